Background: an optimization exercise with open tools, aiming at small area, a short achievable clock period and few clock cycles. Do not read the settings as production practice. At most, simulation tests tie the RTL to the original design; equivalence was not proved. Order is by start time. A run may have started before the one above it ended, and the first run may already hold edits. Some runs may be left out. An edit can pass the tests and still lose a function that they never use. No functional check of the RTL was part of runs 3 to 10, 15, 21, 25 to 27 and 34.

--- design/flow/design.v ---
module alu
  #(parameter WIDTH = 8)
   (
    input [WIDTH-1:0]  data_1,
    input [WIDTH-1:0]  data_2,
    input              subtract,
    output [WIDTH-1:0] data_out,
    output             carry,
    output             zero             
    );                              
   assign {carry, data_out} = subtract ? data_1 - data_2 : data_1 + data_2;
   assign zero = (data_out == 0);
endmodule
module bus_multiplexer (input [7:0] a_data,
                        input        a_data_en,
                        input [7:0]  pc_data,
                        input        pc_data_en,
                        input [7:0]  ram_data,
                        input        ram_data_en,
                        input [7:0]  ireg_data,
                        input        ireg_data_en,
                        input [7:0]  alu_data,
                        input        alu_data_en,
                        output [7:0] bus
                        );
   assign bus = a_data_en ? a_data :
                pc_data_en ? pc_data :
                ram_data_en ? ram_data :
                ireg_data_en ? ireg_data :
                alu_data_en ? alu_data :
                8'b0;
endmodule
module counter 
  #(parameter WIDTH = 4)
   (
    input              clock,
    input              reset,
    input              clear,
    input              set,
    input              incr_en,
    input [WIDTH-1:0]  data_in,
    output [WIDTH-1:0] data_out
    );
   reg [WIDTH-1:0]     cntr;
   localparam [WIDTH-1:0] ONE = { {WIDTH-1 {1'b0}},  1'b1 };
   always @(posedge clock)
     begin
        if (reset || clear)
          cntr <= 0;
        else if (incr_en)
          cntr <= cntr + ONE;
        else if (set) 
          cntr <= data_in;
     end
   assign data_out = cntr;
endmodule
module cpu_register
  #(parameter WIDTH = 8)
   (
    input              clock,
    input              reset,
    input [WIDTH-1:0]  data_in,
    input              data_in_en,
    output [WIDTH-1:0] data_out
    );
   reg [WIDTH-1:0]     register;
   always @(posedge clock)
     begin
        if (reset)
          register <= 0;
        else if (data_in_en) 
          register <= data_in;         
     end
   assign data_out = register;
endmodule
module ram 
  #(parameter DATA_WIDTH = 8,
    parameter ADDR_WIDTH = 4)
   (
    input                   clock,
    input [DATA_WIDTH-1:0]  data_in,
    input [ADDR_WIDTH-1:0]  addr,
    input                   data_in_en,
    input                   prog_en,
    input [ADDR_WIDTH-1:0]  prog_addr,
    input [DATA_WIDTH-1:0]  prog_data,
    output [DATA_WIDTH-1:0] data_out
    );
   localparam DEPTH = 1 << ADDR_WIDTH;
   reg [DATA_WIDTH-1:0]    mem [0:DEPTH-1];
   always @(posedge clock)
     begin
        if (prog_en)
          mem[prog_addr] <= prog_data;
        else if (data_in_en) 
          mem[addr] <= data_in;
     end
   assign data_out = mem[addr];
endmodule
module ucode(
             input [8:0]   address,
             output reg [15:0] data
             );
   localparam HLT = 16'b1000_0000_0000_0000;   
   localparam MI  = 16'b0100_0000_0000_0000;   
   localparam RI  = 16'b0010_0000_0000_0000;   
   localparam RO  = 16'b0001_0000_0000_0000;   
   localparam IO  = 16'b0000_1000_0000_0000;   
   localparam II  = 16'b0000_0100_0000_0000;   
   localparam AI  = 16'b0000_0010_0000_0000;   
   localparam AO  = 16'b0000_0001_0000_0000;   
   localparam EO  = 16'b0000_0000_1000_0000;   
   localparam SU  = 16'b0000_0000_0100_0000;   
   localparam BI  = 16'b0000_0000_0010_0000;   
   localparam OI  = 16'b0000_0000_0001_0000;   
   localparam CE  = 16'b0000_0000_0000_1000;   
   localparam CO  = 16'b0000_0000_0000_0100;   
   localparam J   = 16'b0000_0000_0000_0010;   
   localparam FI  = 16'b0000_0000_0000_0001;   
   always @ (address) 
     begin 
        casez (address)
          9'b??_0000_000:       data = MI | CO;
          9'b??_0000_001:       data = RO | II | CE;
          9'b??_0000_010:       data = 16'b0;
          9'b??_0000_011:       data = 16'b0;
          9'b??_0000_100:       data = 16'b0;
          9'b??_0000_101:       data = 16'b0;
          9'b??_0000_110:       data = 16'b0;
          9'b??_0000_111:       data = 16'b0;
          9'b??_0001_000:       data = MI | CO;
          9'b??_0001_001:       data = RO | II | CE;
          9'b??_0001_010:       data = MI | IO;
          9'b??_0001_011:       data = RO | AI;
          9'b??_0001_100:       data = 16'b0;
          9'b??_0001_101:       data = 16'b0;
          9'b??_0001_110:       data = 16'b0;
          9'b??_0001_111:       data = 16'b0;
          9'b??_0010_000:       data = MI | CO;
          9'b??_0010_001:       data = RO | II | CE;
          9'b??_0010_010:       data = MI | IO;
          9'b??_0010_011:       data = RO | BI;
          9'b??_0010_100:       data = AI | EO | FI;
          9'b??_0010_101:       data = 16'b0;
          9'b??_0010_110:       data = 16'b0;
          9'b??_0010_111:       data = 16'b0;
          9'b??_0011_000:       data = MI | CO;
          9'b??_0011_001:       data = RO | II | CE;
          9'b??_0011_010:       data = MI | IO;
          9'b??_0011_011:       data = RO | BI;
          9'b??_0011_100:       data = AI | EO | SU | FI;
          9'b??_0011_101:       data = 16'b0;
          9'b??_0011_110:       data = 16'b0;
          9'b??_0011_111:       data = 16'b0;
          9'b??_0100_000:       data = MI | CO;
          9'b??_0100_001:       data = RO | II | CE;
          9'b??_0100_010:       data = MI | IO;
          9'b??_0100_011:       data = AO | RI;
          9'b??_0100_100:       data = 16'b0;
          9'b??_0100_101:       data = 16'b0;
          9'b??_0100_110:       data = 16'b0;
          9'b??_0100_111:       data = 16'b0;
          9'b??_0101_000:       data = MI | CO;
          9'b??_0101_001:       data = RO | II | CE;
          9'b??_0101_010:       data = AI | IO;
          9'b??_0101_011:       data = 16'b0;
          9'b??_0101_100:       data = 16'b0;
          9'b??_0101_101:       data = 16'b0;
          9'b??_0101_110:       data = 16'b0;
          9'b??_0101_111:       data = 16'b0;
          9'b??_0110_000:       data = MI | CO;
          9'b??_0110_001:       data = RO | II | CE;
          9'b??_0110_010:       data = J  | IO;
          9'b??_0110_011:       data = 16'b0;
          9'b??_0110_100:       data = 16'b0;
          9'b??_0110_101:       data = 16'b0;
          9'b??_0110_110:       data = 16'b0;
          9'b??_0110_111:       data = 16'b0;
          9'b?0_0111_000:       data = MI | CO;
          9'b?0_0111_001:       data = RO | II | CE;
          9'b?0_0111_010:       data = 16'b0;
          9'b?0_0111_011:       data = 16'b0;
          9'b?0_0111_100:       data = 16'b0;
          9'b?0_0111_101:       data = 16'b0;
          9'b?0_0111_110:       data = 16'b0;
          9'b?0_0111_111:       data = 16'b0;
          9'b?1_0111_000:       data = MI | CO;
          9'b?1_0111_001:       data = RO | II | CE;
          9'b?1_0111_010:       data = J  | IO;
          9'b?1_0111_011:       data = 16'b0;
          9'b?1_0111_100:       data = 16'b0;
          9'b?1_0111_101:       data = 16'b0;
          9'b?1_0111_110:       data = 16'b0;
          9'b?1_0111_111:       data = 16'b0;
          9'b0?_1000_000:       data = MI | CO;
          9'b0?_1000_001:       data = RO | II | CE;
          9'b0?_1000_010:       data = 16'b0;
          9'b0?_1000_011:       data = 16'b0;
          9'b0?_1000_100:       data = 16'b0;
          9'b0?_1000_101:       data = 16'b0;
          9'b0?_1000_110:       data = 16'b0;
          9'b0?_1000_111:       data = 16'b0;
          9'b1?_1000_000:       data = MI | CO;
          9'b1?_1000_001:       data = RO | II | CE;
          9'b1?_1000_010:       data = J  | IO;
          9'b1?_1000_011:       data = 16'b0;
          9'b1?_1000_100:       data = 16'b0;
          9'b1?_1000_101:       data = 16'b0;
          9'b1?_1000_110:       data = 16'b0;
          9'b1?_1000_111:       data = 16'b0;
          9'b??_1110_000:       data = MI | CO;
          9'b??_1110_001:       data = RO | II | CE;
          9'b??_1110_010:       data = OI | AO;
          9'b??_1110_011:       data = 16'b0;
          9'b??_1110_100:       data = 16'b0;
          9'b??_1110_101:       data = 16'b0;
          9'b??_1110_110:       data = 16'b0;
          9'b??_1110_111:       data = 16'b0;
          9'b??_1111_000:       data = MI | CO;
          9'b??_1111_001:       data = RO | II | CE;
          9'b??_1111_010:       data = HLT;
          9'b??_1111_011:       data = 16'b0;
          9'b??_1111_100:       data = 16'b0;
          9'b??_1111_101:       data = 16'b0;
          9'b??_1111_110:       data = 16'b0;
          9'b??_1111_111:       data = 16'b0;
          default:              data = 16'b0;
        endcase 
     end 
endmodule
module cpu(
           input        clk,
           input        reset,
           input        prog_we,     
           input  [3:0] prog_addr,   
           input  [7:0] prog_data,   
           output [7:0] out,
           output       out_valid,   
           output       halt_o);     
   wire hlt;   
   wire mi;    
   wire ri;    
   wire ro;    
   wire io;    
   wire ii;    
   wire ai;    
   wire ao;    
   wire eo;    
   wire su;    
   wire bi;    
   wire oi;    
   wire ce;    
   wire co;    
   wire j;     
   wire fi;    
   wire [7:0] bus;
   wire [3:0] pc_data;
   wire [7:0] rega_data;
   wire [7:0] regb_data;   
   wire [7:0] ireg_data;
   wire [7:0] oreg_data;
   wire [3:0] mar_data;
   wire [7:0] ram_data;
   wire [7:0] alu_data;
   wire [7:0] flags_data;
   wire       carry_ind;
   wire       zero_ind;
   reg        halted;
   always @(posedge clk)
     begin
        if (reset)
          halted <= 1'b0;
        else if (hlt)
          halted <= 1'b1;
     end
   wire [3:0] opcode;
   assign opcode = ireg_data[7:4];
   ram #(.DATA_WIDTH(8), .ADDR_WIDTH(4)) ram
     (
      .clock(clk),
      .data_in(bus),
      .addr(mar_data),
      .data_in_en(ri),
      .prog_en(reset && prog_we),
      .prog_addr(prog_addr),
      .prog_data(prog_data),
      .data_out(ram_data)
      );
   alu alu1
     (
      .data_1(rega_data),
      .data_2(regb_data),
      .subtract(su),
      .data_out(alu_data),
      .carry(carry_ind),
      .zero(zero_ind)
      );
   cpu_register flags
     (
      .clock(clk),
      .reset(reset),
      .data_in({6'b0, zero_ind, carry_ind}),
      .data_in_en(fi),
      .data_out(flags_data)
     );   
   counter #(.WIDTH(4)) pc
     (.clock(clk),
      .reset(reset),
      .clear(1'b0),
      .set(j),
      .incr_en(ce),
      .data_in(bus[3:0]),
      .data_out(pc_data)
      );
   cpu_register regA
     (
      .clock(clk),
      .reset(reset),
      .data_in(bus),
      .data_in_en(ai),
      .data_out(rega_data)
     );
   cpu_register regB
     (
      .clock(clk),
      .reset(reset),
      .data_in(bus),
      .data_in_en(bi),
      .data_out(regb_data)
     );
   cpu_register ireg
     (
      .clock(clk),
      .reset(reset),
      .data_in(bus),
      .data_in_en(ii),
      .data_out(ireg_data)
     );
   cpu_register oreg
     (
      .clock(clk),
      .reset(reset),
      .data_in(bus),
      .data_in_en(oi),
      .data_out(oreg_data)
      );
   cpu_register #(.WIDTH(4)) mar
     (
      .clock(clk),
      .reset(reset),
      .data_in(bus[3:0]),
      .data_in_en(mi),
      .data_out(mar_data)
      );
   bus_multiplexer busmux
     (
      .a_data(rega_data),
      .a_data_en(ao),
      .pc_data({4'b0000, pc_data}),
      .pc_data_en(co),
      .ram_data(ram_data),
      .ram_data_en(ro),
      .ireg_data({4'b0000, ireg_data[3:0]}),
      .ireg_data_en(io),
      .alu_data(alu_data),
      .alu_data_en(eo),
      .bus(bus)
     );
   wire [2:0]  step_data;
   counter #(.WIDTH(3)) ustepper
     (.clock(clk),
      .reset(reset),
      .clear(1'b0),
      .set(1'b0),
      .incr_en(!halted),
      .data_in(3'b0),
      .data_out(step_data)
     );
   reg [7:0]   t_state;
   always @(step_data)
     begin
        case (step_data)
          3'b000: t_state = 1'b1 << 0;
          3'b001: t_state = 1'b1 << 1;
          3'b010: t_state = 1'b1 << 2;
          3'b011: t_state = 1'b1 << 3;
          3'b100: t_state = 1'b1 << 4;
          3'b101: t_state = 1'b1 << 5;
          3'b110: t_state = 1'b1 << 6;
          3'b111: t_state = 1'b1 << 7;
        endcase  
     end
   wire [8:0] ucaddr;
   assign ucaddr = {flags_data[1:0], ireg_data[7:4], step_data};
   wire [15:0] ucdat;
   ucode ucode(.address(ucaddr), 
               .data(ucdat));
   assign {hlt, mi, ri, ro, io, ii, ai, ao, eo, su, bi, oi, ce, co, j, fi} =
          reset ? 16'd0 : ucdat[15:0];
   reg        oreg_loaded;
   always @(posedge clk)
     begin
        if (reset)
          oreg_loaded <= 1'b0;
        else
          oreg_loaded <= oi;
     end
   assign out = oreg_data;
   assign out_valid = oreg_loaded;
   assign halt_o = halted;
endmodule
--- design/flow/run.sh ---
#!/bin/bash
# synth_recipe.tcl (not shown) runs the flow's synth.tcl, then flattens the netlist and writes it again
# the make line also repeats each setting of config.mk as NAME=value (left out here)
make -C /OpenROAD-flow-scripts/flow DESIGN_CONFIG=/design/flow/config.mk WORK_HOME=/design/flow/orfs CLKGATE_MAP_FILE= SYNTH_SCRIPT=/design/flow/synth_recipe.tcl finish
--- design/flow/config.mk ---
export PLATFORM = sky130hd
export DESIGN_NAME = cpu
export DESIGN_NICKNAME = cpu
export VERILOG_FILES = /design/flow/design.v
export SDC_FILE = /design/flow/constraint.sdc
export NUM_CORES = 4
export LEC_CHECK = 0
export CAP_MARGIN = 20
export CORE_MARGIN = 2
export CORE_UTILIZATION = 40
export SLEW_MARGIN = 20
--- design/flow/constraint.sdc ---
create_clock -name core_clock -period 4.5 [get_ports {clk}]
set_input_delay 0.9000 -clock core_clock [delete_from_list [all_inputs] [get_ports {clk}]]
set_output_delay 0.9000 -clock core_clock [all_outputs]
set_load 0.01 [all_outputs]
==> results.txt, run 1 <==
- The number of rows created at floorplan is 52.
- The DRC violations left is 0.
- The buffers plus inverters on the worst setup path is 1.
- The clock reaches the later pin of the worst-skew pair after roughly 0.44 ns.
- Setup repair after global routing left no endpoint under its margin.
- Grouping stages by cell kind, the critical path spends the most delay in simple AND/OR/NAND/NOR gates.
- The total count of hold-check failures in the final report came to 0.
- The synthesized net count is around 650.
- The complex-gate fraction of the synthesized area came to 0.0999.
- Measured along the x axis, the die boundary spans ~150 um.
- The fraction of final layout cells with drive strength greater than 1 is 0.160.
- Across the run, the number of max-cap violations was 0.
- Counting every sink on the clock net gives about 180.
- The layout overhead on the synthesized area is 14.7%.
- The post-synth design cell area is 8140 um^2.
- At the pin with the least slew margin, the transition time is 0.925 ns.
- The first global-routing pass estimated roughly 31000 um of wire.
- The most used flip-flop cell after synthesis is edfxtp_1.
- The cell sitting at the root of the clock tree is a clkbuf_16.
- The final layout net count is 676.
- Dividing the detail-routed wire length by the instance count gives 21.4 um.
- Leaving out fill and tap cells, the most frequent cell in the layout is edfxtp_1.
- The number of nets with antenna violations after detailed routing is 0.
- The post-synthesis sequential area ratio is 0.597.
- STA puts the critical path data arrival time at 4.09 ns.
- Yosys printed 7 warnings.
- The flow ran to the end and the layout has no timing, DRC or antenna violations.
- The clock tree from TritonCTS is yes.
- The data required time of the worst path is approximately 4.9 ns.
- The path class of the tightest hold or removal check is reg2reg.
- The number of primary I/O pins is 25.
- The post-synthesis mux area share is 0.119.
- The total routing resource utilization after global routing is 0.191.
- The first-iteration detailed-routing DRC count is 501.
- Setup violations remaining at the end of the flow were counted as 0.
- After clock tree synthesis, the flow added hold-fix buffers numbering 0.
- The normalized max-slew margin is 0.381.
- The average footprint of a synthesized cell is 13.3 um^2.
- The clock slew seen by the registers of the worst setup and hold paths is approximately 0.07 ns.
- The diode insertion count for antenna repair is 0.
- The floorplan step defined a die boundary enclosing 21500 um^2.
- The type of the setup path with the least slack is in2reg.
- The number of setup buffers added after CTS is 0.
- The worst setup path is launched from a primary input.
- For this configuration, the core starts out at a cell density of 0.405.
- By area, the combinational part of the netlist is dominated by simple AND/OR/NAND/NOR gates.
- The sum of routed wire length over all layers is roughly 20000 um.
- Of the total synthesized cell area, the portion taken by XOR and XNOR cells is 0.0140.
- The simple-gate portion of the synthesized area is 0.120.
- The number of register bits inferred by synthesis is 179.
- Across all hold checks on the routed design, the worst slack comes to around 0.46 ns.
- The number of instances in the synthesized netlist is 614.
- Setup total negative slack on the finished layout was measured at 0 ns.
- The post-synthesis async set-or-reset flop share is 0.
- From bottom edge to top edge, the die measures 147 um.
- Counting flops with a built-in enable in the synthesized netlist gives 128.
- The floorplan step defined a core boundary enclosing a little over 20000 um^2.
- The count of buffers inserted at the top-level ports is 24.
- The via count of the first global-routing pass came to 5366.
- The share of synthesized cell area in full adder, half adder and majority cells is 0.0255.
- After global routing the overflow that remains totals 0.
- The signal on the critical path passes through clkdlybuf4s50_1 -> nor3_1 -> nand2_1 -> nand2_1 -> o21ai_0 -> fa_1 -> nor2b_1 -> o31ai_1 -> a21oi_1 -> a21oi_1 -> or4b_1 -> o31ai_2.
- The wire-length estimate of the detail-placed layout is around 14000 um.
- The element type at the critical path end is a flop.
- The final number of max-transition violations is 0.
- The timing-limited maximum frequency is 268 MHz.
- The number of buffers on the longest clock path is 2.
- The minimum clock period is 3.74 ns.
- After detailed routing, the number of vias per cell comes to slightly below 6.
- Dividing the final minimum period by the clock period gives 0.830.
- The initial antenna violation count is 0.
- The global placer's final weighted congestion is approximately 0.89.
- The number of different library cells used by synthesis comes to 67.
- Before antenna repair, the detailed router went through 5 iterations.
- Of all nets on the critical path, the largest fanout is 8.
- The largest single stage delay on the critical path is 0.55 ns.
- Clock tree synthesis inserted a total of 17 buffers.
- The clock tree synthesis step divided the H-tree into 4 levels.
- Post-CTS repair changed the size of 0 cells.
- In the layout the commonest cells are 128 x edfxtp_1, 61 x nor2_1, 52 x nand2_1.
- The worst clock skew on the final layout is 0.00726 ns.
- The cell with the biggest individual delay on the critical path is or4b_1.
- Detailed routing inserted a total of roughly 5400 vias.
- Entering global routing, the biggest net connects 40 pins.
## worst reg2reg max path, cell delays in order (launching register included)
cell and delay [ns]:
dfxtp_1 0.34, inv_1 0.11, ha_1 0.25, nand4b_4 0.13
nor3_1 0.26, nand2_1 0.24, nand2_1 0.13, o21ai_0 0.16
fa_1 0.50, nor2b_1 0.22, o31ai_1 0.14, a21oi_1 0.22
a21oi_1 0.10, or4b_1 0.55, o31ai_2 0.21
## sequential cells by signal, summed over array words and instances (netlist names), named ones only
signal and count:
ireg.register 8, flags.register 2, halted 1, ustepper.cntr 3, ram.mem 128, mar.register 4, regB.register 8, regA.register 8
pc.cntr 4, oreg.register 8, oreg_loaded 1
## cell families (layout without fill, tap and decap cells)
logic type	count (synthesis)	count (layout)
AOI/OAI and AO/OA	119	119
xor gates and xnor gates	13	13
adders and majority gates	16	16
buffers and inverters	44	88
DFF	179	179
muxes	49	49
and+or+nand+nor	194	194
## metal layers
metal  up-vias  wire [um]  GRT usage
met5         -          0          0
met4         0        330     0.0558
met3        27       1020     0.0434
met2       197       9850      0.314
met1      2718       8640      0.255
li1       2448          -          -
## cell usage after synthesis, drive strengths merged, types with 2 or more instances
library cell | n | area, um^2
o31a | 2 | 17.5
o22a | 2 | 17.5
nand3b | 3 | 22.5
o32ai | 2 | 25.0
ha | 15 | 188
nor3b | 3 | 22.5
nor2b | 4 | 25.0
o311ai | 2 | 17.5
or2 | 4 | 25.0
mux2i | 8 | 80.1
o22ai | 7 | 43.8
nand2 | 53 | 201
xor2 | 6 | 52.6
a31oi | 11 | 68.8
nor3 | 12 | 60.1
a311oi | 4 | 47.6
or3 | 8 | 50.1
and3b | 3 | 26.3
a21oi | 19 | 103
xnor2 | 7 | 61.3
nand2b | 2 | 20.0
buf | 19 | 103
edfxtp | 128 | 3840
nand4b | 3 | 41.3
o21a | 7 | 52.6
clkbuf | 9 | 33.8
mux2 | 3 | 33.8
nor2 | 61 | 229
and3 | 5 | 31.3
o21ai | 29 | 145
mux4 | 38 | 856
a32oi | 4 | 35.0
nor4 | 2 | 12.5
or4b | 2 | 20.0
inv | 16 | 60.1
o211ai | 3 | 22.5
or3b | 3 | 26.3
a211oi | 10 | 75.1
nand4 | 7 | 43.8
o41ai | 2 | 17.5
nand3 | 15 | 75.1
o31ai | 9 | 72.6
dfxtp | 51 | 1020
## path summary, 6_finish.rpt
kind	start	end	slack (ns)	cells after the start
hold / removal	oreg.register[0]	oreg.register[0]	0.46	2
hold reg to reg	oreg.register[0]	oreg.register[0]	0.46	2
setup / recovery	reset	flags.register[1]	0.76	12
setup reg to reg	ustepper.cntr[1]	flags.register[1]	0.86	14
## stage by stage
| stage | setup slack, ns | instance area (um^2) | util | std cells |
|---|---|---|---|---|
| floorplan | 0.831 | 8140 | - | 614 |
| global placement | 0.493 | 8710 | 0.433 | 896 |
| detailed placement | 0.377 | 8710 | 0.433 | 896 |
| CTS | 0.837 | 9330 | 0.464 | 928 |
| global route | 0.573 | 9340 | 0.464 | 928 |
| finish | 0.764 | 9340 | 0.464 | 928 |
## final cells by class
type	instances	area, um^2
clock buffer	17	425
clock inverter	15	200
fill	1765	10800
inverter	16	60.1
multi-input combinational	391	3090
sequential	179	4870
tap	270	338
timing repair buffer	40	360
Testbench counts, summed over its fixed seeds: cycles 263,072.
Power of run 1 is not shown: the default activity estimate is doubtful for this run.
==> run 2: changes to the inputs <==
==> design/flow/design.v (replaced) <==
module cpu(
           input        clk,
           input        reset,
           input        prog_we,     
           input  [3:0] prog_addr,   
           input  [7:0] prog_data,   
           output [7:0] out,
           output       out_valid,   
           output       halt_o);     
   reg [7:0]  mem [0:15];
   reg [7:0]  ir;       
   reg [3:0]  pc;       
   reg [7:0]  opr;      
   reg        e_ld;     
   reg        e_ar;     
   reg        e_sub;
   reg        e_sta;    
   reg        e_out;
   reg        e_hlt;
   reg [7:0]  a;
   reg        c, z;
   reg [7:0]  oreg;
   reg        ovalid;
   reg        halted;
   wire [8:0] sum = {1'b0, a} + {1'b0, opr} + {8'b0, e_sub};
   wire       c_new = sum[8] ^ e_sub;
   wire [7:0] kin = {a[6:0] | opr[6:0], e_sub};
   wire       z_new = &(~(a ^ opr ^ kin));
   wire       c_f = e_ar ? c_new : c;
   wire       z_f = e_ar ? z_new : z;
   wire [3:0] op = ir[7:4];
   wire [3:0] n  = ir[3:0];
   wire d_lda = (op == 4'h1);
   wire d_add = (op == 4'h2);
   wire d_sub = (op == 4'h3);
   wire d_sta = (op == 4'h4);
   wire d_ldi = (op == 4'h5);
   wire d_jmp = (op == 4'h6);
   wire d_jc  = (op == 4'h7);
   wire d_jz  = (op == 4'h8);
   wire d_out = (op == 4'he);
   wire d_hlt = (op == 4'hf);
   wire hold  = d_hlt | (op >= 4'h9 && op <= 4'hd);
   wire [7:0] rd_n = (e_sta && opr[3:0] == n) ? a : mem[n];
   wire [7:0] rd_p = (e_sta && opr[3:0] == pc) ? a : mem[pc];
   wire taken = d_jmp | (d_jc & c_f) | (d_jz & z_f);
   wire stall = d_sta && (n == pc);
   always @(posedge clk) begin
      if (reset) begin
         ir <= 8'h00;
         pc <= 4'd0;
      end else if (!hold) begin
         if (stall) begin
            ir <= 8'h00;
         end else if (taken) begin
            ir <= rd_n;
            pc <= n + 4'd1;
         end else begin
            ir <= rd_p;
            pc <= pc + 4'd1;
         end
      end
   end
   always @(posedge clk) begin
      if (reset) begin
         e_ld  <= 1'b0;
         e_ar  <= 1'b0;
         e_sub <= 1'b0;
         e_sta <= 1'b0;
         e_out <= 1'b0;
         e_hlt <= 1'b0;
      end else begin
         e_ld  <= d_lda | d_ldi;
         e_ar  <= d_add | d_sub;
         e_sub <= d_sub;
         e_sta <= d_sta;
         e_out <= d_out;
         e_hlt <= d_hlt;
      end
      opr <= (d_ldi | d_sta) ? {4'b0, n} : (d_sub ? ~rd_n : rd_n);
   end
   always @(posedge clk) begin
      if (reset) begin
         a <= 8'd0;
         c <= 1'b0;
         z <= 1'b0;
         oreg <= 8'd0;
         ovalid <= 1'b0;
         halted <= 1'b0;
      end else begin
         if (e_ld)
           a <= opr;
         else if (e_ar)
           a <= sum[7:0];
         if (e_ar) begin
            c <= c_new;
            z <= z_new;
         end
         if (e_out)
           oreg <= a;
         ovalid <= e_out;
         if (e_hlt)
           halted <= 1'b1;
      end
   end
   wire       we    = reset ? prog_we : e_sta;
   wire [3:0] waddr = reset ? prog_addr : opr[3:0];
   wire [7:0] wdata = reset ? prog_data : a;
   always @(posedge clk)
     if (we)
       mem[waddr] <= wdata;
   assign out = oreg;
   assign out_valid = ovalid;
   assign halt_o = halted;
endmodule
==> run 2 against run 1 <==
Core utilization increased by 0.10 points; sequential share of layout area decreased by 3.9 points; non-clock buffer count increased by 14; final cell count is 1.8% higher; still clean; die area increased by 10%; maximum frequency is 0.88% lower; area after synthesis grew 11%; via count rose by 3.8%; final area grew 9.5%; setup slack got worse by 0.033 ns.
==> results.txt, run 2 <==
- The flow ran to the end and the layout has no timing, DRC or antenna violations.
- The die extent in y is 154 um.
- The die is 154 um wide.
- In this run, post-CTS repair resized a total of 0 instances.
- The total non-filler cell area in the finished layout is between 10000 and 15000 um^2.
- Yosys mapped a number of flops with a built-in enable equal to 128.
- For this block, the via count after detailed routing is between 5000 and 6000.
- The total count of hold-check failures in the final report is 0.
- The number of inserted filler cells in the final layout is between 1500 and 2000.
- The largest area contributor in the netlist is edfxtp_1.
- The first global-routing pass estimated between 30000 and 40000 um of wire.
- The DRC violations left is 0.
- Summed over all nets, wire length on met3 after detailed routing comes to 1140 um.
- The TritonCTS sink count is 182.
- In the layout the commonest cells are 128 x edfxtp_1, 80 x mux4_2, 53 x nor2_1.
- The global placer's final weighted congestion is between 0.8 and 0.9.
- The area share of the largest cell type after synthesis is 0.426.
- The highest layer touched by signal routing is met4.
- In this run the tightest slew margin relative to its limit is 0.361.
- The final number of max-transition violations is 0.
- Across all register-to-register paths, the minimum setup slack is around 0.73 ns.
- Counting I/O delays and the setup requirement, the final critical path takes 3.77 ns.
- The net count of the finished layout is 684.
- The cell with the biggest individual delay on the critical path is dfxtp_1.
- The number of register bits inferred by synthesis is 182.
- In this run the count of I/O pins placed on the die edge is 25.
- In the final layout, the multi-input gates occupy 3810 um^2.
- After synthesis, the most frequently instantiated cells are 128 x edfxtp_1, 80 x mux4_2, 54 x dfxtp_1, 53 x nor2_1, 38 x nand2_1.
- The worst-margin pin slew is between 0.9 and 1 ns.
- The number of nets handed over by synthesis was 653.
- The final layout contains routed wiring with a total length of roughly 23000 um.
- The number of cells on the worst reg-to-reg path is 12.
- The remaining global-route overflow is 0.
- The register cell area after layout is 4930 um^2.
- The clock slew seen by the registers of the worst setup and hold paths is ~0.070 ns.
- The final core area utilization is 0.465.
- The number of setup buffers added after CTS is 0.
- In the final routed layout, each cell accounts on average for approximately 24 um.
- The HPWL reported at the end of detailed placement is between 15000 and 20000 um.
- The average footprint of a synthesized cell is 14.5 um^2.
- Traced cell by cell, the critical path runs through inv_1 -> fa_1 -> inv_1 -> fa_1 -> a211oi_1 -> o32ai_1 -> a311oi_1 -> o21bai_1 -> mux2_2 -> ha_1 -> or3b_1 -> a31oi_1.
- 0 antenna diodes ended up in the layout.
- The first routing iteration left about 460 violations.
- After routing, the total negative slack on setup checks comes to 0 ns.
- In this run the worst path has a maximum fanout of 5.
- The worst clock skew on the final layout is 0.0173 ns.
- The final worst-path cycle share is 0.837.
- The number of hold buffers added after CTS is 0.
- The register with the most flip-flops in the layout has 128 of them.
- The startpoint of the worst-slack reg-to-reg timing path is a[0].
- The timing-limited maximum frequency is 265 MHz.
- For this run, the number of Yosys warnings is 1.
- The number of violations of the max-capacitance limit is 0.
- The nature of the critical path startpoint is a flop.
- Of the synthesized area, sequential elements account for 0.546.
- The most used flip-flop cell after synthesis is edfxtp_1.
- The number of distinct library cell variants in the gate-level netlist after synthesis is 52.
- The via count of the first global-routing pass is 5781.
- Synthesis produced a netlist whose cell count is 621.
- Among all cell types in the netlist, the one instantiated most often is edfxtp_1.
- At the worst endpoint, the arrival time is between 4 and 5 ns.
- In the synthesized netlist the async set-or-reset flop fraction comes to 0.
- In this run, CTS created clock tree buffers numbering 17.
- The initial antenna violation count is 0.
- The area of the die is roughly 24000 um^2.
- For this configuration, the core starts out at a cell density of 0.410.
- The class of the worst hold path is reg2reg.
- The layout overhead on the synthesized area is 13.4%.
- For the worst setup path, the data required time is ~4.9 ns.
- The cell area that synthesis handed to floorplanning was between 9000 and 10000 um^2.
- Summing all placed instances gives a cell area of 9640 um^2.
- The number of buffers on the longest clock path is 2.
- The most frequent standard cell in the layout excluding fill and tap cells is edfxtp_1.
- The final cell count without fillers is 945.
- The number of nets with antenna violations after detailed routing is 0.
- The first TritonRoute pass finished after 5 iterations.
- The clock tree from TritonCTS is yes.
- In this run the standard cell core region covers between 20000 and 25000 um^2.
- The via density per instance is 5.92.
- Setup repair after global routing left no endpoint under its margin.
- By area the synthesized netlist is led by edfxtp_1 43%, mux4_2 20%, dfxtp_1 12%, mux2i_1 2.8%, nor2_1 2.2%.
- The number of levels in the clock H-tree is 4.
- The worst setup path is captured at a flop.
- The count of buffers added on input and output ports is 24.
- Of the cells placed in the final design, the portion with a size suffix greater than 1 is 0.238.
- The largest single stage delay on the critical path is 0.46 ns.
- The routed length on met2 is 11800 um.
- The detailed router put a total of 9250 um of wire on met1.
- The most flop-heavy register is mem.
- Setup violations remaining at the end of the flow were counted as 0.
- The type of the setup path with the least slack is reg2reg.
- The number of placed instances with taps included is 913.
- The number of rows created at floorplan is 54.
- The critical path launch point is a[0].
- Clock tree synthesis selected as its root buffer the cell clkbuf_16.
- The total routing resource utilization after global routing is 0.196.
- The clock reaches the later pin of the worst-skew pair after 0.44 ns.
- Entering global routing, the biggest net connects 45 pins.
run 2: changes by cell type after synthesis, sizes merged, moves of 6 or more:
cell | before | now
nand2 | 53 | 38
nor2 | 61 | 53
o31ai | 9 | 1
mux4 | 38 | 80
o21a | 7 | 1
a21oi | 19 | 9
xnor2 | 7 | 16
a31oi | 11 | 5
inv | 16 | 23
o22ai | 7 | 0
clkbuf | 9 | 24
mux2i | 8 | 28
run 2: metrics by stage:
step,setup slack (ns),hold WS [ns]
global placement,0.949,0.432
global route,0.600,0.497
CTS,0.788,0.452
detailed placement,0.836,0.434
floorplan,0.874,0.411
finish,0.731,0.446
run 2: final cells by class:
| class | instances | area share |
|---|---|---|
| clock buffers | 17 | 0.0416 |
| clock inverters | 15 | 0.0152 |
| inverters | 23 | 0.00845 |
| multi-input cells | 374 | 0.373 |
| flip-flops and latches | 182 | 0.482 |
| well taps | 280 | 0.0343 |
| repair buffers | 54 | 0.0451 |
run 2: worst max-delay path: cells and delay by family (launching register included):
family,cells,cell delay (ns)
AOI/OAI and AO/OA,5,1.28
adders and majority gates,3,0.92
buffers and inverters,2,0.24
DFF,1,0.46
muxes,1,0.39
and+or+nand+nor,1,0.38
run 2: kinds of logic (layout without fill, tap and decap cells):
kind of cell               count (synthesis)  in the layout  share of synthesized area
AOI/OAI and AO/OA                         81             81                     0.0601
xor gates and xnor gates                  24             24                     0.0233
adders and majority gates                 17             17                     0.0253
buffers and inverters                     65            109                     0.0305
DFF                                      182            182                      0.546
muxes                                    115            115                      0.244
and+or+nand+nor                          137            137                     0.0705
run 2: routing by layer:
metal	up-vias	GRT usage
met4	0	0.0699
met1	2882	0.241
met3	34	0.0400
met5	-	0
li1	2497	-
met2	183	0.345
run 2: worst min path at each step:
| stage | from | to | slack (ns) | cells past startpoint |
|---|---|---|---|---|
| global placement | e_hlt | halted | 0.43 | 2 |
| finish | e_hlt | halted | 0.45 | 2 |
| floorplan | e_hlt | halted | 0.41 | 2 |
| CTS | e_hlt | halted | 0.45 | 2 |
| detailed placement | e_hlt | halted | 0.43 | 2 |
| global route | e_hlt | halted | 0.50 | 2 |
Testbench counts for the RTL of run 2, summed over its fixed seeds: cycles 34,497.
Power of run 2 is not shown: the default activity estimate is doubtful for this run.
==> run 3: changes to the inputs <==
--- a/design/flow/design.v
+++ b/design/flow/design.v
@@ -45,4 +45,6 @@
    wire [7:0] rd_p = (e_sta && opr[3:0] == pc) ? a : mem[pc];
    wire taken = d_jmp | (d_jc & c_f) | (d_jz & z_f);
+   wire [3:0] n_inc  = n + 4'd1;
+   wire [3:0] pc_inc = pc + 4'd1;
    wire stall = d_sta && (n == pc);
    always @(posedge clk) begin
@@ -55,8 +57,8 @@
          end else if (taken) begin
             ir <= rd_n;
-            pc <= n + 4'd1;
+            pc <= n_inc;
          end else begin
             ir <= rd_p;
-            pc <= pc + 4'd1;
+            pc <= pc_inc;
          end
       end
==> run 3 against run 2 <==
Count of clock-buffer cells in the layout unchanged; critical path depth unchanged; sequential share of layout area unchanged; synthesized cell count unchanged; clock skew down 0.0038 ns; flip-flop and latch count unchanged; largest cell class unchanged; global-route usage up 0.73 points; final area unchanged; hold slack worse by 0.0039 ns; final cell count unchanged; first-iteration DRC count up 21%.
==> results.txt, run 3 <==
- The flow ran to the end and the layout has no timing, DRC or antenna violations.
- The data required time of the worst path is 4.85 ns.
- The number of register bits inferred by synthesis is 182.
- Clock-pin slew was measured on the worst setup and hold paths at about 0.080 ns.
- For this run, the number of Yosys warnings is 1.
- After technology mapping, the gate count stands at 621.
- For the finished layout, the period the worst path requires is 3.72 ns.
- The worst register-to-register path has a depth of 12.
- The most frequent standard cell in the layout excluding fill and tap cells is edfxtp_1.
- The top cell types in the final layout, fill and taps aside, are 128 x edfxtp_1, 80 x mux4_2, 53 x nor2_1.
- By instance count, the leading cell after synthesis is edfxtp_1.
- The first TritonRoute pass finished after 8 iterations.
- The final worst-path cycle share is 0.827.
- At the pin with the least slew margin, the transition time is 0.999 ns.
- The post-placement cell area is between 9000 and 10000 um^2.
- The first global-routing pass estimated 35500 um of wire.
- The HPWL reported at the end of detailed placement is around 16000 um.
- The via count of the first global-routing pass was just under 6000.
- In this run the cell area of the synthesized design comes to 9010 um^2.
- Gates resized during post-CTS repair numbered 0.
- The sum of routed wire length over all layers is 23000 um.
- The standard cell core area is 22000 um^2.
- The clock passes through at most 2 buffers.
- The first-iteration detailed-routing DRC count is between 500 and 600.
- The register with the most flip-flops in the layout has approximately 130 of them.
- The clock drives ~180 sinks.
- The worst endpoint data arrival time is 4.07 ns.
- The die covers about 24000 um^2.
- Counting every net in the synthesized netlist gives 653.
- The DRC violations left is 0.
- The total non-filler cell area in the finished layout is 10200 um^2.
- At the end of routability-driven placement, the weighted congestion stood at 0.835.
- After global routing the overflow that remains totals 0.
- The horizontal die dimension is 154 um.
- The final layout net count is 684.
- The worst hold margin is 0.442 ns.
- Summed over all failing endpoints, the final setup total negative slack is 0 ns.
- Of all cell types, the one taking the most synthesized area is edfxtp_1.
- The tightest min-delay check is of the reg2reg type.
- The worst pin sits at a relative slew slack of 0.333.
- The nature of the critical path startpoint is a flop.
- The number of nets with antenna violations after detailed routing is 0.
- The count of buffers inserted at the top-level ports is 24.
- Counting instances in the post-synthesis netlist gives the leading cell types as 128 x edfxtp_1, 80 x mux4_2, 54 x dfxtp_1, 53 x nor2_1, 38 x nand2_1.
- The initial antenna violation count is 0.
- The clock tree root buffer cell is clkbuf_16.
- Setup repair after global routing left no endpoint under its margin.
- The type of the setup path with the least slack is reg2reg.
- Across every metal layer, demand over resource in global routing totals 0.204.
- The final cell count without fillers is 945.
- The area share of the largest cell type after synthesis is 0.426.
- The worst-path maximum fanout is 5.
- The overall via count from detail_route is 5651.
- Dividing the detail-routed wire length by the instance count gives 24.4 um.
- The worst register-to-register path has a setup slack of 0.78 ns.
- The average footprint of a synthesized cell is about 15 um^2.
- The number of rows created at floorplan is 54.
- The total count of hold-check failures in the final report is 0.
- Entering global routing, the biggest net connects 46 pins.
- Synthesis instantiated between 50 and 60 different standard cells from the library.
- STA classifies the critical path endpoint as a flop.
- The tool flagged a number of max-cap violations equal to 0.
- Setup violations remaining at the end of the flow were counted as 0.
- For this configuration, the core starts out at a cell density of 0.410.
- Buffers inserted during clock tree synthesis total 17.
- The number of hold buffers added after CTS is 0.
- The most flop-heavy register is mem.
- The die extent in y is 154 um.
- The startpoint identified for the worst register-to-register timing path is a[0].
- The final number of max-transition violations was 0.
- The critical path launch point is a[0].
- The post-synthesis async set-or-reset flop share is 0.
- The count of flip-flops with a built-in enable after synthesis is 128.
- The clock tree from TritonCTS is yes.
- Using the TritonRoute via totals, the vias-per-cell ratio works out to 5.98.
- Sorting the synthesized cells by area gives the leading types as edfxtp_1 43%, mux4_2 20%, dfxtp_1 12%, mux2i_1 2.8%, nor2_1 2.2%.
- The clock insertion delay at the later pin of the skew report is 0.44 ns.
- Once placement completed, the tool counted placed cells totaling a little over 900.
- For this run, the top clock speed supported by timing is 269 MHz.
- Buffers added to address setup during post-CTS repair amount to 0.
- Among all flip-flop cells after synthesis, the most frequent one is edfxtp_1.
- From synthesis to final layout, the design area changed by 13.4%.
- Of the synthesized area, sequential elements account for 0.546.
- 0 antenna diodes ended up in the layout.
- For the final database, setup skew stands at ~0.014 ns.
- The number of levels in the clock H-tree is 4.
- 25 I/O pins were placed.
- The fraction of final layout cells with drive strength greater than 1 is 0.238.
## run 3: cells by family after synthesis
| logic type | count (synthesis) | share of synthesized area |
|---|---|---|
| AOI/OAI and AO/OA | 81 | 0.0601 |
| xor gates and xnor gates | 24 | 0.0233 |
| adders and majority gates | 17 | 0.0253 |
| buffers and inverters | 65 | 0.0305 |
| DFF | 182 | 0.546 |
| muxes | 115 | 0.244 |
| and+or+nand+nor | 137 | 0.0705 |
## run 3: how the worst min path moves through the flow
stage          slack (ns)  cells after the start   from     end
2_1_floorplan        0.41                      2  e_hlt  halted
5_1_grt              0.50                      2  e_hlt  halted
3_5_place_dp         0.43                      2  e_hlt  halted
4_1_cts              0.45                      2  e_hlt  halted
6_report             0.44                      2  e_hlt  halted
3_3_place_gp         0.43                      2  e_hlt  halted
## run 3: final cells by class
| cell class | count | area (um^2) |
|---|---|---|
| fillers | 1881 | 11700 |
| multi-input cells | 374 | 3810 |
| clock inverters | 15 | 155 |
| inverters | 23 | 86.3 |
| repair buffers | 54 | 460 |
| well taps | 280 | 350 |
| flip-flops and latches | 182 | 4930 |
| clock buffers | 17 | 425 |
## run 3: metrics by stage
step,util,setup slack (ns)
after floorplan,-,0.874
after global placement,0.439,0.948
after detailed placement,0.439,0.829
after CTS,0.465,0.793
after global routing,0.465,0.538
final,0.465,0.780
## run 3: critical path, cell delays in order (launching register included)
cell and delay (ns):
dfxtp_1 0.45, inv_1 0.13, fa_1 0.46, inv_1 0.08, fa_1 0.24, a211oi_1 0.12
o32ai_1 0.36, a311oi_1 0.17, o21bai_1 0.41, mux2_2 0.39, ha_1 0.23, or3b_1 0.38
a31oi_1 0.20
## run 3: layer usage
layer	up-vias	GRT usage	part of all wire
met5	-	0	0
met4	0	0.0685	0.021
met3	35	0.0403	0.060
met2	213	0.352	0.53
met1	2908	0.257	0.39
li1	2495	-	-
Power of run 3 is not shown: the default activity estimate is doubtful for this run.
==> run 4: changes to the inputs <==
--- a/design/flow/config.mk
+++ b/design/flow/config.mk
@@ -9,3 +9,4 @@
 export CORE_MARGIN = 2
 export CORE_UTILIZATION = 40
+export SETUP_SLACK_MARGIN = 2.5
 export SLEW_MARGIN = 20
==> run 4 against run 3 <==
Critical path depth up 3; final area increased by 11%; wire length rose by 7.8%; final cell count up 3.9%; area after synthesis stayed put; first-iteration DRC count is 2.9% lower; sequential share of layout area shrank 4.6 points; hold slack worse by 0.00060 ns; critical path type unchanged; highest routed layer unchanged.
==> results.txt, run 4 <==
- The run finished with no timing, DRC or antenna violations.
- In this run, placement finished with an instance count of 890.
- The average footprint of a synthesized cell is 14.5 um^2.
- Entering global routing, the biggest net connects 33 pins.
- In the synthesized netlist the dominant register cell turns out to be edfxtp_1.
- The number of nets with antenna violations after detailed routing is 0.
- The number of antenna diodes in the final layout is 0.
- After detailed routing, the total wire length is 24800 um.
- The worst register-to-register path begins at opr[0].
- The cell with the most instances after synthesis is edfxtp_1.
- The register with the most flip-flops in the final layout is mem.
- The startpoint of the lowest-slack hold path is e_hlt.
- The library cells used most frequently in the layout, excluding fill and tap cells, are 128 x edfxtp_1, 80 x mux4_2, 39 x dfxtp_1.
- Input and output buffers added on the ports amount to 24.
- For this block, the via count after detailed routing is a little under 6000.
- The signal on the critical path passes through inv_4 -> fa_2 -> inv_2 -> fa_2 -> a211oi_4 -> o32ai_2 -> buf_4 -> a311oi_4 -> o21bai_4 -> buf_4 -> buf_6 -> buf_6 -> buf_12 -> or3_4 -> a31oi_4.
- From synthesis to final layout, the design area changed by 26.2%.
- The post-synthesis sequential area ratio is 0.546.
- The number of violations of the max-capacitance limit is 0.
- The number of search-and-repair iterations in the first detailed-routing pass is 5.
- The library cell used most frequently in the layout, excluding fill and tap cells, is edfxtp_1.
- Setup violations remaining at the end of the flow were counted as 0.
- The wire-length estimate of the detail-placed layout is between 15000 and 20000 um.
- In this run, distinct cell masters in the synthesized netlist total 52.
- The tree built by TritonCTS fans out to ~180 sinks.
- The post-synthesis async set-or-reset flop share is 0.
- The share of synthesized area in the top cell type comes to 0.426.
- Global routing finished with a remaining overflow of 0.
- Measured along the x axis, the die boundary spans 154 um.
- In the routed layout, each cell is associated on average with a via count of between 6 and 7.
- The register with the most flip-flops in the layout has 128 of them.
- TritonCTS built the clock tree.
- In this run the core area contains 54 standard-cell rows.
- The congestion estimate from routability-driven global placement came to 0.884.
- The buffers plus inverters on the worst setup path is 7.
- The fraction of final layout cells with drive strength greater than 1 is 0.410.
- The die extent in y is 154 um.
- The total count of hold-check failures in the final report is 0.
- The via count of the first global-routing pass is 6055.
- Setup repair after global routing could not meet its margin everywhere.
- The critical path runs through a total of 15 cells.
- The setup total negative slack is 0 ns.
- The number of register bits inferred by synthesis is 182.
- For this block, the initial DRC count from the detailed router was ~550.
- The initial antenna violation count was 0.
- Synthesis handed over a netlist of 621 instances.
- STA classifies the critical path endpoint as a flop.
- The worst clock skew on the final layout is 0.0108 ns.
- After clock tree synthesis, the clock-pin slew on the worst setup and hold paths is 0.07 ns.
- The total routing resource utilization after global routing is 0.213.
- Along the worst path, the maximum fanout reaches 6.
- The die covers 23800 um^2.
- The synthesized net count is 653.
- In the routed design, unresolved DRC markers number 0.
- The number of levels in the clock H-tree is 4.
- The count of warnings emitted by yosys is 1.
- The number of primary I/O pins is 25.
- The smallest setup slack after layout is about 1.4 ns.
- Sorting the synthesized cells by area gives the leading types as edfxtp_1 43%, mux4_2 20%, dfxtp_1 12%, mux2i_1 2.8%, nor2_1 2.2%.
- The number of buffers on the longest clock path is 2.
- The largest single stage delay on the critical path is 0.41 ns.
- The commonest cells after synthesis are 128 x edfxtp_1, 80 x mux4_2, 54 x dfxtp_1, 53 x nor2_1, 38 x nand2_1.
- For the worst setup path, the data required time is roughly 4.9 ns.
- The worst setup path is of the reg2reg kind.
- The minimum clock period is 3.12 ns.
- The count of flip-flops with a built-in enable after synthesis is 128.
- The biggest area contributor in the post-synthesis netlist is edfxtp_1.
- The worst-margin pin slew is 0.894 ns.
- The post-synth design cell area is 9010 um^2.
- Across all register-to-register paths, the minimum setup slack is between 1 and 1.5 ns.
- The wire length of the first global-routing pass is 36900 um.
- In the final routed layout, each cell accounts on average for 25.3 um.
- The final core area utilization is 0.518.
- Data arrives at the worst endpoint at between 3 and 4 ns.
- After the last flow step, the layout net total stands at just over 700.
- Clock tree synthesis selected as its root buffer the cell clkbuf_16.
- STA classifies the critical path startpoint as a flop.
- The final worst-path cycle share is 0.693.
- For this configuration, the core starts out at a cell density of 0.410.
- The clock insertion delay at the later pin of the skew report is 0.44 ns.
- The final number of max-transition violations is 0.
- The kind of cell with the highest combined delay on the critical path is compound AO/OA/AOI/OAI gates.
- The worst hold path belongs to the class reg2reg.
- The number of cells on the worst reg-to-reg path is 15.
- The cell with the biggest individual delay on the critical path is fa_2.
- The normalized max-slew margin is 0.404.
- The final cell count without fillers is 982.
- Derived from the worst setup path, the maximum achievable clock frequency is 321 MHz.
- Prior to clock tree synthesis, the placed netlist has a worst setup slack of roughly 1.1 ns.
- The critical path starts at opr[0].
- In this run, CTS created clock tree buffers numbering 17.
- The core region is 22000 um^2.
## run 4: area by class of cell
type	count	area, um^2
clock inverters	15	133
multi-input cells	374	4370
well taps	280	350
repair buffers	91	1050
inverters	23	91.3
clock buffers	17	425
flip-flops and latches	182	4960
fillers	1743	10600
## run 4: worst register-to-register path, cell delays in order (launching register included)
cell and delay (ns):
dfxtp_4 0.35, inv_4 0.06, fa_2 0.22, inv_2 0.05, fa_2 0.41, a211oi_4 0.24, o32ai_2 0.14, buf_4 0.16
a311oi_4 0.27, o21bai_4 0.12, buf_4 0.15, buf_6 0.10, buf_6 0.11, buf_12 0.12, or3_4 0.39, a31oi_4 0.14
## run 4: repair_timing
item | 4_1_cts | 5_1_grt
hold buffers | 0 | 0
gates resized for setup | 60 | 66
setup endpoints to repair | 250 | 181
pin swaps | 33 | 25
gates cloned | 0 | 1
setup buffers | 39 | 20
## run 4: through the flow
| step | hold WS, ns | instance area (um^2) |
|---|---|---|
| 2_1_floorplan | 0.411 | 9350 |
| 3_3_place_gp | 0.429 | 9700 |
| 3_5_place_dp | 0.430 | 9700 |
| 4_1_cts | 0.447 | 10900 |
| 5_1_grt | 0.482 | 11400 |
| 6_report | 0.441 | 11400 |
## run 4: worst min path at each step
| stage | cells after the start | end | slack [ns] |
|---|---|---|---|
| 3_3_place_gp | 2 | halted | 0.43 |
| 3_5_place_dp | 2 | halted | 0.43 |
| 2_1_floorplan | 2 | halted | 0.41 |
| 5_1_grt | 2 | halted | 0.48 |
| 6_report | 2 | halted | 0.44 |
| 4_1_cts | 2 | halted | 0.45 |
## run 4: per-layer routing
| metal | routed length, um | vias to the layer above | track usage |
|---|---|---|---|
| met5 | 0 | - | 0 |
| li1 | - | 2572 | - |
| met2 | 12400 | 230 | 0.349 |
| met4 | 800 | 0 | 0.0903 |
| met1 | 10100 | 3061 | 0.280 |
| met3 | 1520 | 47 | 0.0420 |
## run 4: kinds of logic after synthesis
logic type / Yosys count / share of synthesized area
flip-flops: 182 / 0.546
XOR/XNOR: 24 / 0.0233
AO/OA/AOI/OAI: 81 / 0.0601
AND/OR/NAND/NOR: 137 / 0.0705
adder cells (fa/ha/maj): 17 / 0.0253
multiplexers: 115 / 0.244
buffers and inverters: 65 / 0.0305
Power of run 4 is not shown: the default activity estimate is doubtful for this run.
==> run 5: changes to the inputs <==
--- a/design/flow/design.v
+++ b/design/flow/design.v
@@ -23,5 +23,28 @@
    reg        ovalid;
    reg        halted;
-   wire [8:0] sum = {1'b0, a} + {1'b0, opr} + {8'b0, e_sub};
+   wire [7:0] ag = a & opr;
+   wire [7:0] ap = a ^ opr;
+   wire [8:0] cy;                     
+   assign cy[0] = e_sub;
+   wire g0  = ag[0] | (ap[0] & e_sub);             
+   wire g10 = ag[1] | (ap[1] & g0);                
+   wire g32 = ag[3] | (ap[3] & ag[2]);
+   wire p32 = ap[3] & ap[2];
+   wire g54 = ag[5] | (ap[5] & ag[4]);
+   wire p54 = ap[5] & ap[4];
+   wire g76 = ag[7] | (ap[7] & ag[6]);
+   wire p76 = ap[7] & ap[6];
+   wire g30 = g32 | (p32 & g10);                    
+   wire g74 = g76 | (p76 & g54);
+   wire p74 = p76 & p54;
+   assign cy[1] = g0;
+   assign cy[2] = g10;
+   assign cy[3] = ag[2] | (ap[2] & g10);
+   assign cy[4] = g30;
+   assign cy[5] = ag[4] | (ap[4] & g30);
+   assign cy[6] = g54 | (p54 & g30);
+   assign cy[7] = ag[6] | (ap[6] & cy[6]);
+   assign cy[8] = g74 | (p74 & g30);
+   wire [8:0] sum = {cy[8], ap ^ cy[7:0]};
    wire       c_new = sum[8] ^ e_sub;
    wire [7:0] kin = {a[6:0] | opr[6:0], e_sub};
@@ -45,6 +68,6 @@
    wire [7:0] rd_p = (e_sta && opr[3:0] == pc) ? a : mem[pc];
    wire taken = d_jmp | (d_jc & c_f) | (d_jz & z_f);
-   wire [3:0] n_inc  = n + 4'd1;
-   wire [3:0] pc_inc = pc + 4'd1;
+   wire [3:0] n_inc  = {n[3] ^ (&n[2:0]), n[2] ^ (&n[1:0]), n[1] ^ n[0], ~n[0]};
+   wire [3:0] pc_inc = {pc[3] ^ (&pc[2:0]), pc[2] ^ (&pc[1:0]), pc[1] ^ pc[0], ~pc[0]};
    wire stall = d_sta && (n == pc);
    always @(posedge clk) begin
==> run 5 against run 4 <==
Flip-flop and latch count did not move; core utilization about the same; via count is 3.5% lower; wire length shrank 3.1%; hold slack better by 0.013 ns; sequential share of layout area is 0.14 points higher; final cell count decreased by 1.2%; global-route usage decreased by 0.52 points; critical path depth grew 1; critical path type unchanged.
==> results.txt, run 5 <==
- The clock tree from TritonCTS is yes.
- The wire length of the first global-routing pass is between 30000 and 40000 um.
- The area share of the largest cell type after synthesis is 0.433.
- Measured along the x axis, the die boundary spans 153 um.
- Clock-pin slew was measured on the worst setup and hold paths at 0.07 ns.
- Entering global routing, the biggest net connects between 40 and 50 pins.
- Clock skew on the completed layout was measured at 0.0115 ns.
- The area of the die is ~23000 um^2.
- Counting flops with an async set or reset pin after synthesis yields a share of 0.
- The sum of routed wire length over all layers is 24000 um.
- Relative to the synthesized area, the layout overhead comes to 27.4%.
- The remaining global-route overflow is 0.
- Setup repair after global routing could not meet its margin everywhere.
- After detailed routing, the average wire length per cell comes to 24.8 um.
- In the final layout, the share of cells above drive strength 1 is 0.422.
- The initial antenna violation count is 0.
- For the worst setup path, the data arrival time is 3.09 ns.
- The final layout net count is 714.
- The number of nets with antenna violations after detailed routing is 0.
- STA puts the critical path data required time at 4.88 ns.
- Once placement completed, the tool counted placed cells totaling 876.
- The number of violations of the max-capacitance limit is 0.
- The number of distinct library cell variants in the gate-level netlist after synthesis is 57.
- The post-synthesis sequential area ratio is 0.554.
- The diode insertion count for antenna repair is 0.
- In this run the count of I/O pins placed on the die edge is 25.
- By area the synthesized netlist is led by edfxtp_1 43%, mux4_2 19%, dfxtp_1 12%, mux2i_1 2.7%, nor2_1 2.6%.
- The library cell used most frequently in the layout, excluding fill and tap cells, is edfxtp_1.
- The number of inserted filler cells in the final layout is 1754.
- In this run the worst path has a maximum fanout of 2.
- The count of flip-flops with a built-in enable after synthesis is 128.
- The via count of the first global-routing pass is 5910.
- Counting cells, the worst reg-to-reg path comes to 16.
- The normalized max-slew margin is 0.389.
- The number of cells traversed by the worst hold path is 2.
- The number of hold buffers added after CTS is 0.
- In this run, CTS created clock tree buffers numbering 17.
- For the pin with the worst max-slew slack, the measured transition is slightly above 0.9 ns.
- The region available for standard cell placement spans 21800 um^2.
- The number of nets in the synthesized netlist is 639.
- Clock latency on the worst-skew pair, taken at its later pin, is between 0.4 and 0.5 ns.
- The number of register bits inferred by synthesis is 182.
- For this block, the via count after detailed routing is 5702.
- The final number of max-transition violations is 0.
- For this run, the total global-route usage over all layers was measured as 0.208.
- The nature of the critical path startpoint is a flop.
- For this configuration, the core starts out at a cell density of 0.407.
- More flip-flops sit in one register than any other, and that register is mem.
- The most used flip-flop cell after synthesis is edfxtp_1.
- Leaving out fill and tap cells, the most frequent cells in the layout are 128 x edfxtp_1, 76 x mux4_2, 44 x nor2_1.
- STA classifies the critical path endpoint as a flop.
- The final worst-path cycle share is 0.603.
- The total count of hold-check failures in the final report is 0.
- The first-iteration detailed-routing DRC count is between 400 and 500.
- The register cell area after layout is around 5000 um^2.
- The number of search-and-repair iterations in the first detailed-routing pass is 7.
- The global placer's final weighted congestion is 0.807.
- The class of the worst hold path is reg2reg.
- Counting every instance in the synthesized netlist gives between 600 and 700.
- The minimum setup slack among reg-to-reg paths is approximately 1.8 ns.
- The count of warnings emitted by yosys is 1.
- Summing all multi-input logic gate instances after layout gives 4180 um^2.
- Yosys instantiated no cell more often than edfxtp_1.
- The type of the setup path with the least slack is reg2reg.
- Summing every instance area after synthesis gives approximately 8900 um^2.
- The die is 153 um tall.
- The count of buffers inserted at the top-level ports is 24.
- For this run, the top clock speed supported by timing is 369 MHz.
- The number of flip-flops in the largest register is 128.
- The longest clock path from root to sink contains 2 buffers.
- The run finished with no timing, DRC or antenna violations.
- The setup-violating endpoint count in the final report is 0.
- CTS saw 182 sinks.
- The setup total negative slack is 0 ns.
- Detailed placement ended at an HPWL of approximately 15000 um.
- The average footprint of a synthesized cell is 14.8 um^2.
- For this run, the number of standard cells in the final layout without fillers is 970.
- The via density per instance is between 5 and 6.
- The minimum clock period is 2.71 ns.
- By count the netlist is led by 128 x edfxtp_1, 76 x mux4_2, 61 x nor2_1, 54 x dfxtp_1.
- The clock tree root buffer cell is clkbuf_16.
- edfxtp_1 takes more of the synthesized area than any other cell.
- For this run, design rule violations remaining after detail routing come to 0.
- The floorplan has 54 rows.
- The number of levels in the clock H-tree is 4.
run 5: cell types whose count changed after synthesis, sizes merged, moves of 6 or more:
cell	delta
o211ai	-6
nand3	-10
a22oi	+7
a21oi	+7
nor2	+8
xor2	+6
a211oi	+6
nand2	-13
xnor2	-6
run 5: stage by stage:
stage / utilization / area [um^2] / worst slack, ns / hold WS [ns]
finish: 0.518 / 11300 / 1.79 / 0.454
global route: 0.518 / 11300 / 1.70 / 0.470
CTS: 0.501 / 10900 / 1.77 / 0.460
detailed placement: 0.439 / 9580 / 1.52 / 0.441
global placement: 0.439 / 9580 / 1.58 / 0.428
floorplan: - / 9160 / 1.85 / 0.411
run 5: layout make-up:
cell class,count,share of cell area
inverters,25,0.00874
multi-input cells,356,0.369
clock inverters,15,0.0180
well taps,280,0.0310
clock buffers,17,0.0376
repair buffers,95,0.0978
flip-flops and latches,182,0.437
run 5: kinds of logic after synthesis:
group                    after synthesis  share of synthesized area
AND/OR/NAND/NOR                      119                     0.0610
adder cells (fa/ha/maj)               22                     0.0352
AO/OA/AOI/OAI                         86                     0.0678
flip-flops                           182                      0.554
buffers and inverters                 64                     0.0318
multiplexers                         105                      0.226
XOR/XNOR                              24                     0.0237
run 5: what timing repair did:
action                                  in CTS  in global routing
gates resized for setup                     60                 49
pin swaps                                   42                 25
setup buffers                               48                 13
endpoints found under the setup margin     216                200
endpoints found under the hold margin        0                  0
cloned                                       0                  1
run 5: worst max-delay path, cell delays in order, from the launching register on:
cell and delay (ns):
dfxtp_4 0.35, inv_4 0.06, fa_2 0.20, inv_2 0.04, fa_2 0.33, a21o_1 0.22
o21ai_2 0.15, buf_4 0.13, buf_4 0.09, buf_4 0.09, buf_4 0.09, nand2_1 0.06
fa_2 0.37, xnor2_2 0.15, a211oi_2 0.18, a21oi_1 0.06, nor2_1 0.10
run 5: per-layer routing:
metal	GRT usage	up-vias	wire length (um)
li1	-	2495	-
met1	0.273	2950	9800
met2	0.351	209	12200
met3	0.0335	48	1250
met4	0.0811	0	808
met5	0	-	0
run 5: final timing paths:
path	start	to
hold reg to reg	e_hlt	halted
setup / recovery	a[0]	a[7]
setup reg to reg	a[0]	a[7]
hold / removal	e_hlt	halted
Power of run 5 is not shown: the default activity estimate is doubtful for this run.
==> run 6: changes to the inputs <==
--- a/design/flow/config.mk
+++ b/design/flow/config.mk
@@ -9,4 +9,4 @@
 export CORE_MARGIN = 2
 export CORE_UTILIZATION = 40
-export SETUP_SLACK_MARGIN = 2.5
+export SETUP_SLACK_MARGIN = 3.0
 export SLEW_MARGIN = 20
==> run 6 against run 5 <==
Synthesized cell count stayed put; clock skew about the same; register-to-register slack got worse by 0.05 ns; highest routed layer unchanged; final area grew 3.0%; first-iteration DRC count is 32% higher; global-route usage grew 1.3 points; count of clock-buffer cells in the layout grew 1; area after synthesis did not move.
==> results.txt, run 6 <==
- The worst endpoint data arrival time is 3.12 ns.
- The number of search-and-repair iterations in the first detailed-routing pass is 4.
- The area share of the largest cell type after synthesis is 0.433.
- The layout overhead on the synthesized area is 31.2%.
- The die covers 23400 um^2.
- Synthesis produced a netlist with a net count of 639.
- The worst-path maximum fanout is 8.
- The number of inserted filler cells in the final layout is 1695.
- Yosys mapped the design onto between 50 and 60 distinct sky130hd cell types.
- For this design, the CTS-stage hold fixing added 0 buffers.
- The count of warnings emitted by yosys is 1.
- The nature of the critical path startpoint is a flop.
- For this block, the routed nets add up to 26200 um of wire.
- The wire length of the first global-routing pass is about 38000 um.
- The clock tree root buffer cell is clkbuf_16.
- The diode insertion count for antenna repair is 0.
- The pre-CTS setup slack is roughly 1.4 ns.
- Once detail routing completed, the nets flagged for antenna violations numbered 0.
- Leaving out fill and tap cells, the most frequent cell in the layout is edfxtp_1.
- Following the worst setup path forward leads to its endpoint at ir[2].
- The finished cells cover 11600 um^2.
- The die is around 150 um wide.
- The tool flagged a number of max-cap violations equal to 0.
- Timing would allow up to 362 MHz.
- Buffers placed on the I/O ports in this run total 24.
- The area of the multi-input gates is 4420 um^2.
- The number of primary I/O pins is 25.
- Dividing the detail-routed wire length by the instance count gives 26.8 um.
- Of the available clock period, the critical path in the final layout requires 0.614.
- Counting flops with an async set or reset pin after synthesis yields a share of 0.
- For this run, the post-layout net count is 724.
- Each instance of the synthesized netlist takes up on average 14.8 um^2.
- Clock-pin slew was measured on the worst setup and hold paths at 0.07 ns.
- The register with the most flip-flops in the layout has about 130 of them.
- The worst-margin pin slew is 0.898 ns.
- The clock insertion delay at the later pin of the skew report is 0.44 ns.
- The congestion estimate from routability-driven global placement came to 0.883.
- STA puts the critical path data required time at 4.86 ns.
- After floorplanning, the core was divided into 54 placement rows.
- The TritonCTS sink count is 182.
- For this configuration, the core starts out at a cell density of 0.407.
- In the final layout, the share of cells above drive strength 1 is 0.496.
- The setup total negative slack is 0 ns.
- The run finished with no timing, DRC or antenna violations.
- The die extent in y is roughly 150 um.
- The element type at the critical path end is a flop.
- For this block, the via count after detailed routing is 5879.
- The smallest setup slack after layout is 1.74 ns.
- The final number of max-transition violations was 0.
- The total routing resource utilization after global routing is 0.221.
- Synthesis produced 602 cells.
- The number of register bits inferred by synthesis is 182.
- Summed over all instances, the cell type with the most area after synthesis is edfxtp_1.
- mem holds more flip-flops than any other register.
- The critical path launch point is opr[0].
- In the layout the commonest cells are 128 x edfxtp_1, 76 x mux4_2, 43 x nor2_1.
- The HPWL reported at the end of detailed placement is 16900 um.
- Once placement finished, the instance area stood at between 9000 and 10000 um^2.
- The type of the setup path with the least slack is reg2reg.
- The class of the worst hold path is reg2reg.
- The clock passes through at most 2 buffers.
- The logic depth of the worst register-to-register path is 11.
- In this run the most critical hold path is launched from e_hlt.
- The startpoint of the worst-slack reg-to-reg timing path is opr[0].
- The initial antenna violation count was 0.
- In the post-synthesis netlist, the cell with the most instances is edfxtp_1.
- Among all flip-flop cells after synthesis, the most frequent one is edfxtp_1.
- Counting flops with a built-in enable in the synthesized netlist gives 128.
- The endpoint of the lowest-slack register-to-register path is ir[2].
- The clock tree from TritonCTS is yes.
- After detailed routing, the number of vias per cell comes to 6.00.
- Setup repair after global routing could not meet its margin everywhere.
- The number of levels in the clock H-tree is 4.
- The normalized max-slew margin is 0.401.
- In this run, CTS created clock tree buffers numbering 17.
- The DRC violations left is 0.
- The minimum setup slack among reg-to-reg paths is 1.74 ns.
- Sorting the synthesized cells by area gives the leading types as edfxtp_1 43%, mux4_2 19%, dfxtp_1 12%, mux2i_1 2.7%, nor2_1 2.6%.
- The post-synthesis sequential area ratio is 0.554.
- In this run the cell area of the synthesized design comes to between 8000 and 9000 um^2.
- On the final layout, the worst clock skew is 0.0118 ns.
- The largest net degree at the start of global routing is 33.
- Registers take 4990 um^2.
- After the first detailed-routing iteration, the DRC count stood at 601.
- The via count of the first global-routing pass is roughly 6000.
- On the final layout, the worst hold slack is 0.449 ns.
- The total count of hold-check failures in the final report was 0.
- The remaining global-route overflow is 0.
- By count the netlist is led by 128 x edfxtp_1, 76 x mux4_2, 61 x nor2_1, 54 x dfxtp_1.
- The standard cell core area is 21800 um^2.
- The minimum clock period is between 2 and 3 ns.
- Setup violations remaining at the end of the flow were counted as 0.
-- run 6: cell counts after synthesis --
Identical to the previous run, type by type.
-- run 6: worst min path at each step --
| stage | end | slack (ns) | cells past startpoint |
|---|---|---|---|
| finish | halted | 0.45 | 2 |
| global route | halted | 0.47 | 2 |
| CTS | halted | 0.45 | 2 |
| detailed placement | halted | 0.44 | 2 |
| global placement | halted | 0.42 | 2 |
| floorplan | halted | 0.41 | 2 |
-- run 6: layer usage --
metal / global-route usage / routed length (um) / up-vias
met3: 0.0414 / 1860 / 45
met4: 0.0798 / 813 / 0
met2: 0.373 / 13300 / 268
met1: 0.287 / 10300 / 3036
met5: 0 / 0 / -
li1: - / - / 2530
-- run 6: worst max-delay path, cell delays in order (launching register included) --
cell,delay (ns)
dfxtp_4,0.35
inv_4,0.07
fa_1,0.16
inv_1,0.05
fa_2,0.34
a21o_1,0.22
o21ai_2,0.19
a32oi_2,0.15
xnor2_2,0.17
a221o_2,0.44
or2_4,0.36
o221ai_4,0.18
-- run 6: what timing repair did --
item	in CTS	in global routing
pin swaps	56	36
resized for setup	170	48
cloned	4	2
hold endpoints to repair	0	0
endpoints found under the setup margin	310	224
setup buffers	48	18
-- run 6: area by class of cell --
class	instances	area share
tap	280	0.0301
timing repair buffer	102	0.105
sequential	182	0.428
multi-input combinational	359	0.380
inverter	25	0.00891
clock buffer	18	0.0368
clock inverter	14	0.0115
-- run 6: stage by stage --
stage | std cells | util
3_3_place_gp | 876 | 0.445
2_1_floorplan | 602 | -
5_1_grt | 980 | 0.534
4_1_cts | 960 | 0.516
6_report | 980 | 0.534
3_5_place_dp | 876 | 0.445
-- run 6: kinds of logic after synthesis --
family | after synthesis | synth area share
adders and majority gates | 22 | 0.0352
buffers and inverters | 64 | 0.0318
DFF | 182 | 0.554
muxes | 105 | 0.226
and+or+nand+nor | 119 | 0.0610
AOI/OAI and AO/OA | 86 | 0.0678
xor gates and xnor gates | 24 | 0.0237
Power of run 6 is not shown: the default activity estimate is doubtful for this run.
==> run 7: changes to the inputs <==
--- a/design/flow/design.v
+++ b/design/flow/design.v
@@ -8,5 +8,5 @@
            output       out_valid,   
            output       halt_o);     
-   reg [7:0]  mem [0:15];
+   reg [127:0] mem;
    reg [7:0]  ir;       
    reg [3:0]  pc;       
@@ -52,4 +52,12 @@
    wire       c_f = e_ar ? c_new : c;
    wire       z_f = e_ar ? z_new : z;
+   function [7:0] ram_rd(input [127:0] m, input [3:0] ad);
+      integer k;
+      begin
+         ram_rd = 8'd0;
+         for (k = 0; k < 16; k = k + 1)
+           ram_rd = ram_rd | (m[k*8 +: 8] & {8{ad == k}});
+      end
+   endfunction
    wire [3:0] op = ir[7:4];
    wire [3:0] n  = ir[3:0];
@@ -65,6 +73,6 @@
    wire d_hlt = (op == 4'hf);
    wire hold  = d_hlt | (op >= 4'h9 && op <= 4'hd);
-   wire [7:0] rd_n = (e_sta && opr[3:0] == n) ? a : mem[n];
-   wire [7:0] rd_p = (e_sta && opr[3:0] == pc) ? a : mem[pc];
+   wire [7:0] rd_n = (e_sta && opr[3:0] == n) ? a : ram_rd(mem, n);
+   wire [7:0] rd_p = (e_sta && opr[3:0] == pc) ? a : ram_rd(mem, pc);
    wire taken = d_jmp | (d_jc & c_f) | (d_jz & z_f);
    wire [3:0] n_inc  = {n[3] ^ (&n[2:0]), n[2] ^ (&n[1:0]), n[1] ^ n[0], ~n[0]};
@@ -132,7 +140,12 @@
    wire [3:0] waddr = reset ? prog_addr : opr[3:0];
    wire [7:0] wdata = reset ? prog_data : a;
-   always @(posedge clk)
-     if (we)
-       mem[waddr] <= wdata;
+   genvar i;
+   generate
+      for (i = 0; i < 16; i = i + 1) begin : ram
+         always @(posedge clk)
+           if (we && waddr == i)
+             mem[i*8 +: 8] <= wdata;
+      end
+   endgenerate
    assign out = oreg;
    assign out_valid = ovalid;
--- a/design/flow/config.mk
+++ b/design/flow/config.mk
@@ -9,4 +9,5 @@
 export CORE_MARGIN = 2
 export CORE_UTILIZATION = 40
-export SETUP_SLACK_MARGIN = 3.0
+export CTS_BUF_LIST = sky130_fd_sc_hd__clkbuf_4 sky130_fd_sc_hd__clkbuf_8
+export SETUP_SLACK_MARGIN = 2.5
 export SLEW_MARGIN = 20
==> run 7 against run 6 <==
Hold slack better by 0.036 ns; first-iteration DRC count increased by 62%; wire length rose by 16%; still clean; die area grew 0.48%; final cell count is 18% higher; register-to-register slack gained 0.24 ns; area after synthesis up 0.49%.
==> results.txt, run 7 <==
- The flow ran to the end and the layout has no timing, DRC or antenna violations.
- The final worst-path cycle share is 0.562.
- The TritonCTS sink count is roughly 170.
- Summing all multi-input logic gate instances after layout gives 4500 um^2.
- The number of distinct library cell variants in the gate-level netlist after synthesis is 68.
- The library cell used most frequently in the layout, excluding fill and tap cells, is edfxtp_1.
- The worst register-to-register path begins at e_sub.
- Using the TritonRoute via totals, the vias-per-cell ratio works out to 6.45.
- After detailed routing, the total wire length is 30600 um.
- The minimum clock period is roughly 2.5 ns.
- Of the cells placed in the final design, the portion with a size suffix greater than 1 is 0.342.
- The post-synth design cell area is roughly 8900 um^2.
- The tool flagged a number of max-cap violations equal to 0.
- The HPWL reported at the end of detailed placement is 17700 um.
- Yosys attributes the largest share of cell area to edfxtp_1 43%, dfxtp_1 10%, ha_1 3.2%, a22oi_1 2.9%, a21oi_1 2.8%.
- The die covers 23500 um^2.
- STA classifies the critical path startpoint as a flop.
- The endpoint of the lowest-slack register-to-register path is a[7].
- For the final routed database, the setup TNS stands at 0 ns.
- The first-iteration detailed-routing DRC count is 971.
- The number of inserted filler cells in the final layout is around 1900.
- The synthesized net count is roughly 830.
- The die extent in y is 153 um.
- In the final layout, flip-flops and latches occupy 4810 um^2.
- The count of nets left with antenna violations once routing finished came out at 0.
- The first detailed-routing pass ran for 7 iterations.
- From left edge to right edge, the die measures 153 um.
- The layout overhead on the synthesized area is 29.0%.
- The total count of hold-check failures in the final report is 0.
- The clock insertion delay at the later pin of the skew report is 0.48 ns.
- For this run, the register share of the synthesized area comes to 0.534.
- The worst endpoint data arrival time is 2.93 ns.
- edfxtp_1 takes more of the synthesized area than any other cell.
- The global placer's final weighted congestion is 0.919.
- The initial antenna violation count is 0.
- The final number of max-transition violations is 0.
- The repair_antennas step left the layout with diodes totalling 0.
- For the worst setup path, the data required time is 4.90 ns.
- Once layout is complete, the utilization of the core stands at 0.526.
- The cell with the most instances after synthesis is edfxtp_1.
- The normalized max-slew margin is 0.378.
- Leaving out fill and tap cells, the most frequent cells in the layout are 128 x edfxtp_1, 54 x buf_4, 47 x nand2_1.
- The remaining global-route overflow is 0.
- The area share of the largest cell type after synthesis is 0.431.
- The worst-path maximum fanout is 2.
- The setup path with the least slack is of type reg2reg.
- Among all flip-flop cells after synthesis, the most frequent one is edfxtp_1.
- The cell sitting at the root of the clock tree is a clkbuf_8.
- The H-tree generated during clock tree synthesis spans 4 levels.
- The class of the worst hold path is reg2reg.
- Clock tree synthesis inserted a total of 17 buffers.
- STA classifies the critical path endpoint as a flop.
- The number of rows created at floorplan is 54.
- The register with the most flip-flops in the layout has 128 of them.
- Setup repair after global routing could not meet its margin everywhere.
- For this run, design rule violations remaining after detail routing come to 0.
- Synthesis produced about 800 cells.
- The detail-routed net length per standard cell is about 26 um.
- The first global-routing pass estimated around 46000 um of wire.
- The worst-margin pin slew is between 0.9 and 1 ns.
- Summing over every cut layer, the via total after detailed routing is 7479.
- The startpoint identified for the worst hold timing path is e_hlt.
- The number of buffers on the longest clock path is 2.
- The logic depth of the worst register-to-register path is 12.
- In this run, synthesis produced a sequential element count of between 150 and 200.
- The count of flip-flops with a built-in enable after synthesis is around 130.
- Each instance of the synthesized netlist takes up on average around 11 um^2.
- The count of buffers added on input and output ports is 24.
- The worst hold path was traced through 2 stages.
- In the global route stage, overall resource usage came out at 0.257.
- The minimum setup slack among reg-to-reg paths is 1.97 ns.
- The terminating pin of the worst hold path is halted.
- The standard cell core area is 21900 um^2.
- For this configuration, the core starts out at a cell density of 0.408.
- The clock slew seen by the registers of the worst setup and hold paths is 0.10 ns.
- The most flop-heavy register is mem.
- The number of primary I/O pins is 25.
- The number of hold buffers added after CTS is 0.
- The via count of the first global-routing pass is between 7000 and 8000.
- Clock skew on the completed layout was measured at 0.0241 ns.
- Entering global routing, the biggest net connects 42 pins.
- After synthesis, the most frequently instantiated cells are 128 x edfxtp_1, 53 x nand2_1, 50 x a21oi_1, 50 x nor2_1, 46 x dfxtp_1.
- TritonCTS built the clock tree.
- Setup violations remaining at the end of the flow were counted as 0.
- The final layout net count is 909.
- For this run, the number of Yosys warnings is 1.
- After synthesis, the share of flip-flops with an asynchronous set or reset is 0.
- The timing-limited maximum frequency is 396 MHz.
[run 7: cell count changes after synthesis, moves of 12 or more]
cell | before | now
a21oi_1 | 16 | 50
a221oi_1 | 0 | 19
a222oi_1 | 0 | 21
a22o_1 | 0 | 18
a22oi_1 | 8 | 34
buf_2 | 6 | 24
mux4_2 | 76 | 1
nand2_1 | 25 | 53
nand3_1 | 4 | 18
nor3_1 | 2 | 14
[run 7: how the worst max path moves through the flow]
stage	cells past startpoint	slack, ns	from	end
after detailed placement	4	1.64	prog_addr[3]	mem[23]
after floorplan	12	2.05	opr[0]	ir[6]
after CTS	12	1.98	e_sub	a[7]
after global placement	4	1.70	prog_addr[2]	mem[23]
final	12	1.97	e_sub	a[7]
after global routing	12	1.82	e_sub	a[7]
[run 7: what timing repair did]
item | in CTS | in global routing
pin swaps | 54 | 36
gates cloned | 2 | 0
gates resized for setup | 102 | 62
endpoints found under the setup margin | 221 | 197
setup buffers | 66 | 14
[run 7: logic make-up after synthesis]
group / synth area share
buffers and inverters: 0.0437
AOI/OAI and AO/OA: 0.206
muxes: 0.0548
xor gates and xnor gates: 0.0236
DFF: 0.534
and+or+nand+nor: 0.0943
adders and majority gates: 0.0435
[run 7: layout make-up]
class / instances / area share
Clock inverter: 13 / 0.0133
Multi-Input combinational cell: 525 / 0.391
Inverter: 30 / 0.0109
Sequential cell: 174 / 0.418
Tap cell: 280 / 0.0304
Clock buffer: 19 / 0.0216
Timing Repair Buffer: 118 / 0.115
[run 7: metrics by stage]
stage | setup WS (ns) | std cells | cell area [um^2] | hold WS, ns
6_report | 1.97 | 1159 | 11500 | 0.485
3_3_place_gp | 1.70 | 1045 | 9650 | 0.422
3_5_place_dp | 1.64 | 1045 | 9650 | 0.459
5_1_grt | 1.82 | 1159 | 11500 | 0.510
4_1_cts | 1.98 | 1145 | 11200 | 0.484
2_1_floorplan | 2.05 | 791 | 9340 | 0.411
[run 7: critical path: stages (launching register included)]
cell and delay [ns]:
dfxtp_2 0.35, inv_4 0.07, fa_2 0.20, inv_2 0.04, fa_2 0.36, a211oi_4 0.25, o21bai_1 0.11, a21o_1 0.22
fa_2 0.37, xnor2_2 0.14, a211oi_2 0.17, a21oi_1 0.06, nor2_1 0.11
[run 7: metal layers]
metal	part of all wire	GRT usage	vias up
met4	0.029	0.0865	0
met1	0.41	0.362	3687
met5	0	0	-
li1	-	-	3225
met2	0.46	0.401	486
met3	0.10	0.0476	81
Power of run 7 is not shown: the default activity estimate is doubtful for this run.
==> run 8: changes to the inputs <==
--- a/design/flow/design.v
+++ b/design/flow/design.v
@@ -23,31 +23,10 @@
    reg        ovalid;
    reg        halted;
-   wire [7:0] ag = a & opr;
-   wire [7:0] ap = a ^ opr;
-   wire [8:0] cy;                     
-   assign cy[0] = e_sub;
-   wire g0  = ag[0] | (ap[0] & e_sub);             
-   wire g10 = ag[1] | (ap[1] & g0);                
-   wire g32 = ag[3] | (ap[3] & ag[2]);
-   wire p32 = ap[3] & ap[2];
-   wire g54 = ag[5] | (ap[5] & ag[4]);
-   wire p54 = ap[5] & ap[4];
-   wire g76 = ag[7] | (ap[7] & ag[6]);
-   wire p76 = ap[7] & ap[6];
-   wire g30 = g32 | (p32 & g10);                    
-   wire g74 = g76 | (p76 & g54);
-   wire p74 = p76 & p54;
-   assign cy[1] = g0;
-   assign cy[2] = g10;
-   assign cy[3] = ag[2] | (ap[2] & g10);
-   assign cy[4] = g30;
-   assign cy[5] = ag[4] | (ap[4] & g30);
-   assign cy[6] = g54 | (p54 & g30);
-   assign cy[7] = ag[6] | (ap[6] & cy[6]);
-   assign cy[8] = g74 | (p74 & g30);
-   wire [8:0] sum = {cy[8], ap ^ cy[7:0]};
-   wire       c_new = sum[8] ^ e_sub;
-   wire [7:0] kin = {a[6:0] | opr[6:0], e_sub};
-   wire       z_new = &(~(a ^ opr ^ kin));
+   wire [7:0] ax = a ^ {8{e_sub}};
+   wire [8:0] sx = {1'b0, ax} + {1'b0, opr};
+   wire [7:0] res = sx[7:0] ^ {8{e_sub}};
+   wire       c_new = sx[8];
+   wire [7:0] kin = {a[6:0] | opr[6:0], 1'b0};
+   wire       z_new = e_sub ? (a == opr) : &(~(a ^ opr ^ kin));
    wire       c_f = e_ar ? c_new : c;
    wire       z_f = e_ar ? z_new : z;
@@ -111,5 +90,5 @@
          e_hlt <= d_hlt;
       end
-      opr <= (d_ldi | d_sta) ? {4'b0, n} : (d_sub ? ~rd_n : rd_n);
+      opr <= (d_ldi | d_sta) ? {4'b0, n} : rd_n;
    end
    always @(posedge clk) begin
@@ -125,5 +104,5 @@
            a <= opr;
          else if (e_ar)
-           a <= sum[7:0];
+           a <= res;
          if (e_ar) begin
             c <= c_new;
==> run 8 against run 7 <==
Critical path type unchanged; hold slack lost 0.042 ns; sequential share of layout area shrank 2.0 points; wire length grew 4.7%; highest routed layer unchanged; via count grew 5.2%; core utilization shrank 0.31 points; maximum frequency grew 5.6%; critical path depth shrank 4; still clean on timing, DRC and antenna.
==> results.txt, run 8 <==
- The run finished with no timing, DRC or antenna violations.
- The setup total negative slack is 0 ns.
- Clock latency on the worst-skew pair, taken at its later pin, is 0.47 ns.
- The normalized max-slew margin is 0.408.
- After detailed routing, the number of remaining DRC violations is 0.
- The post-synthesis sequential area ratio is 0.506.
- The floorplan step defined a core boundary enclosing approximately 23000 um^2.
- The initial antenna violation count came to 0.
- After synthesis the cells add up to 9410 um^2.
- For the worst setup path, the data required time is 4.86 ns.
- The post-synthesis async set-or-reset flop share is 0.
- The die is 157 um tall.
- For the pin with the worst max-slew slack, the measured transition is a little under 0.9 ns.
- Between clock sinks in the finished design, the worst skew comes to 0.0138 ns.
- The register with the most flip-flops in the layout has 128 of them.
- The number of buffers and inverters on the critical path is 2.
- The area of the die is 24800 um^2.
- The clock tree synthesis step divided the H-tree into 4 levels.
- The layout overhead on the synthesized area is 29.3%.
- Summed over all layers, the routed wires come to about 32000 um.
- In this run the core area contains 56 standard-cell rows.
- The routed design could run at a clock period as short as 2.40 ns.
- Summing over every cut layer, the via total after detailed routing is between 7000 and 8000.
- In this run, post-CTS hold repair placed 0 buffers.
- The detail-routed net length per standard cell is 25.1 um.
- The number of nets with antenna violations after detailed routing is 0.
- In the post-synthesis netlist, the biggest area contributors are edfxtp_1 41%, dfxtp_1 9.8%, ha_1 3.2%, a22oi_1 2.9%, nand2_1 2.8%.
- Pin placement for this block handled 25 I/O pins.
- The average footprint of a synthesized cell is about 11 um^2.
- The most flop-heavy register is mem.
- The via count of the first global-routing pass is roughly 7500.
- The timing-limited maximum frequency is 418 MHz.
- Entering global routing, the biggest net connects 41 pins.
- The horizontal die dimension is about 160 um.
- The fraction of final layout cells with drive strength greater than 1 is 0.324.
- For this run, the leading register cell type out of synthesis is edfxtp_1.
- In the global route stage, overall resource usage came out at 0.257.
- For this run the aggregate overflow at the end of global routing stands at 0.
- Setup violations remaining at the end of the flow were counted as 0.
- The cell count after synthesis came out at 851.
- By count the netlist is led by 128 x edfxtp_1, 70 x nand2_1, 52 x nor2_1, 46 x dfxtp_1, 36 x a22oi_1.
- The diode insertion count for antenna repair is 0.
- Of the post-synthesis cell area, the dominant cell type holds 0.409.
- The highest metal layer used by the detailed router is met4.
- For this run, the slowest stage of the critical path takes 0.64 ns.
- The library cell used most frequently in the layout, excluding fill and tap cells, is edfxtp_1.
- For this design, the slowest cell found on the critical path is a222oi_1.
- The total count of hold-check failures in the final report is 0.
- By instance count, the leading cell after synthesis is edfxtp_1.
- The signal on the critical path passes through inv_2 -> ha_4 -> buf_12 -> a221o_1 -> a222oi_1 -> and2_1 -> o41ai_4 -> a31o_1.
- The count of flip-flops with a built-in enable after synthesis is ~130.
- The detailed router put a total of 12800 um of wire on met1.
- STA puts the critical path data arrival time at 2.75 ns.
- After clock tree synthesis, the clock-pin slew on the worst setup and hold paths is 0.09 ns.
- After the first detailed-routing iteration, the DRC count stood at 1091.
- The initial core utilization is 0.404.
- The TritonCTS sink count is 174.
- The count of buffers inserted at the top-level ports is 24.
- Along the worst path, the maximum fanout reaches 14.
- For this run, the number of Yosys warnings is 1.
- The clock tree root buffer cell is clkbuf_8.
- The final number of max-transition violations is 0.
- The HPWL reported at the end of detailed placement is 18800 um.
- Detailed routing placed a total of roughly 3200 um of wire on met3.
- The routed length on met2 is 14700 um.
- The type of the setup path with the least slack is reg2reg.
- The number of buffers on the longest clock path is 2.
- The final worst-path cycle share is 0.532.
- TritonCTS built the clock tree.
- The largest area contributor in the netlist is edfxtp_1.
- The global placer's final weighted congestion is 0.878.
- The number of violations of the max-capacitance limit is 0.
- The worst setup path is captured at a flop.
- The number of buffers created by CTS is 17.
- The wire length of the first global-routing pass is roughly 47000 um.
- The via density per instance is 6.17.
- Counting every net in the synthesized netlist gives 891.
- The final layout contains 983 nets.
- STA classifies the critical path startpoint as a flop.
- The class of the worst hold path is reg2reg.
- The first detailed-routing pass took 6 iterations.
- In the layout the commonest cells are 128 x edfxtp_1, 68 x buf_4, 65 x nand2_1.
- The number of different library cells used by synthesis comes to 83.
- Counting flops and latches in the post-synthesis netlist gives 174.
- The kind of cell with the highest combined delay on the critical path is compound AO/OA/AOI/OAI gates.
- Setup repair after global routing could not meet its margin everywhere.
==> run 8: changes by cell type after synthesis, moves of 7 or more <==
cell / previous run / this run
xor2_1: 3 / 24
a21oi_1: 50 / 31
nand2_1: 53 / 70
clkbuf_1: 30 / 16
a222oi_1: 21 / 10
nand3_1: 18 / 28
o211ai_1: 1 / 10
o22ai_1: 2 / 11
a211oi_1: 21 / 13
a22o_1: 18 / 10
nor2b_1: 9 / 17
buf_2: 24 / 31
==> run 8: area by class of cell <==
cell class | count | area, um^2
Fill cell | 2016 | 11100
Inverter | 31 | 134
Clock inverter | 15 | 126
Clock buffer | 17 | 234
Timing Repair Buffer | 138 | 1510
Tap cell | 319 | 399
Multi-Input combinational cell | 581 | 4920
Sequential cell | 174 | 4840
==> run 8: routing by layer <==
metal,track usage,vias to the layer above
met3,0.0647,79
met4,0.101,0
met2,0.395,476
met1,0.348,3856
li1,-,3457
met5,0,-
==> run 8: kinds of logic after synthesis <==
logic type / count (synthesis) / synth area share
buf+inv: 97 / 0.0540
compound gates: 250 / 0.203
simple gates: 225 / 0.116
flops: 174 / 0.506
fa+ha+maj: 25 / 0.0340
xor+xnor: 41 / 0.0382
mux: 39 / 0.0487
==> run 8: final timing paths <==
path	cells after the start	startpoint	endpoint	slack (ns)
min reg2reg	2	e_hlt	halted	0.44
min	2	e_hlt	halted	0.44
max	8	pc[1]	ir[0]	2.10
max reg2reg	8	pc[1]	ir[0]	2.10
==> run 8: worst reg2reg max path: stages (launching register included) <==
cell and delay, ns:
dfxtp_4 0.39, inv_2 0.07, ha_4 0.18, buf_12 0.15, a221o_1 0.34, a222oi_1 0.64
and2_1 0.27, o41ai_4 0.07, a31o_1 0.18
==> run 8: stage by stage <==
step           hold slack (ns)  setup WS [ns]  cells  instance area, um^2   util
2_1_floorplan            0.411           2.13    851                 9710      -
3_3_place_gp             0.420           1.31   1143                10000  0.430
3_5_place_dp             0.427           1.23   1143                10000  0.430
4_1_cts                  0.448           2.20   1248                11600  0.499
5_1_grt                  0.484           2.04   1275                12200  0.523
6_report                 0.443           2.10   1275                12200  0.523
==> run 8: timing repair <==
action	CTS	global route
endpoints found under the setup margin	231	154
pin swaps	52	40
gates resized for setup	127	74
buffers inserted	70	25
cloned	3	2
hold endpoints to repair	0	0
Power of run 8 is not shown: the default activity estimate is doubtful for this run.
==> run 9: changes to the inputs <==
--- a/design/flow/design.v
+++ b/design/flow/design.v
@@ -24,5 +24,26 @@
    reg        halted;
    wire [7:0] ax = a ^ {8{e_sub}};
-   wire [8:0] sx = {1'b0, ax} + {1'b0, opr};
+   wire [7:0] g = ax & opr;
+   wire [7:0] p = ax | opr;
+   wire [8:0] cy;
+   genvar ci, cj;
+   generate
+      for (ci = 0; ci <= 8; ci = ci + 1) begin : cla
+         if (ci == 0) begin : c0
+            assign cy[0] = 1'b0;
+         end else begin : cn
+            wire [ci-1:0] t;
+            for (cj = 0; cj < ci; cj = cj + 1) begin : term
+               if (cj == ci - 1) begin : last
+                  assign t[cj] = g[cj];
+               end else begin : mid
+                  assign t[cj] = g[cj] & (&p[ci-1:cj+1]);
+               end
+            end
+            assign cy[ci] = |t;
+         end
+      end
+   endgenerate
+   wire [8:0] sx = {cy[8], ax ^ opr ^ cy[7:0]};
    wire [7:0] res = sx[7:0] ^ {8{e_sub}};
    wire       c_new = sx[8];
==> run 9 against run 8 <==
Still clean on timing, DRC and antenna; core utilization rose by 1.4 points; area after synthesis fell by 2.1%; via count rose by 2.0%; die area fell by 2.0%.
==> results.txt, run 9 <==
- The flow ran to the end and the layout has no timing, DRC or antenna violations.
- Once detailed placement completed, the half-perimeter wirelength came to 18600 um.
- For this run, the number of Yosys warnings is 1.
- Across all setup checks in the final design, the least slack found is 2.05 ns.
- With fillers left out, the area of the finished cells amounts to 12200 um^2.
- The number of flip-flops in the largest register is 128.
- The number of buffers created by CTS is 17.
- Clock skew on the completed layout was measured at 0.0170 ns.
- Sorting the synthesized cells by area gives the leading types as edfxtp_1 42%, dfxtp_1 10%, ha_1 4.2%, a22oi_1 3.8%, nand2_1 2.7%.
- Setup repair after global routing could not meet its margin everywhere.
- The fraction of final layout cells with drive strength greater than 1 is 0.337.
- From synthesis to final layout, the design area changed by 32.0%.
- After floorplanning, the core was sized to cover 22600 um^2.
- The number of search-and-repair iterations in the first detailed-routing pass is 6.
- For this run, asynchronously set or reset flops after synthesis account for 0.
- The worst-path maximum fanout is 7.
- The number of register bits inferred by synthesis is 174.
- mem holds more flip-flops than any other register.
- The sum of routed wire length over all layers is 33000 um.
- Leaving out fill and tap cells, the most frequent cell in the layout is edfxtp_1.
- The count of buffers inserted at the top-level ports is 24.
- The element type at the critical path end is a flop.
- The floorplan has 55 rows.
- The timing-limited maximum frequency is slightly above 400 MHz.
- After layout, the minimum clock period comes to roughly 2.4 ns.
- The TritonCTS sink count is 174.
- The number of violations of the max-capacitance limit is 0.
- Before CTS, the worst setup slack after placement is approximately 1.5 ns.
- The mapped netlist covers 9210 um^2.
- The total count of hold-check failures in the final report was 0.
- Measured against its own limit, the worst slew margin works out to 0.418.
- The largest area contributor in the netlist is edfxtp_1.
- After detailed placement, the total cell area comes to just under 10000 um^2.
- The number of buffers on the longest clock path is 2.
- The H-tree was split into 4 levels.
- The die is 156 um tall.
- Dividing the detail-routed wire length by the instance count gives 26.1 um.
- The total overflow left after global routing is 0.
- The final layout net count is about 1000.
- The final core area utilization is 0.537.
- The die covers 24300 um^2.
- The final number of max-transition violations was 0.
- Dividing the final minimum period by the clock period gives 0.543.
- The number of inserted filler cells in the final layout is around 1900.
- The clock tree root buffer cell is clkbuf_8.
- Synthesis produced 867 cells.
- The critical path is of the reg2reg type.
- The largest net degree at the start of global routing is 39.
- Once detail routing completed, the nets flagged for antenna violations numbered 0.
- The via count of the first global-routing pass was 7508.
- The global placer's final weighted congestion is 0.847.
- Clock latency on the worst-skew pair, taken at its later pin, is 0.48 ns.
- The setup-violating endpoint count in the final report is 0.
- The most used flip-flop cell after synthesis is edfxtp_1.
- The complex-gate fraction of the synthesized area is 0.200.
- The library cells used most frequently in the layout, excluding fill and tap cells, are 128 x edfxtp_1, 78 x buf_4, 63 x nand2_1.
- The share of synthesized area in the top cell type comes to 0.417.
- The number of distinct library cell variants in the gate-level netlist after synthesis is 68.
- The worst setup path is launched from a flop.
- The share of synthesized cell area in full adder, half adder and majority cells is 0.0443.
- The number of antenna diodes in the final layout is 0.
- The initial core utilization is 0.407.
- The synthesized design contains 128 enable-type register cells.
- The initial antenna violation count is 2.
- The average footprint of a synthesized cell is 10.6 um^2.
- Yosys instantiated no cell more often than edfxtp_1.
- Of the post-synthesis cell area, the part taken by muxes is 0.0310.
- In this run, the number of DRC markers left after iteration 0 of detailed routing was 1016.
- The die is approximately 160 um wide.
- The largest family of logic cells by synthesized area is compound AO/OA/AOI/OAI gates.
- The clock slew seen by the registers of the worst setup and hold paths is approximately 0.10 ns.
- The worst endpoint data arrival time is 2.80 ns.
- The via density per instance is 6.34.
- The setup total negative slack is 0 ns.
- After detailed routing, the number of remaining DRC violations is 0.
- For this design the top-level I/O count stands at 25.
- The first global-routing pass estimated around 47000 um of wire.
- The clock tree from TritonCTS is yes.
- The post-synthesis xor/xnor area fraction is 0.0417.
- The synthesized net count is 914.
- The worst hold path belongs to the class reg2reg.
- By count the netlist is led by 128 x edfxtp_1, 66 x nand2_1, 62 x nor2_1, 48 x a21oi_1, 47 x a22oi_1.
- The worst-margin pin slew is 0.870 ns.
- The total routing resource utilization after global routing is 0.267.
- The post-synthesis sequential area ratio is 0.517.
- Of the total synthesized cell area, the portion taken by AND, OR, NAND and NOR gates is 0.120.
- The detailed router placed 8027 vias in this run.
- STA puts the critical path data required time at 4.86 ns.
==> run 9: changes by cell type after synthesis, sizes merged, moves of 6 or more <==
cell,before,now
ha,24,31
mux2i,21,15
nand3,28,40
a22oi,36,47
a211oi,14,23
nor2,52,62
nor3,17,7
o22ai,11,5
buf,50,44
o21ai,35,46
a222oi,10,16
a21oi,32,48
==> run 9: cells by family (layout without fill, tap and decap cells) <==
group	Yosys count	after routing
AOI/OAI and AO/OA	259	259
and+or+nand+nor	232	232
DFF	174	174
buffers and inverters	101	216
xor gates and xnor gates	43	43
adders and majority gates	32	32
muxes	26	26
==> run 9: worst paths after layout <==
check / cells past startpoint / start / slack, ns / end
worst min register to register: 2 / e_hlt / 0.45 / halted
worst max register to register: 12 / e_sub / 2.05 / pc[2]
worst min-delay path: 2 / e_hlt / 0.45 / halted
worst max-delay path: 12 / e_sub / 2.05 / pc[2]
==> run 9: cell type report <==
class	count	area, um^2	area share
clock buffers	17	234	0.0192
clock inverters	15	171	0.0141
inverters	36	153	0.0126
multi-input cells	592	4830	0.397
flip-flops and latches	174	4840	0.398
well taps	285	357	0.0293
repair buffers	148	1580	0.130
==> run 9: per-layer routing <==
metal  track usage  vias to the layer above  routed length (um)
li1              -                     3502                   -
met2         0.411                      479               15100
met4         0.108                        0                1220
met3        0.0492                       90                3290
met1         0.373                     3956               13400
met5             0                        -                   0
==> run 9: through the flow <==
step / instances / hold slack [ns]
after global routing: 1267 / 0.511
after floorplan: 867 / 0.411
after global placement: 1127 / 0.422
final: 1267 / 0.449
after detailed placement: 1127 / 0.429
after CTS: 1230 / 0.452
==> run 9: repair_timing <==
| item | CTS | global route |
|---|---|---|
| buffers inserted | 70 | 35 |
| endpoints found under the setup margin | 295 | 134 |
| pin swaps | 32 | 47 |
| gates cloned | 1 | 2 |
| hold buffers | 0 | 0 |
| gates resized for setup | 116 | 112 |
| endpoints found under the hold margin | 0 | 0 |
==> run 9: worst max-delay path, stage by stage, from the launching register on <==
cell and delay [ns]:
dfxtp_4 0.40, buf_4 0.16, xor2_2 0.18, inv_2 0.09, ha_4 0.16, nor2b_1 0.06, nor3b_2 0.25, a31oi_4 0.13
a221oi_2 0.30, buf_6 0.18, buf_4 0.12, mux2i_1 0.22, a211oi_2 0.09
Power of run 9 is not shown: the default activity estimate is doubtful for this run.
==> run 10: changes to the inputs <==
--- a/design/flow/config.mk
+++ b/design/flow/config.mk
@@ -6,4 +6,5 @@
 export NUM_CORES = 4
 export LEC_CHECK = 0
+export ABC_AREA = 1
 export CAP_MARGIN = 20
 export CORE_MARGIN = 2
==> run 10 against run 9 <==
Still clean; die area is 5.7% higher; wire length is 16% higher; non-clock buffer count is 48 lower; critical path type unchanged; critical endpoint is now ir[7]; largest cell class is now multi-input combinational cells; highest routed layer unchanged.
==> results.txt, run 10 <==
- The flow ran to the end and the layout has no timing, DRC or antenna violations.
- Of all flip-flops after synthesis, the portion carrying an async set or reset was 0.
- The most used flip-flop cell after synthesis is edfxtp_1.
- The worst clock skew on the final layout is roughly 0.018 ns.
- The die extent in y is 160 um.
- Setup repair after global routing could not meet its margin everywhere.
- The number of primary I/O pins is 25.
- The overall via count from detail_route is 9315.
- The data required time of the worst path is 4.88 ns.
- The synthesized netlist occupies a cell area of 9750 um^2.
- The worst-path maximum fanout is 24.
- The initial antenna violation count came to 0.
- The standard cell core area is roughly 24000 um^2.
- The element type at the critical path end is a flop.
- The startpoint of the worst-slack reg-to-reg timing path is pc[0].
- Derived from the worst setup path, the maximum achievable clock frequency is 447 MHz.
- The final number of max-transition violations came to 0.
- The number of levels in the clock H-tree is 4.
- Once placement finished, the instance area stood at 10700 um^2.
- The clock reaches the later pin of the worst-skew pair after ~0.49 ns.
- The largest area contributor in the netlist is edfxtp_1.
- Of the cells placed in the final design, the portion with a size suffix greater than 1 is 0.255.
- The via count of the first global-routing pass was 8842.
- The die covers 25600 um^2.
- The setup total negative slack is 0 ns.
- The layout has between 2000 and 2500 filler cells.
- The synthesized net count is between 1000 and 1500.
- The largest net degree at the start of global routing is 41.
- The first-iteration detailed-routing DRC count is 1185.
- The remaining global-route overflow is 0.
- The diode insertion count for antenna repair is 0.
- Summing all flip-flop and latch instances after layout gives 4820 um^2.
- The global placer's final weighted congestion is between 0.9 and 1.
- The post-synthesis sequential area ratio is 0.489.
- Measured in cells, the most critical reg-to-reg path has a length of 11.
- The detail-routed net length per standard cell is 23.6 um.
- After detailed routing, the total wire length is 38500 um.
- For this configuration, the core starts out at a cell density of 0.404.
- The horizontal die dimension is between 150 and 200 um.
- For this run, the total global-route usage over all layers was measured as 0.298.
- The normalized max-slew margin is 0.397.
- The number of flip-flops in the largest register is 128.
- The final worst-path cycle share is 0.497.
- The clock tree from TritonCTS is yes.
- The count of flip-flops with a built-in enable after synthesis is 128.
- The via density per instance is between 5 and 6.
- The number of nets with antenna violations after detailed routing is 0.
- The most flop-heavy register is mem.
- After synthesis, the most frequently instantiated cells are 327 x nand2_1, 154 x nor2_1, 137 x inv_1, 128 x edfxtp_1, 93 x nand3_1.
- The share of synthesized area in the top cell type comes to 0.394.
- The number of search-and-repair iterations in the first detailed-routing pass is 7.
- The worst hold path belongs to the class reg2reg.
- The clock passes through at most 2 buffers.
- For the pin with the worst max-slew slack, the measured transition is 0.905 ns.
- The clock tree root buffer cell is clkbuf_8.
- The final layout contains 1340 nets.
- The endpoint of the lowest-slack register-to-register path is ir[7].
- Across the run, the number of max-cap violations was 0.
- For this run, the number of Yosys warnings is 1.
- The count of buffers inserted at the top-level ports is 24.
- The most frequent standard cell in the layout excluding fill and tap cells is nand2_1.
- The number of register bits inferred by synthesis is 174.
- The number of instances in the synthesized netlist is 1212.
- The total count of hold-check failures in the final report came to 0.
- In this run, CTS created clock tree buffers numbering 17.
- The top cell types in the final layout, fill and taps aside, are 306 x nand2_1, 128 x edfxtp_1, 122 x nor2_1.
- After synthesis, the mean cell area works out to about 8.0 um^2.
- The wire length of the first global-routing pass is 55900 um.
- The number of rows created at floorplan is 57.
- Ranked by total cell area, the synthesized netlist is headed by edfxtp_1 39%, nand2_1 13%, dfxtp_1 9.4%, nor2_1 5.9%, inv_1 5.3%.
- The total non-filler cell area in the finished layout is 12600 um^2.
- The minimum setup slack among reg-to-reg paths is ~2.3 ns.
- The TritonCTS sink count is between 150 and 200.
- The area of the multi-input gates is 5330 um^2.
- The worst setup path is launched from a flop.
- The number of distinct library cell variants in the gate-level netlist after synthesis is 38.
- The critical path ends at ir[7].
- Detailed placement finished with a half-perimeter wire length of 27500 um.
- The type of the setup path with the least slack is reg2reg.
- Subtracting the final worst setup slack from the clock period gives around 2.2 ns.
- Compared with the post-synthesis result, the final layout area differs by 28.9%.
- The setup-violating endpoint count in the final report is 0.
- For the worst setup path, the data arrival time is around 2.6 ns.
- The clock slew seen by the registers of the worst setup and hold paths is 0.11 ns.
- The critical path launch point is pc[0].
- The DRC violations left is 0.
- The cell with the most instances after synthesis is nand2_1.
run 10: cell types whose count changed after synthesis, sizes merged, moves of 17 or more:
cell    previous run  this run
nand3             40        97
buf               44        27
a22oi             47         5
nor2              62       164
inv               34       142
nand2             66       327
a221oi            21         1
a211oi            23         2
nand4              7        66
run 10: timing repair:
item                       in CTS  in global routing
setup endpoints to repair     277                174
hold buffers                    0                  0
pin swaps                      36                 52
gates resized for setup       166                 90
gates cloned                    5                  0
buffers inserted               36                 27
run 10: metal layers:
layer	track usage	part of all wire	routed length, um	up-vias
met5	0	0	0	-
met4	0.184	0.069	2640	0
met3	0.0535	0.082	3150	155
met2	0.480	0.46	17700	562
met1	0.373	0.39	15000	4390
li1	-	-	-	4208
run 10: through the flow:
stage	hold WS, ns	setup slack, ns	util	std cells
6_report	0.438	2.26	0.521	1629
5_1_grt	0.470	2.15	0.521	1629
2_1_floorplan	0.411	2.37	-	1212
4_1_cts	0.453	2.28	0.502	1602
3_5_place_dp	0.431	1.61	0.443	1530
3_3_place_gp	0.419	1.60	0.442	1529
run 10: worst min path at each step:
stage	to	start	depth (start not counted)
6_report	halted	e_hlt	2
5_1_grt	halted	e_hlt	2
4_1_cts	halted	e_hlt	2
3_5_place_dp	halted	e_hlt	2
3_3_place_gp	halted	e_hlt	2
2_1_floorplan	halted	e_hlt	2
run 10: area by class of cell:
| cell class | instances | area share |
|---|---|---|
| tap | 324 | 0.0323 |
| timing repair buffer | 100 | 0.0823 |
| clock inverter | 14 | 0.0110 |
| inverter | 142 | 0.0474 |
| clock buffer | 17 | 0.0186 |
| multi-input combinational | 857 | 0.424 |
| sequential | 174 | 0.384 |
| timing repair inverter | 1 | 0.000597 |
run 10: cells by family after synthesis:
logic type / Yosys count / share of synthesized area
xor gates and xnor gates: 22 / 0.0198
buffers and inverters: 184 / 0.0784
DFF: 174 / 0.489
adders and majority gates: 32 / 0.0419
and+or+nand+nor: 686 / 0.306
AOI/OAI and AO/OA: 114 / 0.0647
run 10: worst max-delay path: stages, from the launching register on:
cell and delay, ns:
dfxtp_4 0.40, inv_1 0.13, ha_1 0.27, buf_6 0.20, nand4_1 0.12, nand2_1 0.07
nor2_1 0.23, nand3_1 0.20, o21ai_2 0.21, nand4_1 0.11, nand3_1 0.11, a21oi_2 0.06
Power of run 10 is not shown: the default activity estimate is doubtful for this run.
==> run 11: changes to the inputs <==
--- a/design/flow/design.v
+++ b/design/flow/design.v
@@ -17,5 +17,4 @@
    reg        e_sta;    
    reg        e_out;
-   reg        e_hlt;
    reg [7:0]  a;
    reg        c, z;
@@ -102,5 +101,4 @@
          e_sta <= 1'b0;
          e_out <= 1'b0;
-         e_hlt <= 1'b0;
       end else begin
          e_ld  <= d_lda | d_ldi;
@@ -109,5 +107,4 @@
          e_sta <= d_sta;
          e_out <= d_out;
-         e_hlt <= d_hlt;
       end
       opr <= (d_ldi | d_sta) ? {4'b0, n} : rd_n;
@@ -133,5 +130,5 @@
            oreg <= a;
          ovalid <= e_out;
-         if (e_hlt)
+         if (d_hlt)
            halted <= 1'b1;
       end
--- a/design/flow/config.mk
+++ b/design/flow/config.mk
@@ -6,9 +6,9 @@
 export NUM_CORES = 4
 export LEC_CHECK = 0
-export ABC_AREA = 1
 export CAP_MARGIN = 20
 export CORE_MARGIN = 2
 export CORE_UTILIZATION = 40
 export CTS_BUF_LIST = sky130_fd_sc_hd__clkbuf_4 sky130_fd_sc_hd__clkbuf_8
-export SETUP_SLACK_MARGIN = 2.5
+export SETUP_SLACK_MARGIN = 3.0
 export SLEW_MARGIN = 20
+export TNS_END_PERCENT = 5
==> run 11 against run 10 <==
Core utilization shrank 4.8 points; synthesized cell count is 29% lower; flip-flop and latch count is 1 lower; setup slack worse by 0.31 ns; maximum frequency fell by 12%; critical endpoint unchanged; register-to-register slack got worse by 0.31 ns.
==> results.txt, run 11 <==
- The diode insertion count for antenna repair is 0.
- From left edge to right edge, the die measures 156 um.
- The worst clock skew on the final layout is 0.0153 ns.
- Wires add up to between 20000 and 30000 um.
- The final worst-path cycle share is 0.567.
- At the worst endpoint, the required time is 4.85 ns.
- In this run, synthesis produced a sequential element count of 173.
- STA classifies the critical path startpoint as a flop.
- At the end of the flow the core is filled with cells to 0.474.
- Of the cells placed in the final design, the portion with a size suffix greater than 1 is 0.188.
- The post-synthesis async set-or-reset flop share is 0.
- The H-tree generated during clock tree synthesis spans 4 levels.
- The area of the die is 24400 um^2.
- The number of instances in the synthesized netlist is 861.
- Routability-driven placement finished with a final weighted congestion of 0.904.
- For the pin with the worst max-slew slack, the measured transition is 0.977 ns.
- The final layout net count is 934.
- The most frequent standard cell in the layout excluding fill and tap cells is edfxtp_1.
- TritonCTS built the clock tree.
- Ranked by total cell area, the synthesized netlist is headed by edfxtp_1 42%, dfxtp_1 9.7%, ha_1 4.2%, a22oi_1 3.7%, nand2_1 2.7%.
- The class of the worst hold path is reg2reg.
- After filler insertion, the fill cell instance count of the layout stands at approximately 2000.
- Counting instances in the post-synthesis netlist gives the leading cell types as 128 x edfxtp_1, 67 x nand2_1, 53 x nor2_1, 45 x a22oi_1, 45 x dfxtp_1.
- The initial antenna violation count is 0.
- The critical path launch point is ir[1].
- The wire length of the first global-routing pass is between 40000 and 50000 um.
- The mapped netlist covers 9250 um^2.
- Entering global routing, the biggest net connects 49 pins.
- The initial core utilization is 0.407.
- The count of buffers inserted at the top-level ports is 24.
- The clock tree root buffer cell is clkbuf_8.
- For this design, the slowest cell found on the critical path is dfxtp_2.
- The number of nets with antenna violations after detailed routing is 0.
- Of all nets on the critical path, the largest fanout is 31.
- The via density per instance is between 6 and 7.
- The startpoint of the worst-slack reg-to-reg timing path is ir[1].
- The type of the setup path with the least slack is reg2reg.
- The timing-limited maximum frequency is 392 MHz.
- The initialized floorplan defines 55 standard-cell rows.
- For this run, the slowest stage of the critical path takes 0.45 ns.
- The count of flip-flops with a built-in enable after synthesis is 128.
- The number of primary I/O pins is 25.
- The clock slew seen by the registers of the worst setup and hold paths is 0.10 ns.
- The routed layout has 7545 vias.
- The total count of hold-check failures in the final report was 0.
- The startpoint of the lowest-slack hold path is z.
- The routed design could run at a clock period as short as 2.55 ns.
- The share of synthesized area in the top cell type comes to 0.415.
- In this run the mean area of a mapped cell was ~11 um^2.
- In the final routed layout, each cell accounts on average for 24.3 um.
- The die extent in y is 156 um.
- For this run, the leading register cell type out of synthesis is edfxtp_1.
- The final number of max-transition violations is 0.
- The number of buffers on the longest clock path is 2.
- Setup repair after global routing could not meet its margin everywhere.
- Adding up every negative setup slack in the final design gives 0 ns.
- Before antenna repair, the detailed router went through 7 iterations.
- The synthesized design spends more area on one cell type than any other, namely edfxtp_1.
- The run finished with no timing, DRC or antenna violations.
- The clock drives about 170 sinks.
- Clock latency on the worst-skew pair, taken at its later pin, is 0.47 ns.
- Across the run, the number of max-cap violations was 0.
- The via count of the first global-routing pass is slightly above 7000.
- Measured against its own limit, the worst slew margin works out to 0.346.
- STA classifies the critical path endpoint as a flop.
- The netlist uses 75 different library cells.
- The register with the most flip-flops in the layout has about 130 of them.
- The number of buffers created by CTS is 17.
- The post-synthesis sequential area ratio is 0.513.
- The number of hold buffers added after CTS was 0.
- The top cell types in the final layout, fill and taps aside, are 128 x edfxtp_1, 66 x nand2_1, 48 x nor2_1.
- For this run, the number of Yosys warnings is 1.
- The setup-violating endpoint count in the final report is 0.
- After floorplanning, the core was sized to cover 22700 um^2.
- The synthesized net count is 908.
- The first-iteration detailed-routing DRC count is approximately 1200.
- The cell with the most instances after synthesis is edfxtp_1.
- The total routing resource utilization after global routing is 0.238.
- Traced cell by cell, the critical path runs through inv_1 -> ha_1 -> buf_4 -> a222oi_1 -> a221oi_1 -> a21oi_1 -> and3_1 -> a2111oi_2 -> a311o_2.
- The layout overhead on the synthesized area is 16.2%.
- The kind of cell with the highest combined delay on the critical path is compound AO/OA/AOI/OAI gates.
- For the worst setup path, the data arrival time is 2.90 ns.
- After detailed routing, the number of remaining DRC violations is 0.
- The remaining global-route overflow is 0.
- Counting both buffers and inverters, the worst setup path holds a total of 2.
- The most flop-heavy register is mem.
- Once detailed placement completed, the half-perimeter wirelength came to 19200 um.
run 11: logic make-up (layout without fill, tap and decap cells):
family                   after synthesis  in the layout  share of synthesized area
flip-flops                           173            173                      0.513
buffers and inverters                105            143                     0.0471
AO/OA/AOI/OAI                        256            256                      0.207
adder cells (fa/ha/maj)               32             32                     0.0441
AND/OR/NAND/NOR                      230            230                      0.120
multiplexers                          26             26                     0.0320
XOR/XNOR                              39             39                     0.0377
run 11: worst register-to-register path, cell delays in order, from the launching register on:
cell	delay, ns
dfxtp_2	0.45
inv_1	0.12
ha_1	0.19
buf_4	0.27
a222oi_1	0.43
a221oi_1	0.13
a21oi_1	0.13
and3_1	0.28
a2111oi_2	0.07
a311o_2	0.36
run 11: final cells by class:
| cell class | count | area (um^2) | share of cell area |
|---|---|---|---|
| Multi-Input combinational cell | 583 | 4340 | 0.403 |
| Clock inverter | 14 | 180 | 0.0167 |
| Timing Repair Buffer | 75 | 726 | 0.0675 |
| Tap cell | 285 | 357 | 0.0332 |
| Sequential cell | 173 | 4770 | 0.444 |
| Inverter | 37 | 148 | 0.0137 |
| Clock buffer | 17 | 234 | 0.0218 |
run 11: repair_timing:
| item | CTS | global route |
|---|---|---|
| setup buffers | 12 | 17 |
| endpoints found under the setup margin | 297 | 300 |
| gates resized for setup | 45 | 41 |
| pin swaps | 11 | 13 |
| gates cloned | 0 | 1 |
run 11: through the flow:
stage / area [um^2] / worst slack, ns / std cells / hold slack [ns]
after floorplan: 9330 / 2.01 / 861 / 0.449
after global placement: 9770 / 1.44 / 1123 / 0.471
after detailed placement: 9770 / 1.41 / 1123 / 0.471
after CTS: 10400 / 2.01 / 1166 / 0.494
after global routing: 10800 / 1.87 / 1184 / 0.522
final: 10800 / 1.95 / 1184 / 0.491
run 11: path summary, 6_finish.rpt:
path              slack [ns]    end  cells after the start
setup / recovery        1.95  ir[7]                      9
hold / removal          0.49      z                      2
setup reg to reg        1.95  ir[7]                      9
hold reg to reg         0.49      z                      2
run 11: routing by layer:
layer,global-route usage,wire (um),vias up
met5,0,0,-
met4,0.0738,815,0
met3,0.0519,2750,54
met2,0.362,12800,473
met1,0.339,12400,3674
li1,-,-,3344
Testbench counts for the RTL of run 11, summed over its fixed seeds: cycles 34,401.
Power of run 11 is not shown: the default activity estimate is doubtful for this run.
==> run 12: changes to the inputs <==
--- a/design/flow/config.mk
+++ b/design/flow/config.mk
@@ -8,7 +8,7 @@
 export CAP_MARGIN = 20
 export CORE_MARGIN = 2
-export CORE_UTILIZATION = 40
+export CORE_UTILIZATION = 55
 export CTS_BUF_LIST = sky130_fd_sc_hd__clkbuf_4 sky130_fd_sc_hd__clkbuf_8
-export SETUP_SLACK_MARGIN = 3.0
+export SETUP_SLACK_MARGIN = 2.5
 export SLEW_MARGIN = 20
-export TNS_END_PERCENT = 5
+export TNS_END_PERCENT = 1
==> run 12 against run 11 <==
Highest routed layer unchanged; non-clock buffer count is 15 lower; count of clock-buffer cells in the layout up 1; maximum frequency fell by 1.3%; flip-flop and latch count unchanged; wire length rose by 10%; setup slack got worse by 0.033 ns; register-to-register slack worse by 0.03 ns; critical endpoint is now ir[5]; final area decreased by 2.6%; die area fell by 27%; core utilization increased by 16 points.
==> results.txt, run 12 <==
- The run finished with no timing, DRC or antenna violations.
- Of the cells placed in the final design, the portion with a size suffix greater than 1 is 0.183.
- The number of primary I/O pins is 25.
- For hold timing, the worst endpoint is a[6].
- The number of inserted filler cells in the final layout is 1302.
- The critical path is of the reg2reg type.
- The initial antenna violation count came to 0.
- The worst setup path is launched from a flop.
- The standard cell core area is 16500 um^2.
- The number of buffers created by CTS is 17.
- The wire-length estimate of the detail-placed layout is between 20000 and 25000 um.
- In the post-synthesis netlist, the biggest area contributors are edfxtp_1 42%, dfxtp_1 9.7%, ha_1 4.2%, a22oi_1 3.7%, nand2_1 2.7%.
- The average footprint of a synthesized cell is 10.7 um^2.
- mem holds more flip-flops than any other register.
- Yosys instantiated no cell more often than edfxtp_1.
- After clock tree synthesis, the clock-pin slew on the worst setup and hold paths is 0.10 ns.
- The final number of max-transition violations is 0.
- The via count of the first global-routing pass is 7543.
- The area share of the largest cell type after synthesis is 0.415.
- In the finished design, the share of the clock period the worst path needs comes to 0.574.
- The layout overhead on the synthesized area is 13.3%.
- The first-iteration detailed-routing DRC count is between 1000 and 1500.
- For this run, the top clock speed supported by timing is ~390 MHz.
- The clock tree root buffer cell is clkbuf_8.
- The clock insertion delay at the later pin of the skew report is 0.48 ns.
- The first global-routing pass estimated 47500 um of wire.
- The number of violations of the max-capacitance limit is 0.
- Port buffering added 24 buffers.
- The element type at the critical path end is a flop.
- At the pin with the least slew margin, the transition time is approximately 1.1 ns.
- The diode insertion count for antenna repair is 0.
- The count of warnings emitted by yosys is 1.
- Data arrives at the worst endpoint at between 2 and 3 ns.
- Of the synthesized area, sequential elements account for 0.513.
- CTS built an H-tree with a depth of 4.
- The worst register-to-register path ends at ir[5].
- Dividing the detail-routed via count by the number of cells gives 7.09.
- Along the worst hold path, the cell count comes to 2.
- The number of buffers on the longest clock path is 2.
- The overall via count from detail_route is just under 8000.
- Row generation in the floorplan step produced 47 rows.
- In the final routed layout, each cell accounts on average for 28.8 um.
- The class of the worst hold path is reg2reg.
- The worst clock skew on the final layout is 0.0195 ns.
- In the global route stage, met1 resource usage came out at 0.458.
- The data required time of the worst path is a little under 5 ns.
- The TritonCTS sink count is about 170.
- The synthesized netlist occupies a cell area of roughly 9300 um^2.
- The largest area contributor in the netlist is edfxtp_1.
- For this design, the CTS-stage hold fixing added 0 buffers.
- The routed design could run at a clock period as short as 2.58 ns.
- The worst pin sits at a relative slew slack of 0.266.
- For this configuration, the core starts out at a cell density of 0.560.
- Of all flip-flops after synthesis, the portion carrying an async set or reset was 0.
- Setup repair after global routing could not meet its margin everywhere.
- The number of search-and-repair iterations in the first detailed-routing pass is 8.
- Synthesis produced a netlist whose cell count is 861.
- The minimum setup slack among reg-to-reg paths is between 1.5 and 2 ns.
- For this run, the post-layout net count is 919.
- The number of cells on the worst reg-to-reg path is 9.
- The number of flip-flops in the largest register is 128.
- The synthesized net count is slightly above 900.
- The number of nets with antenna violations after detailed routing is 0.
- The startpoint identified for the worst hold timing path is opr[6].
- Entering global routing, the biggest net connects 45 pins.
- The final core area utilization is 0.634.
- Synthesis inferred 173 register bits.
- The startpoint of the worst-slack reg-to-reg timing path is ir[1].
- In the routed design, unresolved DRC markers number 0.
- The routing usage on met2 is 0.589.
- Sorting the synthesized cells by how often they occur yields 128 x edfxtp_1, 67 x nand2_1, 53 x nor2_1, 45 x a22oi_1, 45 x dfxtp_1.
- The remaining global-route overflow is 0.
- The clock tree from TritonCTS is yes.
- Among all flip-flop cells after synthesis, the most frequent one is edfxtp_1.
- The floorplan step set the die width to 134 um.
- The area of the die is 17900 um^2.
- For met3 alone, demand over resource in global routing was 0.0620.
- Adding up every negative setup slack in the final design gives 0 ns.
- The worst-path maximum fanout is 18.
- The global routing stage identified its most utilized layer as met2.
- Counting distinct cell types in the post-synthesis netlist gives 75.
- In the layout the commonest cells are 128 x edfxtp_1, 67 x nand2_1, 49 x nor2_1.
- At the end of routability-driven placement, the weighted congestion stood at about 1.1.
- The total routing resource utilization after global routing is 0.363.
- The sum of routed wire length over all layers is 31800 um.
- The total count of hold-check failures in the final report was 0.
- The die extent in y is 134 um.
- The setup-violating endpoint count in the final report is 0.
- The count of flip-flops with a built-in enable after synthesis is between 100 and 150.
- The most frequent standard cell in the layout excluding fill and tap cells is edfxtp_1.
==> run 12: cell counts after synthesis <==
Identical to the previous run, type by type.
==> run 12: timing repair <==
item,in CTS,in global routing
setup buffers,13,6
endpoints found under the setup margin,247,263
gates resized for setup,51,32
pin swaps,10,21
==> run 12: layer usage <==
metal  share of wire  wire (um)
met4           0.077       2440
met1            0.37      11700
met2            0.46      14500
met5               0          0
met3           0.099       3140
==> run 12: stage by stage <==
stage,std cells,worst slack (ns),instance area [um^2],hold WS [ns]
2_1_floorplan,861,2.01,9300,0.449
3_3_place_gp,1054,1.53,9650,0.460
3_5_place_dp,1054,1.47,9650,0.476
4_1_cts,1098,2.01,10300,0.481
5_1_grt,1104,1.88,10500,0.511
6_report,1104,1.92,10500,0.488
==> run 12: cells by family after synthesis <==
family	synth area share
mux	0.0320
xor+xnor	0.0377
simple gates	0.120
flops	0.513
buf+inv	0.0471
fa+ha+maj	0.0441
compound gates	0.207
==> run 12: critical path, stage by stage (launching register included) <==
cell	delay [ns]
dfxtp_4	0.40
inv_1	0.15
ha_4	0.29
buf_4	0.30
a22oi_1	0.16
a211oi_1	0.54
a31oi_1	0.08
nand3_1	0.15
o21ai_0	0.17
o31ai_1	0.25
==> run 12: worst max-delay path by stage <==
stage | slack, ns | end | from
after floorplan | 2.01 | mem[32] | reset
after global routing | 1.88 | ir[5] | ir[1]
after CTS | 2.01 | ir[1] | e_sub
final | 1.92 | ir[5] | ir[1]
after global placement | 1.53 | ir[7] | e_sub
after detailed placement | 1.47 | ir[7] | e_sub
==> run 12: layout make-up <==
type | instances | area [um^2] | area share
repair buffers | 60 | 528 | 0.0504
inverters | 37 | 143 | 0.0136
flip-flops and latches | 173 | 4790 | 0.457
clock inverters | 13 | 155 | 0.0148
well taps | 220 | 275 | 0.0263
multi-input cells | 583 | 4350 | 0.415
clock buffers | 18 | 241 | 0.0230
Power of run 12 is not shown: the default activity estimate is doubtful for this run.
==> run 13: changes to the inputs <==
--- a/design/flow/design.v
+++ b/design/flow/design.v
@@ -72,28 +72,22 @@
    wire d_hlt = (op == 4'hf);
    wire hold  = d_hlt | (op >= 4'h9 && op <= 4'hd);
-   wire [7:0] rd_n = (e_sta && opr[3:0] == n) ? a : ram_rd(mem, n);
-   wire [7:0] rd_p = (e_sta && opr[3:0] == pc) ? a : ram_rd(mem, pc);
+   wire uses_n = d_lda | d_add | d_sub | d_jmp | d_jc | d_jz;
+   wire hz_n   = e_sta & (opr[3:0] == n) & uses_n;
+   wire hz_p   = e_sta & (opr[3:0] == pc);
+   wire st_p   = d_sta & (n == pc);
+   wire [7:0] rd_n = ram_rd(mem, n);
+   wire [7:0] rd_p = ram_rd(mem, pc);
    wire taken = d_jmp | (d_jc & c_f) | (d_jz & z_f);
    wire [3:0] n_inc  = {n[3] ^ (&n[2:0]), n[2] ^ (&n[1:0]), n[1] ^ n[0], ~n[0]};
    wire [3:0] pc_inc = {pc[3] ^ (&pc[2:0]), pc[2] ^ (&pc[1:0]), pc[1] ^ pc[0], ~pc[0]};
-   wire stall = d_sta && (n == pc);
+   wire       jump   = taken & ~reset & ~hz_n;
+   wire [7:0] ir_seq = reset ? 8'h00 : (hold | hz_n) ? ir : (st_p | hz_p) ? 8'h00 : rd_p;
+   wire [3:0] pc_seq = reset ? 4'd0 : (hold | hz_n | st_p | hz_p) ? pc : pc_inc;
    always @(posedge clk) begin
-      if (reset) begin
-         ir <= 8'h00;
-         pc <= 4'd0;
-      end else if (!hold) begin
-         if (stall) begin
-            ir <= 8'h00;
-         end else if (taken) begin
-            ir <= rd_n;
-            pc <= n_inc;
-         end else begin
-            ir <= rd_p;
-            pc <= pc_inc;
-         end
-      end
+      ir <= jump ? rd_n : ir_seq;
+      pc <= jump ? n_inc : pc_seq;
    end
    always @(posedge clk) begin
-      if (reset) begin
+      if (reset || hz_n) begin
          e_ld  <= 1'b0;
          e_ar  <= 1'b0;
--- a/design/flow/config.mk
+++ b/design/flow/config.mk
@@ -8,7 +8,7 @@
 export CAP_MARGIN = 20
 export CORE_MARGIN = 2
-export CORE_UTILIZATION = 55
+export CORE_UTILIZATION = 40
 export CTS_BUF_LIST = sky130_fd_sc_hd__clkbuf_4 sky130_fd_sc_hd__clkbuf_8
 export SETUP_SLACK_MARGIN = 2.5
 export SLEW_MARGIN = 20
-export TNS_END_PERCENT = 1
+export TNS_END_PERCENT = 5
==> run 13 against run 12 <==
Setup slack better by 0.12 ns; area after synthesis is 1.3% lower; maximum frequency is 5.0% higher; die area is 35% higher; sequential share of layout area is 5.1 points lower; core utilization is 9.7 points lower; final area is 15% higher; via count is 2.2% lower; critical endpoint is now ir[0]; largest cell class unchanged; highest routed layer unchanged.
==> results.txt, run 13 <==
- The flow ran to the end and the layout has no timing, DRC or antenna violations.
- The synthesized design spends more area on one cell type than any other, namely edfxtp_1.
- The initial antenna violation count is 0.
- The number of violations of the max-capacitance limit is 0.
- Ranked by flip-flop count, first place goes to mem.
- In the synthesized netlist the dominant register cell turns out to be edfxtp_1.
- Setup repair after global routing could not meet its margin everywhere.
- The TritonCTS sink count is 173.
- The type of the setup path with the least slack is reg2reg.
- The library cell used most frequently in the layout, excluding fill and tap cells, is edfxtp_1.
- The endpoint of the lowest-slack register-to-register path is ir[0].
- The number of instances in the synthesized netlist is between 800 and 900.
- Measured against its own limit, the worst slew margin works out to 0.341.
- The number of distinct library cell variants in the gate-level netlist after synthesis is 67.
- In the layout the commonest cells are 140 x edfxtp_1, 94 x buf_4, 69 x nand2_1.
- For this run, the slowest stage of the critical path takes 0.64 ns.
- The wire length of the first global-routing pass is 45200 um.
- The simple-gate portion of the synthesized area is 0.110.
- The pre-antenna-repair detailed-routing pass consisted of 6 iterations.
- The minimum clock period is around 2.5 ns.
- Yosys mapped a number of flops with a built-in enable equal to 140.
- The worst endpoint data arrival time is 2.68 ns.
- The setup-violating endpoint count in the final report is 0.
- The number of buffers on the longest clock path is 2.
- In this run, synthesis produced a sequential element count of approximately 170.
- Counting cells, the worst reg-to-reg path comes to 7.
- The remaining global-route overflow is 0.
- The via count of the first global-routing pass is 7003.
- The startpoint of the lowest-slack hold path is oreg[7].
- Traced cell by cell, the critical path runs through inv_2 -> ha_4 -> buf_6 -> a222oi_1 -> mux4_2 -> and3_4 -> o2bb2ai_2.
- The number of nets in the synthesized netlist is 859.
- The standard cell core area is between 20000 and 25000 um^2.
- The worst clock skew on the final layout is between 0.02 and 0.025 ns.
- The fraction of final layout cells with drive strength greater than 1 is 0.376.
- The area share of the largest cell type after synthesis is 0.460.
- The final number of max-transition violations is 0.
- The clock tree from TritonCTS is yes.
- The floorplan step set the die width to approximately 160 um.
- The floorplan step defined a die boundary enclosing 24100 um^2.
- The number of buffers created by CTS is 17.
- The startpoint identified for the worst register-to-register timing path is pc[0].
- The share of the Yosys chip area taken by registers is 0.532.
- The share of synthesized cell area in full adder, half adder and majority cells is 0.0446.
- At the pin with the least slew margin, the transition time is 0.988 ns.
- The average footprint of a synthesized cell is between 10 and 15 um^2.
- The largest family of logic cells by synthesized area is compound AO/OA/AOI/OAI gates.
- For this run, design rule violations remaining after detail routing come to 0.
- The clock slew seen by the registers of the worst setup and hold paths is about 0.1 ns.
- The worst-path maximum fanout is 8.
- The number of levels in the clock H-tree is 4.
- The data required time of the worst path is 4.72 ns.
- The layout overhead on the synthesized area is 32.4%.
- The global placer's final weighted congestion is just over 1.
- The clock reaches the later pin of the worst-skew pair after between 0.4 and 0.5 ns.
- The number of hold buffers added after CTS was 0.
- The number of primary I/O pins is 25.
- For this run, the top clock speed supported by timing is 406 MHz.
- 0 antenna diodes ended up in the layout.
- The post-synthesis mux area share is 0.0446.
- For this run, the post-layout net count is 969.
- The sum of routed wire length over all layers is between 30000 and 40000 um.
- The HPWL reported at the end of detailed placement is 20300 um.
- After synthesis, the cell types taking the most area are edfxtp_1 46%, dfxtp_1 7.2%, ha_1 4.2%, nand2_1 3.1%, a22oi_1 3.0%.
- The path with the worst hold slack has its endpoint at oreg[7].
- The setup total negative slack is 0 ns.
- The initial utilization of the core area, before any placement, comes to 0.406.
- The register with the most flip-flops in the layout has 128 of them.
- Across all layers, the routed design uses 7651 vias.
- The die extent in y is 155 um.
- The floorplan has 55 rows.
- The number of cells traversed by the worst hold path is 2.
- The count of buffers inserted at the top-level ports is 24.
- The via density per instance is about 6.3.
- The cell with the biggest individual delay on the critical path is a222oi_1.
- The detail-routed net length per standard cell is between 20 and 30 um.
- STA classifies the critical path startpoint as a flop.
- By instance count, the leading cell after synthesis is edfxtp_1.
- For this run, the number of Yosys warnings is 1.
- The complex-gate fraction of the synthesized area is 0.187.
- Of the available clock period, the critical path in the final layout requires 0.547.
- The post-synth design cell area is 9140 um^2.
- In this run the remaining antenna-violating nets after routing total 0.
- After synthesis, the most frequently instantiated cells are 140 x edfxtp_1, 75 x nand2_1, 55 x nor2_1, 41 x a21oi_1, 37 x a22oi_1.
- In the global route stage, overall resource usage came out at 0.254.
- The total count of hold-check failures in the final report is 0.
- The minimum setup slack among reg-to-reg paths is between 2 and 2.5 ns.
- The first routing iteration left 1383 violations.
- The post-synthesis xor/xnor area fraction is 0.0403.
- The worst setup path is captured at a flop.
- The post-synthesis async set-or-reset flop share is 0.
- The clock tree root buffer cell is clkbuf_8.
- Entering global routing, the biggest net connects 51 pins.
- The class of the worst hold path is reg2reg.
[run 13: changes by cell type after synthesis, sizes merged, moves of 8 or more]
| cell | previous run | this run |
|---|---|---|
| a22oi | 45 | 37 |
| dfxtp | 45 | 33 |
| o21ai | 41 | 31 |
| nand2 | 67 | 77 |
| o211ai | 11 | 3 |
| edfxtp | 128 | 140 |
| a221oi | 7 | 18 |
| nand4 | 15 | 4 |
| nand3 | 35 | 26 |
[run 13: per-layer routing]
| layer | global-route usage | part of all wire |
|---|---|---|
| met1 | 0.346 | 0.40 |
| met2 | 0.392 | 0.46 |
| met3 | 0.0532 | 0.090 |
| met4 | 0.112 | 0.047 |
| met5 | 0 | 0 |
[run 13: worst max path at each step]
stage | cells past startpoint | from | endpoint
after floorplan | 11 | e_sub | pc[0]
after global placement | 5 | prog_addr[0] | mem[103]
after detailed placement | 5 | prog_addr[0] | mem[103]
after CTS | 7 | pc[1] | ir[0]
after global routing | 8 | pc[0] | ir[5]
final | 7 | pc[0] | ir[0]
[run 13: worst max-delay path, delay by kind of cell (launching register included)]
kind            cells  cell delay [ns]
mux                 1             0.36
buf+inv             2             0.25
compound gates      2             0.69
simple gates        1             0.20
fa+ha+maj           1             0.24
flops               1             0.47
[run 13: area by class of cell]
| cell class | instances | area, um^2 |
|---|---|---|
| multi-input combinational | 544 | 4900 |
| clock buffer | 17 | 234 |
| tap | 285 | 357 |
| timing repair buffer | 151 | 1390 |
| sequential | 173 | 4910 |
| clock inverter | 15 | 168 |
| inverter | 35 | 139 |
| fill | 1847 | 10400 |
[run 13: kinds of logic (layout without fill, tap and decap cells)]
group | Yosys count | count (layout)
AO/OA/AOI/OAI | 225 | 225
adder cells (fa/ha/maj) | 32 | 32
flip-flops | 173 | 173
AND/OR/NAND/NOR | 210 | 210
multiplexers | 35 | 35
buffers and inverters | 95 | 218
XOR/XNOR | 42 | 42
[run 13: per-stage QoR]
| stage | utilization | setup slack (ns) | hold WS [ns] | cell area (um^2) | cells |
|---|---|---|---|---|---|
| 6_report | 0.538 | 2.04 | 0.508 | 12100 | 1220 |
| 5_1_grt | 0.538 | 1.98 | 0.525 | 12100 | 1220 |
| 3_3_place_gp | 0.436 | 1.47 | 0.470 | 9820 | 1080 |
| 4_1_cts | 0.490 | 2.21 | 0.506 | 11000 | 1170 |
| 2_1_floorplan | - | 2.27 | 0.469 | 9360 | 812 |
| 3_5_place_dp | 0.436 | 1.50 | 0.481 | 9820 | 1080 |
[run 13: what timing repair did]
item | in CTS | in global routing
buffers inserted | 57 | 49
setup endpoints to repair | 224 | 306
resized for setup | 94 | 133
cloned | 1 | 1
pin swaps | 22 | 63
Testbench counts for the RTL of run 13, summed over its fixed seeds: cycles 34,429.
Power of run 13 is not shown: the default activity estimate is doubtful for this run.
==> run 14: changes to the inputs <==
--- a/design/flow/config.mk
+++ b/design/flow/config.mk
@@ -10,5 +10,5 @@
 export CORE_UTILIZATION = 40
 export CTS_BUF_LIST = sky130_fd_sc_hd__clkbuf_4 sky130_fd_sc_hd__clkbuf_8
-export SETUP_SLACK_MARGIN = 2.5
+export SETUP_SLACK_MARGIN = 2.0
 export SLEW_MARGIN = 20
 export TNS_END_PERCENT = 5
==> run 14 against run 13 <==
Clock skew increased by 0.00057 ns; sequential share of layout area is 6.2 points higher; register-to-register slack lost 0.12 ns; via count is 4.9% lower; non-clock buffer count decreased by 76; die area unchanged; wire length shrank 4.7%; first-iteration DRC count fell by 3.3%; critical path depth is 1 lower; flip-flop and latch count unchanged; core utilization fell by 7.5 points; maximum frequency fell by 5.5%; critical path type is now in2reg; critical endpoint is now mem[48]; highest routed layer unchanged.
==> results.txt, run 14 <==
- Buffers placed on the I/O ports in this run total 24.
- The average footprint of a synthesized cell is 11.3 um^2.
- The cell with the biggest individual delay on the critical path is nor2_1.
- The total routing resource utilization after global routing is 0.251.
- Clock tree synthesis found a total of 173 sinks.
- edfxtp_1 takes more of the synthesized area than any other cell.
- Including well taps, the total number of placed cells is 1086.
- The minimum clock period is 2.61 ns.
- The post-synthesis sequential area ratio is 0.532.
- The fraction of final layout cells with drive strength greater than 1 is 0.178.
- The number of antenna diodes in the final layout is 0.
- The detail route stage leaves a number of antenna-violating nets equal to 0.
- The worst setup path is launched from a primary input.
- The horizontal die dimension is 155 um.
- For this run, the number of Yosys warnings is 1.
- For the final routed database, the setup TNS stands at 0 ns.
- The die extent in y is 155 um.
- The HPWL after detailed placement is 20600 um.
- The global placer's final weighted congestion is 0.993.
- The number of search-and-repair iterations in the first detailed-routing pass is 11.
- In this run the worst path has a maximum fanout of 48.
- The count of flip-flops with a built-in enable after synthesis is 140.
- After clock tree synthesis, the clock-pin slew on the worst setup and hold paths is 0.10 ns.
- The worst setup path is captured at a flop.
- The area share of the largest cell type after synthesis is 0.460.
- Setup repair after global routing could not meet its margin everywhere.
- The number of buffers created by CTS is 17.
- The top cell types in the final layout, fill and taps aside, are 140 x edfxtp_1, 75 x nand2_1, 49 x nor2_1.
- The class of the worst hold path is reg2reg.
- Sorting the synthesized cells by area gives the leading types as edfxtp_1 46%, dfxtp_1 7.2%, ha_1 4.2%, nand2_1 3.1%, a22oi_1 3.0%.
- The synthesized net count is 859.
- The final cell count without fillers is about 1100.
- Buffers inserted to repair hold after CTS numbered 0.
- The smallest setup slack after layout is 1.89 ns.
- Dividing the detail-routed via count by the number of cells gives approximately 6.4.
- Of the available clock period, the critical path in the final layout requires 0.579.
- The minimum setup slack among reg-to-reg paths is 1.92 ns.
- The layout overhead on the synthesized area is 14.0%.
- The number of flip-flops in the largest register is 128.
- On the worst path, the slowest cell contributes a delay of 0.68 ns.
- The data required time of the worst path is 4.62 ns.
- The wire length of the first global-routing pass is 44400 um.
- Walking the worst path, the cells encountered are buf_2 -> buf_4 -> nand2b_1 -> o32ai_1 -> nand2_1 -> nor2_1.
- For the worst setup path, the data arrival time is ~2.7 ns.
- Entering global routing, the biggest net connects 49 pins.
- The tool flagged a number of max-cap violations equal to 0.
- The setup-violating endpoint count in the final report is 0.
- The via count of the first global-routing pass is just under 7000.
- The final layout net count is about 890.
- Measured against its own limit, the worst slew margin works out to 0.271.
- The DRC violations left is 0.
- The initial core utilization is 0.406.
- The total count of hold-check failures in the final report is 0.
- The sum of routed wire length over all layers is 30100 um.
- The most frequent standard cell in the layout excluding fill and tap cells is edfxtp_1.
- At the placement stage, the worst setup path has a slack of 1.40 ns.
- The layout has 2041 filler cells.
- The run finished with no timing, DRC or antenna violations.
- The clock tree root buffer cell is clkbuf_8.
- The area of the multi-input gates is 4040 um^2.
- The worst-margin pin slew is 1.09 ns.
- The clock tree from TritonCTS is yes.
- The number of rows created at floorplan is 55.
- The clock arrives with between 0.02 and 0.03 ns of skew.
- The timing-limited maximum frequency is 384 MHz.
- The final number of max-transition violations came to 0.
- The commonest cells after synthesis are 140 x edfxtp_1, 75 x nand2_1, 55 x nor2_1, 41 x a21oi_1, 37 x a22oi_1.
- The register cell area after layout is between 4000 and 5000 um^2.
- The remaining global-route overflow is 0.
- The post-synth design cell area is 9140 um^2.
- The number of register bits inferred by synthesis is roughly 170.
- The worst hold margin is 0.489 ns.
- 25 I/O pins were placed.
- At the later pin of the worst-skew pair, clock insertion delay measures ~0.5 ns.
- The H-tree generated during clock tree synthesis spans 4 levels.
- Dividing the detail-routed wire length by the instance count gives between 20 and 30 um.
- The initial antenna violation count came to 0.
- Across all layers, the routed design uses ~7300 vias.
- The standard cell core area is 22500 um^2.
- In the synthesized netlist the async set-or-reset flop fraction comes to 0.
- The type of the setup path with the least slack is in2reg.
- After the first detailed-routing iteration, the DRC count stood at 1338.
- The die covers approximately 24000 um^2.
- Ranked by flip-flop count, first place goes to mem.
- The number of instances in the synthesized netlist is 812.
- In the synthesized netlist the dominant register cell turns out to be edfxtp_1.
- The most common cell in the synthesized netlist is edfxtp_1.
- Counting along the longest clock path gives a buffer depth of 2.
- The number of distinct library cell variants in the gate-level netlist after synthesis is 67.
run 14: cell counts after synthesis:
No cell type changed its count.
run 14: worst paths after layout:
path / endpoint / cells after the start / from
setup / recovery: mem[48] / 6 / reset
hold / removal: halted / 2 / halted
setup reg to reg: ir[3] / 8 / opr[2]
hold reg to reg: halted / 2 / halted
run 14: metal layers:
| metal | global-route usage | share of wire |
|---|---|---|
| met5 | 0 | 0 |
| met4 | 0.0935 | 0.040 |
| met2 | 0.383 | 0.44 |
| met3 | 0.0635 | 0.11 |
| met1 | 0.348 | 0.41 |
run 14: kinds of logic (layout without fill, tap and decap cells):
family,Yosys count,in the layout,share of synthesized area
AOI/OAI and AO/OA,225,225,0.187
and+or+nand+nor,210,210,0.110
DFF,173,173,0.532
buffers and inverters,95,142,0.0409
xor gates and xnor gates,42,42,0.0403
muxes,35,35,0.0446
adders and majority gates,32,32,0.0446
run 14: stage by stage:
step                area [um^2]  utilization
floorplan                  9140            -
detailed placement         9690        0.431
CTS                       10100        0.451
global route              10400        0.463
global placement           9690        0.431
finish                    10400        0.463
run 14: what timing repair did:
action / 4_1_cts / 5_1_grt
endpoints found under the setup margin: 78 / 162
hold endpoints to repair: 0 / 0
gates resized for setup: 15 / 26
setup buffers: 5 / 21
pin swaps: 3 / 5
run 14: worst max-delay path, delay by kind of cell:
kind,cells,cell delay [ns]
and+or+nand+nor,3,1.09
buffers and inverters,2,0.53
AOI/OAI and AO/OA,1,0.18
run 14: final cells by class:
class                   instances  share of cell area
flip-flops and latches        173               0.468
clock buffers                  17              0.0225
repair buffers                 75              0.0604
well taps                     285              0.0342
clock inverters                15              0.0143
inverters                      35              0.0126
multi-input cells             544               0.388
Power of run 14 is not shown: the default activity estimate is doubtful for this run.
==> run 15: changes to the inputs <==
--- a/design/flow/design.v
+++ b/design/flow/design.v
@@ -15,6 +15,8 @@
    reg        e_ar;     
    reg        e_sub;
-   reg        e_sta;    
    reg        e_out;
+   reg        wq_en;
+   reg [3:0]  wq_addr;
+   reg [7:0]  wq_data;
    reg [7:0]  a;
    reg        c, z;
@@ -73,6 +75,6 @@
    wire hold  = d_hlt | (op >= 4'h9 && op <= 4'hd);
    wire uses_n = d_lda | d_add | d_sub | d_jmp | d_jc | d_jz;
-   wire hz_n   = e_sta & (opr[3:0] == n) & uses_n;
-   wire hz_p   = e_sta & (opr[3:0] == pc);
+   wire hz_n   = wq_en & (wq_addr == n) & uses_n;
+   wire hz_p   = wq_en & (wq_addr == pc);
    wire st_p   = d_sta & (n == pc);
    wire [7:0] rd_n = ram_rd(mem, n);
@@ -93,5 +95,4 @@
          e_ar  <= 1'b0;
          e_sub <= 1'b0;
-         e_sta <= 1'b0;
          e_out <= 1'b0;
       end else begin
@@ -99,9 +100,9 @@
          e_ar  <= d_add | d_sub;
          e_sub <= d_sub;
-         e_sta <= d_sta;
          e_out <= d_out;
       end
-      opr <= (d_ldi | d_sta) ? {4'b0, n} : rd_n;
+      opr <= d_ldi ? {4'b0, n} : rd_n;
    end
+   wire [7:0] a_next = e_ld ? opr : e_ar ? res : a;
    always @(posedge clk) begin
       if (reset) begin
@@ -113,8 +114,5 @@
          halted <= 1'b0;
       end else begin
-         if (e_ld)
-           a <= opr;
-         else if (e_ar)
-           a <= res;
+         a <= a_next;
          if (e_ar) begin
             c <= c_new;
@@ -128,13 +126,15 @@
       end
    end
-   wire       we    = reset ? prog_we : e_sta;
-   wire [3:0] waddr = reset ? prog_addr : opr[3:0];
-   wire [7:0] wdata = reset ? prog_data : a;
+   always @(posedge clk) begin
+      wq_en   <= reset ? prog_we   : d_sta;
+      wq_addr <= reset ? prog_addr : n;
+      wq_data <= reset ? prog_data : a_next;
+   end
    genvar i;
    generate
       for (i = 0; i < 16; i = i + 1) begin : ram
          always @(posedge clk)
-           if (we && waddr == i)
-             mem[i*8 +: 8] <= wdata;
+           if (wq_en && wq_addr == i)
+             mem[i*8 +: 8] <= wq_data;
       end
    endgenerate
==> run 15 against run 14 <==
Clock skew down 0.0012 ns; wire length down 7.3%; critical path depth up 3; area after synthesis up 2.9%; via count down 1.6%; core utilization up 0.38 points.
==> results.txt, run 15 <==
- The flow ran to the end and the layout has no timing, DRC or antenna violations.
- The minimum setup slack among reg-to-reg paths is around 1.8 ns.
- The horizontal die dimension is 157 um.
- At the pin with the least slew margin, the transition time is 1.13 ns.
- The finished layout holds 1182 standard cells, fillers aside.
- After technology mapping, the gate count stands at 818.
- The worst hold path belongs to the class reg2reg.
- The number of primary I/O pins is 25.
- 0 antenna diodes ended up in the layout.
- The DRC violations left is 0.
- In this run, synthesis inferred 140 flip-flops with an integrated enable.
- Entering global routing, the biggest net connects between 50 and 60 pins.
- The initial antenna violation count is 0.
- For this run, the top clock speed supported by timing is 367 MHz.
- Along the worst hold path, the cell count comes to 2.
- The number of levels in the clock H-tree is 4.
- Yosys instantiated no cell more often than edfxtp_1.
- Of the cells placed in the final design, the portion with a size suffix greater than 1 is 0.203.
- Setup violations remaining at the end of the flow were counted as 0.
- The top cell types in the final layout, fill and taps aside, are 140 x edfxtp_1, 54 x nor2_1, 49 x buf_4.
- The worst hold margin is 0.495 ns.
- The signal on the critical path passes through inv_2 -> ha_4 -> or4b_4 -> o31ai_4 -> a21oi_4 -> a2111oi_4 -> a31oi_4 -> buf_6 -> mux2_4.
- The root buffer cell chosen for the clock tree is clkbuf_8.
- The average footprint of a synthesized cell is 11.5 um^2.
- The register with the most flip-flops in the layout has 128 of them.
- The worst clock skew on the final layout is 0.0239 ns.
- The via count of the first global-routing pass is 6721.
- The final core area utilization is 0.467.
- The post-synthesis sequential area ratio is 0.543.
- In this run the tightest slew margin relative to its limit is 0.241.
- The post-synth design cell area is 9400 um^2.
- The data required time of the worst path is 4.74 ns.
- The startpoint of the lowest-slack hold path is halted.
- The buffers plus inverters on the worst setup path is 2.
- The initial core utilization is 0.404.
- The first TritonRoute pass finished after 8 iterations.
- The total area inside the core boundary comes to 23300 um^2.
- The worst path in the final design needs a cycle of 2.73 ns, including I/O delays and setup.
- In this run, post-CTS hold repair placed 0 buffers.
- The kind of cell with the highest combined delay on the critical path is compound AO/OA/AOI/OAI gates.
- The area share of the largest cell type after synthesis is 0.447.
- After detailed routing, the average wire length per cell comes to 23.6 um.
- The sum of routed wire length over all layers is between 20000 and 30000 um.
- Ranked by flip-flop count, first place goes to mem.
- The synthesized design contains about 190 register bits.
- The die extent in y is between 150 and 200 um.
- Data arrives at the worst endpoint at 2.97 ns.
- After the first detailed-routing iteration, the DRC count stood at between 900 and 1000.
- The layout overhead on the synthesized area is 15.5%.
- The clock insertion delay at the later pin of the skew report is 0.50 ns.
- In the finished design, the share of the clock period the worst path needs comes to 0.606.
- Across every metal layer, demand over resource in global routing totals 0.225.
- The cell with the biggest individual delay on the critical path is or4b_4.
- The element type at the critical path end is a flop.
- The clock slew seen by the registers of the worst setup and hold paths is 0.12 ns.
- Global routing finished with a remaining overflow of 0.
- The count of buffers inserted at the top-level ports is 24.
- After legalization and detailed placement, the total HPWL measured approximately 18000 um.
- Across the run, the number of max-cap violations was 0.
- The endpoint of the lowest-slack register-to-register path is ir[6].
- The number of inserted filler cells in the final layout is 2133.
- The terminating pin of the worst hold path is halted.
- In the synthesized netlist the dominant register cell turns out to be edfxtp_1.
- Setup repair after global routing could not meet its margin everywhere.
- The library cell used most frequently in the layout, excluding fill and tap cells, is edfxtp_1.
- In this run the critical register-to-register path is launched from a[4].
- The biggest area contributor in the post-synthesis netlist is edfxtp_1.
- The critical path is of the reg2reg type.
- Ranked by instance count, the synthesized netlist is headed by 140 x edfxtp_1, 58 x nor2_1, 50 x clkbuf_1, 45 x dfxtp_1, 43 x a21oi_1.
- The final number of max-transition violations came to 0.
- The delay of the slowest critical-path stage is 0.54 ns.
- The nature of the critical path startpoint is a flop.
- The logic depth of the worst register-to-register path is 9.
- Counting along the longest clock path gives a buffer depth of 2.
- In the final design database the tool counted approximately 900 nets.
- The post-synthesis async set-or-reset flop share is 0.
- Using the TritonRoute via totals, the vias-per-cell ratio works out to 6.05.
- The worst-path maximum fanout is 7.
- The clock tree from TritonCTS is yes.
- The area of the die is 24800 um^2.
- The detail route stage leaves a number of antenna-violating nets equal to 0.
- The wire length of the first global-routing pass is 40800 um.
- The global placer's final weighted congestion is 0.876.
- The critical path starts at a[4].
- The number of buffers created by CTS is 17.
- For this block, the via count after detailed routing is 7155.
- In this run, distinct cell masters in the synthesized netlist total 69.
- The clock drives between 150 and 200 sinks.
- After detailed placement, the design holds a cell count of 1127.
- In the post-synthesis netlist, the biggest area contributors are edfxtp_1 45%, dfxtp_1 9.6%, ha_1 4.1%, a22oi_1 3.4%, mux2_2 2.8%.
- The total count of hold-check failures in the final report is 0.
- The setup total negative slack is 0 ns.
- Counting every net in the synthesized netlist gives 865.
- The number of rows created at floorplan is 56.
- The count of warnings emitted by yosys is 1.
run 15: cell count changes after synthesis, sizes merged, moves of 6 or more:
cell / before / now
nand2: 77 / 39
clkbuf: 35 / 50
dfxtp: 33 / 45
mux2: 16 / 28
buf: 25 / 14
o2bb2ai: 7 / 0
a211oi: 14 / 8
nand2b: 2 / 8
xor2: 21 / 15
run 15: routing by layer:
metal	track usage	wire length [um]	up-vias
li1	-	-	3187
met1	0.317	12000	3540
met2	0.352	12700	374
met3	0.0446	2480	54
met4	0.0697	657	0
met5	0	0	-
run 15: worst max path at each step:
stage / to / slack (ns) / depth (start not counted)
floorplan: ir[3] / 1.93 / 9
CTS: ir[6] / 1.74 / 9
detailed placement: ir[5] / 1.13 / 8
global placement: ir[5] / 1.15 / 8
global route: pc[0] / 1.73 / 9
finish: ir[6] / 1.77 / 9
run 15: worst min-delay path, cell delays in order (launching register included):
cell and delay (ns):
dfxtp_1 0.34, a41oi_1 0.05, nor2_1 0.07
run 15: layout make-up:
class | instances | area [um^2] | area share
well taps | 319 | 399 | 0.0368
flip-flops and latches | 185 | 5130 | 0.473
multi-input cells | 536 | 4150 | 0.382
inverters | 33 | 126 | 0.0116
clock buffers | 17 | 234 | 0.0215
clock inverters | 15 | 155 | 0.0143
repair buffers | 77 | 656 | 0.0604
run 15: kinds of logic (layout without fill, tap and decap cells):
family,after synthesis,after routing,synth area share
AOI/OAI and AO/OA,221,221,0.173
xor gates and xnor gates,40,40,0.0387
adders and majority gates,32,32,0.0434
buffers and inverters,97,142,0.0399
DFF,185,185,0.543
muxes,48,48,0.0595
and+or+nand+nor,195,195,0.103
run 15: per-stage QoR:
stage / worst slack, ns / instance area (um^2)
global route: 1.73 / 10900
global placement: 1.15 / 10100
CTS: 1.74 / 10700
detailed placement: 1.13 / 10100
finish: 1.77 / 10900
floorplan: 1.93 / 9510
run 15: timing repair:
item	in CTS	in global routing
setup buffers	16	7
pin swaps	5	2
hold endpoints to repair	0	0
setup endpoints to repair	27	31
gates resized for setup	30	8
Power of run 15 is not shown: the default activity estimate is doubtful for this run.
==> run 16: changes to the inputs <==
==> design/flow/design.v: back to that of run 11 <==
--- a/design/flow/config.mk
+++ b/design/flow/config.mk
@@ -10,5 +10,5 @@
 export CORE_UTILIZATION = 40
 export CTS_BUF_LIST = sky130_fd_sc_hd__clkbuf_4 sky130_fd_sc_hd__clkbuf_8
-export SETUP_SLACK_MARGIN = 2.0
+export SETUP_SLACK_MARGIN = 2.5
 export SLEW_MARGIN = 20
 export TNS_END_PERCENT = 5
==> run 16 against run 15 <==
Area after synthesis shrank 1.6%; synthesized cell count up 5.3%; wire length is 3.3% higher; final area shrank 1.4%.
==> results.txt, run 16 <==
- The run finished with no timing, DRC or antenna violations.
- The die covers between 20000 and 25000 um^2.
- edfxtp_1 is the most common cell in the netlist.
- Entering global routing, the biggest net connects 45 pins.
- Along the worst path, the maximum fanout reaches 8.
- Summed over all nets, the half-perimeter wirelength after detailed placement is approximately 19000 um.
- The number of instances in the synthesized netlist is 861.
- The most used flip-flop cell after synthesis is edfxtp_1.
- The critical path goes through clkdlybuf4s50_1 -> inv_1 -> nor2_1 -> o21ai_0 -> nor2_1.
- The cell that appears most often on the critical path is nor2_1.
- After detailed routing, the number of remaining DRC violations is 0.
- The fraction of final layout cells with drive strength greater than 1 is 0.186.
- The normalized max-slew margin is 0.388.
- The largest area contributor in the netlist is edfxtp_1.
- In this run the deepest clock path goes through 2 buffers.
- The number of placed instances with taps included is 1124.
- The worst setup path is launched from a primary input.
- The buffers plus inverters on the worst setup path is 2.
- Before antenna repair, the detailed router went through 6 iterations.
- The count of cells in the finished layout, fillers not included, comes to 1184.
- Clock tree synthesis inserted a total of 17 buffers.
- In this run the number of cells on the critical path is 5.
- Counting the fill cells in the layout gives 2086.
- The H-tree was split into 4 levels.
- TritonCTS built the clock tree.
- The synthesized net count is 908.
- After synthesis the netlist holds a flip-flop and latch count of approximately 170.
- The horizontal die dimension is 156 um.
- For the pin with the worst max-slew slack, the measured transition is 0.918 ns.
- The smallest setup slack after layout is between 1.5 and 2 ns.
- By startpoint and endpoint, the worst setup path is classified as in2reg.
- The library cells used most frequently in the layout, excluding fill and tap cells, are 128 x edfxtp_1, 66 x nand2_1, 48 x nor2_1.
- Derived from the worst setup path, the maximum achievable clock frequency is 397 MHz.
- STA puts the critical path data required time at 4.60 ns.
- Clock tree synthesis selected as its root buffer the cell clkbuf_8.
- Data on the critical path arrives at its endpoint at 2.62 ns.
- The cell with the biggest individual delay on the critical path is nor2_1.
- At the end of the flow, the number of nets in the layout was 934.
- The die extent in y is 156 um.
- The standard cell core area is 22700 um^2.
- The final number of max-transition violations is 0.
- Counting flops with a built-in enable in the synthesized netlist gives between 100 and 150.
- The worst setup path is captured at a flop.
- In this run the worst hold path is classified as reg2reg.
- The congestion estimate from routability-driven global placement came to 0.956.
- On the final layout, the worst clock skew is 0.0155 ns.
- For this block, the initial DRC count from the detailed router was between 1000 and 1500.
- The setup total negative slack is 0 ns.
- More flip-flops sit in one register than any other, and that register is mem.
- In the final routed layout, each cell accounts on average for 24.3 um.
- The final worst-path cycle share is 0.559.
- The pre-CTS setup slack is between 1 and 1.5 ns.
- The number of hold buffers added after CTS is 0.
- The initial antenna violation count is 0.
- The via count of the first global-routing pass was 7072.
- The number of flip-flops in the largest register is between 100 and 150.
- Setup repair after global routing could not meet its margin everywhere.
- The via density per instance is ~6.3.
- The number of nets with antenna violations after detailed routing is 0.
- The count of warnings emitted by yosys is 1.
- The largest single stage delay on the critical path is 0.73 ns.
- The TritonCTS sink count is 173.
- The worst path in the final design needs a cycle of 2.52 ns, including I/O delays and setup.
- The number of cells traversed by the worst hold path is 2.
- The layout overhead on the synthesized area is 15.6%.
- Of the post-synthesis cell area, the dominant cell type holds 0.415.
- Clock-pin slew was measured on the worst setup and hold paths at 0.10 ns.
- The total count of hold-check failures in the final report was 0.
- The sum of routed wire length over all layers is 28800 um.
- The count of buffers inserted at the top-level ports is 24.
- The final core area utilization is 0.471.
- In the synthesized netlist the async set-or-reset flop fraction comes to 0.
- The diode insertion count for antenna repair is 0.
- The clock insertion delay at the later pin of the skew report is 0.48 ns.
- Across the run, the number of max-cap violations was 0.
- The number of primary I/O pins is 25.
- The total routing resource utilization after global routing is 0.238.
- Each instance of the synthesized netlist takes up on average between 10 and 15 um^2.
- The share of the Yosys chip area taken by registers is 0.513.
- The remaining global-route overflow is 0.
- The number of rows created at floorplan is 55.
- The post-synth design cell area is ~9300 um^2.
- The library cell used most frequently in the layout, excluding fill and tap cells, is edfxtp_1.
- Yosys attributes the largest share of cell area to edfxtp_1 42%, dfxtp_1 9.7%, ha_1 4.2%, a22oi_1 3.7%, nand2_1 2.7%.
- For this block, the via count after detailed routing is 7464.
- After synthesis, the most frequently instantiated cells are 128 x edfxtp_1, 67 x nand2_1, 53 x nor2_1, 45 x a22oi_1, 45 x dfxtp_1.
- The wire length of the first global-routing pass is 43300 um.
- For this configuration, the core starts out at a cell density of 0.407.
- The number of distinct library cell variants in the gate-level netlist after synthesis is 75.
- The worst register-to-register path has a depth of 11.
- Setup violations remaining at the end of the flow were counted as 0.
- The kind of cell with the highest combined delay on the critical path is simple AND/OR/NAND/NOR gates.
[run 16: cell count changes after synthesis, moves of 8 or more]
cell      previous run  this run
clkbuf_1            50        40
o21ai_0             26        40
nand4_1              2        15
nand3_1             27        35
edfxtp_1           140       128
a221oi_1            17         6
nand2_1             39        67
mux2_2              23         9
[run 16: per-stage QoR]
stage,hold WS (ns),cell area (um^2)
6_report,0.494,10700
5_1_grt,0.526,10700
4_1_cts,0.495,10500
3_5_place_dp,0.473,9780
3_3_place_gp,0.474,9780
2_1_floorplan,0.449,9330
[run 16: final timing paths]
kind,from,to,slack (ns)
hold / removal,opr[6],a[6],0.49
setup / recovery,prog_addr[1],mem[94],1.98
setup reg to reg,e_sub,ir[2],1.98
hold reg to reg,opr[6],a[6],0.49
[run 16: cells by family (layout without fill, tap and decap cells)]
group                      Yosys count  count (layout)  share of synthesized area
AOI/OAI and AO/OA                  256             256                      0.207
and+or+nand+nor                    230             230                      0.120
DFF                                173             173                      0.513
buffers and inverters              105             143                     0.0471
xor gates and xnor gates            39              39                     0.0377
adders and majority gates           32              32                     0.0441
muxes                               26              26                     0.0320
[run 16: layer usage]
metal / part of all wire / GRT usage
met4: 0.022 / 0.0738
met5: 0 / 0
met3: 0.097 / 0.0639
met2: 0.46 / 0.379
met1: 0.42 / 0.319
[run 16: what timing repair did]
item,in CTS,in global routing
pin swaps,18,7
setup buffers,18,11
gates resized for setup,66,13
setup endpoints to repair,174,229
[run 16: area by class of cell]
cell class                      count  area (um^2)  share of cell area
Clock buffer                       17          234              0.0219
Clock inverter                     14          148              0.0138
Inverter                           37          139              0.0130
Multi-Input combinational cell    583         4390               0.410
Sequential cell                   173         4780               0.447
Tap cell                          285          357              0.0333
Timing Repair Buffer               75          653              0.0610
[run 16: tightest hold or removal path: cells and delay by family, from the launching register on]
kind / cells / cell delay, ns
flops: 1 / 0.35
compound gates: 1 / 0.06
simple gates: 1 / 0.06
Testbench counts for the RTL of run 16, summed over its fixed seeds: cycles 34,401.
Power of run 16 is not shown: the default activity estimate is doubtful for this run.
==> run 17: changes to the inputs <==
==> design/flow/flow/run.sh (new file) <==
#!/bin/bash
# Standard layout (standard synthesis unchanged), with two ORFS settings changed:
# - port buffers are sky130_fd_sc_hd__buf_2 instead of the default choice
#   (a slow delay cell), every port still gets its buffer;
# - the resizer may change a gate's size to one with another footprint.
set -euo pipefail
bash standard.sh MATCH_CELL_FOOTPRINT=0 "BUFFER_PORTS_ARGS=-buffer_cell sky130_fd_sc_hd__buf_2" finish > make_finish.log 2>&1
==> design/flow/standard.sh (new file) <==
#!/bin/bash
# synth_recipe.tcl (not shown) runs the flow's synth.tcl, then flattens the netlist and writes it again
# the make line also repeats each setting of config.mk as NAME=value (left out here)
make -C /OpenROAD-flow-scripts/flow DESIGN_CONFIG=/design/flow/config.mk WORK_HOME=/design/flow/orfs CLKGATE_MAP_FILE= SYNTH_SCRIPT=/design/flow/synth_recipe.tcl "${@:-finish}"
removed: design/flow/run.sh
==> run 17 against run 16 <==
Final area down 0.88%; still clean; highest routed layer unchanged; critical path depth rose by 1; sequential share of layout area increased by 0.54 points; register-to-register slack barely moved.
==> results.txt, run 17 <==
- CTS saw 173 sinks.
- Clock skew on the completed layout was measured at 0.0167 ns.
- The floorplan step defined a die boundary enclosing 24400 um^2.
- STA classifies the critical path endpoint as a flop.
- The flow ran to the end and the layout has no timing, DRC or antenna violations.
- The final layout contains between 900 and 1000 nets.
- The post-synthesis async set-or-reset flop share is 0.
- Data arrives at the worst endpoint at 2.95 ns.
- The via density per instance is 6.45.
- The finished cells cover 10600 um^2.
- Dividing the detail-routed wire length by the instance count gives 25.2 um.
- The initial antenna violation count is 0.
- The register with the most flip-flops in the layout has approximately 130 of them.
- In this run, CTS created clock tree buffers numbering 17.
- The detail route stage leaves a number of antenna-violating nets equal to 0.
- The number of distinct library cell variants in the gate-level netlist after synthesis is 75.
- The clock insertion delay at the later pin of the skew report is ~0.5 ns.
- The largest area contributor in the netlist is edfxtp_1.
- The sum of routed wire length over all layers is between 20000 and 30000 um.
- The number of violations of the max-capacitance limit is 0.
- The die extent in y is 156 um.
- CTS placed an instance of clkbuf_8 at the clock tree root.
- The buffers plus inverters on the worst setup path is 0.
- Synthesis produced 861 cells.
- Ranked by total cell area, the synthesized netlist is headed by edfxtp_1 42%, dfxtp_1 9.7%, ha_1 4.2%, a22oi_1 3.7%, nand2_1 2.7%.
- The via count of the first global-routing pass is 7187.
- The global placer's final weighted congestion is 0.947.
- The count of buffers inserted at the top-level ports is 24.
- On the critical path the largest part of the delay comes from simple AND/OR/NAND/NOR gates.
- For this run, the number of Yosys warnings is 1.
- The H-tree generated during clock tree synthesis spans 4 levels.
- Summing over every cut layer, the via total after detailed routing is 7644.
- The setup-violating endpoint count in the final report is 0.
- For the pin with the worst max-slew slack, the measured transition is between 0.9 and 1 ns.
- Final hold analysis gives a worst-case slack of just under 0.5 ns.
- The clock tree from TritonCTS is yes.
- The final number of max-transition violations was 0.
- On the worst path, the slowest cell contributes a delay of 0.73 ns.
- The most flop-heavy register is mem.
- The number of primary I/O pins is 25.
- The most critical setup path has its startpoint at pc[3].
- The standard cell core area is 22700 um^2.
- The area of the multi-input gates is 4350 um^2.
- The commonest cells after synthesis are 128 x edfxtp_1, 67 x nand2_1, 53 x nor2_1, 45 x a22oi_1, 45 x dfxtp_1.
- Walking the worst path, the cells encountered are nor2b_1 -> a22o_1 -> a21oi_1 -> and3_1 -> o41a_1 -> o31ai_1.
- The worst hold path begins at halted.
- The horizontal die dimension is 156 um.
- The share of the Yosys chip area taken by registers is 0.513.
- The cell with the most instances after synthesis is edfxtp_1.
- The largest individual stage delay along the critical path comes from the cell nor2b_1.
- The final worst-path cycle share is 0.561.
- The most frequent standard cell in the layout excluding fill and tap cells is edfxtp_1.
- The placed instances occupy a cell area of 9660 um^2.
- The type of the setup path with the least slack is reg2reg.
- The worst-path maximum fanout is 8.
- The filler cells instantiated in the layout total roughly 2100.
- The count of flip-flops with a built-in enable after synthesis is 128.
- The synthesized netlist occupies a cell area of 9250 um^2.
- The most used flip-flop cell after synthesis is edfxtp_1.
- The startpoint identified for the worst register-to-register timing path is pc[3].
- The first global-routing pass estimated ~45000 um of wire.
- Counting along the longest clock path gives a buffer depth of 2.
- The total routing resource utilization after global routing is 0.249.
- The data required time of the worst path is around 4.9 ns.
- Across the whole layout, storage elements account for about 4800 um^2.
- Measured against its own limit, the worst slew margin works out to 0.385.
- Setup repair after global routing could not meet its margin everywhere.
- STA classifies the critical path startpoint as a flop.
- The number of rows created at floorplan is between 50 and 60.
- The class of the worst hold path is reg2reg.
- The clock slew seen by the registers of the worst setup and hold paths is 0.10 ns.
- The total overflow left after global routing is 0.
- The share of synthesized area in the top cell type comes to 0.415.
- The setup total negative slack is 0 ns.
- A synthesized cell averages ~11 um^2.
- The total count of hold-check failures in the final report is 0.
- In the layout the commonest cells are 128 x edfxtp_1, 67 x nand2_1, 50 x nor2_1.
- After detailed routing, the number of remaining DRC violations is 0.
- After layout, the minimum clock period comes to about 2.5 ns.
- The initial core utilization is 0.407.
- Derived from the worst setup path, the maximum achievable clock frequency is 396 MHz.
- The layout overhead on the synthesized area is 14.6%.
- Entering global routing, the biggest net connects 40 pins.
- The number of search-and-repair iterations in the first detailed-routing pass is 9.
- The first-iteration detailed-routing DRC count is 1178.
- In the final layout, the share of cells above drive strength 1 is 0.217.
- The diode insertion count for antenna repair is 0.
- The synthesized net count is roughly 900.
- The HPWL reported at the end of detailed placement is 20400 um.
- In this run, synthesis produced a sequential element count of 173.
==> run 17: cell counts after synthesis <==
No cell type changed its count.
==> run 17: cell families after synthesis <==
| kind of cell | count (synthesis) | synth area share |
|---|---|---|
| AOI/OAI and AO/OA | 256 | 0.207 |
| and+or+nand+nor | 230 | 0.120 |
| xor gates and xnor gates | 39 | 0.0377 |
| adders and majority gates | 32 | 0.0441 |
| buffers and inverters | 105 | 0.0471 |
| DFF | 173 | 0.513 |
| muxes | 26 | 0.0320 |
==> run 17: cell type report <==
cell class | count | area share
timing repair buffer | 75 | 0.0505
clock buffer | 17 | 0.0221
inverter | 37 | 0.0138
tap | 285 | 0.0336
sequential | 173 | 0.452
clock inverter | 15 | 0.0183
multi-input combinational | 583 | 0.410
==> run 17: path summary, 6_finish.rpt <==
path         endpoint  slack (ns)  depth (start not counted)
max             ir[5]        1.97                          6
max reg2reg     ir[5]        1.97                          6
min reg2reg    halted        0.49                          2
min            halted        0.49                          2
==> run 17: metal layers <==
layer  global-route usage  part of all wire
met2                0.395              0.46
met4               0.0808             0.032
met1                0.329              0.40
met3               0.0703              0.11
met5                    0                 0
==> run 17: timing repair <==
action,CTS,global route
gates resized for setup,51,34
pin swaps,14,14
hold buffers,0,0
hold endpoints to repair,0,0
buffers inserted,16,11
endpoints found under the setup margin,180,189
==> run 17: tightest hold or removal path: cells and delay by family, from the launching register on <==
family	cells	cell delay [ns]
AO/OA/AOI/OAI	1	0.04
AND/OR/NAND/NOR	1	0.08
flip-flops	1	0.34
==> run 17: through the flow <==
step | utilization | worst slack (ns) | std cells
2_1_floorplan | - | 1.99 | 861
3_3_place_gp | 0.425 | 1.48 | 1126
3_5_place_dp | 0.425 | 1.46 | 1126
4_1_cts | 0.458 | 2.08 | 1174
5_1_grt | 0.467 | 1.97 | 1185
6_report | 0.467 | 1.97 | 1185
Power of run 17 is not shown: the default activity estimate is doubtful for this run.
==> run 18: changes to the inputs <==
--- a/design/flow/config.mk
+++ b/design/flow/config.mk
@@ -10,5 +10,5 @@
 export CORE_UTILIZATION = 40
 export CTS_BUF_LIST = sky130_fd_sc_hd__clkbuf_4 sky130_fd_sc_hd__clkbuf_8
-export SETUP_SLACK_MARGIN = 2.5
+export SETUP_SLACK_MARGIN = 2.2
 export SLEW_MARGIN = 20
 export TNS_END_PERCENT = 5
==> run 18 against run 17 <==
Critical endpoint is now pc[3]; sequential share of layout area shrank 0.23 points; area after synthesis did not move; still clean; global-route usage down 0.29 points; flip-flop and latch count stayed put; clock skew up 0.0044 ns.
==> results.txt, run 18 <==
- The run finished with no timing, DRC or antenna violations.
- The final number of max-transition violations was 0.
- The worst-path maximum fanout is 8.
- In the final layout, flip-flops and latches occupy 4790 um^2.
- The total non-filler cell area in the finished layout is 10700 um^2.
- The worst setup path is captured at a flop.
- The number of register bits inferred by synthesis is 173.
- The setup-violating endpoint count in the final report is 0.
- The share of synthesized area in the top cell type comes to 0.415.
- The most frequent standard cell in the layout excluding fill and tap cells is edfxtp_1.
- The number of flip-flops in the largest register is ~130.
- The signal on the critical path passes through buf_8 -> xor2_2 -> inv_1 -> ha_2 -> or2_4 -> a2111oi_4 -> buf_4 -> o31ai_4 -> buf_6 -> a32oi_2 -> o311ai_2.
- After detailed routing, the total wire length is approximately 30000 um.
- The cell with the most instances after synthesis is edfxtp_1.
- Across all layers, the routed design uses 7603 vias.
- The worst clock skew on the final layout is 0.0211 ns.
- At the end of the flow, the number of nets in the layout was 938.
- The count of flip-flops with a built-in enable after synthesis is 128.
- The delay of the slowest critical-path stage is 0.45 ns.
- The critical path is of the reg2reg type.
- The layout overhead on the synthesized area is 15.2%.
- The number of rows created at floorplan is 55.
- The area of the die is between 20000 and 25000 um^2.
- The DRC violations left is 0.
- The number of placed instances with taps included is 1123.
- Final hold analysis gives a worst-case slack of 0.484 ns.
- The min-delay analysis places its worst path in the category reg2reg.
- The number of search-and-repair iterations in the first detailed-routing pass is 6.
- The average footprint of a synthesized cell is 10.7 um^2.
- The first global-routing pass estimated 44600 um of wire.
- After detailed routing, the number of vias per cell comes to 6.39.
- The post-placement cell area is 9650 um^2.
- The number of buffers on the longest clock path is 2.
- The setup total negative slack is 0 ns.
- The number of hold buffers added after CTS is 0.
- In this run the tightest slew margin relative to its limit is 0.320.
- In the global route stage, overall resource usage came out at 0.246.
- 25 I/O pins were placed.
- The TritonCTS sink count is 173.
- Setup repair after global routing could not meet its margin everywhere.
- The via count of the first global-routing pass was 7159.
- The number of buffers created by CTS is 17.
- The remaining global-route overflow is 0.
- Once detail routing completed, the nets flagged for antenna violations numbered 0.
- The initial core utilization is 0.407.
- mem holds more flip-flops than any other register.
- The post-synthesis sequential area ratio is 0.513.
- Entering global routing, the biggest net connects between 40 and 50 pins.
- The HPWL reported at the end of detailed placement is 19800 um.
- The number of inserted filler cells in the final layout is 2087.
- Yosys attributes the largest share of cell area to edfxtp_1 42%, dfxtp_1 9.7%, ha_1 4.2%, a22oi_1 3.7%, nand2_1 2.7%.
- The cell area that synthesis handed to floorplanning was around 9000 um^2.
- The count of buffers inserted at the top-level ports is 24.
- The nature of the critical path startpoint is a flop.
- The buffers plus inverters on the worst setup path is 4.
- The area of the multi-input gates is 4410 um^2.
- The later pin in the worst-skew pair is clocked with a latency of 0.50 ns.
- The top cell types in the final layout, fill and taps aside, are 128 x edfxtp_1, 67 x nand2_1, 50 x nor2_1.
- The fraction of final layout cells with drive strength greater than 1 is 0.225.
- The number of violations of the max-capacitance limit is 0.
- The standard cell core area is 22700 um^2.
- The finished layout holds about 1200 standard cells, fillers aside.
- 0 antenna diodes ended up in the layout.
- The post-synthesis async set-or-reset flop share is 0.
- In this run the clock root is driven by a clkbuf_8.
- The global placer's final weighted congestion is 0.922.
- The minimum clock period is 2.47 ns.
- After detailed routing, the average wire length per cell comes to 25.1 um.
- In this run the vertical extent of the chip is 156 um.
- The worst endpoint data arrival time is roughly 2.8 ns.
- The first-iteration detailed-routing DRC count is between 1000 and 1500.
- Among all flip-flop cells after synthesis, the most frequent one is edfxtp_1.
- On the critical path the largest part of the delay comes from compound AO/OA/AOI/OAI gates.
- The clock tree from TritonCTS is yes.
- The total count of hold-check failures in the final report is 0.
- The commonest cells after synthesis are 128 x edfxtp_1, 67 x nand2_1, 53 x nor2_1, 45 x a22oi_1, 45 x dfxtp_1.
- The die is 156 um wide.
- The final worst-path cycle share is 0.549.
- For the pin with the worst max-slew slack, the measured transition is 1.02 ns.
- The number of instances in the synthesized netlist is 861.
- The count of warnings emitted by yosys is 1.
- Clock-pin slew was measured on the worst setup and hold paths at 0.12 ns.
- The data required time of the worst path is just under 5 ns.
- The number of nets handed over by synthesis was around 910.
- After synthesis, the netlist uses 75 different library cells.
- The number of levels in the clock H-tree is 4.
- The timing-limited maximum frequency is 405 MHz.
- The cell with the biggest individual delay on the critical path is dfxtp_4.
- The largest area contributor in the netlist is edfxtp_1.
- The initial antenna violation count is 1.
-- run 18: cell counts after synthesis --
Identical to the previous run, type by type.
-- run 18: worst reg2reg max path: stages (launching register included) --
cell and delay [ns]:
dfxtp_4 0.45, buf_8 0.16, xor2_2 0.17, inv_1 0.06, ha_2 0.17, or2_4 0.24
a2111oi_4 0.26, buf_4 0.20, o31ai_4 0.08, buf_6 0.19, a32oi_2 0.23, o311ai_2 0.12
-- run 18: metrics by stage --
stage,util,setup WS [ns]
4_1_cts,0.459,2.08
3_3_place_gp,0.425,1.49
2_1_floorplan,-,1.99
3_5_place_dp,0.425,1.44
5_1_grt,0.469,1.94
6_report,0.469,2.03
-- run 18: final cells by class --
cell class                      count  share of cell area
Sequential cell                   173               0.450
Clock buffer                       18              0.0227
Timing Repair Buffer               79              0.0532
Inverter                           37              0.0134
Clock inverter                     14              0.0136
Tap cell                          285              0.0335
Multi-Input combinational cell    583               0.414
-- run 18: what timing repair did --
| action | CTS | global route |
|---|---|---|
| setup endpoints to repair | 81 | 113 |
| gates resized for setup | 59 | 32 |
| buffers inserted | 20 | 14 |
| pin swaps | 15 | 19 |
-- run 18: cell families after synthesis --
family / share of synthesized area
AOI/OAI and AO/OA: 0.207
and+or+nand+nor: 0.120
DFF: 0.513
buffers and inverters: 0.0471
xor gates and xnor gates: 0.0377
adders and majority gates: 0.0441
muxes: 0.0320
-- run 18: final timing paths --
kind              depth (start not counted)  slack (ns)  startpoint     to
setup / recovery                         11        2.03       e_sub  pc[3]
setup reg to reg                         11        2.03       e_sub  pc[3]
hold reg to reg                           2        0.48      opr[6]   a[6]
hold / removal                            2        0.48      opr[6]   a[6]
-- run 18: routing by layer --
| layer | track usage | vias to the layer above | wire, um |
|---|---|---|---|
| li1 | - | 3345 | - |
| met1 | 0.337 | 3626 | 12200 |
| met2 | 0.385 | 551 | 13500 |
| met3 | 0.0625 | 81 | 3280 |
| met4 | 0.0743 | 0 | 895 |
| met5 | 0 | - | 0 |
Power of run 18 is not shown: the default activity estimate is doubtful for this run.
==> run 19: changes to the inputs <==
--- a/design/flow/design.v
+++ b/design/flow/design.v
@@ -72,28 +72,22 @@
    wire d_hlt = (op == 4'hf);
    wire hold  = d_hlt | (op >= 4'h9 && op <= 4'hd);
-   wire [7:0] rd_n = (e_sta && opr[3:0] == n) ? a : ram_rd(mem, n);
-   wire [7:0] rd_p = (e_sta && opr[3:0] == pc) ? a : ram_rd(mem, pc);
+   wire uses_n = d_lda | d_add | d_sub | d_jmp | d_jc | d_jz;
+   wire hz_n   = e_sta & (opr[3:0] == n) & uses_n;
+   wire hz_p   = e_sta & (opr[3:0] == pc);
+   wire st_p   = d_sta & (n == pc);
+   wire [7:0] rd_n = ram_rd(mem, n);
+   wire [7:0] rd_p = ram_rd(mem, pc);
    wire taken = d_jmp | (d_jc & c_f) | (d_jz & z_f);
    wire [3:0] n_inc  = {n[3] ^ (&n[2:0]), n[2] ^ (&n[1:0]), n[1] ^ n[0], ~n[0]};
    wire [3:0] pc_inc = {pc[3] ^ (&pc[2:0]), pc[2] ^ (&pc[1:0]), pc[1] ^ pc[0], ~pc[0]};
-   wire stall = d_sta && (n == pc);
+   wire       jump   = taken & ~reset & ~hz_n;
+   wire [7:0] ir_seq = reset ? 8'h00 : (hold | hz_n) ? ir : (st_p | hz_p) ? 8'h00 : rd_p;
+   wire [3:0] pc_seq = reset ? 4'd0 : (hold | hz_n | st_p | hz_p) ? pc : pc_inc;
    always @(posedge clk) begin
-      if (reset) begin
-         ir <= 8'h00;
-         pc <= 4'd0;
-      end else if (!hold) begin
-         if (stall) begin
-            ir <= 8'h00;
-         end else if (taken) begin
-            ir <= rd_n;
-            pc <= n_inc;
-         end else begin
-            ir <= rd_p;
-            pc <= pc_inc;
-         end
-      end
+      ir <= jump ? rd_n : ir_seq;
+      pc <= jump ? n_inc : pc_seq;
    end
    always @(posedge clk) begin
-      if (reset) begin
+      if (reset || hz_n) begin
          e_ld  <= 1'b0;
          e_ar  <= 1'b0;
--- a/design/flow/config.mk
+++ b/design/flow/config.mk
@@ -10,4 +10,6 @@
 export CORE_UTILIZATION = 40
 export CTS_BUF_LIST = sky130_fd_sc_hd__clkbuf_4 sky130_fd_sc_hd__clkbuf_8
+export CTS_CLUSTER_DIAMETER = 60
+export CTS_CLUSTER_SIZE = 30
 export SETUP_SLACK_MARGIN = 2.2
 export SLEW_MARGIN = 20
==> run 19 against run 18 <==
Maximum frequency increased by 3.3%; flip-flop and latch count stayed put; clock skew down 0.0019 ns; die area down 1.2%; count of clock-buffer cells in the layout unchanged; non-clock buffer count is 32 higher; final area grew 2.1%; synthesized cell count down 5.7%; first-iteration DRC count fell by 28%; critical path depth is 3 lower; hold slack about the same.
==> results.txt, run 19 <==
- The final number of max-transition violations is 0.
- Averaged over all synthesized cells, the footprint is 11.3 um^2.
- 0 antenna diodes ended up in the layout.
- mem holds more flip-flops than any other register.
- The post-placement cell area is 9640 um^2.
- The top cell types in the final layout, fill and taps aside, are 140 x edfxtp_1, 79 x buf_4, 74 x nand2_1.
- The initialized floorplan defines 55 standard-cell rows.
- Setup repair after global routing could not meet its margin everywhere.
- Traced cell by cell, the critical path runs through buf_4 -> ha_4 -> buf_4 -> a22o_1 -> a211oi_1 -> a211oi_1 -> nor3_1 -> o2bb2ai_1.
- The total count of hold-check failures in the final report was 0.
- The clock tree root buffer cell is clkbuf_8.
- The worst setup path is of the reg2reg kind.
- Yosys attributes the largest share of cell area to edfxtp_1 46%, dfxtp_1 7.2%, ha_1 4.2%, nand2_1 3.1%, a22oi_1 3.0%.
- The via density per instance is 6.21.
- The post-synthesis sequential area ratio is 0.532.
- The synthesized net count is 859.
- The HPWL reported at the end of detailed placement is 17900 um.
- The post-synth design cell area is 9140 um^2.
- The number of instances in the synthesized netlist is about 800.
- The worst setup path is captured at a flop.
- At the end of routability-driven placement, the weighted congestion stood at 0.866.
- The setup-violating endpoint count in the final report is 0.
- The most common cell in the synthesized netlist is edfxtp_1.
- The setup total negative slack is 0 ns.
- In the routed design, unresolved DRC markers number 0.
- The worst endpoint data arrival time is 2.60 ns.
- At the end of the flow, the number of nets in the layout was 929.
- The register with the most flip-flops in the layout has between 100 and 150 of them.
- The normalized max-slew margin is 0.238.
- The TritonCTS sink count is approximately 170.
- The number of distinct library cell variants in the gate-level netlist after synthesis is 67.
- The largest total area in the synthesized netlist belongs to edfxtp_1.
- After routing the design area is 10900 um^2.
- For this run, the leading register cell type out of synthesis is edfxtp_1.
- The die covers 24100 um^2.
- Of the post-synthesis cell area, the dominant cell type holds 0.460.
- For the worst setup path, the data required time is between 4 and 5 ns.
- From left edge to right edge, the die measures roughly 160 um.
- After clock tree synthesis, the flow added hold-fix buffers numbering 0.
- Across all layers, the routed design uses 7328 vias.
- Yosys mapped a number of flops with a built-in enable equal to between 100 and 150.
- Clock-pin slew was measured on the worst setup and hold paths at approximately 0.11 ns.
- The library cell used most frequently in the layout, excluding fill and tap cells, is edfxtp_1.
- The class of the worst hold path is reg2reg.
- The standard cell core area is 22500 um^2.
- The clock tree from TritonCTS is yes.
- The number of violations of the max-capacitance limit is 0.
- The die extent in y is 155 um.
- The setup check on the worst reg-to-reg path leaves a slack of roughly 2.1 ns.
- The number of register bits inferred by synthesis is 173.
- The detail-routed net length per standard cell is 23.9 um.
- The initial core utilization is 0.406.
- The flow ran to the end and the layout has no timing, DRC or antenna violations.
- Entering global routing, the biggest net connects 52 pins.
- Dividing the final minimum period by the clock period gives 0.532.
- The worst path in the final design needs a cycle of around 2.4 ns, including I/O delays and setup.
- Across the routed clock network, the largest skew measured is between 0.015 and 0.02 ns.
- The first global-routing pass estimated 41700 um of wire.
- From synthesis to final layout, the design area changed by 19.1%.
- Along the worst path, the maximum fanout reaches 15.
- The remaining global-route overflow is 0.
- The number of primary I/O pins is 25.
- The number of buffers created by CTS is 17.
- The worst hold margin is about 0.48 ns.
- At the pin with the least slew margin, the transition time is around 1.1 ns.
- In this run the remaining antenna-violating nets after routing total 0.
- The via count of the first global-routing pass is about 7000.
- During placement, the flow inserted port buffers numbering 24.
- The H-tree generated during clock tree synthesis spans 4 levels.
- The cell with the biggest individual delay on the critical path is edfxtp_1.
- After the first detailed-routing iteration, the DRC count stood at 885.
- The post-synthesis async set-or-reset flop share is 0.
- Static timing analysis puts the maximum clock frequency at 418 MHz.
- STA classifies the critical path startpoint as a flop.
- Across every metal layer, demand over resource in global routing totals 0.232.
- The filler cells instantiated in the layout total 1990.
- By count the netlist is led by 140 x edfxtp_1, 75 x nand2_1, 55 x nor2_1, 41 x a21oi_1, 37 x a22oi_1.
- The initial antenna violation count came to 0.
- Summed over all layers, the routed wires come to 28200 um.
- Of the cells placed in the final design, the portion with a size suffix greater than 1 is 0.278.
- The first TritonRoute pass finished after 9 iterations.
- The number of buffers on the longest clock path is 2.
- The delay of the slowest critical-path stage is 0.49 ns.
- For the worst-skew pair, the clock arrives at the later sink with an insertion delay of 0.48 ns.
- For this run, the number of Yosys warnings is 1.
## run 19: area by class of cell
class	count	area, um^2	share of cell area
clock buffers	18	241	0.0222
clock inverters	14	183	0.0168
inverters	35	139	0.0128
multi-input cells	544	4240	0.390
flip-flops and latches	173	4900	0.450
well taps	285	357	0.0328
repair buffers	111	821	0.0754
## run 19: worst paths after layout
kind / start / depth (start not counted) / end
worst min register to register: halted / 2 / halted
worst max register to register: pc[0] / 8 / ir[7]
worst min-delay path: halted / 2 / halted
worst max-delay path: pc[0] / 8 / ir[7]
## run 19: layer usage
layer	share of wire	vias to the layer above	GRT usage
met2	0.47	387	0.371
met4	0.024	0	0.0789
met3	0.082	61	0.0393
met1	0.42	3632	0.321
li1	-	3248	-
met5	0	-	0
## run 19: repair_timing
action,4_1_cts,5_1_grt
hold endpoints to repair,0,0
setup buffers,28,29
pin swaps,5,24
gates resized for setup,40,49
endpoints found under the setup margin,96,140
## run 19: cells by family (layout without fill, tap and decap cells)
logic type,count (synthesis),count (layout),share of synthesized area
DFF,173,173,0.532
AOI/OAI and AO/OA,225,225,0.187
and+or+nand+nor,210,210,0.110
muxes,35,35,0.0446
buffers and inverters,95,178,0.0409
xor gates and xnor gates,42,42,0.0403
adders and majority gates,32,32,0.0446
## run 19: metrics by stage
stage	std cells	utilization	setup WS, ns
global placement	1091	0.428	1.43
finish	1180	0.483	2.11
global route	1180	0.483	2.05
floorplan	812	-	2.07
detailed placement	1091	0.428	1.50
CTS	1151	0.463	2.01
## run 19: worst max-delay path, delay by kind of cell (launching register included)
kind                     cells  cell delay (ns)
AND/OR/NAND/NOR              1             0.32
AO/OA/AOI/OAI                4             0.64
buffers and inverters        2             0.41
flip-flops                   1             0.49
adder cells (fa/ha/maj)      1             0.24
Testbench counts for the RTL of run 19, summed over its fixed seeds: cycles 34,429.
Power of run 19 is not shown: the default activity estimate is doubtful for this run.
==> run 20: changes to the inputs <==
--- a/design/flow/config.mk
+++ b/design/flow/config.mk
@@ -6,10 +6,9 @@
 export NUM_CORES = 4
 export LEC_CHECK = 0
+export ABC_AREA = 1
 export CAP_MARGIN = 20
 export CORE_MARGIN = 2
 export CORE_UTILIZATION = 40
 export CTS_BUF_LIST = sky130_fd_sc_hd__clkbuf_4 sky130_fd_sc_hd__clkbuf_8
-export CTS_CLUSTER_DIAMETER = 60
-export CTS_CLUSTER_SIZE = 30
 export SETUP_SLACK_MARGIN = 2.2
 export SLEW_MARGIN = 20
==> run 20 against run 19 <==
Still clean on timing, DRC and antenna; critical path type unchanged; critical path depth rose by 1; core utilization fell by 0.31 points; area after synthesis rose by 1.6%; critical endpoint is now ir[4]; global-route usage rose by 4.3 points; highest routed layer unchanged; count of clock-buffer cells in the layout fell by 1; non-clock buffer count fell by 43; clock skew rose by 0.0054 ns; setup slack got worse by 0.24 ns; flip-flop and latch count did not move; final area rose by 0.28%; synthesized cell count rose by 33%; via count rose by 11%.
==> results.txt, run 20 <==
- The run finished with no timing, DRC or antenna violations.
- The largest net degree at the start of global routing is 48.
- The via count of the first global-routing pass was 7615.
- The endpoint of the lowest-slack register-to-register path is ir[4].
- Across all setup checks in the final design, the least slack found is 1.87 ns.
- The register with the most flip-flops in the layout has between 100 and 150 of them.
- The register cell area after layout is 4880 um^2.
- Of the post-synthesis cell area, the dominant cell type holds 0.453.
- The terminating pin of the worst hold path is halted.
- In this run the number of H-tree levels came out at 4.
- No sink is reached through more buffers than the 2 on the longest clock path.
- The timing-limited maximum frequency is 380 MHz.
- After synthesis, the share of flip-flops with an asynchronous set or reset is 0.
- For this run the aggregate overflow at the end of global routing stands at 0.
- The multi-input combinational cells in the finished layout cover a total of 4200 um^2.
- The tree is rooted in a clkbuf_8.
- The first global-routing pass estimated 47900 um of wire.
- The pre-antenna-repair detailed-routing pass consisted of 6 iterations.
- The global placer's final weighted congestion is 1.09.
- The worst hold margin is 0.474 ns.
- The standard cell core area is 22700 um^2.
- The clock reaches the later pin of the worst-skew pair after 0.49 ns.
- The horizontal die dimension is 156 um.
- Once layout is done, the placed cells without fillers occupy approximately 11000 um^2.
- The total count of hold-check failures in the final report was 0.
- From bottom edge to top edge, the die measures about 160 um.
- Sorting the synthesized cells by area gives the leading types as edfxtp_1 45%, nand2_1 13%, dfxtp_1 7.1%, inv_1 5.9%, nor2_1 4.6%.
- The via density per instance is around 5.6.
- The final number of max-transition violations is 0.
- The final worst-path cycle share is 0.585.
- Setup violations remaining at the end of the flow were counted as 0.
- Of all nets on the critical path, the largest fanout is 7.
- At the worst endpoint, the required time is 4.74 ns.
- The element type at the critical path end is a flop.
- Synthesis produced a netlist whose cell count is 1081.
- The count of buffers inserted at the top-level ports is 24.
- After synthesis the netlist holds a flip-flop and latch count of about 170.
- The library cell used most frequently in the layout, excluding fill and tap cells, is nand2_1.
- The cell with the most instances after synthesis is nand2_1.
- For this run, the number of Yosys warnings is 1.
- The normalized max-slew margin is 0.305.
- The initial utilization of the core area, before any placement, comes to 0.409.
- The sum of routed wire length over all layers is 33200 um.
- In this run the remaining antenna-violating nets after routing total 0.
- For the pin with the worst max-slew slack, the measured transition is around 1.0 ns.
- The class of the worst hold path is reg2reg.
- The most used flip-flop cell after synthesis is edfxtp_1.
- Counting flops per register, the top entry is mem.
- The final route contains 8119 vias.
- Sorting the synthesized cells by how often they occur yields 312 x nand2_1, 145 x inv_1, 140 x edfxtp_1, 113 x nor2_1, 51 x nand3_1.
- For this block, the initial DRC count from the detailed router was 1130.
- The number of hold buffers added after CTS is 0.
- The clock slew seen by the registers of the worst setup and hold paths is 0.10 ns.
- Dividing the detail-routed wire length by the instance count gives 22.9 um.
- Of the cells placed in the final design, the portion with a size suffix greater than 1 is 0.188.
- The final layout net count is 1200.
- The placed instances occupy a cell area of 9790 um^2.
- The area of the die is 24400 um^2.
- The synthesized design spends more area on one cell type than any other, namely edfxtp_1.
- The startpoint of the worst-slack reg-to-reg timing path is ir[0].
- Adding up every negative setup slack in the final design gives 0 ns.
- TritonCTS built the clock tree.
- In this run, synthesis inferred 140 flip-flops with an integrated enable.
- Between clock sinks in the finished design, the worst skew comes to 0.0246 ns.
- The number of distinct library cell variants in the gate-level netlist after synthesis is 44.
- The pre-CTS setup slack is 1.41 ns.
- Setup repair after global routing could not meet its margin everywhere.
- The minimum clock period is 2.63 ns.
- The diode insertion count for antenna repair is 0.
- The number of primary I/O pins is 25.
- The type of the setup path with the least slack is reg2reg.
- The TritonCTS sink count is between 150 and 200.
- The HPWL reported at the end of detailed placement is ~25000 um.
- The startpoint identified for the worst hold timing path is halted.
- The initial antenna violation count was 0.
- The number of buffers created by CTS is 17.
- The number of cells on the worst reg-to-reg path is 9.
- The post-synthesis sequential area ratio is 0.524.
- After detailed routing, the number of remaining DRC violations is 0.
- The total routing resource utilization after global routing is 0.275.
- The worst endpoint data arrival time is 2.87 ns.
- The nature of the critical path startpoint is a flop.
- The number of rows created at floorplan is 55.
- Counting instances, the worst hold path has a depth of 2.
- The number of nets handed over by synthesis was 1128.
- The number of inserted filler cells in the final layout is 2202.
- The top cell types in the final layout, fill and taps aside, are 308 x nand2_1, 140 x inv_1, 140 x edfxtp_1.
- The minimum setup slack among reg-to-reg paths is approximately 1.9 ns.
- Max-cap violations in this run came to 0.
- Summing every instance area after synthesis gives 9280 um^2.
- After synthesis, the mean cell area works out to about 8.6 um^2.
- From synthesis to final layout, the design area changed by 17.5%.
==> run 20: cell count changes after synthesis, sizes merged, moves of 16 or more <==
cell	before	now
a222oi	18	0
a221oi	18	1
mux2	16	0
clkbuf	35	7
o21ai	31	48
mux2i	16	0
nor2	55	126
nand4	4	35
nand3	26	54
inv	35	150
nand2	77	317
a22oi	37	6
==> run 20: metrics by stage <==
stage          utilization  instances
6_report             0.480       1451
5_1_grt              0.480       1451
4_1_cts              0.463       1427
3_5_place_dp         0.431       1374
3_3_place_gp         0.431       1374
2_1_floorplan            -       1081
==> run 20: logic make-up after synthesis <==
group                    count (synthesis)  share of synthesized area
AO/OA/AOI/OAI                          121                     0.0762
buffers and inverters                  167                     0.0724
XOR/XNOR                                21                     0.0198
flip-flops                             173                      0.524
AND/OR/NAND/NOR                        567                      0.264
adder cells (fa/ha/maj)                 32                     0.0439
==> run 20: cell type report <==
cell class / count / area share
clock buffer: 17 / 0.0214
clock inverter: 15 / 0.0130
inverter: 150 / 0.0520
multi-input combinational: 743 / 0.385
sequential: 173 / 0.447
tap: 285 / 0.0327
timing repair buffer: 68 / 0.0489
==> run 20: what timing repair did <==
action                     in CTS  in global routing
gates resized for setup        35                 51
setup buffers                  21                 22
pin swaps                       6                 17
cloned                          0                  2
setup endpoints to repair     166                136
==> run 20: worst max path at each step <==
stage | startpoint | slack [ns] | cells after the start | to
after floorplan | e_sub | 2.16 | 17 | pc[0]
after global placement | reset | 1.45 | 6 | mem[52]
after detailed placement | reset | 1.41 | 6 | mem[48]
after CTS | ir[0] | 2.05 | 10 | ir[1]
after global routing | e_sub | 1.96 | 15 | ir[0]
final | ir[0] | 1.87 | 9 | ir[4]
==> run 20: per-layer routing <==
metal	up-vias	wire (um)	track usage
li1	3741	-	-
met1	3842	13800	0.383
met2	461	14900	0.420
met3	75	3150	0.0493
met4	0	1400	0.119
met5	-	0	0
==> run 20: worst max-delay path, cell delays in order, from the launching register on <==
cell,delay [ns]
edfxtp_1,0.48
ha_1,0.35
nand3_1,0.18
inv_1,0.17
nand2_1,0.18
o21ai_0,0.18
a211oi_1,0.36
nand4_1,0.27
nand3_1,0.17
nand2_1,0.07
Power of run 20 is not shown: the default activity estimate is doubtful for this run.
==> run 21: changes to the inputs <==
--- a/design/flow/design.v
+++ b/design/flow/design.v
@@ -51,12 +51,4 @@
    wire       c_f = e_ar ? c_new : c;
    wire       z_f = e_ar ? z_new : z;
-   function [7:0] ram_rd(input [127:0] m, input [3:0] ad);
-      integer k;
-      begin
-         ram_rd = 8'd0;
-         for (k = 0; k < 16; k = k + 1)
-           ram_rd = ram_rd | (m[k*8 +: 8] & {8{ad == k}});
-      end
-   endfunction
    wire [3:0] op = ir[7:4];
    wire [3:0] n  = ir[3:0];
@@ -76,6 +68,6 @@
    wire hz_p   = e_sta & (opr[3:0] == pc);
    wire st_p   = d_sta & (n == pc);
-   wire [7:0] rd_n = ram_rd(mem, n);
-   wire [7:0] rd_p = ram_rd(mem, pc);
+   wire [7:0] rd_n = mem[n*8 +: 8];
+   wire [7:0] rd_p = mem[pc*8 +: 8];
    wire taken = d_jmp | (d_jc & c_f) | (d_jz & z_f);
    wire [3:0] n_inc  = {n[3] ^ (&n[2:0]), n[2] ^ (&n[1:0]), n[1] ^ n[0], ~n[0]};
--- a/design/flow/config.mk
+++ b/design/flow/config.mk
@@ -6,5 +6,4 @@
 export NUM_CORES = 4
 export LEC_CHECK = 0
-export ABC_AREA = 1
 export CAP_MARGIN = 20
 export CORE_MARGIN = 2
==> run 21 against run 20 <==
Flip-flop and latch count stayed put; still clean on timing, DRC and antenna; critical path depth unchanged; sequential share of layout area rose by 2.1 points; maximum frequency rose by 3.9%; critical endpoint is now a[6]; final cell count shrank 34%; die area decreased by 3.3%; hold slack better by 0.029 ns; first-iteration DRC count decreased by 58%; wire length down 33%; register-to-register slack improved by 0.10 ns; clock skew shrank 0.0096 ns.
==> results.txt, run 21 <==
- The diode insertion count for antenna repair is 0.
- Averaged over all synthesized cells, the footprint is between 10 and 15 um^2.
- The complex-gate fraction of the synthesized area came to 0.0525.
- In the routed design, unresolved DRC markers number 0.
- Of all flip-flops after synthesis, the portion carrying an async set or reset was 0.
- The count of buffers inserted at the top-level ports is 24.
- The netlist uses 54 different library cells.
- mem holds more flip-flops than any other register.
- The die extent in y is 154 um.
- The setup total negative slack is 0 ns.
- The synthesized net count is 649.
- The TritonCTS sink count is 173.
- The data required time of the worst path is 4.88 ns.
- The type of the setup path with the least slack is reg2reg.
- The remaining global-route overflow is 0.
- For the worst-skew pair, the clock arrives at the later sink with an insertion delay of 0.47 ns.
- The clock passes through at most 2 buffers.
- The post-synthesis mux area share is 0.227.
- The via count of the first global-routing pass is 5735.
- The largest total area in the synthesized netlist belongs to edfxtp_1.
- The first global-routing pass estimated between 30000 and 40000 um of wire.
- In this run the count of I/O pins placed on the die edge is 25.
- The area share of the largest cell type after synthesis is 0.469.
- The total count of hold-check failures in the final report is 0.
- In this run the horizontal extent of the chip is about 150 um.
- For the pin with the worst max-slew slack, the measured transition is 0.898 ns.
- Counting instances in the post-synthesis netlist gives the leading cell types as 140 x edfxtp_1, 72 x mux4_2, 43 x nor2_1, 33 x dfxtp_1, 30 x inv_1.
- In the post-synthesis netlist, the biggest area contributors are edfxtp_1 47%, mux4_2 18%, dfxtp_1 7.4%, ha_1 3.5%, xnor2_1 2.5%.
- For the final database, setup skew stands at 0.0150 ns.
- The total routing resource utilization after global routing is 0.194.
- The run finished with no timing, DRC or antenna violations.
- Setup repair after global routing could not meet its margin everywhere.
- The first-iteration detailed-routing DRC count is approximately 470.
- The timing-limited maximum frequency is 395 MHz.
- The clock tree from TritonCTS is yes.
- The detailed router placed between 5000 and 6000 vias in this run.
- After synthesis, the largest family of logic cells by area is multiplexers.
- The most used flip-flop cell after synthesis is edfxtp_1.
- The floorplan step defined a core boundary enclosing around 22000 um^2.
- The final worst-path cycle share is 0.563.
- The number of hold buffers added after CTS is 0.
- In the final layout, the share of cells above drive strength 1 is 0.390.
- The worst setup path is captured at a flop.
- The initial antenna violation count is 0.
- STA classifies the critical path startpoint as a flop.
- The normalized max-slew margin is 0.399.
- Of the synthesized area, sequential elements account for 0.543.
- Detailed placement ended at an HPWL of 14700 um.
- The smallest clock period supported by the final layout is computed as 2.53 ns.
- In this run the worst path has a maximum fanout of 7.
- Summed over all layers, the routed wires come to 22400 um.
- The global placer's final weighted congestion is approximately 0.8.
- The class of the worst hold path is reg2reg.
- The number of register bits inferred by synthesis is 173.
- Data on the critical path arrives at its endpoint at slightly below 3 ns.
- The first detailed-routing pass took 5 iterations.
- The register with the most flip-flops in the layout has approximately 130 of them.
- The via density per instance is between 5 and 6.
- The count of warnings emitted by yosys is 1.
- Clock-pin slew was measured on the worst setup and hold paths at 0.09 ns.
- In the final routed layout, each cell accounts on average for 23.4 um.
- Of the total synthesized cell area, the portion taken by full adders, half adders and majority gates is 0.0371.
- The area of the die is 23600 um^2.
- The initial core utilization is 0.410.
- In this run, synthesis inferred 140 flip-flops with an integrated enable.
- The final number of max-transition violations was 0.
- The post-synth design cell area is 8970 um^2.
- Setup violations remaining at the end of the flow were counted as 0.
- Relative to the synthesized area, the layout overhead comes to 16.7%.
- Clock tree synthesis selected as its root buffer the cell clkbuf_8.
- The number of instances in the synthesized netlist is 608.
- The number of nets with antenna violations after detailed routing is 0.
- Among all cell types in the netlist, the one instantiated most often is edfxtp_1.
- The post-synthesis xor/xnor area fraction is 0.0389.
- In this run the number of H-tree levels came out at 4.
- Entering global routing, the biggest net connects 37 pins.
- Of the total synthesized cell area, the portion taken by AND, OR, NAND and NOR gates is 0.0666.
- The number of rows created at floorplan is 54.
- The number of inserted filler cells in the final layout is about 1900.
- The final layout net count is ~700.
- The number of buffers created by CTS is 17.
- In the layout the commonest cells are 140 x edfxtp_1, 72 x mux4_2, 46 x buf_4.
- The most frequent standard cell in the layout excluding fill and tap cells is edfxtp_1.
- The number of violations of the max-capacitance limit is 0.
[run 21: cell count changes after synthesis, sizes merged, moves of 21 or more]
cell   change
nor2      -83
nand4     -32
o21ai     -32
nand2    -293
inv      -120
mux4      +72
mux2i     +21
nand3     -49
[run 21: final timing paths]
kind | start | endpoint | slack [ns] | cells past startpoint
hold reg to reg | opr[5] | a[5] | 0.50 | 2
hold / removal | opr[5] | a[5] | 0.50 | 2
setup / recovery | e_sub | a[6] | 1.97 | 9
setup reg to reg | e_sub | a[6] | 1.97 | 9
[run 21: metal layers]
layer / global-route usage / vias to the layer above / wire (um)
li1: - / 2464 / -
met2: 0.318 / 167 / 11100
met4: 0.0660 / 0 / 437
met1: 0.254 / 2827 / 9370
met3: 0.0476 / 29 / 1470
met5: 0 / - / 0
[run 21: repair_timing]
| item | 4_1_cts | 5_1_grt |
|---|---|---|
| resized for setup | 62 | 25 |
| pin swaps | 11 | 5 |
| buffers inserted | 30 | 9 |
| endpoints found under the setup margin | 161 | 139 |
[run 21: layout make-up]
| cell class | count | area (um^2) | share of cell area |
|---|---|---|---|
| clock buffers | 17 | 234 | 0.0224 |
| clock inverters | 15 | 179 | 0.0171 |
| inverters | 30 | 116 | 0.0111 |
| multi-input cells | 364 | 4090 | 0.391 |
| flip-flops and latches | 173 | 4900 | 0.469 |
| well taps | 280 | 350 | 0.0335 |
| repair buffers | 78 | 592 | 0.0566 |
[run 21: per-stage QoR]
stage          setup slack, ns  hold slack, ns  area, um^2  instances   util
2_1_floorplan             1.97           0.449        9050        608      -
6_report                  1.97           0.503       10500        957  0.478
4_1_cts                   1.93           0.479       10300        948  0.469
3_3_place_gp              1.24           0.468        9420        886  0.430
3_5_place_dp              1.15           0.472        9420        886  0.430
5_1_grt                   1.87           0.524       10500        957  0.478
[run 21: logic make-up (layout without fill, tap and decap cells)]
| kind of cell | after synthesis | count (layout) |
|---|---|---|
| AOI/OAI and AO/OA | 67 | 67 |
| xor gates and xnor gates | 39 | 39 |
| adders and majority gates | 26 | 26 |
| buffers and inverters | 71 | 140 |
| DFF | 173 | 173 |
| muxes | 109 | 109 |
| and+or+nand+nor | 123 | 123 |
[run 21: critical path: stages, from the launching register on]
cell      delay, ns
dfxtp_4        0.42
xnor2_2        0.23
ha_4           0.19
inv_2          0.04
a221oi_4       0.31
a21oi_4        0.10
buf_4          0.17
or4b_2         0.61
a41o_1         0.22
a21oi_1        0.16
Power of run 21 is not shown: the default activity estimate is doubtful for this run.
==> run 22: changes to the inputs <==
--- a/design/flow/design.v
+++ b/design/flow/design.v
@@ -51,4 +51,12 @@
    wire       c_f = e_ar ? c_new : c;
    wire       z_f = e_ar ? z_new : z;
+   function [7:0] ram_rd(input [127:0] m, input [3:0] ad);
+      integer k;
+      begin
+         ram_rd = 8'd0;
+         for (k = 0; k < 16; k = k + 1)
+           ram_rd = ram_rd | (m[k*8 +: 8] & {8{ad == k}});
+      end
+   endfunction
    wire [3:0] op = ir[7:4];
    wire [3:0] n  = ir[3:0];
@@ -68,6 +76,6 @@
    wire hz_p   = e_sta & (opr[3:0] == pc);
    wire st_p   = d_sta & (n == pc);
-   wire [7:0] rd_n = mem[n*8 +: 8];
-   wire [7:0] rd_p = mem[pc*8 +: 8];
+   wire [7:0] rd_n = ram_rd(mem, n);
+   wire [7:0] rd_p = ram_rd(mem, pc);
    wire taken = d_jmp | (d_jc & c_f) | (d_jz & z_f);
    wire [3:0] n_inc  = {n[3] ^ (&n[2:0]), n[2] ^ (&n[1:0]), n[1] ^ n[0], ~n[0]};
--- a/design/flow/config.mk
+++ b/design/flow/config.mk
@@ -10,5 +10,5 @@
 export CORE_UTILIZATION = 40
 export CTS_BUF_LIST = sky130_fd_sc_hd__clkbuf_4 sky130_fd_sc_hd__clkbuf_8
-export SETUP_SLACK_MARGIN = 2.2
+export SETUP_SLACK_MARGIN = 2.0
 export SLEW_MARGIN = 20
 export TNS_END_PERCENT = 5
==> run 22 against run 21 <==
Critical path type is now in2reg; critical path depth is 4 lower; synthesized cell count is 34% higher; final cell count is 21% higher; non-clock buffer count is 16 higher; core utilization is 1.5 points lower; first-iteration DRC count grew to 2.5 times the previous value; hold slack worse by 0.012 ns; die area is 1.8% higher; maximum frequency is 1.9% lower; via count is 32% higher.
==> results.txt, run 22 <==
- The floorplan step set the die height to about 160 um.
- Sorting the synthesized cells by how often they occur yields 140 x edfxtp_1, 75 x nand2_1, 55 x nor2_1, 41 x a21oi_1, 37 x a22oi_1.
- Setup repair after global routing could not meet its margin everywhere.
- The kind of cell with the highest combined delay on the critical path is simple AND/OR/NAND/NOR gates.
- Setup violations remaining at the end of the flow were counted as 0.
- The final worst-path cycle share is 0.574.
- The number of primary I/O pins is 25.
- Across every metal layer, demand over resource in global routing totals 0.229.
- Yosys mapped a number of flops with a built-in enable equal to 140.
- The initial antenna violation count is 0.
- The placed instances occupy a cell area of 9660 um^2.
- The timing-limited maximum frequency is around 390 MHz.
- The number of buffers created by CTS is 17.
- The setup path with the least slack is of type in2reg.
- The synthesized net count is 859.
- The element type at the critical path end is a flop.
- The HPWL reported at the end of detailed placement is around 18000 um.
- The total non-filler cell area in the finished layout is between 10000 and 15000 um^2.
- The initial core utilization is 0.406.
- Of the synthesized area, sequential elements account for 0.532.
- The clock tree from TritonCTS is yes.
- Summed over all layers, the global routing overflow is 0.
- The normalized max-slew margin is 0.296.
- The minimum clock period is 2.58 ns.
- The via count of the first global-routing pass was 6577.
- The layout overhead on the synthesized area is 14.0%.
- Data on the critical path arrives at its endpoint at 2.77 ns.
- The number of register bits inferred by synthesis is 173.
- The buffers plus inverters on the worst setup path is 2.
- Measured on the finished design, the core utilization comes to 0.463.
- The number of levels in the clock H-tree is 4.
- The clock slew seen by the registers of the worst setup and hold paths is roughly 0.090 ns.
- For this run, design rule violations remaining after detail routing come to 0.
- The delay of the slowest critical-path stage is 0.66 ns.
- The count of nets left with antenna violations once routing finished came out at 0.
- The detail-routed net length per standard cell is 24.0 um.
- The largest individual stage delay along the critical path comes from the cell nor2_1.
- After synthesis, the cell types taking the most area are edfxtp_1 46%, dfxtp_1 7.2%, ha_1 4.2%, nand2_1 3.1%, a22oi_1 3.0%.
- The count of warnings emitted by yosys is 1.
- Of all cell types, the one taking the most synthesized area is edfxtp_1.
- After clock tree synthesis, the flow added hold-fix buffers numbering 0.
- The flow ran to the end and the layout has no timing, DRC or antenna violations.
- The largest net degree at the start of global routing is 32.
- The clock insertion delay at the later pin of the skew report is 0.48 ns.
- In this run, the number of DRC markers left after iteration 0 of detailed routing was between 1000 and 1500.
- The most used flip-flop cell after synthesis is edfxtp_1.
- Yosys instantiated no cell more often than edfxtp_1.
- The diode insertion count for antenna repair is 0.
- Yosys mapped the design onto 67 distinct sky130hd cell types.
- The share of synthesized area in the top cell type comes to 0.460.
- The area of the die is 24100 um^2.
- The overall via count from detail_route is between 7000 and 8000.
- The clock tree root buffer cell is clkbuf_8.
- The standard cell core area is 22500 um^2.
- Leaving out fill and tap cells, the most frequent cell in the layout is edfxtp_1.
- After synthesis the cells add up to 9140 um^2.
- Of all nets on the critical path, the largest fanout is 25.
- The post-synthesis async set-or-reset flop share is 0.
- The horizontal die dimension is between 150 and 200 um.
- The final number of max-transition violations is 0.
- The class of the worst hold path is reg2reg.
- At the end of the flow, the number of nets in the layout was 912.
- The first detailed-routing pass ran for 6 iterations.
- The total count of hold-check failures in the final report came to 0.
- The number of violations of the max-capacitance limit is 0.
- The count of buffers inserted at the top-level ports is 24.
- The filler cells instantiated in the layout total about 2000.
- The number of rows created at floorplan is 55.
- Averaged over all synthesized cells, the footprint is 11.3 um^2.
- The number of buffers on the longest clock path is 2.
- The TritonCTS sink count is 173.
- In the synthesized netlist, the number of instances is around 810.
- The register with the most flip-flops in the layout has about 130 of them.
- On the final layout, the worst clock skew is 0.0237 ns.
- The first global-routing pass estimated a little over 40000 um of wire.
- The sum of routed wire length over all layers is about 28000 um.
- The worst-margin pin slew is 1.05 ns.
- Setup slack on the worst reg-to-reg path comes out at 1.93 ns.
- Data on the critical path is required at its endpoint by 4.69 ns.
- Of the cells placed in the final design, the portion with a size suffix greater than 1 is 0.218.
- The worst setup path is launched from a primary input.
- Traced cell by cell, the critical path runs through clkbuf_4 -> o32ai_1 -> nand2_1 -> nor2_1 -> buf_4.
- The via density per instance is between 6 and 7.
- The congestion estimate from routability-driven global placement came to 0.880.
- After routing, the total negative slack on setup checks comes to 0 ns.
- The most flop-heavy register is mem.
- In the layout the commonest cells are 140 x edfxtp_1, 75 x nand2_1, 66 x buf_4.
==> run 22: cell count changes in the layout (fill, tap and decap cells not counted), sizes merged, moves of 8 or more <==
cell,before,now
a222oi,0,18
nand2,24,77
a22oi,0,37
buf,78,93
a21oi,8,41
nor2,43,55
nand3,5,26
xor2,13,21
o21ai,16,31
a221oi,2,18
mux4,72,3
a22o,0,9
==> run 22: timing repair <==
| action | in CTS | in global routing |
|---|---|---|
| pin swaps | 2 | 2 |
| resized for setup | 13 | 31 |
| setup buffers | 12 | 20 |
| cloned | 0 | 0 |
| setup endpoints to repair | 130 | 130 |
==> run 22: worst min-delay path, cell delays in order, from the launching register on <==
cell and delay (ns):
dfxtp_1 0.35, a41oi_1 0.05, nor2_1 0.07
==> run 22: stage by stage <==
step | setup slack, ns | hold slack, ns | std cells
after global placement | 1.28 | 0.463 | 1099
after floorplan | 1.93 | 0.469 | 812
final | 1.92 | 0.491 | 1162
after global routing | 1.79 | 0.521 | 1162
after detailed placement | 1.24 | 0.470 | 1099
after CTS | 1.73 | 0.496 | 1142
==> run 22: final timing paths <==
path / to / from / cells after the start
worst max register to register: pc[2] / e_ar / 5
worst min register to register: halted / halted / 2
worst max-delay path: mem[50] / reset / 5
worst min-delay path: halted / halted / 2
==> run 22: logic make-up (layout without fill, tap and decap cells) <==
logic type / after synthesis / after routing / share of synthesized area
xor gates and xnor gates: 42 / 42 / 0.0403
DFF: 173 / 173 / 0.532
buffers and inverters: 95 / 160 / 0.0409
and+or+nand+nor: 210 / 210 / 0.110
muxes: 35 / 35 / 0.0446
adders and majority gates: 32 / 32 / 0.0446
AOI/OAI and AO/OA: 225 / 225 / 0.187
==> run 22: final cells by class <==
type,count,area [um^2],share of cell area
sequential,173,4880,0.468
multi-input combinational,544,4030,0.387
timing repair buffer,94,676,0.0649
tap,285,357,0.0342
clock buffer,17,234,0.0225
inverter,35,135,0.0130
clock inverter,14,111,0.0107
==> run 22: layer usage <==
| layer | GRT usage | part of all wire | wire (um) | up-vias |
|---|---|---|---|---|
| met2 | 0.351 | 0.45 | 12700 | 474 |
| met5 | 0.0207 | 0.0024 | 67 | - |
| met1 | 0.328 | 0.42 | 11800 | 3502 |
| li1 | - | - | - | 3208 |
| met4 | 0.0670 | 0.020 | 566 | 2 |
| met3 | 0.0479 | 0.10 | 2780 | 51 |
Testbench counts for the RTL of run 22, summed over its fixed seeds: cycles 34,429.
Power of run 22 is not shown: the default activity estimate is doubtful for this run.
==> run 23: changes to the inputs <==
--- a/design/flow/config.mk
+++ b/design/flow/config.mk
@@ -10,5 +10,5 @@
 export CORE_UTILIZATION = 40
 export CTS_BUF_LIST = sky130_fd_sc_hd__clkbuf_4 sky130_fd_sc_hd__clkbuf_8
-export SETUP_SLACK_MARGIN = 2.0
+export SETUP_SLACK_MARGIN = 2.2
 export SLEW_MARGIN = 20
 export TNS_END_PERCENT = 5
==> run 23 against run 22 <==
Still clean on timing, DRC and antenna; largest cell class unchanged; wire length is 0.99% higher; area after synthesis stayed put; critical path depth is 3 higher; highest routed layer is now met4; non-clock buffer count is 17 higher; setup slack better by 0.19 ns; die area stayed put; clock skew is 0.0045 ns lower; register-to-register slack better by 0.18 ns.
==> results.txt, run 23 <==
- The flow ran to the end and the layout has no timing, DRC or antenna violations.
- The number of register bits inferred by synthesis is roughly 170.
- Yosys mapped a number of flops with a built-in enable equal to 140.
- The element type at the critical path end is a flop.
- The die extent in y is 155 um.
- The count of warnings emitted by yosys is 1.
- The final layout net count is 929.
- In this run, the number of DRC markers left after iteration 0 of detailed routing was 885.
- The overall via count from detail_route is 7328.
- The average footprint of a synthesized cell is 11.3 um^2.
- The worst endpoint data arrival time is 2.60 ns.
- The H-tree generated during clock tree synthesis spans 4 levels.
- The data required time of the worst path is 4.71 ns.
- After clock tree synthesis, the flow added hold-fix buffers numbering 0.
- The post-synth design cell area is 9140 um^2.
- By area the synthesized netlist is led by edfxtp_1 46%, dfxtp_1 7.2%, ha_1 4.2%, nand2_1 3.1%, a22oi_1 3.0%.
- The first global-routing pass estimated 41700 um of wire.
- Entering global routing, the biggest net connects 52 pins.
- The total count of hold-check failures in the final report is 0.
- Of all cell types, the one taking the most synthesized area is edfxtp_1.
- The most frequent standard cell in the layout excluding fill and tap cells is edfxtp_1.
- The register with the most flip-flops in the layout has 128 of them.
- The TritonCTS sink count is between 150 and 200.
- The setup-violating endpoint count in the final report is 0.
- The setup path with the least slack is of type reg2reg.
- The number of violations of the max-capacitance limit is 0.
- The die covers 24100 um^2.
- After detailed routing, the number of remaining DRC violations is 0.
- TritonCTS created 17 clock buffers.
- The worst path in the final design needs a cycle of 2.39 ns, including I/O delays and setup.
- The final layout contains routed wiring with a total length of ~28000 um.
- The area growth from synthesis to layout is 19.1%.
- The via count of the first global-routing pass is just under 7000.
- Along the worst path, the maximum fanout reaches 15.
- The post-synthesis async set-or-reset flop share is 0.
- By count the netlist is led by 140 x edfxtp_1, 75 x nand2_1, 55 x nor2_1, 41 x a21oi_1, 37 x a22oi_1.
- The synthesized net count is 859.
- The initial antenna violation count is 0.
- The worst-margin pin slew is between 1 and 1.5 ns.
- The clock tree from TritonCTS is yes.
- The final worst-path cycle share is 0.532.
- Derived from the worst setup path, the maximum achievable clock frequency is roughly 420 MHz.
- Signal routing reaches up to met4.
- The number of buffers on the longest clock path is 2.
- Summed over all failing endpoints, the final setup total negative slack is 0 ns.
- The top cell types in the final layout, fill and taps aside, are 140 x edfxtp_1, 79 x buf_4, 74 x nand2_1.
- The most used flip-flop cell after synthesis is edfxtp_1.
- The number of instances in the synthesized netlist is 812.
- The number of search-and-repair iterations in the first detailed-routing pass is 9.
- The remaining global-route overflow is 0.
- The class of the worst hold path is reg2reg.
- 25 I/O pins were placed.
- Once detail routing completed, the nets flagged for antenna violations numbered 0.
- The most flop-heavy register is mem.
- The share of synthesized area in the top cell type comes to 0.460.
- The met1 wire length is 11900 um.
- The post-synthesis sequential area ratio is 0.532.
- In the final layout, the share of cells above drive strength 1 is 0.278.
- The standard cell core area is 22500 um^2.
- Between clock sinks in the finished design, the worst skew comes to 0.0192 ns.
- In the detailed route, the total length drawn on met2 is 13300 um.
- The met3 wire length is 2320 um.
- The normalized max-slew margin is 0.238.
- The clock tree root buffer cell is clkbuf_8.
- The cell with the most instances after synthesis is edfxtp_1.
- For this run, the total global-route usage over all layers was measured as 0.232.
- At the later pin of the worst-skew pair, clock insertion delay measures 0.48 ns.
- The via density per instance is 6.21.
- The count of buffers inserted at the top-level ports is 24.
- The congestion estimate from routability-driven global placement came to around 0.87.
- The horizontal die dimension is 155 um.
- After legalization and detailed placement, the total HPWL measured 17900 um.
- The clock slew seen by the registers of the worst setup and hold paths is 0.11 ns.
- The detail-routed net length per standard cell is 23.9 um.
- The final number of max-transition violations is 0.
- Setup repair after global routing could not meet its margin everywhere.
- The number of antenna diodes in the final layout is 0.
- The number of rows created at floorplan is 55.
- The nature of the critical path startpoint is a flop.
- The number of different library cells used by synthesis comes to 67.
- The initial utilization of the core area, before any placement, comes to 0.406.
==> run 23: cell counts after synthesis <==
No cell type changed its count.
==> run 23: area by class of cell <==
class / count / area [um^2]
clock buffer: 18 / 241
clock inverter: 14 / 183
fill: 1990 / 11600
inverter: 35 / 139
multi-input combinational: 544 / 4240
sequential: 173 / 4900
tap: 285 / 357
timing repair buffer: 111 / 821
==> run 23: cell families after synthesis <==
| logic type | count (synthesis) | share of synthesized area |
|---|---|---|
| AOI/OAI and AO/OA | 225 | 0.187 |
| xor gates and xnor gates | 42 | 0.0403 |
| buffers and inverters | 95 | 0.0409 |
| muxes | 35 | 0.0446 |
| DFF | 173 | 0.532 |
| and+or+nand+nor | 210 | 0.110 |
| adders and majority gates | 32 | 0.0446 |
==> run 23: worst max-delay path, stage by stage, from the launching register on <==
cell	delay (ns)
edfxtp_1	0.49
buf_4	0.19
ha_4	0.24
buf_4	0.22
a22o_1	0.20
a211oi_1	0.22
a211oi_1	0.08
nor3_1	0.32
o2bb2ai_1	0.14
==> run 23: routing by layer <==
metal	vias up	GRT usage
met2	387	0.371
met3	61	0.0393
li1	3248	-
met5	-	0
met4	0	0.0789
met1	3632	0.321
==> run 23: final timing paths <==
kind                from  slack [ns]     end  cells after the start
setup / recovery   pc[0]        2.11   ir[7]                      8
hold reg to reg   halted        0.48  halted                      2
setup reg to reg   pc[0]        2.11   ir[7]                      8
hold / removal    halted        0.48  halted                      2
==> run 23: what timing repair did <==
action	4_1_cts	5_1_grt
pin swaps	5	24
setup endpoints to repair	96	140
gates resized for setup	40	49
setup buffers	28	29
==> run 23: per-stage QoR <==
stage | instance area [um^2] | utilization | worst slack, ns | hold WS (ns) | instances
detailed placement | 9640 | 0.428 | 1.50 | 0.464 | 1091
global route | 10900 | 0.483 | 2.05 | 0.519 | 1180
CTS | 10400 | 0.463 | 2.01 | 0.491 | 1151
floorplan | 9180 | - | 2.07 | 0.469 | 812
global placement | 9630 | 0.428 | 1.43 | 0.462 | 1091
finish | 10900 | 0.483 | 2.11 | 0.484 | 1180
Power of run 23 is not shown: the default activity estimate is doubtful for this run.
==> run 24: changes to the inputs <==
==> design/flow/flow/run.sh (replaced) <==
#!/bin/bash
# Standard layout (standard synthesis unchanged), with two ORFS settings changed:
# - port buffers are sky130_fd_sc_hd__buf_1 instead of the default choice
#   (a slow delay cell), every port still gets its buffer;
# - the resizer may change a gate's size to one with another footprint.
set -euo pipefail
bash standard.sh MATCH_CELL_FOOTPRINT=0 "BUFFER_PORTS_ARGS=-buffer_cell sky130_fd_sc_hd__buf_1" finish > make_finish.log 2>&1
--- a/design/flow/config.mk
+++ b/design/flow/config.mk
@@ -6,9 +6,9 @@
 export NUM_CORES = 4
 export LEC_CHECK = 0
-export CAP_MARGIN = 20
+export CAP_MARGIN = 5
 export CORE_MARGIN = 2
 export CORE_UTILIZATION = 40
 export CTS_BUF_LIST = sky130_fd_sc_hd__clkbuf_4 sky130_fd_sc_hd__clkbuf_8
 export SETUP_SLACK_MARGIN = 2.2
-export SLEW_MARGIN = 20
+export SLEW_MARGIN = 5
 export TNS_END_PERCENT = 5
==> run 24 against run 23 <==
Core utilization grew 0.61 points; die area is the same; final cell count grew 0.85%; flip-flop and latch count is the same; first-iteration DRC count grew 4.0%; area after synthesis is the same; via count grew 0.11%; maximum frequency shrank 0.38%; final area grew 1.3%; still clean on timing, DRC and antenna; highest routed layer unchanged; clock skew shrank 0.0032 ns; sequential share of layout area shrank 0.55 points.
==> results.txt, run 24 <==
- The run finished with no timing, DRC or antenna violations.
- The largest net degree at the start of global routing is 55.
- The startpoint identified for the worst hold timing path is halted.
- The most common cell type on the critical path is buf_4.
- The final layout net count is 939.
- Counting I/O delays and the setup requirement, the final critical path takes 2.40 ns.
- Counting instances in the post-synthesis netlist gives the leading cell types as 140 x edfxtp_1, 75 x nand2_1, 55 x nor2_1, 41 x a21oi_1, 37 x a22oi_1.
- In this design, the stage delay of the slowest critical-path cell is 0.49 ns.
- The worst clock skew on the final layout is 0.0160 ns.
- The number of nets in the synthesized netlist is 859.
- The number of rows created at floorplan is 55.
- The post-synth design cell area is 9140 um^2.
- The most used flip-flop cell after synthesis is edfxtp_1.
- Leaving out fill and tap cells, the most frequent cells in the layout are 140 x edfxtp_1, 87 x buf_4, 72 x nand2_1.
- The core region is 22500 um^2.
- By area the synthesized netlist is led by edfxtp_1 46%, dfxtp_1 7.2%, ha_1 4.2%, nand2_1 3.1%, a22oi_1 3.0%.
- Of the available clock period, the critical path in the final layout requires 0.534.
- The startpoint of the worst-slack reg-to-reg timing path is pc[0].
- The clock tree from TritonCTS is yes.
- mem holds more flip-flops than any other register.
- For the pin with the worst max-slew slack, the measured transition is about 1.3 ns.
- The critical path starts at pc[0].
- Leaving out fill and tap cells, the most frequent cell in the layout is edfxtp_1.
- The cell count along the critical path is 8.
- The number of flip-flops in the largest register is 128.
- For this run, asynchronously set or reset flops after synthesis account for 0.
- The normalized max-slew margin is 0.128.
- The data required time of the worst path is 4.72 ns.
- The initial antenna violation count came to 0.
- The number of buffers created by CTS is 17.
- The area of the multi-input gates is 4380 um^2.
- The clock slew seen by the registers of the worst setup and hold paths is roughly 0.10 ns.
- The fraction of final layout cells with drive strength greater than 1 is 0.277.
- Yosys instantiated no cell more often than edfxtp_1.
- The total routing resource utilization after global routing is 0.239.
- At the end of routability-driven placement, the weighted congestion stood at 0.846.
- The register cell area after layout is ~5000 um^2.
- After detailed routing, the total wire length is 29300 um.
- Setup repair after global routing could not meet its margin everywhere.
- The die extent in y is 155 um.
- Of all nets on the critical path, the largest fanout is 15.
- The total count of hold-check failures in the final report is 0.
- The number of register bits inferred by synthesis is 173.
- The worst setup path is captured at a flop.
- Traced cell by cell, the critical path runs through buf_4 -> ha_4 -> buf_4 -> and3_2 -> a32oi_1 -> nand2_1 -> a2111oi_4 -> o2bb2ai_1.
- The TritonCTS sink count is 173.
- For the worst flop-to-flop path, the logic depth is 8.
- The longest clock path from root to sink contains 2 buffers.
- The routed layout has about 7300 vias.
- For this run, the number of Yosys warnings is 1.
- The via density per instance is just over 6.
- In the final routed layout, each cell accounts on average for 24.6 um.
- The setup-violating endpoint count in the final report is 0.
- The area share of the largest cell type after synthesis is 0.460.
- STA puts the critical path data arrival time at between 2 and 3 ns.
- 0 antenna diodes ended up in the layout.
- The netlist uses 67 different library cells.
- In this run, placement finished with an instance count of ~1100.
- The die covers between 20000 and 25000 um^2.
- The final number of max-transition violations was 0.
- The nature of the critical path startpoint is a flop.
- The number of primary I/O pins is 25.
- For this run, the number of standard cells in the final layout without fillers is 1190.
- The post-synthesis sequential area ratio is 0.532.
- The kind of cell with the highest combined delay on the critical path is compound AO/OA/AOI/OAI gates.
- Across the run, the number of max-cap violations was 0.
- The worst hold path belongs to the class reg2reg.
- The cell with the biggest individual delay on the critical path is edfxtp_1.
- The first global-routing pass estimated 42700 um of wire.
- The worst hold path passes through 2 cells.
- The clock insertion delay at the later pin of the skew report is roughly 0.48 ns.
- The via count of the first global-routing pass came to about 7000.
- Counting the fill cells in the layout gives 1990.
- The number of search-and-repair iterations in the first detailed-routing pass is 7.
- The remaining global-route overflow is 0.
- The horizontal die dimension is 155 um.
- The setup total negative slack is 0 ns.
- The number of instances in the synthesized netlist is 812.
- The largest area contributor in the netlist is edfxtp_1.
- The timing-limited maximum frequency is 416 MHz.
- The initial core utilization is 0.406.
- The DRC violations left is 0.
- Compared with the post-synthesis result, the final layout area differs by 20.6%.
- Detailed placement ended at an HPWL of 18500 um.
- The tree is rooted in a clkbuf_8.
- The first-iteration detailed-routing DRC count is 920.
- The H-tree was split into 4 levels.
- A synthesized cell averages 11.3 um^2.
- The count of buffers inserted at the top-level ports is 24.
- The synthesized design contains 140 enable-type register cells.
- The number of nets with antenna violations after detailed routing is 0.
- The critical path is of the reg2reg type.
- The buffers plus inverters on the worst setup path is 2.
==> run 24: cell counts after synthesis <==
Identical to the previous run, type by type.
==> run 24: final cells by class <==
type,instances,share of cell area
multi-input combinational,544,0.397
sequential,173,0.445
inverter,35,0.0129
clock buffer,17,0.0212
clock inverter,15,0.0117
timing repair buffer,121,0.0798
tap,285,0.0324
==> run 24: routing by layer <==
metal | vias up | wire (um) | global-route usage
met4 | 0 | 918 | 0.0908
li1 | 3263 | - | -
met2 | 412 | 13800 | 0.382
met3 | 68 | 2710 | 0.0465
met5 | - | 0 | 0
met1 | 3593 | 11900 | 0.324
==> run 24: logic make-up (layout without fill, tap and decap cells) <==
group / after synthesis / in the layout / synth area share
fa+ha+maj: 32 / 32 / 0.0446
xor+xnor: 42 / 42 / 0.0403
simple gates: 210 / 210 / 0.110
flops: 173 / 173 / 0.532
buf+inv: 95 / 188 / 0.0409
mux: 35 / 35 / 0.0446
compound gates: 225 / 225 / 0.187
==> run 24: through the flow <==
step                setup slack, ns  cell area (um^2)  hold WS (ns)   util
finish                         2.10             11000         0.499  0.490
global route                   2.05             11000         0.528  0.490
CTS                            1.97             10400         0.503  0.463
detailed placement             1.36              9640         0.476  0.428
global placement               1.42              9640         0.468  0.428
floorplan                      2.07              9180         0.469      -
==> run 24: worst paths after layout <==
path / end / slack (ns)
setup / recovery: ir[4] / 2.10
hold / removal: halted / 0.50
hold reg to reg: halted / 0.50
setup reg to reg: ir[4] / 2.10
==> run 24: repair_timing <==
action | 4_1_cts | 5_1_grt
hold buffers | 0 | 0
gates resized for setup | 45 | 69
buffers inserted | 29 | 32
endpoints found under the setup margin | 128 | 179
pin swaps | 11 | 20
==> run 24: tightest hold or removal path, delay by kind of cell (launching register included) <==
kind | cells | cell delay [ns]
flip-flops | 1 | 0.35
AND/OR/NAND/NOR | 1 | 0.07
AO/OA/AOI/OAI | 1 | 0.05
Power of run 24 is not shown: the default activity estimate is doubtful for this run.
==> run 25: changes to the inputs <==
--- a/design/flow/design.v
+++ b/design/flow/design.v
@@ -22,7 +22,6 @@
    reg        ovalid;
    reg        halted;
-   wire [7:0] ax = a ^ {8{e_sub}};
-   wire [7:0] g = ax & opr;
-   wire [7:0] p = ax | opr;
+   wire [7:0] g = a & opr;
+   wire [7:0] p = a | opr;
    wire [8:0] cy;
    genvar ci, cj;
@@ -30,7 +29,7 @@
       for (ci = 0; ci <= 8; ci = ci + 1) begin : cla
          if (ci == 0) begin : c0
-            assign cy[0] = 1'b0;
+            assign cy[0] = e_sub;
          end else begin : cn
-            wire [ci-1:0] t;
+            wire [ci:0] t;
             for (cj = 0; cj < ci; cj = cj + 1) begin : term
                if (cj == ci - 1) begin : last
@@ -40,23 +39,15 @@
                end
             end
+            assign t[ci] = e_sub & (&p[ci-1:0]);
             assign cy[ci] = |t;
          end
       end
    endgenerate
-   wire [8:0] sx = {cy[8], ax ^ opr ^ cy[7:0]};
-   wire [7:0] res = sx[7:0] ^ {8{e_sub}};
-   wire       c_new = sx[8];
-   wire [7:0] kin = {a[6:0] | opr[6:0], 1'b0};
-   wire       z_new = e_sub ? (a == opr) : &(~(a ^ opr ^ kin));
+   wire [7:0] res = a ^ opr ^ cy[7:0];
+   wire       c_new = cy[8] ^ e_sub;
+   wire [7:0] kin = {a[6:0] | opr[6:0], e_sub};
+   wire       z_new = &(~(a ^ opr ^ kin));
    wire       c_f = e_ar ? c_new : c;
    wire       z_f = e_ar ? z_new : z;
-   function [7:0] ram_rd(input [127:0] m, input [3:0] ad);
-      integer k;
-      begin
-         ram_rd = 8'd0;
-         for (k = 0; k < 16; k = k + 1)
-           ram_rd = ram_rd | (m[k*8 +: 8] & {8{ad == k}});
-      end
-   endfunction
    wire [3:0] op = ir[7:4];
    wire [3:0] n  = ir[3:0];
@@ -76,6 +67,6 @@
    wire hz_p   = e_sta & (opr[3:0] == pc);
    wire st_p   = d_sta & (n == pc);
-   wire [7:0] rd_n = ram_rd(mem, n);
-   wire [7:0] rd_p = ram_rd(mem, pc);
+   wire [7:0] rd_n = mem[n*8 +: 8];
+   wire [7:0] rd_p = mem[pc*8 +: 8];
    wire taken = d_jmp | (d_jc & c_f) | (d_jz & z_f);
    wire [3:0] n_inc  = {n[3] ^ (&n[2:0]), n[2] ^ (&n[1:0]), n[1] ^ n[0], ~n[0]};
@@ -102,5 +93,5 @@
          e_out <= d_out;
       end
-      opr <= (d_ldi | d_sta) ? {4'b0, n} : rd_n;
+      opr <= (d_ldi | d_sta) ? {4'b0, n} : (d_sub ? ~rd_n : rd_n);
    end
    always @(posedge clk) begin
==> design/flow/flow/run.sh (replaced) <==
#!/bin/bash
# Standard layout (standard synthesis unchanged), with two ORFS settings changed:
# - port buffers are sky130_fd_sc_hd__buf_2 instead of the default choice
#   (a slow delay cell), every port still gets its buffer;
# - the resizer may change a gate's size to one with another footprint.
set -euo pipefail
bash standard.sh MATCH_CELL_FOOTPRINT=0 "BUFFER_PORTS_ARGS=-buffer_cell sky130_fd_sc_hd__buf_2" finish > make_finish.log 2>&1
--- a/design/flow/config.mk
+++ b/design/flow/config.mk
@@ -6,9 +6,9 @@
 export NUM_CORES = 4
 export LEC_CHECK = 0
-export CAP_MARGIN = 5
+export CAP_MARGIN = 20
 export CORE_MARGIN = 2
 export CORE_UTILIZATION = 40
 export CTS_BUF_LIST = sky130_fd_sc_hd__clkbuf_4 sky130_fd_sc_hd__clkbuf_8
 export SETUP_SLACK_MARGIN = 2.2
-export SLEW_MARGIN = 5
+export SLEW_MARGIN = 20
 export TNS_END_PERCENT = 5
==> run 25 against run 24 <==
Count of clock-buffer cells in the layout unchanged; synthesized cell count decreased by 26%; global-route usage decreased by 4.0 points; highest routed layer unchanged; wire length decreased by 23%.
==> results.txt, run 25 <==
- Setup repair after global routing could not meet its margin everywhere.
- The number of rows created at floorplan is 54.
- Sorting the synthesized cells by area gives the leading types as edfxtp_1 47%, mux4_2 18%, dfxtp_1 7.4%, mux4_1 2.9%, ha_1 2.8%.
- The logic depth of the worst register-to-register path is 8.
- The largest net degree at the start of global routing is 36.
- 0 antenna diodes ended up in the layout.
- The clock tree from TritonCTS is yes.
- The total routing resource utilization after global routing is 0.199.
- The final number of max-transition violations came to 0.
- The via count of the first global-routing pass is ~5700.
- The via density per instance is 5.89.
- The HPWL reported at the end of detailed placement is 15200 um.
- Wires add up to 22700 um.
- The post-synthesis sequential area ratio is 0.545.
- The flow ran to the end and the layout has no timing, DRC or antenna violations.
- The minimum clock period is 2.53 ns.
- The register with the most flip-flops in the layout has about 130 of them.
- The final layout contains 700 nets.
- The nature of the critical path startpoint is a flop.
- The total count of hold-check failures in the final report came to 0.
- The overall via count from detail_route is 5634.
- Buffers placed on the I/O ports in this run total 24.
- Data arrives at the worst endpoint at ~2.8 ns.
- The number of inserted filler cells in the final layout is between 1500 and 2000.
- The library cells used most frequently in the layout, excluding fill and tap cells, are 140 x edfxtp_1, 70 x mux4_2, 51 x buf_4.
- The count of flip-flops with a built-in enable after synthesis is 140.
- For this block, the initial DRC count from the detailed router was about 440.
- The number of violations of the max-capacitance limit is 0.
- The worst-margin pin slew is 0.885 ns.
- The number of instances in the synthesized netlist is 600.
- The number of register bits inferred by synthesis is 173.
- The number of search-and-repair iterations in the first detailed-routing pass is 5.
- The initial antenna violation count is 0.
- The critical path is of the reg2reg type.
- The pre-CTS setup slack is 1.39 ns.
- Measured along the y axis, the die boundary spans 153 um.
- The worst clock skew on the final layout is 0.0185 ns.
- For this design the top-level I/O count stands at 25.
- No sink is reached through more buffers than the 2 on the longest clock path.
- The path class of the tightest hold or removal check is reg2reg.
- For the worst setup path, the data required time is 4.73 ns.
- The area of the multi-input gates is 4070 um^2.
- The clock tree root buffer cell is clkbuf_8.
- The normalized max-slew margin is 0.410.
- The number of levels in the clock H-tree is 4.
- The number of distinct library cell variants in the gate-level netlist after synthesis is 58.
- The fraction of final layout cells with drive strength greater than 1 is 0.386.
- The detail route stage leaves a number of antenna-violating nets equal to 0.
- The worst-path maximum fanout is 5.
- The synthesized net count is 636.
- Summing all flip-flop and latch instances after layout gives about 5000 um^2.
- Setup violations remaining at the end of the flow were counted as 0.
- The most flop-heavy register is mem.
- The clock slew seen by the registers of the worst setup and hold paths is ~0.11 ns.
- For this run, the number of Yosys warnings is 1.
- The DRC violations left is 0.
- The area of the die is 23500 um^2.
- The wire length of the first global-routing pass is about 35000 um.
- The setup total negative slack is 0 ns.
- The cell with the most instances after synthesis is edfxtp_1.
- Along the worst hold path, the cell count comes to 2.
- The largest area contributor in the netlist is edfxtp_1.
- Setup slack closes at roughly 2 ns.
- The total overflow left after global routing is 0.
- The global placer's final weighted congestion is 0.841.
- Counting instances in the post-synthesis netlist gives the leading cell types as 140 x edfxtp_1, 70 x mux4_2, 44 x nor2_1, 33 x dfxtp_1, 31 x nand2_1.
- A synthesized cell averages around 15 um^2.
- Dividing the detail-routed wire length by the instance count gives 23.7 um.
- The most used flip-flop cell after synthesis is edfxtp_1.
- The number of buffers created by CTS is 17.
- The area share of the largest cell type after synthesis is 0.471.
- The TritonCTS sink count is 173.
- The most frequent standard cell in the layout excluding fill and tap cells is edfxtp_1.
- Buffers inserted to repair hold after CTS numbered 0.
- Based on the critical path, the design can be clocked at up to 395 MHz.
- The initial core utilization is 0.408.
- From synthesis to final layout, the design area changed by 17.8%.
- The die is 153 um wide.
- Of the available clock period, the critical path in the final layout requires 0.562.
- The total area inside the core boundary comes to 21900 um^2.
- The clock insertion delay at the later pin of the skew report is 0.49 ns.
- The post-synth design cell area is between 8000 and 9000 um^2.
- The post-synthesis async set-or-reset flop share is 0.
- The element type at the critical path end is a flop.
-- run 25: changes by cell type after synthesis, moves of 18 or more --
cell      delta
nand2_1     -44
mux4_2      +67
a21oi_1     -20
a22oi_1     -36
a222oi_1    -18
nand3_1     -21
-- run 25: metrics by stage --
stage | util | hold WS (ns) | instance area, um^2 | cells
after floorplan | - | 0.462 | 9040 | 600
final | 0.480 | 0.481 | 10500 | 957
after global routing | 0.480 | 0.518 | 10500 | 957
after detailed placement | 0.430 | 0.463 | 9410 | 879
after CTS | 0.477 | 0.490 | 10500 | 957
after global placement | 0.430 | 0.458 | 9410 | 879
-- run 25: worst max-delay path: stages, from the launching register on --
cell and delay (ns):
dfxtp_4 0.38, buf_4 0.14, ha_4 0.16, o41ai_4 0.50, mux2i_4 0.34, a21oi_4 0.12, a21oi_4 0.18, buf_6 0.15
mux2_4 0.30
-- run 25: cell type report --
class	instances	share of cell area
Multi-Input combinational cell	358	0.387
Inverter	30	0.0121
Timing Repair Buffer	84	0.0626
Sequential cell	173	0.466
Tap cell	280	0.0333
Clock inverter	15	0.0164
Clock buffer	17	0.0223
-- run 25: cell families after synthesis --
| group | Yosys count | share of synthesized area |
|---|---|---|
| AOI/OAI and AO/OA | 81 | 0.0612 |
| xor gates and xnor gates | 27 | 0.0265 |
| adders and majority gates | 21 | 0.0303 |
| buffers and inverters | 69 | 0.0345 |
| DFF | 173 | 0.545 |
| muxes | 105 | 0.236 |
| and+or+nand+nor | 124 | 0.0663 |
-- run 25: layer usage --
metal  routed length, um  global-route usage  share of wire  up-vias
met5                   0                   0              0        -
met1                9420               0.268           0.42     2894
met3                1360              0.0369          0.060       37
met2               11400               0.328           0.50      211
met4                 517              0.0647          0.023        0
li1                    -                   -              -     2492
-- run 25: timing repair --
action / 4_1_cts / 5_1_grt
resized for setup: 66 / 11
pin swaps: 12 / 5
buffers inserted: 44 / 0
cloned: 2 / 0
setup endpoints to repair: 158 / 162
-- run 25: path summary, 6_finish.rpt --
| kind | slack [ns] | start | endpoint |
|---|---|---|---|
| worst max-delay path | 1.97 | opr[2] | ir[5] |
| worst max register to register | 1.97 | opr[2] | ir[5] |
| worst min register to register | 0.48 | halted | halted |
| worst min-delay path | 0.48 | halted | halted |
Power of run 25 is not shown: the default activity estimate is doubtful for this run.
==> run 26: changes to the inputs <==
==> design/flow/flow/run.sh (replaced) <==
#!/bin/bash
# Standard layout (standard synthesis unchanged), with two ORFS settings changed:
# - port buffers are sky130_fd_sc_hd__buf_1 instead of the default choice
#   (a slow delay cell), every port still gets its buffer;
# - the resizer may change a gate's size to one with another footprint.
set -euo pipefail
bash standard.sh MATCH_CELL_FOOTPRINT=0 "BUFFER_PORTS_ARGS=-buffer_cell sky130_fd_sc_hd__buf_1" finish > make_finish.log 2>&1
==> run 26 against run 25 <==
Synthesized cell count did not move; wire length grew 10%; flip-flop and latch count unchanged; core utilization rose by 0.19 points; first-iteration DRC count up 20%; die area is the same; setup slack worse by 0.0072 ns; critical path depth down 2; non-clock buffer count shrank 12; register-to-register slack barely moved; final cell count is 1.3% lower; via count up 2.3%; highest routed layer unchanged.
==> results.txt, run 26 <==
- The run finished with no timing, DRC or antenna violations.
- The timing-limited maximum frequency is 394 MHz.
- STA classifies the critical path endpoint as a flop.
- The layout overhead on the synthesized area is 18.3%.
- The final layout net count is between 600 and 700.
- The most used flip-flop cell after synthesis is edfxtp_1.
- The number of register bits inferred by synthesis is about 170.
- The number of violations of the max-capacitance limit is 0.
- The via count of the first global-routing pass came to roughly 6000.
- The clock slew seen by the registers of the worst setup and hold paths is 0.10 ns.
- The clock tree root buffer cell is clkbuf_8.
- The largest area contributor in the netlist is edfxtp_1.
- Entering global routing, the biggest net connects 36 pins.
- The TritonCTS sink count is between 150 and 200.
- In the routed design, unresolved DRC markers number 0.
- The total routing resource utilization after global routing is 0.216.
- The standard cell core area is roughly 22000 um^2.
- The critical path is of the reg2reg type.
- Dividing the detail-routed via count by the number of cells gives 6.10.
- The endpoint of the worst setup timing path is ir[3].
- Clock tree synthesis inserted a total of 17 buffers.
- The initial core utilization is 0.408.
- The worst-margin pin slew is 1.05 ns.
- The sum of routed wire length over all layers is 24900 um.
- Ranked by total cell area, the synthesized netlist is headed by edfxtp_1 47%, mux4_2 18%, dfxtp_1 7.4%, mux4_1 2.9%, ha_1 2.8%.
- The count of warnings emitted by yosys is 1.
- The most critical setup path has its startpoint at pc[0].
- The clock insertion delay at the later pin of the skew report is roughly 0.5 ns.
- For the finished layout, the period the worst path requires is 2.54 ns.
- Before antenna repair, the detailed router went through 5 iterations.
- The final number of max-transition violations came to 0.
- The final worst-path cycle share is 0.564.
- The number of rows created at floorplan is 54.
- In this run the worst hold path is classified as reg2reg.
- The number of hold buffers added after CTS was 0.
- The logic depth of the worst register-to-register path is 6.
- The register with the most flip-flops in the layout has 128 of them.
- The setup-violating endpoint count in the final report is 0.
- The most frequent standard cell in the layout excluding fill and tap cells is edfxtp_1.
- Measured along the x axis, the die boundary spans 153 um.
- In the final layout, the share of cells above drive strength 1 is 0.371.
- The number of instances in the synthesized netlist is 600.
- The post-synthesis async set-or-reset flop share is 0.
- The average footprint of a synthesized cell is roughly 15 um^2.
- The count of nets left with antenna violations once routing finished came out at 0.
- The nature of the critical path startpoint is a flop.
- Counting flops per register, the top entry is mem.
- Buffers placed on the I/O ports in this run total 24.
- The post-synth design cell area is 8920 um^2.
- During I/O placement, the number of pins put on the boundary was 25.
- The number of buffers on the longest clock path is 2.
- The initial antenna violation count is 0.
- The total count of hold-check failures in the final report is 0.
- The worst hold path begins at halted.
- The diode insertion count for antenna repair is 0.
- The HPWL reported at the end of detailed placement is 16100 um.
- In the layout the commonest cells are 140 x edfxtp_1, 73 x mux4_2, 35 x buf_4.
- The die covers approximately 24000 um^2.
- Counting every net in the synthesized netlist gives 636.
- The first-iteration detailed-routing DRC count is 529.
- The number of distinct library cell variants in the gate-level netlist after synthesis is 58.
- Setup repair after global routing could not meet its margin everywhere.
- The cell with the most instances after synthesis is edfxtp_1.
- For the worst setup path, the data arrival time is 2.78 ns.
- In this run the number of H-tree levels came out at 4.
- Across the routed clock network, the largest skew measured is 0.0196 ns.
- The wire length of the first global-routing pass is 37100 um.
- The data required time of the worst path is 4.74 ns.
- After detailed routing, the average wire length per cell comes to 26.4 um.
- For the final routed database, the setup TNS stands at 0 ns.
- Across all layers, the routed design uses 5763 vias.
- The worst register-to-register path begins at pc[0].
- The clock tree from TritonCTS is yes.
- Headroom to the max-slew limit came out at 0.300.
- The global placer's final weighted congestion is 0.851.
- Counting instances in the post-synthesis netlist gives the leading cell types as 140 x edfxtp_1, 70 x mux4_2, 44 x nor2_1, 33 x dfxtp_1, 31 x nand2_1.
- The remaining global-route overflow is 0.
- The endpoint of the lowest-slack register-to-register path is ir[3].
- The post-synthesis sequential area ratio is 0.545.
- The minimum setup slack among reg-to-reg paths is 1.96 ns.
- The count of flip-flops with a built-in enable after synthesis is 140.
- The worst-path maximum fanout is 7.
- The area share of the largest cell type after synthesis is 0.471.
- The die extent in y is 153 um.
## run 26: stage by stage
stage | utilization | cell area [um^2] | instances | hold WS [ns] | setup slack, ns
3_5_place_dp | 0.429 | 9390 | 876 | 0.468 | 1.31
5_1_grt | 0.482 | 10600 | 945 | 0.541 | 1.93
6_report | 0.482 | 10600 | 945 | 0.484 | 1.96
4_1_cts | 0.475 | 10400 | 942 | 0.492 | 2.01
3_3_place_gp | 0.429 | 9390 | 876 | 0.456 | 1.37
2_1_floorplan | - | 9040 | 600 | 0.462 | 2.04
## run 26: worst min-delay path by stage
stage | end | slack, ns | cells after the start
2_1_floorplan | a[5] | 0.46 | 2
3_3_place_gp | halted | 0.46 | 2
3_5_place_dp | halted | 0.47 | 2
4_1_cts | halted | 0.49 | 2
5_1_grt | oreg[5] | 0.54 | 2
6_report | halted | 0.48 | 2
## run 26: worst max-delay path, stage by stage, from the launching register on
cell and delay, ns:
edfxtp_1 0.44, buf_6 0.18, buf_12 0.15, mux4_2 0.58
mux4_2 0.50, and3_4 0.19, mux2_4 0.25
## run 26: timing repair
action                                  in CTS  in global routing
buffers inserted                            31                  2
pin swaps                                   15                  4
cloned                                       3                  1
resized for setup                           71                 27
endpoints found under the setup margin     161                161
## run 26: logic make-up (layout without fill, tap and decap cells)
| logic type | after synthesis | in the layout | share of synthesized area |
|---|---|---|---|
| compound gates | 81 | 81 | 0.0612 |
| xor+xnor | 27 | 27 | 0.0265 |
| fa+ha+maj | 21 | 21 | 0.0303 |
| buf+inv | 69 | 134 | 0.0345 |
| flops | 173 | 173 | 0.545 |
| mux | 105 | 105 | 0.236 |
| simple gates | 124 | 124 | 0.0663 |
## run 26: cell type report
cell class / instances / area (um^2)
Tap cell: 280 / 350
Sequential cell: 173 / 4900
Inverter: 30 / 128
Multi-Input combinational cell: 358 / 4170
Clock buffer: 17 / 234
Clock inverter: 15 / 193
Timing Repair Buffer: 72 / 572
Fill cell: 1845 / 11300
## run 26: routing by layer
metal | share of wire | up-vias | track usage
li1 | - | 2465 | -
met1 | 0.39 | 2954 | 0.285
met2 | 0.48 | 300 | 0.340
met3 | 0.093 | 44 | 0.0615
met4 | 0.034 | 0 | 0.0874
met5 | 0 | - | 0
Power of run 26 is not shown: the default activity estimate is doubtful for this run.
==> run 27: changes to the inputs <==
==> design/flow/flow/run.sh (replaced) <==
#!/bin/bash
# Standard layout (standard synthesis unchanged), with these ORFS settings changed:
# - port buffers are sky130_fd_sc_hd__buf_2 instead of the default choice
#   (a slow delay cell), every port still gets its buffer;
# - the resizer may change a gate's size to one with another footprint;
# - clock tree synthesis adds no dummy loads.
set -euo pipefail
bash standard.sh MATCH_CELL_FOOTPRINT=0 "BUFFER_PORTS_ARGS=-buffer_cell sky130_fd_sc_hd__buf_2" \
  "CTS_ARGS=-sink_clustering_enable -repair_clock_nets -buf_list {sky130_fd_sc_hd__clkbuf_4 sky130_fd_sc_hd__clkbuf_8} -dont_use_dummy_load" \
  finish > make_finish.log 2>&1
==> run 27 against run 26 <==
Final area is 1.4% lower; area after synthesis is the same; wire length fell by 8.6%; non-clock buffer count rose by 13; core utilization shrank 0.67 points; global-route usage decreased by 1.8 points; sequential share of layout area is 0.63 points higher; setup slack improved by 0.0051 ns; maximum frequency increased by 0.20%; critical path type unchanged.
==> results.txt, run 27 <==
- The number of flip-flops in the largest register is ~130.
- The number of primary I/O pins is 25.
- The synthesized netlist occupies a cell area of ~9000 um^2.
- The worst-margin pin slew is ~0.99 ns.
- The type of the setup path with the least slack is reg2reg.
- The worst register-to-register path has a setup slack of 1.97 ns.
- The post-synthesis async set-or-reset flop share is 0.
- Ranked by instance count, the synthesized netlist is headed by 140 x edfxtp_1, 70 x mux4_2, 44 x nor2_1, 33 x dfxtp_1, 31 x nand2_1.
- The clock insertion delay at the later pin of the skew report is 0.47 ns.
- The via count of the first global-routing pass was 5634.
- The via density per instance is 5.90.
- The delay of the slowest critical-path stage is slightly above 0.5 ns.
- The initial antenna violation count is 0.
- Broken down by cell family, the worst path's largest delay share belongs to compound AO/OA/AOI/OAI gates.
- The final layout net count is 701.
- The overall via count from detail_route is about 5600.
- TritonCTS created 17 clock buffers.
- The startpoint of the worst-slack reg-to-reg timing path is opr[2].
- Dividing the detail-routed wire length by the instance count gives 24.1 um.
- From left edge to right edge, the die measures 153 um.
- The number of levels in the clock H-tree is 4.
- The clock tree root buffer cell is clkbuf_8.
- Row generation in the floorplan step produced 54 rows.
- Measured against its own limit, the worst slew margin works out to 0.339.
- The standard cell core area is 21900 um^2.
- Of the available clock period, the critical path in the final layout requires 0.563.
- Counting stages on the worst path, the most repeated cell is a21oi_4.
- Measured along the y axis, the die boundary spans 153 um.
- The initial core utilization is 0.408.
- The number of antenna diodes in the final layout is 0.
- The wire length of the first global-routing pass is around 34000 um.
- The cell with the biggest individual delay on the critical path is o41ai_4.
- TritonCTS built the clock tree.
- After global routing the overflow that remains totals 0.
- Setup repair after global routing could not meet its margin everywhere.
- For this run, the register share of the synthesized area comes to 0.545.
- The number of search-and-repair iterations in the first detailed-routing pass is 5.
- Input and output buffers added on the ports amount to 24.
- The top cell types in the final layout, fill and taps aside, are 140 x edfxtp_1, 70 x mux4_2, 50 x buf_4.
- The element type at the critical path end is a flop.
- The min-delay analysis places its worst path in the category reg2reg.
- The startpoint of the lowest-slack hold path is halted.
- The area share of the largest cell type after synthesis is 0.471.
- The floorplan step defined a die boundary enclosing 23500 um^2.
- The longest clock path from root to sink contains 2 buffers.
- Dividing the synthesized area by the synthesized cell count gives 14.9 um^2.
- Setup violations remaining at the end of the flow were counted as 0.
- The worst-path maximum fanout is 5.
- Max-cap violations in this run came to 0.
- The TritonCTS sink count is ~170.
- The number of hold buffers added after CTS is 0.
- Entering global routing, the biggest net connects 36 pins.
- In the synthesized netlist the dominant register cell turns out to be edfxtp_1.
- Clock-pin slew was measured on the worst setup and hold paths at 0.07 ns.
- edfxtp_1 is the most common cell in the netlist.
- In the global route stage, overall resource usage came out at 0.199.
- The worst clock skew on the final layout is ~0.043 ns.
- The biggest area contributor in the post-synthesis netlist is edfxtp_1.
- When the netlist entered floorplanning its net count stood at 636.
- The critical path launch point is opr[2].
- In the routed design, unresolved DRC markers number 0.
- By area the synthesized netlist is led by edfxtp_1 47%, mux4_2 18%, dfxtp_1 7.4%, mux4_1 2.9%, ha_1 2.8%.
- The count of flip-flops with a built-in enable after synthesis is 140.
- The flow ran to the end and the layout has no timing, DRC or antenna violations.
- The number of register bits inferred by synthesis is around 170.
- Yosys mapped the design onto just under 60 distinct sky130hd cell types.
- In the final layout, the share of cells above drive strength 1 is 0.386.
- The timing-limited maximum frequency is 395 MHz.
- STA classifies the critical path startpoint as a flop.
- The setup total negative slack is 0 ns.
- The area growth from synthesis to layout is 16.6%.
- The wire-length estimate of the detail-placed layout is 15200 um.
- The most flop-heavy register is mem.
- The congestion estimate from routability-driven global placement came to 0.841.
- The smallest clock period supported by the final layout is computed as 2.53 ns.
- The total count of hold-check failures in the final report came to 0.
- The detail route stage leaves a number of antenna-violating nets equal to 0.
- For this run, the number of Yosys warnings is 1.
- At the worst endpoint, the arrival time is 2.72 ns.
- The final number of max-transition violations is 0.
- Walking the worst path, the cells encountered are buf_4 -> ha_4 -> o41ai_4 -> mux2i_4 -> a21oi_4 -> a21oi_4 -> buf_6 -> mux2_4.
- The data required time of the worst path is 4.69 ns.
- The first-iteration detailed-routing DRC count is 482.
- The number of instances in the synthesized netlist is 600.
- The final layout contains routed wiring with a total length of 22800 um.
- The critical path contains buffers and inverters numbering 2 combined.
- The library cell used most frequently in the layout, excluding fill and tap cells, is edfxtp_1.
==> run 27: cell counts after synthesis <==
No cell type changed its count.
==> run 27: repair_timing <==
action                                 CTS  global route
setup endpoints to repair              161           161
gates cloned                             3             0
setup buffers                           37             7
pin swaps                               14            10
endpoints found under the hold margin    0             0
gates resized for setup                 65            26
==> run 27: worst paths after layout <==
path                 end  cells after the start
setup / recovery   ir[5]                      8
hold / removal    halted                      2
setup reg to reg   ir[5]                      8
hold reg to reg   halted                      2
==> run 27: kinds of logic after synthesis <==
family | synth area share
buffers and inverters | 0.0345
multiplexers | 0.236
adder cells (fa/ha/maj) | 0.0303
AND/OR/NAND/NOR | 0.0663
AO/OA/AOI/OAI | 0.0612
XOR/XNOR | 0.0265
flip-flops | 0.545
==> run 27: area by class of cell <==
type	instances	area, um^2
Timing Repair Buffer	85	689
Multi-Input combinational cell	358	4110
Sequential cell	173	4900
Clock buffer	17	234
Inverter	30	125
Tap cell	280	350
Fill cell	1904	11500
==> run 27: worst register-to-register path, stage by stage (launching register included) <==
cell	delay, ns
dfxtp_4	0.37
buf_4	0.15
ha_4	0.16
o41ai_4	0.51
mux2i_4	0.34
a21oi_4	0.12
a21oi_4	0.18
buf_6	0.15
mux2_4	0.30
==> run 27: stage by stage <==
step	hold slack (ns)	util	instance area, um^2	std cells	worst slack [ns]
CTS	0.484	0.468	10200	936	2.00
global placement	0.458	0.430	9410	879	1.45
floorplan	0.462	-	9040	600	2.04
global route	0.511	0.475	10400	943	1.91
detailed placement	0.463	0.430	9410	879	1.39
finish	0.473	0.475	10400	943	1.97
==> run 27: per-layer routing <==
metal,GRT usage,part of all wire
met4,0.0612,0.018
met5,0,0
met3,0.0408,0.068
met1,0.265,0.41
met2,0.330,0.50
Power of run 27 is not shown: the default activity estimate is doubtful for this run.
==> run 28: changes to the inputs <==
--- a/design/flow/design.v
+++ b/design/flow/design.v
@@ -24,4 +24,5 @@
    wire [7:0] g = a & opr;
    wire [7:0] p = a | opr;
+   wire       c1 = e_sub ? (a[0] | ~opr[0]) : (a[0] & opr[0]);
    wire [8:0] cy;
    genvar ci, cj;
@@ -29,8 +30,10 @@
       for (ci = 0; ci <= 8; ci = ci + 1) begin : cla
          if (ci == 0) begin : c0
-            assign cy[0] = e_sub;
+            assign cy[0] = 1'b0;
+         end else if (ci == 1) begin : c1b
+            assign cy[1] = c1;
          end else begin : cn
-            wire [ci:0] t;
-            for (cj = 0; cj < ci; cj = cj + 1) begin : term
+            wire [ci-1:1] t;
+            for (cj = 1; cj < ci; cj = cj + 1) begin : term
                if (cj == ci - 1) begin : last
                   assign t[cj] = g[cj];
@@ -39,6 +42,5 @@
                end
             end
-            assign t[ci] = e_sub & (&p[ci-1:0]);
-            assign cy[ci] = |t;
+            assign cy[ci] = (|t) | (c1 & (&p[ci-1:1]));
          end
       end
@@ -46,7 +48,6 @@
    wire [7:0] res = a ^ opr ^ cy[7:0];
    wire       c_new = cy[8] ^ e_sub;
-   wire [7:0] kin = {a[6:0] | opr[6:0], e_sub};
+   wire [7:0] kin = {a[6:1] | opr[6:1], e_sub | a[0], 1'b0};
    wire       z_new = &(~(a ^ opr ^ kin));
-   wire       c_f = e_ar ? c_new : c;
    wire       z_f = e_ar ? z_new : z;
    wire [3:0] op = ir[7:4];
@@ -69,13 +70,20 @@
    wire [7:0] rd_n = mem[n*8 +: 8];
    wire [7:0] rd_p = mem[pc*8 +: 8];
-   wire taken = d_jmp | (d_jc & c_f) | (d_jz & z_f);
    wire [3:0] n_inc  = {n[3] ^ (&n[2:0]), n[2] ^ (&n[1:0]), n[1] ^ n[0], ~n[0]};
    wire [3:0] pc_inc = {pc[3] ^ (&pc[2:0]), pc[2] ^ (&pc[1:0]), pc[1] ^ pc[0], ~pc[0]};
-   wire       jump   = taken & ~reset & ~hz_n;
+   wire       c_if1 = e_ar ? ~e_sub : c;
+   wire       c_if0 = e_ar ?  e_sub : c;
+   wire       jgo   = ~reset & ~hz_n;
+   wire       jump1 = jgo & (d_jmp | (d_jc & c_if1) | (d_jz & z_f));
+   wire       jump0 = jgo & (d_jmp | (d_jc & c_if0) | (d_jz & z_f));
    wire [7:0] ir_seq = reset ? 8'h00 : (hold | hz_n) ? ir : (st_p | hz_p) ? 8'h00 : rd_p;
    wire [3:0] pc_seq = reset ? 4'd0 : (hold | hz_n | st_p | hz_p) ? pc : pc_inc;
+   wire [7:0] ir_1 = jump1 ? rd_n : ir_seq;
+   wire [7:0] ir_0 = jump0 ? rd_n : ir_seq;
+   wire [3:0] pc_1 = jump1 ? n_inc : pc_seq;
+   wire [3:0] pc_0 = jump0 ? n_inc : pc_seq;
    always @(posedge clk) begin
-      ir <= jump ? rd_n : ir_seq;
-      pc <= jump ? n_inc : pc_seq;
+      ir <= cy[8] ? ir_1 : ir_0;
+      pc <= cy[8] ? pc_1 : pc_0;
    end
    always @(posedge clk) begin
@@ -93,23 +101,17 @@
          e_out <= d_out;
       end
-      opr <= (d_ldi | d_sta) ? {4'b0, n} : (d_sub ? ~rd_n : rd_n);
+      opr <= (d_ldi | d_sta) ? {4'b0, n} : (d_sub ? {~rd_n[7:1], rd_n[0]} : rd_n);
    end
+   wire       ar     = e_ar & ~reset;
+   wire [7:0] a_oth  = reset ? 8'd0 : e_ld ? opr : a;
    always @(posedge clk) begin
+      a <= ar ? res : a_oth;
+      c <= ar ? c_new : (~reset & c);
+      z <= ar ? z_new : (~reset & z);
       if (reset) begin
-         a <= 8'd0;
-         c <= 1'b0;
-         z <= 1'b0;
          oreg <= 8'd0;
          ovalid <= 1'b0;
          halted <= 1'b0;
       end else begin
-         if (e_ld)
-           a <= opr;
-         else if (e_ar)
-           a <= res;
-         if (e_ar) begin
-            c <= c_new;
-            z <= z_new;
-         end
          if (e_out)
            oreg <= a;
==> design/flow/flow/run.sh (replaced) <==
#!/bin/bash
# Standard layout (standard synthesis unchanged), with two ORFS settings changed:
# - port buffers are sky130_fd_sc_hd__buf_2 instead of the default choice
#   (a slow delay cell), every port still gets its buffer;
# - the resizer may change a gate's size to one with another footprint.
set -euo pipefail
bash standard.sh MATCH_CELL_FOOTPRINT=0 "BUFFER_PORTS_ARGS=-buffer_cell sky130_fd_sc_hd__buf_2" finish > make_finish.log 2>&1
==> run 28 against run 27 <==
Register-to-register slack better by 0.11 ns; wire length decreased by 1.5%; final cell count increased by 3.4%; global-route usage is 0.66 points lower; setup slack better by 0.11 ns; core utilization fell by 0.22 points; non-clock buffer count fell by 16; synthesized cell count rose by 6.2%; hold slack improved by 0.013 ns; die area rose by 0.45%; via count grew 1.9%; critical endpoint is now opr[5]; highest routed layer unchanged.
==> results.txt, run 28 <==
- The flow ran to the end and the layout has no timing, DRC or antenna violations.
- TritonCTS built the clock tree.
- The standard cell core area is roughly 22000 um^2.
- The worst-margin pin slew is 0.696 ns.
- The diode insertion count for antenna repair is 0.
- CTS built an H-tree with a depth of 4.
- The count of flip-flops with a built-in enable after synthesis is 136.
- The cell with the most instances after synthesis is edfxtp_1.
- The smallest setup slack after layout is about 2.1 ns.
- The via count of the first global-routing pass is 5732.
- In this run the worst path has a maximum fanout of 30.
- In the layout the commonest cells are 136 x edfxtp_1, 72 x mux4_2, 39 x mux2i_1.
- The library cell used most frequently in the layout, excluding fill and tap cells, is edfxtp_1.
- By count the netlist is led by 136 x edfxtp_1, 72 x mux4_2, 52 x nor2_1, 39 x mux2i_1, 37 x dfxtp_1.
- The largest area contributor in the netlist is edfxtp_1.
- Setup repair after global routing could not meet its margin everywhere.
- In the final layout, the share of cells above drive strength 1 is 0.350.
- The average footprint of a synthesized cell is between 10 and 15 um^2.
- The share of synthesized area in the top cell type comes to 0.456.
- In this run, CTS created clock tree buffers numbering 17.
- The timing-limited maximum frequency is 412 MHz.
- The worst clock skew on the final layout is 0.0138 ns.
- The die extent in y is 154 um.
- The later pin in the worst-skew pair is clocked with a latency of 0.48 ns.
- The count of buffers added on input and output ports is 24.
- After synthesis the cells add up to 8960 um^2.
- The number of instances in the synthesized netlist is around 640.
- The most common cell type on the critical path is mux4_2.
- Entering global routing, the biggest net connects 39 pins.
- Ranked by total cell area, the synthesized netlist is headed by edfxtp_1 46%, mux4_2 18%, dfxtp_1 8.3%, mux2i_1 4.4%, ha_1 2.5%.
- In this run the count of I/O pins placed on the die edge is 25.
- Summing all multi-input logic gate instances after layout gives about 4100 um^2.
- After detailed routing, the total wire length is 22400 um.
- The TritonCTS sink count is 173.
- The die covers ~24000 um^2.
- For this run, asynchronously set or reset flops after synthesis account for 0.
- The count of warnings emitted by yosys is 1.
- The cell with the biggest individual delay on the critical path is mux4_2.
- The signal on the critical path passes through buf_6 -> mux4_2 -> mux4_2 -> nor2_1 -> a21oi_1 -> o21ai_0.
- The post-synthesis sequential area ratio is 0.538.
- The overall via count from detail_route is 5665.
- Timing analysis after detailed placement gives a worst setup slack of roughly 1.5 ns.
- The floorplan has 54 rows.
- The synthesized net count is between 600 and 700.
- In the final design database the tool counted 716 nets.
- The initial antenna violation count is 0.
- The number of inserted filler cells in the final layout is 1906.
- The total routing resource utilization after global routing is 0.192.
- The class of the worst hold path is reg2reg.
- The tool flagged a number of max-cap violations equal to 0.
- STA classifies the critical path endpoint as a flop.
- The setup-violating endpoint count in the final report is 0.
- In this run the tightest slew margin relative to its limit is 0.536.
- The total overflow left after global routing is 0.
- The DRC violations left is 0.
- The wire length of the first global-routing pass is approximately 34000 um.
- The detail route stage leaves a number of antenna-violating nets equal to 0.
- The clock passes through at most 2 buffers.
- Counting distinct cell types in the post-synthesis netlist gives 60.
- The delay of the slowest critical-path stage is just under 0.6 ns.
- The data required time of the worst path is 4.87 ns.
- The final core area utilization is 0.473.
- The clock slew seen by the registers of the worst setup and hold paths is 0.11 ns.
- For the final routed database, the setup TNS stands at 0 ns.
- The total count of hold-check failures in the final report is 0.
- The layout overhead on the synthesized area is 15.6%.
- The first-iteration detailed-routing DRC count is 375.
- The first detailed-routing pass ran for 5 iterations.
- STA classifies the critical path startpoint as a flop.
- For the worst setup path, the data arrival time is 2.80 ns.
- The initial core utilization is 0.409.
- The number of flip-flops in the largest register is 128.
- Counting flops and latches in the post-synthesis netlist gives 173.
- In the routed layout, each cell is associated on average with a via count of approximately 5.8.
- On the final layout, the worst hold slack is 0.486 ns.
- The tree is rooted in a clkbuf_8.
- The minimum clock period is 2.42 ns.
- In the final routed layout, each cell accounts on average for between 20 and 25 um.
- The number of hold buffers added after CTS is 0.
- The most flop-heavy register is mem.
- The worst setup path is of the reg2reg kind.
- The HPWL reported at the end of detailed placement is around 15000 um.
- The final number of max-transition violations is 0.
- The horizontal die dimension is between 150 and 200 um.
- Of the available clock period, the critical path in the final layout requires 0.539.
- The global placer's final weighted congestion is roughly 0.84.
- The most used flip-flop cell after synthesis is edfxtp_1.
- The sequential cells in the finished layout cover a total of 4850 um^2.
-- run 28: cell type report --
cell class | instances | share of cell area
Tap cell | 280 | 0.0338
Timing Repair Buffer | 69 | 0.0528
Clock inverter | 15 | 0.0193
Multi-Input combinational cell | 390 | 0.391
Clock buffer | 17 | 0.0226
Sequential cell | 173 | 0.469
Inverter | 31 | 0.0116
-- run 28: worst paths after layout --
kind / start / to / slack (ns) / cells after the start
min: halted / halted / 0.49 / 2
min reg2reg: halted / halted / 0.49 / 2
max: ir[1] / opr[5] / 2.08 / 6
max reg2reg: ir[1] / opr[5] / 2.08 / 6
-- run 28: logic make-up after synthesis --
kind of cell    Yosys count  synth area share
compound gates           90            0.0641
xor+xnor                 27            0.0264
fa+ha+maj                19            0.0274
buf+inv                  74            0.0366
flops                   173             0.538
mux                     117             0.232
simple gates            137            0.0748
-- run 28: critical path: cells and delay by family (launching register included) --
kind / cells / cell delay [ns]
DFF: 1 / 0.49
muxes: 2 / 0.97
AOI/OAI and AO/OA: 2 / 0.34
and+or+nand+nor: 1 / 0.13
buffers and inverters: 1 / 0.36
-- run 28: per-layer routing --
metal  share of wire  up-vias  track usage
met3           0.052       30       0.0428
met5               0        -            0
met1            0.43     2930        0.259
met2            0.50      162        0.318
met4           0.017        0       0.0485
li1                -     2543            -
-- run 28: through the flow --
stage / instance area, um^2 / cells
after floorplan: 9070 / 637
after global placement: 9440 / 913
after detailed placement: 9450 / 914
after CTS: 10200 / 965
after global routing: 10400 / 975
final: 10400 / 975
-- run 28: what timing repair did --
action                                  in CTS  in global routing
pin swaps                                   10                  7
cloned                                       0                  1
setup buffers                               19                  9
endpoints found under the setup margin      20                156
resized for setup                           41                 15
hold endpoints to repair                     0                  0
Testbench counts for the RTL of run 28, summed over its fixed seeds: cycles 34,429.
Power of run 28 is not shown: the default activity estimate is doubtful for this run.
==> run 29: changes to the inputs <==
==> design/flow/flow/run.sh (replaced) <==
#!/bin/bash
# Standard layout (standard synthesis unchanged), with these ORFS settings changed:
# - port buffers are sky130_fd_sc_hd__buf_2 instead of the default choice
#   (a slow delay cell), every port still gets its buffer;
# - the resizer may change a gate's size to one with another footprint;
# - clock tree synthesis adds no dummy loads.
set -euo pipefail
bash standard.sh MATCH_CELL_FOOTPRINT=0 "BUFFER_PORTS_ARGS=-buffer_cell sky130_fd_sc_hd__buf_2" \
  "CTS_ARGS=-sink_clustering_enable -repair_clock_nets -buf_list {sky130_fd_sc_hd__clkbuf_4 sky130_fd_sc_hd__clkbuf_8} -dont_use_dummy_load" \
  finish > make_finish.log 2>&1
--- a/design/flow/config.mk
+++ b/design/flow/config.mk
@@ -10,5 +10,5 @@
 export CORE_UTILIZATION = 40
 export CTS_BUF_LIST = sky130_fd_sc_hd__clkbuf_4 sky130_fd_sc_hd__clkbuf_8
-export SETUP_SLACK_MARGIN = 2.2
+export SETUP_SLACK_MARGIN = 2.4
 export SLEW_MARGIN = 20
 export TNS_END_PERCENT = 5
==> run 29 against run 28 <==
Sequential share of layout area is 0.93 points higher; maximum frequency shrank 1.8%; setup slack got worse by 0.046 ns; critical path depth increased by 4; via count is 2.0% lower; clock skew is 0.028 ns higher; register-to-register slack got worse by 0.05 ns; critical endpoint is now pc[1].
==> results.txt, run 29 <==
- For this run, the number of Yosys warnings is 1.
- The initial core utilization is 0.409.
- The final worst-path cycle share is 0.549.
- The via count of the first global-routing pass came to roughly 5700.
- The worst clock skew on the final layout is 0.0418 ns.
- The complex-gate fraction of the synthesized area came to 0.0641.
- Counting I/O delays and the setup requirement, the final critical path takes about 2.5 ns.
- mem holds more flip-flops than any other register.
- In this run the clock root is driven by a clkbuf_8.
- The area share of the largest cell type after synthesis is 0.456.
- Data arrives at the worst endpoint at 2.77 ns.
- The DRC violations left is 0.
- Synthesis produced a netlist whose cell count is roughly 640.
- The first-iteration detailed-routing DRC count is 510.
- The cell with the most instances after synthesis is edfxtp_1.
- After detailed routing, the average wire length per cell comes to 23.2 um.
- In this run, post-CTS hold repair placed 0 buffers.
- The most frequent standard cell in the layout excluding fill and tap cells is edfxtp_1.
- The number of rows created at floorplan is 54.
- Setup repair after global routing could not meet its margin everywhere.
- The worst-margin pin slew is 0.862 ns.
- The portion of synthesized area spent on multiplexers is 0.232.
- After detailed routing, the total wire length is 22100 um.
- Of the total synthesized cell area, the portion taken by AND, OR, NAND and NOR gates is 0.0748.
- The total count of hold-check failures in the final report is 0.
- The layout overhead on the synthesized area is 13.4%.
- The final number of max-transition violations is 0.
- After detailed routing, the number of vias per cell comes to 5.83.
- The class of the worst hold path is reg2reg.
- Counting flops with a built-in enable in the synthesized netlist gives around 140.
- Summed over all failing endpoints, the final setup total negative slack is 0 ns.
- The most used flip-flop cell after synthesis is edfxtp_1.
- The mapped netlist covers 8960 um^2.
- The initial antenna violation count is 0.
- STA classifies the critical path endpoint as a flop.
- The die is about 150 um wide.
- The congestion estimate from routability-driven global placement came to 0.839.
- Counting flops with an async set or reset pin after synthesis yields a share of 0.
- Max-cap violations in this run came to 0.
- The number of flip-flops in the largest register is about 130.
- In this run, CTS created clock tree buffers numbering 17.
- Clock-pin slew was measured on the worst setup and hold paths at approximately 0.060 ns.
- The number of search-and-repair iterations in the first detailed-routing pass is 5.
- The H-tree was split into 4 levels.
- The floorplan step defined a die boundary enclosing 23600 um^2.
- The largest net degree at the start of global routing is 56.
- Once detail routing completed, the nets flagged for antenna violations numbered 0.
- Of the cells placed in the final design, the portion with a size suffix greater than 1 is 0.349.
- The top cell types in the final layout, fill and taps aside, are 136 x edfxtp_1, 72 x mux4_2, 39 x mux2i_1.
- The worst setup path is of the reg2reg kind.
- The normalized max-slew margin is 0.425.
- The clock tree from TritonCTS is yes.
- The synthesized net count is between 600 and 700.
- The die extent in y is 154 um.
- The number of cells traversed by the worst hold path is 2.
- Along the worst path, the maximum fanout reaches 7.
- After synthesis, the cell types taking the most area are edfxtp_1 46%, mux4_2 18%, dfxtp_1 8.3%, mux2i_1 4.4%, ha_1 2.5%.
- For this run, the total global-route usage over all layers was measured as 0.193.
- The run finished with no timing, DRC or antenna violations.
- At the end of the flow, the number of nets in the layout was 709.
- The commonest cells after synthesis are 136 x edfxtp_1, 72 x mux4_2, 52 x nor2_1, 39 x mux2i_1, 37 x dfxtp_1.
- The largest family of logic cells by synthesized area is multiplexers.
- The number of register bits inferred by synthesis is approximately 170.
- The setup-violating endpoint count in the final report is 0.
- The number of distinct library cell variants in the gate-level netlist after synthesis is 60.
- Once detailed placement completed, the half-perimeter wirelength came to 15200 um.
- The number of primary I/O pins is 25.
- The diode insertion count for antenna repair is 0.
- The post-synthesis sequential area ratio is 0.538.
- The detailed router placed 5554 vias in this run.
- After global routing the overflow that remains totals 0.
- Timing analysis after detailed placement gives a worst setup slack of roughly 1.6 ns.
- The number of buffers on the longest clock path is 2.
- Of the total synthesized cell area, the portion taken by full adders, half adders and majority gates is 0.0274.
- After layout, the worst setup slack is between 2 and 2.5 ns.
- The logic depth of the worst register-to-register path is 10.
- The TritonCTS sink count is approximately 170.
- The clock insertion delay at the later pin of the skew report is 0.46 ns.
- The standard cell core area is 21900 um^2.
- The first global-routing pass estimated between 30000 and 40000 um of wire.
- The nature of the critical path startpoint is a flop.
- The largest area contributor in the netlist is edfxtp_1.
- Of the total synthesized cell area, the portion taken by XOR and XNOR cells is 0.0264.
- Data on the critical path is required at its endpoint by around 4.8 ns.
- Timing would allow up to about 400 MHz.
- Fill cells in the final layout number 1914.
- The average footprint of a synthesized cell is 14.1 um^2.
- Input and output buffers added on the ports amount to 24.
==> run 29: cell counts after synthesis <==
Identical to the previous run, type by type.
==> run 29: per-stage QoR <==
stage / util / hold slack (ns) / std cells / area [um^2]
2_1_floorplan: - / 0.471 / 637 / 9220
3_3_place_gp: 0.436 / 0.466 / 907 / 9530
3_5_place_dp: 0.436 / 0.467 / 907 / 9540
4_1_cts: 0.459 / 0.486 / 946 / 10000
5_1_grt: 0.464 / 0.535 / 953 / 10200
6_report: 0.464 / 0.490 / 953 / 10200
==> run 29: worst max-delay path: stages, from the launching register on <==
cell	delay [ns]
dfxtp_2	0.48
inv_4	0.08
ha_4	0.19
buf_4	0.13
xor2_1	0.15
nand2_1	0.11
nor4_4	0.36
a21oi_2	0.10
nor3b_2	0.21
a31o_4	0.21
mux2_4	0.32
==> run 29: layout make-up <==
cell class	count	area (um^2)	area share
clock buffer	17	234	0.0230
timing repair buffer	62	464	0.0457
tap	280	350	0.0345
inverter	31	123	0.0121
sequential	173	4860	0.478
multi-input combinational	390	4140	0.407
==> run 29: worst paths after layout <==
check	from	slack [ns]	endpoint
worst min register to register	halted	0.49	halted
worst max register to register	opr[3]	2.03	pc[1]
worst max-delay path	opr[3]	2.03	pc[1]
worst min-delay path	halted	0.49	halted
==> run 29: routing by layer <==
metal,share of wire,vias up,global-route usage
met5,0,-,0
li1,-,2508,-
met4,0.013,0,0.0533
met3,0.048,22,0.0364
met1,0.44,2857,0.265
met2,0.49,167,0.316
==> run 29: cells by family (layout without fill, tap and decap cells) <==
kind of cell	Yosys count	in the layout
xor+xnor	27	27
flops	173	173
simple gates	137	137
fa+ha+maj	19	19
buf+inv	74	110
mux	117	117
compound gates	90	90
==> run 29: repair_timing <==
item / 4_1_cts / 5_1_grt
buffers inserted: 22 / 7
pin swaps: 9 / 9
endpoints found under the setup margin: 208 / 268
gates resized for setup: 30 / 16
Power of run 29 is not shown: the default activity estimate is doubtful for this run.
==> run 30: changes to the inputs <==
--- a/design/flow/config.mk
+++ b/design/flow/config.mk
@@ -8,7 +8,7 @@
 export CAP_MARGIN = 20
 export CORE_MARGIN = 2
-export CORE_UTILIZATION = 40
+export CORE_UTILIZATION = 50
 export CTS_BUF_LIST = sky130_fd_sc_hd__clkbuf_4 sky130_fd_sc_hd__clkbuf_8
-export SETUP_SLACK_MARGIN = 2.4
+export SETUP_SLACK_MARGIN = 2.2
 export SLEW_MARGIN = 20
 export TNS_END_PERCENT = 5
==> run 30 against run 29 <==
Still clean on timing, DRC and antenna; synthesized cell count stayed put; via count is 2.0% higher; critical path depth is 2 lower; hold slack worse by 0.0028 ns; core utilization is 11 points higher; final cell count is 5.4% lower; sequential share of layout area is 0.55 points higher; global-route usage is 6.3 points higher; non-clock buffer count is 4 higher; critical path type unchanged; critical endpoint unchanged; largest cell class unchanged.
==> results.txt, run 30 <==
- Measured along the x axis, the die boundary spans 138 um.
- The total count of hold-check failures in the final report came to 0.
- The number of buffers created by CTS is 17.
- The most used flip-flop cell after synthesis is edfxtp_1.
- The minimum setup slack among reg-to-reg paths is 2.07 ns.
- Of the cells placed in the final design, the portion with a size suffix greater than 1 is 0.334.
- The worst endpoint data arrival time is between 2 and 3 ns.
- Setup repair after global routing could not meet its margin everywhere.
- The sum of routed wire length over all layers is between 20000 and 25000 um.
- The die extent in y is 138 um.
- The diode insertion count for antenna repair is 0.
- The via count of the first global-routing pass is 5813.
- Across the run, the number of max-cap violations was 0.
- The data required time of the worst path is 4.84 ns.
- The kind of cell with the highest combined delay along the critical path is compound AO/OA/AOI/OAI gates.
- The initial core utilization is 0.515.
- The detail-routed net length per standard cell is 25.0 um.
- The delay of the slowest critical-path stage is 0.44 ns.
- The number of primary I/O pins is 25.
- The buffers plus inverters on the worst setup path is 1.
- The post-synthesis sequential area ratio is 0.538.
- The setup-violating endpoint count in the final report is 0.
- The post-synth design cell area is 8960 um^2.
- The number of buffers on the longest clock path is 2.
- The normalized max-slew margin is 0.293.
- The final number of max-transition violations was 0.
- The first global-routing pass estimated roughly 34000 um of wire.
- The commonest cells after synthesis are 136 x edfxtp_1, 72 x mux4_2, 52 x nor2_1, 39 x mux2i_1, 37 x dfxtp_1.
- The worst setup path is captured at a flop.
- TritonCTS built the clock tree.
- The largest area contributor in the netlist is edfxtp_1.
- Ranked by flip-flop count, first place goes to mem.
- The minimum clock period is 2.43 ns.
- Clock latency on the worst-skew pair, taken at its later pin, is 0.47 ns.
- The first-iteration detailed-routing DRC count is 432.
- The total routing resource utilization after global routing is 0.256.
- After synthesis the netlist holds a flip-flop and latch count of ~170.
- The run finished with no timing, DRC or antenna violations.
- For this design, the sink count on the clock tree is 173.
- The global placer's final weighted congestion is between 0.8 and 0.9.
- The number of levels in the clock H-tree is 4.
- The clock tree root buffer cell is clkbuf_8.
- The post-placement cell area is 9350 um^2.
- The total non-filler cell area in the finished layout is 10000 um^2.
- In the final design database the tool counted 713 nets.
- The worst setup path is launched from a flop.
- Detailed placement finished with a half-perimeter wire length of 15000 um.
- The tightest min-delay check is of the reg2reg type.
- The number of distinct library cell variants in the gate-level netlist after synthesis is 60.
- The floorplan step defined a die boundary enclosing approximately 19000 um^2.
- Static timing analysis puts the maximum clock frequency at a little over 400 MHz.
- The worst-path maximum fanout is 6.
- The worst clock skew on the final layout is 0.0388 ns.
- The count of buffers inserted at the top-level ports is 24.
- The most common cell in the synthesized netlist is edfxtp_1.
- For this block, the via count after detailed routing is 5665.
- The number of rows created at floorplan is 48.
- The initial antenna violation count was 0.
- The register with the most flip-flops in the layout has 128 of them.
- Synthesis produced a netlist whose cell count is 637.
- The top cell types in the final layout, fill and taps aside, are 136 x edfxtp_1, 72 x mux4_2, 39 x mux2i_1.
- The synthesized net count is roughly 670.
- The number of nets with antenna violations after detailed routing is 0.
- The via density per instance is 6.28.
- A synthesized cell averages between 10 and 15 um^2.
- The final worst-path cycle share is 0.540.
- The core region is 17400 um^2.
- In the post-synthesis netlist, the biggest area contributors are edfxtp_1 46%, mux4_2 18%, dfxtp_1 8.3%, mux2i_1 4.4%, ha_1 2.5%.
- The signal on the critical path passes through buf_4 -> ha_2 -> or3_4 -> a221oi_4 -> o21bai_4 -> nor3b_2 -> a31o_4 -> mux2_4.
- The setup total negative slack is 0 ns.
- The DRC violations left is 0.
- At the pin with the least slew margin, the transition time is 1.05 ns.
- The area share of the largest cell type after synthesis is 0.456.
- The post-synthesis async set-or-reset flop share is 0.
- Counting flops with a built-in enable in the synthesized netlist gives approximately 140.
- The library cell used most frequently in the layout, excluding fill and tap cells, is edfxtp_1.
- The first detailed-routing pass took 5 iterations.
- Global routing finished with a remaining overflow of 0.
- The largest individual stage delay along the critical path comes from the cell edfxtp_1.
- For this run, the number of Yosys warnings is 1.
- Buffers inserted to repair hold after CTS numbered 0.
- The layout overhead on the synthesized area is 12.1%.
- The type of the setup path with the least slack is reg2reg.
- Entering global routing, the biggest net connects 54 pins.
- After clock tree synthesis, the clock-pin slew on the worst setup and hold paths is 0.08 ns.
-- run 30: changes by cell type in the layout (fill, tap and decap cells not counted), moves of 3 or more --
cell,before,now
nand2_2,4,0
dfxtp_2,9,6
buf_6,3,7
nor2_2,1,6
inv_2,9,5
buf_12,3,0
nand2_1,24,28
nor2_4,16,10
-- run 30: cells by family after synthesis --
logic type | after synthesis | synth area share
flip-flops | 173 | 0.538
adder cells (fa/ha/maj) | 19 | 0.0274
XOR/XNOR | 27 | 0.0264
AND/OR/NAND/NOR | 137 | 0.0748
AO/OA/AOI/OAI | 90 | 0.0641
multiplexers | 117 | 0.232
buffers and inverters | 74 | 0.0366
-- run 30: area by class of cell --
| class | count | area [um^2] |
|---|---|---|
| clock buffer | 17 | 234 |
| fill | 1383 | 7370 |
| multi-input combinational | 390 | 4080 |
| sequential | 173 | 4860 |
| tap | 225 | 282 |
| inverter | 31 | 128 |
| timing repair buffer | 66 | 472 |
-- run 30: what timing repair did --
item / 4_1_cts / 5_1_grt
endpoints found under the hold margin: 0 / 0
buffers inserted: 22 / 9
resized for setup: 50 / 11
pin swaps: 10 / 10
setup endpoints to repair: 225 / 125
-- run 30: worst paths after layout --
path,start,to,cells past startpoint
worst max-delay path,a[5],pc[1],8
worst min-delay path,halted,halted,2
worst max register to register,a[5],pc[1],8
worst min register to register,halted,halted,2
-- run 30: stage by stage --
step	worst slack, ns	instances	hold slack, ns	utilization
2_1_floorplan	2.15	637	0.471	-
4_1_cts	2.10	893	0.496	0.570
5_1_grt	1.97	902	0.522	0.577
3_5_place_dp	1.20	854	0.473	0.537
3_3_place_gp	1.26	854	0.459	0.536
6_report	2.07	902	0.487	0.577
-- run 30: routing by layer --
| layer | GRT usage | routed length (um) |
|---|---|---|
| met1 | 0.342 | 9670 |
| met2 | 0.409 | 11000 |
| met3 | 0.0651 | 1390 |
| met4 | 0.0958 | 547 |
| met5 | 0 | 0 |
-- run 30: worst register-to-register path: stages (launching register included) --
cell and delay (ns):
edfxtp_1 0.44, buf_4 0.16, ha_2 0.19, or3_4 0.40, a221oi_4 0.33, o21bai_4 0.09, nor3b_2 0.21, a31o_4 0.19
mux2_4 0.31
Power of run 30 is not shown: the default activity estimate is doubtful for this run.
==> run 31: changes to the inputs <==
==> design/flow/config.mk (replaced) <==
export PLATFORM = sky130hd
export DESIGN_NAME = cpu
export DESIGN_NICKNAME = cpu
export VERILOG_FILES = /design/flow/design.v
export SDC_FILE = /design/flow/constraint.sdc
export NUM_CORES = 4
export LEC_CHECK = 0
export CAP_MARGIN = 20
export CORE_MARGIN = 2
export CORE_UTILIZATION = 40
export SETUP_SLACK_MARGIN = 2.0
export SLEW_MARGIN = 20
export TNS_END_PERCENT = 5
==> run 31 against run 30 <==
Still clean; core utilization down 12 points; hold slack worse by 0.0058 ns; first-iteration DRC count increased by 0.93%; clock skew down 0.0061 ns; critical path depth did not move; synthesized cell count did not move; wire length shrank 2.9%; register-to-register slack got worse by 0.10 ns; global-route usage fell by 6.9 points; die area rose by 24%; maximum frequency is 4.1% lower; non-clock buffer count up 5; critical path type unchanged; highest routed layer unchanged.
==> results.txt, run 31 <==
- The data required time of the worst path is a little under 5 ns.
- STA classifies the critical path startpoint as a flop.
- met2 is the most crowded layer.
- The area of the multi-input gates is 3960 um^2.
- The area share of the largest cell type after synthesis is 0.456.
- For met3 alone, demand over resource in global routing was 0.0440.
- Yosys attributes the largest share of cell area to edfxtp_1 46%, mux4_2 18%, dfxtp_1 8.3%, mux2i_1 4.4%, ha_1 2.5%.
- The post-synthesis sequential area ratio is 0.538.
- The final layout net count is 718.
- The register cell area after layout is 4860 um^2.
- Dividing the final minimum period by the clock period gives 0.563.
- When the netlist entered floorplanning its net count stood at 671.
- In this run the clock root is driven by a clkbuf_8.
- Setup violations remaining at the end of the flow were counted as 0.
- edfxtp_1 takes more of the synthesized area than any other cell.
- The number of flip-flops in the largest register is about 130.
- For this design, the slowest cell found on the critical path is edfxtp_1.
- The worst hold path begins at halted.
- Measured against its own limit, the worst slew margin works out to 0.355.
- The final number of max-transition violations is 0.
- The die is 154 um wide.
- The wire length of the first global-routing pass is 33200 um.
- The count of buffers inserted at the top-level ports is 24.
- The standard cell core area is 21900 um^2.
- The minimum setup slack among reg-to-reg paths is a little under 2 ns.
- The number of buffers on the longest clock path is 2.
- The final cell count without fillers is 962.
- The remaining global-route overflow is 0.
- The number of violations of the max-capacitance limit is 0.
- The number of nets with antenna violations after detailed routing is 0.
- Summing every instance area after synthesis gives 8960 um^2.
- Routability-driven placement finished with a final weighted congestion of 0.820.
- The kind of cell with the highest combined delay on the critical path is compound AO/OA/AOI/OAI gates.
- Setup slack closes at 1.97 ns.
- In the layout the commonest cells are 136 x edfxtp_1, 72 x mux4_2, 45 x nor2_1.
- The element type at the critical path end is a flop.
- The H-tree was split into 4 levels.
- The detail-routed net length per standard cell is approximately 23 um.
- Setup repair after global routing could not meet its margin everywhere.
- The initial core utilization is 0.409.
- The largest net degree at the start of global routing is 40.
- The number of buffers created by CTS is 17.
- The count of warnings emitted by yosys is 1.
- Adding up every negative setup slack in the final design gives 0 ns.
- The post-placement cell area is 9360 um^2.
- The class of the worst hold path is reg2reg.
- The endpoint of the lowest-slack register-to-register path is ir[6].
- The tree built by TritonCTS fans out to 173 sinks.
- For this block, the via count after detailed routing is around 5500.
- The minimum clock period is approximately 2.5 ns.
- Sorting the synthesized cells by how often they occur yields 136 x edfxtp_1, 72 x mux4_2, 52 x nor2_1, 39 x mux2i_1, 37 x dfxtp_1.
- The startpoint of the worst-slack reg-to-reg timing path is a[0].
- In this run the count of I/O pins placed on the die edge is 25.
- For this run, the slowest stage of the critical path takes 0.49 ns.
- The post-synthesis async set-or-reset flop share is 0.
- The total routing resource utilization after global routing is 0.187.
- The average footprint of a synthesized cell is 14.1 um^2.
- The most common cell in the synthesized netlist is edfxtp_1.
- The worst clock skew on the final layout is 0.0327 ns.
- The number of instances in the synthesized netlist is 637.
- Along the worst path, the maximum fanout reaches 6.
- The number of inserted filler cells in the final layout is slightly below 2000.
- For the pin with the worst max-slew slack, the measured transition is 0.963 ns.
- In this run, the number of DRC markers left after iteration 0 of detailed routing was 436.
- Static timing analysis puts the maximum clock frequency at 395 MHz.
- In this run the number of cells on the critical path is 8.
- Clock-pin slew was measured on the worst setup and hold paths at 0.08 ns.
- The number of antenna diodes in the final layout is 0.
- The number of register bits inferred by synthesis is 173.
- Of the cells placed in the final design, the portion with a size suffix greater than 1 is 0.315.
- The most frequent standard cell in the layout excluding fill and tap cells is edfxtp_1.
- The area growth from synthesis to layout is 11.8%.
- The clock tree from TritonCTS is yes.
- The clock insertion delay at the later pin of the skew report is 0.47 ns.
- After detailed routing, the total wire length is 21900 um.
- The most flop-heavy register is mem.
- For this run, the leading register cell type out of synthesis is edfxtp_1.
- The number of hold buffers added after CTS is 0.
- Counting tap cells, the placed design contains a total of between 900 and 1000 instances.
- The count of flip-flops with a built-in enable after synthesis is 136.
- The total count of hold-check failures in the final report was 0.
- The number of distinct library cell variants in the gate-level netlist after synthesis is 60.
- The flow ran to the end and the layout has no timing, DRC or antenna violations.
- The number of rows created at floorplan is 54.
- The initial antenna violation count is 0.
- The die is 154 um tall.
- After detailed routing, the number of remaining DRC violations is 0.
- The buffers plus inverters on the worst setup path is 1.
- The total non-filler cell area in the finished layout is 10000 um^2.
- For this run, the detailed router's first-pass iteration total came to 4.
- The via count of the first global-routing pass is 5598.
- For this run, global-route usage on met1 was measured as 0.252.
- The pre-CTS setup slack is 1.43 ns.
- The type of the setup path with the least slack is reg2reg.
- Detailed placement finished with a half-perimeter wire length of 14700 um.
- For met2 alone, demand over resource in global routing was 0.307.
- For the worst setup path, the data arrival time is between 2 and 3 ns.
- In the routed layout, each cell is associated on average with a via count of 5.74.
- The logic depth of the worst register-to-register path is 8.
- The critical path launch point is a[0].
- Traced cell by cell, the critical path runs through mux2_4 -> a221o_1 -> a221oi_4 -> o21bai_4 -> nor3b_2 -> a31o_4 -> buf_4 -> mux2i_1.
- The die covers 23600 um^2.
- The endpoint of the worst setup timing path is ir[6].
-- run 31: cell counts after synthesis --
Identical to the previous run, type by type.
-- run 31: worst min path at each step --
stage,endpoint,cells past startpoint,slack [ns]
3_5_place_dp,halted,2,0.47
6_report,halted,2,0.48
4_1_cts,halted,2,0.49
3_3_place_gp,halted,2,0.47
2_1_floorplan,c,2,0.47
5_1_grt,oreg[0],2,0.52
-- run 31: kinds of logic after synthesis --
group           synth area share
fa+ha+maj                 0.0274
compound gates            0.0641
buf+inv                   0.0366
mux                        0.232
simple gates              0.0748
flops                      0.538
xor+xnor                  0.0264
-- run 31: metal layers --
layer	vias up	share of wire
met5	-	0
met4	0	0.015
met3	30	0.052
met2	132	0.50
met1	2837	0.44
li1	2527	-
-- run 31: through the flow --
step	hold WS (ns)	util
after floorplan	0.471	-
final	0.481	0.458
after global placement	0.465	0.428
after CTS	0.490	0.445
after detailed placement	0.470	0.428
after global routing	0.523	0.458
-- run 31: final cells by class --
class | count | share of cell area
clock buffer | 17 | 0.0233
inverter | 31 | 0.0120
multi-input combinational | 390 | 0.395
sequential | 173 | 0.485
tap | 280 | 0.0350
timing repair buffer | 71 | 0.0498
-- run 31: what timing repair did --
item,4_1_cts,5_1_grt
gates resized for setup,18,40
pin swaps,2,13
setup endpoints to repair,62,145
buffers inserted,9,20
-- run 31: tightest hold or removal path, cell delays in order (launching register included) --
cell and delay (ns):
dfxtp_1 0.33, a41oi_1 0.05, nor2_1 0.07
Power of run 31 is not shown: the default activity estimate is doubtful for this run.
==> run 32: changes to the inputs <==
--- a/design/flow/config.mk
+++ b/design/flow/config.mk
@@ -9,5 +9,5 @@
 export CORE_MARGIN = 2
 export CORE_UTILIZATION = 40
-export SETUP_SLACK_MARGIN = 2.0
+export SETUP_SLACK_MARGIN = 2.2
 export SLEW_MARGIN = 20
-export TNS_END_PERCENT = 5
+export TNS_END_PERCENT = 20
==> run 32 against run 31 <==
Clock skew is 0.0070 ns higher; first-iteration DRC count decreased by 11%; flip-flop and latch count is the same; final area is 1.7% higher; count of clock-buffer cells in the layout unchanged; still clean; via count rose by 1.9%; area after synthesis unchanged.
==> results.txt, run 32 <==
- The most common cell type on the critical path is o21ai_1.
- The die extent in y is 154 um.
- The clock arrives with between 0.03 and 0.04 ns of skew.
- The run finished with no timing, DRC or antenna violations.
- The initial antenna violation count is 0.
- The average footprint of a synthesized cell is 14.1 um^2.
- The final number of max-transition violations came to 0.
- The count of flip-flops with a built-in enable after synthesis is 136.
- The largest net degree at the start of global routing is 39.
- Setup repair after global routing could not meet its margin everywhere.
- The data required time of the worst path is 4.80 ns.
- The clock insertion delay at the later pin of the skew report is around 0.45 ns.
- The number of search-and-repair iterations in the first detailed-routing pass is 5.
- Buffers inserted during clock tree synthesis total 17.
- The fraction of final layout cells with drive strength greater than 1 is 0.343.
- The cell with the biggest individual delay on the critical path is dfxtp_4.
- The number of levels in the clock H-tree is 4.
- The standard cell core area is 21900 um^2.
- mem holds more flip-flops than any other register.
- The delay of the slowest critical-path stage is 0.43 ns.
- The TritonCTS sink count is 173.
- Summing all placed instances gives a cell area of around 9400 um^2.
- The area of the die is 23600 um^2.
- The endpoint of the lowest-slack register-to-register path is pc[1].
- Setup violations remaining at the end of the flow were counted as 0.
- During I/O placement, the number of pins put on the boundary was 25.
- The layout overhead on the synthesized area is 13.7%.
- The number of inserted filler cells in the final layout is 1912.
- The nature of the critical path startpoint is a flop.
- The buffers plus inverters on the worst setup path is 1.
- The global placer's final weighted congestion is 0.871.
- The via count of the first global-routing pass came to 5757.
- The commonest cells after synthesis are 136 x edfxtp_1, 72 x mux4_2, 52 x nor2_1, 39 x mux2i_1, 37 x dfxtp_1.
- The most used flip-flop cell after synthesis is edfxtp_1.
- The cell with the most instances after synthesis is edfxtp_1.
- For this run, the number of Yosys warnings is 1.
- The detailed router finished its first iteration with 390 violations.
- In the final routed layout, each cell accounts on average for 23.5 um.
- The DRC violations left is 0.
- After floorplanning, the core was divided into 54 placement rows.
- The remaining global-route overflow is 0.
- The clock tree root buffer cell is clkbuf_8.
- The setup path with the least slack is of type reg2reg.
- By area the synthesized netlist is led by edfxtp_1 46%, mux4_2 18%, dfxtp_1 8.3%, mux2i_1 4.4%, ha_1 2.5%.
- For the worst setup path, the data arrival time is approximately 2.8 ns.
- The terminating pin of the worst hold path is oreg[0].
- After synthesis the cells add up to 8960 um^2.
- The normalized max-slew margin is 0.469.
- The horizontal die dimension is 154 um.
- TritonCTS built the clock tree.
- In the final design database the tool counted 713 nets.
- The total non-filler cell area in the finished layout is just over 10000 um^2.
- The number of nets with antenna violations after detailed routing is 0.
- The via density per instance is 5.89.
- The register with the most flip-flops in the layout has 128 of them.
- The worst setup path is captured at a flop.
- In the final layout, flip-flops and latches occupy about 4900 um^2.
- Walking the worst path, the cells encountered are clkinvlp_4 -> ha_4 -> xor2_1 -> nand2_1 -> nor4_4 -> o21ai_1 -> o21ai_1 -> a31o_4 -> mux2_4.
- The HPWL after detailed placement is about 15000 um.
- In this run the worst path has a maximum fanout of 7.
- In this run the tool buffered the top-level ports with 24 buffer cells.
- The sum of routed wire length over all layers is 22500 um.
- The most frequent standard cell in the layout excluding fill and tap cells is edfxtp_1.
- The kind of cell with the highest combined delay on the critical path is compound AO/OA/AOI/OAI gates.
- The clock slew seen by the registers of the worst setup and hold paths is about 0.080 ns.
- The top cell types in the final layout, fill and taps aside, are 136 x edfxtp_1, 72 x mux4_2, 39 x mux2i_1.
- Yosys mapped the design onto 60 distinct sky130hd cell types.
- The number of register bits inferred by synthesis is around 170.
- The minimum clock period is 2.45 ns.
- Of the synthesized area, sequential elements account for 0.538.
- The synthesized net count is 671.
- After synthesis, the share of flip-flops with an asynchronous set or reset is 0.
- The number of instances in the synthesized netlist is 637.
- The share of synthesized area in the top cell type comes to 0.456.
- The setup check on the worst reg-to-reg path leaves a slack of between 2 and 2.5 ns.
- The largest area contributor in the netlist is edfxtp_1.
- The diode insertion count for antenna repair is 0.
- Max-cap violations in this run came to 0.
- For the pin with the worst max-slew slack, the measured transition is ~0.8 ns.
- The first global-routing pass estimated 34800 um of wire.
- The final worst-path cycle share is 0.545.
- Static timing analysis puts the maximum clock frequency at 408 MHz.
- The total count of hold-check failures in the final report came to 0.
- The number of cells traversed by the worst hold path is 2.
- The routed layout has 5632 vias.
- Hold timing on the final database bottoms out at a slack of just under 0.5 ns.
- The number of buffers on the longest clock path is 2.
- The area of the multi-input gates is 4110 um^2.
- The initial utilization of the core area, before any placement, comes to 0.409.
- The worst hold path belongs to the class reg2reg.
- The startpoint of the worst-slack reg-to-reg timing path is opr[3].
- The setup total negative slack is 0 ns.
- The worst register-to-register path has a depth of 9.
- The startpoint identified for the worst hold timing path is oreg[0].
- The total routing resource utilization after global routing is 0.196.
==> run 32: changes by cell type in the layout (fill, tap and decap cells not counted), sizes merged <==
cell      before  now
buf           70   64
clkinvlp       1    2
clkbuf        18   19
inv           30   29
==> run 32: layout make-up <==
class / instances / share of cell area
clock buffers: 17 / 0.0230
inverters: 31 / 0.0122
multi-input cells: 390 / 0.404
flip-flops and latches: 173 / 0.477
well taps: 280 / 0.0344
repair buffers: 66 / 0.0505
==> run 32: worst max path at each step <==
stage | cells past startpoint | slack (ns) | startpoint | to
global route | 11 | 1.96 | opr[3] | ir[7]
floorplan | 10 | 2.15 | opr[3] | pc[1]
finish | 9 | 2.05 | opr[3] | pc[1]
CTS | 4 | 2.06 | reset | mem[111]
global placement | 9 | 1.54 | opr[3] | pc[1]
detailed placement | 9 | 1.45 | opr[3] | pc[2]
==> run 32: metal layers <==
metal	vias up	routed length, um	GRT usage
met5	-	0	0
met4	0	311	0.0524
met3	20	1320	0.0440
met2	195	11100	0.321
met1	2894	9760	0.265
li1	2523	-	-
==> run 32: cell families (layout without fill, tap and decap cells) <==
kind of cell	count (synthesis)	count (layout)	synth area share
compound gates	90	90	0.0641
flops	173	173	0.538
xor+xnor	27	27	0.0264
simple gates	137	137	0.0748
fa+ha+maj	19	19	0.0274
buf+inv	74	114	0.0366
mux	117	117	0.232
==> run 32: metrics by stage <==
stage                     setup slack (ns)  std cells  utilization
after global routing                  1.96        957        0.466
after detailed placement              1.45        910        0.431
final                                 2.05        957        0.466
after CTS                             2.06        948        0.459
after floorplan                       2.15        637            -
after global placement                1.54        910        0.430
==> run 32: timing repair <==
action	CTS	global route
pin swaps	13	8
setup endpoints to repair	89	165
setup buffers	21	9
resized for setup	55	12
hold buffers	0	0
==> run 32: tightest hold or removal path, stage by stage, from the launching register on <==
cell	delay [ns]
dfxtp_1	0.33
mux2i_1	0.06
nor2_1	0.07
Power of run 32 is not shown: the default activity estimate is doubtful for this run.
==> run 33: changes to the inputs <==
--- a/design/flow/config.mk
+++ b/design/flow/config.mk
@@ -9,5 +9,6 @@
 export CORE_MARGIN = 2
 export CORE_UTILIZATION = 40
+export CTS_BUF_LIST = sky130_fd_sc_hd__clkbuf_4 sky130_fd_sc_hd__clkbuf_8
 export SETUP_SLACK_MARGIN = 2.2
 export SLEW_MARGIN = 20
-export TNS_END_PERCENT = 20
+export TNS_END_PERCENT = 5
==> run 33 against run 32 <==
Critical path type unchanged; setup slack better by 0.044 ns; still clean on timing, DRC and antenna; critical path depth unchanged; non-clock buffer count unchanged; wire length down 1.4%; die area unchanged; final cell count unchanged; highest routed layer unchanged.
==> results.txt, run 33 <==
- The run finished with no timing, DRC or antenna violations.
- The layout overhead on the synthesized area is 12.6%.
- The standard cell core area is ~22000 um^2.
- The TritonCTS sink count is 173.
- The data required time of the worst path is 4.82 ns.
- No sink is reached through more buffers than the 2 on the longest clock path.
- The worst setup path is captured at a flop.
- The initial antenna violation count is 0.
- Setup repair after global routing could not meet its margin everywhere.
- The sum of routed wire length over all layers is 22200 um.
- The count of warnings emitted by yosys is 1.
- Leaving out fill and tap cells, the most frequent cell in the layout is edfxtp_1.
- By area the synthesized netlist is led by edfxtp_1 46%, mux4_2 18%, dfxtp_1 8.3%, mux2i_1 4.4%, ha_1 2.5%.
- For the worst-skew pair, the clock arrives at the later sink with an insertion delay of 0.48 ns.
- During placement, the flow inserted port buffers numbering 24.
- In this run, distinct cell masters in the synthesized netlist total 60.
- The final number of max-transition violations came to 0.
- In the synthesized netlist, the cells that appear most often are 136 x edfxtp_1, 72 x mux4_2, 52 x nor2_1, 39 x mux2i_1, 37 x dfxtp_1.
- The wire length of the first global-routing pass is 33600 um.
- The repair_antennas step left the layout with diodes totalling 0.
- The number of primary I/O pins is 25.
- The DRC violations left is 0.
- The synthesized net count is 671.
- The average footprint of a synthesized cell is 14.1 um^2.
- Entering global routing, the biggest net connects 39 pins.
- edfxtp_1 takes more of the synthesized area than any other cell.
- The via count of the first global-routing pass is 5698.
- The nature of the critical path startpoint is a flop.
- The H-tree was split into 4 levels.
- The clock tree from TritonCTS is yes.
- The post-synth design cell area is 8960 um^2.
- Counting flops and latches in the post-synthesis netlist gives 173.
- Between clock sinks in the finished design, the worst skew comes to 0.0526 ns.
- The floorplan step defined a die boundary enclosing between 20000 and 25000 um^2.
- The register with the most flip-flops in the final layout is mem.
- The detail-routed net length per standard cell is roughly 23 um.
- Among all flip-flop cells after synthesis, the most frequent one is edfxtp_1.
- After clock tree synthesis, the clock-pin slew on the worst setup and hold paths is approximately 0.070 ns.
- Counting every instance in the synthesized netlist gives 637.
- For this configuration, the core starts out at a cell density of 0.409.
- The cell with the most instances after synthesis is edfxtp_1.
- The overall via count from detail_route is ~5500.
- For the finished layout, the period the worst path requires is 2.41 ns.
- In this run, synthesis inferred around 140 flip-flops with an integrated enable.
- The clock tree root buffer cell is clkbuf_8.
- The library cells used most frequently in the layout, excluding fill and tap cells, are 136 x edfxtp_1, 72 x mux4_2, 39 x mux2i_1.
- After legalization and detailed placement, the total HPWL measured ~15000 um.
- The horizontal die dimension is 154 um.
- The post-synthesis async set-or-reset flop share is 0.
- The first-iteration detailed-routing DRC count is 329.
- The total overflow left after global routing is 0.
- In the finished design, the share of the clock period the worst path needs comes to 0.535.
- After detailed routing, the number of vias per cell comes to 5.80.
- The setup-violating endpoint count in the final report is 0.
- The die extent in y is 154 um.
- For the pin with the worst max-slew slack, the measured transition is 0.703 ns.
- The final layout net count is 713.
- The floorplan has 54 rows.
- The total count of hold-check failures in the final report was 0.
- The number of search-and-repair iterations in the first detailed-routing pass is 5.
- The worst-path maximum fanout is 7.
- The post-synthesis sequential area ratio is 0.538.
- The setup total negative slack is 0 ns.
- The worst endpoint data arrival time is 2.73 ns.
- The type of the setup path with the least slack is reg2reg.
- The detail route stage leaves a number of antenna-violating nets equal to 0.
- The global placer's final weighted congestion is 0.840.
- The number of flip-flops in the largest register is 128.
- The timing-limited maximum frequency is 415 MHz.
- Of the cells placed in the final design, the portion with a size suffix greater than 1 is 0.331.
- The total routing resource utilization after global routing is 0.190.
- The number of violations of the max-capacitance limit is 0.
- The path class of the tightest hold or removal check is reg2reg.
- Clock tree synthesis inserted a total of 17 buffers.
- The share of synthesized area in the top cell type comes to 0.456.
- In this run the tightest slew margin relative to its limit is 0.531.
run 33: timing repair:
item | 4_1_cts | 5_1_grt
gates resized for setup | 43 | 9
hold buffers | 0 | 0
endpoints found under the setup margin | 40 | 155
buffers inserted | 17 | 9
pin swaps | 9 | 6
run 33: final timing paths:
path | startpoint | slack, ns | to | depth (start not counted)
max reg2reg | opr[3] | 2.09 | pc[1] | 9
max | opr[3] | 2.09 | pc[1] | 9
min | halted | 0.47 | halted | 2
min reg2reg | halted | 0.47 | halted | 2
run 33: cell type report:
| cell class | count | area [um^2] |
|---|---|---|
| Clock buffer | 17 | 234 |
| Timing Repair Buffer | 66 | 482 |
| Fill cell | 1939 | 11800 |
| Multi-Input combinational cell | 390 | 4060 |
| Inverter | 31 | 120 |
| Tap cell | 280 | 350 |
| Sequential cell | 173 | 4850 |
run 33: layer usage:
metal | global-route usage | vias up | part of all wire
li1 | - | 2518 | -
met5 | 0 | - | 0
met3 | 0.0372 | 27 | 0.046
met1 | 0.259 | 2849 | 0.45
met2 | 0.317 | 153 | 0.49
met4 | 0.0463 | 0 | 0.017
run 33: cell families (layout without fill, tap and decap cells):
logic type | after synthesis | after routing | synth area share
compound gates | 90 | 90 | 0.0641
xor+xnor | 27 | 27 | 0.0264
fa+ha+maj | 19 | 19 | 0.0274
buf+inv | 74 | 114 | 0.0366
flops | 173 | 173 | 0.538
mux | 117 | 117 | 0.232
simple gates | 137 | 137 | 0.0748
run 33: critical path, stage by stage, from the launching register on:
cell and delay (ns):
dfxtp_2 0.45, inv_2 0.09, ha_4 0.29, xor2_1 0.15, nand2_1 0.11, nor4_4 0.35, o21ai_0 0.12, o21ai_1 0.15
a31o_4 0.23, mux2_2 0.33
run 33: stage by stage:
stage	util	cell area (um^2)	hold slack (ns)	worst slack, ns	cells
3_5_place_dp	0.432	9450	0.459	1.46	914
2_1_floorplan	-	9070	0.471	2.15	637
5_1_grt	0.461	10100	0.516	1.99	957
4_1_cts	0.456	9980	0.478	2.07	948
3_3_place_gp	0.431	9440	0.459	1.47	913
6_report	0.461	10100	0.469	2.09	957
Power of run 33 is not shown: the default activity estimate is doubtful for this run.
==> run 34: changes to the inputs <==
--- a/design/flow/design.v
+++ b/design/flow/design.v
@@ -51,4 +51,12 @@
    wire       z_new = &(~(a ^ opr ^ kin));
    wire       z_f = e_ar ? z_new : z;
+   function [7:0] ram_rd(input [127:0] m, input [3:0] ad);
+      integer k;
+      begin
+         ram_rd = 8'd0;
+         for (k = 0; k < 16; k = k + 1)
+           ram_rd = ram_rd | (m[k*8 +: 8] & {8{ad == k}});
+      end
+   endfunction
    wire [3:0] op = ir[7:4];
    wire [3:0] n  = ir[3:0];
@@ -68,6 +76,6 @@
    wire hz_p   = e_sta & (opr[3:0] == pc);
    wire st_p   = d_sta & (n == pc);
-   wire [7:0] rd_n = mem[n*8 +: 8];
-   wire [7:0] rd_p = mem[pc*8 +: 8];
+   wire [7:0] rd_n = ram_rd(mem, n);
+   wire [7:0] rd_p = ram_rd(mem, pc);
    wire [3:0] n_inc  = {n[3] ^ (&n[2:0]), n[2] ^ (&n[1:0]), n[1] ^ n[0], ~n[0]};
    wire [3:0] pc_inc = {pc[3] ^ (&pc[2:0]), pc[2] ^ (&pc[1:0]), pc[1] ^ pc[0], ~pc[0]};
==> run 34 against run 33 <==
Core utilization is 0.57 points higher; non-clock buffer count up 25; synthesized cell count increased by 25%; largest cell class unchanged.
==> results.txt, run 34 <==
- The run finished with no timing, DRC or antenna violations.
- The placed instances occupy a cell area of 9560 um^2.
- The clock tree root buffer cell is clkbuf_8.
- 25 I/O pins were placed.
- In the post-synthesis netlist, the cell with the most instances is edfxtp_1.
- Static timing analysis puts the maximum clock frequency at 393 MHz.
- The total count of hold-check failures in the final report is 0.
- The number of inserted filler cells in the final layout is ~2000.
- The layout overhead on the synthesized area is 15.8%.
- The tree built by TritonCTS fans out to around 170 sinks.
- The post-synthesis sequential area ratio is 0.533.
- The die extent in y is about 150 um.
- For this run, the slowest stage of the critical path takes 0.61 ns.
- The cell with the biggest individual delay on the critical path is nor2_2.
- The number of levels in the clock H-tree is 4.
- The largest area contributor in the netlist is edfxtp_1.
- The class of the worst hold path is reg2reg.
- Along the worst path, the maximum fanout reaches 48.
- The multi-input combinational cells in the finished layout cover a total of 4220 um^2.
- The count of buffers inserted at the top-level ports is 24.
- The number of flip-flops in the largest register is 128.
- The initial antenna violation count was 0.
- The pre-CTS setup slack is 1.36 ns.
- The most flop-heavy register is mem.
- The kind of cell with the highest combined delay on the critical path is simple AND/OR/NAND/NOR gates.
- The number of clock buffers added by TritonCTS is 17.
- The first global-routing pass estimated between 40000 and 50000 um of wire.
- For this configuration, the core starts out at a cell density of 0.403.
- The final layout net count is around 890.
- The nature of the critical path startpoint is a primary input.
- The initialized floorplan defines 55 standard-cell rows.
- The overall via count from detail_route is 7062.
- The worst path needs 2.55 ns of the cycle, external delays included.
- The worst clock skew on the final layout is ~0.027 ns.
- The post-synth design cell area is about 9000 um^2.
- The number of nets handed over by synthesis was 836.
- Summed over all layers, the global routing overflow is 0.
- The share of synthesized area in the top cell type comes to 0.451.
- The post-synthesis async set-or-reset flop share is 0.
- For the pin with the worst max-slew slack, the measured transition is 0.784 ns.
- The clock tree from TritonCTS is yes.
- Traced cell by cell, the critical path runs through buf_2 -> buf_4 -> nand2_1 -> o32a_1 -> nor2_2.
- The worst hold margin is 0.491 ns.
- After routing the design area is 10500 um^2.
- The worst endpoint data arrival time is about 2.6 ns.
- The type of the setup path with the least slack is in2reg.
- The horizontal die dimension is 154 um.
- The total area inside the core boundary comes to 22400 um^2.
- The clock slew seen by the registers of the worst setup and hold paths is ~0.080 ns.
- The top cell types in the final layout, fill and taps aside, are 136 x edfxtp_1, 59 x buf_4, 57 x nand2_1.
- The final worst-path cycle share is 0.566.
- The largest net degree at the start of global routing is 49.
- No sink is reached through more buffers than the 2 on the longest clock path.
- The DRC violations left is 0.
- The normalized max-slew margin is 0.477.
- The setup-violating endpoint count in the final report is 0.
- The area of the die is 23800 um^2.
- The via count of the first global-routing pass was between 6000 and 7000.
- Registers take around 4900 um^2.
- Ranked by total cell area, the synthesized netlist is headed by edfxtp_1 45%, dfxtp_1 8.2%, mux2_2 4.6%, mux2i_1 3.5%, ha_1 3.3%.
- The number of violations of the max-capacitance limit is 0.
- In this run, synthesis inferred roughly 140 flip-flops with an integrated enable.
- The congestion estimate from routability-driven global placement came to 0.879.
- The critical path contains buffers and inverters numbering 2 combined.
- In the routed layout, each cell is associated on average with a via count of 6.26.
- Synthesis inferred around 170 register bits.
- The first-iteration detailed-routing DRC count is 917.
- The final number of max-transition violations was 0.
- In the synthesized netlist the dominant register cell turns out to be edfxtp_1.
- The setup total negative slack is 0 ns.
- The sum of routed wire length over all layers is 28300 um.
- In the final layout, the share of cells above drive strength 1 is 0.275.
- The wire-length estimate of the detail-placed layout is 17900 um.
- The number of search-and-repair iterations in the first detailed-routing pass is 9.
- The commonest cells after synthesis are 136 x edfxtp_1, 65 x nor2_1, 57 x nand2_1, 39 x clkbuf_1, 38 x a21oi_1.
- STA puts the critical path data required time at 4.57 ns.
- The clock insertion delay at the later pin of the skew report is 0.48 ns.
- The detail-routed net length per standard cell is about 25 um.
- 0 antenna diodes ended up in the layout.
- STA classifies the critical path endpoint as a flop.
- Synthesis instantiated between 60 and 70 different standard cells from the library.
- The average footprint of a synthesized cell is 11.4 um^2.
- The number of instances in the synthesized netlist is 796.
- The smallest setup slack after layout is 1.95 ns.
- The number of nets with antenna violations after detailed routing is 0.
- The count of warnings emitted by yosys is 1.
- Setup repair after global routing could not meet its margin everywhere.
- Leaving out fill and tap cells, the most frequent cell in the layout is edfxtp_1.
- The total routing resource utilization after global routing is 0.235.
==> run 34: cell count changes after synthesis, moves of 14 or more <==
cell      delta
a21oi_1     +15
a222oi_1    +19
mux4_2      -70
clkbuf_1    +15
nand2_1     +29
a22oi_1     +34
nand3_1     +14
mux2_2      +32
==> run 34: cell type report <==
type | instances | share of cell area
Tap cell | 285 | 0.0341
Timing Repair Buffer | 91 | 0.0640
Inverter | 30 | 0.0112
Multi-Input combinational cell | 533 | 0.403
Sequential cell | 173 | 0.465
Clock buffer | 17 | 0.0223
==> run 34: cells by family after synthesis <==
group                    Yosys count  share of synthesized area
flip-flops                       173                      0.533
multiplexers                      75                     0.0922
AND/OR/NAND/NOR                  189                     0.0975
buffers and inverters             91                     0.0412
adder cells (fa/ha/maj)           25                     0.0354
XOR/XNOR                          30                     0.0290
AO/OA/AOI/OAI                    213                      0.171
==> run 34: layer usage <==
layer | vias up | routed length (um) | global-route usage
met5 | - | 0 | 0
met4 | 0 | 824 | 0.0864
met3 | 57 | 2410 | 0.0417
met2 | 397 | 13100 | 0.369
met1 | 3477 | 12000 | 0.328
li1 | 3131 | - | -
==> run 34: path summary, 6_finish.rpt <==
kind / from / slack (ns) / cells after the start / end
worst max register to register: ir[3] / 1.98 / 8 / ir[7]
worst max-delay path: reset / 1.95 / 5 / mem[60]
worst min-delay path: oreg[7] / 0.49 / 2 / oreg[7]
worst min register to register: oreg[7] / 0.49 / 2 / oreg[7]
==> run 34: worst reg2reg max path, cell delays in order, from the launching register on <==
cell     delay (ns)
dfxtp_4        0.58
buf_4          0.38
xor2_1         0.14
nor4_2         0.46
nor3_4         0.14
buf_4          0.22
a22oi_1        0.17
nor2_1         0.06
mux2_2         0.27
==> run 34: timing repair <==
| action | CTS | global route |
|---|---|---|
| pin swaps | 14 | 22 |
| hold buffers | 0 | 0 |
| cloned | 1 | 0 |
| buffers inserted | 21 | 19 |
| setup endpoints to repair | 118 | 138 |
| resized for setup | 56 | 43 |
==> run 34: per-stage QoR <==
stage	util	std cells
2_1_floorplan	-	796
5_1_grt	0.467	1129
3_5_place_dp	0.426	1071
6_report	0.467	1129
4_1_cts	0.453	1110
3_3_place_gp	0.426	1071
Power of run 34 is not shown: the default activity estimate is doubtful for this run.
==> run 35: changes to the inputs <==
--- a/design/flow/design.v
+++ b/design/flow/design.v
@@ -51,12 +51,4 @@
    wire       z_new = &(~(a ^ opr ^ kin));
    wire       z_f = e_ar ? z_new : z;
-   function [7:0] ram_rd(input [127:0] m, input [3:0] ad);
-      integer k;
-      begin
-         ram_rd = 8'd0;
-         for (k = 0; k < 16; k = k + 1)
-           ram_rd = ram_rd | (m[k*8 +: 8] & {8{ad == k}});
-      end
-   endfunction
    wire [3:0] op = ir[7:4];
    wire [3:0] n  = ir[3:0];
@@ -76,6 +68,6 @@
    wire hz_p   = e_sta & (opr[3:0] == pc);
    wire st_p   = d_sta & (n == pc);
-   wire [7:0] rd_n = ram_rd(mem, n);
-   wire [7:0] rd_p = ram_rd(mem, pc);
+   wire [7:0] rd_n = mem[n*8 +: 8];
+   wire [7:0] rd_p = mem[pc*8 +: 8];
    wire [3:0] n_inc  = {n[3] ^ (&n[2:0]), n[2] ^ (&n[1:0]), n[1] ^ n[0], ~n[0]};
    wire [3:0] pc_inc = {pc[3] ^ (&pc[2:0]), pc[2] ^ (&pc[1:0]), pc[1] ^ pc[0], ~pc[0]};
--- a/design/flow/config.mk
+++ b/design/flow/config.mk
@@ -8,6 +8,6 @@
 export CAP_MARGIN = 20
 export CORE_MARGIN = 2
-export CORE_UTILIZATION = 40
-export CTS_BUF_LIST = sky130_fd_sc_hd__clkbuf_4 sky130_fd_sc_hd__clkbuf_8
+export CORE_UTILIZATION = 50
+export PLACE_DENSITY = 0.75
 export SETUP_SLACK_MARGIN = 2.2
 export SLEW_MARGIN = 20
==> run 35 against run 34 <==
Die area decreased by 20%; area after synthesis fell by 0.94%; core utilization is 11 points higher; sequential share of layout area is 1.4 points higher; via count down 18%; count of clock-buffer cells in the layout is the same; maximum frequency is 5.3% higher; global-route usage increased by 0.86 points; register-to-register slack gained 0.10 ns; highest routed layer unchanged.
==> results.txt, run 35 <==
- Leaving out fill and tap cells, the most frequent cells in the layout are 136 x edfxtp_1, 72 x mux4_2, 39 x mux2i_1.
- The number of buffers on the longest clock path is 2.
- Subtracting the final worst setup slack from the clock period gives 2.42 ns.
- The worst-path maximum fanout is 5.
- The initial core utilization is 0.515.
- Clock-pin slew was measured on the worst setup and hold paths at 0.08 ns.
- The count of warnings emitted by yosys is 1.
- The TritonCTS sink count is 173.
- The floorplan step set the die height to about 140 um.
- Clock tree synthesis selected as its root buffer the cell clkbuf_8.
- After detailed routing, the number of vias per cell comes to 6.40.
- The worst endpoint data arrival time is approximately 2.8 ns.
- Yosys attributes the largest share of cell area to edfxtp_1 46%, mux4_2 18%, dfxtp_1 8.3%, mux2i_1 4.4%, ha_1 2.5%.
- In the synthesized netlist the async set-or-reset flop fraction comes to 0.
- The tool flagged a number of max-cap violations equal to 0.
- The layout overhead on the synthesized area is 12.9%.
- After synthesis the cells add up to between 8000 and 9000 um^2.
- The count of flip-flops with a built-in enable after synthesis is 136.
- The count of buffers inserted at the top-level ports is 24.
- The clock tree from TritonCTS is yes.
- For this design the top-level I/O count stands at 25.
- Yosys instantiated no cell more often than edfxtp_1.
- For the worst-skew pair, the clock arrives at the later sink with an insertion delay of 0.47 ns.
- The data required time of the worst path is roughly 4.8 ns.
- STA classifies the critical path endpoint as a flop.
- The number of buffers created by CTS is 17.
- Setup total negative slack on the finished layout was measured at 0 ns.
- The number of levels in the clock H-tree is 4.
- The synthesized net count is 671.
- In the synthesized netlist, the cells that appear most often are 136 x edfxtp_1, 72 x mux4_2, 52 x nor2_1, 39 x mux2i_1, 37 x dfxtp_1.
- STA classifies the critical path startpoint as a flop.
- The synthesized design contains 173 register bits.
- The floorplan step defined a die boundary enclosing 19000 um^2.
- Derived from the worst setup path, the maximum achievable clock frequency is 414 MHz.
- The first global-routing pass estimated between 30000 and 40000 um of wire.
- The number of flip-flops in the largest register is between 100 and 150.
- The HPWL reported at the end of detailed placement is between 10000 and 15000 um.
- The remaining global-route overflow is 0.
- Setup repair after global routing could not meet its margin everywhere.
- The number of hold buffers added after CTS is 0.
- The first-iteration detailed-routing DRC count is 535.
- The sum of routed wire length over all layers is approximately 22000 um.
- The number of rows created at floorplan is 48.
- The area share of the largest cell type after synthesis is 0.456.
- The number of antenna diodes in the final layout is 0.
- The worst clock skew on the final layout is 0.0262 ns.
- The initial antenna violation count is 0.
- The overall via count from detail_route is 5762.
- Timing analysis after detailed placement gives a worst setup slack of 1.43 ns.
- The number of search-and-repair iterations in the first detailed-routing pass is 5.
- At the pin with the least slew margin, the transition time is 0.804 ns.
- The most used flip-flop cell after synthesis is edfxtp_1.
- Setup violations remaining at the end of the flow were counted as 0.
- The count of nets left with antenna violations once routing finished came out at 0.
- The number of instances in the synthesized netlist is between 600 and 700.
- The detail-routed net length per standard cell is 24.2 um.
- The total count of hold-check failures in the final report is 0.
- Entering global routing, the biggest net connects 62 pins.
- The netlist uses 60 different library cells.
- The global placer's final weighted congestion is 0.897.
- The final number of max-transition violations came to 0.
- For this run, design rule violations remaining after detail routing come to 0.
- The biggest area contributor in the post-synthesis netlist is edfxtp_1.
- The share of the Yosys chip area taken by registers is 0.538.
- The final layout net count is roughly 700.
- Dividing the synthesized area by the synthesized cell count gives 14.1 um^2.
- Ranked by flip-flop count, first place goes to mem.
- The fraction of final layout cells with drive strength greater than 1 is 0.339.
- The path class of the tightest hold or removal check is reg2reg.
- The final worst-path cycle share is 0.537.
- The worst path meets setup with approximately 2.1 ns of slack.
- Leaving out fill and tap cells, the most frequent cell in the layout is edfxtp_1.
- The via count of the first global-routing pass is 5692.
- The region available for standard cell placement spans 17400 um^2.
- The total routing resource utilization after global routing is 0.244.
- The run finished with no timing, DRC or antenna violations.
- The floorplan step set the die width to 138 um.
- The normalized max-slew margin is 0.464.
- The type of the setup path with the least slack is reg2reg.
==> run 35: area by class of cell <==
class | instances | area (um^2)
clock buffer | 17 | 234
fill | 1317 | 7300
inverter | 31 | 120
multi-input combinational | 390 | 4110
sequential | 173 | 4850
tap | 225 | 282
timing repair buffer | 65 | 518
==> run 35: through the flow <==
step	hold WS (ns)	instances	util	cell area [um^2]
after global routing	0.530	901	0.581	10100
after CTS	0.484	894	0.573	9980
final	0.488	901	0.581	10100
after detailed placement	0.463	852	0.536	9330
after floorplan	0.471	637	-	9070
after global placement	0.462	852	0.535	9320
==> run 35: cells by family after synthesis <==
kind of cell	Yosys count	synth area share
mux	117	0.232
fa+ha+maj	19	0.0274
flops	173	0.538
xor+xnor	27	0.0264
compound gates	90	0.0641
simple gates	137	0.0748
buf+inv	74	0.0366
==> run 35: final timing paths <==
check | start | to | slack, ns | cells past startpoint
worst max-delay path | a[2] | pc[1] | 2.08 | 9
worst min-delay path | halted | halted | 0.49 | 2
worst max register to register | a[2] | pc[1] | 2.08 | 9
worst min register to register | halted | halted | 0.49 | 2
==> run 35: layer usage <==
layer	share of wire	vias up	routed length, um	track usage
li1	-	2520	-	-
met1	0.40	2943	8650	0.320
met2	0.50	253	11000	0.405
met3	0.072	46	1560	0.0493
met4	0.027	0	593	0.0901
met5	0	-	0	0
==> run 35: critical path, cell delays in order, from the launching register on <==
cell,delay (ns)
edfxtp_1,0.44
inv_2,0.12
ha_4,0.17
nor4_2,0.06
a221o_1,0.36
a221oi_4,0.32
o21bai_2,0.12
buf_4,0.15
a31o_4,0.26
mux2_4,0.30
==> run 35: repair_timing <==
action,CTS,global route
gates cloned,0,1
endpoints found under the hold margin,0,0
endpoints found under the setup margin,189,132
gates resized for setup,56,15
setup buffers,25,6
pin swaps,13,5
Testbench counts for the RTL of run 35, summed over its fixed seeds: cycles 34,429.
Power of run 35 is not shown: the default activity estimate is doubtful for this run.
==> run 36: changes to the inputs <==
--- a/design/flow/config.mk
+++ b/design/flow/config.mk
@@ -8,6 +8,6 @@
 export CAP_MARGIN = 20
 export CORE_MARGIN = 2
-export CORE_UTILIZATION = 50
-export PLACE_DENSITY = 0.75
+export CORE_UTILIZATION = 40
+export PLACE_DENSITY = 0.85
 export SETUP_SLACK_MARGIN = 2.2
 export SLEW_MARGIN = 20
==> run 36 against run 35 <==
Register-to-register slack about the same; sequential share of layout area rose by 0.41 points; first-iteration DRC count decreased by 3.4%; via count is 2.2% lower; synthesized cell count did not move; wire length decreased by 6.1%; flip-flop and latch count stayed put; area after synthesis stayed put; final area fell by 0.77%; final cell count is 4.8% higher; die area increased by 24%; global-route usage is 6.9 points lower.
==> results.txt, run 36 <==
- The run finished with no timing, DRC or antenna violations.
- The DRC violations left is 0.
- The area of the die is around 24000 um^2.
- The congestion estimate from routability-driven global placement came to 0.847.
- Based on the critical path, the design can be clocked at up to 412 MHz.
- Synthesis produced a netlist whose cell count is 637.
- For the worst setup path, the data required time is slightly below 5 ns.
- The clock net in this run drives a total of 173 sinks.
- The area share of the largest cell type after synthesis is 0.456.
- The number of buffers on the longest clock path is 2.
- Of the cells placed in the final design, the portion with a size suffix greater than 1 is 0.322.
- The horizontal die dimension is approximately 150 um.
- The register with the most flip-flops in the layout has 128 of them.
- The setup-violating endpoint count in the final report is 0.
- The initial antenna violation count is 0.
- In this run the standard cell core region covers approximately 22000 um^2.
- The post-synthesis async set-or-reset flop share is 0.
- In the detailed route, the total length drawn on met2 is 9950 um.
- The first global-routing pass estimated between 30000 and 40000 um of wire.
- Yosys mapped the design onto 60 distinct sky130hd cell types.
- At the pin with the least slew margin, the transition time is 1.12 ns.
- The share of the Yosys chip area taken by registers is 0.538.
- Counting flops and latches in the post-synthesis netlist gives 173.
- Across the run, the number of max-cap violations was 0.
- The total count of hold-check failures in the final report is 0.
- Clock latency on the worst-skew pair, taken at its later pin, is 0.46 ns.
- Setup repair after global routing could not meet its margin everywhere.
- The worst clock skew on the final layout is between 0.03 and 0.04 ns.
- After synthesis, the cell types taking the most area are edfxtp_1 46%, mux4_2 18%, dfxtp_1 8.3%, mux2i_1 4.4%, ha_1 2.5%.
- Adding up every negative setup slack in the final design gives 0 ns.
- The class of the worst hold path is reg2reg.
- For this design, the CTS-stage hold fixing added 0 buffers.
- After clock tree synthesis, the clock-pin slew on the worst setup and hold paths is 0.08 ns.
- The minimum setup slack among reg-to-reg paths is between 2 and 2.5 ns.
- On the critical path, the stage with the largest delay is an instance of edfxtp_1.
- The number of primary I/O pins is 25.
- The most flop-heavy register is mem.
- STA puts the critical path data arrival time at 2.75 ns.
- The HPWL reported at the end of detailed placement is 13500 um.
- Along the worst path, the maximum fanout reaches 5.
- Row generation in the floorplan step produced between 50 and 60 rows.
- The diode insertion count for antenna repair is 0.
- By count the netlist is led by 136 x edfxtp_1, 72 x mux4_2, 52 x nor2_1, 39 x mux2i_1, 37 x dfxtp_1.
- For this run, the detailed router's first-pass iteration total came to 4.
- The most used flip-flop cell after synthesis is edfxtp_1.
- The count of flip-flops with a built-in enable after synthesis is 136.
- A synthesized cell averages 14.1 um^2.
- The clock tree root buffer cell is clkbuf_8.
- The initial core utilization is 0.409.
- The final layout net count is 700.
- In the global route stage, overall resource usage came out at 0.175.
- For this run, the slowest stage of the critical path takes 0.43 ns.
- For this block, wires on met1 add up to 8160 um.
- The met3 wire length is 1880 um.
- The post-synth design cell area is 8960 um^2.
- The cell with the most instances after synthesis is edfxtp_1.
- The count of buffers inserted at the top-level ports is 24.
- The detail-routed net length per standard cell is 21.7 um.
- The worst setup path is captured at a flop.
- Detailed routing inserted a total of 5634 vias.
- Traced cell by cell, the critical path runs through inv_2 -> ha_4 -> nor2_2 -> a221o_1 -> a221oi_4 -> o21bai_2 -> nor3b_2 -> a31o_4 -> mux2_4.
- Buffers inserted during clock tree synthesis total 17.
- Headroom to the max-slew limit came out at 0.250.
- The via density per instance is 5.97.
- The critical path is of the reg2reg type.
- The final worst-path cycle share is 0.539.
- The most frequent standard cell in the layout excluding fill and tap cells is edfxtp_1.
- The nature of the critical path startpoint is a flop.
- Counting every net in the synthesized netlist gives ~670.
- The sum of routed wire length over all layers is a little over 20000 um.
- The minimum clock period is 2.43 ns.
- The remaining global-route overflow is 0.
- The first-iteration detailed-routing DRC count is between 500 and 600.
- The via count of the first global-routing pass is 5582.
- Entering global routing, the biggest net connects between 50 and 60 pins.
- From bottom edge to top edge, the die measures 154 um.
- The biggest area contributor in the post-synthesis netlist is edfxtp_1.
- After detailed routing, no signal wire sits above met4.
- The number of nets with antenna violations after detailed routing is 0.
- Leaving out fill and tap cells, the most frequent cells in the layout are 136 x edfxtp_1, 72 x mux4_2, 39 x mux2i_1.
- The final number of max-transition violations came to 0.
- The number of levels in the clock H-tree is 4.
- The count of warnings emitted by yosys is 1.
- The clock tree from TritonCTS is yes.
- The area growth from synthesis to layout is 12.0%.
- The final core area utilization is 0.459.
-- run 36: cell types whose count changed in the layout (fill, tap and decap cells not counted), sizes merged --
| cell | delta |
|---|---|
| buf | -13 |
| clkbuf | +1 |
-- run 36: final cells by class --
cell class	count	area, um^2
flip-flops and latches	173	4860
well taps	280	350
clock buffers	17	234
multi-input cells	390	4070
repair buffers	53	410
inverters	31	120
fillers	1841	11900
-- run 36: timing repair --
item | in CTS | in global routing
endpoints found under the setup margin | 149 | 132
gates resized for setup | 37 | 24
pin swaps | 8 | 9
cloned | 1 | 0
setup buffers | 14 | 6
-- run 36: path summary, 6_finish.rpt --
path	end	cells after the start	start
max	pc[2]	9	a[3]
min	oreg[5]	2	oreg[5]
max reg2reg	pc[2]	9	a[3]
min reg2reg	oreg[5]	2	oreg[5]
-- run 36: kinds of logic after synthesis --
logic type | synth area share
compound gates | 0.0641
xor+xnor | 0.0264
fa+ha+maj | 0.0274
buf+inv | 0.0366
flops | 0.538
mux | 0.232
simple gates | 0.0748
-- run 36: through the flow --
step	instances	worst slack (ns)	hold WS, ns	area (um^2)
CTS	938	2.10	0.498	9920
global route	944	1.98	0.535	10000
finish	944	2.07	0.488	10000
detailed placement	906	1.47	0.477	9400
global placement	906	1.52	0.467	9400
floorplan	637	2.15	0.471	9070
-- run 36: worst max-delay path: cells and delay by family (launching register included) --
family                   cells  cell delay, ns
AO/OA/AOI/OAI                4            1.00
adder cells (fa/ha/maj)      1            0.17
buffers and inverters        1            0.10
flip-flops                   1            0.43
multiplexers                 1            0.31
AND/OR/NAND/NOR              2            0.28
-- run 36: layer usage --
metal  vias up  global-route usage
met4         0              0.0677
met5         -                   0
met1      2812               0.232
met3        44              0.0426
met2       287               0.280
li1       2491                   -
Power of run 36 is not shown: the default activity estimate is doubtful for this run.
==> run 37: changes to the inputs <==
--- a/design/flow/config.mk
+++ b/design/flow/config.mk
@@ -9,6 +9,6 @@
 export CORE_MARGIN = 2
 export CORE_UTILIZATION = 40
-export PLACE_DENSITY = 0.85
-export SETUP_SLACK_MARGIN = 2.2
+export PLACE_DENSITY = 0.75
+export SETUP_SLACK_MARGIN = 2.3
 export SLEW_MARGIN = 20
 export TNS_END_PERCENT = 5
==> run 37 against run 36 <==
Critical endpoint is now ir[2]; largest cell class unchanged; final cell count rose by 1.1%; global-route usage up 1.2 points; area after synthesis did not move; still clean on timing, DRC and antenna; synthesized cell count did not move; core utilization up 0.46 points.
==> results.txt, run 37 <==
- The flow ran to the end and the layout has no timing, DRC or antenna violations.
- In the synthesized netlist the async set-or-reset flop fraction comes to 0.
- In this run the mean area of a mapped cell was 14.1 um^2.
- After floorplanning, the core was sized to cover roughly 22000 um^2.
- The initial antenna violation count is 0.
- The DRC violations left is 0.
- The cell with the most instances after synthesis is edfxtp_1.
- The synthesized net count is 671.
- The number of nets with antenna violations after detailed routing is 0.
- On the worst path, the slowest cell contributes a delay of 0.44 ns.
- For the pin with the worst max-slew slack, the measured transition is 1.08 ns.
- STA puts the critical path data required time at 4.87 ns.
- The total overflow left after global routing is 0.
- The final layout net count is 710.
- Routability-driven placement finished with a final weighted congestion of ~0.8.
- The worst setup path is of the reg2reg kind.
- The post-synth design cell area is 8960 um^2.
- The largest net degree at the start of global routing is 50.
- Sorting the synthesized cells by how often they occur yields 136 x edfxtp_1, 72 x mux4_2, 52 x nor2_1, 39 x mux2i_1, 37 x dfxtp_1.
- The root buffer cell chosen for the clock tree is clkbuf_8.
- The number of search-and-repair iterations in the first detailed-routing pass is 5.
- Yosys attributes the largest share of cell area to edfxtp_1 46%, mux4_2 18%, dfxtp_1 8.3%, mux2i_1 4.4%, ha_1 2.5%.
- The number of register bits inferred by synthesis is 173.
- The timing-limited maximum frequency is 406 MHz.
- In this run the horizontal extent of the chip is 154 um.
- The area of the die is about 24000 um^2.
- The HPWL reported at the end of detailed placement is ~14000 um.
- Counting every sink on the clock net gives 173.
- The multi-input combinational cells in the finished layout cover a total of 4100 um^2.
- The number of distinct library cell variants in the gate-level netlist after synthesis is 60.
- The number of buffers created by CTS is 17.
- For this run, the leading register cell type out of synthesis is edfxtp_1.
- The number of primary I/O pins is 25.
- For this block, the routed nets add up to 21700 um of wire.
- Leaving out fill and tap cells, the most frequent cell in the layout is edfxtp_1.
- Of the available clock period, the critical path in the final layout requires 0.547.
- The clock tree from TritonCTS is yes.
- The most flop-heavy register is mem.
- Setup repair after global routing could not meet its margin everywhere.
- The first-iteration detailed-routing DRC count is 585.
- The number of rows created at floorplan is 54.
- Headroom to the max-slew limit came out at 0.278.
- Along the worst path, the maximum fanout reaches 7.
- The count of buffers inserted at the top-level ports is 24.
- The via count of the first global-routing pass is approximately 5600.
- Measured on the finished design, the core utilization comes to 0.463.
- The number of levels in the clock H-tree is 4.
- The setup total negative slack is 0 ns.
- The area share of the largest cell type after synthesis is 0.456.
- The final number of max-transition violations was 0.
- The total routing resource utilization after global routing is 0.186.
- 0 antenna diodes ended up in the layout.
- The via density per instance is between 5 and 6.
- For this run, the number of standard cells in the final layout without fillers is between 900 and 1000.
- Setup violations remaining at the end of the flow were counted as 0.
- Measured along the y axis, the die boundary spans 154 um.
- The total count of hold-check failures in the final report is 0.
- The top cell types in the final layout, fill and taps aside, are 136 x edfxtp_1, 72 x mux4_2, 38 x mux2i_1.
- The number of flip-flops in the largest register is 128.
- The number of inserted filler cells in the final layout is between 1500 and 2000.
- Compared with the post-synthesis result, the final layout area differs by 13.2%.
- The number of cells traversed by the worst hold path is 2.
- Of the synthesized area, sequential elements account for 0.538.
- The fraction of final layout cells with drive strength greater than 1 is 0.337.
- The detail-routed net length per standard cell is 22.7 um.
- Counting along the longest clock path gives a buffer depth of 2.
- The overall via count from detail_route is 5591.
- The logic depth of the worst register-to-register path is 9.
- The worst clock skew on the final layout is 0.0384 ns.
- The initial core utilization is 0.409.
- The largest area contributor in the netlist is edfxtp_1.
- For the worst-skew pair, the clock arrives at the later sink with an insertion delay of 0.48 ns.
- The first global-routing pass estimated between 30000 and 40000 um of wire.
- The class of the worst hold path is reg2reg.
- Walking the worst path, the cells encountered are ha_2 -> nor3b_1 -> or3_4 -> a221oi_4 -> o21bai_2 -> nor3b_2 -> a31o_4 -> buf_12 -> mux2i_2.
- The tool flagged a number of max-cap violations equal to 0.
- The number of placed instances with taps included is approximately 900.
- The cell count after synthesis came out at 637.
- The minimum clock period is 2.46 ns.
- For this run, the number of Yosys warnings is 1.
- For this design, the slowest cell found on the critical path is edfxtp_1.
- Registers take 4850 um^2.
- The element type at the critical path end is a flop.
- STA classifies the critical path startpoint as a flop.
- The clock slew seen by the registers of the worst setup and hold paths is 0.07 ns.
- For the worst setup path, the data arrival time is 2.83 ns.
- The synthesized design contains between 100 and 150 enable-type register cells.
## run 37: cell families (layout without fill, tap and decap cells)
group / Yosys count / count (layout) / share of synthesized area
flops: 173 / 173 / 0.538
simple gates: 137 / 137 / 0.0748
mux: 117 / 117 / 0.232
compound gates: 90 / 90 / 0.0641
buf+inv: 74 / 111 / 0.0366
xor+xnor: 27 / 27 / 0.0264
fa+ha+maj: 19 / 19 / 0.0274
## run 37: cell type report
type / count / area share
Multi-Input combinational cell: 390 / 0.404
Clock buffer: 17 / 0.0231
Inverter: 31 / 0.0118
Sequential cell: 173 / 0.478
Tap cell: 280 / 0.0345
Timing Repair Buffer: 63 / 0.0480
## run 37: metrics by stage
| stage | worst slack (ns) | cell area, um^2 | hold WS [ns] |
|---|---|---|---|
| global route | 1.98 | 10100 | 0.517 |
| floorplan | 2.23 | 9170 | 0.471 |
| global placement | 1.44 | 9500 | 0.466 |
| finish | 2.04 | 10100 | 0.490 |
| CTS | 2.04 | 10000 | 0.490 |
| detailed placement | 1.44 | 9500 | 0.470 |
## run 37: routing by layer
metal | wire length [um] | share of wire | vias up | GRT usage
li1 | - | - | 2509 | -
met4 | 587 | 0.027 | 0 | 0.0730
met1 | 9240 | 0.43 | 2850 | 0.252
met3 | 1170 | 0.054 | 41 | 0.0299
met5 | 0 | 0 | - | 0
met2 | 10700 | 0.49 | 191 | 0.304
## run 37: what timing repair did
| item | 4_1_cts | 5_1_grt |
|---|---|---|
| cloned | 0 | 0 |
| hold buffers | 0 | 0 |
| gates resized for setup | 41 | 7 |
| setup endpoints to repair | 231 | 190 |
| setup buffers | 20 | 8 |
| pin swaps | 9 | 6 |
## run 37: final timing paths
path	slack (ns)	from	to
worst max register to register	2.04	a[1]	ir[2]
worst max-delay path	2.04	a[1]	ir[2]
worst min register to register	0.49	halted	halted
worst min-delay path	0.49	halted	halted
## run 37: critical path, delay by kind of cell, from the launching register on
family                   cells  cell delay [ns]
AND/OR/NAND/NOR              3             0.71
AO/OA/AOI/OAI                3             0.65
flip-flops                   1             0.44
adder cells (fa/ha/maj)      1             0.22
multiplexers                 1             0.22
buffers and inverters        1             0.13
Power of run 37 is not shown: the default activity estimate is doubtful for this run.
==> run 38: changes to the inputs <==
--- a/design/flow/config.mk
+++ b/design/flow/config.mk
@@ -10,5 +10,5 @@
 export CORE_UTILIZATION = 40
 export PLACE_DENSITY = 0.75
-export SETUP_SLACK_MARGIN = 2.3
+export SETUP_SLACK_MARGIN = 2.1
 export SLEW_MARGIN = 20
 export TNS_END_PERCENT = 5
==> run 38 against run 37 <==
Hold slack got worse by 0.0093 ns; global-route usage decreased by 0.95 points; wire length decreased by 3.9%; maximum frequency about the same; core utilization decreased by 0.85 points; critical path depth unchanged; final area decreased by 1.8%; setup slack about the same.
==> results.txt, run 38 <==
- The worst hold margin is between 0.4 and 0.5 ns.
- The path class of the tightest hold or removal check is reg2reg.
- In this run, distinct cell masters in the synthesized netlist total 60.
- Counting the buffers created by CTS gives 17.
- Of the post-synthesis cell area, the dominant cell type holds 0.456.
- For this run, the number of Yosys warnings is 1.
- The most flop-heavy register is mem.
- The TritonCTS sink count is 173.
- The via density per instance is 5.82.
- The total count of hold-check failures in the final report was 0.
- The number of instances in the synthesized netlist is 637.
- After legalization and detailed placement, the total HPWL measured between 10000 and 15000 um.
- The synthesized design spends more area on one cell type than any other, namely edfxtp_1.
- The clock insertion delay at the later pin of the skew report is approximately 0.47 ns.
- The clock tree root buffer cell is clkbuf_8.
- The number of register bits inferred by synthesis is 173.
- The minimum clock period is 2.46 ns.
- TritonCTS built the clock tree.
- The number of hold buffers added after CTS is 0.
- The most used flip-flop cell after synthesis is edfxtp_1.
- The timing-limited maximum frequency is about 410 MHz.
- The setup total negative slack is 0 ns.
- The library cell used most frequently in the layout, excluding fill and tap cells, is edfxtp_1.
- The via count of the first global-routing pass was 5376.
- In the post-synthesis netlist, the cell with the most instances is edfxtp_1.
- The diode insertion count for antenna repair is 0.
- For this run, the post-layout net count is 710.
- In the layout the commonest cells are 136 x edfxtp_1, 72 x mux4_2, 47 x nor2_1.
- STA classifies the critical path startpoint as a flop.
- The initial antenna violation count was 0.
- In the final routed layout, each cell accounts on average for ~22 um.
- The worst-path maximum fanout is 5.
- The count of buffers inserted at the top-level ports is 24.
- The clock slew seen by the registers of the worst setup and hold paths is 0.07 ns.
- For the pin with the worst max-slew slack, the measured transition is roughly 0.83 ns.
- The synthesized netlist occupies a cell area of 8960 um^2.
- The number of nets with antenna violations after detailed routing is 0.
- The final number of max-transition violations is 0.
- For this run, the register share of the synthesized area comes to 0.538.
- The die covers roughly 24000 um^2.
- The worst endpoint data arrival time is 2.79 ns.
- The final worst-path cycle share is 0.547.
- The data required time of the worst path is 4.83 ns.
- In this run the tightest slew margin relative to its limit is 0.441.
- The fraction of final layout cells with drive strength greater than 1 is 0.298.
- The global placer's final weighted congestion is ~0.86.
- STA classifies the critical path endpoint as a flop.
- In the post-synthesis netlist, the biggest area contributors are edfxtp_1 46%, mux4_2 18%, dfxtp_1 8.3%, mux2i_1 4.4%, ha_1 2.5%.
- The standard cell core area is 21900 um^2.
- The setup-violating endpoint count in the final report is 0.
- In this run the count of I/O pins placed on the die edge is 25.
- The largest net degree at the start of global routing is 50.
- The worst clock skew on the final layout is approximately 0.033 ns.
- The commonest cells after synthesis are 136 x edfxtp_1, 72 x mux4_2, 52 x nor2_1, 39 x mux2i_1, 37 x dfxtp_1.
- The synthesized net count is between 600 and 700.
- The DRC violations left is 0.
- The number of violations of the max-capacitance limit is 0.
- Counting flops with a built-in enable in the synthesized netlist gives ~140.
- The post-synthesis async set-or-reset flop share is 0.
- In this run the number of H-tree levels came out at 4.
- The remaining global-route overflow is 0.
- In this run, the number of DRC markers left after iteration 0 of detailed routing was 543.
- The register with the most flip-flops in the layout has between 100 and 150 of them.
- The type of the setup path with the least slack is reg2reg.
- In the global route stage, overall resource usage came out at 0.177.
- Compared with the post-synthesis result, the final layout area differs by 11.1%.
- The routed layout has 5548 vias.
- Each instance of the synthesized netlist takes up on average 14.1 um^2.
- The number of search-and-repair iterations in the first detailed-routing pass is 7.
- The number of placed instances with taps included is 914.
- The floorplan has 54 rows.
- The die is 154 um tall.
- After the flow finishes, the layout carries non-filler instances totaling about 950.
- The flow ran to the end and the layout has no timing, DRC or antenna violations.
- Setup repair after global routing could not meet its margin everywhere.
- The number of buffers on the longest clock path is 2.
- The initial core utilization is 0.409.
- The horizontal die dimension is 154 um.
- The sum of routed wire length over all layers is about 21000 um.
- The wire length of the first global-routing pass is 31400 um.
## run 38: cell counts after synthesis
No cell type changed its count.
## run 38: kinds of logic after synthesis
family	Yosys count	synth area share
flops	173	0.538
simple gates	137	0.0748
mux	117	0.232
compound gates	90	0.0641
buf+inv	74	0.0366
xor+xnor	27	0.0264
fa+ha+maj	19	0.0274
## run 38: critical path, stage by stage, from the launching register on
cell      delay (ns)
edfxtp_1        0.44
inv_2           0.13
ha_4            0.21
xor2_1          0.17
nand4_1         0.17
nor4_4          0.38
o21ai_0         0.13
o21ai_1         0.14
a31o_4          0.23
mux2_2          0.34
## run 38: path summary, 6_finish.rpt
path	startpoint	end	slack [ns]	cells after the start
hold / removal	halted	halted	0.48	2
setup / recovery	a[5]	pc[1]	2.04	9
setup reg to reg	a[5]	pc[1]	2.04	9
hold reg to reg	halted	halted	0.48	2
## run 38: metrics by stage
| stage | area [um^2] | util | worst slack (ns) |
|---|---|---|---|
| 2_1_floorplan | 8980 | - | 1.98 |
| 3_3_place_gp | 9370 | 0.428 | 1.58 |
| 3_5_place_dp | 9370 | 0.428 | 1.61 |
| 4_1_cts | 9720 | 0.444 | 2.00 |
| 5_1_grt | 9950 | 0.455 | 1.93 |
| 6_report | 9950 | 0.455 | 2.04 |
## run 38: what timing repair did
item                                    CTS  global route
pin swaps                                 1            10
endpoints found under the setup margin   20            65
buffers inserted                          8            15
resized for setup                        15            28
## run 38: per-layer routing
layer | part of all wire | global-route usage | vias up
li1 | - | - | 2514
met1 | 0.43 | 0.240 | 2804
met2 | 0.48 | 0.279 | 194
met3 | 0.069 | 0.0454 | 36
met4 | 0.024 | 0.0607 | 0
met5 | 0 | 0 | -
## run 38: area by class of cell
cell class | count | area, um^2
clock buffer | 17 | 234
sequential | 173 | 4860
timing repair buffer | 63 | 444
multi-input combinational | 390 | 3950
tap | 280 | 350
fill | 1913 | 11900
inverter | 31 | 120
Power of run 38 is not shown: the default activity estimate is doubtful for this run.
==> run 39: changes to the inputs <==
--- a/design/flow/config.mk
+++ b/design/flow/config.mk
@@ -9,6 +9,6 @@
 export CORE_MARGIN = 2
 export CORE_UTILIZATION = 40
-export PLACE_DENSITY = 0.75
-export SETUP_SLACK_MARGIN = 2.1
+export PLACE_DENSITY = 0.68
+export SETUP_SLACK_MARGIN = 2.2
 export SLEW_MARGIN = 20
 export TNS_END_PERCENT = 5
==> run 39 against run 38 <==
Critical path type unchanged; still clean; first-iteration DRC count is 9.6% lower; non-clock buffer count grew 3; setup slack better by 0.063 ns; die area is the same; synthesized cell count did not move; critical endpoint is now ir[3]; core utilization rose by 0.78 points; final cell count increased by 0.31%; sequential share of layout area decreased by 0.86 points; via count is 1.9% higher; register-to-register slack improved by 0.06 ns.
==> results.txt, run 39 <==
- The run finished with no timing, DRC or antenna violations.
- After synthesis the cells add up to 8960 um^2.
- Across all register-to-register paths, the minimum setup slack is 2.10 ns.
- The signal on the critical path passes through ha_2 -> nor3b_1 -> or3_4 -> a221oi_4 -> o21bai_4 -> nor3b_2 -> a31o_4 -> buf_12 -> mux2i_1.
- The startpoint identified for the worst hold timing path is halted.
- The number of hold buffers added after CTS was 0.
- The global routing's busiest layer is met2.
- In the global route stage, met2 resource usage came out at 0.306.
- In the layout the commonest cells are 136 x edfxtp_1, 72 x mux4_2, 39 x mux2i_1.
- The number of instances in the synthesized netlist is around 640.
- The die extent in y is about 150 um.
- The element type at the critical path end is a flop.
- The number of different library cells used by synthesis comes to 60.
- Once detail routing completed, the nets flagged for antenna violations numbered 0.
- The total overflow left after global routing is 0.
- The final number of max-transition violations is 0.
- The nature of the critical path startpoint is a flop.
- The H-tree generated during clock tree synthesis spans 4 levels.
- Across the whole layout, storage elements account for between 4000 and 5000 um^2.
- From left edge to right edge, the die measures between 150 and 200 um.
- The clock drives ~170 sinks.
- The first-iteration detailed-routing DRC count is 491.
- For this run, the top clock speed supported by timing is 417 MHz.
- The number of violations of the max-capacitance limit is 0.
- Ranked by flip-flop count, first place goes to mem.
- The logic depth of the worst register-to-register path is 9.
- The DRC violations left is 0.
- The worst pin sits at a relative slew slack of 0.524.
- The most frequent standard cell in the layout excluding fill and tap cells is edfxtp_1.
- For this run, the slowest stage of the critical path takes 0.45 ns.
- The clock slew seen by the registers of the worst setup and hold paths is 0.08 ns.
- In the final layout, the share of cells above drive strength 1 is 0.340.
- For this run, the number of Yosys warnings is 1.
- Between clock sinks in the finished design, the worst skew comes to 0.0260 ns.
- Ranked by total cell area, the synthesized netlist is headed by edfxtp_1 46%, mux4_2 18%, dfxtp_1 8.3%, mux2i_1 4.4%, ha_1 2.5%.
- The data required time of the worst path is 4.86 ns.
- The number of inserted filler cells in the final layout is 1876.
- In this run the mean area of a mapped cell was 14.1 um^2.
- Sorting the synthesized cells by how often they occur yields 136 x edfxtp_1, 72 x mux4_2, 52 x nor2_1, 39 x mux2i_1, 37 x dfxtp_1.
- The detail-routed net length per standard cell is 22.6 um.
- The synthesized net count is approximately 670.
- The number of register bits inferred by synthesis is roughly 170.
- The post-synthesis sequential area ratio is 0.538.
- The worst-path maximum fanout is 8.
- The worst-margin pin slew is 0.714 ns.
- The register with the most flip-flops in the layout has ~130 of them.
- The total count of hold-check failures in the final report came to 0.
- The largest net degree at the start of global routing is 41.
- The diode insertion count for antenna repair is 0.
- The worst path in the final design needs a cycle of 2.40 ns, including I/O delays and setup.
- The cell with the most instances after synthesis is edfxtp_1.
- The clock tree root buffer cell is clkbuf_8.
- During I/O placement, the number of pins put on the boundary was 25.
- Once layout is complete, the utilization of the core stands at 0.463.
- The class of the worst hold path is reg2reg.
- The later pin in the worst-skew pair is clocked with a latency of 0.45 ns.
- The cell family contributing the most delay on the critical path is simple AND/OR/NAND/NOR gates.
- For this configuration, the core starts out at a cell density of 0.409.
- Routability-driven placement finished with a final weighted congestion of roughly 0.86.
- The final worst-path cycle share is 0.533.
- The sum of routed wire length over all layers is 21600 um.
- The number of rows created at floorplan is 54.
- Across every metal layer, demand over resource in global routing totals 0.185.
- The setup total negative slack is 0 ns.
- Clock tree synthesis inserted a total of 17 buffers.
- Counting flops with a built-in enable in the synthesized netlist gives 136.
- For this run, asynchronously set or reset flops after synthesis account for 0.
- The worst endpoint data arrival time is 2.76 ns.
- The largest area contributor in the netlist is edfxtp_1.
- The cell with the biggest individual delay on the critical path is edfxtp_1.
- The endpoint identified for the worst register-to-register timing path is ir[3].
- The worst hold path terminates at halted.
- The number of search-and-repair iterations in the first detailed-routing pass is 5.
- For this block, the via count after detailed routing is 5651.
- The first global-routing pass estimated roughly 33000 um of wire.
- The startpoint of the worst-slack reg-to-reg timing path is a[1].
- Setup repair after global routing could not meet its margin everywhere.
- Summed over all nets, the half-perimeter wirelength after detailed placement is around 14000 um.
- The via count of the first global-routing pass is 5701.
- From synthesis to final layout, the design area changed by 13.0%.
- The worst setup path is of the reg2reg kind.
- The initial antenna violation count is 0.
- The region available for standard cell placement spans 21900 um^2.
- Along the worst hold path, the cell count comes to 2.
- The final layout net count is 713.
- The clock tree from TritonCTS is yes.
- The number of buffers and inverters on the critical path is 1.
- The die covers 23600 um^2.
- Among all flip-flop cells after synthesis, the most frequent one is edfxtp_1.
- The met3 usage in global routing is 0.0358.
- Buffers placed on the I/O ports in this run total 24.
- The via density per instance is just under 6.
- The area of the multi-input gates is 4090 um^2.
- The number of buffers on the longest clock path is 2.
- In the global route stage, met1 resource usage came out at 0.246.
- The setup-violating endpoint count in the final report is 0.
- The share of synthesized area in the top cell type comes to 0.456.
==> run 39: cell count changes in the layout (fill, tap and decap cells not counted), moves of 4 or more <==
cell     before  now
o21ai_0      24   15
nor2_2        3    7
nor2_1       47   35
o21ai_2       0    6
nor2_4        2   10
==> run 39: timing repair <==
action / 4_1_cts / 5_1_grt
gates resized for setup: 53 / 8
gates cloned: 0 / 0
pin swaps: 9 / 10
setup endpoints to repair: 60 / 89
buffers inserted: 20 / 9
==> run 39: area by class of cell <==
class	count	share of cell area
Clock buffer	17	0.0231
Multi-Input combinational cell	390	0.404
Sequential cell	173	0.479
Timing Repair Buffer	66	0.0472
Tap cell	280	0.0346
Inverter	31	0.0119
==> run 39: per-stage QoR <==
| stage | setup slack [ns] | hold slack (ns) | instance area, um^2 | std cells |
|---|---|---|---|---|
| 3_5_place_dp | 1.55 | 0.467 | 9420 | 911 |
| 6_report | 2.10 | 0.476 | 10100 | 957 |
| 5_1_grt | 1.96 | 0.515 | 10100 | 957 |
| 3_3_place_gp | 1.60 | 0.461 | 9420 | 911 |
| 2_1_floorplan | 2.15 | 0.471 | 9070 | 637 |
| 4_1_cts | 2.12 | 0.489 | 10000 | 948 |
==> run 39: worst max-delay path by stage <==
| stage | startpoint | to | slack, ns | cells past startpoint |
|---|---|---|---|---|
| 2_1_floorplan | opr[3] | pc[1] | 2.15 | 10 |
| 3_5_place_dp | reset | pc[2] | 1.55 | 6 |
| 6_report | a[1] | ir[3] | 2.10 | 9 |
| 3_3_place_gp | reset | pc[1] | 1.60 | 6 |
| 4_1_cts | a[2] | ir[3] | 2.12 | 9 |
| 5_1_grt | a[1] | ir[1] | 1.96 | 10 |
==> run 39: logic make-up (layout without fill, tap and decap cells) <==
group                      Yosys count  in the layout  share of synthesized area
AOI/OAI and AO/OA                   90             90                     0.0641
muxes                              117            117                      0.232
xor gates and xnor gates            27             27                     0.0264
and+or+nand+nor                    137            137                     0.0748
adders and majority gates           19             19                     0.0274
buffers and inverters               74            114                     0.0366
DFF                                173            173                      0.538
==> run 39: layer usage <==
layer,up-vias,wire [um]
li1,2511,-
met1,2930,9170
met2,172,10700
met3,38,1170
met4,0,525
met5,-,0
==> run 39: tightest hold or removal path, delay by kind of cell (launching register included) <==
family	cells	cell delay, ns
flip-flops	1	0.33
AND/OR/NAND/NOR	1	0.07
AO/OA/AOI/OAI	1	0.04
Power of run 39 is not shown: the default activity estimate is doubtful for this run.
==> run 40: changes to the inputs <==
--- a/design/flow/config.mk
+++ b/design/flow/config.mk
@@ -9,5 +9,6 @@
 export CORE_MARGIN = 2
 export CORE_UTILIZATION = 40
-export PLACE_DENSITY = 0.68
+export GPL_ROUTABILITY_DRIVEN = 0
+export PLACE_DENSITY = 0.75
 export SETUP_SLACK_MARGIN = 2.2
 export SLEW_MARGIN = 20
==> run 40 against run 39 <==
Non-clock buffer count is 5 lower; sequential share of layout area rose by 0.11 points; area after synthesis unchanged; synthesized cell count is the same; core utilization down 0.11 points; final cell count shrank 0.52%; flip-flop and latch count is the same; register-to-register slack is essentially flat; global-route usage is 0.55 points lower; clock skew up 0.0099 ns.
==> results.txt, run 40 <==
- The final number of max-transition violations was 0.
- STA puts the critical path data required time at 4.86 ns.
- The number of inserted filler cells in the final layout is approximately 1900.
- The tightest min-delay check is of the reg2reg type.
- The number of rows created at floorplan is 54.
- The total routing resource utilization after global routing is 0.179.
- The most flop-heavy register is mem.
- The highest metal layer used by the detailed router is met4.
- By startpoint and endpoint, the worst setup path is classified as reg2reg.
- The met3 wire length is 1260 um.
- In this run the number of H-tree levels came out at 4.
- The routed design uses ~10000 um of met2 wire.
- The post-synthesis async set-or-reset flop share is 0.
- The worst clock skew on the final layout is approximately 0.036 ns.
- The via density per instance is 5.79.
- The initial antenna violation count is 0.
- In this run, CTS created clock tree buffers numbering 17.
- The clock tree from TritonCTS is yes.
- For this run, the number of Yosys warnings is 1.
- At the pin with the least slew margin, the transition time is 1.05 ns.
- The share of the Yosys chip area taken by registers is 0.538.
- The initial core utilization is 0.409.
- The commonest cells after synthesis are 136 x edfxtp_1, 72 x mux4_2, 52 x nor2_1, 39 x mux2i_1, 37 x dfxtp_1.
- The clock slew seen by the registers of the worst setup and hold paths is 0.09 ns.
- Global routing finished with a remaining overflow of 0.
- For the final routed database, the setup TNS stands at 0 ns.
- The number of search-and-repair iterations in the first detailed-routing pass is 5.
- No sink is reached through more buffers than the 2 on the longest clock path.
- The smallest clock period supported by the final layout is computed as around 2.4 ns.
- Ranked by total cell area, the synthesized netlist is headed by edfxtp_1 46%, mux4_2 18%, dfxtp_1 8.3%, mux2i_1 4.4%, ha_1 2.5%.
- The count of flip-flops with a built-in enable after synthesis is roughly 140.
- The flow ran to the end and the layout has no timing, DRC or antenna violations.
- The number of primary I/O pins is 25.
- Max-cap violations in this run came to 0.
- The final worst-path cycle share is 0.532.
- The final layout net count is 708.
- The fraction of final layout cells with drive strength greater than 1 is 0.329.
- The later pin in the worst-skew pair is clocked with a latency of 0.46 ns.
- The total count of hold-check failures in the final report is 0.
- The area of the multi-input gates is 4090 um^2.
- The number of register bits inferred by synthesis is between 150 and 200.
- The number of instances in the synthesized netlist is 637.
- The layout overhead on the synthesized area is 12.7%.
- The nature of the critical path startpoint is a flop.
- The post-synth design cell area is 8960 um^2.
- Summing over every cut layer, the via total after detailed routing is roughly 5500.
- After detailed routing, the number of remaining DRC violations is 0.
- In the final routed layout, each cell accounts on average for ~22 um.
- In this run the tightest slew margin relative to its limit is 0.297.
- The floorplan step set the die width to between 150 and 200 um.
- Summed over all nets, the half-perimeter wirelength after detailed placement is roughly 14000 um.
- Measured along the y axis, the die boundary spans 154 um.
- The first global-routing pass estimated approximately 32000 um of wire.
- The cell with the most instances after synthesis is edfxtp_1.
- Synthesis instantiated 60 different standard cells from the library.
- STA classifies the critical path endpoint as a flop.
- The register with the most flip-flops in the layout has approximately 130 of them.
- CTS saw 173 sinks.
- After floorplanning, the core was sized to cover 21900 um^2.
- The library cells used most frequently in the layout, excluding fill and tap cells, are 136 x edfxtp_1, 72 x mux4_2, 38 x mux2i_1.
- Entering global routing, the biggest net connects 45 pins.
- At the worst endpoint, the arrival time is about 2.8 ns.
- The average instance in the mapped netlist occupies 14.1 um^2.
- Summed over all layers, the routed wires come to 20800 um.
- The most used flip-flop cell after synthesis is edfxtp_1.
- In this run the tool buffered the top-level ports with 24 buffer cells.
- The first-iteration detailed-routing DRC count is 574.
- The number of nets with antenna violations after detailed routing is 0.
- The largest area contributor in the netlist is edfxtp_1.
- The setup-violating endpoint count in the final report is 0.
- The number of hold buffers added after CTS is 0.
- Setup repair after global routing could not meet its margin everywhere.
- Of the post-synthesis cell area, the dominant cell type holds 0.456.
- The most frequent standard cell in the layout excluding fill and tap cells is edfxtp_1.
- The clock tree root buffer cell is clkbuf_8.
- The timing-limited maximum frequency is 417 MHz.
- The register cell area after layout is 4850 um^2.
- The synthesized net count is 671.
- The worst-path maximum fanout is 6.
- The via count of the first global-routing pass is 5367.
- For this block, wires on met1 add up to between 9000 and 10000 um.
- The area of the die is 23600 um^2.
- 0 antenna diodes ended up in the layout.
run 40: cell counts after synthesis:
No cell type changed its count.
run 40: cells by family after synthesis:
logic type                 share of synthesized area
DFF                                            0.538
and+or+nand+nor                               0.0748
muxes                                          0.232
AOI/OAI and AO/OA                             0.0641
buffers and inverters                         0.0366
xor gates and xnor gates                      0.0264
adders and majority gates                     0.0274
run 40: worst max-delay path, cell delays in order (launching register included):
cell      delay [ns]
edfxtp_1        0.41
inv_2           0.07
ha_4            0.27
nor2b_1         0.04
o31a_1          0.26
nor4_4          0.35
o21ai_0         0.12
o21ai_1         0.16
a31o_4          0.25
buf_12          0.14
mux2i_2         0.21
run 40: routing by layer:
metal	up-vias	global-route usage
met5	-	0
met4	0	0.0450
met3	15	0.0369
met2	178	0.288
met1	2809	0.252
li1	2513	-
run 40: what timing repair did:
action,4_1_cts,5_1_grt
resized for setup,47,14
endpoints found under the hold margin,0,0
pin swaps,13,4
buffers inserted,15,8
endpoints found under the setup margin,45,144
run 40: layout make-up:
cell class,count,share of cell area
flip-flops and latches,173,0.480
inverters,31,0.0119
well taps,280,0.0347
clock buffers,17,0.0232
repair buffers,61,0.0451
multi-input cells,390,0.405
run 40: worst paths after layout:
path | cells after the start | to | slack, ns | from
max | 10 | ir[6] | 2.10 | a[1]
min | 2 | oreg[3] | 0.49 | oreg[3]
max reg2reg | 10 | ir[6] | 2.10 | a[1]
min reg2reg | 2 | oreg[3] | 0.49 | oreg[3]
run 40: metrics by stage:
stage	instances	worst slack [ns]	area (um^2)	util	hold WS, ns
CTS	944	2.10	9990	0.456	0.497
floorplan	637	2.15	9070	-	0.471
detailed placement	912	1.57	9430	0.431	0.480
global route	952	2.03	10100	0.461	0.549
global placement	912	1.60	9430	0.431	0.466
finish	952	2.10	10100	0.461	0.494
Power of run 40 is not shown: the default activity estimate is doubtful for this run.
==> run 41: changes to the inputs <==
--- a/design/flow/config.mk
+++ b/design/flow/config.mk
@@ -9,5 +9,4 @@
 export CORE_MARGIN = 2
 export CORE_UTILIZATION = 40
-export GPL_ROUTABILITY_DRIVEN = 0
 export PLACE_DENSITY = 0.75
 export SETUP_SLACK_MARGIN = 2.2
==> run 41 against run 40 <==
Synthesized cell count did not move; non-clock buffer count unchanged; largest cell class unchanged; highest routed layer unchanged; critical endpoint unchanged; first-iteration DRC count unchanged; still clean on timing, DRC and antenna; maximum frequency unchanged; hold slack stayed put.
==> results.txt, run 41 <==
- No sink is reached through more buffers than the 2 on the longest clock path.
- The number of register bits inferred by synthesis is 173.
- In this run the critical register-to-register path is launched from a[1].
- A synthesized cell averages about 14 um^2.
- For this run, the number of Yosys warnings is 1.
- The setup total negative slack is 0 ns.
- The worst setup path is launched from a flop.
- The HPWL reported at the end of detailed placement is 13800 um.
- For flop-to-flop paths, the worst setup slack is 2.10 ns.
- The class of the worst hold path is reg2reg.
- The number of instances in the synthesized netlist is 637.
- At the worst endpoint, the arrival time is 2.75 ns.
- The final layout net count is between 700 and 800.
- The via count of the first global-routing pass came to 5367.
- The worst pin sits at a relative slew slack of 0.297.
- Timing would allow up to between 400 and 500 MHz.
- The total count of hold-check failures in the final report is 0.
- The post-synthesis sequential area ratio is 0.538.
- The slowest stage of the critical path is the edfxtp_1 cell.
- The horizontal die dimension is about 150 um.
- The area of the die is 23600 um^2.
- The count of buffers inserted at the top-level ports is 24.
- The most used flip-flop cell after synthesis is edfxtp_1.
- The worst-path maximum fanout is 6.
- The global placer's final weighted congestion is 0.864.
- In the routed design, unresolved DRC markers number 0.
- The TritonCTS sink count is about 170.
- Of the post-synthesis cell area, the dominant cell type holds 0.456.
- The count of flip-flops with a built-in enable after synthesis is 136.
- The number of rows created at floorplan is 54.
- The detail-routed net length per standard cell is 21.8 um.
- The die extent in y is roughly 150 um.
- The initial core utilization is 0.409.
- The data required time of the worst path is 4.86 ns.
- At the later pin of the worst-skew pair, clock insertion delay measures 0.46 ns.
- The clock tree from TritonCTS is yes.
- For the final database, setup skew stands at around 0.036 ns.
- The flow ran to the end and the layout has no timing, DRC or antenna violations.
- Compared with the post-synthesis result, the final layout area differs by 12.7%.
- For the finished layout, the period the worst path requires is 2.40 ns.
- Setup violations remaining at the end of the flow were counted as 0.
- The number of hold buffers added after CTS is 0.
- The core region is about 22000 um^2.
- Across every metal layer, demand over resource in global routing totals 0.179.
- The number of levels in the clock H-tree is 4.
- The register with the most flip-flops in the final layout is mem.
- Counting every net in the synthesized netlist gives 671.
- The worst hold path begins at oreg[3].
- In this run the clock root is driven by a clkbuf_8.
- The worst register-to-register path ends at ir[6].
- The number of flip-flops in the largest register is 128.
- The first-iteration detailed-routing DRC count is roughly 570.
- The filler cells instantiated in the layout total 1910.
- The element type at the critical path end is a flop.
- The largest area contributor in the netlist is edfxtp_1.
- The post-synthesis async set-or-reset flop share is 0.
- The mapped netlist covers 8960 um^2.
- Counting the buffers created by CTS gives 17.
- The logic depth of the worst register-to-register path is 10.
- Walking the worst path, the cells encountered are inv_2 -> ha_4 -> nor2b_1 -> o31a_1 -> nor4_4 -> o21ai_0 -> o21ai_1 -> a31o_4 -> buf_12 -> mux2i_2.
- Leaving out fill and tap cells, the most frequent cell in the layout is edfxtp_1.
- The tool flagged a number of max-cap violations equal to 0.
- The number of distinct library cell variants in the gate-level netlist after synthesis is 60.
- The clock slew seen by the registers of the worst setup and hold paths is 0.09 ns.
- The final worst-path cycle share is 0.532.
- Yosys instantiated no cell more often than edfxtp_1.
- The initial antenna violation count came to 0.
- The sum of routed wire length over all layers is between 20000 and 25000 um.
- The critical path launch point is a[1].
- The first global-routing pass estimated about 32000 um of wire.
- The worst setup path is of the reg2reg kind.
- The overall via count from detail_route is 5515.
- The number of nets with antenna violations after detailed routing is 0.
- Sorting the synthesized cells by area gives the leading types as edfxtp_1 46%, mux4_2 18%, dfxtp_1 8.3%, mux2i_1 4.4%, ha_1 2.5%.
- The via density per instance is 5.79.
- Sorting the synthesized cells by how often they occur yields 136 x edfxtp_1, 72 x mux4_2, 52 x nor2_1, 39 x mux2i_1, 37 x dfxtp_1.
- The largest net degree at the start of global routing is 45.
- The fraction of final layout cells with drive strength greater than 1 is 0.329.
- On the worst path, the slowest cell contributes a delay of 0.41 ns.
- The number of cells traversed by the worst hold path is 2.
- The terminating pin of the worst hold path is oreg[3].
- The final number of max-transition violations is 0.
- The worst-margin pin slew is ~1.0 ns.
- The diode insertion count for antenna repair is 0.
- The number of search-and-repair iterations in the first detailed-routing pass is 5.
- The number of primary I/O pins is 25.
- Setup repair after global routing could not meet its margin everywhere.
- The remaining global-route overflow is 0.
- In the layout the commonest cells are 136 x edfxtp_1, 72 x mux4_2, 38 x mux2i_1.
-- run 41: cell counts in the layout (fill, tap and decap cells not counted) --
Identical to the previous run, type by type.
-- run 41: repair_timing --
item / in CTS / in global routing
gates resized for setup: 47 / 14
pin swaps: 13 / 4
endpoints found under the setup margin: 45 / 144
endpoints found under the hold margin: 0 / 0
setup buffers: 15 / 8
-- run 41: layout make-up --
class / count / area [um^2] / share of cell area
inverter: 31 / 120 / 0.0119
clock buffer: 17 / 234 / 0.0232
tap: 280 / 350 / 0.0347
sequential: 173 / 4850 / 0.480
timing repair buffer: 61 / 455 / 0.0451
multi-input combinational: 390 / 4090 / 0.405
-- run 41: worst max-delay path by stage --
| stage | cells past startpoint | slack, ns | end |
|---|---|---|---|
| 6_report | 10 | 2.10 | ir[6] |
| 5_1_grt | 5 | 2.03 | mem[70] |
| 4_1_cts | 8 | 2.10 | pc[1] |
| 3_5_place_dp | 6 | 1.57 | pc[2] |
| 3_3_place_gp | 6 | 1.60 | pc[2] |
| 2_1_floorplan | 10 | 2.15 | pc[1] |
-- run 41: cell families (layout without fill, tap and decap cells) --
group	Yosys count	count (layout)	share of synthesized area
compound gates	90	90	0.0641
xor+xnor	27	27	0.0264
fa+ha+maj	19	19	0.0274
buf+inv	74	109	0.0366
flops	173	173	0.538
mux	117	117	0.232
simple gates	137	137	0.0748
-- run 41: worst max-delay path, delay by kind of cell, from the launching register on --
kind                       cells  cell delay (ns)
AOI/OAI and AO/OA              4             0.79
adders and majority gates      1             0.27
buffers and inverters          2             0.21
DFF                            1             0.41
muxes                          1             0.21
and+or+nand+nor                2             0.39
-- run 41: per-stage QoR --
stage | util | instances | setup WS, ns | hold WS (ns) | area (um^2)
after floorplan | - | 637 | 2.15 | 0.471 | 9070
after global routing | 0.461 | 952 | 2.03 | 0.549 | 10100
after detailed placement | 0.431 | 912 | 1.57 | 0.480 | 9430
after CTS | 0.456 | 944 | 2.10 | 0.497 | 9990
final | 0.461 | 952 | 2.10 | 0.494 | 10100
after global placement | 0.431 | 912 | 1.60 | 0.466 | 9430
-- run 41: per-layer routing --
metal / vias up / GRT usage / wire length, um
li1: 2513 / - / -
met1: 2809 / 0.252 / 9060
met2: 178 / 0.288 / 10200
met3: 15 / 0.0369 / 1260
met4: 0 / 0.0450 / 230
met5: - / 0 / 0
Power of run 41 is not shown: the default activity estimate is doubtful for this run.

re-timing with driven ports:
No port has a modelled driver above. Below, the same layouts with a new extraction and two added sets of constraints.
Step 1: set_driving_cell puts a clkbuf_16 on clk and a buf_2 on each other input, an assumption about the parent block.
Step 2, shift: input delay + t, output delay - t, t = (earliest + latest rising clock arrival at the registers) / 2. This alone moves slack from input paths to output paths.
a / b / c = ideal ports / drivers / drivers and shift; a / b = the first two.
| run | t, ns | slack for setup (ns) | worst slew at a driven data input, ns | cell pins on the clock port's net |
|---|---|---|---|---|
| run 1 | 0.473 | 0.764 / 0.785 / 0.312 | 0.04 | 1 |
| run 2 | 0.478 | 0.731 / 0.731 / 0.731 | 0.04 | 1 |
| run 3 | 0.482 | 0.780 / 0.780 / 0.780 | 0.04 | 1 |
| run 4 | 0.478 | 1.382 / 1.382 / 1.382 | 0.08 | 1 |
| run 5 | 0.486 | 1.788 / 1.788 / 1.788 | 0.04 | 1 |
| run 6 | 0.481 | 1.736 / 1.736 / 1.736 | 0.32 | 1 |
| run 7 | 0.510 | 1.972 / 1.972 / 1.972 | 0.04 | 1 |
| run 8 | 0.500 | 2.105 / 2.105 / 2.006 | 0.04 | 1 |
| run 9 | 0.510 | 2.055 / 2.055 / 2.024 | 0.04 | 1 |
| run 10 | 0.532 | 2.263 / 2.263 / 1.991 | 0.06 | 1 |
| run 11 | 0.503 | 1.950 / 1.950 / 1.584 | 0.22 | 1 |
| run 12 | 0.512 | 1.917 / 1.917 / 1.500 | 0.04 | 1 |
| run 13 | 0.506 | 2.039 / 2.039 / 1.673 | 0.04 | 1 |
| run 14 | 0.520 | 1.895 / 1.914 / 1.394 | 0.04 | 1 |
| run 15 | 0.525 | 1.774 / 1.774 / 1.559 | 0.04 | 1 |
| run 16 | 0.509 | 1.984 / 1.985 / 1.493 | 0.04 | 1 |
| run 17 | 0.534 | 1.974 / 1.974 / 1.692 | 0.03 | 1 |
| run 18 | 0.530 | 2.028 / 2.028 / 1.609 | 0.03 | 1 |
| run 19 | 0.508 | 2.107 / 2.107 / 1.691 | 0.03 | 1 |
| run 20 | 0.522 | 1.867 / 1.867 / 1.586 | 0.04 | 1 |
| run 21 | 0.504 | 1.966 / 1.966 / 1.577 | 0.04 | 1 |
| run 22 | 0.505 | 1.918 / 1.933 / 1.428 | 0.04 | 1 |
| run 23 | 0.508 | 2.107 / 2.107 / 1.691 | 0.03 | 1 |
| run 24 | 0.512 | 2.098 / 2.098 / 1.716 | 0.03 | 1 |
| run 25 | 0.518 | 1.970 / 1.970 / 1.539 | 0.05 | 1 |
| run 26 | 0.522 | 1.963 / 1.963 / 1.668 | 0.03 | 1 |
| run 27 | 0.493 | 1.968 / 1.968 / 1.609 | 0.05 | 1 |
| run 28 | 0.520 | 2.075 / 2.075 / 1.692 | 0.04 | 1 |
| run 29 | 0.479 | 2.030 / 2.030 / 2.000 | 0.04 | 1 |
| run 30 | 0.494 | 2.072 / 2.072 / 1.691 | 0.04 | 1 |
| run 31 | 0.489 | 1.968 / 1.954 / 1.465 | 0.07 | 1 |
| run 32 | 0.471 | 2.048 / 2.048 / 1.691 | 0.04 | 1 |
| run 33 | 0.492 | 2.092 / 2.092 / 1.678 | 0.04 | 1 |
| run 34 | 0.494 | 1.954 / 1.964 / 1.470 | 0.04 | 1 |
| run 35 | 0.504 | 2.082 / 2.082 / 1.713 | 0.03 | 1 |
| run 36 | 0.493 | 2.074 / 2.074 / 1.623 | 0.04 | 1 |
| run 37 | 0.495 | 2.040 / 2.040 / 1.620 | 0.04 | 1 |
| run 38 | 0.500 | 2.040 / 2.040 / 1.601 | 0.03 | 1 |
| run 39 | 0.484 | 2.103 / 2.103 / 1.691 | 0.05 | 1 |
| run 40 | 0.485 | 2.104 / 2.104 / 1.662 | 0.04 | 1 |
| run 41 | 0.485 | 2.104 / 2.104 / 1.662 | 0.04 | 1 |
After both steps setup and hold are still met in every run listed. For run 31, which loses most, drivers alone change the setup slack by -0.014 ns; drivers and shift together by -0.503 ns.
